Background: an optimization exercise with open tools, aiming at small area. Do not read the settings as production practice.
At most, simulation tests tie the RTL to the original design; equivalence was not proved.
Runs are listed by start time; runs that overlapped did not see each other's results, and the first one shown may already differ from the original design.
The series may have gaps, and a smaller design here may also do less where the tests do not look.
The RTL of runs 1 to 9 was laid out without a check of its function.
Power and IR drop assume default switching activity.

**constraint.sdc**
```tcl
create_clock -name core_clock -period 10.0 [get_ports {clk_i}]
set_input_delay 2.0000 -clock core_clock [delete_from_list [all_inputs] [get_ports {clk_i}]]
set_output_delay 2.0000 -clock core_clock [all_outputs]
set_load 0.01 [all_outputs]
```
**config.mk**
```make
export PLATFORM = sky130hd
export DESIGN_NAME = usb_uvc_top
export DESIGN_NICKNAME = usb_uvc_top
export VERILOG_FILES = /design/flow/design.v
export SDC_FILE = /design/flow/constraint.sdc
export NUM_CORES = 4
export LEC_CHECK = 0
export CAP_MARGIN = 20
export CORE_MARGIN = 2
export CORE_UTILIZATION = 40
export SLEW_MARGIN = 20
```
**design.v**
```verilog
module usbf_crc16
(
     input  [ 15:0]  crc_in_i
    ,input  [  7:0]  din_i
    ,output [ 15:0]  crc_out_o
);
assign crc_out_o[15] =    din_i[0] ^ din_i[1] ^ din_i[2] ^ din_i[3] ^ din_i[4] ^ din_i[5] ^ din_i[6] ^ din_i[7] ^ 
                        crc_in_i[7] ^ crc_in_i[6] ^ crc_in_i[5] ^ crc_in_i[4] ^ crc_in_i[3] ^ crc_in_i[2] ^ crc_in_i[1] ^ crc_in_i[0];
assign crc_out_o[14] =    din_i[0] ^ din_i[1] ^ din_i[2] ^ din_i[3] ^ din_i[4] ^ din_i[5] ^ din_i[6] ^
                        crc_in_i[6] ^ crc_in_i[5] ^ crc_in_i[4] ^ crc_in_i[3] ^ crc_in_i[2] ^ crc_in_i[1] ^ crc_in_i[0];
assign crc_out_o[13] =    din_i[6] ^ din_i[7] ^ 
                        crc_in_i[7] ^ crc_in_i[6];
assign crc_out_o[12] =    din_i[5] ^ din_i[6] ^ 
                        crc_in_i[6] ^ crc_in_i[5];
assign crc_out_o[11] =    din_i[4] ^ din_i[5] ^ 
                        crc_in_i[5] ^ crc_in_i[4];
assign crc_out_o[10] =    din_i[3] ^ din_i[4] ^ 
                        crc_in_i[4] ^ crc_in_i[3];
assign crc_out_o[9] =     din_i[2] ^ din_i[3] ^ 
                        crc_in_i[3] ^ crc_in_i[2];
assign crc_out_o[8] =     din_i[1] ^ din_i[2] ^ 
                        crc_in_i[2] ^ crc_in_i[1];
assign crc_out_o[7] =     din_i[0] ^ din_i[1] ^ 
                        crc_in_i[15] ^ crc_in_i[1] ^ crc_in_i[0];
assign crc_out_o[6] =     din_i[0] ^ 
                        crc_in_i[14] ^ crc_in_i[0];
assign crc_out_o[5] =     crc_in_i[13];
assign crc_out_o[4] =     crc_in_i[12];
assign crc_out_o[3] =     crc_in_i[11];
assign crc_out_o[2] =     crc_in_i[10];
assign crc_out_o[1] =     crc_in_i[9];
assign crc_out_o[0] =     din_i[0] ^ din_i[1] ^ din_i[2] ^ din_i[3] ^ din_i[4] ^ din_i[5] ^ din_i[6] ^ din_i[7] ^
                        crc_in_i[8] ^ crc_in_i[7] ^ crc_in_i[6] ^ crc_in_i[5] ^ crc_in_i[4] ^ crc_in_i[3] ^ crc_in_i[2] ^ crc_in_i[1] ^ crc_in_i[0];
endmodule
module usbf_sie_rx
(
     input           clk_i
    ,input           rst_i
    ,input           enable_i
    ,input  [  7:0]  utmi_data_i
    ,input           utmi_rxvalid_i
    ,input           utmi_rxactive_i
    ,input  [  6:0]  current_addr_i
    ,output [  7:0]  pid_o
    ,output          frame_valid_o
    ,output [ 10:0]  frame_number_o
    ,output          token_valid_o
    ,output [  6:0]  token_addr_o
    ,output [  3:0]  token_ep_o
    ,output          token_crc_err_o
    ,output          handshake_valid_o
    ,output          data_valid_o
    ,output          data_strb_o
    ,output [  7:0]  data_o
    ,output          data_last_o
    ,output          data_crc_err_o
    ,output          data_complete_o
);
localparam STATE_W                       = 4;
localparam STATE_RX_IDLE                 = 4'd0;
localparam STATE_RX_TOKEN2               = 4'd1;
localparam STATE_RX_TOKEN3               = 4'd2;
localparam STATE_RX_TOKEN_COMPLETE       = 4'd3;
localparam STATE_RX_SOF2                 = 4'd4;
localparam STATE_RX_SOF3                 = 4'd5;
localparam STATE_RX_DATA                 = 4'd6;
localparam STATE_RX_DATA_COMPLETE        = 4'd7;
localparam STATE_RX_IGNORED              = 4'd8;
reg [STATE_W-1:0] state_q;
reg [11-1:0]      frame_num_q;
reg [7-1:0]        token_dev_q;
reg [4-1:0]         token_ep_q;
reg [8-1:0]        token_pid_q;
reg [31:0] data_buffer_q;
reg [3:0]  data_valid_q;
reg [3:0]  rx_active_q;
wire shift_en_w = (utmi_rxvalid_i & utmi_rxactive_i) || !utmi_rxactive_i;
always @ (posedge clk_i or posedge rst_i)
if (rst_i)
    data_buffer_q <= 32'b0;
else if (shift_en_w)
    data_buffer_q <= {utmi_data_i, data_buffer_q[31:8]};
always @ (posedge clk_i or posedge rst_i)
if (rst_i)
    data_valid_q <= 4'b0;
else if (shift_en_w)
    data_valid_q <= {(utmi_rxvalid_i & utmi_rxactive_i), data_valid_q[3:1]};
else
    data_valid_q <= {data_valid_q[3:1], 1'b0};
reg [1:0] data_crc_q;
always @ (posedge clk_i or posedge rst_i)
if (rst_i)
    data_crc_q <= 2'b0;
else if (shift_en_w)
    data_crc_q <= {!utmi_rxactive_i, data_crc_q[1]};
always @ (posedge clk_i or posedge rst_i)
if (rst_i)
    rx_active_q <= 4'b0;
else
    rx_active_q <= {utmi_rxactive_i, rx_active_q[3:1]};
wire [7:0] data_w       = data_buffer_q[7:0];
wire       data_ready_w = data_valid_q[0];
wire       crc_byte_w   = data_crc_q[0];
wire       rx_active_w  = rx_active_q[0];
wire       address_match_w = (token_dev_q == current_addr_i);
reg [STATE_W-1:0] next_state_r;
always @ *
begin
    next_state_r = state_q;
    case (state_q)
    STATE_RX_IDLE :
    begin
       if (data_ready_w)
       begin
           case (data_w)
              8'hE1, 8'h69, 8'h2D, 8'hB4:
                    next_state_r  = STATE_RX_TOKEN2;
              8'hA5:
                    next_state_r  = STATE_RX_SOF2;
              8'hC3, 8'h4B, 8'h87, 8'h0F:
              begin
                    next_state_r  = STATE_RX_DATA;
              end
              8'hD2, 8'h5A, 8'h1E, 8'h96:
                    next_state_r  = STATE_RX_IDLE;
              default :  
                    next_state_r  = STATE_RX_IGNORED;
           endcase
       end
    end
    STATE_RX_IGNORED :
    begin
        if (!rx_active_w)
           next_state_r = STATE_RX_IDLE;
    end
    STATE_RX_SOF2 :
    begin
       if (data_ready_w)
           next_state_r = STATE_RX_SOF3;
       else if (!rx_active_w)
           next_state_r = STATE_RX_IDLE;
    end
    STATE_RX_SOF3 :
    begin
       if (data_ready_w || !rx_active_w)
           next_state_r = STATE_RX_IDLE;
    end
    STATE_RX_TOKEN2 :
    begin
       if (data_ready_w)
           next_state_r = STATE_RX_TOKEN3;
       else if (!rx_active_w)
           next_state_r = STATE_RX_IDLE;
    end
    STATE_RX_TOKEN3 :
    begin
       if (data_ready_w)
           next_state_r = STATE_RX_TOKEN_COMPLETE;
       else if (!rx_active_w)
           next_state_r = STATE_RX_IDLE;
    end
    STATE_RX_TOKEN_COMPLETE :
    begin
        next_state_r  = STATE_RX_IDLE;
    end
    STATE_RX_DATA :
    begin
       if (crc_byte_w)
            next_state_r = STATE_RX_DATA_COMPLETE;
    end
    STATE_RX_DATA_COMPLETE :
    begin
        if (!rx_active_w)
            next_state_r = STATE_RX_IDLE;
    end
    default :
       ;
    endcase
end
always @ (posedge clk_i or posedge rst_i)
if (rst_i)
    state_q   <= STATE_RX_IDLE;
else if (!enable_i)
    state_q   <= STATE_RX_IDLE;
else
    state_q   <= next_state_r;
reg handshake_valid_q;
always @ (posedge clk_i or posedge rst_i)
if (rst_i)
    handshake_valid_q <= 1'b0;
else if (state_q == STATE_RX_IDLE && data_ready_w)
begin
    case (data_w)
    8'hD2, 8'h5A, 8'h1E, 8'h96:
        handshake_valid_q <= address_match_w;
    default :
        handshake_valid_q <= 1'b0;
    endcase
end
else
    handshake_valid_q <= 1'b0;
assign handshake_valid_o = handshake_valid_q;
always @ (posedge clk_i or posedge rst_i)
if (rst_i)
    frame_num_q         <= 11'b0;
else if (state_q == STATE_RX_SOF2 && data_ready_w)
    frame_num_q         <= {3'b0, data_w};
else if (state_q == STATE_RX_SOF3 && data_ready_w)
    frame_num_q         <= {data_w[2:0], frame_num_q[7:0]};
else if (!enable_i)
    frame_num_q         <= 11'b0;
assign frame_number_o = frame_num_q;
reg frame_valid_q;
always @ (posedge clk_i or posedge rst_i)
if (rst_i)
    frame_valid_q <= 1'b0;
else
    frame_valid_q <= (state_q == STATE_RX_SOF3 && data_ready_w);
assign frame_valid_o = frame_valid_q;
always @ (posedge clk_i or posedge rst_i)
if (rst_i)
    token_pid_q <= 8'b0;
else if (state_q == STATE_RX_IDLE && data_ready_w)
    token_pid_q <= data_w;
else if (!enable_i)
    token_pid_q <= 8'b0;
assign pid_o = token_pid_q;
reg token_valid_q;
always @ (posedge clk_i or posedge rst_i)
if (rst_i)
    token_valid_q <= 1'b0;
else
    token_valid_q <= (state_q == STATE_RX_TOKEN_COMPLETE) && address_match_w;
assign token_valid_o = token_valid_q;
always @ (posedge clk_i or posedge rst_i)
if (rst_i)
    token_dev_q <= 7'b0;
else if (state_q == STATE_RX_TOKEN2 && data_ready_w)
    token_dev_q <= data_w[6:0];
else if (!enable_i)
    token_dev_q <= 7'b0;
assign token_addr_o = token_dev_q;
always @ (posedge clk_i or posedge rst_i)
if (rst_i)
    token_ep_q      <= 4'b0;
else if (state_q == STATE_RX_TOKEN2 && data_ready_w)
    token_ep_q[0]   <= data_w[7];
else if (state_q == STATE_RX_TOKEN3 && data_ready_w)
    token_ep_q[3:1] <= data_w[2:0];
else if (!enable_i)
    token_ep_q      <= 4'b0;
assign token_ep_o = token_ep_q;
assign token_crc_err_o = 1'b0;
wire [7:0] input_data_w  = data_w;
wire       input_ready_w = state_q == STATE_RX_DATA && data_ready_w && !crc_byte_w;
reg [15:0]  crc_sum_q;
wire [15:0] crc_out_w;
reg         crc_err_q;
usbf_crc16
u_crc16
(
    .crc_in_i(crc_sum_q),
    .din_i(data_w),
    .crc_out_o(crc_out_w)
);
always @ (posedge clk_i or posedge rst_i)
if (rst_i)
    crc_sum_q   <= 16'hFFFF;
else if (state_q == STATE_RX_IDLE)
    crc_sum_q   <= 16'hFFFF;
else if (data_ready_w)
    crc_sum_q   <= crc_out_w;
always @ (posedge clk_i or posedge rst_i)
if (rst_i)
    crc_err_q   <= 1'b0;
else if (state_q == STATE_RX_IDLE)
    crc_err_q   <= 1'b0;
else if (state_q == STATE_RX_DATA_COMPLETE && next_state_r == STATE_RX_IDLE)
    crc_err_q   <= (crc_sum_q != 16'hB001);
assign data_crc_err_o = crc_err_q;
reg data_complete_q;
always @ (posedge clk_i or posedge rst_i)
if (rst_i)
    data_complete_q   <= 1'b0;
else if (state_q == STATE_RX_DATA_COMPLETE && next_state_r == STATE_RX_IDLE)
    data_complete_q   <= 1'b1;
else
    data_complete_q   <= 1'b0;
assign data_complete_o = data_complete_q;
reg data_zlp_q;
always @ (posedge clk_i or posedge rst_i)
if (rst_i)
    data_zlp_q   <= 1'b0;
else if (state_q == STATE_RX_IDLE && next_state_r == STATE_RX_DATA)
    data_zlp_q   <= 1'b1;
else if (input_ready_w)
    data_zlp_q   <= 1'b0;
reg        valid_q;
reg        last_q;
reg [7:0]  data_q;
reg        mask_q;
always @ (posedge clk_i or posedge rst_i)
if (rst_i)
begin
    valid_q  <= 1'b0;
    data_q   <= 8'b0;
    mask_q   <= 1'b0;
    last_q   <= 1'b0;
end
else
begin
    valid_q  <= input_ready_w || ((state_q == STATE_RX_DATA) && crc_byte_w && data_zlp_q);
    data_q   <= input_data_w;
    mask_q   <= input_ready_w;
    last_q   <= (state_q == STATE_RX_DATA) && crc_byte_w;
end
assign data_valid_o = valid_q;
assign data_strb_o  = mask_q;
assign data_o       = data_q;
assign data_last_o  = last_q | crc_byte_w;
endmodule
module usbf_sie_tx
(
     input           clk_i
    ,input           rst_i
    ,input           enable_i
    ,input           chirp_i
    ,input           utmi_txready_i
    ,input           tx_valid_i
    ,input  [  7:0]  tx_pid_i
    ,input           data_valid_i
    ,input           data_strb_i
    ,input  [  7:0]  data_i
    ,input           data_last_i
    ,output [  7:0]  utmi_data_o
    ,output          utmi_txvalid_o
    ,output          tx_accept_o
    ,output          data_accept_o
);
localparam STATE_W                       = 3;
localparam STATE_TX_IDLE                 = 3'd0;
localparam STATE_TX_PID                  = 3'd1;
localparam STATE_TX_DATA                 = 3'd2;
localparam STATE_TX_CRC1                 = 3'd3;
localparam STATE_TX_CRC2                 = 3'd4;
localparam STATE_TX_DONE                 = 3'd5;
localparam STATE_TX_CHIRP                = 3'd6;
reg [STATE_W-1:0] state_q;
reg [STATE_W-1:0] next_state_r;
reg data_pid_q;
reg data_zlp_q;
always @ (posedge clk_i or posedge rst_i)
if (rst_i)
begin
    data_pid_q <= 1'b0;
    data_zlp_q <= 1'b0;
end
else if (!enable_i)
begin
    data_pid_q <= 1'b0;
    data_zlp_q <= 1'b0;
end
else if (tx_valid_i && tx_accept_o)
begin
    case (tx_pid_i)
    8'h0F, 8'h87, 8'hC3, 8'h4B:
    begin
        data_pid_q <= 1'b1;
        data_zlp_q <= data_valid_i && (data_strb_i == 1'b0) && data_last_i;
    end
    default :
    begin
        data_pid_q <= 1'b0;
        data_zlp_q <= 1'b0;
    end
    endcase
end
else if (next_state_r == STATE_TX_CRC1)
begin
    data_pid_q <= 1'b0;
    data_zlp_q <= 1'b0;
end
assign tx_accept_o = (state_q == STATE_TX_IDLE);
always @ *
begin
    next_state_r = state_q;
    case (state_q)
    STATE_TX_IDLE :
    begin
        if (chirp_i)
            next_state_r  = STATE_TX_CHIRP;
        else if (tx_valid_i)
            next_state_r  = STATE_TX_PID;
    end
    STATE_TX_PID :
    begin
        if (utmi_txready_i)
        begin
            if (data_zlp_q)
                next_state_r = STATE_TX_CRC1;
            else if (data_pid_q)
                next_state_r = STATE_TX_DATA;
            else
                next_state_r = STATE_TX_DONE;
        end
    end
    STATE_TX_DATA :
    begin
        if (utmi_txready_i)
        begin
            if (data_last_i)
                next_state_r  = STATE_TX_CRC1;
        end
    end
    STATE_TX_CRC1 :
    begin
        if (utmi_txready_i)
            next_state_r  = STATE_TX_CRC2;
    end
    STATE_TX_CRC2 :
    begin
        if (utmi_txready_i)
            next_state_r  = STATE_TX_DONE;
    end
    STATE_TX_DONE :
    begin
        if (!utmi_txvalid_o || utmi_txready_i)
            next_state_r  = STATE_TX_IDLE;
    end
    STATE_TX_CHIRP :
    begin
        if (!chirp_i)
            next_state_r  = STATE_TX_IDLE;
    end
    default :
       ;
    endcase
    if (!enable_i && !chirp_i)
        next_state_r  = STATE_TX_IDLE;
end
always @ (posedge clk_i or posedge rst_i)
if (rst_i)
    state_q   <= STATE_TX_IDLE;
else
    state_q   <= next_state_r;
reg       input_valid_r;
reg [7:0] input_byte_r;
reg       input_last_r;
always @ *
begin
    input_valid_r = data_strb_i & data_pid_q;
    input_byte_r  = data_i;
    input_last_r  = data_last_i;
end
reg data_accept_r;
always @ *
begin
    if (state_q == STATE_TX_DATA)
        data_accept_r = utmi_txready_i;
    else if (state_q == STATE_TX_PID && data_zlp_q)
        data_accept_r = utmi_txready_i;
    else
        data_accept_r = 1'b0;
end
assign data_accept_o = data_accept_r;
reg [15:0]  crc_sum_q;
wire [15:0] crc_out_w;
reg         crc_err_q;
usbf_crc16
u_crc16
(
    .crc_in_i(crc_sum_q),
    .din_i(utmi_data_o),
    .crc_out_o(crc_out_w)
);
always @ (posedge clk_i or posedge rst_i)
if (rst_i)
    crc_sum_q   <= 16'hFFFF;
else if (state_q == STATE_TX_IDLE)
    crc_sum_q   <= 16'hFFFF;
else if (state_q == STATE_TX_DATA && utmi_txvalid_o && utmi_txready_i)
    crc_sum_q   <= crc_out_w;
reg       valid_q;
reg [7:0] data_q;
always @ (posedge clk_i or posedge rst_i)
if (rst_i)
begin
    valid_q <= 1'b0;
    data_q  <= 8'b0;
end
else if (!enable_i)
begin
    valid_q <= 1'b0;
    data_q  <= 8'b0;
end
else if (tx_valid_i && tx_accept_o)
begin
    valid_q <= 1'b1;
    data_q  <= tx_pid_i;
end
else if (utmi_txready_i)
begin
    valid_q <= 1'b0;
    data_q  <= 8'b0;
end
reg       utmi_txvalid_r;
reg [7:0] utmi_data_r;
always @ *
begin
    if (state_q == STATE_TX_CHIRP)
    begin
        utmi_txvalid_r = 1'b1;
        utmi_data_r    = 8'b0;
    end
    else if (state_q == STATE_TX_CRC1)
    begin
        utmi_txvalid_r = 1'b1;
        utmi_data_r    = crc_sum_q[7:0] ^ 8'hFF;
    end
    else if (state_q == STATE_TX_CRC2)
    begin
        utmi_txvalid_r = 1'b1;
        utmi_data_r    = crc_sum_q[15:8] ^ 8'hFF;
    end
    else if (state_q == STATE_TX_DATA)
    begin
        utmi_txvalid_r = data_valid_i;
        utmi_data_r    = data_i;
    end
    else
    begin
        utmi_txvalid_r = valid_q;
        utmi_data_r    = data_q;
    end
end
assign utmi_txvalid_o = utmi_txvalid_r;
assign utmi_data_o    = utmi_data_r;
endmodule
module usbf_device_core
(
     input           clk_i
    ,input           rst_i
    ,input  [  7:0]  utmi_data_i
    ,input           utmi_txready_i
    ,input           utmi_rxvalid_i
    ,input           utmi_rxactive_i
    ,input           utmi_rxerror_i
    ,input  [  1:0]  utmi_linestate_i
    ,input           ep0_stall_i
    ,input           ep0_iso_i
    ,input           ep0_cfg_int_rx_i
    ,input           ep0_cfg_int_tx_i
    ,input           ep0_rx_space_i
    ,input           ep0_tx_ready_i
    ,input           ep0_tx_data_valid_i
    ,input           ep0_tx_data_strb_i
    ,input  [  7:0]  ep0_tx_data_i
    ,input           ep0_tx_data_last_i
    ,input           ep1_stall_i
    ,input           ep1_iso_i
    ,input           ep1_cfg_int_rx_i
    ,input           ep1_cfg_int_tx_i
    ,input           ep1_rx_space_i
    ,input           ep1_tx_ready_i
    ,input           ep1_tx_data_valid_i
    ,input           ep1_tx_data_strb_i
    ,input  [  7:0]  ep1_tx_data_i
    ,input           ep1_tx_data_last_i
    ,input           ep2_stall_i
    ,input           ep2_iso_i
    ,input           ep2_cfg_int_rx_i
    ,input           ep2_cfg_int_tx_i
    ,input           ep2_rx_space_i
    ,input           ep2_tx_ready_i
    ,input           ep2_tx_data_valid_i
    ,input           ep2_tx_data_strb_i
    ,input  [  7:0]  ep2_tx_data_i
    ,input           ep2_tx_data_last_i
    ,input           ep3_stall_i
    ,input           ep3_iso_i
    ,input           ep3_cfg_int_rx_i
    ,input           ep3_cfg_int_tx_i
    ,input           ep3_rx_space_i
    ,input           ep3_tx_ready_i
    ,input           ep3_tx_data_valid_i
    ,input           ep3_tx_data_strb_i
    ,input  [  7:0]  ep3_tx_data_i
    ,input           ep3_tx_data_last_i
    ,input           reg_chirp_en_i
    ,input           reg_int_en_sof_i
    ,input           reg_sts_rst_clr_i
    ,input  [  6:0]  reg_dev_addr_i
    ,input  [  1:0]  iso_pid_init_i
    ,output          intr_o
    ,output          txact_o
    ,output [  7:0]  utmi_data_o
    ,output          utmi_txvalid_o
    ,output          rx_strb_o
    ,output [  7:0]  rx_data_o
    ,output          rx_last_o
    ,output          rx_crc_err_o
    ,output          ep0_rx_setup_o
    ,output          ep0_rx_valid_o
    ,output          ep0_tx_data_accept_o
    ,output          ep1_rx_setup_o
    ,output          ep1_rx_valid_o
    ,output          ep1_tx_data_accept_o
    ,output          ep2_rx_setup_o
    ,output          ep2_rx_valid_o
    ,output          ep2_tx_data_accept_o
    ,output          ep3_rx_setup_o
    ,output          ep3_rx_valid_o
    ,output          ep3_tx_data_accept_o
    ,output          reg_sts_rst_o
    ,output [ 10:0]  reg_sts_frame_num_o
);
localparam STATE_W                       = 3;
localparam STATE_RX_IDLE                 = 3'd0;
localparam STATE_RX_DATA                 = 3'd1;
localparam STATE_RX_DATA_READY           = 3'd2;
localparam STATE_RX_DATA_IGNORE          = 3'd3;
localparam STATE_TX_DATA                 = 3'd4;
localparam STATE_TX_DATA_COMPLETE        = 3'd5;
localparam STATE_TX_HANDSHAKE            = 3'd6;
localparam STATE_TX_CHIRP                = 3'd7;
reg [STATE_W-1:0] state_q;
reg [15-1:0] se0_cnt_q;
always @ (posedge clk_i or posedge rst_i)
if (rst_i)
    se0_cnt_q <= 15'b0;
else if (utmi_linestate_i == 2'b0)
begin
    if (!se0_cnt_q[15-1])
        se0_cnt_q <= se0_cnt_q + 15'd1;
end    
else
    se0_cnt_q <= 15'b0;
wire usb_rst_w = se0_cnt_q[15-1];
wire [11-1:0] frame_num_w;
wire                    frame_valid_w;
wire [7-1:0]   token_dev_w;
wire [4-1:0]    token_ep_w;
wire [8-1:0]   token_pid_w;
wire                    token_valid_w;
wire                    rx_data_valid_w;
wire                    rx_data_complete_w;
wire                    rx_handshake_w;
reg                     tx_data_valid_r;
reg                     tx_data_strb_r;
reg  [7:0]              tx_data_r;
reg                     tx_data_last_r;
wire                    tx_data_accept_w;
reg                     tx_valid_q;
reg [7:0]               tx_pid_q;
reg [1:0]               tx_iso_pid_sel;
wire                    tx_accept_w;
reg                     rx_space_q;
reg                     rx_space_r;
reg                     tx_ready_r;
reg                     out_data_bit_r;
reg                     in_data_bit_r;
reg                     ep_stall_r;
reg                     ep_iso_r;
reg                     rx_enable_q;
reg                     rx_setup_q;
reg                     ep0_out_data_bit_q;
reg                     ep0_in_data_bit_q;
reg                     ep1_out_data_bit_q;
reg                     ep1_in_data_bit_q;
reg                     ep2_out_data_bit_q;
reg                     ep2_in_data_bit_q;
reg                     ep3_out_data_bit_q;
reg                     ep3_in_data_bit_q;
reg [7-1:0]    current_addr_q;
usbf_sie_tx
u_sie_tx
(
    .clk_i(clk_i),
    .rst_i(rst_i),
    .enable_i(~usb_rst_w),
    .chirp_i(reg_chirp_en_i),
    .utmi_data_o(utmi_data_o),
    .utmi_txvalid_o(utmi_txvalid_o),
    .utmi_txready_i(utmi_txready_i),
    .tx_valid_i(tx_valid_q),
    .tx_pid_i(tx_pid_q),
    .tx_accept_o(tx_accept_w),
    .data_valid_i(tx_data_valid_r),
    .data_strb_i(tx_data_strb_r),
    .data_i(tx_data_r),
    .data_last_i(tx_data_last_r),
    .data_accept_o(tx_data_accept_w)
);
always @ *
begin
    tx_data_valid_r = 1'b0;
    tx_data_strb_r  = 1'b0;
    tx_data_r       = 8'b0;
    tx_data_last_r  = 1'b0;
    case (token_ep_w)
    4'd0:
    begin
        tx_data_valid_r = ep0_tx_data_valid_i;
        tx_data_strb_r  = ep0_tx_data_strb_i;
        tx_data_r       = ep0_tx_data_i;
        tx_data_last_r  = ep0_tx_data_last_i;
    end
    4'd1:
    begin
        tx_data_valid_r = ep1_tx_data_valid_i;
        tx_data_strb_r  = ep1_tx_data_strb_i;
        tx_data_r       = ep1_tx_data_i;
        tx_data_last_r  = ep1_tx_data_last_i;
    end
    4'd2:
    begin
        tx_data_valid_r = ep2_tx_data_valid_i;
        tx_data_strb_r  = ep2_tx_data_strb_i;
        tx_data_r       = ep2_tx_data_i;
        tx_data_last_r  = ep2_tx_data_last_i;
    end
    4'd3:
    begin
        tx_data_valid_r = ep3_tx_data_valid_i;
        tx_data_strb_r  = ep3_tx_data_strb_i;
        tx_data_r       = ep3_tx_data_i;
        tx_data_last_r  = ep3_tx_data_last_i;
    end
    default:
        ;
    endcase    
end
assign ep0_tx_data_accept_o = tx_data_accept_w & (token_ep_w == 4'd0);
assign ep1_tx_data_accept_o = tx_data_accept_w & (token_ep_w == 4'd1);
assign ep2_tx_data_accept_o = tx_data_accept_w & (token_ep_w == 4'd2);
assign ep3_tx_data_accept_o = tx_data_accept_w & (token_ep_w == 4'd3);
always @ *
begin
    rx_space_r     = 1'b0;
    tx_ready_r     = 1'b0;
    out_data_bit_r = 1'b0;
    in_data_bit_r  = 1'b0;
    ep_stall_r = 1'b0;
    ep_iso_r   = 1'b0;
    case (token_ep_w)
    4'd0:
    begin
        rx_space_r    = ep0_rx_space_i;
        tx_ready_r    = ep0_tx_ready_i;
        out_data_bit_r= ep0_out_data_bit_q;
        in_data_bit_r = ep0_in_data_bit_q;
        ep_stall_r    = ep0_stall_i;
        ep_iso_r      = ep0_iso_i;
    end
    4'd1:
    begin
        rx_space_r    = ep1_rx_space_i;
        tx_ready_r    = ep1_tx_ready_i;
        out_data_bit_r= ep1_out_data_bit_q;
        in_data_bit_r = ep1_in_data_bit_q;
        ep_stall_r    = ep1_stall_i;
        ep_iso_r      = ep1_iso_i;
    end
    4'd2:
    begin
        rx_space_r    = ep2_rx_space_i;
        tx_ready_r    = ep2_tx_ready_i;
        out_data_bit_r= ep2_out_data_bit_q;
        in_data_bit_r = ep2_in_data_bit_q;
        ep_stall_r    = ep2_stall_i;
        ep_iso_r      = ep2_iso_i;
    end
    4'd3:
    begin
        rx_space_r    = ep3_rx_space_i;
        tx_ready_r    = ep3_tx_ready_i;
        out_data_bit_r= ep3_out_data_bit_q;
        in_data_bit_r = ep3_in_data_bit_q;
        ep_stall_r    = ep3_stall_i;
        ep_iso_r      = ep3_iso_i;
    end
    default:
        ;
    endcase
end
always @ (posedge clk_i or posedge rst_i)
if (rst_i)
    rx_space_q <= 1'b0;
else if (state_q == STATE_RX_IDLE)
    rx_space_q <= rx_space_r;
usbf_sie_rx
u_sie_rx
(
    .clk_i(clk_i),
    .rst_i(rst_i),
    .enable_i(~usb_rst_w && ~reg_chirp_en_i),
    .utmi_data_i(utmi_data_i),
    .utmi_rxvalid_i(utmi_rxvalid_i),
    .utmi_rxactive_i(utmi_rxactive_i),
    .current_addr_i(current_addr_q),
    .pid_o(token_pid_w),
    .frame_valid_o(frame_valid_w),
    .frame_number_o(reg_sts_frame_num_o),
    .token_valid_o(token_valid_w),
    .token_addr_o(token_dev_w),
    .token_ep_o(token_ep_w),
    .token_crc_err_o(),
    .handshake_valid_o(rx_handshake_w),
    .data_valid_o(rx_data_valid_w),
    .data_strb_o(rx_strb_o),
    .data_o(rx_data_o),
    .data_last_o(rx_last_o),
    .data_complete_o(rx_data_complete_w),
    .data_crc_err_o(rx_crc_err_o)
);
assign ep0_rx_valid_o = rx_enable_q & rx_data_valid_w & (token_ep_w == 4'd0);
assign ep0_rx_setup_o = rx_setup_q & (token_ep_w == 4'd0);
assign ep1_rx_valid_o = rx_enable_q & rx_data_valid_w & (token_ep_w == 4'd1);
assign ep1_rx_setup_o = rx_setup_q & (token_ep_w == 4'd0);
assign ep2_rx_valid_o = rx_enable_q & rx_data_valid_w & (token_ep_w == 4'd2);
assign ep2_rx_setup_o = rx_setup_q & (token_ep_w == 4'd0);
assign ep3_rx_valid_o = rx_enable_q & rx_data_valid_w & (token_ep_w == 4'd3);
assign ep3_rx_setup_o = rx_setup_q & (token_ep_w == 4'd0);
reg [STATE_W-1:0] next_state_r;
assign txact_o = state_q == STATE_TX_DATA;
always @ *
begin
    next_state_r = state_q;
    case (state_q)
    STATE_RX_IDLE :
    begin
        if (token_valid_w)
        begin
            if (token_pid_w == 8'h69)
            begin
                if (ep_stall_r)
                    next_state_r  = STATE_TX_HANDSHAKE;
                else if (tx_ready_r)
                    next_state_r  = STATE_TX_DATA;
                else
                    next_state_r  = STATE_TX_HANDSHAKE;
            end
            else if (token_pid_w == 8'hB4)
            begin
                next_state_r  = STATE_TX_HANDSHAKE;
            end
            else if (token_pid_w == 8'hE1)
            begin
                if (ep_stall_r)
                    next_state_r  = STATE_RX_DATA_IGNORE;
                else if (rx_space_r)
                    next_state_r  = STATE_RX_DATA;
                else
                    next_state_r  = STATE_RX_DATA_IGNORE;
            end
            else if (token_pid_w == 8'h2D)
            begin
                if (rx_space_r)
                    next_state_r  = STATE_RX_DATA;
                else
                    next_state_r  = STATE_RX_DATA_IGNORE;
            end
        end
        else if (reg_chirp_en_i)
            next_state_r  = STATE_TX_CHIRP;
    end
    STATE_RX_DATA :
    begin
        if ((token_pid_w == 8'hC3 &&  out_data_bit_r && !ep_iso_r) ||
            (token_pid_w == 8'h4B && !out_data_bit_r && !ep_iso_r))
            next_state_r  = STATE_RX_DATA_IGNORE;
        else if (rx_data_valid_w && rx_last_o)
            next_state_r  = STATE_RX_DATA_READY;
    end
    STATE_RX_DATA_IGNORE :
    begin
        if (rx_data_valid_w && rx_last_o)
            next_state_r  = STATE_RX_DATA_READY;
    end
    STATE_RX_DATA_READY :
    begin
        if (rx_data_complete_w)
        begin
            if (rx_crc_err_o)
                next_state_r  = STATE_RX_IDLE;
            else if (ep_iso_r)
                next_state_r  = STATE_RX_IDLE;
            else
                next_state_r  = STATE_TX_HANDSHAKE;
        end
    end
    STATE_TX_DATA :
    begin
        if (!tx_valid_q || tx_accept_w)
            if (tx_data_valid_r && tx_data_last_r && tx_data_accept_w)
                next_state_r  = STATE_TX_DATA_COMPLETE;
    end
    STATE_TX_DATA_COMPLETE :
    begin
        next_state_r  = STATE_RX_IDLE;
    end
    STATE_TX_HANDSHAKE :
    begin
        if (tx_accept_w)
            next_state_r  = STATE_RX_IDLE;
    end
    STATE_TX_CHIRP :
    begin
        if (!reg_chirp_en_i)
            next_state_r  = STATE_RX_IDLE;
    end
    default :
       ;
    endcase
    if (usb_rst_w && !reg_chirp_en_i)
        next_state_r  = STATE_RX_IDLE;
end
always @ (posedge clk_i or posedge rst_i)
if (rst_i)
    state_q   <= STATE_RX_IDLE;
else
    state_q   <= next_state_r;
reg         tx_valid_r;
reg [7:0]   tx_pid_r;
always @ *
begin
    tx_valid_r = 1'b0;
    tx_pid_r   = 8'b0;
    case (state_q)
    STATE_RX_IDLE :
    begin
        if (token_valid_w)
        begin
            if (token_pid_w == 8'h69)
            begin
                if (ep_stall_r)
                begin
                    tx_valid_r = 1'b1;
                    tx_pid_r   = 8'h1E;
                end
                else if (tx_ready_r)
                begin
                    tx_valid_r = 1'b1;
                    if(ep_iso_r)
                        case(tx_iso_pid_sel)
                            2'd0: tx_pid_r   = 8'hC3;
                            2'd1: tx_pid_r   = 8'h4B;
                            2'd2: tx_pid_r   = 8'h87;
                            default: tx_pid_r   = 8'hC3;
                        endcase
                    else
                        tx_pid_r   = in_data_bit_r ? 8'h4B : 8'hC3;
                end
                else
                begin
                    tx_valid_r = 1'b1;
                    tx_pid_r   = 8'h5A;
                end
            end
            else if (token_pid_w == 8'hB4)
            begin
                if (ep_stall_r)
                begin
                    tx_valid_r = 1'b1;
                    tx_pid_r   = 8'h1E;
                end
                else if (rx_space_r)
                begin
                    tx_valid_r = 1'b1;
                    tx_pid_r   = 8'hD2;
                end
                else
                begin
                    tx_valid_r = 1'b1;
                    tx_pid_r   = 8'h5A;
                end
            end
        end
    end
    STATE_RX_DATA_READY :
    begin
       if (rx_data_complete_w)
       begin
            if (rx_crc_err_o)
                ;
            else if (ep_iso_r)
                ;
            else if (ep_stall_r)
            begin
                tx_valid_r = 1'b1;
                tx_pid_r   = 8'h1E;
            end
            else if ( (token_pid_w == 8'hC3 && out_data_bit_r) ||
                      (token_pid_w == 8'h4B && !out_data_bit_r) )
            begin
                tx_valid_r = 1'b1;
                tx_pid_r   = 8'hD2;
            end
            else if (!rx_space_q)
            begin
                tx_valid_r = 1'b1;
                tx_pid_r   = 8'h5A;
            end
            else
            begin
                tx_valid_r = 1'b1;
                tx_pid_r   = 8'hD2;
            end
       end
    end
    STATE_TX_CHIRP :
    begin
        tx_valid_r = 1'b1;
        tx_pid_r   = 8'b0;
    end
    default :
       ;
    endcase
end
always @ (posedge clk_i or posedge rst_i)
if (rst_i)
    tx_valid_q <= 1'b0;
else if (!tx_valid_q || tx_accept_w)
    tx_valid_q <= tx_valid_r;
always @ (posedge clk_i or posedge rst_i)
if (rst_i)
    tx_pid_q <= 8'b0;
else if (!tx_valid_q || tx_accept_w)
    tx_pid_q <= tx_pid_r;
always @ (posedge clk_i or posedge rst_i)
if (rst_i)
    rx_enable_q <= 1'b0;
else if (usb_rst_w ||reg_chirp_en_i)
    rx_enable_q <= 1'b0;
else
    rx_enable_q <= (state_q == STATE_RX_DATA);
always @ (posedge clk_i or posedge rst_i)
if (rst_i)
    rx_setup_q <= 1'b0;
else if (usb_rst_w ||reg_chirp_en_i)
    rx_setup_q <= 1'b0;
else if ((state_q == STATE_RX_IDLE) && token_valid_w && (token_pid_w == 8'h2D) && (token_ep_w == 4'd0))
    rx_setup_q <= 1'b1;
else
    rx_setup_q <= 1'b0;
reg addr_update_pending_q;
wire ep0_tx_zlp_w = ep0_tx_data_valid_i && (ep0_tx_data_strb_i == 1'b0) && 
                    ep0_tx_data_last_i && ep0_tx_data_accept_o;
reg sent_status_zlp_q;
always @ (posedge clk_i or posedge rst_i)
if (rst_i)
    sent_status_zlp_q   <= 1'b0;
else if (usb_rst_w)
    sent_status_zlp_q   <= 1'b0;
else if (ep0_tx_zlp_w)
    sent_status_zlp_q   <= 1'b1;
else if (rx_handshake_w)
    sent_status_zlp_q   <= 1'b0;
always @ (posedge clk_i or posedge rst_i)
if (rst_i)
    addr_update_pending_q   <= 1'b0;
else if ((sent_status_zlp_q && addr_update_pending_q && rx_handshake_w && token_pid_w == 8'hD2) || usb_rst_w)
    addr_update_pending_q   <= 1'b0;
else if (reg_dev_addr_i != current_addr_q)
    addr_update_pending_q   <= 1'b1;
always @ (posedge clk_i or posedge rst_i)
if (rst_i)
    current_addr_q  <= 7'b0;
else if (sent_status_zlp_q && addr_update_pending_q && rx_handshake_w && token_pid_w == 8'hD2)
    current_addr_q  <= reg_dev_addr_i;
reg new_out_bit_r;
reg new_in_bit_r;
always @ *
begin
    new_out_bit_r = out_data_bit_r;
    new_in_bit_r  = in_data_bit_r;
    case (state_q)
    STATE_RX_DATA_READY :
    begin
       if (rx_data_complete_w)
       begin
            if (rx_crc_err_o)
                ;
            else if (ep_iso_r)
                ;  
            else if (ep_stall_r)
                ;
            else if ( (token_pid_w == 8'hC3 && out_data_bit_r) ||
                      (token_pid_w == 8'h4B && !out_data_bit_r) )
                ;
            else if (!rx_space_q)
                ;
            else
                new_out_bit_r = !out_data_bit_r;
       end
    end
    STATE_RX_IDLE :
    begin
        if (token_valid_w)
        begin
            if (token_pid_w == 8'h2D)
            begin
                new_out_bit_r = 1'b0;
                new_in_bit_r  = 1'b1;
            end
        end
        else if (rx_handshake_w && token_pid_w == 8'hD2)
        begin
            new_in_bit_r = !in_data_bit_r;
        end
    end
    default:
        ;
    endcase
end
always @ (posedge clk_i or posedge rst_i)
if (rst_i)
begin
    ep0_out_data_bit_q <= 1'b0;
    ep0_in_data_bit_q  <= 1'b0;
end
else if (usb_rst_w)
begin
    ep0_out_data_bit_q <= 1'b0;
    ep0_in_data_bit_q  <= 1'b0;
end
else if (token_ep_w == 4'd0)
begin
    ep0_out_data_bit_q <= new_out_bit_r;
    ep0_in_data_bit_q  <= new_in_bit_r;
end
always @ (posedge clk_i or posedge rst_i)
if (rst_i)
begin
    ep1_out_data_bit_q <= 1'b0;
    ep1_in_data_bit_q  <= 1'b0;
end
else if (usb_rst_w)
begin
    ep1_out_data_bit_q <= 1'b0;
    ep1_in_data_bit_q  <= 1'b0;
end
else if (token_ep_w == 4'd1)
begin
    ep1_out_data_bit_q <= new_out_bit_r;
    ep1_in_data_bit_q  <= new_in_bit_r;
end
always @ (posedge clk_i or posedge rst_i)
if (rst_i)
begin
    ep2_out_data_bit_q <= 1'b0;
    ep2_in_data_bit_q  <= 1'b0;
end
else if (usb_rst_w)
begin
    ep2_out_data_bit_q <= 1'b0;
    ep2_in_data_bit_q  <= 1'b0;
end
else if (token_ep_w == 4'd2)
begin
    ep2_out_data_bit_q <= new_out_bit_r;
    ep2_in_data_bit_q  <= new_in_bit_r;
end
always @ (posedge clk_i or posedge rst_i)
if (rst_i)
begin
    ep3_out_data_bit_q <= 1'b0;
    ep3_in_data_bit_q  <= 1'b0;
end
else if (usb_rst_w)
begin
    ep3_out_data_bit_q <= 1'b0;
    ep3_in_data_bit_q  <= 1'b0;
end
else if (token_ep_w == 4'd3)
begin
    ep3_out_data_bit_q <= new_out_bit_r;
    ep3_in_data_bit_q  <= new_in_bit_r;
end
reg sof_r1;
reg sof_r2;
always @ (posedge clk_i)begin
    sof_r1 <= frame_valid_w;
    sof_r2 <= sof_r1;
end
always @ (posedge clk_i or posedge rst_i)
if (rst_i)
    tx_iso_pid_sel <= 2'b0;
else if (sof_r2)
    tx_iso_pid_sel <= iso_pid_init_i;
else if (ep_iso_r & tx_data_valid_r & tx_data_last_r & tx_data_accept_w)
    case(tx_iso_pid_sel)
        2'd2: tx_iso_pid_sel <= 2'b1;
        2'd1: tx_iso_pid_sel <= 2'b0;
        default: tx_iso_pid_sel <= 2'b0;
    endcase
reg rst_event_q;
always @ (posedge clk_i or posedge rst_i)
if (rst_i)
    rst_event_q <= 1'b0;
else if (usb_rst_w)
    rst_event_q <= 1'b1;
else if (reg_sts_rst_clr_i)
    rst_event_q <= 1'b0;
assign reg_sts_rst_o = rst_event_q;
reg intr_q;
reg cfg_int_rx_r;
reg cfg_int_tx_r;
always @ *
begin
    cfg_int_rx_r = 1'b0;
    cfg_int_tx_r = 1'b0;
    case (token_ep_w)
    4'd0:
    begin
        cfg_int_rx_r = ep0_cfg_int_rx_i;
        cfg_int_tx_r = ep0_cfg_int_tx_i;
    end
    4'd1:
    begin
        cfg_int_rx_r = ep1_cfg_int_rx_i;
        cfg_int_tx_r = ep1_cfg_int_tx_i;
    end
    4'd2:
    begin
        cfg_int_rx_r = ep2_cfg_int_rx_i;
        cfg_int_tx_r = ep2_cfg_int_tx_i;
    end
    4'd3:
    begin
        cfg_int_rx_r = ep3_cfg_int_rx_i;
        cfg_int_tx_r = ep3_cfg_int_tx_i;
    end
    default:
        ;
    endcase
end
always @ (posedge clk_i or posedge rst_i)
if (rst_i)
    intr_q <= 1'b0;
else if (frame_valid_w && reg_int_en_sof_i)
    intr_q <= 1'b1;
else if (!rst_event_q && usb_rst_w)
    intr_q <= 1'b1;
else if (state_q == STATE_RX_DATA_READY && rx_space_q && cfg_int_rx_r)
    intr_q <= 1'b1;
else if (state_q == STATE_TX_DATA_COMPLETE && cfg_int_tx_r)
    intr_q <= 1'b1;    
else
    intr_q <= 1'b0;
assign intr_o = intr_q;
/*verilator lint_off WIDTH*/
reg [79:0] dbg_state;
always @ *
begin
    dbg_state = "-";
    case (state_q)
    STATE_RX_IDLE: dbg_state = "IDLE";
    STATE_RX_DATA: dbg_state = "RX_DATA";
    STATE_RX_DATA_READY: dbg_state = "RX_DATA_READY";
    STATE_RX_DATA_IGNORE: dbg_state = "RX_IGNORE";
    STATE_TX_DATA: dbg_state = "TX_DATA";
    STATE_TX_DATA_COMPLETE: dbg_state = "TX_DATA_COMPLETE";
    STATE_TX_HANDSHAKE: dbg_state = "TX_HANDSHAKE";
    STATE_TX_CHIRP: dbg_state = "CHIRP";
    endcase
end
reg [79:0] dbg_pid;
reg [7:0]  dbg_pid_r;
always @ *
begin
    dbg_pid = "-";
    if (tx_valid_q && tx_accept_w)
        dbg_pid_r = tx_pid_q;
    else if (token_valid_w || rx_handshake_w || rx_data_valid_w)
        dbg_pid_r = token_pid_w;
    else
        dbg_pid_r = 8'b0;
    case (dbg_pid_r)
    8'hE1:
        dbg_pid = "OUT";
    8'h69:
        dbg_pid = "IN";
    8'hA5:
        dbg_pid = "SOF";
    8'h2D:
        dbg_pid = "SETUP";
    8'hB4:
        dbg_pid = "PING";
    8'hC3:
        dbg_pid = "DATA0";
    8'h4B:
        dbg_pid = "DATA1";
    8'h87:
        dbg_pid = "DATA2";
    8'h0F:
        dbg_pid = "MDATA";
    8'hD2:
        dbg_pid = "ACK";
    8'h5A:
        dbg_pid = "NAK";
    8'h1E:
        dbg_pid = "STALL";
    8'h96:
        dbg_pid = "NYET";
    8'h3C:
        dbg_pid = "PRE/ERR";
    8'h78:
        dbg_pid = "SPLIT";
    default:
        ;
    endcase
end
/*verilator lint_on WIDTH*/
endmodule
module usb_desc #(
        parameter VENDORID = 16'h0403, 
        parameter PRODUCTID = 16'h6010, 
        parameter VERSIONBCD = 16'h0100, 
        parameter VENDORSTR = "Gowinsemi",
        parameter VENDORSTR_LEN = 9, 
        parameter PRODUCTSTR = "Gowin USB Video",
        parameter PRODUCTSTR_LEN = 15, 
        parameter SERIALSTR = "Blank string",
        parameter SERIALSTR_LEN = 0,
        parameter HSSUPPORT = 0,
        parameter SELFPOWERED = 0
)
(
        input        CLK                  ,
        input        RESET                ,
        input  [9:0] i_descrom_raddr        ,
        output [7:0] o_descrom_rdat         ,
        output [9:0] o_desc_dev_addr        ,
        output [7:0] o_desc_dev_len         ,
        output [9:0] o_desc_qual_addr       ,
        output [7:0] o_desc_qual_len        ,
        output [9:0] o_desc_fscfg_addr      ,
        output [7:0] o_desc_fscfg_len       ,
        output [9:0] o_desc_hscfg_addr      ,
        output [7:0] o_desc_hscfg_len       ,
        output [9:0] o_desc_oscfg_addr      ,
        output [9:0] o_desc_strlang_addr    ,
        output [9:0] o_desc_strvendor_addr  ,
        output [7:0] o_desc_strvendor_len   ,
        output [9:0] o_desc_strproduct_addr ,
        output [7:0] o_desc_strproduct_len  ,
        output [9:0] o_desc_strserial_addr  ,
        output [7:0] o_desc_strserial_len   ,
        output       o_descrom_have_strings
);
    localparam  DESC_DEV_ADDR         = 0;
    localparam  DESC_DEV_LEN          = 18;
    localparam  DESC_QUAL_ADDR        = 20;
    localparam  DESC_QUAL_LEN         = 10;
    localparam  DESC_FSCFG_ADDR       = 32;
    localparam  DESC_FSCFG_LEN        = 174;
    localparam  DESC_HSCFG_ADDR       = DESC_FSCFG_ADDR;
    localparam  DESC_HSCFG_LEN        = DESC_FSCFG_LEN;
    localparam  DESC_OSCFG_ADDR       = DESC_HSCFG_ADDR + DESC_HSCFG_LEN;
    localparam  DESC_OSCFG_LEN        = 13;
    localparam  DESC_STRLANG_ADDR     = DESC_OSCFG_ADDR + DESC_OSCFG_LEN;
    localparam  DESC_STRVENDOR_ADDR   = DESC_STRLANG_ADDR + 4;
    localparam  DESC_STRVENDOR_LEN    = 2 + 2*VENDORSTR_LEN;
    localparam  DESC_STRPRODUCT_ADDR  = DESC_STRVENDOR_ADDR + DESC_STRVENDOR_LEN;
    localparam  DESC_STRPRODUCT_LEN   = 2 + 2*PRODUCTSTR_LEN;
    localparam  DESC_STRSERIAL_ADDR   = DESC_STRPRODUCT_ADDR + DESC_STRPRODUCT_LEN;
    localparam  DESC_STRSERIAL_LEN    = 2 + 2*SERIALSTR_LEN;
    localparam  DESC_END_ADDR         = DESC_STRSERIAL_ADDR + DESC_STRSERIAL_LEN;
    assign  o_desc_dev_addr        = DESC_DEV_ADDR        ;
    assign  o_desc_dev_len         = DESC_DEV_LEN         ;
    assign  o_desc_qual_addr       = DESC_QUAL_ADDR       ;
    assign  o_desc_qual_len        = DESC_QUAL_LEN        ;
    assign  o_desc_fscfg_addr      = DESC_FSCFG_ADDR      ;
    assign  o_desc_fscfg_len       = DESC_FSCFG_LEN       ;
    assign  o_desc_hscfg_addr      = DESC_HSCFG_ADDR      ;
    assign  o_desc_hscfg_len       = DESC_HSCFG_LEN       ;
    assign  o_desc_oscfg_addr      = DESC_OSCFG_ADDR      ;
    assign  o_desc_strlang_addr    = DESC_STRLANG_ADDR    ;
    assign  o_desc_strvendor_addr  = DESC_STRVENDOR_ADDR  ;
    assign  o_desc_strvendor_len   = DESC_STRVENDOR_LEN   ;
    assign  o_desc_strproduct_addr = DESC_STRPRODUCT_ADDR ;
    assign  o_desc_strproduct_len  = DESC_STRPRODUCT_LEN  ;
    assign  o_desc_strserial_addr  = DESC_STRSERIAL_ADDR  ;
    assign  o_desc_strserial_len   = DESC_STRSERIAL_LEN   ;
    localparam descrom_have_strings = (VENDORSTR_LEN > 0 || PRODUCTSTR_LEN > 0 || SERIALSTR_LEN > 0);
    localparam descrom_len = (HSSUPPORT || descrom_have_strings)?((descrom_have_strings)? DESC_END_ADDR : DESC_OSCFG_ADDR + DESC_OSCFG_LEN) : DESC_FSCFG_ADDR + DESC_FSCFG_LEN;
    assign o_descrom_have_strings = descrom_have_strings;
    localparam [31:0] C_WIDTH = 480;
    localparam [31:0] C_HEIGHT = 361;
    localparam [31:0] C_MIN_BIT_RATE = ((480 * 361 * 16 / 8) * 1 * 8);
    localparam [31:0] C_MAX_BIT_RATE = ((480 * 361 * 16 / 8) * 60 * 8);
    localparam [31:0] C_MAX_FRAME_SIZE = (480 * 361 * 16 / 8);
    localparam [31:0] C_FRAME_INTERVAL = (10000000/30);
    localparam [31:0] C_PACKET_SIZE = (1024);
    localparam [31:0] C_ADDITIONAL_PACKET = (2);
    reg [7:0] descrom [0 : descrom_len-1];
    integer i;
    integer z;
    always @(posedge CLK or posedge RESET)
      if(RESET) begin
        descrom[0]  <= 8'h12; 
        descrom[1]  <= 8'h01  ; 
        descrom[2]  <= (HSSUPPORT)? 8'h00 :8'h10; 
        descrom[3]  <= (HSSUPPORT)? 8'h02 :8'h01;
        descrom[4]  <= 8'hEF; 
        descrom[5]  <= 8'h02; 
        descrom[6]  <= 8'h01; 
        descrom[7]  <= 8'h40; 
        descrom[8]  <= VENDORID[7 : 0]; 
        descrom[9]  <= VENDORID[15 :8];
        descrom[10] <= PRODUCTID[7 :0]; 
        descrom[11] <= PRODUCTID[15 :8];
        descrom[12] <= VERSIONBCD[7 : 0]; 
        descrom[13] <= VERSIONBCD[15 : 8];
        descrom[14] <= (VENDORSTR_LEN > 0)?  8'h01: 8'h00; 
        descrom[15] <= (PRODUCTSTR_LEN > 0)? 8'h02: 8'h00; 
        descrom[16] <= (SERIALSTR_LEN > 0)?  8'h03: 8'h00; 
        descrom[17] <= 8'h01;                   
        descrom[18] <= 8'h00;
        descrom[19] <= 8'h00;
        descrom[DESC_QUAL_ADDR + 0] <= 8'h0a; 
        descrom[DESC_QUAL_ADDR + 1] <= 8'h06; 
        descrom[DESC_QUAL_ADDR + 2] <= 8'h00;
        descrom[DESC_QUAL_ADDR + 3] <= 8'h02; 
        descrom[DESC_QUAL_ADDR + 4] <= 8'h01; 
        descrom[DESC_QUAL_ADDR + 5] <= 8'h00; 
        descrom[DESC_QUAL_ADDR + 6] <= 8'h00; 
        descrom[DESC_QUAL_ADDR + 7] <= 8'h40; 
        descrom[DESC_QUAL_ADDR + 8] <= 8'h00; 
        descrom[DESC_QUAL_ADDR + 9] <= 8'h00; 
        descrom[DESC_QUAL_ADDR + 10] <= 8'h00;
        descrom[DESC_QUAL_ADDR + 11] <= 8'h00;
        descrom[DESC_FSCFG_ADDR + 0] <= 8'h09; 
        descrom[DESC_FSCFG_ADDR + 1] <= 8'h02  ; 
        descrom[DESC_FSCFG_ADDR + 2] <= DESC_FSCFG_LEN[7:0]; 
        descrom[DESC_FSCFG_ADDR + 3] <= DESC_FSCFG_LEN[15:8]; 
        descrom[DESC_FSCFG_ADDR + 4] <= 8'h02; 
        descrom[DESC_FSCFG_ADDR + 5] <= 8'h01; 
        descrom[DESC_FSCFG_ADDR + 6] <= 8'h00; 
        descrom[DESC_FSCFG_ADDR + 7] <= (SELFPOWERED)? 8'hc0 : 8'h80;  
        descrom[DESC_FSCFG_ADDR + 8] <= 8'hFA; 
        descrom[DESC_FSCFG_ADDR + 9 + 0]  <= 8'h08; 
        descrom[DESC_FSCFG_ADDR + 9 + 1] <= 8'h0B  ; 
        descrom[DESC_FSCFG_ADDR + 9 + 2] <= 8'h00; 
        descrom[DESC_FSCFG_ADDR + 9 + 3] <= 8'h02; 
        descrom[DESC_FSCFG_ADDR + 9 + 4] <= 8'h0E; 
        descrom[DESC_FSCFG_ADDR + 9 + 5] <= 8'h03; 
        descrom[DESC_FSCFG_ADDR + 9 + 6] <= 8'h00; 
        descrom[DESC_FSCFG_ADDR + 9 + 7] <= 8'h02; 
        descrom[DESC_FSCFG_ADDR + 17 + 0] <= 8'h09; 
        descrom[DESC_FSCFG_ADDR + 17 + 1] <= 8'h04  ; 
        descrom[DESC_FSCFG_ADDR + 17 + 2] <= 8'h00; 
        descrom[DESC_FSCFG_ADDR + 17 + 3] <= 8'h00; 
        descrom[DESC_FSCFG_ADDR + 17 + 4] <= 8'h01; 
        descrom[DESC_FSCFG_ADDR + 17 + 5] <= 8'h0E; 
        descrom[DESC_FSCFG_ADDR + 17 + 6] <= 8'h01; 
        descrom[DESC_FSCFG_ADDR + 17 + 7] <= 8'h00; 
        descrom[DESC_FSCFG_ADDR + 17 + 8] <= 8'h02; 
        descrom[DESC_FSCFG_ADDR + 26 + 0] <= 8'h0D; 
        descrom[DESC_FSCFG_ADDR + 26 + 1] <= 8'h24; 
        descrom[DESC_FSCFG_ADDR + 26 + 2] <= 8'h01; 
        descrom[DESC_FSCFG_ADDR + 26 + 3] <= 8'h10; 
        descrom[DESC_FSCFG_ADDR + 26 + 4] <= 8'h01; 
        descrom[DESC_FSCFG_ADDR + 26 + 5] <= 8'h28; 
        descrom[DESC_FSCFG_ADDR + 26 + 6] <= 8'h00; 
        descrom[DESC_FSCFG_ADDR + 26 + 7] <=  8'h00; 
        descrom[DESC_FSCFG_ADDR + 26 + 8] <=  8'h87; 
        descrom[DESC_FSCFG_ADDR + 26 + 9] <=  8'h93; 
        descrom[DESC_FSCFG_ADDR + 26 + 10] <= 8'h03; 
        descrom[DESC_FSCFG_ADDR + 26 + 11] <= 8'h01; 
        descrom[DESC_FSCFG_ADDR + 26 + 12] <= 8'h01; 
        descrom[DESC_FSCFG_ADDR + 39 + 0] <= 8'h12; 
        descrom[DESC_FSCFG_ADDR + 39 + 1] <= 8'h24; 
        descrom[DESC_FSCFG_ADDR + 39 + 2] <= 8'h02; 
        descrom[DESC_FSCFG_ADDR + 39 + 3] <= 8'h01; 
        descrom[DESC_FSCFG_ADDR + 39 + 4] <= 8'h01; 
        descrom[DESC_FSCFG_ADDR + 39 + 5] <= 8'h02; 
        descrom[DESC_FSCFG_ADDR + 39 + 6] <= 8'h00; 
        descrom[DESC_FSCFG_ADDR + 39 + 7] <= 8'h00; 
        descrom[DESC_FSCFG_ADDR + 39 + 8] <= 8'h00; 
        descrom[DESC_FSCFG_ADDR + 39 + 9] <= 8'h00; 
        descrom[DESC_FSCFG_ADDR + 39 + 10] <= 8'h00; 
        descrom[DESC_FSCFG_ADDR + 39 + 11] <= 8'h00; 
        descrom[DESC_FSCFG_ADDR + 39 + 12] <= 8'h00; 
        descrom[DESC_FSCFG_ADDR + 39 + 13] <= 8'h00; 
        descrom[DESC_FSCFG_ADDR + 39 + 14] <= 8'h03; 
        descrom[DESC_FSCFG_ADDR + 39 + 15] <= 8'h00; 
        descrom[DESC_FSCFG_ADDR + 39 + 16] <= 8'h00; 
        descrom[DESC_FSCFG_ADDR + 39 + 17] <= 8'h00; 
        descrom[DESC_FSCFG_ADDR + 57 + 0] <= 8'h09; 
        descrom[DESC_FSCFG_ADDR + 57 + 1] <= 8'h24; 
        descrom[DESC_FSCFG_ADDR + 57 + 2] <= 8'h03; 
        descrom[DESC_FSCFG_ADDR + 57 + 3] <= 8'h02; 
        descrom[DESC_FSCFG_ADDR + 57 + 4] <= 8'h01; 
        descrom[DESC_FSCFG_ADDR + 57 + 5] <= 8'h01; 
        descrom[DESC_FSCFG_ADDR + 57 + 6] <= 8'h00; 
        descrom[DESC_FSCFG_ADDR + 57 + 7] <= 8'h01; 
        descrom[DESC_FSCFG_ADDR + 57 + 8] <= 8'h00; 
        descrom[DESC_FSCFG_ADDR + 66 + 0] <= 8'h07; 
        descrom[DESC_FSCFG_ADDR + 66 + 1] <= 8'h05  ; 
        descrom[DESC_FSCFG_ADDR + 66 + 2] <= (8'h01   | 8'h80); 
        descrom[DESC_FSCFG_ADDR + 66 + 3] <= 8'h03; 
        descrom[DESC_FSCFG_ADDR + 66 + 4] <= 8'h40; 
        descrom[DESC_FSCFG_ADDR + 66 + 5] <= 8'h00; 
        descrom[DESC_FSCFG_ADDR + 66 + 6] <= 8'h09; 
        descrom[DESC_FSCFG_ADDR + 73 + 0] <= 8'h05; 
        descrom[DESC_FSCFG_ADDR + 73 + 1] <= 8'h25; 
        descrom[DESC_FSCFG_ADDR + 73 + 2] <= 8'h03; 
        descrom[DESC_FSCFG_ADDR + 73 + 3] <= 8'h40; 
        descrom[DESC_FSCFG_ADDR + 73 + 4] <= 8'h00; 
        descrom[DESC_FSCFG_ADDR + 78 + 0] <= 8'h09; 
        descrom[DESC_FSCFG_ADDR + 78 + 1] <= 8'h04  ; 
        descrom[DESC_FSCFG_ADDR + 78 + 2] <= 8'h01; 
        descrom[DESC_FSCFG_ADDR + 78 + 3] <= 8'h00; 
        descrom[DESC_FSCFG_ADDR + 78 + 4] <= 8'h00; 
        descrom[DESC_FSCFG_ADDR + 78 + 5] <= 8'h0E; 
        descrom[DESC_FSCFG_ADDR + 78 + 6] <= 8'h02; 
        descrom[DESC_FSCFG_ADDR + 78 + 7] <= 8'h00; 
        descrom[DESC_FSCFG_ADDR + 78 + 8] <= 8'h00; 
        descrom[DESC_FSCFG_ADDR + 87 + 0] <= 8'h0E; 
        descrom[DESC_FSCFG_ADDR + 87 + 1] <= 8'h24; 
        descrom[DESC_FSCFG_ADDR + 87 + 2] <= 8'h01; 
        descrom[DESC_FSCFG_ADDR + 87 + 3] <= 8'h01; 
        descrom[DESC_FSCFG_ADDR + 87 + 4] <= 8'h47; 
        descrom[DESC_FSCFG_ADDR + 87 + 5] <= 8'h00; 
        descrom[DESC_FSCFG_ADDR + 87 + 6] <= (8'h02   | 8'h80); 
        descrom[DESC_FSCFG_ADDR + 87 + 7] <= 8'h00; 
        descrom[DESC_FSCFG_ADDR + 87 + 8] <= 8'h02; 
        descrom[DESC_FSCFG_ADDR + 87 + 9] <= 8'h01; 
        descrom[DESC_FSCFG_ADDR + 87 + 10] <= 8'h00; 
        descrom[DESC_FSCFG_ADDR + 87 + 11] <= 8'h00; 
        descrom[DESC_FSCFG_ADDR + 87 + 12] <= 8'h01; 
        descrom[DESC_FSCFG_ADDR + 87 + 13] <= 8'h00; 
        descrom[DESC_FSCFG_ADDR + 101 + 0] <= 8'h1B; 
        descrom[DESC_FSCFG_ADDR + 101 + 1] <= 8'h24; 
        descrom[DESC_FSCFG_ADDR + 101 + 2] <= 8'h04; 
        descrom[DESC_FSCFG_ADDR + 101 + 3] <= 8'h01; 
        descrom[DESC_FSCFG_ADDR + 101 + 4] <= 8'h01; 
        descrom[DESC_FSCFG_ADDR + 101 + 5 ] <= 8'h59; 
        descrom[DESC_FSCFG_ADDR + 101 + 6 ] <= 8'h55; 
        descrom[DESC_FSCFG_ADDR + 101 + 7 ] <= 8'h59; 
        descrom[DESC_FSCFG_ADDR + 101 + 8 ] <= 8'h32; 
        descrom[DESC_FSCFG_ADDR + 101 + 9 ] <= 8'h00; 
        descrom[DESC_FSCFG_ADDR + 101 + 10] <= 8'h00; 
        descrom[DESC_FSCFG_ADDR + 101 + 11] <= 8'h10; 
        descrom[DESC_FSCFG_ADDR + 101 + 12] <= 8'h00; 
        descrom[DESC_FSCFG_ADDR + 101 + 13] <= 8'h80; 
        descrom[DESC_FSCFG_ADDR + 101 + 14] <= 8'h00; 
        descrom[DESC_FSCFG_ADDR + 101 + 15] <= 8'h00; 
        descrom[DESC_FSCFG_ADDR + 101 + 16] <= 8'hAA; 
        descrom[DESC_FSCFG_ADDR + 101 + 17] <= 8'h00; 
        descrom[DESC_FSCFG_ADDR + 101 + 18] <= 8'h38; 
        descrom[DESC_FSCFG_ADDR + 101 + 19] <= 8'h9B; 
        descrom[DESC_FSCFG_ADDR + 101 + 20] <= 8'h71; 
        descrom[DESC_FSCFG_ADDR + 101 + 21] <= 16; 
        descrom[DESC_FSCFG_ADDR + 101 + 22] <= 8'h01; 
        descrom[DESC_FSCFG_ADDR + 101 + 23] <= 8'h00; 
        descrom[DESC_FSCFG_ADDR + 101 + 24] <= 8'h00; 
        descrom[DESC_FSCFG_ADDR + 101 + 25] <= 8'h00; 
        descrom[DESC_FSCFG_ADDR + 101 + 26] <= 8'h00; 
        descrom[DESC_FSCFG_ADDR + 128 + 0 ] <= 8'h1E; 
        descrom[DESC_FSCFG_ADDR + 128 + 1 ] <= 8'h24; 
        descrom[DESC_FSCFG_ADDR + 128 + 2 ] <= 8'h05; 
        descrom[DESC_FSCFG_ADDR + 128 + 3 ] <= 8'h01; 
        descrom[DESC_FSCFG_ADDR + 128 + 4 ] <= 8'h01; 
        descrom[DESC_FSCFG_ADDR + 128 + 5 ] <= C_WIDTH[7:0]; 
        descrom[DESC_FSCFG_ADDR + 128 + 6 ] <= C_WIDTH[15:8]; 
        descrom[DESC_FSCFG_ADDR + 128 + 7 ] <= C_HEIGHT[7:0]; 
        descrom[DESC_FSCFG_ADDR + 128 + 8 ] <= C_HEIGHT[15:8]; 
        descrom[DESC_FSCFG_ADDR + 128 + 9 ] <= C_MIN_BIT_RATE[7:0]; 
        descrom[DESC_FSCFG_ADDR + 128 + 10] <= C_MIN_BIT_RATE[15:8]; 
        descrom[DESC_FSCFG_ADDR + 128 + 11] <= C_MIN_BIT_RATE[23:16]; 
        descrom[DESC_FSCFG_ADDR + 128 + 12] <= C_MIN_BIT_RATE[31:24]; 
        descrom[DESC_FSCFG_ADDR + 128 + 13] <= C_MAX_BIT_RATE[7:0]; 
        descrom[DESC_FSCFG_ADDR + 128 + 14] <= C_MAX_BIT_RATE[15:8]; 
        descrom[DESC_FSCFG_ADDR + 128 + 15] <= C_MAX_BIT_RATE[23:16]; 
        descrom[DESC_FSCFG_ADDR + 128 + 16] <= C_MAX_BIT_RATE[31:24]; 
        descrom[DESC_FSCFG_ADDR + 128 + 17] <= C_MAX_FRAME_SIZE[7:0]; 
        descrom[DESC_FSCFG_ADDR + 128 + 18] <= C_MAX_FRAME_SIZE[15:8]; 
        descrom[DESC_FSCFG_ADDR + 128 + 19] <= C_MAX_FRAME_SIZE[23:16]; 
        descrom[DESC_FSCFG_ADDR + 128 + 20] <= C_MAX_FRAME_SIZE[31:24]; 
        descrom[DESC_FSCFG_ADDR + 128 + 21] <= C_FRAME_INTERVAL[7:0]; 
        descrom[DESC_FSCFG_ADDR + 128 + 22] <= C_FRAME_INTERVAL[15:8]; 
        descrom[DESC_FSCFG_ADDR + 128 + 23] <= C_FRAME_INTERVAL[23:16]; 
        descrom[DESC_FSCFG_ADDR + 128 + 24] <= C_FRAME_INTERVAL[31:24]; 
        descrom[DESC_FSCFG_ADDR + 128 + 25] <= 8'h01; 
        descrom[DESC_FSCFG_ADDR + 128 + 26] <= C_FRAME_INTERVAL[7:0]; 
        descrom[DESC_FSCFG_ADDR + 128 + 27] <= C_FRAME_INTERVAL[15:8]; 
        descrom[DESC_FSCFG_ADDR + 128 + 28] <= C_FRAME_INTERVAL[23:16]; 
        descrom[DESC_FSCFG_ADDR + 128 + 29] <= C_FRAME_INTERVAL[31:24]; 
        descrom[DESC_FSCFG_ADDR + 158 + 0] <= 8'h09; 
        descrom[DESC_FSCFG_ADDR + 158 + 1] <= 8'h04  ; 
        descrom[DESC_FSCFG_ADDR + 158 + 2] <= 8'h01; 
        descrom[DESC_FSCFG_ADDR + 158 + 3] <= 8'h01; 
        descrom[DESC_FSCFG_ADDR + 158 + 4] <= 8'h01; 
        descrom[DESC_FSCFG_ADDR + 158 + 5] <= 8'h0E; 
        descrom[DESC_FSCFG_ADDR + 158 + 6] <= 8'h02; 
        descrom[DESC_FSCFG_ADDR + 158 + 7] <= 8'h00; 
        descrom[DESC_FSCFG_ADDR + 158 + 8] <= 8'h00; 
        descrom[DESC_FSCFG_ADDR + 167 + 0] <= 8'h07; 
        descrom[DESC_FSCFG_ADDR + 167 + 1] <= 8'h05  ; 
        descrom[DESC_FSCFG_ADDR + 167 + 2] <= (8'h02   | 8'h80); 
        descrom[DESC_FSCFG_ADDR + 167 + 3] <= 8'h05; 
        descrom[DESC_FSCFG_ADDR + 167 + 4] <= C_PACKET_SIZE[7:0]; 
        descrom[DESC_FSCFG_ADDR + 167 + 5] <= {3'd0,C_ADDITIONAL_PACKET[1:0],C_PACKET_SIZE[10:8]}; 
        descrom[DESC_FSCFG_ADDR + 167 + 6] <= 8'h01; 
        descrom[DESC_OSCFG_ADDR + 0]  <= 8'h07;
        descrom[DESC_OSCFG_ADDR + 1]  <= 8'h00; 
        descrom[DESC_OSCFG_ADDR + 2]  <= 8'h00;
        descrom[DESC_OSCFG_ADDR + 3]  <= 8'h00; 
        descrom[DESC_OSCFG_ADDR + 4]  <= 8'h00; 
        descrom[DESC_OSCFG_ADDR + 5]  <= 8'h00; 
        descrom[DESC_OSCFG_ADDR + 6]  <= 8'h00; 
        descrom[DESC_OSCFG_ADDR + 7]  <= 8'h00; 
        descrom[DESC_OSCFG_ADDR + 8]  <= 8'h00; 
        descrom[DESC_OSCFG_ADDR + 9]  <= 8'h00; 
        descrom[DESC_OSCFG_ADDR + 10] <= 8'h00;
        descrom[DESC_OSCFG_ADDR + 11] <= 8'h00; 
        descrom[DESC_OSCFG_ADDR + 12] <= 8'h00; 
        if(descrom_len > DESC_STRLANG_ADDR)begin
            descrom[DESC_STRLANG_ADDR + 0] <= 8'h04;                 
            descrom[DESC_STRLANG_ADDR + 1] <= 8'h03;                 
            descrom[DESC_STRLANG_ADDR + 2] <= 8'h09;
            descrom[DESC_STRLANG_ADDR + 3] <= 8'h04;          
            descrom[DESC_STRVENDOR_ADDR + 0] <= 2 + 2*VENDORSTR_LEN;
            descrom[DESC_STRVENDOR_ADDR + 1] <= 8'h03;
            for(i = 0; i < VENDORSTR_LEN; i = i + 1) begin
                for(z = 0; z < 8; z = z + 1) begin
                    descrom[DESC_STRVENDOR_ADDR+ 2*i + 2][z] <= VENDORSTR[(VENDORSTR_LEN - 1 -i)*8+z];
                end
                descrom[DESC_STRVENDOR_ADDR+ 2*i + 3] <= 8'h00;
            end
            descrom[DESC_STRPRODUCT_ADDR + 0] <= 2 + 2*PRODUCTSTR_LEN;
            descrom[DESC_STRPRODUCT_ADDR + 1] <= 8'h03;
            for(i = 0; i < PRODUCTSTR_LEN; i = i + 1) begin
                for(z = 0; z < 8; z = z + 1) begin
                    descrom[DESC_STRPRODUCT_ADDR + 2*i + 2][z] <= PRODUCTSTR[(PRODUCTSTR_LEN - 1 - i)*8+z];
                end
                descrom[DESC_STRPRODUCT_ADDR + 2*i + 3] <= 8'h00;
            end
            descrom[DESC_STRSERIAL_ADDR + 0] <= 2 + 2*SERIALSTR_LEN;
            descrom[DESC_STRSERIAL_ADDR + 1] <= 8'h03;
            for(i = 0; i < SERIALSTR_LEN; i = i + 1) begin
                for(z = 0; z < 8; z = z + 1) begin
                    descrom[DESC_STRSERIAL_ADDR + 2*i + 2][z] <= SERIALSTR[(SERIALSTR_LEN - 1 - i)*8+z];
                end
                descrom[DESC_STRSERIAL_ADDR + 2*i + 3] <= 8'h00;
            end
        end
      end
    assign o_descrom_rdat = descrom[i_descrom_raddr];
endmodule
module usb_uvc_core
(
     input           clk_i
    ,input           rst_i
    ,input           enable_i
    ,input  [  7:0]  utmi_data_in_i
    ,input           utmi_txready_i
    ,input           utmi_rxvalid_i
    ,input           utmi_rxactive_i
    ,input           utmi_rxerror_i
    ,input  [  1:0]  utmi_linestate_i
    ,input           inport_valid_i
    ,input  [  7:0]  inport_data_i
    ,input  [  9:0]  inport_len_i
    ,input  [  1:0]  iso_pid_sel_i
    ,input  [  7:0]  frame_i
    ,input  [ 31:0]  pts_i
    ,output [  7:0]  utmi_data_out_o
    ,output          utmi_txvalid_o
    ,output [  1:0]  utmi_op_mode_o
    ,output [  1:0]  utmi_xcvrselect_o
    ,output          utmi_termselect_o
    ,output          utmi_dppulldown_o
    ,output          utmi_dmpulldown_o
    ,output          sof_o
    ,output          inport_accept_o
    ,output          txact_o
);
parameter USB_SPEED_HS = "True";  
function  [31:0] toLittleEndian_4byte;
    input [31:0] value;
begin
    toLittleEndian_4byte = {value[7:0], value[15:8], value[23:16], value[31:24]};
end
endfunction
wire [7:0]          DESC_DEVICE_ADDR    ;        
wire [15:0]         DESC_DEVICE_SIZE    ;        
wire [7:0]          DESC_CONF_ADDR      ;        
wire [15:0]         DESC_CONF_SIZE      ;        
wire [7:0]          DESC_STR_LANG_ADDR  ;        
wire [15:0]         DESC_STR_LANG_SIZE  ;        
wire [7:0]          DESC_STR_MAN_ADDR   ;        
wire [15:0]         DESC_STR_MAN_SIZE   ;        
wire [7:0]          DESC_STR_PROD_ADDR  ;        
wire [15:0]         DESC_STR_PROD_SIZE  ;        
wire [7:0]          DESC_STR_SERIAL_ADDR;        
wire [15:0]         DESC_STR_SERIAL_SIZE;        
wire [7:0]          CDC_LINE_CODING_ADDR;        
wire [15:0]         CDC_LINE_CODING_SIZE;        
assign DESC_STR_LANG_SIZE = 16'd4;
wire         usb_reset_w;
reg  [6:0]   device_addr_q;
wire         usb_ep0_tx_rd_w;
wire [7:0]   usb_ep0_tx_data_w;
wire         usb_ep0_tx_empty_w;
wire         usb_ep0_rx_wr_w;
wire [7:0]   usb_ep0_rx_data_w;
wire         usb_ep0_rx_full_w;
wire         usb_ep1_tx_rd_w;
wire [7:0]   usb_ep1_tx_data_w;
wire         usb_ep1_tx_empty_w;
wire         usb_ep1_rx_wr_w;
wire [7:0]   usb_ep1_rx_data_w;
wire         usb_ep1_rx_full_w;
wire         usb_ep2_tx_rd_w;
wire [7:0]   usb_ep2_tx_data_w;
wire         usb_ep2_tx_empty_w;
wire         usb_ep2_rx_wr_w;
wire [7:0]   usb_ep2_rx_data_w;
wire         usb_ep2_rx_full_w;
wire         usb_ep3_tx_rd_w;
wire [7:0]   usb_ep3_tx_data_w;
wire         usb_ep3_tx_empty_w;
wire         usb_ep3_rx_wr_w;
wire [7:0]   usb_ep3_rx_data_w;
wire         usb_ep3_rx_full_w;
wire        rx_strb_w;
wire [7:0]  rx_data_w;
wire        rx_last_w;
wire        rx_crc_err_w;
wire        ep0_rx_space_w;
wire        ep0_rx_valid_w;
wire        ep0_rx_setup_w;
wire        ep0_tx_ready_w;
wire        ep0_tx_data_valid_w;
wire        ep0_tx_data_strb_w;
wire [7:0]  ep0_tx_data_w;
wire        ep0_tx_data_last_w;
wire        ep0_tx_data_accept_w;
wire        ep0_tx_stall_w;
wire        ep1_rx_space_w;
wire        ep1_rx_valid_w;
wire        ep1_rx_setup_w;
wire        ep1_tx_ready_w;
wire        ep1_tx_data_valid_w;
wire        ep1_tx_data_strb_w;
wire [7:0]  ep1_tx_data_w;
wire        ep1_tx_data_last_w;
wire        ep1_tx_data_accept_w;
wire        ep1_tx_stall_w;
wire        ep2_rx_space_w;
wire        ep2_rx_valid_w;
wire        ep2_rx_setup_w;
wire        ep2_tx_ready_w;
wire        ep2_tx_data_valid_w;
wire        ep2_tx_data_strb_w;
wire [7:0]  ep2_tx_data_w;
wire        ep2_tx_data_last_w;
wire        ep2_tx_data_accept_w;
wire        ep2_tx_stall_w;
wire        ep3_rx_space_w;
wire        ep3_rx_valid_w;
wire        ep3_rx_setup_w;
wire        ep3_tx_ready_w;
wire        ep3_tx_data_valid_w;
wire        ep3_tx_data_strb_w;
wire [7:0]  ep3_tx_data_w;
wire        ep3_tx_data_last_w;
wire        ep3_tx_data_accept_w;
wire        ep3_tx_stall_w;
wire utmi_chirp_en_w;
wire usb_hs_w;
generate 
if (USB_SPEED_HS == "True")
begin
localparam STATE_W                       = 3;
localparam STATE_IDLE                    = 3'd0;
localparam STATE_WAIT_RST                = 3'd1;
localparam STATE_SEND_CHIRP_K            = 3'd2;
localparam STATE_WAIT_CHIRP_JK           = 3'd3;
localparam STATE_FULLSPEED               = 3'd4;
localparam STATE_HIGHSPEED               = 3'd5;
reg [STATE_W-1:0] state_q;
reg [STATE_W-1:0] next_state_r;
reg [20-1:0] usb_rst_time_q;
reg [7:0]            chirp_count_q;
reg [1:0]            last_linestate_q;
reg [21-1:0] usb_resume_time_q;
reg [20-1:0] usb_suspend_time_q;
localparam DETACH_TIME    = 20'd60000;   
localparam ATTACH_FS_TIME = 20'd180000;  
localparam CHIRPK_TIME    = 20'd246000;  
localparam HS_RESET_TIME  = 20'd600000;  
localparam HS_CHIRP_COUNT = 8'd5;
localparam SUSPEND_TIME   = 20'd180000;  
reg [  1:0]  utmi_op_mode_r;
reg [  1:0]  utmi_xcvrselect_r;
reg          utmi_termselect_r;
reg          utmi_dppulldown_r;
reg          utmi_dmpulldown_r;
always @ *
begin
    next_state_r = state_q;
    utmi_op_mode_r    = 2'd1;
    utmi_xcvrselect_r = 2'd0;
    utmi_termselect_r = 1'b0;
    utmi_dppulldown_r = 1'b0;
    utmi_dmpulldown_r = 1'b0;
    case (state_q)
    STATE_IDLE:
    begin
        if (enable_i && usb_rst_time_q >= DETACH_TIME)
            next_state_r = STATE_WAIT_RST;
    end
    STATE_WAIT_RST:
    begin
        utmi_op_mode_r    = 2'd0;
        utmi_xcvrselect_r = 2'd1;
        utmi_termselect_r = 1'b1;
        utmi_dppulldown_r = 1'b0;
        utmi_dmpulldown_r = 1'b0;
        if (usb_rst_time_q >= ATTACH_FS_TIME)
            next_state_r = STATE_SEND_CHIRP_K;
    end
    STATE_SEND_CHIRP_K:
    begin
        utmi_op_mode_r    = 2'd2;
        utmi_xcvrselect_r = 2'd0;
        utmi_termselect_r = 1'b1;
        utmi_dppulldown_r = 1'b0;
        utmi_dmpulldown_r = 1'b0;
        if (usb_rst_time_q >= CHIRPK_TIME)
            next_state_r = STATE_WAIT_CHIRP_JK;
    end
    STATE_WAIT_CHIRP_JK:
    begin
        utmi_op_mode_r    = 2'd2;
        utmi_xcvrselect_r = 2'd0;
        utmi_termselect_r = 1'b1;
        utmi_dppulldown_r = 1'b0;
        utmi_dmpulldown_r = 1'b0;
        if (chirp_count_q >= HS_CHIRP_COUNT)
            next_state_r = STATE_HIGHSPEED;
        else if (usb_rst_time_q >= HS_RESET_TIME)
            next_state_r = STATE_FULLSPEED;
    end
    STATE_FULLSPEED:
    begin
        utmi_op_mode_r    = 2'd0;
        utmi_xcvrselect_r = 2'd1;
        utmi_termselect_r = 1'b1;
        utmi_dppulldown_r = 1'b0;
        utmi_dmpulldown_r = 1'b0;
        if (usb_resume_time_q[21-1])
            next_state_r = STATE_HIGHSPEED;
        else if (usb_suspend_time_q >= HS_RESET_TIME)
            next_state_r = STATE_WAIT_RST;
    end
    STATE_HIGHSPEED:
    begin
        utmi_op_mode_r    = 2'd0;
        utmi_xcvrselect_r = 2'd0;
        utmi_termselect_r = 1'b0;
        utmi_dppulldown_r = 1'b0;
        utmi_dmpulldown_r = 1'b0;
        if (usb_suspend_time_q >= SUSPEND_TIME)
            next_state_r = STATE_FULLSPEED;
    end
    default:
        ;
    endcase
end
always @ (posedge clk_i or posedge rst_i)
if (rst_i)
    state_q   <= STATE_IDLE;
else
    state_q   <= next_state_r;
always @ (posedge clk_i or posedge rst_i)
if (rst_i)
    usb_rst_time_q <= 20'b0;
else if (next_state_r == STATE_WAIT_RST && state_q != STATE_WAIT_RST)
    usb_rst_time_q <=  20'b0;
else if (state_q == STATE_WAIT_RST && (utmi_linestate_i != 2'b00))
    usb_rst_time_q <=  20'b0;
else if (usb_rst_time_q != {(20){1'b1}})
    usb_rst_time_q <= usb_rst_time_q + 20'd1;
always @(posedge clk_i or posedge rst_i) begin
if(rst_i)
    usb_resume_time_q <= 0;
else if(state_q == STATE_FULLSPEED && utmi_linestate_i == 2'b10)
    usb_resume_time_q <= usb_resume_time_q + 21'd1;
else
    usb_resume_time_q <= 0;
end
always @(posedge clk_i or posedge rst_i) begin
if(rst_i)
    usb_suspend_time_q <= 0;
else if(utmi_linestate_i == 2'b00)
    usb_suspend_time_q <= usb_suspend_time_q + 20'd1;
else
    usb_suspend_time_q <= 0;
end
always @ (posedge clk_i or posedge rst_i)
if (rst_i)
    last_linestate_q   <= 2'b0;
else
    last_linestate_q   <= utmi_linestate_i;
always @ (posedge clk_i or posedge rst_i)
if (rst_i)
    chirp_count_q   <= 8'b0;
else if (state_q == STATE_SEND_CHIRP_K)
    chirp_count_q   <= 8'b0;
else if (state_q == STATE_WAIT_CHIRP_JK && (last_linestate_q != utmi_linestate_i) && chirp_count_q != 8'hFF)
    chirp_count_q   <= chirp_count_q + 8'd1;
assign utmi_op_mode_o    = utmi_op_mode_r;
assign utmi_xcvrselect_o = utmi_xcvrselect_r;
assign utmi_termselect_o = utmi_termselect_r;
assign utmi_dppulldown_o = utmi_dppulldown_r;
assign utmi_dmpulldown_o = utmi_dmpulldown_r;
assign utmi_chirp_en_w   = (state_q == STATE_SEND_CHIRP_K);
assign usb_hs_w          = (state_q == STATE_HIGHSPEED);
end
else
begin
reg [  1:0]  utmi_op_mode_r;
reg [  1:0]  utmi_xcvrselect_r;
reg          utmi_termselect_r;
reg          utmi_dppulldown_r;
reg          utmi_dmpulldown_r;
always @ *
begin
    if (enable_i)
    begin
        utmi_op_mode_r    = 2'd0;
        utmi_xcvrselect_r = 2'd1;
        utmi_termselect_r = 1'b1;
        utmi_dppulldown_r = 1'b0;
        utmi_dmpulldown_r = 1'b0;
    end
    else
    begin
        utmi_op_mode_r    = 2'd1;
        utmi_xcvrselect_r = 2'd0;
        utmi_termselect_r = 1'b0;
        utmi_dppulldown_r = 1'b0;
        utmi_dmpulldown_r = 1'b0;
    end
end
assign utmi_op_mode_o    = utmi_op_mode_r;
assign utmi_xcvrselect_o = utmi_xcvrselect_r;
assign utmi_termselect_o = utmi_termselect_r;
assign utmi_dppulldown_o = utmi_dppulldown_r;
assign utmi_dmpulldown_o = utmi_dmpulldown_r;
assign utmi_chirp_en_w   = 1'b0;
assign usb_hs_w          = 1'b0;
end
endgenerate
usbf_device_core
u_core
(
    .clk_i(clk_i),
    .rst_i(rst_i),
    .intr_o(sof_o),
    .utmi_data_o(utmi_data_out_o),
    .utmi_data_i(utmi_data_in_i),
    .utmi_txvalid_o(utmi_txvalid_o),
    .utmi_txready_i(utmi_txready_i),
    .utmi_rxvalid_i(utmi_rxvalid_i),
    .utmi_rxactive_i(utmi_rxactive_i),
    .utmi_rxerror_i(utmi_rxerror_i),
    .utmi_linestate_i(utmi_linestate_i),
    .reg_chirp_en_i(utmi_chirp_en_w),
    .reg_int_en_sof_i(1'b1),
    .reg_dev_addr_i(device_addr_q),
    .rx_strb_o(rx_strb_w),
    .rx_data_o(rx_data_w),
    .rx_last_o(rx_last_w),
    .rx_crc_err_o(rx_crc_err_w),
    .ep0_iso_i(1'b0),
    .ep0_stall_i(ep0_tx_stall_w),
    .ep0_cfg_int_rx_i(1'b0),
    .ep0_cfg_int_tx_i(1'b0),
    .ep0_rx_setup_o(ep0_rx_setup_w),
    .ep0_rx_valid_o(ep0_rx_valid_w),
    .ep0_rx_space_i(ep0_rx_space_w),
    .ep0_tx_ready_i(ep0_tx_ready_w),
    .ep0_tx_data_valid_i(ep0_tx_data_valid_w),
    .ep0_tx_data_strb_i(ep0_tx_data_strb_w),
    .ep0_tx_data_i(ep0_tx_data_w),
    .ep0_tx_data_last_i(ep0_tx_data_last_w),
    .ep0_tx_data_accept_o(ep0_tx_data_accept_w),
    .ep1_iso_i(1'b0),
    .ep1_stall_i(ep1_tx_stall_w),
    .ep1_cfg_int_rx_i(1'b0),
    .ep1_cfg_int_tx_i(1'b0),
    .ep1_rx_setup_o(ep1_rx_setup_w),
    .ep1_rx_valid_o(ep1_rx_valid_w),
    .ep1_rx_space_i(ep1_rx_space_w),
    .ep1_tx_ready_i(ep1_tx_ready_w),
    .ep1_tx_data_valid_i(ep1_tx_data_valid_w),
    .ep1_tx_data_strb_i(ep1_tx_data_strb_w),
    .ep1_tx_data_i(ep1_tx_data_w),
    .ep1_tx_data_last_i(ep1_tx_data_last_w),
    .ep1_tx_data_accept_o(ep1_tx_data_accept_w),
    .ep2_iso_i(1'b1),
    .ep2_stall_i(ep2_tx_stall_w),
    .ep2_cfg_int_rx_i(1'b0),
    .ep2_cfg_int_tx_i(1'b0),
    .ep2_rx_setup_o(ep2_rx_setup_w),
    .ep2_rx_valid_o(ep2_rx_valid_w),
    .ep2_rx_space_i(ep2_rx_space_w),
    .ep2_tx_ready_i(ep2_tx_ready_w),
    .ep2_tx_data_valid_i(ep2_tx_data_valid_w),
    .ep2_tx_data_strb_i(ep2_tx_data_strb_w),
    .ep2_tx_data_i(ep2_tx_data_w),
    .ep2_tx_data_last_i(ep2_tx_data_last_w),
    .ep2_tx_data_accept_o(ep2_tx_data_accept_w),
    .ep3_iso_i(1'b0),
    .ep3_stall_i(ep3_tx_stall_w),
    .ep3_cfg_int_rx_i(1'b0),
    .ep3_cfg_int_tx_i(1'b0),
    .ep3_rx_setup_o(ep3_rx_setup_w),
    .ep3_rx_valid_o(ep3_rx_valid_w),
    .ep3_rx_space_i(ep3_rx_space_w),
    .ep3_tx_ready_i(ep3_tx_ready_w),
    .ep3_tx_data_valid_i(ep3_tx_data_valid_w),
    .ep3_tx_data_strb_i(ep3_tx_data_strb_w),
    .ep3_tx_data_i(ep3_tx_data_w),
    .ep3_tx_data_last_i(ep3_tx_data_last_w),
    .ep3_tx_data_accept_o(ep3_tx_data_accept_w),
    .reg_sts_rst_clr_i(1'b1),
    .reg_sts_rst_o(usb_reset_w),
    .reg_sts_frame_num_o(),
    .txact_o(txact_o),
    .iso_pid_init_i(iso_pid_sel_i)
);
assign ep0_rx_space_w = 1'b1;
reg [7:0] setup_packet_q[0:7];
reg [2:0] setup_wr_idx_q;
reg       setup_frame_q;
reg       setup_valid_q;
reg       setup_data_q;
reg       status_ready_q;  
always @ (posedge clk_i or posedge rst_i)
if (rst_i)
begin
    setup_packet_q[0]  <= 8'b0;
    setup_packet_q[1]  <= 8'b0;
    setup_packet_q[2]  <= 8'b0;
    setup_packet_q[3]  <= 8'b0;
    setup_packet_q[4]  <= 8'b0;
    setup_packet_q[5]  <= 8'b0;
    setup_packet_q[6]  <= 8'b0;
    setup_packet_q[7]  <= 8'b0;
    setup_wr_idx_q     <= 3'b0;
    setup_valid_q      <= 1'b0;
    setup_frame_q      <= 1'b0;
    setup_data_q       <= 1'b0;
    status_ready_q     <= 1'b0;
end
else if (ep0_rx_setup_w)
begin
    setup_packet_q[0]  <= 8'b0;
    setup_packet_q[1]  <= 8'b0;
    setup_packet_q[2]  <= 8'b0;
    setup_packet_q[3]  <= 8'b0;
    setup_packet_q[4]  <= 8'b0;
    setup_packet_q[5]  <= 8'b0;
    setup_packet_q[6]  <= 8'b0;
    setup_packet_q[7]  <= 8'b0;
    setup_wr_idx_q     <= 3'b0;
    setup_valid_q      <= 1'b0;
    setup_frame_q      <= 1'b1;
    setup_data_q       <= 1'b0;
    status_ready_q     <= 1'b0;
end
else if (ep0_rx_valid_w && rx_strb_w)
begin
    setup_packet_q[setup_wr_idx_q] <= rx_data_w;
    setup_wr_idx_q      <= setup_wr_idx_q + 3'd1;
    setup_valid_q       <= setup_frame_q && rx_last_w;
    setup_data_q        <= !setup_frame_q && rx_last_w;
    if (rx_last_w)
        setup_frame_q   <= 1'b0;
end
else if (ep0_rx_valid_w && !rx_strb_w && rx_last_w)
begin
    setup_valid_q       <= 1'b0;
    status_ready_q      <= 1'b1;
end
else
    setup_valid_q       <= 1'b0;
wire [7:0]  bmRequestType_w = setup_packet_q[0];
wire [7:0]  bRequest_w      = setup_packet_q[1];
wire [15:0] wValue_w        = {setup_packet_q[3], setup_packet_q[2]};
wire [15:0] wIndex_w        = {setup_packet_q[5], setup_packet_q[4]};
wire [15:0] wLength         = {setup_packet_q[7], setup_packet_q[6]};
wire setup_get_w            = setup_valid_q && (bmRequestType_w[7] == 1'b1);
wire setup_set_w            = setup_valid_q && (bmRequestType_w[7] == 1'b0);
wire setup_no_data_w        = setup_set_w && (wLength == 16'b0);
wire [7:0]  bDescriptorType_w  = setup_packet_q[3];
wire [7:0]  bDescriptorIndex_w = setup_packet_q[2];
reg        ctrl_stall_r;  
reg        ctrl_ack_r;    
reg [15:0] ctrl_get_len_r;
reg        ctrl_resp_r;
reg        ctrl_resp_q;
reg [7:0]  desc_addr_r;
reg        addressed_q;
reg        addressed_r;
reg [6:0]  device_addr_r;
reg        configured_q;
reg        configured_r;
reg        set_with_data_q;
reg        set_with_data_r;
wire       data_status_zlp_w;
reg        endpt0_send_r;
reg        endpt0_send_q;
always @ *
begin
    ctrl_stall_r    = 1'b0;
    ctrl_get_len_r  = 16'b0;
    ctrl_ack_r      = 1'b0;
    desc_addr_r     = 8'b0;
    device_addr_r   = device_addr_q;
    addressed_r     = addressed_q;
    configured_r    = configured_q;
    set_with_data_r = set_with_data_q;
    ctrl_resp_r     = ctrl_resp_q;
    if (setup_valid_q)
    begin
        set_with_data_r = 1'b0;
        case (bmRequestType_w & 8'h60)
        8'h00:
        begin
            case (bRequest_w)
            8'h00:
            begin
                $display("GET_STATUS");
            end
            8'h01:
            begin
                $display("CLEAR_FEATURE");
                ctrl_ack_r = setup_set_w && setup_no_data_w;
            end
            8'h03:
            begin
                $display("SET_FEATURE");
                ctrl_ack_r = setup_set_w && setup_no_data_w;
            end
            8'h05:
            begin
                $display("SET_ADDRESS: Set device address %d", wValue_w[6:0]);
                ctrl_ack_r    = setup_set_w && setup_no_data_w;
                device_addr_r = wValue_w[6:0];
                addressed_r   = 1'b1;
            end
            8'h06:
            begin
                $display("GET_DESCRIPTOR: Type %d", bDescriptorType_w);
                case (bDescriptorType_w)
                8'h01:
                begin
                    desc_addr_r    = DESC_DEVICE_ADDR;
                    ctrl_get_len_r = DESC_DEVICE_SIZE;
                end
                8'h02:
                begin
                    desc_addr_r    = DESC_CONF_ADDR;
                    ctrl_get_len_r = DESC_CONF_SIZE;
                end
                8'h03:
                begin
                    case (bDescriptorIndex_w)
                    8'd0:
                    begin
                        desc_addr_r    = DESC_STR_LANG_ADDR;
                        ctrl_get_len_r = DESC_STR_LANG_SIZE;
                    end
                    8'd1:
                    begin
                        desc_addr_r    = DESC_STR_MAN_ADDR;
                        ctrl_get_len_r = DESC_STR_MAN_SIZE;
                    end
                    8'd2:
                    begin
                        desc_addr_r    = DESC_STR_PROD_ADDR;
                        ctrl_get_len_r = DESC_STR_PROD_SIZE;
                    end
                    8'd3:
                    begin
                        desc_addr_r    = DESC_STR_SERIAL_ADDR;
                        ctrl_get_len_r = DESC_STR_SERIAL_SIZE;
                    end
                    default:
                        ;
                    endcase
                end
                default:
                    ;
                endcase
            end
            8'h08:
            begin
                $display("GET_CONF");
            end
            8'h09:
            begin
                $display("SET_CONF: Configuration %x", wValue_w);
                if (wValue_w[7:0] == 8'd0)
                begin
                    configured_r = 1'b0;
                    ctrl_ack_r   = setup_set_w && setup_no_data_w;
                end
                else if (wValue_w[7:0] == 8'd1)
                begin
                    configured_r = 1'b1;
                    ctrl_ack_r   = setup_set_w && setup_no_data_w;
                end
                else
                    ctrl_stall_r = 1'b1;
            end
            8'h0A:
            begin
                $display("GET_INTERFACE");
                ctrl_stall_r = 1'b1;
            end
            8'h0B:
            begin
                $display("SET_INTERFACE: %x %x", wValue_w, wIndex_w);
                if ((wValue_w[7:0] == 8'd0 || wValue_w[7:0] == 8'd1) && wIndex_w[7:0] == 8'd1)
                    ctrl_ack_r   = setup_set_w && setup_no_data_w;
                else
                    ctrl_stall_r = 1'b1;
            end
            default:
            begin
                ctrl_stall_r = 1'b1;
            end
            endcase
        end
        8'h40:
        begin
            ctrl_stall_r = 1'b1;
        end
        8'h20:
        begin
            if (bRequest_w == 8'h81 && wIndex_w[7:0] == 8'd1 && wValue_w[15:8] == 8'd1)begin
                $display("UVC_GET_CONFIGURATION");
                ctrl_resp_r    = 1'b1;
                ctrl_get_len_r = 'd34;
            end
            else begin
                ctrl_ack_r      = 1'b1;
                set_with_data_r = setup_set_w && !setup_no_data_w;
            end
        end
        default:
        begin
            ctrl_stall_r = 1'b1;
        end
        endcase
    end
    else if (data_status_zlp_w)
        set_with_data_r = 1'b0;
end
always @ (posedge clk_i or posedge rst_i)
if (rst_i)
begin
    device_addr_q   <= 7'b0;
    addressed_q     <= 1'b0;
    configured_q    <= 1'b0;
    set_with_data_q <= 1'b0;
end
else if (usb_reset_w)
begin
    addressed_q     <= 1'b0;
    configured_q    <= 1'b0;
    set_with_data_q <= 1'b0;
end
else
begin
    device_addr_q   <= device_addr_r;
    addressed_q     <= addressed_r;
    configured_q    <= configured_r;
    set_with_data_q <= set_with_data_r;
end
reg        ctrl_sending_q;
reg [15:0] ctrl_send_idx_q;
reg [15:0] ctrl_send_len_q;
wire       ctrl_send_zlp_w = ctrl_sending_q && (ctrl_send_len_q != wLength);
reg        ctrl_sending_r;
reg [15:0] ctrl_send_idx_r;
reg [15:0] ctrl_send_len_r;
reg        ctrl_txvalid_q;
reg [7:0]  ctrl_txdata_q;
reg        ctrl_txstrb_q;
reg        ctrl_txlast_q;
reg        ctrl_txstall_q;
reg        ctrl_txvalid_r;
reg [7:0]  ctrl_txdata_r;
reg        ctrl_txstrb_r;
reg        ctrl_txlast_r;
reg        ctrl_txstall_r;
wire       ctrl_send_accept_w = ep0_tx_data_accept_w || !ep0_tx_data_valid_w;
reg [7:0]  desc_addr_q;
wire[7:0]  desc_data_w;
always @ *
begin
    ctrl_sending_r  = ctrl_sending_q;
    ctrl_send_idx_r = ctrl_send_idx_q;
    ctrl_send_len_r = ctrl_send_len_q;
    ctrl_txvalid_r  = ctrl_txvalid_q;
    ctrl_txdata_r   = ctrl_txdata_q;
    ctrl_txstrb_r   = ctrl_txstrb_q;
    ctrl_txlast_r   = ctrl_txlast_q;
    ctrl_txstall_r  = ctrl_txstall_q;
    if (setup_valid_q)
    begin
        if (ctrl_stall_r)
        begin
            ctrl_txvalid_r  = 1'b1;
            ctrl_txstrb_r   = 1'b0;
            ctrl_txlast_r   = 1'b1;
            ctrl_txstall_r  = 1'b1;
        end
        else if (ctrl_ack_r)
        begin
            ctrl_txvalid_r  = 1'b1;
            ctrl_txstrb_r   = 1'b0;
            ctrl_txlast_r   = 1'b1;
            ctrl_txstall_r  = 1'b0;
        end
        else
        begin
            ctrl_sending_r  = setup_get_w && !ctrl_stall_r;
            ctrl_send_idx_r = 16'b0;
            ctrl_send_len_r = ctrl_get_len_r;
            ctrl_txstall_r  = 1'b0;
        end
    end
    else if (status_ready_q)
    begin
        ctrl_sending_r  = 1'b0;
        ctrl_send_idx_r = 16'b0;
        ctrl_send_len_r = 16'b0;
        ctrl_txvalid_r  = 1'b0;
    end
    else if (set_with_data_q && setup_data_q)
    begin
        ctrl_txvalid_r  = 1'b1;
        ctrl_txstrb_r   = 1'b0;
        ctrl_txlast_r   = 1'b1;
        ctrl_txstall_r  = 1'b0;
    end
    else if (ctrl_sending_r && ctrl_send_accept_w)
    begin
        ctrl_txvalid_r  = 1'b1;
        ctrl_txdata_r   = ctrl_resp_q ? ep00_resp : desc_data_w;
        ctrl_txstrb_r   = 1'b1;
        ctrl_txlast_r   = usb_hs_w ? (ctrl_send_idx_r[5:0] == 6'b111111) : (ctrl_send_idx_r[2:0] == 3'b111);
        ctrl_send_idx_r = ctrl_send_idx_r + 16'd1;
        if (ctrl_send_idx_r == wLength)
        begin
            ctrl_sending_r = 1'b0;
            ctrl_txlast_r  = 1'b1;
        end
    end
    else if (ctrl_send_accept_w)
        ctrl_txvalid_r  = 1'b0;
end
assign data_status_zlp_w = set_with_data_q && setup_data_q && ctrl_send_accept_w;
always @ (posedge clk_i or posedge rst_i)
if (rst_i)
begin
    ctrl_sending_q  <= 1'b0;
    ctrl_send_idx_q <= 16'b0;
    ctrl_send_len_q <= 16'b0;
    ctrl_txvalid_q  <= 1'b0;
    ctrl_txdata_q   <= 8'b0;
    ctrl_txstrb_q   <= 1'b0;
    ctrl_txlast_q   <= 1'b0;
    ctrl_txstall_q  <= 1'b0;
    desc_addr_q     <= 8'b0;
    ctrl_resp_q     <= 1'b0;
end
else if (usb_reset_w)
begin
    ctrl_sending_q  <= 1'b0;
    ctrl_send_idx_q <= 16'b0;
    ctrl_send_len_q <= 16'b0;
    ctrl_txvalid_q  <= 1'b0;
    ctrl_txdata_q   <= 8'b0;
    ctrl_txstrb_q   <= 1'b0;
    ctrl_txlast_q   <= 1'b0;
    ctrl_txstall_q  <= 1'b0;
    desc_addr_q     <= 8'b0;
    ctrl_resp_q     <= 1'b0;
end
else
begin
    ctrl_sending_q  <= ctrl_sending_r;
    ctrl_send_idx_q <= ctrl_send_idx_r;
    ctrl_send_len_q <= ctrl_send_len_r;
    ctrl_txvalid_q  <= ctrl_txvalid_r;
    ctrl_txdata_q   <= ctrl_txdata_r;
    ctrl_txstrb_q   <= ctrl_txstrb_r;
    ctrl_txlast_q   <= ctrl_txlast_r;
    ctrl_txstall_q  <= ctrl_txstall_r;
    if (setup_valid_q)
        desc_addr_q     <= desc_addr_r;
    else if (ctrl_sending_r && ctrl_send_accept_w)
        desc_addr_q     <= desc_addr_q + 8'd1;
    if(ctrl_resp_q && ~ctrl_sending_r)
        ctrl_resp_q     <= 1'b0;
    else
        ctrl_resp_q     <= ctrl_resp_r;
end
assign ep0_tx_ready_w      = ctrl_txvalid_q;
assign ep0_tx_data_valid_w = ctrl_txvalid_q;
assign ep0_tx_data_strb_w  = ctrl_txstrb_q;
assign ep0_tx_data_w       = ctrl_txdata_q;
assign ep0_tx_data_last_w  = ctrl_txlast_q;
assign ep0_tx_stall_w      = ctrl_txstall_q;
wire [34*8-1:0] UVC_PROBE_COMMIT = {
    16'h00_00,                                                      
     8'h01,                                                         
     8'h01,                                                         
    toLittleEndian_4byte((10000000/30)),                          
    16'h00_00,                                                      
    16'h00_00,                                                      
    16'h00_00,                                                      
    16'h00_00,                                                      
    16'h00_00,                                                      
    toLittleEndian_4byte((480 * 361 * 16 / 8)),                          
    toLittleEndian_4byte({32'd1024}),                               
    toLittleEndian_4byte({32'd60000000}),                           
     8'h00,                                                         
     8'h00,                                                         
     8'h00,                                                         
     8'h00                                                          
};
reg  [ 7:0] ep00_resp;
always @ (posedge clk_i)
    if ((bmRequestType_w[7:0] == 8'hA1) && wIndex_w[7:0] == 8'd1 && wValue_w[15:8] == 8'd1)
        ep00_resp <= (ctrl_send_idx_r < 16'd34) ? UVC_PROBE_COMMIT[ (34 - 1 - ctrl_send_idx_r) * 8 +: 8 ] : 8'h00;
    else
        ep00_resp <= 8'h0;
usb_desc
#(
         .VENDORID    (16'h33AA) 
        ,.PRODUCTID   (16'h0200) 
        ,.VERSIONBCD  (16'h0200)
        ,.HSSUPPORT   (1)
        ,.SELFPOWERED (0)
)
u_usb_desc (
         .CLK                    (clk_i               )
        ,.RESET                  (rst_i               )
        ,.i_descrom_raddr        (desc_addr_q         )
        ,.o_descrom_rdat         (desc_data_w         )
        ,.o_desc_dev_addr        (DESC_DEVICE_ADDR    )
        ,.o_desc_dev_len         (DESC_DEVICE_SIZE    )
        ,.o_desc_qual_addr       (DESC_QUAL_ADDR      )
        ,.o_desc_qual_len        (DESC_QUAL_LEN       )
        ,.o_desc_fscfg_addr      (DESC_CONF_ADDR      )
        ,.o_desc_fscfg_len       (DESC_CONF_SIZE      )
        ,.o_desc_hscfg_addr      (                    )
        ,.o_desc_hscfg_len       (                    )
        ,.o_desc_oscfg_addr      (                    )
        ,.o_desc_strlang_addr    (DESC_STR_LANG_ADDR  )
        ,.o_desc_strvendor_addr  (DESC_STR_MAN_ADDR   )
        ,.o_desc_strvendor_len   (DESC_STR_MAN_SIZE   )
        ,.o_desc_strproduct_addr (DESC_STR_PROD_ADDR  )
        ,.o_desc_strproduct_len  (DESC_STR_PROD_SIZE  )
        ,.o_desc_strserial_addr  (DESC_STR_SERIAL_ADDR)
        ,.o_desc_strserial_len   (DESC_STR_SERIAL_SIZE)
        ,.o_descrom_have_strings (DESCROM_HAVE_STRINGS)
);
assign ep1_tx_ready_w      = 1'b0;
assign ep1_tx_data_valid_w = 1'b0;
assign ep1_tx_data_strb_w  = 1'b0;
assign ep1_tx_data_w       = 8'b0;
assign ep1_tx_data_last_w  = 1'b0;
assign ep1_tx_stall_w      = 1'b0;
assign ep3_tx_ready_w      = 1'b0;
assign ep3_tx_data_valid_w = 1'b0;
assign ep3_tx_data_strb_w  = 1'b0;
assign ep3_tx_data_w       = 8'b0;
assign ep3_tx_data_last_w  = 1'b0;
assign ep3_tx_stall_w      = 1'b0;
assign ep1_rx_space_w      = 1'b0;
assign ep2_rx_space_w      = 1'b0;
assign ep3_rx_space_w      = 1'b0;
localparam HERADER_LEN = 12;
reg sof_d0;
reg sof_d1;
wire sof_rise;
always @(posedge clk_i or posedge rst_i) begin
    if (rst_i) begin
        sof_d0 <= 1'b0;
        sof_d1 <= 1'b0;
    end
    else begin
        sof_d0 <= sof_o;
        sof_d1 <= sof_d0;
    end
end
assign sof_rise = (sof_d0)&(~sof_d1);
reg [10:0] sofCounts;
reg [10:0] sofCounts_reg;
reg [3:0] sof_1ms;
always @(posedge clk_i or posedge rst_i) begin
    if (rst_i) begin
        sofCounts <= 11'd0;
        sof_1ms <= 4'd0;
    end
    else begin
        if (sof_rise) begin
            if (sof_1ms >= 4'd7) begin
                sof_1ms <= 4'd0;
            end
            else begin
                sof_1ms <= sof_1ms + 4'd1;
            end
        end
        if ((sof_rise)&&(sof_1ms == 3'd7)) begin
            sofCounts <= sofCounts + 'd1;
        end
    end
end
reg        inport_valid_q;
reg [9:0]  inport_cnt_q;
reg [7:0]  ep2_tx_data_r;
reg        pkt_head;
always @ (posedge clk_i or posedge rst_i)
if (rst_i)
    inport_valid_q <= 1'b0;
else if (inport_accept_o)
    inport_valid_q <= inport_valid_i;
wire [9:0]  max_packet_w   = inport_len_i;
wire        inport_last_w  = !inport_valid_i || (inport_cnt_q == max_packet_w);
always @ (posedge clk_i or posedge rst_i)
if (rst_i)
    inport_cnt_q  <= 10'd0;
else if (inport_last_w && ep2_tx_data_accept_w)
    inport_cnt_q  <= 10'd0;
else if (ep2_tx_data_valid_w && ep2_tx_data_accept_w)
    inport_cnt_q  <= inport_cnt_q + 10'd1;
assign ep2_tx_data_valid_w = inport_valid_q | pkt_head;
assign ep2_tx_data_w       = ep2_tx_data_r;
assign ep2_tx_ready_w      = ep2_tx_data_valid_w;
assign ep2_tx_data_strb_w  = ep2_tx_data_valid_w & ~(inport_len_i == 0);
assign ep2_tx_data_last_w  = inport_last_w;
assign ep2_tx_stall_w      = inport_len_i == 0;
assign inport_accept_o     = !inport_valid_q | (ep2_tx_data_accept_w & ~pkt_head);
always @ (*)
if(pkt_head)
    case (inport_cnt_q)
        10'd0 : ep2_tx_data_r = HERADER_LEN;
        10'd1 : ep2_tx_data_r = frame_i;
        10'd2 : ep2_tx_data_r = pts_i[7:0];      
        10'd3 : ep2_tx_data_r = pts_i[15:8];     
        10'd4 : ep2_tx_data_r = pts_i[23:16];    
        10'd5 : ep2_tx_data_r = pts_i[31:24];    
        10'd6 : ep2_tx_data_r = pts_i[7:0];      
        10'd7 : ep2_tx_data_r = pts_i[15:8];     
        10'd8 : ep2_tx_data_r = pts_i[23:16];    
        10'd9 : ep2_tx_data_r = pts_i[31:24];    
        10'd10 : ep2_tx_data_r = sofCounts[7:0];             
        10'd11 : ep2_tx_data_r = {5'd0,sofCounts[10:8]};     
        default: ep2_tx_data_r = inport_data_i;
    endcase
else
    ep2_tx_data_r = inport_data_i;
always @(posedge clk_i or posedge rst_i) begin
    if(rst_i)
        pkt_head <= 0;
    else if(sof_o)
        pkt_head <= 1;
    else if(inport_cnt_q == HERADER_LEN-1)
        pkt_head <= 0;
end
endmodule
module ulpi_wrapper
(
     input           ulpi_clk60_i
    ,input           ulpi_rst_i
    ,input  [  7:0]  ulpi_data_out_i
    ,input           ulpi_dir_i
    ,input           ulpi_nxt_i
    ,input  [  7:0]  utmi_data_out_i
    ,input           utmi_txvalid_i
    ,input  [  1:0]  utmi_op_mode_i
    ,input  [  1:0]  utmi_xcvrselect_i
    ,input           utmi_termselect_i
    ,input           utmi_dppulldown_i
    ,input           utmi_dmpulldown_i
    ,output [  7:0]  ulpi_data_in_o
    ,output          ulpi_stp_o
    ,output [  7:0]  utmi_data_in_o
    ,output          utmi_txready_o
    ,output          utmi_rxvalid_o
    ,output          utmi_rxactive_o
    ,output          utmi_rxerror_o
    ,output [  1:0]  utmi_linestate_o
);
localparam STATE_W          = 2;
localparam STATE_IDLE       = 2'd0;
localparam STATE_CMD        = 2'd1;
localparam STATE_DATA       = 2'd2;
localparam STATE_REG        = 2'd3;
reg [STATE_W-1:0]   state_q;
localparam REG_FUNC_CTRL = 8'h84;
localparam REG_OTG_CTRL  = 8'h8a;
localparam REG_TRANSMIT  = 8'h40;
localparam REG_WRITE     = 8'h80;
localparam REG_READ      = 8'hC0;
reg         mode_update_q;
reg [1:0]   xcvrselect_q;
reg         termselect_q;
reg [1:0]   opmode_q;
reg         phy_reset_q;
reg         mode_write_q;
wire mode_complete_w = (state_q == STATE_REG &&
                        mode_write_q         && 
                        ulpi_nxt_i           && 
                        !ulpi_dir_i);            
always @ (posedge ulpi_clk60_i or posedge ulpi_rst_i)
if (ulpi_rst_i)
begin
    mode_update_q   <= 1'b0;
    xcvrselect_q    <= 2'b0;
    termselect_q    <= 1'b0;
    opmode_q        <= 2'b11;
    phy_reset_q     <= 1'b1;
end
else
begin
    xcvrselect_q    <= utmi_xcvrselect_i;
    termselect_q    <= utmi_termselect_i;
    opmode_q        <= utmi_op_mode_i;
    if (mode_update_q && mode_complete_w)
    begin
        mode_update_q <= 1'b0;
        phy_reset_q   <= 1'b0;
    end
    else if (opmode_q     != utmi_op_mode_i     ||
             termselect_q != utmi_termselect_i ||
             xcvrselect_q != utmi_xcvrselect_i)
        mode_update_q <= 1'b1;
end
reg otg_update_q;
reg dppulldown_q;
reg dmpulldown_q;
reg otg_write_q;
wire otg_complete_w  = (state_q == STATE_REG &&
                        otg_write_q         && 
                        ulpi_nxt_i           && 
                        !ulpi_dir_i);            
always @ (posedge ulpi_clk60_i or posedge ulpi_rst_i)
if (ulpi_rst_i)
begin
    otg_update_q    <= 1'b0;
    dppulldown_q    <= 1'b1;
    dmpulldown_q    <= 1'b1;
end
else
begin
    dppulldown_q    <= utmi_dppulldown_i;
    dmpulldown_q    <= utmi_dmpulldown_i;
    if (otg_update_q && otg_complete_w)
        otg_update_q <= 1'b0;
    else if (dppulldown_q != utmi_dppulldown_i ||
             dmpulldown_q != utmi_dmpulldown_i)
        otg_update_q <= 1'b1;
end
reg ulpi_dir_q;
always @ (posedge ulpi_clk60_i or posedge ulpi_rst_i)
if (ulpi_rst_i)
    ulpi_dir_q <= 1'b0;
else
    ulpi_dir_q <= ulpi_dir_i;
wire turnaround_w = ulpi_dir_q ^ ulpi_dir_i;
localparam TX_DELAY_W       = 3;
localparam TX_START_DELAY   = 3'd7;
reg [TX_DELAY_W-1:0] tx_delay_q;
always @ (posedge ulpi_clk60_i or posedge ulpi_rst_i)
if (ulpi_rst_i)
    tx_delay_q <= {TX_DELAY_W{1'b0}};
else if (utmi_rxactive_o)
    tx_delay_q <= TX_START_DELAY;
else if (tx_delay_q != {TX_DELAY_W{1'b0}})
    tx_delay_q <= tx_delay_q - 1;
wire tx_delay_complete_w = (tx_delay_q == {TX_DELAY_W{1'b0}});
reg [7:0] tx_buffer_q[0:1];
reg       tx_valid_q[0:1];
reg       tx_wr_idx_q;
reg       tx_rd_idx_q;
wire      utmi_tx_ready_w;
wire      utmi_tx_accept_w;
always @ (posedge ulpi_clk60_i or posedge ulpi_rst_i)
if (ulpi_rst_i)
begin
    tx_buffer_q[0] <= 8'b0;
    tx_buffer_q[1] <= 8'b0;
    tx_valid_q[0]  <= 1'b0;
    tx_valid_q[1]  <= 1'b0;
    tx_wr_idx_q    <= 1'b0;
    tx_rd_idx_q    <= 1'b0;
end    
else
begin
    if (utmi_txvalid_i && utmi_txready_o)
    begin
        tx_buffer_q[tx_wr_idx_q] <= utmi_data_out_i;
        tx_valid_q[tx_wr_idx_q]  <= 1'b1;
        tx_wr_idx_q <= tx_wr_idx_q + 1'b1;
    end
    if (utmi_tx_ready_w && utmi_tx_accept_w)
    begin
        tx_valid_q[tx_rd_idx_q]  <= 1'b0;
        tx_rd_idx_q <= tx_rd_idx_q + 1'b1;
    end
end
assign utmi_txready_o  = ~tx_valid_q[tx_wr_idx_q] & tx_delay_complete_w;
assign utmi_tx_ready_w = tx_valid_q[tx_rd_idx_q];
wire [7:0] utmi_tx_data_w = tx_buffer_q[tx_rd_idx_q];
reg [7:0]           ulpi_data_q;
reg                 ulpi_stp_q;
reg [7:0]           data_q;
reg                 utmi_rxvalid_q;
reg                 utmi_rxerror_q;
reg                 utmi_rxactive_q;
reg [1:0]           utmi_linestate_q;
reg [7:0]           utmi_data_q;
always @ (posedge ulpi_clk60_i or posedge ulpi_rst_i)
if (ulpi_rst_i)
begin
    state_q             <= STATE_IDLE;
    ulpi_data_q         <= 8'b0;
    data_q              <= 8'b0;
    ulpi_stp_q          <= 1'b1;
    utmi_rxvalid_q      <= 1'b0;
    utmi_rxerror_q      <= 1'b0;
    utmi_rxactive_q     <= 1'b0;
    utmi_linestate_q    <= 2'b0;
    utmi_data_q         <= 8'b0;
    mode_write_q        <= 1'b0;
    otg_write_q         <= 1'b0;
end
else
begin
    ulpi_stp_q          <= 1'b0;
    utmi_rxvalid_q      <= 1'b0;
    if (turnaround_w && ulpi_dir_i && ulpi_nxt_i)
    begin
        utmi_rxactive_q <= 1'b1;
        if (state_q == STATE_REG)
        begin
            state_q       <= STATE_IDLE;
            ulpi_data_q   <= 8'b0;   
        end
    end
    else if (turnaround_w && !ulpi_dir_i)
    begin
        utmi_rxactive_q <= 1'b0;
        if (state_q == STATE_REG)
        begin
            state_q       <= STATE_IDLE;
            ulpi_data_q   <= 8'b0;   
        end
    end
    else if (!turnaround_w)
    begin
        if (ulpi_dir_i && !ulpi_nxt_i)
        begin
            utmi_linestate_q <= ulpi_data_out_i[1:0];
            case (ulpi_data_out_i[5:4])
            2'b00:
            begin
                utmi_rxactive_q <= 1'b0;
                utmi_rxerror_q  <= 1'b0;
            end
            2'b01: 
            begin
                utmi_rxactive_q <= 1'b1;
                utmi_rxerror_q  <= 1'b0;
            end
            2'b11:
            begin
                utmi_rxactive_q <= 1'b1;
                utmi_rxerror_q  <= 1'b1;
            end
            default:
                ;  
            endcase
        end
        else if (ulpi_dir_i && ulpi_nxt_i)
        begin
            utmi_rxvalid_q  <= 1'b1;
            utmi_data_q     <= ulpi_data_out_i;
        end
        else if (!ulpi_dir_i)
        begin        
            if ((state_q == STATE_IDLE) && mode_update_q)
            begin
                data_q        <= {1'b0, 1'b1, phy_reset_q, opmode_q, termselect_q, xcvrselect_q};
                ulpi_data_q   <= REG_FUNC_CTRL;
                otg_write_q   <= 1'b0;
                mode_write_q  <= 1'b1;
                state_q       <= STATE_CMD;
            end
            else if ((state_q == STATE_IDLE) && otg_update_q)
            begin
                data_q        <= {5'b0, dmpulldown_q, dppulldown_q, 1'b0};
                ulpi_data_q   <= REG_OTG_CTRL;
                otg_write_q   <= 1'b1;
                mode_write_q  <= 1'b0;
                state_q       <= STATE_CMD;
            end
            else if ((state_q == STATE_IDLE) && utmi_tx_ready_w)
            begin
                ulpi_data_q <= REG_TRANSMIT | {4'b0, utmi_tx_data_w[3:0]};
                state_q     <= STATE_DATA;
            end
            else if ((state_q == STATE_CMD) && ulpi_nxt_i)
            begin
                state_q     <= STATE_REG;
                ulpi_data_q <= data_q;
            end
            else if (state_q == STATE_REG && ulpi_nxt_i)
            begin
                state_q       <= STATE_IDLE;
                ulpi_data_q   <= 8'b0;   
                ulpi_stp_q    <= 1'b1;
                otg_write_q   <= 1'b0;
                mode_write_q  <= 1'b0;
            end
            else if (state_q == STATE_DATA && ulpi_nxt_i)
            begin
                if (!utmi_tx_ready_w)
                begin
                    state_q       <= STATE_IDLE;
                    ulpi_data_q   <= 8'b0;   
                    ulpi_stp_q    <= 1'b1;
                end
                else
                begin
                    state_q        <= STATE_DATA;
                    ulpi_data_q    <= utmi_tx_data_w;
                end
            end
        end
    end
end
assign utmi_tx_accept_w = ((state_q == STATE_IDLE) && !(mode_update_q || otg_update_q || turnaround_w) && !ulpi_dir_i) ||
                          (state_q == STATE_DATA && ulpi_nxt_i && !ulpi_dir_i);
assign ulpi_data_in_o       = ulpi_data_q;
assign ulpi_stp_o           = ulpi_stp_q;
assign utmi_linestate_o     = utmi_linestate_q;
assign utmi_data_in_o       = utmi_data_q;
assign utmi_rxerror_o       = utmi_rxerror_q;
assign utmi_rxactive_o      = utmi_rxactive_q;
assign utmi_rxvalid_o       = utmi_rxvalid_q;
endmodule
module frame
(
    input              CLK_I     ,        
    input              RST_I     ,        
    input              FIFO_AFULL_I,     
    input              FIFO_EMPTY_I,     
    input              SOF_I     ,       
    output [7:0]       DATA_O    ,       
    output             DVAL_O    ,       
    output [7:0]       FRAME_O   ,
    output [31:0]      PTS_O
);
localparam HERADER_LEN = 12;
localparam WIDTH  = 480 ; 
localparam HEIGHT = 361; 
localparam PAYLOAD_SIZE = ((3) * (1024));
localparam FRAME_SIZE = WIDTH * HEIGHT * 2;
reg sof_d0;
reg sof_d1;
wire sof_rise;
always @(posedge CLK_I or posedge RST_I) begin
    if (RST_I) begin
        sof_d0 <= 1'b0;
        sof_d1 <= 1'b0;
    end
    else begin
        sof_d0 <= SOF_I;
        sof_d1 <= sof_d0;
    end
end
assign sof_rise = (sof_d0)&(~sof_d1);
reg [10:0] sofCounts;
reg [10:0] sofCounts_reg;
reg [3:0] sof_1ms;
always @(posedge CLK_I or posedge RST_I) begin
    if (RST_I) begin
        sofCounts <= 11'd0;
        sof_1ms <= 4'd0;
    end
    else begin
        if (sof_rise) begin
            if (sof_1ms >= 4'd7) begin
                sof_1ms <= 4'd0;
            end
            else begin
                sof_1ms <= sof_1ms + 4'd1;
            end
        end
        if ((sof_rise)&&(sof_1ms == 3'd7)) begin
            sofCounts <= sofCounts + 'd1;
        end
    end
end
reg [31:0] pts;
reg [31:0] pts_reg;
always @(posedge CLK_I or posedge RST_I) begin
    if (RST_I) begin
        pts <= 32'd0;
    end
    else begin
        pts <= pts + 32'd1;
    end
end
reg [7:0] frame_r;
reg [15:0] byte_cnt;
reg [11:0] color_cnt;
reg [31:0] expectPixels;
reg frame_valid;
assign DATA_O = dout;
assign DVAL_O = dval;
reg [7:0] moving_pixel;
reg [7:0] dout;
reg       dval;
reg pkt_end;
assign FRAME_O = pkt_end ? frame_r | 8'h02 : frame_r;
assign PTS_O   = pts_reg;
always @(posedge CLK_I or posedge RST_I) begin
    if(RST_I)
        pkt_end <= 0;
    else if(expectPixels > FRAME_SIZE - PAYLOAD_SIZE - HERADER_LEN)
        pkt_end <= 1;
    else if(~frame_valid)
        pkt_end <= 0;
end
always @(posedge CLK_I or posedge RST_I) begin
    if (RST_I) begin
        frame_valid <= 1'b0;
        dout <= 8'd0;
        dval <= 1'd0;
        byte_cnt <= 16'd0;
        color_cnt <= 12'd0;
        expectPixels <= 32'd0;
        frame_r <= 8'h0C;
        pts_reg <= 32'd0;
        sofCounts_reg <= 11'd0;
        moving_pixel <= 8'd0;
    end
    else
        if (frame_valid) begin
            if(FIFO_AFULL_I == 1'b0) begin
                dval <= 1'b1;
                byte_cnt <= byte_cnt + 16'd1;
                if (color_cnt >= 12'd480 - 1) begin
                    color_cnt <= 12'd0;
                end
                else begin
                    color_cnt <= color_cnt + 4'd1;
                end
                if (expectPixels >= FRAME_SIZE - 1'b1) begin
                    frame_valid <= 1'b0;
                    expectPixels <= 32'd0;
                    frame_r <= {frame_r[7:1],frame_r[0]^1'b1};
                end
                else begin
                    expectPixels <= expectPixels + 1'b1;
                end
                if (color_cnt < 12'd80 - moving_pixel) begin  
                    case (byte_cnt[1:0])
                        2'd0 : dout <= 8'h20;
                        2'd1 : dout <= 8'h60;
                        2'd2 : dout <= 8'h20;
                        2'd3 : dout <= 8'hDC;
                    endcase
                end
                else if (color_cnt < 12'd160 - moving_pixel) begin  
                    case (byte_cnt[1:0])
                        2'd0 : dout <= 8'h00; 
                        2'd1 : dout <= 8'h00; 
                        2'd2 : dout <= 8'h00; 
                        2'd3 : dout <= 8'h00; 
                    endcase
                end
                else if (color_cnt < 12'd240 - moving_pixel) begin  
                    case (byte_cnt[1:0])
                        2'd0 : dout <= 8'h10; 
                        2'd1 : dout <= 8'hD0; 
                        2'd2 : dout <= 8'h10; 
                        2'd3 : dout <= 8'h70; 
                    endcase
                end
                else if (color_cnt < 12'd320 - moving_pixel) begin  
                    case (byte_cnt[1:0])
                        2'd0 : dout <= 8'h20; 
                        2'd1 : dout <= 8'h60; 
                        2'd2 : dout <= 8'h20; 
                        2'd3 : dout <= 8'hDC; 
                    endcase
                end
                else if (color_cnt < 12'd400 - moving_pixel) begin  
                    case (byte_cnt[1:0])
                        2'd0 : dout <= 8'h00; 
                        2'd1 : dout <= 8'h00; 
                        2'd2 : dout <= 8'h00; 
                        2'd3 : dout <= 8'h00; 
                    endcase
                end
                else if (color_cnt < 12'd480 - moving_pixel) begin  
                    case (byte_cnt[1:0])
                        2'd0 : dout <= 8'h10; 
                        2'd1 : dout <= 8'hD0; 
                        2'd2 : dout <= 8'h10; 
                        2'd3 : dout <= 8'h70; 
                    endcase
                end
                else begin
                    case (byte_cnt[1:0])
                        2'd0 : dout <= 8'h20;
                        2'd1 : dout <= 8'h60;
                        2'd2 : dout <= 8'h20;
                        2'd3 : dout <= 8'hDC;
                    endcase
                end
            end
            else begin
                dval <= 1'b0;
            end
        end
        else if ((sof_cnt == 16'd0)&&(sof_rise)) begin
            if (FIFO_EMPTY_I) begin
                if (color_cnt >= 480) begin
                    color_cnt <= 12'd4;
                end
                else if (color_cnt >= 476) begin
                    color_cnt <= 12'd0;
                end
                else begin
                    color_cnt <= color_cnt + 12'd4;
                end
                frame_valid <= 1'b1;
                pts_reg <= pts;
                sofCounts_reg <= sofCounts;
            end
            byte_cnt <= 16'd0;
            expectPixels <= 32'd0;
            dout <= 8'd0;
            dval <= 1'd0;
        end
        else begin
            byte_cnt <= 16'd0;
            expectPixels <= 32'd0;
            dout <= 8'd0;
            dval <= 1'd0;
        end
end
reg [15:0] sof_cnt;
always @(posedge CLK_I or posedge RST_I) begin
    if (RST_I) begin
        sof_cnt <= 16'd0;
    end
    else begin
        if (sof_rise) begin
            if (sof_cnt >= 103) begin
                sof_cnt <= 16'd0;
            end
            else begin
                sof_cnt <= sof_cnt + 16'd1;
            end
        end
    end
end
endmodule
module usb_uvc_top
(
     input           clk_i
    ,input           rst_i
    ,input  [  7:0]  ulpi_data_out_i
    ,input           ulpi_dir_i
    ,input           ulpi_nxt_i
    ,output [  7:0]  ulpi_data_in_o
    ,output          ulpi_stp_o
    ,output          fifo_wr_en_o
    ,output [  7:0]  fifo_wr_data_o
    ,output          fifo_rd_en_o
    ,input  [  7:0]  fifo_rd_data_i
    ,input  [ 11:0]  fifo_wnum_i
    ,input           fifo_aempty_i
    ,input           fifo_afull_i
    ,input           fifo_empty_i
);
wire  [  7:0]  utmi_data_out_w;
wire  [  7:0]  usb_rx_data_w;
wire           usb_tx_accept_w;
wire           enable_w = 1'h1;
wire           sof;
wire  [  1:0]  utmi_xcvrselect_w;
wire           utmi_termselect_w;
wire           utmi_rxvalid_w;
wire  [  1:0]  utmi_op_mode_w;
wire  [  7:0]  utmi_data_in_w;
wire           utmi_rxerror_w;
wire           utmi_rxactive_w;
wire  [  1:0]  utmi_linestate_w;
wire           usb_tx_valid_w;
wire           usb_rx_accept_w;
wire           utmi_dppulldown_w;
wire  [  7:0]  usb_tx_data_w;
wire           usb_rx_valid_w;
wire           utmi_txready_w;
wire           utmi_txvalid_w;
wire           utmi_dmpulldown_w;
wire [7:0]     usb_txdat;
reg  [9:0]     txdat_len;
reg            usb_txval;
wire           usb_txact;
reg  [1:0]     iso_pid_sel;
wire [7:0]     frame_idx;
wire [31:0]    frame_pts;
wire fifo_afull;
wire fifo_aempty;
wire fifo_empty;
wire [7:0]  fifo_rdat;
wire        fifo_rden;
wire [11:0] fifo_wnum;
usb_uvc_core
u_usb_uvc_core
(
     .clk_i(clk_i)
    ,.rst_i(rst_i)
    ,.enable_i(enable_w)
    ,.utmi_data_in_i(utmi_data_in_w)
    ,.utmi_txready_i(utmi_txready_w)
    ,.utmi_rxvalid_i(utmi_rxvalid_w)
    ,.utmi_rxactive_i(utmi_rxactive_w)
    ,.utmi_rxerror_i(utmi_rxerror_w)
    ,.utmi_linestate_i(utmi_linestate_w)
    ,.inport_valid_i(usb_tx_valid_w)
    ,.inport_data_i(usb_tx_data_w)
    ,.inport_len_i(txdat_len)
    ,.iso_pid_sel_i(iso_pid_sel)
    ,.frame_i(frame_idx)
    ,.pts_i(frame_pts)
    ,.utmi_data_out_o(utmi_data_out_w)
    ,.utmi_txvalid_o(utmi_txvalid_w)
    ,.utmi_op_mode_o(utmi_op_mode_w)
    ,.utmi_xcvrselect_o(utmi_xcvrselect_w)
    ,.utmi_termselect_o(utmi_termselect_w)
    ,.utmi_dppulldown_o(utmi_dppulldown_w)
    ,.utmi_dmpulldown_o(utmi_dmpulldown_w)
    ,.inport_accept_o(usb_tx_accept_w)
    ,.txact_o(usb_txact)
    ,.sof_o(sof)
);
ulpi_wrapper
u_usb_phy
(
     .ulpi_clk60_i(clk_i)
    ,.ulpi_rst_i(rst_i)
    ,.ulpi_data_out_i(ulpi_data_out_i)
    ,.ulpi_dir_i(ulpi_dir_i)
    ,.ulpi_nxt_i(ulpi_nxt_i)
    ,.utmi_data_out_i(utmi_data_out_w)
    ,.utmi_txvalid_i(utmi_txvalid_w)
    ,.utmi_op_mode_i(utmi_op_mode_w)
    ,.utmi_xcvrselect_i(utmi_xcvrselect_w)
    ,.utmi_termselect_i(utmi_termselect_w)
    ,.utmi_dppulldown_i(utmi_dppulldown_w)
    ,.utmi_dmpulldown_i(utmi_dmpulldown_w)
    ,.ulpi_data_in_o(ulpi_data_in_o)
    ,.ulpi_stp_o(ulpi_stp_o)
    ,.utmi_data_in_o(utmi_data_in_w)
    ,.utmi_txready_o(utmi_txready_w)
    ,.utmi_rxvalid_o(utmi_rxvalid_w)
    ,.utmi_rxactive_o(utmi_rxactive_w)
    ,.utmi_rxerror_o(utmi_rxerror_w)
    ,.utmi_linestate_o(utmi_linestate_w)
);
always @(posedge clk_i or posedge rst_i) begin
    if(rst_i) begin
                iso_pid_sel <= 2'd2; 
    end
    else begin
                if (sof) begin
                    if (fifo_afull) begin
                        iso_pid_sel <= 2'd2; 
                    end
                    else if (fifo_aempty) begin
                        iso_pid_sel <= 2'd0; 
                    end
                    else begin
                        iso_pid_sel <= 2'd1; 
                    end
                end
    end
end
wire [7:0] frame_data;
wire frame_dval;
assign usb_tx_data_w = fifo_rdat[7:0];
assign fifo_rden = usb_txact & usb_tx_accept_w;
frame u_frame
(
     .CLK_I       (clk_i     )       
    ,.RST_I       (rst_i     )       
    ,.FIFO_AFULL_I(fifo_afull)      
    ,.FIFO_EMPTY_I(fifo_empty)      
    ,.SOF_I       (sof       )      
    ,.DATA_O      (frame_data)      
    ,.DVAL_O      (frame_dval)      
    ,.FRAME_O     (frame_idx )
    ,.PTS_O       (frame_pts )
);
assign fifo_wr_en_o   = frame_dval;
assign fifo_wr_data_o = frame_data;
assign fifo_rd_en_o   = fifo_rden;
assign fifo_rdat      = fifo_rd_data_i;
assign fifo_wnum      = fifo_wnum_i;
assign fifo_aempty    = fifo_aempty_i;
assign fifo_afull     = fifo_afull_i;
assign fifo_empty     = fifo_empty_i;
assign usb_tx_valid_w = ~fifo_empty;
always@(posedge clk_i or posedge rst_i) begin
    if (rst_i) 
        txdat_len <= 10'd0;
    else if(usb_txact)
        txdat_len <= txdat_len;
    else begin
        if (fifo_afull)
            txdat_len <= 10'd1023;
        else begin
            if (frame_dval)
                txdat_len <= 10'd0;
            else if (fifo_empty)
                txdat_len <= 10'd0;
            else if (fifo_aempty)
                txdat_len <= fifo_wnum + 10'd11;
            else
                txdat_len <= 10'd1023;
        end
    end
end
endmodule
```
**run.sh**
```bash
#!/bin/bash
# synth_recipe.tcl (not shown) runs the flow's synth.tcl, then flattens the netlist and writes it again
# the make line also repeats each setting of config.mk as NAME=value (left out here)
make -C /OpenROAD-flow-scripts/flow DESIGN_CONFIG=/design/flow/config.mk WORK_HOME=/design/flow/orfs CLKGATE_MAP_FILE= SYNTH_SCRIPT=/design/flow/synth_recipe.tcl finish
```
==> run_results.csv, run 1 <==
group,metric,value,unit
timing,grt_setup_unrepaired,"false",
power_and_ir_drop,p_per_area,180.3,nW/µm²
cts,cts_setup_buffers,0,
detailed_routing,wl,84340,µm
layout,layout-drive-gt1-share,0.09369,
job,maxCapViolCount,0,
detailed_routing,drt-wirelength-per-cell,18.20,µm
yosys,yosys_most_used_dff,"dfrtp_1",
timing,slew_viol_final,0,
yosys,synth_seq_area_share,0.4618,
power_and_ir_drop,peakVddDrop,0.1452,mV
layout,fillers,7877,
critical_path,end_kind,"primary output",
cts,cts_tree,"done",
yosys,ys_seq_elements,609,
layout,fin_cells,4635,
critical_path,critPathMaxFanout,9,
timing,finalSetupViolCount,0,
yosys,synth_edf_count,0,
yosys,yosys.area.top_type_share,0.4261,
timing,slew-limit-headroom,0.2977,
timing,hold_viol,0,
layout,layout_common_cells,"dfrtp_1, nand2_1, nor2_1, o21ai_0, a21oi_1",
cts,clock_path_buffers,3,
timing,whs,0.3255,ns
placement,hpwlAfterDp,58070,µm
detailed_routing,first_iter_violations,2137,
layout,nNetsFinal,3611,
floorplanning,start_util,0.4033,
cts,cts_max_level,3,
placement,placed_cell_area,34440,µm²
floorplanning,die_height,291.3,µm
critical_path,r2r_setup_slack,4.85,ns
layout,largest_register_ffs,64,
critical_path,slowest_stage,"clkdlybuf4s50_1",
floorplanning,die-width,291.3,µm
global_routing,grt_pass1_wl,138900,µm
layout,multiInputGateArea,16730,µm²
placement,place.gp.congestion,0.9494,
floorplanning,core,81850,µm²
cts,clk_latency,0.61,ns
global_routing,grt_util_all_layers,0.1977,
cts,clkSinkCount,609,
min_path,hold_path.class,"reg2reg",
yosys,async_reset_ff_frac,0.9852,
floorplanning,rows,105,
global_routing,grt_pass1_vias,25320,
global_routing,grt_start_max_net_pins,166,
yosys,yosysTopAreaCell,"dfrtp_1",
power_and_ir_drop,power.total,0.006604,W
layout,diodes,0,
floorplanning,die_area,84830,µm²
yosys,synth_area,33010,µm²
yosys,yosysWarnings,29,
detailed_routing,vias_per_cell,5.663,
critical_path,crit_arrival,3.46,ns
timing,clock_skew,0.02408,ns
layout,register_area,15240,µm²
timing,fmax,183.1,MHz
yosys,synth_cells,3547,
yosys,synth.area.top_cells,"dfrtp_1, nand2_1, nor2_1, mux2_2, o21ai_0",
cts,clk_pin_slew_worst_paths,0.06,ns
cts,cts_inserted_buffers,67,
cts,cts_root_buf,"clkbuf_16",
global_routing,antenna_found_initial,0,
power_and_ir_drop,leakage,15.66,nW
critical_path,cpPeakStageDelay,0.59,ns
critical_path,crit_type,"reg2out",
timing,finalCriticalPeriod,5.462,ns
layout,utilization,0.4475,
timing,fin_crit_sh,0.5462,
detailed_routing,dr.pass1.iters,5,
detailed_routing,vias,26248,
critical_path,path_cells,"inv_1 -> ha_1 -> nor2b_1 -> nand2_1 -> nor3_1 -> buf_4 -> nand2_1 -> o21ai_0 -> nor2b_1 -> clkdlybuf4s50_1",
yosys,yosysUniqueCellTypes,96,
detailed_routing,final_antenna_net_count,0,
global_routing,grt.overflow.total,0,
yosys,syn_avg_cell_area,9.306,µm²
placement,portBuffers,49,
floorplanning,ios,54,
layout,layout_commonest_cell,"dfrtp_1",
detailed_routing,drc,0,
placement,place_inst,4516,
layout,fin_area,36630,µm²
critical_path,cp.required,8.00,ns
cts,cts_hold_buffers,0,
timing,worst_slew_pin_slew,1.045,ns
status,status,"no timing/DRC/antenna violations",
cts,cts_resized,0,
critical_path,cp-start-kind,"register",
layout,syn_to_final_growth,10.97,%
==> area by class of cell <==
cell class	count	area share
multi-input cells	2661	0.4568
flip-flops and latches	609	0.4161
clock buffers	100	0.05383
well taps	1070	0.03655
repair buffers	83	0.02114
inverters	93	0.009633
clock inverters	19	0.005909
==> power by group <==
group | internal [W] | switching (W)
sequential | 0.00268 | 0.000274
combinational | 0.000530 | 0.000663
clock | 0.00145 | 0.00101
==> worst max-delay path, delay by kind of cell, from the launching register on <==
| kind | cells | cell delay, ns |
|---|---|---|
| adders and majority gates | 1 | 0.17 |
| buffers and inverters | 3 | 0.88 |
| DFF | 1 | 0.36 |
| AOI/OAI and AO/OA | 1 | 0.22 |
| and+or+nand+nor | 5 | 1.23 |
==> path summary, 6_finish.rpt <==
path                                                                    end                                       startpoint  cells past startpoint
min in group asynchronous                 u_frame.color_cnt[10]$_DFFE_PP0P_                                            rst_i                      3
max in group asynchronous       u_usb_uvc_core.device_addr_q[0]$_DFFE_PP0P_                                            rst_i                      4
worst min-delay path                   u_usb_uvc_core.u_core.sof_r2$_DFF_P_             u_usb_uvc_core.u_core.sof_r1$_DFF_P_                      0
worst max-delay path                                           fifo_rd_en_o              u_usb_phy.tx_delay_q[0]$_DFFE_PP0P_                     10
worst max register to register       u_usb_uvc_core.ep00_resp[6]$_SDFF_PN0_  u_usb_uvc_core.setup_packet_q[2][5]$_DFFE_PP0P_                     14
worst min register to register         u_usb_uvc_core.u_core.sof_r2$_DFF_P_             u_usb_uvc_core.u_core.sof_r1$_DFF_P_                      0
==> routing by layer <==
metal / GRT usage / part of all wire / vias to the layer above
li1: - / - / 12673
met3: 0.02871 / 0.048 / 143
met2: 0.3068 / 0.45 / 668
met1: 0.2842 / 0.47 / 12764
met4: 0.06281 / 0.026 / 0
met5: 0 / 0 / -
==> metrics by stage <==
stage	setup TNS, ns	setup WS (ns)
finish	0	4.538
detailed placement	0	4.771
floorplan	-85.54	-0.1522
global placement	0	4.799
global route	0	4.213
CTS	0	4.442
==> Yosys cell counts (17+ instances only) <==
| master | number |
|---|---|
| dfrtp_1 | 562 |
| o31ai_1 | 18 |
| and3_1 | 55 |
| mux2i_1 | 50 |
| clkbuf_1 | 159 |
| nor3_1 | 88 |
| nand4_1 | 56 |
| ha_1 | 61 |
| mux2_2 | 107 |
| nor3b_1 | 17 |
| nor2b_1 | 52 |
| a211oi_1 | 21 |
| inv_1 | 93 |
| o21ai_0 | 220 |
| a22oi_1 | 27 |
| a21oi_1 | 217 |
| nand3_1 | 160 |
| o22ai_1 | 38 |
| nor4_1 | 50 |
| or2_2 | 21 |
| a31oi_1 | 43 |
| dfstp_2 | 38 |
| nor2_1 | 324 |
| or3_1 | 34 |
| and2_1 | 30 |
| a22o_1 | 39 |
| nand2b_1 | 39 |
| xor2_1 | 109 |
| buf_1 | 19 |
| xnor2_1 | 120 |
| nand2_1 | 369 |
| a21o_1 | 26 |
==> cells by family after synthesis <==
logic type,share of synthesized area
mux,0.05167
fa+ha+maj,0.02312
xor+xnor,0.06543
buf+inv,0.03252
simple gates,0.2090
other cells,0.0001136
compound gates,0.1564
flops,0.4618
==> run 2, diff against run 1 <==
--- a/config.mk
+++ b/config.mk
@@ -8,4 +8,5 @@
 export CAP_MARGIN = 20
 export CORE_MARGIN = 2
 export CORE_UTILIZATION = 40
+export CTS_BUF_LIST = sky130_fd_sc_hd__clkbuf_4
 export SLEW_MARGIN = 20
==> run 2 against run 1 <==
Effect of this change: still clean on timing, DRC and antenna; clock power decreased by 8.9%; global-route usage is 0.41 points higher; wire length rose by 1.3%; setup slack got worse by 0.41 ns; synthesized cell count unchanged; clock skew grew 0.038 ns; register-to-register slack got worse by 0.02 ns; clock-buffer cell count increased by 135; combinational power hardly changed; largest power group unchanged.
==> run_results.csv, run 2 <==
group,metric,value,unit
status,status,"no timing/DRC/antenna violations",
timing,finalSetupViolCount,0,
cts,cts_hold_buffers,0,
layout,layout_commonest_cell,"dfrtp_1",
global_routing,grt.overflow.total,0,
detailed_routing,first_iter_violations,2038,
critical_path,cp.required,8.00,ns
critical_path,end_kind,"primary output",
layout,multiInputGateArea,16730,µm²
placement,hpwlAfterDp,58070,µm
power_and_ir_drop,p_per_area,174.6,nW/µm²
detailed_routing,final_antenna_net_count,0,
global_routing,gr-max-usage-layer,"met2",
critical_path,crit_cells,10,
global_routing,grt_pass1_wl,140800,µm
critical_path,critPathMaxFanout,9,
critical_path,slowest_stage,"clkdlybuf4s50_1",
global_routing,use_met3,0.03825,
layout,nNetsFinal,3705,
critical_path,cpPeakStageDelay,0.59,ns
yosys,synth_seq_area_share,0.4618,
power_and_ir_drop,p_sw,0.002011,W
yosys,yosys_most_used_dff,"dfrtp_1",
detailed_routing,dr.pass1.iters,6,
global_routing,grt_start_max_net_pins,166,
power_and_ir_drop,power_frac_comb,0.187,
timing,fmax,170.4,MHz
cts,cts_setup_buffers,0,
critical_path,cp_num_buf_inv,3,
timing,fin_crit_sh,0.5868,
timing,slew-limit-headroom,0.3041,
layout,syn_to_final_growth,10.80,%
global_routing,met1_usage,0.2830,
floorplanning,die_area,84830,µm²
job,maxCapViolCount,0,
yosys,synth_cells,3547,
timing,slew_viol_final,0,
detailed_routing,drc,0,
floorplanning,die_height,291.3,µm
cts,clkSinkCount,609,
yosys,synth.area.top_cells,"dfrtp_1, nand2_1, nor2_1, mux2_2, o21ai_0",
timing,clock_skew,0.06238,ns
critical_path,critical-path-top-delay-family,"simple AND/OR/NAND/NOR gates",
layout,register_area,15240,µm²
floorplanning,rows,105,
power_and_ir_drop,peakVddDrop,0.1173,mV
critical_path,crit_arrival,3.87,ns
layout,layout_common_cells,"dfrtp_1, nand2_1, nor2_1, clkbuf_4, o21ai_0",
critical_path,r2r_setup_slack,4.83,ns
detailed_routing,wl,85400,µm
yosys,ys_seq_elements,609,
cts,cts_resized,0,
cts,clk_pin_slew_worst_paths,0.06,ns
yosys,synth_most_common_cell,"dfrtp_1",
global_routing,grt_use_met2,0.3044,
placement,portBuffers,49,
yosys,yosysWarnings,29,
detailed_routing,drt-wirelength-per-cell,17.76,µm
layout,layout-drive-gt1-share,0.1309,
power_and_ir_drop,internal-power,0.004376,W
layout,fillers,7983,
floorplanning,core,81850,µm²
yosys,yosys-top-cells-count,"dfrtp_1, nand2_1, nor2_1",
global_routing,antenna_found_initial,2,
critical_path,path_cells,"inv_1 -> ha_1 -> nor2b_1 -> nand2_1 -> nor3_1 -> buf_4 -> nand2_1 -> o21ai_0 -> nor2b_1 -> clkdlybuf4s50_1",
timing,setup_tns,0,ns
detailed_routing,vias_per_cell,5.595,
global_routing,grt_pass1_vias,26097,
timing,finalCriticalPeriod,5.868,ns
critical_path,ff2ff_path_depth,14,
cts,cts_inserted_buffers,160,
cts,clock_path_buffers,3,
cts,clk_latency,0.99,ns
detailed_routing,vias,26906,
yosys,yosys.area.top_type_share,0.4261,
yosys,yosysUniqueCellTypes,96,
min_path,holdPathStages,0,
power_and_ir_drop,switching_share,0.3149,
yosys,syn_avg_cell_area,9.306,µm²
cts,cts_tree,"done",
power_and_ir_drop,leakage,15.84,nW
yosys,async_reset_ff_frac,0.9852,
critical_path,cp-start-kind,"register",
critical_path,crit_type,"reg2out",
min_path,hold_path.class,"reg2reg",
layout,largest_register_ffs,64,
global_routing,grt_util_all_layers,0.2018,
power_and_ir_drop,power.total,0.006387,W
cts,cts_root_buf,"clkbuf_4",
timing,hold_viol,0,
yosys,yosysTopAreaCell,"dfrtp_1",
floorplanning,ios,54,
cts,cts_max_level,4,
timing,worst_slew_pin_slew,1.036,ns
yosys,synth_edf_count,0,
power_and_ir_drop,p_seq_frac,0.462,
floorplanning,die-width,291.3,µm
yosys,synth_area,33010,µm²
placement,place.gp.congestion,0.9494,
timing,grt_setup_unrepaired,"false",
floorplanning,start_util,0.4033,
power_and_ir_drop,p_clk_frac,0.350,
[run 2: cell count changes in the layout (fill, tap and decap cells not counted), sizes merged]
cell and change:
diode +3, clkbuf +135, inv +1, buf +1, clkinv +34
[run 2: worst paths after layout]
kind	start	endpoint
max	u_usb_phy.tx_delay_q[0]$_DFFE_PP0P_	fifo_rd_en_o
min	u_usb_uvc_core.u_core.sof_r1$_DFF_P_	u_usb_uvc_core.u_core.sof_r2$_DFF_P_
max reg2reg	u_usb_uvc_core.setup_packet_q[2][5]$_DFFE_PP0P_	u_usb_uvc_core.ep00_resp[6]$_SDFF_PN0_
min reg2reg	u_usb_uvc_core.u_core.sof_r1$_DFF_P_	u_usb_uvc_core.u_core.sof_r2$_DFF_P_
max in group asynchronous	rst_i	u_usb_uvc_core.u_core.sent_status_zlp_q$_DFFE_PP0P_
min in group asynchronous	rst_i	u_frame.color_cnt[9]$_DFFE_PP0P_
[run 2: power groups by stage]
stage	clock, W	combinational (W)	sequential [W]
global placement	0	0.00119	0.00299
detailed placement	0	0.00120	0.00300
finish	0.00224	0.00120	0.00295
floorplan	0	0.000954	0.00287
global route	0.00246	0.00133	0.00299
CTS	0.00233	0.00121	0.00295
[run 2: cells by family after synthesis]
kind of cell	after synthesis	share of synthesized area
compound gates	814	0.1564
xor+xnor	236	0.06543
fa+ha+maj	61	0.02312
buf+inv	279	0.03252
flops	609	0.4618
mux	157	0.05167
other cells	1	0.0001136
simple gates	1390	0.2090
[run 2: routing by layer]
layer | wire length [µm] | vias up | share of wire
li1 | - | 12999 | -
met1 | 39730 | 12891 | 0.47
met2 | 38030 | 806 | 0.45
met3 | 4645 | 210 | 0.054
met4 | 2999 | 0 | 0.035
met5 | 0 | - | 0
[run 2: layout make-up]
type,instances,area share
multi-input combinational,2661,0.4575
sequential,609,0.4168
clock buffer,235,0.04824
tap,1070,0.03661
timing repair buffer,84,0.02162
inverter,93,0.009648
clock inverter,54,0.009340
antenna,3,0.0002053
[run 2: through the flow]
step                setup WS [ns]  utilization  hold WS [ns]  cells  cell area [µm²]
finish                      4.132       0.4468        0.3267   4809            36570
global route                3.802       0.4468        0.3349   4808            36570
CTS                         4.007       0.4465        0.3299   4805            36540
detailed placement          4.771       0.4207        0.3138   4516            34440
global placement            4.799       0.4207        0.3101   4516            34430
floorplan                 -0.1522            -        0.3096   3549            33020
==> run 3, diff against run 2 <==
--- a/config.mk
+++ b/config.mk
@@ -8,5 +8,5 @@
 export CAP_MARGIN = 20
 export CORE_MARGIN = 2
 export CORE_UTILIZATION = 40
-export CTS_BUF_LIST = sky130_fd_sc_hd__clkbuf_4
+export CTS_BUF_LIST = sky130_fd_sc_hd__clkbuf_8
 export SLEW_MARGIN = 20
==> run 3 against run 2 <==
Effect of this change: still clean on timing, DRC and antenna; utilization hardly changed; synthesized cell count unchanged; clock-buffer cell count is 110 lower; clock skew fell by 0.0068 ns; first-iteration DRC count up 6.7%; register-to-register slack barely moved; final cell count shrank 2.1%; wire length shrank 0.65%; global-route usage shrank 0.28 points; largest power group unchanged.
==> run_results.csv, run 3 <==
group,metric,value,unit
critical_path,crit_type,"reg2out",
timing,clock_skew,0.05558,ns
layout,layout_common_cells,"dfrtp_1, nand2_1, nor2_1, o21ai_0, a21oi_1",
floorplanning,die_height,291.3,µm
critical_path,cp_num_buf_inv,3,
timing,finalSetupViolCount,0,
cts,cts_hold_buffers,0,
detailed_routing,wl,84840,µm
critical_path,slowest_stage,"clkdlybuf4s50_1",
layout,utilization,0.4472,
cts,cts_resized,0,
yosys,yosysWarnings,29,
power_and_ir_drop,p_seq_frac,0.458,
yosys,yosys_most_used_dff,"dfrtp_1",
min_path,holdPathStages,0,
yosys,synth_area,33010,µm²
placement,hpwlAfterDp,58070,µm
critical_path,cp-start-kind,"register",
critical_path,critPathMaxFanout,9,
power_and_ir_drop,switching_share,0.3116,
layout,layout_commonest_cell,"dfrtp_1",
timing,worst_slew_pin_slew,1.077,ns
layout,syn_to_final_growth,10.89,%
global_routing,grt_pass1_wl,139600,µm
cts,cts_root_buf,"clkbuf_8",
timing,fmax,179.9,MHz
layout,nNetsFinal,3646,
job,maxCapViolCount,0,
power_and_ir_drop,leakage,15.84,nW
yosys,synth_edf_count,0,
yosys,synth_seq_area_share,0.4618,
cts,clk_pin_slew_worst_paths,0.06,ns
global_routing,grt_pass1_vias,25593,
critical_path,crit_cells,10,
global_routing,grt_start_max_net_pins,166,
cts,cts_tree,"done",
cts,cts_setup_buffers,0,
critical_path,crit_arrival,3.56,ns
floorplanning,die_area,84830,µm²
power_and_ir_drop,p_sw,0.002009,W
detailed_routing,first_iter_violations,2175,
timing,whs,0.3248,ns
yosys,yosys.area.top_type_share,0.4261,
detailed_routing,final_antenna_net_count,0,
yosys,synth_most_common_cell,"dfrtp_1",
detailed_routing,drc,0,
floorplanning,rows,105,
cts,clkSinkCount,609,
floorplanning,ios,54,
placement,place.gp.congestion,0.9494,
floorplanning,die-width,291.3,µm
detailed_routing,vias_per_cell,5.610,
critical_path,cpPeakStageDelay,0.60,ns
timing,fin_crit_sh,0.5558,
timing,hold_viol,0,
yosys,yosysTopAreaCell,"dfrtp_1",
cts,clk_latency,0.73,ns
timing,slew_viol_final,0,
power_and_ir_drop,peakVddDrop,0.1095,mV
yosys,synth_cells,3547,
critical_path,ff2ff_path_depth,14,
yosys,ys_seq_elements,609,
yosys,yosys-top-cells-count,"dfrtp_1, nand2_1, nor2_1",
status,status,"no timing/DRC/antenna violations",
timing,grt_setup_unrepaired,"false",
detailed_routing,vias,26418,
placement,portBuffers,49,
yosys,synth.area.top_cells,"dfrtp_1, nand2_1, nor2_1, mux2_2, o21ai_0",
critical_path,critical-path-top-delay-family,"simple AND/OR/NAND/NOR gates",
layout,fin_area,36600,µm²
floorplanning,core,81850,µm²
layout,largest_register_ffs,64,
power_and_ir_drop,p_per_area,176.2,nW/µm²
power_and_ir_drop,power_frac_comb,0.185,
cts,cts_max_level,3,
critical_path,cp.required,8.00,ns
timing,slew-limit-headroom,0.2763,
detailed_routing,drt-wirelength-per-cell,18.02,µm
detailed_routing,dr.pass1.iters,6,
timing,finalCriticalPeriod,5.558,ns
power_and_ir_drop,internal-power,0.004439,W
cts,clock_path_buffers,3,
global_routing,grt.overflow.total,0,
floorplanning,start_util,0.4033,
yosys,async_reset_ff_frac,0.9852,
yosys,yosysUniqueCellTypes,96,
yosys,syn_avg_cell_area,9.306,µm²
critical_path,end_kind,"primary output",
power_and_ir_drop,p_clk_frac,0.357,
layout,layout-drive-gt1-share,0.1078,
min_path,hold_path.class,"reg2reg",
critical_path,path_cells,"inv_1 -> ha_1 -> nor2b_1 -> nand2_1 -> nor3_1 -> buf_4 -> nand2_1 -> o21ai_0 -> nor2b_1 -> clkdlybuf4s50_1",
global_routing,grt_util_all_layers,0.1990,
global_routing,antenna_found_initial,1,
cts,cts_inserted_buffers,102,
placement,placed_cell_area,34440,µm²
[run 3: kinds of logic (layout without fill, tap and decap cells)]
logic type / count (synthesis) / after routing / share of synthesized area
DFF: 609 / 609 / 0.4618
other: 1 / 4 / 0.0001136
and+or+nand+nor: 1390 / 1390 / 0.2090
buffers and inverters: 279 / 368 / 0.03252
AOI/OAI and AO/OA: 814 / 814 / 0.1564
adders and majority gates: 61 / 61 / 0.02312
muxes: 157 / 157 / 0.05167
xor gates and xnor gates: 236 / 236 / 0.06543
[run 3: final cells by class]
| type | count | area, µm² |
|---|---|---|
| fill | 7879 | 45240 |
| clock buffer | 125 | 1720 |
| tap | 1070 | 1339 |
| inverter | 93 | 352.8 |
| sequential | 609 | 15240 |
| antenna | 1 | 2.502 |
| timing repair buffer | 83 | 774.5 |
| multi-input combinational | 2661 | 16730 |
| clock inverter | 67 | 439.2 |
[run 3: power groups by stage]
stage          combinational [W]  clock, W  sequential [W]
4_1_cts                  0.00121   0.00238         0.00295
6_report                 0.00119   0.00230         0.00296
3_5_place_dp             0.00120         0         0.00300
3_3_place_gp             0.00119         0         0.00299
2_1_floorplan           0.000954         0         0.00287
5_1_grt                  0.00133   0.00250         0.00299
[run 3: routing by layer]
layer | part of all wire | GRT usage | vias up | routed length (µm)
li1 | - | - | 12755 | -
met1 | 0.47 | 0.2840 | 12791 | 39860
met2 | 0.45 | 0.3049 | 692 | 38140
met3 | 0.048 | 0.02817 | 180 | 4051
met4 | 0.033 | 0.07835 | 0 | 2784
met5 | 0 | 0 | - | 0
[run 3: through the flow]
step / instances / worst slack (ns) / TNS, ns / total power [W]
4_1_cts: 4708 / 4.311 / 0 / 0.006542
3_3_place_gp: 4516 / 4.799 / 0 / 0.004178
6_report: 4709 / 4.442 / 0 / 0.006448
5_1_grt: 4709 / 4.100 / 0 / 0.006819
2_1_floorplan: 3549 / -0.1522 / -85.54 / 0.003821
3_5_place_dp: 4516 / 4.771 / 0 / 0.004198
[run 3: worst paths after layout]
| path | to | slack [ns] | startpoint |
|---|---|---|---|
| setup / recovery | fifo_rd_en_o | 4.44 | u_usb_phy.tx_delay_q[0]$_DFFE_PP0P_ |
| hold / removal | u_usb_uvc_core.u_core.sof_r2$_DFF_P_ | 0.32 | u_usb_uvc_core.u_core.sof_r1$_DFF_P_ |
| setup reg to reg | u_usb_uvc_core.ep00_resp[6]$_SDFF_PN0_ | 4.84 | u_usb_uvc_core.setup_packet_q[2][5]$_DFFE_PP0P_ |
| hold reg to reg | u_usb_uvc_core.u_core.sof_r2$_DFF_P_ | 0.32 | u_usb_uvc_core.u_core.sof_r1$_DFF_P_ |
| max in group asynchronous | u_usb_uvc_core.u_core.u_sie_rx.token_ep_q[2]$_DFFE_PP0P_ | 6.58 | rst_i |
| min in group asynchronous | u_frame.color_cnt[10]$_DFFE_PP0P_ | 1.85 | rst_i |
==> run 4, diff against run 3 <==
==> design.v (replaced) <==
module usbf_crc16
(
     input  [ 15:0]  crc_in_i
    ,input  [  7:0]  din_i
    ,output [ 15:0]  crc_out_o
);
assign crc_out_o[15] =    din_i[0] ^ din_i[1] ^ din_i[2] ^ din_i[3] ^ din_i[4] ^ din_i[5] ^ din_i[6] ^ din_i[7] ^ 
                        crc_in_i[7] ^ crc_in_i[6] ^ crc_in_i[5] ^ crc_in_i[4] ^ crc_in_i[3] ^ crc_in_i[2] ^ crc_in_i[1] ^ crc_in_i[0];
assign crc_out_o[14] =    din_i[0] ^ din_i[1] ^ din_i[2] ^ din_i[3] ^ din_i[4] ^ din_i[5] ^ din_i[6] ^
                        crc_in_i[6] ^ crc_in_i[5] ^ crc_in_i[4] ^ crc_in_i[3] ^ crc_in_i[2] ^ crc_in_i[1] ^ crc_in_i[0];
assign crc_out_o[13] =    din_i[6] ^ din_i[7] ^ 
                        crc_in_i[7] ^ crc_in_i[6];
assign crc_out_o[12] =    din_i[5] ^ din_i[6] ^ 
                        crc_in_i[6] ^ crc_in_i[5];
assign crc_out_o[11] =    din_i[4] ^ din_i[5] ^ 
                        crc_in_i[5] ^ crc_in_i[4];
assign crc_out_o[10] =    din_i[3] ^ din_i[4] ^ 
                        crc_in_i[4] ^ crc_in_i[3];
assign crc_out_o[9] =     din_i[2] ^ din_i[3] ^ 
                        crc_in_i[3] ^ crc_in_i[2];
assign crc_out_o[8] =     din_i[1] ^ din_i[2] ^ 
                        crc_in_i[2] ^ crc_in_i[1];
assign crc_out_o[7] =     din_i[0] ^ din_i[1] ^ 
                        crc_in_i[15] ^ crc_in_i[1] ^ crc_in_i[0];
assign crc_out_o[6] =     din_i[0] ^ 
                        crc_in_i[14] ^ crc_in_i[0];
assign crc_out_o[5] =     crc_in_i[13];
assign crc_out_o[4] =     crc_in_i[12];
assign crc_out_o[3] =     crc_in_i[11];
assign crc_out_o[2] =     crc_in_i[10];
assign crc_out_o[1] =     crc_in_i[9];
assign crc_out_o[0] =     din_i[0] ^ din_i[1] ^ din_i[2] ^ din_i[3] ^ din_i[4] ^ din_i[5] ^ din_i[6] ^ din_i[7] ^
                        crc_in_i[8] ^ crc_in_i[7] ^ crc_in_i[6] ^ crc_in_i[5] ^ crc_in_i[4] ^ crc_in_i[3] ^ crc_in_i[2] ^ crc_in_i[1] ^ crc_in_i[0];
endmodule
module usbf_sie_rx
(
     input           clk_i
    ,input           rst_i
    ,input           enable_i
    ,input  [  7:0]  utmi_data_i
    ,input           utmi_rxvalid_i
    ,input           utmi_rxactive_i
    ,input  [  6:0]  current_addr_i
    ,output [  2:0]  pid_o
    ,output          frame_valid_o
    ,output          token_valid_o
    ,output [  3:0]  token_ep_o
    ,output          handshake_valid_o
    ,output          data_valid_o
    ,output          data_strb_o
    ,output [  7:0]  data_o
    ,output          data_last_o
    ,output          data_crc_err_o
    ,output          data_complete_o
);
localparam STATE_W                       = 4;
localparam STATE_RX_IDLE                 = 4'd0;
localparam STATE_RX_TOKEN2               = 4'd1;
localparam STATE_RX_TOKEN3               = 4'd2;
localparam STATE_RX_TOKEN_COMPLETE       = 4'd3;
localparam STATE_RX_SOF2                 = 4'd4;
localparam STATE_RX_SOF3                 = 4'd5;
localparam STATE_RX_DATA                 = 4'd6;
localparam STATE_RX_DATA_COMPLETE        = 4'd7;
localparam STATE_RX_IGNORED              = 4'd8;
reg [STATE_W-1:0] state_q;
reg [7-1:0]        token_dev_q;
reg [4-1:0]         token_ep_q;
reg [2:0]                   token_pid_q;
function [2:0] rp_code;
    input [7:0] pid;
begin
    case (pid)
    8'h69:    rp_code = 3'd1;
    8'hE1:   rp_code = 3'd2;
    8'h2D: rp_code = 3'd3;
    8'hB4:  rp_code = 3'd4;
    8'hC3: rp_code = 3'd5;
    8'h4B: rp_code = 3'd6;
    8'hD2:   rp_code = 3'd7;
    default:    rp_code = 3'd0;
    endcase
end
endfunction
reg [31:0] data_buffer_q;
reg [3:0]  data_valid_q;
reg [3:0]  rx_active_q;
wire shift_en_w = (utmi_rxvalid_i & utmi_rxactive_i) || !utmi_rxactive_i;
always @ (posedge clk_i)
    data_buffer_q[31:24] <= utmi_data_i;
always @ (posedge clk_i)
if (shift_en_w)
    data_buffer_q[23:0] <= data_buffer_q[31:8];
always @ (posedge clk_i or posedge rst_i)
if (rst_i)
    data_valid_q <= 4'b0;
else if (shift_en_w)
    data_valid_q <= {(utmi_rxvalid_i & utmi_rxactive_i), data_valid_q[3:1]};
else
    data_valid_q <= {data_valid_q[3:1], 1'b0};
reg [1:0] data_crc_q;
always @ (posedge clk_i or posedge rst_i)
if (rst_i)
    data_crc_q <= 2'b0;
else if (shift_en_w)
    data_crc_q <= {!utmi_rxactive_i, data_crc_q[1]};
always @ (posedge clk_i or posedge rst_i)
if (rst_i)
    rx_active_q <= 4'b0;
else
    rx_active_q <= {utmi_rxactive_i, rx_active_q[3:1]};
wire [7:0] data_w       = data_buffer_q[7:0];
wire       data_ready_w = data_valid_q[0];
wire       crc_byte_w   = data_crc_q[0];
wire       rx_active_w  = rx_active_q[0];
wire       address_match_w = (token_dev_q == current_addr_i);
reg [STATE_W-1:0] next_state_r;
always @ *
begin
    next_state_r = state_q;
    case (state_q)
    STATE_RX_IDLE :
    begin
       if (data_ready_w)
       begin
           case (data_w)
              8'hE1, 8'h69, 8'h2D, 8'hB4:
                    next_state_r  = STATE_RX_TOKEN2;
              8'hA5:
                    next_state_r  = STATE_RX_SOF2;
              8'hC3, 8'h4B, 8'h87, 8'h0F:
              begin
                    next_state_r  = STATE_RX_DATA;
              end
              8'hD2, 8'h5A, 8'h1E, 8'h96:
                    next_state_r  = STATE_RX_IDLE;
              default :  
                    next_state_r  = STATE_RX_IGNORED;
           endcase
       end
    end
    STATE_RX_IGNORED :
    begin
        if (!rx_active_w)
           next_state_r = STATE_RX_IDLE;
    end
    STATE_RX_SOF2 :
    begin
       if (data_ready_w)
           next_state_r = STATE_RX_SOF3;
       else if (!rx_active_w)
           next_state_r = STATE_RX_IDLE;
    end
    STATE_RX_SOF3 :
    begin
       if (data_ready_w || !rx_active_w)
           next_state_r = STATE_RX_IDLE;
    end
    STATE_RX_TOKEN2 :
    begin
       if (data_ready_w)
           next_state_r = STATE_RX_TOKEN3;
       else if (!rx_active_w)
           next_state_r = STATE_RX_IDLE;
    end
    STATE_RX_TOKEN3 :
    begin
       if (data_ready_w)
           next_state_r = STATE_RX_TOKEN_COMPLETE;
       else if (!rx_active_w)
           next_state_r = STATE_RX_IDLE;
    end
    STATE_RX_TOKEN_COMPLETE :
    begin
        next_state_r  = STATE_RX_IDLE;
    end
    STATE_RX_DATA :
    begin
       if (crc_byte_w)
            next_state_r = STATE_RX_DATA_COMPLETE;
    end
    STATE_RX_DATA_COMPLETE :
    begin
        if (!rx_active_w)
            next_state_r = STATE_RX_IDLE;
    end
    default :
       ;
    endcase
end
always @ (posedge clk_i or posedge rst_i)
if (rst_i)
    state_q   <= STATE_RX_IDLE;
else if (!enable_i)
    state_q   <= STATE_RX_IDLE;
else
    state_q   <= next_state_r;
reg handshake_valid_q;
always @ (posedge clk_i or posedge rst_i)
if (rst_i)
    handshake_valid_q <= 1'b0;
else if (state_q == STATE_RX_IDLE && data_ready_w)
begin
    case (data_w)
    8'hD2, 8'h5A, 8'h1E, 8'h96:
        handshake_valid_q <= address_match_w;
    default :
        handshake_valid_q <= 1'b0;
    endcase
end
else
    handshake_valid_q <= 1'b0;
assign handshake_valid_o = handshake_valid_q;
reg frame_valid_q;
always @ (posedge clk_i or posedge rst_i)
if (rst_i)
    frame_valid_q <= 1'b0;
else
    frame_valid_q <= (state_q == STATE_RX_SOF3 && data_ready_w);
assign frame_valid_o = frame_valid_q;
always @ (posedge clk_i or posedge rst_i)
if (rst_i)
    token_pid_q <= 3'd0;
else if (state_q == STATE_RX_IDLE && data_ready_w)
    token_pid_q <= rp_code(data_w);
else if (!enable_i)
    token_pid_q <= 3'd0;
assign pid_o = token_pid_q;
reg token_valid_q;
always @ (posedge clk_i or posedge rst_i)
if (rst_i)
    token_valid_q <= 1'b0;
else
    token_valid_q <= (state_q == STATE_RX_TOKEN_COMPLETE) && address_match_w;
assign token_valid_o = token_valid_q;
always @ (posedge clk_i or posedge rst_i)
if (rst_i)
    token_dev_q <= 7'b0;
else if (state_q == STATE_RX_TOKEN2 && data_ready_w)
    token_dev_q <= data_w[6:0];
else if (!enable_i)
    token_dev_q <= 7'b0;
always @ (posedge clk_i or posedge rst_i)
if (rst_i)
    token_ep_q      <= 4'b0;
else if (state_q == STATE_RX_TOKEN2 && data_ready_w)
    token_ep_q[0]   <= data_w[7];
else if (state_q == STATE_RX_TOKEN3 && data_ready_w)
    token_ep_q[3:1] <= data_w[2:0];
else if (!enable_i)
    token_ep_q      <= 4'b0;
assign token_ep_o = token_ep_q;
wire [7:0] input_data_w  = data_w;
wire       input_ready_w = state_q == STATE_RX_DATA && data_ready_w && !crc_byte_w;
reg [15:0]  crc_sum_q;
wire [15:0] crc_out_w;
reg         crc_err_q;
usbf_crc16
u_crc16
(
    .crc_in_i(crc_sum_q),
    .din_i(data_w),
    .crc_out_o(crc_out_w)
);
always @ (posedge clk_i or posedge rst_i)
if (rst_i)
    crc_sum_q   <= 16'hFFFF;
else if (state_q == STATE_RX_IDLE)
    crc_sum_q   <= 16'hFFFF;
else if (data_ready_w)
    crc_sum_q   <= crc_out_w;
always @ (posedge clk_i or posedge rst_i)
if (rst_i)
    crc_err_q   <= 1'b0;
else if (state_q == STATE_RX_IDLE)
    crc_err_q   <= 1'b0;
else if (state_q == STATE_RX_DATA_COMPLETE && next_state_r == STATE_RX_IDLE)
    crc_err_q   <= (crc_sum_q != 16'hB001);
assign data_crc_err_o = crc_err_q;
reg data_complete_q;
always @ (posedge clk_i or posedge rst_i)
if (rst_i)
    data_complete_q   <= 1'b0;
else if (state_q == STATE_RX_DATA_COMPLETE && next_state_r == STATE_RX_IDLE)
    data_complete_q   <= 1'b1;
else
    data_complete_q   <= 1'b0;
assign data_complete_o = data_complete_q;
reg data_zlp_q;
always @ (posedge clk_i or posedge rst_i)
if (rst_i)
    data_zlp_q   <= 1'b0;
else if (state_q == STATE_RX_IDLE && next_state_r == STATE_RX_DATA)
    data_zlp_q   <= 1'b1;
else if (input_ready_w)
    data_zlp_q   <= 1'b0;
reg        valid_q;
reg        last_q;
reg [7:0]  data_q;
reg        mask_q;
always @ (posedge clk_i or posedge rst_i)
if (rst_i)
begin
    valid_q  <= 1'b0;
    mask_q   <= 1'b0;
    last_q   <= 1'b0;
end
else
begin
    valid_q  <= input_ready_w || ((state_q == STATE_RX_DATA) && crc_byte_w && data_zlp_q);
    mask_q   <= input_ready_w;
    last_q   <= (state_q == STATE_RX_DATA) && crc_byte_w;
end
always @ (posedge clk_i)
    data_q   <= input_data_w;
assign data_valid_o = valid_q;
assign data_strb_o  = mask_q;
assign data_o       = data_q;
assign data_last_o  = last_q | crc_byte_w;
endmodule
module usbf_sie_tx
(
     input           clk_i
    ,input           rst_i
    ,input           enable_i
    ,input           chirp_i
    ,input           utmi_txready_i
    ,input           tx_valid_i
    ,input  [  2:0]  tx_pid_i
    ,input           data_valid_i
    ,input           data_strb_i
    ,input  [  7:0]  data_i
    ,input           data_last_i
    ,output [  7:0]  utmi_data_o
    ,output          utmi_txvalid_o
    ,output          tx_accept_o
    ,output          data_accept_o
);
localparam STATE_W                       = 3;
localparam STATE_TX_IDLE                 = 3'd0;
localparam STATE_TX_PID                  = 3'd1;
localparam STATE_TX_DATA                 = 3'd2;
localparam STATE_TX_CRC1                 = 3'd3;
localparam STATE_TX_CRC2                 = 3'd4;
localparam STATE_TX_DONE                 = 3'd5;
localparam STATE_TX_CHIRP                = 3'd6;
reg [STATE_W-1:0] state_q;
reg [STATE_W-1:0] next_state_r;
reg data_pid_q;
reg data_zlp_q;
always @ (posedge clk_i or posedge rst_i)
if (rst_i)
begin
    data_pid_q <= 1'b0;
    data_zlp_q <= 1'b0;
end
else if (!enable_i)
begin
    data_pid_q <= 1'b0;
    data_zlp_q <= 1'b0;
end
else if (tx_valid_i && tx_accept_o)
begin
    data_pid_q <= tx_pid_i[2];
    data_zlp_q <= tx_pid_i[2] && data_valid_i && (data_strb_i == 1'b0) && data_last_i;
end
else if (next_state_r == STATE_TX_CRC1)
begin
    data_pid_q <= 1'b0;
    data_zlp_q <= 1'b0;
end
assign tx_accept_o = (state_q == STATE_TX_IDLE);
always @ *
begin
    next_state_r = state_q;
    case (state_q)
    STATE_TX_IDLE :
    begin
        if (chirp_i)
            next_state_r  = STATE_TX_CHIRP;
        else if (tx_valid_i)
            next_state_r  = STATE_TX_PID;
    end
    STATE_TX_PID :
    begin
        if (utmi_txready_i)
        begin
            if (data_zlp_q)
                next_state_r = STATE_TX_CRC1;
            else if (data_pid_q)
                next_state_r = STATE_TX_DATA;
            else
                next_state_r = STATE_TX_DONE;
        end
    end
    STATE_TX_DATA :
    begin
        if (utmi_txready_i)
        begin
            if (data_last_i)
                next_state_r  = STATE_TX_CRC1;
        end
    end
    STATE_TX_CRC1 :
    begin
        if (utmi_txready_i)
            next_state_r  = STATE_TX_CRC2;
    end
    STATE_TX_CRC2 :
    begin
        if (utmi_txready_i)
            next_state_r  = STATE_TX_DONE;
    end
    STATE_TX_DONE :
    begin
        if (!utmi_txvalid_o || utmi_txready_i)
            next_state_r  = STATE_TX_IDLE;
    end
    STATE_TX_CHIRP :
    begin
        if (!chirp_i)
            next_state_r  = STATE_TX_IDLE;
    end
    default :
       ;
    endcase
    if (!enable_i && !chirp_i)
        next_state_r  = STATE_TX_IDLE;
end
always @ (posedge clk_i or posedge rst_i)
if (rst_i)
    state_q   <= STATE_TX_IDLE;
else
    state_q   <= next_state_r;
reg       input_valid_r;
reg [7:0] input_byte_r;
reg       input_last_r;
always @ *
begin
    input_valid_r = data_strb_i & data_pid_q;
    input_byte_r  = data_i;
    input_last_r  = data_last_i;
end
reg data_accept_r;
always @ *
begin
    if (state_q == STATE_TX_DATA)
        data_accept_r = utmi_txready_i;
    else if (state_q == STATE_TX_PID && data_zlp_q)
        data_accept_r = utmi_txready_i;
    else
        data_accept_r = 1'b0;
end
assign data_accept_o = data_accept_r;
reg [15:0]  crc_sum_q;
wire [15:0] crc_out_w;
reg         crc_err_q;
usbf_crc16
u_crc16
(
    .crc_in_i(crc_sum_q),
    .din_i(utmi_data_o),
    .crc_out_o(crc_out_w)
);
always @ (posedge clk_i or posedge rst_i)
if (rst_i)
    crc_sum_q   <= 16'hFFFF;
else if (state_q == STATE_TX_IDLE)
    crc_sum_q   <= 16'hFFFF;
else if (state_q == STATE_TX_DATA && utmi_txvalid_o && utmi_txready_i)
    crc_sum_q   <= crc_out_w;
reg       valid_q;
reg [2:0] data_q;      
reg [7:0] pid_byte_w;
always @ *
    case (data_q)
    3'd1: pid_byte_w = 8'h1E;
    3'd2:   pid_byte_w = 8'h5A;
    3'd3:   pid_byte_w = 8'hD2;
    3'd4: pid_byte_w = 8'hC3;
    3'd5: pid_byte_w = 8'h4B;
    3'd6: pid_byte_w = 8'h87;
    default:   pid_byte_w = 8'h00;
    endcase
always @ (posedge clk_i or posedge rst_i)
if (rst_i)
begin
    valid_q <= 1'b0;
    data_q  <= 3'd0;
end
else if (!enable_i)
begin
    valid_q <= 1'b0;
    data_q  <= 3'd0;
end
else if (tx_valid_i && tx_accept_o)
begin
    valid_q <= 1'b1;
    data_q  <= tx_pid_i;
end
else if (utmi_txready_i)
begin
    valid_q <= 1'b0;
    data_q  <= 3'd0;
end
reg       utmi_txvalid_r;
reg [7:0] utmi_data_r;
always @ *
begin
    if (state_q == STATE_TX_CHIRP)
    begin
        utmi_txvalid_r = 1'b1;
        utmi_data_r    = 8'b0;
    end
    else if (state_q == STATE_TX_CRC1)
    begin
        utmi_txvalid_r = 1'b1;
        utmi_data_r    = crc_sum_q[7:0] ^ 8'hFF;
    end
    else if (state_q == STATE_TX_CRC2)
    begin
        utmi_txvalid_r = 1'b1;
        utmi_data_r    = crc_sum_q[15:8] ^ 8'hFF;
    end
    else if (state_q == STATE_TX_DATA)
    begin
        utmi_txvalid_r = data_valid_i;
        utmi_data_r    = data_i;
    end
    else
    begin
        utmi_txvalid_r = valid_q;
        utmi_data_r    = pid_byte_w;
    end
end
assign utmi_txvalid_o = utmi_txvalid_r;
assign utmi_data_o    = utmi_data_r;
endmodule
module usbf_device_core
(
     input           clk_i
    ,input           rst_i
    ,input           usb_rst_i
    ,input  [  7:0]  utmi_data_i
    ,input           utmi_txready_i
    ,input           utmi_rxvalid_i
    ,input           utmi_rxactive_i
    ,input           reg_chirp_en_i
    ,input  [  6:0]  reg_dev_addr_i
    ,input           ep0_stall_i
    ,input           ep0_tx_data_valid_i
    ,input           ep0_tx_data_strb_i
    ,input  [  7:0]  ep0_tx_data_i
    ,input           ep0_tx_data_last_i
    ,input           ep2_stall_i
    ,input           ep2_tx_data_valid_i
    ,input           ep2_tx_data_strb_i
    ,input  [  7:0]  ep2_tx_data_i
    ,input           ep2_tx_data_last_i
    ,input  [  1:0]  iso_pid_init_i
    ,output          intr_o
    ,output [  7:0]  utmi_data_o
    ,output          utmi_txvalid_o
    ,output          rx_strb_o
    ,output [  7:0]  rx_data_o
    ,output          rx_last_o
    ,output          ep0_rx_setup_o
    ,output          ep0_rx_valid_o
    ,output          ep0_tx_data_accept_o
    ,output          ep2_tx_data_accept_o
    ,output          reg_sts_rst_o
    ,output          txact_o
);
localparam STATE_RX_IDLE                 = 3'd0;
localparam STATE_RX_DATA                 = 3'd1;
localparam STATE_RX_DATA_READY           = 3'd2;
localparam STATE_RX_DATA_IGNORE          = 3'd3;
localparam STATE_TX_DATA                 = 3'd4;
localparam STATE_TX_DATA_COMPLETE        = 3'd5;
localparam STATE_TX_HANDSHAKE            = 3'd6;
localparam STATE_TX_CHIRP                = 3'd7;
reg [2:0] state_q;
wire usb_rst_w = usb_rst_i;
wire                    frame_valid_w;
wire [3:0]              token_ep_w;
wire [2:0]              token_pid_w;
wire                    token_valid_w;
wire                    rx_data_valid_w;
wire                    rx_data_complete_w;
wire                    rx_crc_err_w;
wire                    rx_handshake_w;
reg                     tx_data_valid_r;
reg                     tx_data_strb_r;
reg  [7:0]              tx_data_r;
reg                     tx_data_last_r;
wire                    tx_data_accept_w;
reg                     tx_valid_q;
reg [2:0]               tx_pid_q;
reg [1:0]               tx_iso_pid_sel;
wire                    tx_accept_w;
reg                     rx_space_q;
reg                     rx_enable_q;
reg                     rx_setup_q;
reg                     ep0_out_data_bit_q;
reg                     ep0_in_data_bit_q;
reg                     ep1_out_data_bit_q;
reg                     ep3_out_data_bit_q;
reg [6:0]               current_addr_q;
wire ep0_w = (token_ep_w == 4'd0);
wire ep1_w = (token_ep_w == 4'd1);
wire ep2_w = (token_ep_w == 4'd2);
wire ep3_w = (token_ep_w == 4'd3);
usbf_sie_tx
u_sie_tx
(
    .clk_i(clk_i),
    .rst_i(rst_i),
    .enable_i(~usb_rst_w),
    .chirp_i(reg_chirp_en_i),
    .utmi_data_o(utmi_data_o),
    .utmi_txvalid_o(utmi_txvalid_o),
    .utmi_txready_i(utmi_txready_i),
    .tx_valid_i(tx_valid_q),
    .tx_pid_i(tx_pid_q),
    .tx_accept_o(tx_accept_w),
    .data_valid_i(tx_data_valid_r),
    .data_strb_i(tx_data_strb_r),
    .data_i(tx_data_r),
    .data_last_i(tx_data_last_r),
    .data_accept_o(tx_data_accept_w)
);
always @ *
begin
    tx_data_valid_r = 1'b0;
    tx_data_strb_r  = 1'b0;
    tx_data_r       = 8'b0;
    tx_data_last_r  = 1'b0;
    if (ep0_w)
    begin
        tx_data_valid_r = ep0_tx_data_valid_i;
        tx_data_strb_r  = ep0_tx_data_strb_i;
        tx_data_r       = ep0_tx_data_i;
        tx_data_last_r  = ep0_tx_data_last_i;
    end
    else if (ep2_w)
    begin
        tx_data_valid_r = ep2_tx_data_valid_i;
        tx_data_strb_r  = ep2_tx_data_strb_i;
        tx_data_r       = ep2_tx_data_i;
        tx_data_last_r  = ep2_tx_data_last_i;
    end
end
assign ep0_tx_data_accept_o = tx_data_accept_w & ep0_w;
assign ep2_tx_data_accept_o = tx_data_accept_w & ep2_w;
wire rx_space_r     = ep0_w;
wire tx_ready_r     = (ep0_w & ep0_tx_data_valid_i) | (ep2_w & ep2_tx_data_valid_i);
wire out_data_bit_r = (ep0_w & ep0_out_data_bit_q) | (ep1_w & ep1_out_data_bit_q) |
                      (ep3_w & ep3_out_data_bit_q);
wire in_data_bit_r  = ep0_in_data_bit_q;    
wire ep_stall_r     = (ep0_w & ep0_stall_i) | (ep2_w & ep2_stall_i);
wire ep_iso_r       = ep2_w;
always @ (posedge clk_i or posedge rst_i)
if (rst_i)
    rx_space_q <= 1'b0;
else if (state_q == STATE_RX_IDLE)
    rx_space_q <= rx_space_r;
usbf_sie_rx
u_sie_rx
(
    .clk_i(clk_i),
    .rst_i(rst_i),
    .enable_i(~usb_rst_w && ~reg_chirp_en_i),
    .utmi_data_i(utmi_data_i),
    .utmi_rxvalid_i(utmi_rxvalid_i),
    .utmi_rxactive_i(utmi_rxactive_i),
    .current_addr_i(current_addr_q),
    .pid_o(token_pid_w),
    .frame_valid_o(frame_valid_w),
    .token_valid_o(token_valid_w),
    .token_ep_o(token_ep_w),
    .handshake_valid_o(rx_handshake_w),
    .data_valid_o(rx_data_valid_w),
    .data_strb_o(rx_strb_o),
    .data_o(rx_data_o),
    .data_last_o(rx_last_o),
    .data_complete_o(rx_data_complete_w),
    .data_crc_err_o(rx_crc_err_w)
);
assign ep0_rx_valid_o = rx_enable_q & rx_data_valid_w & ep0_w;
assign ep0_rx_setup_o = rx_setup_q & ep0_w;
reg [2:0] next_state_r;
assign txact_o = state_q == STATE_TX_DATA;
wire pid_mismatch_w = (token_pid_w == 3'd5 &&  out_data_bit_r) ||
                      (token_pid_w == 3'd6 && !out_data_bit_r);
always @ *
begin
    next_state_r = state_q;
    case (state_q)
    STATE_RX_IDLE :
    begin
        if (token_valid_w)
        begin
            if (token_pid_w == 3'd1)
            begin
                if (ep_stall_r)
                    next_state_r  = STATE_TX_HANDSHAKE;
                else if (tx_ready_r)
                    next_state_r  = STATE_TX_DATA;
                else
                    next_state_r  = STATE_TX_HANDSHAKE;
            end
            else if (token_pid_w == 3'd4)
                next_state_r  = STATE_TX_HANDSHAKE;
            else if (token_pid_w == 3'd2)
            begin
                if (ep_stall_r)
                    next_state_r  = STATE_RX_DATA_IGNORE;
                else if (rx_space_r)
                    next_state_r  = STATE_RX_DATA;
                else
                    next_state_r  = STATE_RX_DATA_IGNORE;
            end
            else if (token_pid_w == 3'd3)
            begin
                if (rx_space_r)
                    next_state_r  = STATE_RX_DATA;
                else
                    next_state_r  = STATE_RX_DATA_IGNORE;
            end
        end
        else if (reg_chirp_en_i)
            next_state_r  = STATE_TX_CHIRP;
    end
    STATE_RX_DATA :
    begin
        if (pid_mismatch_w && !ep_iso_r)
            next_state_r  = STATE_RX_DATA_IGNORE;
        else if (rx_data_valid_w && rx_last_o)
            next_state_r  = STATE_RX_DATA_READY;
    end
    STATE_RX_DATA_IGNORE :
    begin
        if (rx_data_valid_w && rx_last_o)
            next_state_r  = STATE_RX_DATA_READY;
    end
    STATE_RX_DATA_READY :
    begin
        if (rx_data_complete_w)
        begin
            if (rx_crc_err_w)
                next_state_r  = STATE_RX_IDLE;
            else if (ep_iso_r)
                next_state_r  = STATE_RX_IDLE;
            else
                next_state_r  = STATE_TX_HANDSHAKE;
        end
    end
    STATE_TX_DATA :
    begin
        if (!tx_valid_q || tx_accept_w)
            if (tx_data_valid_r && tx_data_last_r && tx_data_accept_w)
                next_state_r  = STATE_TX_DATA_COMPLETE;
    end
    STATE_TX_DATA_COMPLETE :
        next_state_r  = STATE_RX_IDLE;
    STATE_TX_HANDSHAKE :
    begin
        if (tx_accept_w)
            next_state_r  = STATE_RX_IDLE;
    end
    default :  
    begin
        if (!reg_chirp_en_i)
            next_state_r  = STATE_RX_IDLE;
    end
    endcase
    if (usb_rst_w && !reg_chirp_en_i)
        next_state_r  = STATE_RX_IDLE;
end
always @ (posedge clk_i or posedge rst_i)
if (rst_i)
    state_q   <= STATE_RX_IDLE;
else
    state_q   <= next_state_r;
reg         tx_valid_r;
reg [2:0]   tx_pid_r;
always @ *
begin
    tx_valid_r = 1'b0;
    tx_pid_r   = 3'd0;
    case (state_q)
    STATE_RX_IDLE :
    begin
        if (token_valid_w)
        begin
            if (token_pid_w == 3'd1)
            begin
                tx_valid_r = 1'b1;
                if (ep_stall_r)
                    tx_pid_r   = 3'd1;
                else if (tx_ready_r)
                begin
                    if (ep_iso_r)
                        case (tx_iso_pid_sel)
                        2'd1:    tx_pid_r = 3'd5;
                        2'd2:    tx_pid_r = 3'd6;
                        default: tx_pid_r = 3'd4;
                        endcase
                    else
                        tx_pid_r   = in_data_bit_r ? 3'd5 : 3'd4;
                end
                else
                    tx_pid_r   = 3'd2;
            end
            else if (token_pid_w == 3'd4)
            begin
                tx_valid_r = 1'b1;
                if (ep_stall_r)
                    tx_pid_r   = 3'd1;
                else if (rx_space_r)
                    tx_pid_r   = 3'd3;
                else
                    tx_pid_r   = 3'd2;
            end
        end
    end
    STATE_RX_DATA_READY :
    begin
       if (rx_data_complete_w && !rx_crc_err_w && !ep_iso_r)
       begin
            tx_valid_r = 1'b1;
            if (ep_stall_r)
                tx_pid_r   = 3'd1;
            else if (pid_mismatch_w)
                tx_pid_r   = 3'd3;
            else if (!rx_space_q)
                tx_pid_r   = 3'd2;
            else
                tx_pid_r   = 3'd3;
       end
    end
    STATE_TX_CHIRP :
        tx_valid_r = 1'b1;
    default :
       ;
    endcase
end
always @ (posedge clk_i or posedge rst_i)
if (rst_i)
begin
    tx_valid_q <= 1'b0;
    tx_pid_q   <= 3'd0;
end
else if (!tx_valid_q || tx_accept_w)
begin
    tx_valid_q <= tx_valid_r;
    tx_pid_q   <= tx_pid_r;
end
always @ (posedge clk_i or posedge rst_i)
if (rst_i)
    rx_enable_q <= 1'b0;
else if (usb_rst_w || reg_chirp_en_i)
    rx_enable_q <= 1'b0;
else
    rx_enable_q <= (state_q == STATE_RX_DATA);
always @ (posedge clk_i or posedge rst_i)
if (rst_i)
    rx_setup_q <= 1'b0;
else if (usb_rst_w || reg_chirp_en_i)
    rx_setup_q <= 1'b0;
else
    rx_setup_q <= (state_q == STATE_RX_IDLE) && token_valid_w && (token_pid_w == 3'd3) && ep0_w;
reg addr_update_pending_q;
reg sent_status_zlp_q;
wire ep0_tx_zlp_w = ep0_tx_data_valid_i && !ep0_tx_data_strb_i &&
                    ep0_tx_data_last_i && ep0_tx_data_accept_o;
wire addr_ack_w = sent_status_zlp_q && addr_update_pending_q && rx_handshake_w &&
                  token_pid_w == 3'd7;
always @ (posedge clk_i or posedge rst_i)
if (rst_i)
    sent_status_zlp_q   <= 1'b0;
else if (usb_rst_w)
    sent_status_zlp_q   <= 1'b0;
else if (ep0_tx_zlp_w)
    sent_status_zlp_q   <= 1'b1;
else if (rx_handshake_w)
    sent_status_zlp_q   <= 1'b0;
always @ (posedge clk_i or posedge rst_i)
if (rst_i)
    addr_update_pending_q   <= 1'b0;
else if (addr_ack_w || usb_rst_w)
    addr_update_pending_q   <= 1'b0;
else if (reg_dev_addr_i != current_addr_q)
    addr_update_pending_q   <= 1'b1;
always @ (posedge clk_i or posedge rst_i)
if (rst_i)
    current_addr_q  <= 7'b0;
else if (addr_ack_w)
    current_addr_q  <= reg_dev_addr_i;
reg new_out_bit_r;
reg new_in_bit_r;
always @ *
begin
    new_out_bit_r = out_data_bit_r;
    new_in_bit_r  = in_data_bit_r;
    case (state_q)
    STATE_RX_DATA_READY :
    begin
       if (rx_data_complete_w && !rx_crc_err_w && !ep_iso_r && !ep_stall_r &&
           !pid_mismatch_w && rx_space_q)
            new_out_bit_r = !out_data_bit_r;
    end
    STATE_RX_IDLE :
    begin
        if (token_valid_w)
        begin
            if (token_pid_w == 3'd3)
            begin
                new_out_bit_r = 1'b0;
                new_in_bit_r  = 1'b1;
            end
        end
        else if (rx_handshake_w && token_pid_w == 3'd7)
            new_in_bit_r = !in_data_bit_r;
    end
    default:
        ;
    endcase
end
always @ (posedge clk_i or posedge rst_i)
if (rst_i)
begin
    ep0_out_data_bit_q <= 1'b0;
    ep0_in_data_bit_q  <= 1'b0;
end
else if (usb_rst_w)
begin
    ep0_out_data_bit_q <= 1'b0;
    ep0_in_data_bit_q  <= 1'b0;
end
else if (ep0_w)
begin
    ep0_out_data_bit_q <= new_out_bit_r;
    ep0_in_data_bit_q  <= new_in_bit_r;
end
always @ (posedge clk_i or posedge rst_i)
if (rst_i)
    ep1_out_data_bit_q <= 1'b0;
else if (usb_rst_w)
    ep1_out_data_bit_q <= 1'b0;
else if (ep1_w)
    ep1_out_data_bit_q <= new_out_bit_r;
always @ (posedge clk_i or posedge rst_i)
if (rst_i)
    ep3_out_data_bit_q <= 1'b0;
else if (usb_rst_w)
    ep3_out_data_bit_q <= 1'b0;
else if (ep3_w)
    ep3_out_data_bit_q <= new_out_bit_r;
reg sof_r1;
reg sof_r2;
always @ (posedge clk_i) begin
    sof_r1 <= frame_valid_w;
    sof_r2 <= sof_r1;
end
always @ (posedge clk_i or posedge rst_i)
if (rst_i)
    tx_iso_pid_sel <= 2'b0;
else if (sof_r2)
    tx_iso_pid_sel <= iso_pid_init_i;
else if (ep_iso_r & tx_data_valid_r & tx_data_last_r & tx_data_accept_w)
    tx_iso_pid_sel <= (tx_iso_pid_sel == 2'd2) ? 2'd1 : 2'd0;
reg rst_event_q;
always @ (posedge clk_i or posedge rst_i)
if (rst_i)
    rst_event_q <= 1'b0;
else
    rst_event_q <= usb_rst_w;
assign reg_sts_rst_o = rst_event_q;
reg intr_q;
always @ (posedge clk_i or posedge rst_i)
if (rst_i)
    intr_q <= 1'b0;
else
    intr_q <= frame_valid_w | (!rst_event_q && usb_rst_w);
assign intr_o = intr_q;
endmodule
module usb_desc
(
     input  [7:0] i_descrom_raddr
    ,output [7:0] o_descrom_rdat
);
reg [7:0] rom_r;
always @(*)
    case (i_descrom_raddr)
    8'd0: rom_r = 8'h12;
    8'd1: rom_r = 8'h01;
    8'd3: rom_r = 8'h02;
    8'd4: rom_r = 8'hEF;
    8'd5: rom_r = 8'h02;
    8'd6: rom_r = 8'h01;
    8'd7: rom_r = 8'h40;
    8'd8: rom_r = 8'hAA;
    8'd9: rom_r = 8'h33;
    8'd11: rom_r = 8'h02;
    8'd13: rom_r = 8'h02;
    8'd14: rom_r = 8'h01;
    8'd15: rom_r = 8'h02;
    8'd17: rom_r = 8'h01;
    8'd20: rom_r = 8'h0A;
    8'd21: rom_r = 8'h06;
    8'd23: rom_r = 8'h02;
    8'd24: rom_r = 8'h01;
    8'd27: rom_r = 8'h40;
    8'd32: rom_r = 8'h09;
    8'd33: rom_r = 8'h02;
    8'd34: rom_r = 8'hAE;
    8'd36: rom_r = 8'h02;
    8'd37: rom_r = 8'h01;
    8'd39: rom_r = 8'h80;
    8'd40: rom_r = 8'hFA;
    8'd41: rom_r = 8'h08;
    8'd42: rom_r = 8'h0B;
    8'd44: rom_r = 8'h02;
    8'd45: rom_r = 8'h0E;
    8'd46: rom_r = 8'h03;
    8'd48: rom_r = 8'h02;
    8'd49: rom_r = 8'h09;
    8'd50: rom_r = 8'h04;
    8'd53: rom_r = 8'h01;
    8'd54: rom_r = 8'h0E;
    8'd55: rom_r = 8'h01;
    8'd57: rom_r = 8'h02;
    8'd58: rom_r = 8'h0D;
    8'd59: rom_r = 8'h24;
    8'd60: rom_r = 8'h01;
    8'd61: rom_r = 8'h10;
    8'd62: rom_r = 8'h01;
    8'd63: rom_r = 8'h28;
    8'd66: rom_r = 8'h87;
    8'd67: rom_r = 8'h93;
    8'd68: rom_r = 8'h03;
    8'd69: rom_r = 8'h01;
    8'd70: rom_r = 8'h01;
    8'd71: rom_r = 8'h12;
    8'd72: rom_r = 8'h24;
    8'd73: rom_r = 8'h02;
    8'd74: rom_r = 8'h01;
    8'd75: rom_r = 8'h01;
    8'd76: rom_r = 8'h02;
    8'd85: rom_r = 8'h03;
    8'd89: rom_r = 8'h09;
    8'd90: rom_r = 8'h24;
    8'd91: rom_r = 8'h03;
    8'd92: rom_r = 8'h02;
    8'd93: rom_r = 8'h01;
    8'd94: rom_r = 8'h01;
    8'd96: rom_r = 8'h01;
    8'd98: rom_r = 8'h07;
    8'd99: rom_r = 8'h05;
    8'd100: rom_r = 8'h81;
    8'd101: rom_r = 8'h03;
    8'd102: rom_r = 8'h40;
    8'd104: rom_r = 8'h09;
    8'd105: rom_r = 8'h05;
    8'd106: rom_r = 8'h25;
    8'd107: rom_r = 8'h03;
    8'd108: rom_r = 8'h40;
    8'd110: rom_r = 8'h09;
    8'd111: rom_r = 8'h04;
    8'd112: rom_r = 8'h01;
    8'd115: rom_r = 8'h0E;
    8'd116: rom_r = 8'h02;
    8'd119: rom_r = 8'h0E;
    8'd120: rom_r = 8'h24;
    8'd121: rom_r = 8'h01;
    8'd122: rom_r = 8'h01;
    8'd123: rom_r = 8'h47;
    8'd125: rom_r = 8'h82;
    8'd127: rom_r = 8'h02;
    8'd128: rom_r = 8'h01;
    8'd131: rom_r = 8'h01;
    8'd133: rom_r = 8'h1B;
    8'd134: rom_r = 8'h24;
    8'd135: rom_r = 8'h04;
    8'd136: rom_r = 8'h01;
    8'd137: rom_r = 8'h01;
    8'd138: rom_r = 8'h59;
    8'd139: rom_r = 8'h55;
    8'd140: rom_r = 8'h59;
    8'd141: rom_r = 8'h32;
    8'd144: rom_r = 8'h10;
    8'd146: rom_r = 8'h80;
    8'd149: rom_r = 8'hAA;
    8'd151: rom_r = 8'h38;
    8'd152: rom_r = 8'h9B;
    8'd153: rom_r = 8'h71;
    8'd154: rom_r = 8'h10;
    8'd155: rom_r = 8'h01;
    8'd160: rom_r = 8'h1E;
    8'd161: rom_r = 8'h24;
    8'd162: rom_r = 8'h05;
    8'd163: rom_r = 8'h01;
    8'd164: rom_r = 8'h01;
    8'd165: rom_r = 8'hE0;
    8'd166: rom_r = 8'h01;
    8'd167: rom_r = 8'h69;
    8'd168: rom_r = 8'h01;
    8'd170: rom_r = 8'h4E;
    8'd171: rom_r = 8'h2A;
    8'd174: rom_r = 8'h48;
    8'd175: rom_r = 8'hEA;
    8'd176: rom_r = 8'h09;
    8'd177: rom_r = 8'hC0;
    8'd178: rom_r = 8'h49;
    8'd179: rom_r = 8'h05;
    8'd181: rom_r = 8'h15;
    8'd182: rom_r = 8'h16;
    8'd183: rom_r = 8'h05;
    8'd185: rom_r = 8'h01;
    8'd186: rom_r = 8'h15;
    8'd187: rom_r = 8'h16;
    8'd188: rom_r = 8'h05;
    8'd190: rom_r = 8'h09;
    8'd191: rom_r = 8'h04;
    8'd192: rom_r = 8'h01;
    8'd193: rom_r = 8'h01;
    8'd194: rom_r = 8'h01;
    8'd195: rom_r = 8'h0E;
    8'd196: rom_r = 8'h02;
    8'd199: rom_r = 8'h07;
    8'd200: rom_r = 8'h05;
    8'd201: rom_r = 8'h82;
    8'd202: rom_r = 8'h05;
    8'd204: rom_r = 8'h14;
    8'd205: rom_r = 8'h01;
    8'd206: rom_r = 8'h07;
    8'd219: rom_r = 8'h04;
    8'd220: rom_r = 8'h03;
    8'd221: rom_r = 8'h09;
    8'd222: rom_r = 8'h04;
    8'd223: rom_r = 8'h14;
    8'd224: rom_r = 8'h03;
    8'd225: rom_r = 8'h47;
    8'd227: rom_r = 8'h6F;
    8'd229: rom_r = 8'h77;
    8'd231: rom_r = 8'h69;
    8'd233: rom_r = 8'h6E;
    8'd235: rom_r = 8'h73;
    8'd237: rom_r = 8'h65;
    8'd239: rom_r = 8'h6D;
    8'd241: rom_r = 8'h69;
    8'd243: rom_r = 8'h20;
    8'd244: rom_r = 8'h03;
    8'd245: rom_r = 8'h47;
    8'd247: rom_r = 8'h6F;
    8'd249: rom_r = 8'h77;
    8'd251: rom_r = 8'h69;
    8'd253: rom_r = 8'h6E;
    8'd255: rom_r = 8'h20;
    default: rom_r = 8'h00;
    endcase
assign o_descrom_rdat = rom_r;
endmodule
module usb_uvc_core
(
     input           clk_i
    ,input           rst_i
    ,input           enable_i
    ,input  [  7:0]  utmi_data_in_i
    ,input           utmi_txready_i
    ,input           utmi_rxvalid_i
    ,input           utmi_rxactive_i
    ,input           utmi_rxerror_i
    ,input  [  1:0]  utmi_linestate_i
    ,input           inport_valid_i
    ,input  [  7:0]  inport_data_i
    ,input  [  9:0]  inport_len_i
    ,input  [  1:0]  iso_pid_sel_i
    ,input  [  7:0]  frame_i
    ,input  [ 31:0]  pts_i
    ,output [  7:0]  utmi_data_out_o
    ,output          utmi_txvalid_o
    ,output [  1:0]  utmi_op_mode_o
    ,output [  1:0]  utmi_xcvrselect_o
    ,output          utmi_termselect_o
    ,output          utmi_dppulldown_o
    ,output          utmi_dmpulldown_o
    ,output          sof_o
    ,output          inport_accept_o
    ,output          txact_o
);
localparam STATE_IDLE                    = 3'd0;
localparam STATE_WAIT_RST                = 3'd1;
localparam STATE_SEND_CHIRP_K            = 3'd2;
localparam STATE_WAIT_CHIRP_JK           = 3'd3;
localparam STATE_FULLSPEED               = 3'd4;
localparam STATE_HIGHSPEED               = 3'd5;
localparam DETACH_TIME    = 20'd60000;
localparam ATTACH_FS_TIME = 20'd180000;
localparam CHIRPK_TIME    = 20'd246000;
localparam HS_RESET_TIME  = 20'd600000;
localparam SUSPEND_TIME   = 20'd180000;
reg [2:0]  state_q;
reg [2:0]  next_state_r;
reg [20:0] tmr_q;
reg [19:0] susp_q;        
reg        susp_wrap_q;   
reg [2:0]  chirp_count_q;
reg [1:0]  last_linestate_q;
reg [1:0]  utmi_op_mode_r;
reg [1:0]  utmi_xcvrselect_r;
reg        utmi_termselect_r;
wire ls_se0_w = (utmi_linestate_i == 2'b00);
always @ *
begin
    next_state_r      = state_q;
    utmi_op_mode_r    = 2'd1;
    utmi_xcvrselect_r = 2'd0;
    utmi_termselect_r = 1'b0;
    case (state_q)
    STATE_IDLE:
    begin
        if (enable_i && tmr_q[19:0] >= DETACH_TIME)
            next_state_r = STATE_WAIT_RST;
    end
    STATE_WAIT_RST:
    begin
        utmi_op_mode_r    = 2'd0;
        utmi_xcvrselect_r = 2'd1;
        utmi_termselect_r = 1'b1;
        if (tmr_q[19:0] >= ATTACH_FS_TIME)
            next_state_r = STATE_SEND_CHIRP_K;
    end
    STATE_SEND_CHIRP_K:
    begin
        utmi_op_mode_r    = 2'd2;
        utmi_termselect_r = 1'b1;
        if (tmr_q[19:0] >= CHIRPK_TIME)
            next_state_r = STATE_WAIT_CHIRP_JK;
    end
    STATE_WAIT_CHIRP_JK:
    begin
        utmi_op_mode_r    = 2'd2;
        utmi_termselect_r = 1'b1;
        if (chirp_count_q >= 3'd5)
            next_state_r = STATE_HIGHSPEED;
        else if (tmr_q[19:0] >= HS_RESET_TIME)
            next_state_r = STATE_FULLSPEED;
    end
    STATE_FULLSPEED:
    begin
        utmi_op_mode_r    = 2'd0;
        utmi_xcvrselect_r = 2'd1;
        utmi_termselect_r = 1'b1;
        if (tmr_q[20])
            next_state_r = STATE_HIGHSPEED;
        else if (susp_q >= HS_RESET_TIME)
            next_state_r = STATE_WAIT_RST;
    end
    STATE_HIGHSPEED:
    begin
        utmi_op_mode_r    = 2'd0;
        if (susp_q >= SUSPEND_TIME)
            next_state_r = STATE_FULLSPEED;
    end
    default:
        ;
    endcase
end
always @ (posedge clk_i or posedge rst_i)
if (rst_i)
    state_q   <= STATE_IDLE;
else
    state_q   <= next_state_r;
wire tmr_clr_w = (next_state_r == STATE_WAIT_RST  && state_q != STATE_WAIT_RST) ||
                 (state_q == STATE_WAIT_RST && !ls_se0_w) ||
                 (next_state_r == STATE_FULLSPEED && state_q != STATE_FULLSPEED) ||
                 (state_q == STATE_FULLSPEED && utmi_linestate_i != 2'b10);
always @ (posedge clk_i or posedge rst_i)
if (rst_i)
    tmr_q <= 21'd0;
else if (tmr_clr_w)
    tmr_q <= 21'd0;
else
    tmr_q <= tmr_q + 21'd1;
always @(posedge clk_i or posedge rst_i)
if (rst_i)
begin
    susp_q      <= 20'd0;
    susp_wrap_q <= 1'b0;
end
else if (ls_se0_w)
begin
    susp_q      <= susp_q + 20'd1;
    if (&susp_q)
        susp_wrap_q <= 1'b1;
end
else
begin
    susp_q      <= 20'd0;
    susp_wrap_q <= 1'b0;
end
wire usb_rst_w = susp_wrap_q | (|susp_q[19:14]);
always @ (posedge clk_i or posedge rst_i)
if (rst_i)
    last_linestate_q   <= 2'b0;
else
    last_linestate_q   <= utmi_linestate_i;
always @ (posedge clk_i or posedge rst_i)
if (rst_i)
    chirp_count_q   <= 3'b0;
else if (state_q == STATE_SEND_CHIRP_K)
    chirp_count_q   <= 3'b0;
else if (state_q == STATE_WAIT_CHIRP_JK && (last_linestate_q != utmi_linestate_i))
    chirp_count_q   <= chirp_count_q + 3'd1;
assign utmi_op_mode_o    = utmi_op_mode_r;
assign utmi_xcvrselect_o = utmi_xcvrselect_r;
assign utmi_termselect_o = utmi_termselect_r;
assign utmi_dppulldown_o = 1'b0;
assign utmi_dmpulldown_o = 1'b0;
wire utmi_chirp_en_w = (state_q == STATE_SEND_CHIRP_K);
wire usb_hs_w        = (state_q == STATE_HIGHSPEED);
wire        usb_reset_w;
reg  [6:0]  device_addr_q;
wire        rx_strb_w;
wire [7:0]  rx_data_w;
wire        rx_last_w;
wire        ep0_rx_valid_w;
wire        ep0_rx_setup_w;
wire        ep0_tx_data_accept_w;
wire        ep2_tx_data_accept_w;
wire        ep0_tx_data_valid_w;
wire        ep0_tx_data_strb_w;
wire [7:0]  ep0_tx_data_w;
wire        ep0_tx_data_last_w;
wire        ep0_tx_stall_w;
wire        ep2_tx_data_valid_w;
wire        ep2_tx_data_strb_w;
wire [7:0]  ep2_tx_data_w;
wire        ep2_tx_data_last_w;
wire        ep2_tx_stall_w;
usbf_device_core
u_core
(
    .clk_i(clk_i),
    .rst_i(rst_i),
    .usb_rst_i(usb_rst_w),
    .intr_o(sof_o),
    .utmi_data_o(utmi_data_out_o),
    .utmi_data_i(utmi_data_in_i),
    .utmi_txvalid_o(utmi_txvalid_o),
    .utmi_txready_i(utmi_txready_i),
    .utmi_rxvalid_i(utmi_rxvalid_i),
    .utmi_rxactive_i(utmi_rxactive_i),
    .reg_chirp_en_i(utmi_chirp_en_w),
    .reg_dev_addr_i(device_addr_q),
    .rx_strb_o(rx_strb_w),
    .rx_data_o(rx_data_w),
    .rx_last_o(rx_last_w),
    .ep0_stall_i(ep0_tx_stall_w),
    .ep0_rx_setup_o(ep0_rx_setup_w),
    .ep0_rx_valid_o(ep0_rx_valid_w),
    .ep0_tx_data_valid_i(ep0_tx_data_valid_w),
    .ep0_tx_data_strb_i(ep0_tx_data_strb_w),
    .ep0_tx_data_i(ep0_tx_data_w),
    .ep0_tx_data_last_i(ep0_tx_data_last_w),
    .ep0_tx_data_accept_o(ep0_tx_data_accept_w),
    .ep2_stall_i(ep2_tx_stall_w),
    .ep2_tx_data_valid_i(ep2_tx_data_valid_w),
    .ep2_tx_data_strb_i(ep2_tx_data_strb_w),
    .ep2_tx_data_i(ep2_tx_data_w),
    .ep2_tx_data_last_i(ep2_tx_data_last_w),
    .ep2_tx_data_accept_o(ep2_tx_data_accept_w),
    .reg_sts_rst_o(usb_reset_w),
    .txact_o(txact_o),
    .iso_pid_init_i(iso_pid_sel_i)
);
localparam RQ_NOP   = 3'd0;  
localparam RQ_ACK   = 3'd1;  
localparam RQ_ADDR  = 3'd2;  
localparam RQ_DESC  = 3'd3;  
localparam RQ_CONF  = 3'd4;  
localparam RQ_SETIF = 3'd5;  
localparam RQ_UVC   = 3'd6;  
localparam RQ_STALL = 3'd7;  
function [2:0] rq_class;
    input [7:0] b;
begin
    case (b)
    8'h00, 8'h08: rq_class = RQ_NOP;
    8'h01, 8'h03: rq_class = RQ_ACK;
    8'h05:        rq_class = RQ_ADDR;
    8'h06:        rq_class = RQ_DESC;
    8'h09:        rq_class = RQ_CONF;
    8'h0B:        rq_class = RQ_SETIF;
    8'h81:        rq_class = RQ_UVC;
    default:      rq_class = RQ_STALL;
    endcase
end
endfunction
reg        rt_dir_q;      
reg [1:0]  rt_type_q;     
reg        rt_rcp1_q;     
reg [2:0]  rq_q;          
reg [7:0]  wvl_q;         
reg [1:0]  wvh_q;         
reg        wil1_q;        
reg [15:0] wLength;
reg [2:0] setup_wr_idx_q;
reg       setup_frame_q;
reg       setup_valid_q;
reg       setup_data_q;
reg       status_ready_q;
wire      setup_wr_w = ep0_rx_valid_w && rx_strb_w;
always @ (posedge clk_i or posedge rst_i)
if (rst_i)
begin
    rt_dir_q  <= 1'b0;
    rt_type_q <= 2'b0;
    rt_rcp1_q <= 1'b0;
    rq_q      <= RQ_NOP;
    wvl_q     <= 8'b0;
    wvh_q     <= 2'b0;
    wil1_q    <= 1'b0;
    wLength   <= 16'b0;
end
else if (ep0_rx_setup_w)
begin
    rt_dir_q  <= 1'b0;
    rt_type_q <= 2'b0;
    rt_rcp1_q <= 1'b0;
    rq_q      <= RQ_NOP;
    wvl_q     <= 8'b0;
    wvh_q     <= 2'b0;
    wil1_q    <= 1'b0;
    wLength   <= 16'b0;
end
else if (setup_wr_w)
begin
    case (setup_wr_idx_q)
    3'd0:
    begin
        rt_dir_q  <= rx_data_w[7];
        rt_type_q <= rx_data_w[6:5];
        rt_rcp1_q <= (rx_data_w[4:0] == 5'd1);
    end
    3'd1: rq_q  <= rq_class(rx_data_w);
    3'd2: wvl_q <= rx_data_w;
    3'd3: wvh_q <= (rx_data_w[7:2] == 6'd0) ? rx_data_w[1:0] : 2'd0;
    3'd4: wil1_q <= (rx_data_w == 8'd1);
    3'd5: ;
    3'd6: wLength[7:0]  <= rx_data_w;
    default: wLength[15:8] <= rx_data_w;
    endcase
end
always @ (posedge clk_i or posedge rst_i)
if (rst_i)
begin
    setup_wr_idx_q     <= 3'b0;
    setup_valid_q      <= 1'b0;
    setup_frame_q      <= 1'b0;
    setup_data_q       <= 1'b0;
    status_ready_q     <= 1'b0;
end
else if (ep0_rx_setup_w)
begin
    setup_wr_idx_q     <= 3'b0;
    setup_valid_q      <= 1'b0;
    setup_frame_q      <= 1'b1;
    setup_data_q       <= 1'b0;
    status_ready_q     <= 1'b0;
end
else if (setup_wr_w)
begin
    setup_wr_idx_q      <= setup_wr_idx_q + 3'd1;
    setup_valid_q       <= setup_frame_q && rx_last_w;
    setup_data_q        <= !setup_frame_q && rx_last_w;
    if (rx_last_w)
        setup_frame_q   <= 1'b0;
end
else if (ep0_rx_valid_w && !rx_strb_w && rx_last_w)
begin
    setup_valid_q       <= 1'b0;
    status_ready_q      <= 1'b1;
end
else
    setup_valid_q       <= 1'b0;
wire setup_get_w     = setup_valid_q &&  rt_dir_q;
wire setup_set_w     = setup_valid_q && !rt_dir_q;
wire setup_no_data_w = setup_set_w && (wLength == 16'b0);
wire set_ack_w       = setup_set_w && setup_no_data_w;
reg        ctrl_stall_r;
reg        ctrl_ack_r;
reg        ctrl_resp_r;
reg        ctrl_resp_q;
reg [7:0]  desc_addr_r;
reg [6:0]  device_addr_r;
reg        set_with_data_q;
reg        set_with_data_r;
wire       data_status_zlp_w;
always @ *
begin
    ctrl_stall_r    = 1'b0;
    ctrl_ack_r      = 1'b0;
    desc_addr_r     = 8'b0;
    device_addr_r   = device_addr_q;
    set_with_data_r = set_with_data_q;
    ctrl_resp_r     = ctrl_resp_q;
    if (setup_valid_q)
    begin
        set_with_data_r = 1'b0;
        case (rt_type_q)
        2'b00:
        begin
            case (rq_q)
            RQ_NOP:
                ;
            RQ_ACK:
                ctrl_ack_r = set_ack_w;
            RQ_ADDR:
            begin
                ctrl_ack_r    = set_ack_w;
                device_addr_r = wvl_q[6:0];
            end
            RQ_DESC:
            begin
                case (wvh_q)
                2'd1: desc_addr_r = 8'd0;
                2'd2: desc_addr_r = 8'd32;
                2'd3:
                    case (wvl_q)
                    8'd0: desc_addr_r = 8'd219;
                    8'd1: desc_addr_r = 8'd223;
                    8'd2: desc_addr_r = 8'd243;
                    8'd3: desc_addr_r = 8'd19;
                    default: ;
                    endcase
                default: ;
                endcase
            end
            RQ_CONF:
            begin
                if (wvl_q == 8'd0 || wvl_q == 8'd1)
                    ctrl_ack_r   = set_ack_w;
                else
                    ctrl_stall_r = 1'b1;
            end
            RQ_SETIF:
            begin
                if ((wvl_q == 8'd0 || wvl_q == 8'd1) && wil1_q)
                    ctrl_ack_r   = set_ack_w;
                else
                    ctrl_stall_r = 1'b1;
            end
            default:
                ctrl_stall_r = 1'b1;
            endcase
        end
        2'b01:
        begin
            if (rq_q == RQ_UVC && wil1_q && wvh_q == 2'd1)
                ctrl_resp_r    = 1'b1;
            else
            begin
                ctrl_ack_r      = 1'b1;
                set_with_data_r = setup_set_w && !setup_no_data_w;
            end
        end
        default:
            ctrl_stall_r = 1'b1;
        endcase
    end
    else if (data_status_zlp_w)
        set_with_data_r = 1'b0;
end
always @ (posedge clk_i or posedge rst_i)
if (rst_i)
begin
    device_addr_q   <= 7'b0;
    set_with_data_q <= 1'b0;
end
else if (usb_reset_w)
    set_with_data_q <= 1'b0;
else
begin
    device_addr_q   <= device_addr_r;
    set_with_data_q <= set_with_data_r;
end
reg        ctrl_sending_q;
reg [15:0] ctrl_send_idx_q;
reg        ctrl_sending_r;
reg [15:0] ctrl_send_idx_r;
reg        ctrl_txvalid_q;
reg [7:0]  ctrl_txdata_q;
reg        ctrl_txstrb_q;
reg        ctrl_txlast_q;
reg        ctrl_txstall_q;
reg        ctrl_txvalid_r;
reg [7:0]  ctrl_txdata_r;
reg        ctrl_txstrb_r;
reg        ctrl_txlast_r;
reg        ctrl_txstall_r;
wire       ctrl_send_accept_w = ep0_tx_data_accept_w || !ep0_tx_data_valid_w;
reg  [7:0] desc_addr_q;
wire [7:0] desc_data_w;
wire [7:0] ep00_resp;
always @ *
begin
    ctrl_sending_r  = ctrl_sending_q;
    ctrl_send_idx_r = ctrl_send_idx_q;
    ctrl_txvalid_r  = ctrl_txvalid_q;
    ctrl_txdata_r   = ctrl_txdata_q;
    ctrl_txstrb_r   = ctrl_txstrb_q;
    ctrl_txlast_r   = ctrl_txlast_q;
    ctrl_txstall_r  = ctrl_txstall_q;
    if (setup_valid_q)
    begin
        if (ctrl_stall_r)
        begin
            ctrl_txvalid_r  = 1'b1;
            ctrl_txstrb_r   = 1'b0;
            ctrl_txlast_r   = 1'b1;
            ctrl_txstall_r  = 1'b1;
        end
        else if (ctrl_ack_r)
        begin
            ctrl_txvalid_r  = 1'b1;
            ctrl_txstrb_r   = 1'b0;
            ctrl_txlast_r   = 1'b1;
            ctrl_txstall_r  = 1'b0;
        end
        else
        begin
            ctrl_sending_r  = setup_get_w;
            ctrl_send_idx_r = 16'b0;
            ctrl_txstall_r  = 1'b0;
        end
    end
    else if (status_ready_q)
    begin
        ctrl_sending_r  = 1'b0;
        ctrl_send_idx_r = 16'b0;
        ctrl_txvalid_r  = 1'b0;
    end
    else if (set_with_data_q && setup_data_q)
    begin
        ctrl_txvalid_r  = 1'b1;
        ctrl_txstrb_r   = 1'b0;
        ctrl_txlast_r   = 1'b1;
        ctrl_txstall_r  = 1'b0;
    end
    else if (ctrl_sending_r && ctrl_send_accept_w)
    begin
        ctrl_txvalid_r  = 1'b1;
        ctrl_txdata_r   = ctrl_resp_q ? ep00_resp : desc_data_w;
        ctrl_txstrb_r   = 1'b1;
        ctrl_txlast_r   = usb_hs_w ? (ctrl_send_idx_q[5:0] == 6'b111111) : (ctrl_send_idx_q[2:0] == 3'b111);
        ctrl_send_idx_r = ctrl_send_idx_q + 16'd1;
        if (ctrl_send_idx_r == wLength)
        begin
            ctrl_sending_r = 1'b0;
            ctrl_txlast_r  = 1'b1;
        end
    end
    else if (ctrl_send_accept_w)
        ctrl_txvalid_r  = 1'b0;
end
assign data_status_zlp_w = set_with_data_q && setup_data_q && ctrl_send_accept_w;
always @ (posedge clk_i or posedge rst_i)
if (rst_i)
begin
    ctrl_sending_q  <= 1'b0;
    ctrl_send_idx_q <= 16'b0;
    ctrl_txvalid_q  <= 1'b0;
    ctrl_txdata_q   <= 8'b0;
    ctrl_txstrb_q   <= 1'b0;
    ctrl_txlast_q   <= 1'b0;
    ctrl_txstall_q  <= 1'b0;
    desc_addr_q     <= 8'b0;
    ctrl_resp_q     <= 1'b0;
end
else if (usb_reset_w)
begin
    ctrl_sending_q  <= 1'b0;
    ctrl_send_idx_q <= 16'b0;
    ctrl_txvalid_q  <= 1'b0;
    ctrl_txdata_q   <= 8'b0;
    ctrl_txstrb_q   <= 1'b0;
    ctrl_txlast_q   <= 1'b0;
    ctrl_txstall_q  <= 1'b0;
    desc_addr_q     <= 8'b0;
    ctrl_resp_q     <= 1'b0;
end
else
begin
    ctrl_sending_q  <= ctrl_sending_r;
    ctrl_send_idx_q <= ctrl_send_idx_r;
    ctrl_txvalid_q  <= ctrl_txvalid_r;
    ctrl_txdata_q   <= ctrl_txdata_r;
    ctrl_txstrb_q   <= ctrl_txstrb_r;
    ctrl_txlast_q   <= ctrl_txlast_r;
    ctrl_txstall_q  <= ctrl_txstall_r;
    if (setup_valid_q)
        desc_addr_q     <= desc_addr_r;
    else if (ctrl_sending_r && ctrl_send_accept_w)
        desc_addr_q     <= desc_addr_q + 8'd1;
    if (ctrl_resp_q && ~ctrl_sending_r)
        ctrl_resp_q     <= 1'b0;
    else
        ctrl_resp_q     <= ctrl_resp_r;
end
assign ep0_tx_data_valid_w = ctrl_txvalid_q;
assign ep0_tx_data_strb_w  = ctrl_txstrb_q;
assign ep0_tx_data_w       = ctrl_txdata_q;
assign ep0_tx_data_last_w  = ctrl_txlast_q;
assign ep0_tx_stall_w      = ctrl_txstall_q;
reg probe_sel_q;
always @ (posedge clk_i)
    probe_sel_q <= rt_dir_q && (rt_type_q == 2'b01) && rt_rcp1_q && wil1_q && (wvh_q == 2'd1);
reg [7:0] probe_r;
always @ *
begin
    probe_r = 8'h00;
    if (ctrl_send_idx_q[15:6] == 10'd0)
        case (ctrl_send_idx_q[5:0])
        6'd2:  probe_r = 8'h01;
        6'd3:  probe_r = 8'h01;
        6'd4:  probe_r = 8'h15;
        6'd5:  probe_r = 8'h16;
        6'd6:  probe_r = 8'h05;
        6'd18: probe_r = 8'hC0;
        6'd19: probe_r = 8'h49;
        6'd20: probe_r = 8'h05;
        6'd23: probe_r = 8'h04;
        6'd27: probe_r = 8'h87;
        6'd28: probe_r = 8'h93;
        6'd29: probe_r = 8'h03;
        default: ;
        endcase
end
assign ep00_resp = probe_sel_q ? probe_r : 8'h00;
usb_desc
u_usb_desc
(
     .i_descrom_raddr (desc_addr_q)
    ,.o_descrom_rdat  (desc_data_w)
);
localparam HERADER_LEN = 12;
reg sof_d0;
reg sof_d1;
always @(posedge clk_i or posedge rst_i)
    if (rst_i) begin
        sof_d0 <= 1'b0;
        sof_d1 <= 1'b0;
    end else begin
        sof_d0 <= sof_o;
        sof_d1 <= sof_d0;
    end
wire sof_rise = sof_d0 & ~sof_d1;
reg [13:0] sof_cnt_q;
always @(posedge clk_i or posedge rst_i)
    if (rst_i)
        sof_cnt_q <= 14'd0;
    else if (sof_rise)
        sof_cnt_q <= sof_cnt_q + 14'd1;
wire [10:0] sofCounts = sof_cnt_q[13:3];
reg        inport_valid_q;
reg [9:0]  inport_cnt_q;
reg [7:0]  ep2_tx_data_r;
reg        pkt_head;
always @ (posedge clk_i or posedge rst_i)
if (rst_i)
    inport_valid_q <= 1'b0;
else if (inport_accept_o)
    inport_valid_q <= inport_valid_i;
wire        inport_last_w  = !inport_valid_i || (inport_cnt_q == inport_len_i);
always @ (posedge clk_i or posedge rst_i)
if (rst_i)
    inport_cnt_q  <= 10'd0;
else if (inport_last_w && ep2_tx_data_accept_w)
    inport_cnt_q  <= 10'd0;
else if (ep2_tx_data_valid_w && ep2_tx_data_accept_w)
    inport_cnt_q  <= inport_cnt_q + 10'd1;
assign ep2_tx_data_valid_w = inport_valid_q | pkt_head;
assign ep2_tx_data_w       = ep2_tx_data_r;
assign ep2_tx_data_strb_w  = ep2_tx_data_valid_w & ~(inport_len_i == 0);
assign ep2_tx_data_last_w  = inport_last_w;
assign ep2_tx_stall_w      = inport_len_i == 0;
assign inport_accept_o     = !inport_valid_q | (ep2_tx_data_accept_w & ~pkt_head);
always @ (*)
if (pkt_head && inport_cnt_q[9:4] == 6'd0)
    case (inport_cnt_q[3:0])
        4'd0 : ep2_tx_data_r = HERADER_LEN;
        4'd1 : ep2_tx_data_r = frame_i;
        4'd2 : ep2_tx_data_r = pts_i[7:0];
        4'd3 : ep2_tx_data_r = pts_i[15:8];
        4'd4 : ep2_tx_data_r = pts_i[23:16];
        4'd5 : ep2_tx_data_r = pts_i[31:24];
        4'd6 : ep2_tx_data_r = pts_i[7:0];
        4'd7 : ep2_tx_data_r = pts_i[15:8];
        4'd8 : ep2_tx_data_r = pts_i[23:16];
        4'd9 : ep2_tx_data_r = pts_i[31:24];
        4'd10: ep2_tx_data_r = sofCounts[7:0];
        4'd11: ep2_tx_data_r = {5'd0,sofCounts[10:8]};
        default: ep2_tx_data_r = inport_data_i;
    endcase
else
    ep2_tx_data_r = inport_data_i;
always @(posedge clk_i or posedge rst_i) begin
    if(rst_i)
        pkt_head <= 0;
    else if(sof_o)
        pkt_head <= 1;
    else if(inport_cnt_q == HERADER_LEN-1)
        pkt_head <= 0;
end
endmodule
module ulpi_wrapper
(
     input           ulpi_clk60_i
    ,input           ulpi_rst_i
    ,input  [  7:0]  ulpi_data_out_i
    ,input           ulpi_dir_i
    ,input           ulpi_nxt_i
    ,input  [  7:0]  utmi_data_out_i
    ,input           utmi_txvalid_i
    ,input  [  1:0]  utmi_op_mode_i
    ,input  [  1:0]  utmi_xcvrselect_i
    ,input           utmi_termselect_i
    ,input           utmi_dppulldown_i
    ,input           utmi_dmpulldown_i
    ,output [  7:0]  ulpi_data_in_o
    ,output          ulpi_stp_o
    ,output [  7:0]  utmi_data_in_o
    ,output          utmi_txready_o
    ,output          utmi_rxvalid_o
    ,output          utmi_rxactive_o
    ,output          utmi_rxerror_o
    ,output [  1:0]  utmi_linestate_o
);
localparam STATE_W          = 2;
localparam STATE_IDLE       = 2'd0;
localparam STATE_CMD        = 2'd1;
localparam STATE_DATA       = 2'd2;
localparam STATE_REG        = 2'd3;
reg [STATE_W-1:0]   state_q;
localparam REG_FUNC_CTRL = 8'h84;
localparam REG_OTG_CTRL  = 8'h8a;
localparam REG_TRANSMIT  = 8'h40;
localparam REG_WRITE     = 8'h80;
localparam REG_READ      = 8'hC0;
reg         mode_update_q;
reg [1:0]   xcvrselect_q;
reg         termselect_q;
reg [1:0]   opmode_q;
reg         phy_reset_q;
reg         mode_write_q;
wire mode_complete_w = (state_q == STATE_REG &&
                        mode_write_q         && 
                        ulpi_nxt_i           && 
                        !ulpi_dir_i);            
always @ (posedge ulpi_clk60_i or posedge ulpi_rst_i)
if (ulpi_rst_i)
begin
    mode_update_q   <= 1'b0;
    xcvrselect_q    <= 2'b0;
    termselect_q    <= 1'b0;
    opmode_q        <= 2'b11;
    phy_reset_q     <= 1'b1;
end
else
begin
    xcvrselect_q    <= utmi_xcvrselect_i;
    termselect_q    <= utmi_termselect_i;
    opmode_q        <= utmi_op_mode_i;
    if (mode_update_q && mode_complete_w)
    begin
        mode_update_q <= 1'b0;
        phy_reset_q   <= 1'b0;
    end
    else if (opmode_q     != utmi_op_mode_i     ||
             termselect_q != utmi_termselect_i ||
             xcvrselect_q != utmi_xcvrselect_i)
        mode_update_q <= 1'b1;
end
reg otg_update_q;
reg dppulldown_q;
reg dmpulldown_q;
reg otg_write_q;
wire otg_complete_w  = (state_q == STATE_REG &&
                        otg_write_q         && 
                        ulpi_nxt_i           && 
                        !ulpi_dir_i);            
always @ (posedge ulpi_clk60_i or posedge ulpi_rst_i)
if (ulpi_rst_i)
begin
    otg_update_q    <= 1'b0;
    dppulldown_q    <= 1'b1;
    dmpulldown_q    <= 1'b1;
end
else
begin
    dppulldown_q    <= utmi_dppulldown_i;
    dmpulldown_q    <= utmi_dmpulldown_i;
    if (otg_update_q && otg_complete_w)
        otg_update_q <= 1'b0;
    else if (dppulldown_q != utmi_dppulldown_i ||
             dmpulldown_q != utmi_dmpulldown_i)
        otg_update_q <= 1'b1;
end
reg ulpi_dir_q;
always @ (posedge ulpi_clk60_i or posedge ulpi_rst_i)
if (ulpi_rst_i)
    ulpi_dir_q <= 1'b0;
else
    ulpi_dir_q <= ulpi_dir_i;
wire turnaround_w = ulpi_dir_q ^ ulpi_dir_i;
localparam TX_DELAY_W       = 3;
localparam TX_START_DELAY   = 3'd7;
reg [TX_DELAY_W-1:0] tx_delay_q;
always @ (posedge ulpi_clk60_i or posedge ulpi_rst_i)
if (ulpi_rst_i)
    tx_delay_q <= {TX_DELAY_W{1'b0}};
else if (utmi_rxactive_o)
    tx_delay_q <= TX_START_DELAY;
else if (tx_delay_q != {TX_DELAY_W{1'b0}})
    tx_delay_q <= tx_delay_q - 1;
wire tx_delay_complete_w = (tx_delay_q == {TX_DELAY_W{1'b0}});
reg [7:0] tx_buffer_q[0:1];
reg       tx_valid_q[0:1];
reg       tx_wr_idx_q;
reg       tx_rd_idx_q;
wire      utmi_tx_ready_w;
wire      utmi_tx_accept_w;
always @ (posedge ulpi_clk60_i or posedge ulpi_rst_i)
if (ulpi_rst_i)
begin
    tx_valid_q[0]  <= 1'b0;
    tx_valid_q[1]  <= 1'b0;
    tx_wr_idx_q    <= 1'b0;
    tx_rd_idx_q    <= 1'b0;
end    
else
begin
    if (utmi_txvalid_i && utmi_txready_o)
    begin
        tx_valid_q[tx_wr_idx_q]  <= 1'b1;
        tx_wr_idx_q <= tx_wr_idx_q + 1'b1;
    end
    if (utmi_tx_ready_w && utmi_tx_accept_w)
    begin
        tx_valid_q[tx_rd_idx_q]  <= 1'b0;
        tx_rd_idx_q <= tx_rd_idx_q + 1'b1;
    end
end
always @ (posedge ulpi_clk60_i)
    if (utmi_txvalid_i && utmi_txready_o)
        tx_buffer_q[tx_wr_idx_q] <= utmi_data_out_i;
assign utmi_txready_o  = ~tx_valid_q[tx_wr_idx_q] & tx_delay_complete_w;
assign utmi_tx_ready_w = tx_valid_q[tx_rd_idx_q];
wire [7:0] utmi_tx_data_w = tx_buffer_q[tx_rd_idx_q];
reg [7:0]           ulpi_data_q;
reg                 ulpi_stp_q;
reg [7:0]           data_q;
reg                 utmi_rxvalid_q;
reg                 utmi_rxerror_q;
reg                 utmi_rxactive_q;
reg [1:0]           utmi_linestate_q;
reg [7:0]           utmi_data_q;
always @ (posedge ulpi_clk60_i or posedge ulpi_rst_i)
if (ulpi_rst_i)
begin
    state_q             <= STATE_IDLE;
    ulpi_data_q         <= 8'b0;
    ulpi_stp_q          <= 1'b1;
    utmi_rxvalid_q      <= 1'b0;
    utmi_rxerror_q      <= 1'b0;
    utmi_rxactive_q     <= 1'b0;
    utmi_linestate_q    <= 2'b0;
    mode_write_q        <= 1'b0;
    otg_write_q         <= 1'b0;
end
else
begin
    ulpi_stp_q          <= 1'b0;
    utmi_rxvalid_q      <= 1'b0;
    if (turnaround_w && ulpi_dir_i && ulpi_nxt_i)
    begin
        utmi_rxactive_q <= 1'b1;
        if (state_q == STATE_REG)
        begin
            state_q       <= STATE_IDLE;
            ulpi_data_q   <= 8'b0;   
        end
    end
    else if (turnaround_w && !ulpi_dir_i)
    begin
        utmi_rxactive_q <= 1'b0;
        if (state_q == STATE_REG)
        begin
            state_q       <= STATE_IDLE;
            ulpi_data_q   <= 8'b0;   
        end
    end
    else if (!turnaround_w)
    begin
        if (ulpi_dir_i && !ulpi_nxt_i)
        begin
            utmi_linestate_q <= ulpi_data_out_i[1:0];
            case (ulpi_data_out_i[5:4])
            2'b00:
            begin
                utmi_rxactive_q <= 1'b0;
                utmi_rxerror_q  <= 1'b0;
            end
            2'b01: 
            begin
                utmi_rxactive_q <= 1'b1;
                utmi_rxerror_q  <= 1'b0;
            end
            2'b11:
            begin
                utmi_rxactive_q <= 1'b1;
                utmi_rxerror_q  <= 1'b1;
            end
            default:
                ;  
            endcase
        end
        else if (ulpi_dir_i && ulpi_nxt_i)
        begin
            utmi_rxvalid_q  <= 1'b1;
        end
        else if (!ulpi_dir_i)
        begin        
            if ((state_q == STATE_IDLE) && mode_update_q)
            begin
                ulpi_data_q   <= REG_FUNC_CTRL;
                otg_write_q   <= 1'b0;
                mode_write_q  <= 1'b1;
                state_q       <= STATE_CMD;
            end
            else if ((state_q == STATE_IDLE) && otg_update_q)
            begin
                ulpi_data_q   <= REG_OTG_CTRL;
                otg_write_q   <= 1'b1;
                mode_write_q  <= 1'b0;
                state_q       <= STATE_CMD;
            end
            else if ((state_q == STATE_IDLE) && utmi_tx_ready_w)
            begin
                ulpi_data_q <= REG_TRANSMIT | {4'b0, utmi_tx_data_w[3:0]};
                state_q     <= STATE_DATA;
            end
            else if ((state_q == STATE_CMD) && ulpi_nxt_i)
            begin
                state_q     <= STATE_REG;
                ulpi_data_q <= data_q;
            end
            else if (state_q == STATE_REG && ulpi_nxt_i)
            begin
                state_q       <= STATE_IDLE;
                ulpi_data_q   <= 8'b0;   
                ulpi_stp_q    <= 1'b1;
                otg_write_q   <= 1'b0;
                mode_write_q  <= 1'b0;
            end
            else if (state_q == STATE_DATA && ulpi_nxt_i)
            begin
                if (!utmi_tx_ready_w)
                begin
                    state_q       <= STATE_IDLE;
                    ulpi_data_q   <= 8'b0;   
                    ulpi_stp_q    <= 1'b1;
                end
                else
                begin
                    state_q        <= STATE_DATA;
                    ulpi_data_q    <= utmi_tx_data_w;
                end
            end
        end
    end
end
always @ (posedge ulpi_clk60_i)
    if (!turnaround_w && ulpi_dir_i && ulpi_nxt_i)
        utmi_data_q <= ulpi_data_out_i;
always @ (posedge ulpi_clk60_i)
    if (!turnaround_w && !ulpi_dir_i && state_q == STATE_IDLE)
    begin
        if (mode_update_q)
            data_q <= {1'b0, 1'b1, phy_reset_q, opmode_q, termselect_q, xcvrselect_q};
        else if (otg_update_q)
            data_q <= {5'b0, dmpulldown_q, dppulldown_q, 1'b0};
    end
assign utmi_tx_accept_w = ((state_q == STATE_IDLE) && !(mode_update_q || otg_update_q || turnaround_w) && !ulpi_dir_i) ||
                          (state_q == STATE_DATA && ulpi_nxt_i && !ulpi_dir_i);
assign ulpi_data_in_o       = ulpi_data_q;
assign ulpi_stp_o           = ulpi_stp_q;
assign utmi_linestate_o     = utmi_linestate_q;
assign utmi_data_in_o       = utmi_data_q;
assign utmi_rxerror_o       = utmi_rxerror_q;
assign utmi_rxactive_o      = utmi_rxactive_q;
assign utmi_rxvalid_o       = utmi_rxvalid_q;
endmodule
module frame
(
    input              CLK_I     ,
    input              RST_I     ,
    input              FIFO_AFULL_I,
    input              FIFO_EMPTY_I,
    input              SOF_I     ,
    output [7:0]       DATA_O    ,
    output             DVAL_O    ,
    output [7:0]       FRAME_O   ,
    output [31:0]      PTS_O
);
localparam FRAME_SIZE = 480 * 361 * 2;           
localparam PKT_END_TH = FRAME_SIZE - 3072 - 12;  
reg sof_d0;
reg sof_d1;
always @(posedge CLK_I or posedge RST_I)
    if (RST_I) begin
        sof_d0 <= 1'b0;
        sof_d1 <= 1'b0;
    end else begin
        sof_d0 <= SOF_I;
        sof_d1 <= sof_d0;
    end
wire sof_rise = sof_d0 & ~sof_d1;
reg [31:0] pts;
always @(posedge CLK_I or posedge RST_I)
    if (RST_I) pts <= 32'd0;
    else       pts <= pts + 32'd1;
reg [31:0] pts_reg;
reg [18:0] cnt_q;        
reg [4:0]  bar_q;        
reg [1:0]  col_q;        
reg        frame_valid;
reg        fr0;
reg        pkt_end;
reg        dval;
reg [7:0]  dout;
reg [6:0]  sof_cnt;
assign DATA_O  = dout;
assign DVAL_O  = dval;
assign FRAME_O = {6'b000011, pkt_end, fr0};
assign PTS_O   = pts_reg;
always @(posedge CLK_I or posedge RST_I)
    if (RST_I)
        pkt_end <= 1'b0;
    else if (cnt_q > PKT_END_TH)
        pkt_end <= 1'b1;
    else if (~frame_valid)
        pkt_end <= 1'b0;
wire       last_w   = (cnt_q == FRAME_SIZE - 1);
wire       bar_end  = (bar_q == 5'd19);
wire [1:0] col_inc  = (col_q == 2'd2) ? 2'd0 : col_q + 2'd1;
reg [7:0] pix_r;
always @(*)
    case (col_q)
    2'd0:    case (cnt_q[1:0])
             2'd0: pix_r = 8'h20; 2'd1: pix_r = 8'h60;
             2'd2: pix_r = 8'h20; default: pix_r = 8'hDC;
             endcase
    2'd2:    case (cnt_q[1:0])
             2'd0: pix_r = 8'h10; 2'd1: pix_r = 8'hD0;
             2'd2: pix_r = 8'h10; default: pix_r = 8'h70;
             endcase
    default: pix_r = 8'h00;
    endcase
always @(posedge CLK_I or posedge RST_I)
    if (RST_I) begin
        frame_valid <= 1'b0;
        dval        <= 1'b0;
        cnt_q       <= 19'd0;
        bar_q       <= 5'd0;
        col_q       <= 2'd0;
        fr0         <= 1'b0;
        pts_reg     <= 32'd0;
    end else if (frame_valid) begin
        if (!FIFO_AFULL_I) begin
            dval <= 1'b1;
            if (cnt_q[1:0] == 2'd3) begin
                if (bar_end) begin
                    bar_q <= 5'd0;
                    col_q <= col_inc;
                end else
                    bar_q <= bar_q + 5'd1;
            end
            if (last_w) begin
                frame_valid <= 1'b0;
                cnt_q       <= 19'd0;
                fr0         <= ~fr0;
            end else
                cnt_q <= cnt_q + 19'd1;
        end else
            dval <= 1'b0;
    end else begin
        if ((sof_cnt == 7'd0) && sof_rise && FIFO_EMPTY_I) begin
            if (bar_end) begin
                bar_q <= 5'd0;
                col_q <= col_inc;
            end else
                bar_q <= bar_q + 5'd1;
            frame_valid <= 1'b1;
            pts_reg     <= pts;
        end
        dval <= 1'b0;
    end
always @(posedge CLK_I)
    dout <= pix_r;
always @(posedge CLK_I or posedge RST_I)
    if (RST_I)
        sof_cnt <= 7'd0;
    else if (sof_rise)
        sof_cnt <= (sof_cnt >= 7'd103) ? 7'd0 : sof_cnt + 7'd1;
endmodule
module usb_uvc_top
(
     input           clk_i
    ,input           rst_i
    ,input  [  7:0]  ulpi_data_out_i
    ,input           ulpi_dir_i
    ,input           ulpi_nxt_i
    ,output [  7:0]  ulpi_data_in_o
    ,output          ulpi_stp_o
    ,output          fifo_wr_en_o
    ,output [  7:0]  fifo_wr_data_o
    ,output          fifo_rd_en_o
    ,input  [  7:0]  fifo_rd_data_i
    ,input  [ 11:0]  fifo_wnum_i
    ,input           fifo_aempty_i
    ,input           fifo_afull_i
    ,input           fifo_empty_i
);
wire  [  7:0]  utmi_data_out_w;
wire  [  7:0]  usb_rx_data_w;
wire           usb_tx_accept_w;
wire           enable_w = 1'h1;
wire           sof;
wire  [  1:0]  utmi_xcvrselect_w;
wire           utmi_termselect_w;
wire           utmi_rxvalid_w;
wire  [  1:0]  utmi_op_mode_w;
wire  [  7:0]  utmi_data_in_w;
wire           utmi_rxerror_w;
wire           utmi_rxactive_w;
wire  [  1:0]  utmi_linestate_w;
wire           usb_tx_valid_w;
wire           usb_rx_accept_w;
wire           utmi_dppulldown_w;
wire  [  7:0]  usb_tx_data_w;
wire           usb_rx_valid_w;
wire           utmi_txready_w;
wire           utmi_txvalid_w;
wire           utmi_dmpulldown_w;
wire [7:0]     usb_txdat;
reg  [9:0]     txdat_len;
reg            usb_txval;
wire           usb_txact;
reg  [1:0]     iso_pid_sel;
wire [7:0]     frame_idx;
wire [31:0]    frame_pts;
wire fifo_afull;
wire fifo_aempty;
wire fifo_empty;
wire [7:0]  fifo_rdat;
wire        fifo_rden;
wire [11:0] fifo_wnum;
usb_uvc_core
u_usb_uvc_core
(
     .clk_i(clk_i)
    ,.rst_i(rst_i)
    ,.enable_i(enable_w)
    ,.utmi_data_in_i(utmi_data_in_w)
    ,.utmi_txready_i(utmi_txready_w)
    ,.utmi_rxvalid_i(utmi_rxvalid_w)
    ,.utmi_rxactive_i(utmi_rxactive_w)
    ,.utmi_rxerror_i(utmi_rxerror_w)
    ,.utmi_linestate_i(utmi_linestate_w)
    ,.inport_valid_i(usb_tx_valid_w)
    ,.inport_data_i(usb_tx_data_w)
    ,.inport_len_i(txdat_len)
    ,.iso_pid_sel_i(iso_pid_sel)
    ,.frame_i(frame_idx)
    ,.pts_i(frame_pts)
    ,.utmi_data_out_o(utmi_data_out_w)
    ,.utmi_txvalid_o(utmi_txvalid_w)
    ,.utmi_op_mode_o(utmi_op_mode_w)
    ,.utmi_xcvrselect_o(utmi_xcvrselect_w)
    ,.utmi_termselect_o(utmi_termselect_w)
    ,.utmi_dppulldown_o(utmi_dppulldown_w)
    ,.utmi_dmpulldown_o(utmi_dmpulldown_w)
    ,.inport_accept_o(usb_tx_accept_w)
    ,.txact_o(usb_txact)
    ,.sof_o(sof)
);
ulpi_wrapper
u_usb_phy
(
     .ulpi_clk60_i(clk_i)
    ,.ulpi_rst_i(rst_i)
    ,.ulpi_data_out_i(ulpi_data_out_i)
    ,.ulpi_dir_i(ulpi_dir_i)
    ,.ulpi_nxt_i(ulpi_nxt_i)
    ,.utmi_data_out_i(utmi_data_out_w)
    ,.utmi_txvalid_i(utmi_txvalid_w)
    ,.utmi_op_mode_i(utmi_op_mode_w)
    ,.utmi_xcvrselect_i(utmi_xcvrselect_w)
    ,.utmi_termselect_i(utmi_termselect_w)
    ,.utmi_dppulldown_i(utmi_dppulldown_w)
    ,.utmi_dmpulldown_i(utmi_dmpulldown_w)
    ,.ulpi_data_in_o(ulpi_data_in_o)
    ,.ulpi_stp_o(ulpi_stp_o)
    ,.utmi_data_in_o(utmi_data_in_w)
    ,.utmi_txready_o(utmi_txready_w)
    ,.utmi_rxvalid_o(utmi_rxvalid_w)
    ,.utmi_rxactive_o(utmi_rxactive_w)
    ,.utmi_rxerror_o(utmi_rxerror_w)
    ,.utmi_linestate_o(utmi_linestate_w)
);
always @(posedge clk_i or posedge rst_i) begin
    if(rst_i) begin
                iso_pid_sel <= 2'd2; 
    end
    else begin
                if (sof) begin
                    if (fifo_afull) begin
                        iso_pid_sel <= 2'd2; 
                    end
                    else if (fifo_aempty) begin
                        iso_pid_sel <= 2'd0; 
                    end
                    else begin
                        iso_pid_sel <= 2'd1; 
                    end
                end
    end
end
wire [7:0] frame_data;
wire frame_dval;
assign usb_tx_data_w = fifo_rdat[7:0];
assign fifo_rden = usb_txact & usb_tx_accept_w;
frame u_frame
(
     .CLK_I       (clk_i     )       
    ,.RST_I       (rst_i     )       
    ,.FIFO_AFULL_I(fifo_afull)      
    ,.FIFO_EMPTY_I(fifo_empty)      
    ,.SOF_I       (sof       )      
    ,.DATA_O      (frame_data)      
    ,.DVAL_O      (frame_dval)      
    ,.FRAME_O     (frame_idx )
    ,.PTS_O       (frame_pts )
);
assign fifo_wr_en_o   = frame_dval;
assign fifo_wr_data_o = frame_data;
assign fifo_rd_en_o   = fifo_rden;
assign fifo_rdat      = fifo_rd_data_i;
assign fifo_wnum      = fifo_wnum_i;
assign fifo_aempty    = fifo_aempty_i;
assign fifo_afull     = fifo_afull_i;
assign fifo_empty     = fifo_empty_i;
assign usb_tx_valid_w = ~fifo_empty;
always@(posedge clk_i or posedge rst_i) begin
    if (rst_i) 
        txdat_len <= 10'd0;
    else if(usb_txact)
        txdat_len <= txdat_len;
    else begin
        if (fifo_afull)
            txdat_len <= 10'd1023;
        else begin
            if (frame_dval)
                txdat_len <= 10'd0;
            else if (fifo_empty)
                txdat_len <= 10'd0;
            else if (fifo_aempty)
                txdat_len <= fifo_wnum + 10'd11;
            else
                txdat_len <= 10'd1023;
        end
    end
end
endmodule
--- a/config.mk
+++ b/config.mk
@@ -8,5 +8,7 @@
 export CAP_MARGIN = 20
 export CORE_MARGIN = 2
 export CORE_UTILIZATION = 40
-export CTS_BUF_LIST = sky130_fd_sc_hd__clkbuf_8
+export CTS_BUF_LIST = sky130_fd_sc_hd__clkbuf_16
+export CTS_CLUSTER_DIAMETER = 60
+export CTS_CLUSTER_SIZE = 22
 export SLEW_MARGIN = 20
==> run 4 against run 3 <==
Effect of this change: fmax shrank 2.4%; clock skew shrank 0.029 ns; final cell count down 20%; final area fell by 18%; clock-buffer cell count fell by 82; synthesized cell count decreased by 18%; still clean; setup slack worse by 0.14 ns; total power is 31% lower.
==> run_results.csv, run 4 <==
group,metric,value,unit
floorplanning,die-width,265.4,µm
yosys,ys_seq_elements,495,
yosys,yosys-top-cells-count,"dfrtp_1, nand2_1, nor2_1",
yosys,synth_edf_count,55,
cts,cts_max_level,2,
placement,place_inst,3685,
yosys,syn_avg_cell_area,9.419,µm²
layout,nNetsFinal,2958,
floorplanning,die_area,70420,µm²
cts,cts_tree,"done",
critical_path,end_kind,"primary output",
cts,clk_pin_slew_worst_paths,0.09,ns
layout,syn_to_final_growth,9.186,%
detailed_routing,drc,0,
global_routing,antenna_found_initial,1,
layout,utilization,0.4427,
global_routing,grt.overflow.total,0,
cts,cts_setup_buffers,0,
cts,clkSinkCount,495,
placement,portBuffers,49,
timing,finalSetupViolCount,0,
yosys,synth_cells,2901,
critical_path,r2r-end,"u_usb_uvc_core.u_core.u_sie_tx.crc_sum_q[0]$_DFFE_PP1P_",
floorplanning,ios,54,
global_routing,use_met3,0.02500,
timing,slew-limit-headroom,0.2478,
timing,fmax,175.5,MHz
status,status,"no timing/DRC/antenna violations",
min_path,min_from,"u_usb_uvc_core.u_core.sof_r1$_DFF_P_",
yosys,synth_seq_area_share,0.4607,
floorplanning,die_height,265.4,µm
yosys,yosysUniqueCellTypes,108,
timing,hold_viol,0,
floorplanning,rows,95,
layout,fillers,6347,
layout,largest_register_ffs,64,
global_routing,met1_usage,0.2717,
detailed_routing,dr.pass1.iters,6,
placement,hpwlAfterDp,47870,µm
critical_path,critPathMaxFanout,34,
layout,layout_common_cells,"dfrtp_1, nand2_1, nor2_1, o21ai_0, a21oi_1",
layout,fin_cells,3760,
min_path,holdPathStages,0,
power_and_ir_drop,p_per_area,150.2,nW/µm²
placement,placed_cell_area,28400,µm²
timing,grt_setup_unrepaired,"false",
global_routing,gr-max-usage-layer,"met2",
global_routing,grt_start_max_net_pins,170,
detailed_routing,first_iter_violations,2108,
cts,clk_latency,0.59,ns
timing,fin_crit_sh,0.5697,
min_path,min_to,"u_usb_uvc_core.u_core.sof_r2$_DFF_P_",
timing,clock_skew,0.02638,ns
yosys,yosysWarnings,9,
timing,slew_viol_final,0,
cts,cts_root_buf,"clkbuf_16",
power_and_ir_drop,leakage,12.35,nW
power_and_ir_drop,peakVddDrop,0.1436,mV
cts,cts_hold_buffers,0,
floorplanning,start_util,0.4054,
detailed_routing,vias,21678,
critical_path,r2r_setup_slack,6.07,ns
layout,fin_area,29830,µm²
detailed_routing,vias_per_cell,5.765,
critical_path,cp.required,8.00,ns
global_routing,grt_pass1_wl,113500,µm
global_routing,grt_util_all_layers,0.1936,
detailed_routing,wl,68340,µm
yosys,synth.area.top_cells,"dfrtp_1, edfxtp_1, nand2_1, xnor2_1, dfstp_2",
critical_path,ff2ff_path_depth,10,
placement,place.gp.congestion,0.8861,
yosys,synth_area,27320,µm²
critical_path,crit_start,"u_usb_uvc_core.u_core.u_sie_tx.state_q[1]$_DFF_PP0_",
yosys,yosysTopAreaCell,"dfrtp_1",
yosys,yosys_most_used_dff,"dfrtp_1",
yosys,synth_most_common_cell,"dfrtp_1",
detailed_routing,final_antenna_net_count,0,
critical_path,cp-start-kind,"register",
job,maxCapViolCount,0,
cts,clock_path_buffers,3,
global_routing,grt_pass1_vias,21059,
global_routing,grt_use_met2,0.3181,
min_path,hold_path.class,"reg2reg",
critical_path,r2r-start,"u_usb_uvc_core.u_core.u_sie_tx.state_q[1]$_DFF_PP0_",
layout,layout-drive-gt1-share,0.08071,
timing,finalCriticalPeriod,5.697,ns
floorplanning,core,67400,µm²
yosys,async_reset_ff_frac,0.8404,
yosys,yosys.area.top_type_share,0.3462,
timing,worst_slew_pin_slew,1.128,ns
critical_path,crit_type,"reg2out",
critical_path,crit_arrival,3.70,ns
timing,setup_tns,0,ns
cts,cts_inserted_buffers,41,
layout,diodes,0,
cts,cts_resized,0,
detailed_routing,drt-wirelength-per-cell,18.18,µm
layout,layout_commonest_cell,"dfrtp_1",
run 4: cell count changes in the layout (fill, tap and decap cells not counted), sizes merged, moves of 24 or more:
cell and delta:
mux2 -45, nand2 -34, a22o -24, nor3 -26, nor2 -73, dfrtp -184, inv -24, edfxtp +55
clkbuf -82, a21oi -45, nand3 -54, o21ai -37
run 4: cell type report:
class                           instances  area, µm²  share of cell area
Sequential cell                       495      12590              0.4221
Inverter                               87      330.3             0.01107
Clock buffer                           43       1076             0.03607
Tap cell                              873       1092             0.03661
Clock inverter                         32      346.6             0.01162
Multi-Input combinational cell       2162      13740              0.4605
Timing Repair Buffer                   68      658.1             0.02206
run 4: power by group:
part / internal [W] / leakage (nW) / switching, W
logic: 0.000208 / 5.43 / 0.000291
registers: 0.00213 / 6.21 / 0.000135
clock network: 0.000864 / 0.705 / 0.000851
run 4: critical path: stages (launching register included):
cell and delay, ns:
dfrtp_1 0.95, nor2b_1 0.31, nor2_1 0.08, or3_1 0.42, nand2b_1 0.28, o21ai_0 0.34
nor2b_1 0.18, clkdlybuf4s50_1 0.55
run 4: kinds of logic (layout without fill, tap and decap cells):
family,after synthesis,after routing,share of synthesized area
xor+xnor,219,219,0.07326
flops,495,495,0.4607
compound gates,691,691,0.1631
simple gates,1073,1073,0.1916
fa+ha+maj,69,69,0.03150
buf+inv,246,230,0.03709
other cells,1,3,0.0001372
mux,107,107,0.04263
run 4: worst max-delay path by stage:
stage                                            end  slack (ns)  cells past startpoint
after floorplan           iso_pid_sel[0]$_DFFE_PP0P_        2.42                      1
after global placement                  fifo_rd_en_o        4.97                      9
after detailed placement                fifo_rd_en_o        4.93                      7
after CTS                               fifo_rd_en_o        4.27                      9
after global routing                    fifo_rd_en_o        4.04                      7
final                                   fifo_rd_en_o        4.30                      7
run 4: metal layers:
layer  wire [µm]  vias up
li1            -    10334
met1       31380    10702
met2       32210      531
met3        3291      109
met4        1449        2
met5          15        -
run 4: stage by stage:
stage	setup slack [ns]	hold slack (ns)	power, W
finish	4.303	0.3385	0.004480
global placement	4.967	0.3142	0.002791
global route	4.042	0.3502	0.004695
CTS	4.267	0.3407	0.004539
detailed placement	4.926	0.3200	0.002803
floorplan	2.421	0.3096	0.002634
==> run 5, diff against run 4 <==
--- a/config.mk
+++ b/config.mk
@@ -7,8 +7,8 @@
 export LEC_CHECK = 0
 export CAP_MARGIN = 20
 export CORE_MARGIN = 2
-export CORE_UTILIZATION = 40
+export CORE_UTILIZATION = 55
 export CTS_BUF_LIST = sky130_fd_sc_hd__clkbuf_16
-export CTS_CLUSTER_DIAMETER = 60
-export CTS_CLUSTER_SIZE = 22
+export CTS_CLUSTER_DIAMETER = 80
+export CTS_CLUSTER_SIZE = 18
 export SLEW_MARGIN = 20
==> run 5 against run 4 <==
Effect of this change: still clean; utilization increased by 15 points; synthesized cell count did not move; clock-buffer cell count decreased by 6; sequential power is essentially flat; setup slack worse by 0.0022 ns.
==> run_results.csv, run 5 <==
group,metric,value,unit
yosys,synth_cells,2901,
yosys,synthMuxAreaShare,0.04263,
placement,place.gp.congestion,0.9354,
yosys,yosys_most_used_dff,"dfrtp_1",
timing,hold_viol,0,
global_routing,grt_pass1_vias,20460,
status,status,"no timing/DRC/antenna violations",
cts,cts_resized,0,
critical_path,crit_type,"reg2out",
yosys,async_reset_ff_frac,0.8404,
layout,layout_commonest_cell,"dfrtp_1",
placement,hpwlAfterDp,47220,µm
floorplanning,die_height,226.9,µm
cts,clk_latency,0.57,ns
yosys,synth_most_common_cell,"dfrtp_1",
timing,whs,0.3206,ns
min_path,min_to,"u_usb_uvc_core.u_core.sof_r2$_DFF_P_",
detailed_routing,vias_per_cell,6.135,
critical_path,cp.required,8.00,ns
yosys,synth_xor_xnor_area_share,0.07326,
layout,layout_common_cells,"dfrtp_1, nand2_1, nor2_1, o21ai_0, a21oi_1",
cts,clk_pin_slew_worst_paths,0.08,ns
layout,nNetsFinal,2951,
yosys,ys_seq_elements,495,
cts,cts_hold_buffers,0,
detailed_routing,first_iter_violations,2095,
yosys,synth_area,27320,µm²
critical_path,crit_start,"u_usb_uvc_core.u_core.u_sie_tx.state_q[1]$_DFF_PP0_",
timing,slew_viol_final,0,
yosys,synthSimpleGateAreaFrac,0.1916,
global_routing,grt_pass1_wl,110900,µm
timing,finalWorstSetupSlack,4.301,ns
layout,diodes,0,
cts,cts_setup_buffers,0,
min_path,hold_path.class,"reg2reg",
floorplanning,die_area,51480,µm²
timing,finalCriticalPeriod,5.699,ns
min_path,min_from,"u_usb_uvc_core.u_core.sof_r1$_DFF_P_",
global_routing,grt_start_max_net_pins,171,
cts,cts_inserted_buffers,35,
yosys,syn_avg_cell_area,9.419,µm²
layout,layout-drive-gt1-share,0.07130,
floorplanning,start_util,0.5582,
cts,cts_root_buf,"clkbuf_16",
detailed_routing,drt-wirelength-per-cell,19.12,µm
global_routing,grt_util_all_layers,0.2678,
timing,setup_tns,0,ns
yosys,synth_edf_count,55,
floorplanning,die-width,226.9,µm
power_and_ir_drop,peakVddDrop,0.1190,mV
critical_path,crit_arrival,3.70,ns
yosys,synthAdderAreaFrac,0.03150,
timing,fin_crit_sh,0.5699,
layout,register_area,12590,µm²
detailed_routing,dr.pass1.iters,6,
cts,cts_tree,"done",
critical_path,end_kind,"primary output",
power_and_ir_drop,p_per_area,142.8,nW/µm²
yosys,yosysWarnings,9,
yosys,synth.area.top_cells,"dfrtp_1, edfxtp_1, nand2_1, xnor2_1, dfstp_2",
layout,utilization,0.5967,
timing,fmax,175.5,MHz
power_and_ir_drop,power.total,0.004172,W
cts,clkSinkCount,495,
floorplanning,ios,54,
layout,largest_register_ffs,64,
timing,slew-limit-headroom,0.3158,
critical_path,critPathMaxFanout,34,
floorplanning,rows,81,
power_and_ir_drop,leakage,12.23,nW
cts,clock_path_buffers,3,
yosys,yosysTopAreaCell,"dfrtp_1",
timing,worst_slew_pin_slew,1.021,ns
detailed_routing,final_antenna_net_count,0,
detailed_routing,drc,0,
yosys,synth_seq_area_share,0.4607,
global_routing,antenna_found_initial,0,
timing,clock_skew,0.02763,ns
layout,fillers,4206,
placement,portBuffers,49,
floorplanning,core,48950,µm²
critical_path,r2r-start,"u_usb_uvc_core.u_core.u_sie_tx.state_q[1]$_DFF_PP0_",
timing,finalSetupViolCount,0,
layout,multiInputGateArea,13740,µm²
yosys,synth_top_family_by_area,"simple AND/OR/NAND/NOR gates",
detailed_routing,wl,67680,µm
cts,cts_max_level,2,
job,maxCapViolCount,0,
placement,pre_cts_slack,4.841,ns
critical_path,r2r_setup_slack,5.92,ns
yosys,yosys.area.top_type_share,0.3462,
global_routing,grt.overflow.total,0,
critical_path,cp-start-kind,"register",
critical_path,r2r-end,"u_usb_uvc_core.u_core.u_sie_tx.crc_sum_q[0]$_DFFE_PP1P_",
layout,syn_to_final_growth,6.900,%
timing,grt_setup_unrepaired,"false",
min_path,holdPathStages,0,
critical_path,ff2ff_path_depth,10,
yosys,synth_compound_area_frac,0.1631,
yosys,yosys-top-cells-count,"dfrtp_1, nand2_1, nor2_1",
detailed_routing,vias,21713,
yosys,yosysUniqueCellTypes,108,
run 5: cell counts after synthesis:
No cell type changed its count.
run 5: where the power goes:
part / internal, W / switching (W) / leakage [nW] / total, W
registers: 0.00213 / 0.000135 / 6.21 / 0.00227
logic: 0.000206 / 0.000291 / 5.42 / 0.000497
clock network: 0.000684 / 0.000725 / 0.588 / 0.00141
run 5: how the worst max path moves through the flow:
stage	to	slack [ns]	cells past startpoint
after floorplan	iso_pid_sel[0]$_DFFE_PP0P_	2.42	1
after global placement	fifo_rd_en_o	4.86	7
after detailed placement	fifo_rd_en_o	4.84	7
after CTS	fifo_rd_en_o	4.22	7
after global routing	fifo_rd_en_o	4.01	7
final	fifo_rd_en_o	4.30	7
run 5: cell families (layout without fill, tap and decap cells):
kind of cell             Yosys count  count (layout)
adder cells (fa/ha/maj)           69              69
other                              1               3
AND/OR/NAND/NOR                 1073            1073
flip-flops                       495             495
XOR/XNOR                         219             219
multiplexers                     107             107
buffers and inverters            246             218
AO/OA/AOI/OAI                    691             691
run 5: per-stage QoR:
step                cell area [µm²]  std cells
finish                        29210       3539
global route                  29210       3539
CTS                           29200       3539
detailed placement            28130       3475
global placement              28130       3475
floorplan                     27340       2903
run 5: metal layers:
| metal | wire [µm] | GRT usage |
|---|---|---|
| met1 | 31340 | 0.3859 |
| met2 | 31470 | 0.4229 |
| met3 | 3333 | 0.03706 |
| met4 | 1539 | 0.07619 |
| met5 | 0 | 0 |
run 5: layout make-up:
cell class | count | share of cell area
well taps | 664 | 0.02844
repair buffers | 67 | 0.02197
flip-flops and latches | 495 | 0.4311
clock inverters | 27 | 0.005097
inverters | 87 | 0.01131
clock buffers | 37 | 0.03170
multi-input cells | 2162 | 0.4704
run 5: worst max-delay path: stages (launching register included):
cell             delay, ns
dfrtp_1               1.01
nor2b_1               0.31
nor2_1                0.07
or3_1                 0.44
nand2b_1              0.22
o21ai_0               0.21
nor2b_1               0.27
clkdlybuf4s50_1       0.59
==> run 6, diff against run 5 <==
==> flow/run.sh (new file) <==
#!/bin/bash
# Layout flow: the standard flow (standard.sh) with two changes.
#  1. Synthesis is the standard flow's own script (synth_recipe.tcl, ORFS synth.tcl) except
#     that the ABC call maps the logic with an area-oriented script
#     (flow/abc.script) in place of ORFS's speed script. The registers are
#     mapped before ABC runs, so they are the standard synthesis's.
#  2. The port buffers are buf_1 cells.
# Each tool's output is in orfs/logs/ (per step) and standard.log (make).
set -euo pipefail
W=$(pwd)
F=$W/flow
sed "s#^source \$::env(SCRIPTS_DIR)/synth_preamble.tcl\$#&\nset abc_args [lreplace \$abc_args 1 1 $F/abc.script]#" \
    "$FLOW_HOME/scripts/synth.tcl" > "$W/synth_area.tcl"
grep -q "$F/abc.script" "$W/synth_area.tcl"
sed "s#source \$::env(SCRIPTS_DIR)/synth.tcl#source $W/synth_area.tcl#" synth_recipe.tcl > "$W/synth_recipe_area.tcl"
grep -q "synth_area.tcl" "$W/synth_recipe_area.tcl"
export BUFFER_PORTS_ARGS="-buffer_cell sky130_fd_sc_hd__buf_1"
bash standard.sh SYNTH_SCRIPT="$W/synth_recipe_area.tcl" finish > "$W/standard.log" 2>&1
==> flow/abc.script (new file) <==
strash
&get -n
&deepsyn -T 60
&put
dch -f
amap
&get -n
&st
&dch
&nf -R 1000
&put
topo
==> standard.sh (new file) <==
#!/bin/bash
# synth_recipe.tcl (not shown) runs the flow's synth.tcl, then flattens the netlist and writes it again
# the make line also repeats each setting of config.mk as NAME=value (left out here)
make -C /OpenROAD-flow-scripts/flow DESIGN_CONFIG=/design/flow/config.mk WORK_HOME=/design/flow/orfs CLKGATE_MAP_FILE= SYNTH_SCRIPT=/design/flow/synth_recipe.tcl "${@:-finish}"
removed: run.sh
==> run 6 against run 5 <==
Effect of this change: setup slack better by 0.65 ns; area after synthesis is 12% lower; critical path type unchanged; sequential cell count unchanged; clock skew fell by 0.0083 ns; largest cell class is now registers; global-route usage shrank 0.30 points; die area is 12% lower; wire length decreased by 13%.
==> run_results.csv, run 6 <==
group,metric,value,unit
detailed_routing,drc,0,
min_path,min_from,"u_usb_uvc_core.u_core.sof_r1$_DFF_P_",
cts,cts_inserted_buffers,34,
power_and_ir_drop,p_seq_frac,0.545,
critical_path,critPathMaxFanout,8,
timing,fin_crit_sh,0.5049,
global_routing,grt_start_max_net_pins,158,
layout,layout_commonest_cell,"dfrtp_1",
critical_path,cp_num_buf_inv,2,
layout,largest_register_ffs,64,
timing,fmax,198.1,MHz
critical_path,cp-start-kind,"register",
power_and_ir_drop,leakage,11.43,nW
cts,cts_tree,"done",
min_path,min_to,"u_usb_uvc_core.u_core.sof_r2$_DFF_P_",
critical_path,path_cells,"clkinv_1 -> ha_1 -> nor2b_1 -> nand2_1 -> o21bai_1 -> o31ai_1 -> and2_0 -> buf_1",
yosys,synth.area.top_cells,"dfrtp_1, edfxtp_1, nand2_1, dfstp_2, a21oi_1",
critical_path,ff2ff_path_depth,11,
yosys,syn_avg_cell_area,10.04,µm²
critical_path,cp.required,8.00,ns
layout,syn_to_final_growth,8.722,%
layout,fin_area,26140,µm²
yosys,synth_cells,2394,
global_routing,grt_util_all_layers,0.2649,
timing,finalSetupViolCount,0,
power_and_ir_drop,internal-power,0.003081,W
power_and_ir_drop,switching_share,0.2849,
detailed_routing,final_antenna_net_count,0,
yosys,synth_seq_area_share,0.5236,
cts,cts_max_level,2,
min_path,hold_path.class,"reg2reg",
layout,layout-drive-gt1-share,0.03970,
cts,cts_resized,0,
critical_path,crit_arrival,3.05,ns
status,status,"no timing/DRC/antenna violations",
power_and_ir_drop,p_sw,0.001227,W
timing,worst_slew_pin_slew,1.033,ns
detailed_routing,drt-met1-wl,27080,µm
power_and_ir_drop,power_frac_comb,0.137,
detailed_routing,vias,19036,
detailed_routing,wl,58850,µm
yosys,synth_most_common_cell,"dfrtp_1",
timing,slew-limit-headroom,0.3063,
layout,nNetsFinal,2596,
critical_path,critical-path-top-delay-family,"simple AND/OR/NAND/NOR gates",
yosys,synth_edf_count,55,
timing,clock_skew,0.01929,ns
critical_path,end_kind,"primary output",
timing,setup_tns,0,ns
floorplanning,ios,54,
timing,finalCriticalPeriod,5.049,ns
yosys,synth_area,24040,µm²
floorplanning,die_height,213.1,µm
cts,clkSinkCount,495,
power_and_ir_drop,peakVddDrop,0.2096,mV
yosys,yosysUniqueCellTypes,65,
floorplanning,die-width,213.1,µm
placement,place.gp.congestion,0.9920,
floorplanning,die_area,45400,µm²
layout,layout_common_cells,"dfrtp_1, nand2_1, nor2_1, a21oi_1, o21ai_0",
power_and_ir_drop,p_per_area,164.8,nW/µm²
floorplanning,core,43080,µm²
critical_path,r2r-start,"u_usb_phy.tx_delay_q[0]$_DFFE_PP0P_",
critical_path,slowest_stage,"o21bai_1",
min_path,holdPathStages,0,
floorplanning,rows,76,
placement,hpwlAfterDp,41910,µm
yosys,async_reset_ff_frac,0.8404,
yosys,yosys-top-cells-count,"dfrtp_1, nand2_1, nor2_1",
detailed_routing,wl_met2,27210,µm
detailed_routing,dr.pass1.iters,6,
timing,hold_viol,0,
timing,grt_setup_unrepaired,"false",
yosys,yosysWarnings,9,
detailed_routing,wl_met3,3224,µm
layout,diodes,0,
yosys,yosys.area.top_type_share,0.3934,
cts,clk_latency,0.57,ns
detailed_routing,drt-wirelength-per-cell,18.96,µm
critical_path,r2r-end,"u_usb_uvc_core.ctrl_send_idx_q[3]$_DFFE_PP0P_",
critical_path,crit_type,"reg2out",
yosys,yosysTopAreaCell,"dfrtp_1",
detailed_routing,top_layer_used,"met4",
layout,fillers,3710,
global_routing,grt_pass1_vias,18186,
yosys,ys_seq_elements,495,
yosys,yosys_most_used_dff,"dfrtp_1",
cts,cts_hold_buffers,0,
detailed_routing,first_iter_violations,1697,
job,maxCapViolCount,0,
global_routing,grt_pass1_wl,96080,µm
cts,clock_path_buffers,3,
placement,placed_cell_area,25090,µm²
floorplanning,start_util,0.5582,
cts,clk_pin_slew_worst_paths,0.08,ns
critical_path,cpPeakStageDelay,0.41,ns
timing,slew_viol_final,0,
critical_path,crit_cells,8,
critical_path,r2r_setup_slack,5.30,ns
global_routing,antenna_found_initial,0,
placement,portBuffers,49,
cts,cts_root_buf,"clkbuf_16",
global_routing,grt.overflow.total,0,
power_and_ir_drop,p_clk_frac,0.318,
cts,cts_setup_buffers,0,
detailed_routing,vias_per_cell,6.133,
-- run 6: changes by cell type in the layout (fill, tap and decap cells not counted), sizes merged, moves of 46 or more --
cell           delta
o21ai            -70
nand3            -47
xnor2            -63
inv              -81
clkinv           +79
buf              +46
and3             +47
nand2            -64
clkdlybuf4s50    -49
-- run 6: worst max-delay path by stage --
stage | endpoint | slack, ns | startpoint
2_1_floorplan | iso_pid_sel[0]$_DFFE_PP0P_ | 0.28 | rst_i
6_report | fifo_rd_en_o | 4.95 | u_usb_phy.tx_delay_q[0]$_DFFE_PP0P_
4_1_cts | fifo_rd_en_o | 4.92 | u_usb_phy.tx_delay_q[0]$_DFFE_PP0P_
3_3_place_gp | u_usb_phy.ulpi_data_q[0]$_DFFE_PP0P_ | 4.82 | ulpi_dir_i
5_1_grt | fifo_rd_en_o | 4.77 | u_usb_phy.tx_delay_q[0]$_DFFE_PP0P_
3_5_place_dp | u_usb_phy.ulpi_data_q[3]$_DFFE_PP0P_ | 4.58 | ulpi_dir_i
-- run 6: cell families (layout without fill, tap and decap cells) --
kind of cell             Yosys count  count (layout)  synth area share
flip-flops                       495             495            0.5236
adder cells (fa/ha/maj)           68              68           0.03539
AND/OR/NAND/NOR                  942             942            0.1876
AO/OA/AOI/OAI                    622             622            0.1690
multiplexers                      56              56           0.02581
XOR/XNOR                         121             121           0.04408
buffers and inverters             89             212           0.01436
other                              1               3         0.0001560
-- run 6: area by class of cell --
cell class | count | area, µm² | area share
Inverter | 86 | 330.3 | 0.01264
Sequential cell | 495 | 12590 | 0.4816
Clock inverter | 27 | 163.9 | 0.006270
Multi-Input combinational cell | 1812 | 11140 | 0.4261
Timing Repair Buffer | 64 | 309.0 | 0.01182
Clock buffer | 35 | 875.8 | 0.03351
Tap cell | 585 | 732.0 | 0.02800
-- run 6: power groups by stage --
stage,Combinational [W],Clock [W],Sequential [W]
after global routing,0.000666,0.00149,0.00237
after floorplan,0.000426,0,0.00234
after CTS,0.000595,0.00141,0.00235
after detailed placement,0.000590,0,0.00238
final,0.000589,0.00137,0.00235
after global placement,0.000573,0,0.00238
-- run 6: through the flow --
step | hold slack (ns) | setup slack (ns) | util | power (W) | instances
3_5_place_dp | 0.3161 | 4.576 | 0.5824 | 0.002975 | 3042
5_1_grt | 0.3368 | 4.771 | 0.6068 | 0.004525 | 3104
6_report | 0.3338 | 4.951 | 0.6068 | 0.004308 | 3104
4_1_cts | 0.3303 | 4.919 | 0.6066 | 0.004353 | 3104
3_3_place_gp | 0.3135 | 4.824 | 0.5824 | 0.002952 | 3042
2_1_floorplan | 0.3096 | 0.2753 | - | 0.002771 | 2396
-- run 6: per-layer routing --
metal | vias to the layer above | GRT usage
li1 | 8994 | -
met1 | 9405 | 0.3830
met2 | 545 | 0.4222
met3 | 92 | 0.03339
met4 | 0 | 0.07331
met5 | - | 0
==> run 7, diff against run 6 <==
==> run.sh (new file) <==
#!/bin/bash
# synth_recipe.tcl (not shown) runs the flow's synth.tcl, then flattens the netlist and writes it again
# the make line also repeats each setting of config.mk as NAME=value (left out here)
make -C /OpenROAD-flow-scripts/flow DESIGN_CONFIG=/design/flow/config.mk WORK_HOME=/design/flow/orfs CLKGATE_MAP_FILE= SYNTH_SCRIPT=/design/flow/synth_recipe.tcl finish
--- a/config.mk
+++ b/config.mk
@@ -7,8 +7,8 @@
 export LEC_CHECK = 0
 export CAP_MARGIN = 20
 export CORE_MARGIN = 2
-export CORE_UTILIZATION = 55
+export CORE_UTILIZATION = 60
 export CTS_BUF_LIST = sky130_fd_sc_hd__clkbuf_16
-export CTS_CLUSTER_DIAMETER = 80
-export CTS_CLUSTER_SIZE = 18
+export CTS_CLUSTER_DIAMETER = 90
+export CTS_CLUSTER_SIZE = 26
 export SLEW_MARGIN = 20
removed: flow/run.sh
removed: flow/abc.script
removed: standard.sh
==> run 7 against run 6 <==
Effect of this change: synthesized cell count increased by 21%; clock skew rose by 0.0098 ns; still clean on timing, DRC and antenna; non-clock buffer count rose by 8; largest cell class is now multi-input gates; sequential share of layout area is 4.6 points lower; sequential power fell by 4%; register-to-register slack better by 0.67 ns.
==> run_results.csv, run 7 <==
group,metric,value,unit
floorplanning,die_height,217.4,µm
floorplanning,die_area,47260,µm²
critical_path,ff2ff_path_depth,12,
layout,diodes,0,
timing,whs,0.3378,ns
cts,clk_pin_slew_worst_paths,0.10,ns
status,status,"no timing/DRC/antenna violations",
yosys,yosys-top-cells-count,"dfrtp_1, nand2_1, nor2_1",
power_and_ir_drop,peakVddDrop,0.1413,mV
cts,clk_latency,0.60,ns
cts,clkSinkCount,495,
power_and_ir_drop,power.total,0.003937,W
min_path,min_to,"u_usb_uvc_core.u_core.sof_r2$_DFF_P_",
yosys,synth_top_family_by_area,"simple AND/OR/NAND/NOR gates",
yosys,synth.area.top_cells,"dfrtp_1, edfxtp_1, nand2_1, xnor2_1, dfstp_2",
yosys,synthSimpleGateAreaFrac,0.1916,
layout,layout_common_cells,"dfrtp_1, nand2_1, nor2_1, o21ai_0, a21oi_1",
layout,largest_register_ffs,64,
yosys,yosysUniqueCellTypes,108,
critical_path,crit_start,"u_usb_phy.tx_delay_q[0]$_DFFE_PP0P_",
yosys,synth_most_common_cell,"dfrtp_1",
global_routing,grt.overflow.total,0,
critical_path,slowest_stage,"clkdlybuf4s50_1",
min_path,min_from,"u_usb_uvc_core.u_core.sof_r1$_DFF_P_",
timing,slew-limit-headroom,0.2056,
layout,layout_commonest_cell,"dfrtp_1",
timing,fin_crit_sh,0.5799,
cts,cts_root_buf,"clkbuf_16",
timing,worst_slew_pin_slew,1.182,ns
yosys,synth_edf_count,55,
critical_path,cp-start-kind,"register",
yosys,synth_cells,2901,
job,maxCapViolCount,0,
yosys,syn_avg_cell_area,9.419,µm²
critical_path,cp.required,8.00,ns
critical_path,cpPeakStageDelay,0.60,ns
critical_path,crit_cells,9,
critical_path,critical-path-top-delay-family,"simple AND/OR/NAND/NOR gates",
cts,cts_tree,"done",
placement,place_inst,3416,
timing,fmax,172.5,MHz
floorplanning,core,45190,µm²
yosys,yosysWarnings,9,
critical_path,r2r-start,"u_usb_uvc_core.inport_cnt_q[0]$_DFFE_PP0P_",
layout,layout-drive-gt1-share,0.06918,
placement,hpwlAfterDp,47680,µm
critical_path,crit_type,"reg2out",
global_routing,antenna_found_initial,1,
detailed_routing,vias,21723,
yosys,synth_seq_area_share,0.4607,
yosys,async_reset_ff_frac,0.8404,
placement,portBuffers,49,
cts,cts_setup_buffers,0,
detailed_routing,drt-wirelength-per-cell,19.34,µm
detailed_routing,wl,66950,µm
layout,nNetsFinal,2946,
detailed_routing,vias_per_cell,6.275,
cts,cts_resized,0,
global_routing,grt_start_max_net_pins,138,
floorplanning,die-width,217.4,µm
timing,finalCriticalPeriod,5.799,ns
yosys,yosys.area.top_type_share,0.3462,
floorplanning,rows,78,
timing,setup_tns,0,ns
yosys,synthAdderAreaFrac,0.03150,
global_routing,grt_pass1_wl,109800,µm
layout,syn_to_final_growth,5.683,%
timing,clock_skew,0.02910,ns
yosys,synth_xor_xnor_area_share,0.07326,
floorplanning,start_util,0.6047,
min_path,hold_path.class,"reg2reg",
critical_path,crit_arrival,3.80,ns
cts,cts_inserted_buffers,25,
yosys,yosysTopAreaCell,"dfrtp_1",
detailed_routing,final_antenna_net_count,0,
critical_path,r2r-end,"u_usb_uvc_core.u_core.u_sie_tx.crc_sum_q[15]$_DFFE_PP1P_",
global_routing,grt_util_all_layers,0.2850,
detailed_routing,first_iter_violations,2114,
timing,grt_setup_unrepaired,"false",
power_and_ir_drop,leakage,12.09,nW
yosys,synthMuxAreaShare,0.04263,
timing,slew_viol_final,0,
detailed_routing,drc,0,
critical_path,end_kind,"primary output",
cts,cts_max_level,1,
placement,place.gp.congestion,0.9469,
min_path,holdPathStages,0,
timing,finalSetupViolCount,0,
yosys,synth_area,27320,µm²
detailed_routing,dr.pass1.iters,6,
yosys,synth_compound_area_frac,0.1631,
critical_path,cp_num_buf_inv,2,
floorplanning,ios,54,
critical_path,critPathMostFrequentCell,"nand2b_1",
cts,clock_path_buffers,3,
cts,cts_hold_buffers,0,
yosys,ys_seq_elements,495,
power_and_ir_drop,p_per_area,136.3,nW/µm²
global_routing,grt_pass1_vias,20657,
timing,hold_viol,0,
critical_path,critPathMaxFanout,11,
yosys,yosys_most_used_dff,"dfrtp_1",
layout,fin_cells,3462,
critical_path,r2r_setup_slack,5.97,ns
critical_path,path_cells,"inv_1 -> ha_1 -> nand2b_1 -> a211o_1 -> or3_1 -> nand2b_1 -> o21ai_0 -> nor2b_1 -> clkdlybuf4s50_1",
## run 7: cell count changes after synthesis, sizes merged, moves of 35 or more
cell,previous run,this run
nand3,59,106
and3,82,35
clkinv,86,1
xnor2,61,124
o21ai,117,187
nand2,272,336
inv,0,86
buf,3,38
a22o,50,15
clkbuf,0,121
mux2i,8,44
## run 7: area by class of cell
type,instances,area [µm²]
fillers,3750,16310
multi-input cells,2162,13740
flip-flops and latches,495,12590
well taps,600,750.7
repair buffers,72,675.6
clock buffers,25,625.6
inverters,87,330.3
clock inverters,21,163.9
## run 7: worst max-delay path by stage
stage	to	slack (ns)
2_1_floorplan	iso_pid_sel[0]$_DFFE_PP0P_	2.42
3_3_place_gp	fifo_rd_en_o	4.85
3_5_place_dp	fifo_rd_en_o	4.82
4_1_cts	fifo_rd_en_o	4.17
5_1_grt	fifo_rd_en_o	4.05
6_report	fifo_rd_en_o	4.20
## run 7: per-layer routing
| layer | routed length (µm) | global-route usage | up-vias | part of all wire |
|---|---|---|---|---|
| met3 | 3727 | 0.03047 | 108 | 0.056 |
| li1 | - | - | 10291 | - |
| met5 | 13 | 0 | - | 0.00019 |
| met4 | 1832 | 0.08402 | 2 | 0.027 |
| met2 | 31730 | 0.4659 | 690 | 0.47 |
| met1 | 29640 | 0.4036 | 10632 | 0.44 |
## run 7: worst register-to-register path, delay by kind of cell, from the launching register on
family / cells / cell delay (ns)
compound gates: 3 / 1.34
xor+xnor: 4 / 1.15
fa+ha+maj: 1 / 0.29
buf+inv: 1 / 0.13
flops: 1 / 0.48
mux: 1 / 0.32
simple gates: 2 / 0.25
## run 7: report_power, final
part	switching (W)	internal [W]	total, W	leakage [nW]
combinational	0.000310	0.000209	0.000519	5.45
sequential	0.000120	0.00213	0.00225	6.21
clock	0.000684	0.000482	0.00117	0.432
## run 7: kinds of logic (layout without fill, tap and decap cells)
family,after synthesis,in the layout
and+or+nand+nor,1073,1073
AOI/OAI and AO/OA,691,691
DFF,495,495
buffers and inverters,246,205
xor gates and xnor gates,219,219
muxes,107,107
adders and majority gates,69,69
other,1,3
## run 7: through the flow
stage	area (µm²)	util	worst slack [ns]
final	28880	0.6391	4.201
after CTS	28870	0.6390	4.165
after global routing	28880	0.6391	4.054
after detailed placement	28080	0.6215	4.820
after global placement	28080	0.6215	4.854
after floorplan	27340	-	2.421
==> run 8, diff against run 7 <==
==> flow/run.sh (new file) <==
#!/bin/bash
# Layout flow: the standard flow (standard.sh) with two changes.
#  1. Synthesis is the standard flow's own script (synth_recipe.tcl, ORFS synth.tcl) except
#     that the ABC call maps the logic with an area-oriented script
#     (flow/abc.script) in place of ORFS's speed script. The registers are
#     mapped before ABC runs, so they are the standard synthesis's.
#  2. The port buffers are buf_1 cells.
# Each tool's output is in orfs/logs/ (per step) and standard.log (make).
set -euo pipefail
W=$(pwd)
F=$W/flow
sed "s#^source \$::env(SCRIPTS_DIR)/synth_preamble.tcl\$#&\nset abc_args [lreplace \$abc_args 1 1 $F/abc.script]#" \
    "$FLOW_HOME/scripts/synth.tcl" > "$W/synth_area.tcl"
grep -q "$F/abc.script" "$W/synth_area.tcl"
sed "s#source \$::env(SCRIPTS_DIR)/synth.tcl#source $W/synth_area.tcl#" synth_recipe.tcl > "$W/synth_recipe_area.tcl"
grep -q "synth_area.tcl" "$W/synth_recipe_area.tcl"
export BUFFER_PORTS_ARGS="-buffer_cell sky130_fd_sc_hd__buf_1"
bash standard.sh SYNTH_SCRIPT="$W/synth_recipe_area.tcl" finish > "$W/standard.log" 2>&1
==> flow/abc.script (new file) <==
strash
&get -n
&deepsyn -T 60
&put
dch -f
amap
&get -n
&st
&dch
&nf -R 1000
&put
topo
==> standard.sh (new file) <==
#!/bin/bash
# synth_recipe.tcl (not shown) runs the flow's synth.tcl, then flattens the netlist and writes it again
# the make line also repeats each setting of config.mk as NAME=value (left out here)
make -C /OpenROAD-flow-scripts/flow DESIGN_CONFIG=/design/flow/config.mk WORK_HOME=/design/flow/orfs CLKGATE_MAP_FILE= SYNTH_SCRIPT=/design/flow/synth_recipe.tcl "${@:-finish}"
removed: run.sh
==> run 8 against run 7 <==
Effect of this change: final cell count fell by 11%; sequential share of layout area rose by 5.1 points; critical path depth fell by 1; total power fell by 2.6%; fmax rose by 10%; wire length fell by 11%; combinational power fell by 12%; die area fell by 11%; global-route usage rose by 0.31 points; area after synthesis fell by 11%.
==> run_results.csv, run 8 <==
group,metric,value,unit
yosys,synth_most_common_cell,"dfrtp_1",
cts,cts_max_level,1,
placement,hpwlAfterDp,42670,µm
timing,grt_setup_unrepaired,"false",
layout,layout_common_cells,"dfrtp_1, nand2_1, nor2_1, a21oi_1, o21ai_0",
timing,slew_viol_final,0,
yosys,ys_seq_elements,495,
detailed_routing,vias_per_cell,6.325,
timing,finalCriticalPeriod,5.256,ns
floorplanning,rows,73,
critical_path,end_kind,"primary output",
timing,setup_tns,0,ns
global_routing,grt_util_all_layers,0.2881,
job,maxCapViolCount,0,
cts,cts_tree,"done",
floorplanning,die-width,204.8,µm
yosys,synth_seq_area_share,0.5202,
detailed_routing,drt-wirelength-per-cell,19.37,µm
timing,hold_viol,0,
global_routing,grt_pass1_wl,98220,µm
timing,fin_crit_sh,0.5256,
yosys,synth.area.top_cells,"dfrtp_1, edfxtp_1, a21oi_1, dfstp_2, nand2_1",
yosys,yosys_most_used_dff,"dfrtp_1",
yosys,yosys.area.top_type_share,0.3909,
timing,finalSetupViolCount,0,
cts,clk_pin_slew_worst_paths,0.10,ns
floorplanning,ios,54,
yosys,yosysUniqueCellTypes,65,
detailed_routing,vias,19404,
placement,portBuffers,49,
global_routing,grt_pass1_vias,18899,
critical_path,cp.required,8.00,ns
min_path,hold_path.class,"reg2reg",
global_routing,grt_start_max_net_pins,158,
yosys,syn_avg_cell_area,9.943,µm²
cts,clock_path_buffers,3,
placement,place.gp.congestion,0.9376,
floorplanning,die_area,41960,µm²
cts,cts_inserted_buffers,23,
detailed_routing,wl,59440,µm
detailed_routing,dr.pass1.iters,6,
status,status,"no timing/DRC/antenna violations",
cts,clk_latency,0.59,ns
cts,cts_resized,0,
yosys,synth_area,24200,µm²
cts,clkSinkCount,495,
power_and_ir_drop,power.total,0.003832,W
cts,cts_root_buf,"clkbuf_16",
cts,cts_setup_buffers,0,
timing,slew-limit-headroom,0.2426,
power_and_ir_drop,peakVddDrop,0.1795,mV
power_and_ir_drop,p_per_area,148.1,nW/µm²
yosys,synth_cells,2434,
critical_path,cp-start-kind,"register",
detailed_routing,first_iter_violations,1547,
layout,layout-drive-gt1-share,0.03344,
power_and_ir_drop,leakage,11.13,nW
yosys,yosysWarnings,9,
timing,worst_slew_pin_slew,1.127,ns
critical_path,critPathMaxFanout,7,
yosys,async_reset_ff_frac,0.8404,
cts,cts_hold_buffers,0,
global_routing,grt.overflow.total,0,
layout,syn_to_final_growth,6.897,%
floorplanning,core,39730,µm²
critical_path,crit_type,"reg2out",
floorplanning,start_util,0.6091,
layout,largest_register_ffs,64,
layout,layout_commonest_cell,"dfrtp_1",
global_routing,antenna_found_initial,1,
yosys,yosysTopAreaCell,"dfrtp_1",
timing,clock_skew,0.02589,ns
timing,finalWorstSetupSlack,4.744,ns
layout,nNetsFinal,2628,
yosys,yosys-top-cells-count,"dfrtp_1, nand2_1, nor2_1",
timing,fmax,190.3,MHz
placement,pre_cts_slack,5.128,ns
critical_path,crit_arrival,3.26,ns
yosys,synth_edf_count,55,
detailed_routing,drc,0,
floorplanning,die_height,204.8,µm
detailed_routing,final_antenna_net_count,0,
-- run 8: final timing paths --
kind | from | endpoint | slack, ns | cells past startpoint
max | u_usb_phy.tx_delay_q[0]$_DFFE_PP0P_ | fifo_rd_en_o | 4.74 | 8
min reg2reg | u_usb_uvc_core.u_core.sof_r1$_DFF_P_ | u_usb_uvc_core.u_core.sof_r2$_DFF_P_ | 0.33 | 0
min in group asynchronous | rst_i | u_frame.sof_cnt[3]$_DFFE_PP0P_ | 1.59 | 2
max in group asynchronous | rst_i | u_usb_uvc_core.u_core.current_addr_q[3]$_DFFE_PP0P_ | 6.99 | 3
min | u_usb_uvc_core.u_core.sof_r1$_DFF_P_ | u_usb_uvc_core.u_core.sof_r2$_DFF_P_ | 0.33 | 0
max reg2reg | u_usb_uvc_core.ctrl_send_idx_q[0]$_DFFE_PP0P_ | u_usb_uvc_core.desc_addr_q[7]$_DFFE_PP0P_ | 5.60 | 17
-- run 8: layout make-up --
class | count | area, µm²
Timing Repair Buffer | 67 | 331.6
Multi-Input combinational cell | 1840 | 11230
Fill cell | 3230 | 13860
Sequential cell | 495 | 12590
Inverter | 98 | 375.4
Clock inverter | 19 | 103.9
Antenna cell | 1 | 2.502
Tap cell | 525 | 656.9
Clock buffer | 23 | 575.6
-- run 8: routing by layer --
| layer | global-route usage | wire length (µm) |
|---|---|---|
| met4 | 0.07635 | 1581 |
| met3 | 0.02609 | 3134 |
| met2 | 0.4697 | 27920 |
| met1 | 0.4165 | 26810 |
| met5 | 0 | 0 |
-- run 8: metrics by stage --
| stage | area [µm²] | utilization | instances | hold slack, ns |
|---|---|---|---|---|
| finish | 25870 | 0.6511 | 3068 | 0.3347 |
| CTS | 25870 | 0.6510 | 3067 | 0.3340 |
| detailed placement | 25190 | 0.6339 | 3025 | 0.3121 |
| global route | 25870 | 0.6510 | 3067 | 0.3520 |
| floorplan | 24210 | - | 2436 | 0.3096 |
| global placement | 25190 | 0.6339 | 3025 | 0.3119 |
-- run 8: power by group --
| part | switching, W | internal (W) |
|---|---|---|
| Combinational | 0.000286 | 0.000173 |
| Clock | 0.000642 | 0.000433 |
| Sequential | 0.000144 | 0.00216 |
| Total | 0.00107 | 0.00276 |
-- run 8: logic make-up after synthesis --
kind of cell	count (synthesis)	synth area share
buffers and inverters	101	0.01613
flip-flops	495	0.5202
adder cells (fa/ha/maj)	68	0.03516
other	1	0.0001550
AND/OR/NAND/NOR	931	0.1852
multiplexers	50	0.02290
AO/OA/AOI/OAI	659	0.1735
XOR/XNOR	129	0.04669
-- run 8: worst max-delay path: stages, from the launching register on --
cell and delay (ns):
dfrtp_1 0.40, clkinv_1 0.07, ha_1 0.16, nor2b_1 0.37, nand2_1 0.27, a21o_1 0.31
or4_1 0.52, a21oi_1 0.37, buf_1 0.20
==> run 9, diff against run 8 <==
--- a/config.mk
+++ b/config.mk
@@ -7,8 +7,8 @@
 export LEC_CHECK = 0
 export CAP_MARGIN = 20
 export CORE_MARGIN = 2
-export CORE_UTILIZATION = 60
+export CORE_UTILIZATION = 65
 export CTS_BUF_LIST = sky130_fd_sc_hd__clkbuf_16
-export CTS_CLUSTER_DIAMETER = 90
-export CTS_CLUSTER_SIZE = 26
+export CTS_CLUSTER_DIAMETER = 80
+export CTS_CLUSTER_SIZE = 32
 export SLEW_MARGIN = 20
==> run 9 against run 8 <==
Effect of this change: hold slack improved by 0.0077 ns; setup slack gained 0.062 ns; wire length is 1.3% lower; sequential cell count is the same; clock power up 7%; critical path type unchanged; critical endpoint unchanged; largest cell class unchanged.
==> run_results.csv, run 9 <==
group,metric,value,unit
global_routing,grt_pass1_vias,18933,
global_routing,grt_use_met2,0.4885,
detailed_routing,vias,19559,
timing,fmax,192.5,MHz
critical_path,critical-path-top-delay-family,"simple AND/OR/NAND/NOR gates",
power_and_ir_drop,power.total,0.003909,W
yosys,yosys-top-cells-count,"dfrtp_1, nand2_1, nor2_1",
layout,multiInputGateArea,11240,µm²
layout,syn_to_final_growth,7.166,%
power_and_ir_drop,peakVddDrop,0.2028,mV
global_routing,grt_pass1_wl,96740,µm
timing,worst_slew_pin_slew,0.9665,ns
yosys,yosys.area.top_type_share,0.3909,
floorplanning,die_height,197.0,µm
layout,register_area,12590,µm²
cts,clock_path_buffers,3,
yosys,synth_seq_area_share,0.5202,
global_routing,grt_start_max_net_pins,195,
yosys,async_reset_ff_frac,0.8404,
floorplanning,die_area,38790,µm²
timing,fin_crit_sh,0.5194,
yosys,synth.area.top_cells,"dfrtp_1, edfxtp_1, a21oi_1, dfstp_2, nand2_1",
timing,slew-limit-headroom,0.3557,
cts,clkSinkCount,495,
min_path,hold_path.class,"reg2reg",
detailed_routing,final_antenna_net_count,0,
critical_path,r2r-start,"u_usb_uvc_core.ctrl_send_idx_q[0]$_DFFE_PP0P_",
floorplanning,die-width,197.0,µm
job,maxCapViolCount,0,
critical_path,end_kind,"primary output",
floorplanning,rows,70,
timing,slew_viol_final,0,
yosys,yosysTopAreaCell,"dfrtp_1",
cts,cts_tree,"done",
timing,setup_tns,0,ns
layout,layout_commonest_cell,"dfrtp_1",
placement,placed_cell_area,25120,µm²
cts,cts_hold_buffers,0,
global_routing,gr-max-usage-layer,"met2",
critical_path,critPathMaxFanout,7,
yosys,yosysUniqueCellTypes,65,
yosys,synth_area,24200,µm²
timing,clock_skew,0.03239,ns
critical_path,slowest_stage,"or4_1",
placement,hpwlAfterDp,41960,µm
placement,place_inst,2968,
yosys,syn_avg_cell_area,9.943,µm²
yosys,yosysWarnings,9,
critical_path,path_cells,"clkinv_1 -> ha_1 -> nor2b_1 -> nand2_1 -> a21o_1 -> or4_1 -> a21oi_1 -> buf_1",
layout,nNetsFinal,2629,
cts,cts_inserted_buffers,23,
placement,portBuffers,49,
floorplanning,ios,54,
detailed_routing,drc,0,
cts,cts_setup_buffers,0,
critical_path,cp_num_buf_inv,2,
global_routing,grt_util_all_layers,0.3063,
timing,finalSetupViolCount,0,
yosys,synth_most_common_cell,"dfrtp_1",
power_and_ir_drop,p_per_area,150.7,nW/µm²
detailed_routing,dr.pass1.iters,6,
status,status,"no timing/DRC/antenna violations",
yosys,synth_edf_count,55,
critical_path,cpPeakStageDelay,0.53,ns
detailed_routing,vias_per_cell,6.496,
global_routing,grt.overflow.total,0,
timing,grt_setup_unrepaired,"false",
layout,layout_common_cells,"dfrtp_1, nand2_1, nor2_1, a21oi_1, o21ai_0",
critical_path,crit_type,"reg2out",
layout,fillers,2691,
layout,layout-drive-gt1-share,0.03814,
detailed_routing,drt-wirelength-per-cell,19.48,µm
floorplanning,core,36610,µm²
cts,clk_pin_slew_worst_paths,0.11,ns
critical_path,cp.required,8.00,ns
detailed_routing,first_iter_violations,1704,
layout,largest_register_ffs,64,
detailed_routing,wl,58640,µm
cts,cts_resized,0,
yosys,yosys_most_used_dff,"dfrtp_1",
global_routing,use_met3,0.03628,
critical_path,crit_arrival,3.19,ns
layout,fin_area,25930,µm²
timing,finalCriticalPeriod,5.194,ns
cts,clk_latency,0.59,ns
min_path,min_from,"u_usb_uvc_core.u_core.sof_r1$_DFF_P_",
timing,whs,0.3424,ns
layout,fin_cells,3011,
layout,diodes,0,
floorplanning,start_util,0.6610,
placement,place.gp.congestion,0.9580,
global_routing,antenna_found_initial,0,
yosys,ys_seq_elements,495,
timing,hold_viol,0,
cts,cts_root_buf,"clkbuf_16",
critical_path,crit_start,"u_usb_phy.tx_delay_q[0]$_DFFE_PP0P_",
yosys,synth_cells,2434,
power_and_ir_drop,leakage,11.15,nW
critical_path,cp-start-kind,"register",
global_routing,met1_usage,0.4389,
cts,cts_max_level,1,
[run 9: cell type report]
cell class,count,share of cell area
repair buffers,68,0.01399
clock inverters,19,0.007960
inverters,98,0.01447
well taps,468,0.02258
flip-flops and latches,495,0.4854
multi-input cells,1840,0.4334
clock buffers,23,0.02219
[run 9: worst paths after layout]
check,slack (ns),cells past startpoint,endpoint
min in group asynchronous,1.65,2,u_usb_phy.ulpi_data_q[3]$_DFFE_PP0P_
min reg2reg,0.34,0,u_usb_uvc_core.u_core.sof_r2$_DFF_P_
max reg2reg,5.61,20,u_usb_uvc_core.desc_addr_q[7]$_DFFE_PP0P_
min,0.34,0,u_usb_uvc_core.u_core.sof_r2$_DFF_P_
max,4.81,8,fifo_rd_en_o
max in group asynchronous,6.81,4,u_usb_uvc_core.u_core.u_sie_rx.token_ep_q[2]$_DFFE_PP0P_
[run 9: cells by family after synthesis]
logic type               after synthesis  share of synthesized area
AO/OA/AOI/OAI                        659                     0.1735
XOR/XNOR                             129                    0.04669
other                                  1                  0.0001550
AND/OR/NAND/NOR                      931                     0.1852
buffers and inverters                101                    0.01613
flip-flops                           495                     0.5202
multiplexers                          50                    0.02290
adder cells (fa/ha/maj)               68                    0.03516
[run 9: per-stage QoR]
stage / util / setup slack, ns
floorplan: - / 0.2753
detailed placement: 0.6861 / 5.143
global route: 0.7084 / 4.599
global placement: 0.6861 / 5.271
finish: 0.7084 / 4.807
CTS: 0.7074 / 4.765
[run 9: metal layers]
layer | vias to the layer above | share of wire
li1 | 9104 | -
met1 | 9635 | 0.44
met2 | 697 | 0.47
met3 | 123 | 0.056
met4 | 0 | 0.034
met5 | - | 0
[run 9: power breakdown]
part           internal (W)  total (W)  switching [W]  leakage [nW]
Sequential          0.00216    0.00230       0.000141          6.21
Clock              0.000462    0.00115       0.000690         0.388
Combinational      0.000174   0.000461       0.000286          4.55
==> run 10, diff against run 9 <==
--- a/design.v
+++ b/design.v
@@ -262,10 +262,8 @@
     .din_i(data_w),
     .crc_out_o(crc_out_w)
 );
-always @ (posedge clk_i or posedge rst_i)
-if (rst_i)
-    crc_sum_q   <= 16'hFFFF;
-else if (state_q == STATE_RX_IDLE)
+always @ (posedge clk_i)
+if (state_q == STATE_RX_IDLE)
     crc_sum_q   <= 16'hFFFF;
 else if (data_ready_w)
     crc_sum_q   <= crc_out_w;
@@ -462,10 +460,8 @@
     .din_i(utmi_data_o),
     .crc_out_o(crc_out_w)
 );
-always @ (posedge clk_i or posedge rst_i)
-if (rst_i)
-    crc_sum_q   <= 16'hFFFF;
-else if (state_q == STATE_TX_IDLE)
+always @ (posedge clk_i)
+if (state_q == STATE_TX_IDLE)
     crc_sum_q   <= 16'hFFFF;
 else if (state_q == STATE_TX_DATA && utmi_txvalid_o && utmi_txready_i)
     crc_sum_q   <= crc_out_w;
@@ -1196,11 +1192,13 @@
 localparam STATE_WAIT_CHIRP_JK           = 3'd3;
 localparam STATE_FULLSPEED               = 3'd4;
 localparam STATE_HIGHSPEED               = 3'd5;
-localparam DETACH_TIME    = 20'd60000;
-localparam ATTACH_FS_TIME = 20'd180000;
-localparam CHIRPK_TIME    = 20'd246000;
 localparam HS_RESET_TIME  = 20'd600000;
 localparam SUSPEND_TIME   = 20'd180000;
+localparam L_DETACH_TIME    = 21'h1CD0C2;
+localparam L_ATTACH_FS_TIME = 21'h1134A1;
+localparam L_CHIRPK_TIME    = 21'h09CCC6;
+localparam L_HS_RESET_TIME  = 21'h076E15;
+localparam L_RESUME_TIME    = 21'h1557FF;
 reg [2:0]  state_q;
 reg [2:0]  next_state_r;
 reg [20:0] tmr_q;
@@ -1221,7 +1219,7 @@
     case (state_q)
     STATE_IDLE:
     begin
-        if (enable_i && tmr_q[19:0] >= DETACH_TIME)
+        if (enable_i && tmr_q == L_DETACH_TIME)
             next_state_r = STATE_WAIT_RST;
     end
     STATE_WAIT_RST:
@@ -1229,14 +1227,14 @@
         utmi_op_mode_r    = 2'd0;
         utmi_xcvrselect_r = 2'd1;
         utmi_termselect_r = 1'b1;
-        if (tmr_q[19:0] >= ATTACH_FS_TIME)
+        if (tmr_q == L_ATTACH_FS_TIME)
             next_state_r = STATE_SEND_CHIRP_K;
     end
     STATE_SEND_CHIRP_K:
     begin
         utmi_op_mode_r    = 2'd2;
         utmi_termselect_r = 1'b1;
-        if (tmr_q[19:0] >= CHIRPK_TIME)
+        if (tmr_q == L_CHIRPK_TIME)
             next_state_r = STATE_WAIT_CHIRP_JK;
     end
     STATE_WAIT_CHIRP_JK:
@@ -1245,7 +1243,7 @@
         utmi_termselect_r = 1'b1;
         if (chirp_count_q >= 3'd5)
             next_state_r = STATE_HIGHSPEED;
-        else if (tmr_q[19:0] >= HS_RESET_TIME)
+        else if (tmr_q == L_HS_RESET_TIME)
             next_state_r = STATE_FULLSPEED;
     end
     STATE_FULLSPEED:
@@ -1253,7 +1251,7 @@
         utmi_op_mode_r    = 2'd0;
         utmi_xcvrselect_r = 2'd1;
         utmi_termselect_r = 1'b1;
-        if (tmr_q[20])
+        if (tmr_q == L_RESUME_TIME)
             next_state_r = STATE_HIGHSPEED;
         else if (susp_q >= HS_RESET_TIME)
             next_state_r = STATE_WAIT_RST;
@@ -1283,7 +1281,7 @@
 else if (tmr_clr_w)
     tmr_q <= 21'd0;
 else
-    tmr_q <= tmr_q + 21'd1;
+    tmr_q <= {tmr_q[19:0], ~(tmr_q[20] ^ tmr_q[18])};
 always @(posedge clk_i or posedge rst_i)
 if (rst_i)
 begin
@@ -2116,8 +2114,8 @@
     output [7:0]       FRAME_O   ,
     output [31:0]      PTS_O
 );
-localparam FRAME_SIZE = 480 * 361 * 2;           
-localparam PKT_END_TH = FRAME_SIZE - 3072 - 12;  
+localparam L_PKT_END = 17'h06A37;    
+localparam L_LAST    = 17'h152C7;    
 reg sof_d0;
 reg sof_d1;
 always @(posedge CLK_I or posedge RST_I)
@@ -2134,7 +2132,8 @@
     if (RST_I) pts <= 32'd0;
     else       pts <= pts + 32'd1;
 reg [31:0] pts_reg;
-reg [18:0] cnt_q;        
+reg [1:0]  cnt_lo;       
+reg [16:0] cnt_hi;
 reg [4:0]  bar_q;        
 reg [1:0]  col_q;        
 reg        frame_valid;
@@ -2150,21 +2149,21 @@
 always @(posedge CLK_I or posedge RST_I)
     if (RST_I)
         pkt_end <= 1'b0;
-    else if (cnt_q > PKT_END_TH)
+    else if (cnt_lo == 2'd1 && cnt_hi == L_PKT_END)
         pkt_end <= 1'b1;
     else if (~frame_valid)
         pkt_end <= 1'b0;
-wire       last_w   = (cnt_q == FRAME_SIZE - 1);
+wire       last_w   = (cnt_lo == 2'd3 && cnt_hi == L_LAST);
 wire       bar_end  = (bar_q == 5'd19);
 wire [1:0] col_inc  = (col_q == 2'd2) ? 2'd0 : col_q + 2'd1;
 reg [7:0] pix_r;
 always @(*)
     case (col_q)
-    2'd0:    case (cnt_q[1:0])
+    2'd0:    case (cnt_lo)
              2'd0: pix_r = 8'h20; 2'd1: pix_r = 8'h60;
              2'd2: pix_r = 8'h20; default: pix_r = 8'hDC;
              endcase
-    2'd2:    case (cnt_q[1:0])
+    2'd2:    case (cnt_lo)
              2'd0: pix_r = 8'h10; 2'd1: pix_r = 8'hD0;
              2'd2: pix_r = 8'h10; default: pix_r = 8'h70;
              endcase
@@ -2174,7 +2173,8 @@
     if (RST_I) begin
         frame_valid <= 1'b0;
         dval        <= 1'b0;
-        cnt_q       <= 19'd0;
+        cnt_lo      <= 2'd0;
+        cnt_hi      <= 17'd0;
         bar_q       <= 5'd0;
         col_q       <= 2'd0;
         fr0         <= 1'b0;
@@ -2182,7 +2182,7 @@
     end else if (frame_valid) begin
         if (!FIFO_AFULL_I) begin
             dval <= 1'b1;
-            if (cnt_q[1:0] == 2'd3) begin
+            if (cnt_lo == 2'd3) begin
                 if (bar_end) begin
                     bar_q <= 5'd0;
                     col_q <= col_inc;
@@ -2191,10 +2191,14 @@
             end
             if (last_w) begin
                 frame_valid <= 1'b0;
-                cnt_q       <= 19'd0;
+                cnt_lo      <= 2'd0;
+                cnt_hi      <= 17'd0;
                 fr0         <= ~fr0;
-            end else
-                cnt_q <= cnt_q + 19'd1;
+            end else begin
+                cnt_lo <= cnt_lo + 2'd1;
+                if (cnt_lo == 2'd3)
+                    cnt_hi <= {cnt_hi[15:0], ~(cnt_hi[16] ^ cnt_hi[13])};
+            end
         end else
             dval <= 1'b0;
     end else begin
--- a/config.mk
+++ b/config.mk
@@ -7,8 +7,8 @@
 export LEC_CHECK = 0
 export CAP_MARGIN = 20
 export CORE_MARGIN = 2
-export CORE_UTILIZATION = 65
+export CORE_UTILIZATION = 60
 export CTS_BUF_LIST = sky130_fd_sc_hd__clkbuf_16
-export CTS_CLUSTER_DIAMETER = 80
-export CTS_CLUSTER_SIZE = 32
+export CTS_CLUSTER_DIAMETER = 90
+export CTS_CLUSTER_SIZE = 26
 export SLEW_MARGIN = 20
==> run 10 against run 9 <==
Effect of this change: sequential cell count unchanged; via count down 3.4%; combinational power increased by 39%; wire length grew 0.31%; clock skew down 0.013 ns; hold slack worse by 0.0049 ns; non-clock buffer count is 5 lower; final cell count shrank 0.96%; sequential share of layout area grew 0.35 points; largest cell class unchanged.
==> run_results.csv, run 10 <==
group,metric,value,unit
status,status,"no timing/DRC/antenna violations",
detailed_routing,first_iter_violations,1708,
cts,clkSinkCount,495,
detailed_routing,dr.pass1.iters,6,
detailed_routing,drt-wirelength-per-cell,19.73,µm
yosys,yosys_most_used_dff,"dfrtp_1",
critical_path,cp-endpoint,"fifo_rd_en_o",
critical_path,cpPeakStageDelay,0.41,ns
detailed_routing,drc,0,
layout,layout_commonest_cell,"dfrtp_1",
critical_path,crit_type,"reg2out",
cts,cts_setup_buffers,0,
cts,cts_max_level,1,
critical_path,r2r-end,"u_usb_uvc_core.desc_addr_q[7]$_DFFE_PP0P_",
global_routing,grt_pass1_wl,95830,µm
timing,fmax,190.6,MHz
power_and_ir_drop,p_per_area,159.2,nW/µm²
critical_path,path_cells,"clkinv_1 -> ha_1 -> nor2b_1 -> nand2_1 -> nor2_1 -> nor2_1 -> nand2b_1 -> o21ai_0 -> nor2b_1 -> buf_1",
yosys,yosysWarnings,9,
power_and_ir_drop,peakVddDrop,0.1734,mV
layout,diodes,0,
timing,slew-limit-headroom,0.3461,
yosys,synth_most_common_cell,"dfrtp_1",
floorplanning,die_area,41100,µm²
timing,setup_tns,0,ns
layout,layout_common_cells,"dfrtp_1, nand2_1, nor2_1, a21oi_1, o21ai_0",
timing,clock_skew,0.01985,ns
yosys,yosysUniqueCellTypes,68,
yosys,yosys-top-cells-count,"dfrtp_1, nand2_1, nor2_1",
cts,cts_root_buf,"clkbuf_16",
floorplanning,ios,54,
cts,clk_pin_slew_worst_paths,0.10,ns
detailed_routing,final_antenna_net_count,0,
critical_path,cp_num_buf_inv,2,
layout,nNetsFinal,2550,
placement,place_inst,2940,
cts,cts_tree,"done",
cts,cts_inserted_buffers,23,
yosys,ys_seq_elements,495,
layout,fin_cells,2982,
timing,finalSetupViolCount,0,
floorplanning,core,38830,µm²
power_and_ir_drop,leakage,10.79,nW
layout,layout-drive-gt1-share,0.02029,
critical_path,ff2ff_path_depth,22,
yosys,yosys.area.top_type_share,0.3992,
cts,cts_resized,0,
yosys,synth_area,23700,µm²
critical_path,slowest_stage,"dfrtp_1",
detailed_routing,wl,58820,µm
layout,largest_register_ffs,64,
detailed_routing,vias,18885,
layout,syn_to_final_growth,6.933,%
floorplanning,rows,72,
global_routing,grt_start_max_net_pins,107,
timing,finalCriticalPeriod,5.246,ns
job,maxCapViolCount,0,
yosys,async_reset_ff_frac,0.7758,
critical_path,critical-path-top-delay-family,"simple AND/OR/NAND/NOR gates",
global_routing,grt_pass1_vias,18275,
critical_path,critPathMaxFanout,11,
placement,portBuffers,49,
timing,fin_crit_sh,0.5246,
global_routing,antenna_found_initial,1,
critical_path,r2r-start,"u_usb_uvc_core.ctrl_send_idx_q[0]$_DFFE_PP0P_",
global_routing,grt_util_all_layers,0.2872,
critical_path,crit_arrival,3.25,ns
yosys,syn_avg_cell_area,10.04,µm²
critical_path,cp-start-kind,"register",
cts,cts_hold_buffers,0,
placement,place.gp.congestion,0.9221,
detailed_routing,vias_per_cell,6.333,
critical_path,crit_start,"u_usb_phy.tx_delay_q[0]$_DFFE_PP0P_",
yosys,synth_seq_area_share,0.5229,
yosys,synth.area.top_cells,"dfrtp_1, edfxtp_1, dfxtp_1, a21oi_1, nand2_1",
critical_path,r2r_setup_slack,5.09,ns
floorplanning,die_height,202.7,µm
timing,worst_slew_pin_slew,0.9733,ns
timing,hold_viol,0,
critical_path,cp.required,8.00,ns
placement,hpwlAfterDp,42310,µm
floorplanning,start_util,0.6103,
yosys,synth_edf_count,55,
timing,slew_viol_final,0,
yosys,yosysTopAreaCell,"dfrtp_1",
cts,clock_path_buffers,3,
floorplanning,die-width,202.7,µm
critical_path,end_kind,"primary output",
global_routing,grt.overflow.total,0,
timing,grt_setup_unrepaired,"false",
critical_path,crit_cells,10,
min_path,hold_path.class,"reg2reg",
yosys,synth_cells,2361,
cts,clk_latency,0.57,ns
-- run 10: worst min-delay path by stage --
stage / startpoint / endpoint / slack [ns] / depth (start not counted)
final: u_usb_uvc_core.u_core.sof_r1$_DFF_P_ / u_usb_uvc_core.u_core.sof_r2$_DFF_P_ / 0.34 / 0
after global routing: u_usb_uvc_core.u_core.sof_r1$_DFF_P_ / u_usb_uvc_core.u_core.sof_r2$_DFF_P_ / 0.35 / 0
after CTS: u_usb_uvc_core.u_core.sof_r1$_DFF_P_ / u_usb_uvc_core.u_core.sof_r2$_DFF_P_ / 0.34 / 0
after global placement: u_usb_uvc_core.u_core.sof_r1$_DFF_P_ / u_usb_uvc_core.u_core.sof_r2$_DFF_P_ / 0.31 / 0
after floorplan: u_usb_uvc_core.u_core.sof_r1$_DFF_P_ / u_usb_uvc_core.u_core.sof_r2$_DFF_P_ / 0.31 / 0
after detailed placement: u_usb_uvc_core.u_core.sof_r1$_DFF_P_ / u_usb_uvc_core.u_core.sof_r2$_DFF_P_ / 0.31 / 0
-- run 10: cell families after synthesis --
kind of cell / share of synthesized area
and+or+nand+nor: 0.1877
buffers and inverters: 0.01346
DFF: 0.5229
other: 0.0001583
AOI/OAI and AO/OA: 0.1653
muxes: 0.02968
xor gates and xnor gates: 0.04546
adders and majority gates: 0.03538
-- run 10: per-layer routing --
| metal | wire [µm] | up-vias | GRT usage |
|---|---|---|---|
| met5 | 0 | - | 0 |
| met4 | 2191 | 0 | 0.1053 |
| met3 | 3358 | 142 | 0.02857 |
| met2 | 27050 | 669 | 0.4596 |
| met1 | 26230 | 9274 | 0.4105 |
| li1 | - | 8800 | - |
-- run 10: worst register-to-register path, delay by kind of cell, from the launching register on --
kind / cells / cell delay, ns
AOI/OAI and AO/OA: 10 / 1.85
and+or+nand+nor: 8 / 1.72
DFF: 1 / 0.52
xor gates and xnor gates: 2 / 0.33
adders and majority gates: 1 / 0.29
buffers and inverters: 1 / 0.11
-- run 10: power by group --
part           switching (W)  internal, W
clock               0.000623     0.000444
combinational       0.000399     0.000240
sequential          0.000159      0.00217
-- run 10: layout make-up --
type | instances | area, µm²
Fill cell | 3169 | 13490
Clock inverter | 17 | 81.33
Multi-Input combinational cell | 1786 | 11010
Clock buffer | 24 | 600.6
Inverter | 79 | 304.0
Sequential cell | 495 | 12390
Timing Repair Buffer | 63 | 305.3
Tap cell | 518 | 648.1
-- run 10: metrics by stage --
stage                     hold slack (ns)  worst slack [ns]  utilization  total power (W)  cell area [µm²]
final                              0.3376             4.754       0.6526         0.004034            25340
after global routing               0.3485             4.413       0.6526         0.004227            25340
after CTS                          0.3397             4.782       0.6520         0.004049            25310
after detailed placement           0.3146             5.196       0.6344         0.002994            24630
after global placement             0.3108             5.180       0.6342         0.002973            24620
after floorplan                    0.3096            0.8540            -         0.002789            23700
==> run 11, diff against run 10 <==
--- a/design.v
+++ b/design.v
@@ -267,12 +267,8 @@
     crc_sum_q   <= 16'hFFFF;
 else if (data_ready_w)
     crc_sum_q   <= crc_out_w;
-always @ (posedge clk_i or posedge rst_i)
-if (rst_i)
-    crc_err_q   <= 1'b0;
-else if (state_q == STATE_RX_IDLE)
-    crc_err_q   <= 1'b0;
-else if (state_q == STATE_RX_DATA_COMPLETE && next_state_r == STATE_RX_IDLE)
+always @ (posedge clk_i)
+if (state_q == STATE_RX_DATA_COMPLETE && next_state_r == STATE_RX_IDLE)
     crc_err_q   <= (crc_sum_q != 16'hB001);
 assign data_crc_err_o = crc_err_q;
 reg data_complete_q;
@@ -285,10 +281,8 @@
     data_complete_q   <= 1'b0;
 assign data_complete_o = data_complete_q;
 reg data_zlp_q;
-always @ (posedge clk_i or posedge rst_i)
-if (rst_i)
-    data_zlp_q   <= 1'b0;
-else if (state_q == STATE_RX_IDLE && next_state_r == STATE_RX_DATA)
+always @ (posedge clk_i)
+if (state_q == STATE_RX_IDLE && next_state_r == STATE_RX_DATA)
     data_zlp_q   <= 1'b1;
 else if (input_ready_w)
     data_zlp_q   <= 1'b0;
@@ -482,23 +476,22 @@
 if (rst_i)
 begin
     valid_q <= 1'b0;
-    data_q  <= 3'd0;
 end
 else if (!enable_i)
 begin
     valid_q <= 1'b0;
-    data_q  <= 3'd0;
 end
 else if (tx_valid_i && tx_accept_o)
 begin
     valid_q <= 1'b1;
-    data_q  <= tx_pid_i;
 end
 else if (utmi_txready_i)
 begin
     valid_q <= 1'b0;
-    data_q  <= 3'd0;
 end
+always @ (posedge clk_i)
+if (tx_valid_i && tx_accept_o)
+    data_q  <= tx_pid_i;
 reg       utmi_txvalid_r;
 reg [7:0] utmi_data_r;
 always @ *
@@ -843,15 +836,12 @@
 end
 always @ (posedge clk_i or posedge rst_i)
 if (rst_i)
-begin
     tx_valid_q <= 1'b0;
-    tx_pid_q   <= 3'd0;
-end
 else if (!tx_valid_q || tx_accept_w)
-begin
     tx_valid_q <= tx_valid_r;
+always @ (posedge clk_i)
+if (!tx_valid_q || tx_accept_w)
     tx_pid_q   <= tx_pid_r;
-end
 always @ (posedge clk_i or posedge rst_i)
 if (rst_i)
     rx_enable_q <= 1'b0;
@@ -1411,19 +1401,8 @@
 reg       setup_data_q;
 reg       status_ready_q;
 wire      setup_wr_w = ep0_rx_valid_w && rx_strb_w;
-always @ (posedge clk_i or posedge rst_i)
-if (rst_i)
-begin
-    rt_dir_q  <= 1'b0;
-    rt_type_q <= 2'b0;
-    rt_rcp1_q <= 1'b0;
-    rq_q      <= RQ_NOP;
-    wvl_q     <= 8'b0;
-    wvh_q     <= 2'b0;
-    wil1_q    <= 1'b0;
-    wLength   <= 16'b0;
-end
-else if (ep0_rx_setup_w)
+always @ (posedge clk_i)
+if (ep0_rx_setup_w)
 begin
     rt_dir_q  <= 1'b0;
     rt_type_q <= 2'b0;
@@ -1669,45 +1648,50 @@
 if (rst_i)
 begin
     ctrl_sending_q  <= 1'b0;
-    ctrl_send_idx_q <= 16'b0;
     ctrl_txvalid_q  <= 1'b0;
     ctrl_txdata_q   <= 8'b0;
     ctrl_txstrb_q   <= 1'b0;
     ctrl_txlast_q   <= 1'b0;
     ctrl_txstall_q  <= 1'b0;
-    desc_addr_q     <= 8'b0;
     ctrl_resp_q     <= 1'b0;
 end
 else if (usb_reset_w)
 begin
     ctrl_sending_q  <= 1'b0;
-    ctrl_send_idx_q <= 16'b0;
     ctrl_txvalid_q  <= 1'b0;
     ctrl_txdata_q   <= 8'b0;
     ctrl_txstrb_q   <= 1'b0;
     ctrl_txlast_q   <= 1'b0;
     ctrl_txstall_q  <= 1'b0;
-    desc_addr_q     <= 8'b0;
     ctrl_resp_q     <= 1'b0;
 end
 else
 begin
     ctrl_sending_q  <= ctrl_sending_r;
-    ctrl_send_idx_q <= ctrl_send_idx_r;
     ctrl_txvalid_q  <= ctrl_txvalid_r;
     ctrl_txdata_q   <= ctrl_txdata_r;
     ctrl_txstrb_q   <= ctrl_txstrb_r;
     ctrl_txlast_q   <= ctrl_txlast_r;
     ctrl_txstall_q  <= ctrl_txstall_r;
-    if (setup_valid_q)
-        desc_addr_q     <= desc_addr_r;
-    else if (ctrl_sending_r && ctrl_send_accept_w)
-        desc_addr_q     <= desc_addr_q + 8'd1;
     if (ctrl_resp_q && ~ctrl_sending_r)
         ctrl_resp_q     <= 1'b0;
     else
         ctrl_resp_q     <= ctrl_resp_r;
 end
+always @ (posedge clk_i or posedge rst_i)
+if (rst_i)
+begin
+    ctrl_send_idx_q <= 16'b0;
+    desc_addr_q     <= 8'b0;
+end
+else
+begin
+    ctrl_send_idx_q <= ctrl_send_idx_r;
+    if (setup_valid_q)
+        desc_addr_q     <= desc_addr_r;
+    else if (ctrl_sending_r && ctrl_send_accept_w)
+        desc_addr_q     <= desc_addr_q + 8'd1;
+end
 assign ep0_tx_data_valid_w = ctrl_txvalid_q;
 assign ep0_tx_data_strb_w  = ctrl_txstrb_q;
 assign ep0_tx_data_w       = ctrl_txdata_q;
@@ -2370,7 +2354,7 @@
 assign fifo_empty     = fifo_empty_i;
 assign usb_tx_valid_w = ~fifo_empty;
 always@(posedge clk_i or posedge rst_i) begin
-    if (rst_i) 
+    if (rst_i)
         txdat_len <= 10'd0;
     else if(usb_txact)
         txdat_len <= txdat_len;
==> run 11 against run 10 <==
Effect of this change: utilization fell by 0.17 points; register-to-register slack better by 0.42 ns; clock skew is 0.0026 ns higher; critical path depth shrank 1; hold slack gained 0.0029 ns; clock-buffer cell count shrank 1; combinational power is 7.2% lower; largest power group unchanged; highest routed layer unchanged.
==> run_results.csv, run 11 <==
group,metric,value,unit
status,status,"no timing/DRC/antenna violations",
yosys,synth_most_common_cell,"dfrtp_1",
timing,fin_crit_sh,0.5196,
critical_path,cp.required,8.00,ns
yosys,syn_avg_cell_area,9.974,µm²
layout,layout_commonest_cell,"dfrtp_1",
critical_path,crit_arrival,3.20,ns
detailed_routing,drt-wirelength-per-cell,18.99,µm
global_routing,grt_pass1_vias,17889,
cts,cts_resized,0,
cts,clk_latency,0.56,ns
yosys,async_reset_ff_frac,0.6909,
yosys,yosysUniqueCellTypes,69,
floorplanning,rows,72,
min_path,min_to,"u_usb_uvc_core.u_core.sof_r2$_DFF_P_",
global_routing,grt_util_all_layers,0.2764,
detailed_routing,drc,0,
critical_path,r2r-start,"u_usb_uvc_core.inport_cnt_q[0]$_DFFE_PP0P_",
yosys,yosysTopAreaCell,"dfrtp_1",
timing,finalCriticalPeriod,5.196,ns
yosys,synth_area,23490,µm²
timing,worst_slew_pin_slew,0.8959,ns
layout,fillers,3069,
layout,syn_to_final_growth,7.090,%
job,maxCapViolCount,0,
global_routing,antenna_found_initial,0,
placement,hpwlAfterDp,40480,µm
yosys,yosysWarnings,9,
critical_path,end_kind,"primary output",
yosys,synth.area.top_cells,"dfrtp_1, edfxtp_1, dfxtp_1, a21oi_1, nand2_1",
timing,clock_skew,0.02243,ns
yosys,synth_cells,2355,
critical_path,ff2ff_path_depth,18,
placement,placed_cell_area,24430,µm²
power_and_ir_drop,p_per_area,159.7,nW/µm²
yosys,synth_edf_count,62,
timing,fmax,192.5,MHz
timing,slew_viol_final,0,
placement,pre_cts_slack,5.356,ns
floorplanning,start_util,0.6078,
critical_path,critPathMaxFanout,9,
min_path,hold_path.class,"reg2reg",
cts,clkSinkCount,495,
layout,layout-drive-gt1-share,0.02076,
yosys,yosys_most_used_dff,"dfrtp_1",
detailed_routing,first_iter_violations,1790,
power_and_ir_drop,leakage,10.51,nW
min_path,min_from,"u_usb_uvc_core.u_core.sof_r1$_DFF_P_",
cts,clock_path_buffers,3,
floorplanning,die-width,201.9,µm
detailed_routing,vias,18697,
floorplanning,ios,54,
cts,cts_max_level,1,
yosys,yosys.area.top_type_share,0.3580,
cts,cts_tree,"done",
detailed_routing,wl,56510,µm
yosys,synth_seq_area_share,0.5215,
layout,fin_area,25150,µm²
detailed_routing,dr.pass1.iters,9,
cts,clk_pin_slew_worst_paths,0.09,ns
floorplanning,core,38650,µm²
placement,place.gp.congestion,0.9382,
timing,hold_viol,0,
timing,setup_tns,0,ns
critical_path,cp-start-kind,"register",
detailed_routing,vias_per_cell,6.285,
timing,slew-limit-headroom,0.4027,
critical_path,r2r-end,"u_usb_uvc_core.u_core.u_sie_tx.crc_sum_q[0]$_SDFFE_PP1P_",
detailed_routing,final_antenna_net_count,0,
layout,diodes,0,
layout,utilization,0.6509,
layout,largest_register_ffs,64,
critical_path,r2r_setup_slack,5.51,ns
floorplanning,die_height,201.9,µm
timing,finalWorstSetupSlack,4.804,ns
layout,nNetsFinal,2544,
timing,grt_setup_unrepaired,"false",
yosys,yosys-top-cells-count,"dfrtp_1, nand2_1, nor2_1",
yosys,ys_seq_elements,495,
global_routing,grt.overflow.total,0,
global_routing,grt_pass1_wl,92600,µm
placement,portBuffers,49,
power_and_ir_drop,power.total,0.004016,W
cts,cts_root_buf,"clkbuf_16",
layout,layout_common_cells,"dfrtp_1, nand2_1, nor2_1, a21oi_1, o21ai_0",
power_and_ir_drop,peakVddDrop,0.1623,mV
cts,cts_setup_buffers,0,
floorplanning,die_area,40750,µm²
cts,cts_hold_buffers,0,
global_routing,grt_start_max_net_pins,189,
critical_path,crit_type,"reg2out",
timing,finalSetupViolCount,0,
min_path,holdPathStages,0,
cts,cts_inserted_buffers,23,
run 11: changes by cell type after synthesis, sizes merged, moves of 10 or more:
| cell | change |
|---|---|
| dfrtp | -42 |
| clkinv | +11 |
| o21ai | -10 |
| dfxtp | +35 |
| xnor2 | -12 |
| o22ai | +15 |
| nand2 | -16 |
run 11: cell families after synthesis:
logic type,synth area share
xor+xnor,0.04139
buf+inv,0.01534
other cells,0.0001597
flops,0.5215
simple gates,0.1877
compound gates,0.1688
fa+ha+maj,0.03569
mux,0.02951
run 11: worst max-delay path, stage by stage, from the launching register on:
cell and delay [ns]:
dfrtp_1 0.40, clkinv_1 0.07, ha_1 0.15, nor2b_1 0.30
nand2_1 0.28, nor2_1 0.21, nand2_1 0.26, or3_1 0.41
a21boi_0 0.35, buf_1 0.20
run 11: worst max path at each step:
stage                                                    from  cells after the start  slack, ns                          to
after floorplan                                         rst_i                      1       1.66  iso_pid_sel[0]$_DFFE_PP0P_
after global placement    u_usb_phy.tx_delay_q[0]$_DFFE_PP0P_                      9       5.40                fifo_rd_en_o
after detailed placement  u_usb_phy.tx_delay_q[0]$_DFFE_PP0P_                      9       5.36                fifo_rd_en_o
after CTS                 u_usb_phy.tx_delay_q[0]$_DFFE_PP0P_                      9       4.74                fifo_rd_en_o
after global routing      u_usb_phy.tx_delay_q[0]$_DFFE_PP0P_                      9       4.55                fifo_rd_en_o
final                     u_usb_phy.tx_delay_q[0]$_DFFE_PP0P_                      9       4.80                fifo_rd_en_o
run 11: layer usage:
| layer | up-vias | GRT usage | routed length [µm] |
|---|---|---|---|
| met2 | 639 | 0.4289 | 25570 |
| li1 | 8821 | - | - |
| met4 | 0 | 0.07983 | 1533 |
| met3 | 116 | 0.03757 | 3668 |
| met5 | - | 0 | 0 |
| met1 | 9121 | 0.4088 | 25730 |
run 11: stage by stage:
| stage | instances | hold slack [ns] |
|---|---|---|
| 5_1_grt | 2975 | 0.3534 |
| 6_report | 2975 | 0.3404 |
| 3_3_place_gp | 2933 | 0.3119 |
| 4_1_cts | 2973 | 0.3420 |
| 2_1_floorplan | 2357 | 0.3096 |
| 3_5_place_dp | 2933 | 0.3193 |
run 11: report_power, final:
part,switching [W],internal (W)
Sequential,0.000161,0.00219
Clock,0.000622,0.000454
Combinational,0.000361,0.000232
run 11: cell type report:
| type | count | area, µm² | share of cell area |
|---|---|---|---|
| inverter | 90 | 350.3 | 0.01393 |
| multi-input combinational | 1769 | 10900 | 0.4335 |
| clock inverter | 17 | 105.1 | 0.004178 |
| sequential | 495 | 12250 | 0.4870 |
| clock buffer | 23 | 575.6 | 0.02288 |
| tap | 518 | 648.1 | 0.02577 |
| timing repair buffer | 63 | 321.6 | 0.01278 |
==> run 12, diff against run 11 <==
--- a/design.v
+++ b/design.v
@@ -1165,6 +1165,7 @@
     ,input  [  1:0]  iso_pid_sel_i
     ,input  [  7:0]  frame_i
     ,input  [ 31:0]  pts_i
+    ,input           pts_vld_i
     ,output [  7:0]  utmi_data_out_o
     ,output          utmi_txvalid_o
     ,output [  1:0]  utmi_op_mode_o
@@ -1290,10 +1291,7 @@
     susp_wrap_q <= 1'b0;
 end
 wire usb_rst_w = susp_wrap_q | (|susp_q[19:14]);
-always @ (posedge clk_i or posedge rst_i)
-if (rst_i)
-    last_linestate_q   <= 2'b0;
-else
+always @ (posedge clk_i)
     last_linestate_q   <= utmi_linestate_i;
 always @ (posedge clk_i or posedge rst_i)
 if (rst_i)
@@ -1770,19 +1768,30 @@
 assign ep2_tx_data_last_w  = inport_last_w;
 assign ep2_tx_stall_w      = inport_len_i == 0;
 assign inport_accept_o     = !inport_valid_q | (ep2_tx_data_accept_w & ~pkt_head);
+reg [7:0] pts_b;
+always @ (*)
+begin
+    case ({~inport_cnt_q[1], inport_cnt_q[0]})
+    2'd0:    pts_b = pts_i[7:0];
+    2'd1:    pts_b = pts_i[15:8];
+    2'd2:    pts_b = pts_i[23:16];
+    default: pts_b = pts_i[31:24];
+    endcase
+    pts_b = pts_b & {8{pts_vld_i}};
+end
 always @ (*)
 if (pkt_head && inport_cnt_q[9:4] == 6'd0)
     case (inport_cnt_q[3:0])
         4'd0 : ep2_tx_data_r = HERADER_LEN;
         4'd1 : ep2_tx_data_r = frame_i;
-        4'd2 : ep2_tx_data_r = pts_i[7:0];
-        4'd3 : ep2_tx_data_r = pts_i[15:8];
-        4'd4 : ep2_tx_data_r = pts_i[23:16];
-        4'd5 : ep2_tx_data_r = pts_i[31:24];
-        4'd6 : ep2_tx_data_r = pts_i[7:0];
-        4'd7 : ep2_tx_data_r = pts_i[15:8];
-        4'd8 : ep2_tx_data_r = pts_i[23:16];
-        4'd9 : ep2_tx_data_r = pts_i[31:24];
+        4'd2 : ep2_tx_data_r = pts_b;
+        4'd3 : ep2_tx_data_r = pts_b;
+        4'd4 : ep2_tx_data_r = pts_b;
+        4'd5 : ep2_tx_data_r = pts_b;
+        4'd6 : ep2_tx_data_r = pts_b;
+        4'd7 : ep2_tx_data_r = pts_b;
+        4'd8 : ep2_tx_data_r = pts_b;
+        4'd9 : ep2_tx_data_r = pts_b;
         4'd10: ep2_tx_data_r = sofCounts[7:0];
         4'd11: ep2_tx_data_r = {5'd0,sofCounts[10:8]};
         default: ep2_tx_data_r = inport_data_i;
@@ -2096,7 +2105,8 @@
     output [7:0]       DATA_O    ,
     output             DVAL_O    ,
     output [7:0]       FRAME_O   ,
-    output [31:0]      PTS_O
+    output [31:0]      PTS_O     ,
+    output             PTS_VLD_O
 );
 localparam L_PKT_END = 17'h06A37;    
 localparam L_LAST    = 17'h152C7;    
@@ -2116,6 +2126,7 @@
     if (RST_I) pts <= 32'd0;
     else       pts <= pts + 32'd1;
 reg [31:0] pts_reg;
+reg        pts_vld;      
 reg [1:0]  cnt_lo;       
 reg [16:0] cnt_hi;
 reg [4:0]  bar_q;        
@@ -2130,6 +2141,7 @@
 assign DVAL_O  = dval;
 assign FRAME_O = {6'b000011, pkt_end, fr0};
 assign PTS_O   = pts_reg;
+assign PTS_VLD_O = pts_vld;
 always @(posedge CLK_I or posedge RST_I)
     if (RST_I)
         pkt_end <= 1'b0;
@@ -2162,7 +2174,7 @@
         bar_q       <= 5'd0;
         col_q       <= 2'd0;
         fr0         <= 1'b0;
-        pts_reg     <= 32'd0;
+        pts_vld     <= 1'b0;
     end else if (frame_valid) begin
         if (!FIFO_AFULL_I) begin
             dval <= 1'b1;
@@ -2193,7 +2205,7 @@
             end else
                 bar_q <= bar_q + 5'd1;
             frame_valid <= 1'b1;
-            pts_reg     <= pts;
+            pts_vld     <= 1'b1;
         end
         dval <= 1'b0;
     end
@@ -2204,6 +2216,9 @@
         sof_cnt <= 7'd0;
     else if (sof_rise)
         sof_cnt <= (sof_cnt >= 7'd103) ? 7'd0 : sof_cnt + 7'd1;
+always @(posedge CLK_I)
+    if (!frame_valid && (sof_cnt == 7'd0) && sof_rise && FIFO_EMPTY_I)
+        pts_reg <= pts;
 endmodule
 module usb_uvc_top
 (
@@ -2251,6 +2266,7 @@
 reg  [1:0]     iso_pid_sel;
 wire [7:0]     frame_idx;
 wire [31:0]    frame_pts;
+wire           frame_pts_vld;
 wire fifo_afull;
 wire fifo_aempty;
 wire fifo_empty;
@@ -2275,6 +2291,7 @@
     ,.iso_pid_sel_i(iso_pid_sel)
     ,.frame_i(frame_idx)
     ,.pts_i(frame_pts)
+    ,.pts_vld_i(frame_pts_vld)
     ,.utmi_data_out_o(utmi_data_out_w)
     ,.utmi_txvalid_o(utmi_txvalid_w)
     ,.utmi_op_mode_o(utmi_op_mode_w)
@@ -2343,6 +2360,7 @@
     ,.DVAL_O      (frame_dval)      
     ,.FRAME_O     (frame_idx )
     ,.PTS_O       (frame_pts )
+    ,.PTS_VLD_O   (frame_pts_vld)
 );
 assign fifo_wr_en_o   = frame_dval;
 assign fifo_wr_data_o = frame_data;
==> flow/abc.script (replaced) <==
strash
&get -n
&deepsyn -T 60
&put
dch -f
amap
&get -n
&st
&dch
&nf -R 1000
&put
&get -n
&st
&dch -f
&nf -R 1000 -p
&put
topo
==> run 12 against run 11 <==
Effect of this change: fmax increased by 2.6%; sequential power increased by 3%; total power increased by 7.5%; wire length increased by 3.1%; hold slack got worse by 0.00091 ns; setup slack improved by 0.13 ns; critical path type unchanged.
==> run_results.csv, run 12 <==
group,metric,value,unit
detailed_routing,drc,0,
yosys,yosysUniqueCellTypes,63,
yosys,synth.area.top_cells,"dfrtp_1, edfxtp_1, dfxtp_1, a21oi_1, nor2_1",
cts,cts_root_buf,"clkbuf_16",
yosys,syn_avg_cell_area,10.16,µm²
layout,fillers,3178,
yosys,yosys-top-cells-count,"dfrtp_1, nor2_1, nand2_1",
placement,hpwlAfterDp,41760,µm
yosys,ys_seq_elements,496,
global_routing,grt_pass1_vias,17679,
detailed_routing,vias,18455,
floorplanning,ios,54,
timing,slew-limit-headroom,0.2684,
timing,worst_slew_pin_slew,1.089,ns
cts,cts_setup_buffers,0,
floorplanning,core,38560,µm²
yosys,synth_seq_area_share,0.5326,
critical_path,cp-start-kind,"register",
yosys,yosys.area.top_type_share,0.3250,
status,status,"no timing/DRC/antenna violations",
layout,layout-drive-gt1-share,0.02246,
yosys,async_reset_ff_frac,0.6230,
cts,cts_inserted_buffers,24,
power_and_ir_drop,leakage,10.12,nW
detailed_routing,vias_per_cell,6.316,
layout,diodes,0,
layout,layout_commonest_cell,"dfrtp_1",
cts,clkSinkCount,496,
power_and_ir_drop,power.total,0.004315,W
floorplanning,die_height,201.2,µm
critical_path,end_kind,"primary output",
global_routing,grt_pass1_wl,94330,µm
power_and_ir_drop,peakVddDrop,0.2022,mV
floorplanning,rows,72,
cts,cts_tree,"done",
timing,finalWorstSetupSlack,4.935,ns
detailed_routing,final_antenna_net_count,0,
yosys,yosys_most_used_dff,"dfrtp_1",
timing,clock_skew,0.02792,ns
yosys,synth_area,23330,µm²
yosys,yosysTopAreaCell,"dfrtp_1",
detailed_routing,dr.pass1.iters,6,
min_path,hold_path.class,"reg2reg",
floorplanning,die_area,40470,µm²
layout,utilization,0.6498,
cts,clock_path_buffers,3,
detailed_routing,wl,58260,µm
detailed_routing,first_iter_violations,1713,
critical_path,crit_arrival,3.06,ns
critical_path,crit_type,"reg2out",
layout,largest_register_ffs,64,
global_routing,grt.overflow.total,0,
cts,cts_hold_buffers,0,
cts,clk_pin_slew_worst_paths,0.11,ns
floorplanning,die-width,201.2,µm
timing,grt_setup_unrepaired,"false",
global_routing,grt_util_all_layers,0.2875,
detailed_routing,drt-wirelength-per-cell,19.94,µm
layout,nNetsFinal,2485,
yosys,synth_edf_count,94,
timing,hold_viol,0,
timing,slew_viol_final,0,
job,maxCapViolCount,0,
placement,place.gp.congestion,0.9745,
global_routing,antenna_found_initial,0,
timing,fmax,197.4,MHz
power_and_ir_drop,p_per_area,172.2,nW/µm²
layout,syn_to_final_growth,7.391,%
layout,layout_common_cells,"dfrtp_1, nor2_1, nand2_1, a21oi_1, o21ai_0",
yosys,synth_most_common_cell,"dfrtp_1",
floorplanning,start_util,0.6050,
timing,finalSetupViolCount,0,
critical_path,critPathMaxFanout,8,
timing,setup_tns,0,ns
timing,finalCriticalPeriod,5.065,ns
cts,cts_resized,0,
yosys,yosysWarnings,9,
global_routing,grt_start_max_net_pins,179,
critical_path,cp.required,8.00,ns
yosys,synth_cells,2297,
placement,portBuffers,49,
timing,whs,0.3395,ns
cts,cts_max_level,1,
placement,pre_cts_slack,5.528,ns
cts,clk_latency,0.58,ns
timing,fin_crit_sh,0.5065,
## run 12: cell count changes after synthesis, moves of 13 or more
cell      delta
dfrtp_1     -33
mux2_1      -33
edfxtp_1    +32
nand2_1     -30
a21oi_1     -18
clkinv_1    -18
nand3_1     +17
nor2b_1     +17
xor2_1      +13
## run 12: path summary, 6_finish.rpt
| check | cells past startpoint | to | slack (ns) | start |
|---|---|---|---|---|
| min reg2reg | 0 | u_usb_uvc_core.u_core.sof_r2$_DFF_P_ | 0.34 | u_usb_uvc_core.u_core.sof_r1$_DFF_P_ |
| min in group asynchronous | 2 | u_usb_uvc_core.ctrl_txdata_q[1]$_DFFE_PP0P_ | 1.65 | rst_i |
| min | 0 | u_usb_uvc_core.u_core.sof_r2$_DFF_P_ | 0.34 | u_usb_uvc_core.u_core.sof_r1$_DFF_P_ |
| max | 8 | fifo_rd_en_o | 4.94 | u_usb_phy.tx_delay_q[1]$_DFFE_PP0P_ |
| max in group asynchronous | 3 | u_usb_uvc_core.ctrl_txstall_q$_DFFE_PP0P_ | 6.75 | rst_i |
| max reg2reg | 16 | u_usb_uvc_core.u_core.u_sie_tx.crc_sum_q[0]$_SDFFE_PP1P_ | 5.79 | u_usb_uvc_core.inport_cnt_q[0]$_DFFE_PP0P_ |
## run 12: cell families after synthesis
family | count (synthesis) | share of synthesized area
AND/OR/NAND/NOR | 893 | 0.1883
AO/OA/AOI/OAI | 611 | 0.1700
flip-flops | 496 | 0.5326
XOR/XNOR | 124 | 0.04655
buffers and inverters | 75 | 0.01255
adder cells (fa/ha/maj) | 64 | 0.03433
multiplexers | 33 | 0.01550
other | 1 | 0.0001607
## run 12: power breakdown
part | switching [W] | leakage, nW | internal, W
combinational | 0.000464 | 4.12 | 0.000305
sequential | 0.000187 | 5.58 | 0.00224
clock | 0.000650 | 0.417 | 0.000470
total | 0.00130 | 10.1 | 0.00301
## run 12: final cells by class
cell class	count	area, µm²	share of cell area
well taps	518	648.1	0.02587
clock buffers	25	625.6	0.02497
multi-input cells	1728	10640	0.4246
repair buffers	64	316.6	0.01264
clock inverters	19	123.9	0.004944
inverters	72	277.8	0.01109
flip-flops and latches	496	12420	0.4959
## run 12: metrics by stage
stage	instances	instance area, µm²
6_report	2922	25050
5_1_grt	2922	25050
4_1_cts	2922	25050
3_5_place_dp	2878	24300
3_3_place_gp	2877	24290
2_1_floorplan	2299	23340
## run 12: worst max-delay path, cell delays in order, from the launching register on
cell and delay (ns):
dfrtp_1 0.40, clkinv_1 0.07, ha_1 0.15, nor2b_1 0.27
nand2_1 0.28, or3_1 0.55, o31ai_1 0.42, and2_0 0.19
buf_1 0.15
## run 12: per-layer routing
metal  share of wire  vias up  track usage
li1                -     8680            -
met1            0.45     9046       0.4105
met2            0.46      614       0.4548
met3           0.057      115      0.03580
met4           0.038        0       0.1069
met5               0        -            0
==> run 13, diff against run 12 <==
--- a/config.mk
+++ b/config.mk
@@ -8,7 +8,7 @@
 export CAP_MARGIN = 20
 export CORE_MARGIN = 2
 export CORE_UTILIZATION = 60
-export CTS_BUF_LIST = sky130_fd_sc_hd__clkbuf_16
-export CTS_CLUSTER_DIAMETER = 90
-export CTS_CLUSTER_SIZE = 26
+export CTS_BUF_LIST = sky130_fd_sc_hd__clkbuf_8
+export CTS_CLUSTER_DIAMETER = 60
+export CTS_CLUSTER_SIZE = 14
 export SLEW_MARGIN = 20
==> run 13 against run 12 <==
Effect of this change: critical endpoint unchanged; global-route usage rose by 0.48 points; wire length rose by 0.57%; die area did not move; utilization rose by 0.21 points; still clean.
==> run_results.csv, run 13 <==
group,metric,value,unit
power_and_ir_drop,leakage,10.21,nW
timing,finalCriticalPeriod,5.135,ns
critical_path,r2r-end,"u_usb_uvc_core.u_core.u_sie_tx.crc_sum_q[0]$_SDFFE_PP1P_",
power_and_ir_drop,p_per_area,172.8,nW/µm²
floorplanning,ios,54,
global_routing,grt_pass1_wl,95270,µm
cts,cts_max_level,2,
critical_path,critPathMaxFanout,8,
layout,nNetsFinal,2504,
floorplanning,core,38560,µm²
yosys,yosysTopAreaCell,"dfrtp_1",
yosys,synth_edf_count,94,
global_routing,grt_pass1_vias,17885,
detailed_routing,drt-wirelength-per-cell,19.80,µm
critical_path,end_kind,"primary output",
cts,cts_inserted_buffers,43,
placement,portBuffers,49,
critical_path,cpPeakStageDelay,0.55,ns
critical_path,slowest_stage,"or3_1",
cts,cts_hold_buffers,0,
cts,clkSinkCount,496,
timing,worst_slew_pin_slew,1.081,ns
yosys,yosysWarnings,9,
power_and_ir_drop,p_sw,0.001325,W
critical_path,r2r-start,"u_usb_uvc_core.inport_cnt_q[0]$_DFFE_PP0P_",
layout,layout_commonest_cell,"dfrtp_1",
yosys,yosys-top-cells-count,"dfrtp_1, nor2_1, nand2_1",
min_path,hold_path.class,"reg2reg",
yosys,synth.area.top_cells,"dfrtp_1, edfxtp_1, dfxtp_1, a21oi_1, nor2_1",
detailed_routing,vias_per_cell,6.287,
cts,cts_tree,"done",
timing,fin_crit_sh,0.5135,
status,status,"no timing/DRC/antenna violations",
detailed_routing,vias,18602,
global_routing,antenna_found_initial,0,
timing,clock_skew,0.03564,ns
yosys,yosys.area.top_type_share,0.3250,
min_path,holdPathStages,0,
floorplanning,die_height,201.2,µm
floorplanning,die-width,201.2,µm
cts,clk_latency,0.66,ns
timing,slew-limit-headroom,0.2736,
critical_path,crit_arrival,3.14,ns
critical_path,path_cells,"clkinv_1 -> ha_1 -> nor2b_1 -> nand2_1 -> or3_1 -> o31ai_1 -> and2_0 -> buf_1",
critical_path,cp-start-kind,"register",
global_routing,grt_start_max_net_pins,179,
cts,cts_setup_buffers,0,
yosys,yosysUniqueCellTypes,63,
power_and_ir_drop,peakVddDrop,0.1596,mV
yosys,syn_avg_cell_area,10.16,µm²
detailed_routing,dr.pass1.iters,6,
cts,clk_pin_slew_worst_paths,0.09,ns
global_routing,grt_util_all_layers,0.2924,
timing,setup_tns,0,ns
yosys,synth_area,23330,µm²
floorplanning,die_area,40470,µm²
layout,syn_to_final_growth,7.734,%
floorplanning,rows,72,
power_and_ir_drop,p_clk_frac,0.266,
placement,hpwlAfterDp,41760,µm
power_and_ir_drop,switching_share,0.3051,
critical_path,r2r_setup_slack,5.76,ns
timing,finalSetupViolCount,0,
cts,clock_path_buffers,3,
job,maxCapViolCount,0,
min_path,min_to,"u_usb_uvc_core.u_core.sof_r2$_DFF_P_",
cts,cts_resized,0,
timing,grt_setup_unrepaired,"false",
critical_path,crit_type,"reg2out",
min_path,min_from,"u_usb_uvc_core.u_core.sof_r1$_DFF_P_",
yosys,synth_most_common_cell,"dfrtp_1",
critical_path,crit_start,"u_usb_phy.tx_delay_q[0]$_DFFE_PP0P_",
detailed_routing,wl,58590,µm
critical_path,cp_num_buf_inv,2,
layout,largest_register_ffs,64,
power_and_ir_drop,power_frac_comb,0.176,
global_routing,grt.overflow.total,0,
critical_path,ff2ff_path_depth,16,
power_and_ir_drop,p_seq_frac,0.559,
detailed_routing,first_iter_violations,1743,
yosys,yosys_most_used_dff,"dfrtp_1",
yosys,synth_seq_area_share,0.5326,
detailed_routing,drc,0,
layout,fin_area,25130,µm²
layout,layout_common_cells,"dfrtp_1, nor2_1, nand2_1, a21oi_1, o21ai_0",
placement,placed_cell_area,24300,µm²
timing,hold_viol,0,
critical_path,critical-path-top-delay-family,"simple AND/OR/NAND/NOR gates",
power_and_ir_drop,internal-power,0.003018,W
layout,layout-drive-gt1-share,0.03361,
layout,fillers,3191,
floorplanning,start_util,0.6050,
detailed_routing,final_antenna_net_count,0,
yosys,ys_seq_elements,496,
placement,place.gp.congestion,0.9745,
yosys,async_reset_ff_frac,0.6230,
critical_path,cp.required,8.00,ns
timing,fmax,194.7,MHz
cts,cts_root_buf,"clkbuf_8",
timing,slew_viol_final,0,
yosys,synth_cells,2297,
-- run 13: cell counts after synthesis --
Identical to the previous run, type by type.
-- run 13: logic make-up (layout without fill, tap and decap cells) --
| family | Yosys count | count (layout) | share of synthesized area |
|---|---|---|---|
| AND/OR/NAND/NOR | 893 | 893 | 0.1883 |
| other | 1 | 4 | 0.0001607 |
| buffers and inverters | 75 | 216 | 0.01255 |
| multiplexers | 33 | 33 | 0.01550 |
| adder cells (fa/ha/maj) | 64 | 64 | 0.03433 |
| XOR/XNOR | 124 | 124 | 0.04655 |
| AO/OA/AOI/OAI | 611 | 611 | 0.1700 |
| flip-flops | 496 | 496 | 0.5326 |
-- run 13: how the worst max path moves through the flow --
stage | end | cells after the start | slack [ns]
floorplan | iso_pid_sel[0]$_DFFE_PP0P_ | 1 | 2.29
global placement | u_frame.col_q[0]$_DFFE_PP0P_ | 9 | 5.12
detailed placement | fifo_rd_en_o | 8 | 5.53
CTS | fifo_rd_en_o | 8 | 4.83
global route | fifo_rd_en_o | 8 | 4.71
finish | fifo_rd_en_o | 8 | 4.86
-- run 13: worst reg2reg max path, cell delays in order (launching register included) --
cell	delay, ns
dfrtp_1	0.48
clkinv_1	0.14
ha_1	0.38
nor4_1	0.43
nor2_1	0.11
nor2_1	0.62
a221oi_1	0.20
o21ai_0	0.13
a31oi_1	0.06
a21oi_1	0.27
xnor2_1	0.21
xor2_1	0.29
xor2_1	0.20
xnor2_1	0.12
xnor2_1	0.27
xnor2_1	0.15
a21oi_1	0.08
-- run 13: metal layers --
| layer | GRT usage | part of all wire |
|---|---|---|
| met1 | 0.4133 | 0.44 |
| met2 | 0.4574 | 0.45 |
| met3 | 0.04341 | 0.065 |
| met4 | 0.1182 | 0.037 |
| met5 | 0 | 0 |
-- run 13: power groups by stage --
stage                     Clock [W]  Sequential, W  Combinational [W]
after floorplan                   0        0.00241           0.000572
after global placement            0        0.00246           0.000741
after detailed placement          0        0.00246           0.000761
after CTS                   0.00119        0.00242           0.000764
after global routing        0.00127        0.00245           0.000853
final                       0.00115        0.00243           0.000764
-- run 13: final cells by class --
class	count	area, µm²	share of cell area
Tap cell	518	648.1	0.02579
Inverter	72	277.8	0.01105
Timing Repair Buffer	64	316.6	0.01260
Antenna cell	1	2.502	0.00009957
Multi-Input combinational cell	1728	10640	0.4232
Clock inverter	32	166.4	0.006621
Clock buffer	48	660.6	0.02629
Sequential cell	496	12420	0.4943
-- run 13: per-stage QoR --
step | total power [W] | std cells | hold WS, ns | utilization | worst slack, ns
2_1_floorplan | 0.002986 | 2299 | 0.3096 | - | 2.294
3_3_place_gp | 0.003196 | 2877 | 0.3163 | 0.6299 | 5.121
3_5_place_dp | 0.003226 | 2878 | 0.3175 | 0.6303 | 5.528
4_1_cts | 0.004379 | 2958 | 0.3389 | 0.6518 | 4.830
5_1_grt | 0.004571 | 2958 | 0.3402 | 0.6518 | 4.713
6_report | 0.004343 | 2959 | 0.3381 | 0.6518 | 4.865
==> run 14, diff against run 13 <==
==> config.mk (replaced) <==
export PLATFORM = sky130hd
export DESIGN_NAME = usb_uvc_top
export DESIGN_NICKNAME = usb_uvc_top
export VERILOG_FILES = /design/flow/design.v
export SDC_FILE = /design/flow/constraint.sdc
export NUM_CORES = 4
export LEC_CHECK = 0
export CAP_MARGIN = 5
export CORE_MARGIN = 2
export CORE_UTILIZATION = 60
export CTS_BUF_LIST = sky130_fd_sc_hd__clkbuf_16
export CTS_CLUSTER_DIAMETER = 90
export CTS_CLUSTER_SIZE = 26
export SLEW_MARGIN = 5
==> run 14 against run 13 <==
Effect of this change: sequential cell count unchanged; sequential share of layout area increased by 0.20 points; critical path depth unchanged; via count decreased by 0.78%; wire length decreased by 0.20%; utilization decreased by 0.26 points; clock power about the same; fmax increased by 0.51%; setup slack improved by 0.026 ns; die area unchanged; synthesized cell count unchanged; largest cell class unchanged.
==> run_results.csv, run 14 <==
group,metric,value,unit
placement,portBuffers,49,
power_and_ir_drop,power_frac_comb,0.178,
timing,setup_tns,0,ns
detailed_routing,vias,18457,
critical_path,slowest_stage,"or3_1",
yosys,synth.area.top_cells,"dfrtp_1, edfxtp_1, dfxtp_1, a21oi_1, nor2_1",
power_and_ir_drop,peakVddDrop,0.1896,mV
timing,hold_viol,0,
yosys,yosys_most_used_dff,"dfrtp_1",
cts,cts_setup_buffers,0,
timing,whs,0.3362,ns
power_and_ir_drop,leakage,10.11,nW
power_and_ir_drop,switching_share,0.3015,
critical_path,critPathMaxFanout,8,
cts,cts_max_level,1,
critical_path,crit_type,"reg2out",
cts,cts_tree,"done",
yosys,yosysTopAreaCell,"dfrtp_1",
cts,cts_root_buf,"clkbuf_16",
timing,clock_skew,0.02499,ns
timing,slew_viol_final,0,
yosys,yosys-top-cells-count,"dfrtp_1, nor2_1, nand2_1",
layout,syn_to_final_growth,7.310,%
timing,finalSetupViolCount,0,
yosys,yosys.area.top_type_share,0.3250,
yosys,synthAdderAreaFrac,0.03433,
timing,grt_setup_unrepaired,"false",
yosys,synthMuxAreaShare,0.01550,
layout,nNetsFinal,2484,
yosys,ys_seq_elements,496,
yosys,yosysUniqueCellTypes,63,
global_routing,antenna_found_initial,1,
detailed_routing,vias_per_cell,6.317,
placement,hpwlAfterDp,41740,µm
critical_path,cp-start-kind,"register",
power_and_ir_drop,p_sw,0.001301,W
cts,cts_resized,0,
critical_path,cp_num_buf_inv,2,
detailed_routing,wl,58470,µm
cts,clk_pin_slew_worst_paths,0.11,ns
job,maxCapViolCount,0,
global_routing,met1_usage,0.4112,
layout,layout-drive-gt1-share,0.02206,
yosys,synth_cells,2297,
timing,fmax,195.7,MHz
yosys,synth_area,23330,µm²
yosys,syn_avg_cell_area,10.16,µm²
timing,slew-limit-headroom,0.2487,
power_and_ir_drop,p_per_area,172.3,nW/µm²
timing,finalCriticalPeriod,5.110,ns
global_routing,use_met3,0.03984,
cts,clkSinkCount,496,
critical_path,crit_arrival,3.11,ns
timing,finalWorstSetupSlack,4.890,ns
min_path,hold_path.class,"reg2reg",
critical_path,cp.required,8.00,ns
layout,layout_commonest_cell,"dfrtp_1",
detailed_routing,first_iter_violations,1716,
critical_path,cpPeakStageDelay,0.56,ns
power_and_ir_drop,p_seq_frac,0.563,
power_and_ir_drop,p_clk_frac,0.259,
layout,layout_common_cells,"dfrtp_1, nor2_1, nand2_1, a21oi_1, o21ai_0",
power_and_ir_drop,internal-power,0.003013,W
floorplanning,die_height,201.2,µm
layout,fillers,3249,
global_routing,gr-max-usage-layer,"met2",
timing,fin_crit_sh,0.5110,
yosys,yosysWarnings,9,
yosys,synth_most_common_cell,"dfrtp_1",
cts,clk_latency,0.59,ns
layout,largest_register_ffs,64,
global_routing,grt_pass1_wl,94550,µm
yosys,async_reset_ff_frac,0.6230,
placement,place.gp.congestion,0.9745,
detailed_routing,drc,0,
critical_path,path_cells,"clkinv_1 -> ha_1 -> nor2b_1 -> nand2_1 -> or3_1 -> o31ai_1 -> and2_0 -> buf_1",
yosys,synth_xor_xnor_area_share,0.04655,
floorplanning,core,38560,µm²
status,status,"no timing/DRC/antenna violations",
cts,cts_inserted_buffers,24,
cts,cts_hold_buffers,0,
yosys,synth_compound_area_frac,0.1700,
critical_path,end_kind,"primary output",
placement,pre_cts_slack,5.058,ns
yosys,synth_edf_count,94,
cts,clock_path_buffers,3,
detailed_routing,drt-wirelength-per-cell,20.01,µm
critical_path,critical-path-top-delay-family,"simple AND/OR/NAND/NOR gates",
detailed_routing,dr.pass1.iters,6,
floorplanning,die-width,201.2,µm
global_routing,grt_pass1_vias,17710,
global_routing,grt_util_all_layers,0.2887,
floorplanning,ios,54,
global_routing,grt_start_max_net_pins,179,
global_routing,grt.overflow.total,0,
global_routing,grt_use_met2,0.4496,
floorplanning,rows,72,
timing,worst_slew_pin_slew,1.118,ns
yosys,synth_seq_area_share,0.5326,
yosys,synthSimpleGateAreaFrac,0.1883,
yosys,synth_top_family_by_area,"simple AND/OR/NAND/NOR gates",
detailed_routing,final_antenna_net_count,0,
floorplanning,die_area,40470,µm²
floorplanning,start_util,0.6050,
run 14: cell counts after synthesis:
No cell type changed its count.
run 14: layer usage:
layer / part of all wire / vias to the layer above / wire, µm
li1: - / 8664 / -
met3: 0.061 / 127 / 3591
met5: 0 / - / 0
met2: 0.45 / 611 / 26200
met4: 0.044 / 0 / 2571
met1: 0.45 / 9055 / 26100
run 14: metrics by stage:
stage / utilization / std cells / cell area [µm²] / power [W]
after floorplan: - / 2299 / 23340 / 0.002986
after global placement: 0.6299 / 2877 / 24290 / 0.003196
after detailed placement: 0.6299 / 2877 / 24290 / 0.003224
after CTS: 0.6492 / 2921 / 25030 / 0.004335
after global routing: 0.6492 / 2921 / 25030 / 0.004522
final: 0.6493 / 2922 / 25030 / 0.004314
run 14: kinds of logic (layout without fill, tap and decap cells):
family,count (synthesis),in the layout
AO/OA/AOI/OAI,611,611
other,1,4
flip-flops,496,496
buffers and inverters,75,179
AND/OR/NAND/NOR,893,893
adder cells (fa/ha/maj),64,64
multiplexers,33,33
XOR/XNOR,124,124
run 14: area by class of cell:
cell class	count	area, µm²	area share
clock buffer	25	625.6	0.02499
clock inverter	19	117.6	0.004698
timing repair buffer	63	301.5	0.01205
inverter	72	277.8	0.01110
antenna	1	2.502	0.00009996
tap	518	648.1	0.02589
multi-input combinational	1728	10640	0.4249
sequential	496	12420	0.4963
run 14: path summary, 6_finish.rpt:
check / to / from / slack, ns / cells past startpoint
worst min-delay path: u_usb_uvc_core.u_core.sof_r2$_DFF_P_ / u_usb_uvc_core.u_core.sof_r1$_DFF_P_ / 0.34 / 0
min in group asynchronous: u_frame.pts[23]$_DFF_PP0_ / rst_i / 1.62 / 2
max in group asynchronous: u_usb_uvc_core.tmr_q[6]$_DFF_PP0_ / rst_i / 6.76 / 3
worst min register to register: u_usb_uvc_core.u_core.sof_r2$_DFF_P_ / u_usb_uvc_core.u_core.sof_r1$_DFF_P_ / 0.34 / 0
worst max-delay path: fifo_rd_en_o / u_usb_phy.tx_delay_q[1]$_DFFE_PP0P_ / 4.89 / 8
worst max register to register: u_usb_uvc_core.u_core.u_sie_tx.crc_sum_q[0]$_SDFFE_PP1P_ / u_usb_uvc_core.inport_cnt_q[0]$_DFFE_PP0P_ / 5.81 / 16
run 14: worst reg2reg max path, stage by stage, from the launching register on:
cell and delay, ns:
dfrtp_1 0.47, clkinv_1 0.13, ha_1 0.38, nor4_1 0.44, nor2_1 0.11, nor2_1 0.60
a221oi_1 0.21, o21ai_0 0.13, a31oi_1 0.06, a21oi_1 0.27, xnor2_1 0.20, xor2_1 0.28
xor2_1 0.20, xnor2_1 0.19, xnor2_1 0.20, xnor2_1 0.15, a21oi_1 0.08
run 14: power groups by stage:
stage,combinational (W),sequential (W),clock [W]
floorplan,0.000572,0.00241,0
global placement,0.000741,0.00246,0
detailed placement,0.000761,0.00246,0
CTS,0.000766,0.00242,0.00115
global route,0.000858,0.00245,0.00121
finish,0.000769,0.00243,0.00112
==> run 15, diff against run 14 <==
--- a/config.mk
+++ b/config.mk
@@ -5,10 +5,11 @@
 export SDC_FILE = /design/flow/constraint.sdc
 export NUM_CORES = 4
 export LEC_CHECK = 0
-export CAP_MARGIN = 5
+export CAP_MARGIN = 20
 export CORE_MARGIN = 2
-export CORE_UTILIZATION = 60
+export CORE_UTILIZATION = 70
 export CTS_BUF_LIST = sky130_fd_sc_hd__clkbuf_16
 export CTS_CLUSTER_DIAMETER = 90
 export CTS_CLUSTER_SIZE = 26
-export SLEW_MARGIN = 5
+export PLACE_DENSITY = 0.8
+export SLEW_MARGIN = 20
==> run 15 against run 14 <==
Effect of this change: area after synthesis decreased by 0.35%; die area decreased by 14%; highest routed layer is now met5; still clean on timing, DRC and antenna; final cell count decreased by 2.4%; fmax increased by 1.1%; largest power group unchanged; combinational power decreased by 9.9%.
==> run_results.csv, run 15 <==
group,metric,value,unit
status,status,"no timing/DRC/antenna violations",
global_routing,use_met3,0.05315,
placement,place.gp.congestion,0.9614,
yosys,async_reset_ff_frac,0.6230,
cts,clock_path_buffers,3,
floorplanning,die-width,186.2,µm
critical_path,cp_num_buf_inv,0,
detailed_routing,wl,59980,µm
layout,fillers,2179,
yosys,synth_cells,2305,
power_and_ir_drop,peakVddDrop,0.1998,mV
critical_path,crit_arrival,5.50,ns
floorplanning,core,32620,µm²
yosys,yosys-top-cells-count,"dfrtp_1, nor2_1, nand2_1",
critical_path,ff2ff_path_depth,16,
yosys,yosys_most_used_dff,"dfrtp_1",
yosys,syn_avg_cell_area,10.09,µm²
layout,nNetsFinal,2490,
floorplanning,start_util,0.7127,
global_routing,grt_pass1_wl,94790,µm
detailed_routing,vias_per_cell,6.760,
detailed_routing,first_iter_violations,2350,
critical_path,r2r-start,"u_usb_uvc_core.inport_cnt_q[6]$_DFFE_PP0P_",
timing,slew_viol_final,0,
layout,largest_register_ffs,64,
critical_path,end_kind,"register",
layout,layout_commonest_cell,"dfrtp_1",
floorplanning,ios,54,
yosys,ys_seq_elements,496,
critical_path,r2r-end,"u_usb_uvc_core.u_core.u_sie_tx.crc_sum_q[0]$_SDFFE_PP1P_",
power_and_ir_drop,p_per_area,168.2,nW/µm²
cts,clk_pin_slew_worst_paths,0.10,ns
layout,layout-drive-gt1-share,0.02076,
detailed_routing,final_antenna_net_count,0,
cts,clk_latency,0.58,ns
yosys,synth.area.top_cells,"dfrtp_1, edfxtp_1, dfxtp_1, nor2_1, a21oi_1",
cts,cts_hold_buffers,0,
timing,grt_setup_unrepaired,"false",
cts,cts_max_level,1,
detailed_routing,dr.pass1.iters,7,
cts,clkSinkCount,496,
cts,cts_setup_buffers,0,
placement,place_inst,2807,
yosys,synth_edf_count,94,
critical_path,slowest_stage,"a2111oi_0",
placement,pre_cts_slack,5.018,ns
critical_path,cpPeakStageDelay,0.67,ns
timing,finalWorstSetupSlack,4.948,ns
layout,syn_to_final_growth,6.674,%
yosys,yosys.area.top_type_share,0.3262,
yosys,yosysTopAreaCell,"dfrtp_1",
global_routing,antenna_found_initial,3,
min_path,holdPathStages,0,
layout,fin_cells,2851,
critical_path,path_cells,"or4_1 -> a2111oi_0 -> nand2_1 -> a21oi_1 -> nor2_1 -> a221oi_1 -> o21ai_0 -> a221oi_1 -> a21oi_1 -> xnor2_1 -> xor2_1 -> xor2_1 -> xnor2_1 -> xor2_1 -> xor2_1 -> a21oi_1",
timing,worst_slew_pin_slew,0.9521,ns
min_path,min_to,"u_usb_uvc_core.u_core.sof_r2$_DFF_P_",
timing,hold_viol,0,
cts,cts_tree,"done",
critical_path,critPathMostFrequentCell,"xor2_1",
timing,setup_tns,0,ns
timing,slew-limit-headroom,0.3640,
timing,finalCriticalPeriod,5.052,ns
yosys,synth_most_common_cell,"dfrtp_1",
critical_path,cp-start-kind,"register",
detailed_routing,drc,0,
layout,utilization,0.7602,
floorplanning,rows,66,
cts,cts_resized,0,
yosys,yosysUniqueCellTypes,65,
timing,fmax,198.0,MHz
global_routing,grt_start_max_net_pins,154,
yosys,synth_seq_area_share,0.5345,
detailed_routing,vias,19274,
layout,layout_common_cells,"dfrtp_1, nor2_1, nand2_1, a21oi_1, o21ai_0",
floorplanning,die_height,186.2,µm
timing,whs,0.3426,ns
global_routing,grt.overflow.total,0,
critical_path,cp.required,10.45,ns
yosys,yosysWarnings,9,
cts,cts_inserted_buffers,23,
floorplanning,die_area,34680,µm²
cts,cts_root_buf,"clkbuf_16",
critical_path,crit_type,"reg2reg",
placement,portBuffers,49,
global_routing,grt_pass1_vias,18317,
placement,hpwlAfterDp,42190,µm
yosys,synth_area,23250,µm²
global_routing,grt_use_met2,0.5597,
power_and_ir_drop,leakage,10.20,nW
global_routing,gr-max-usage-layer,"met2",
job,maxCapViolCount,0,
timing,clock_skew,0.02894,ns
critical_path,critical-path-top-delay-family,"compound AO/OA/AOI/OAI gates",
min_path,hold_path.class,"reg2reg",
timing,finalSetupViolCount,0,
global_routing,met1_usage,0.4662,
critical_path,critPathMaxFanout,8,
min_path,min_from,"u_usb_uvc_core.u_core.sof_r1$_DFF_P_",
detailed_routing,drt-wirelength-per-cell,21.04,µm
critical_path,r2r_setup_slack,4.95,ns
timing,fin_crit_sh,0.5052,
global_routing,grt_util_all_layers,0.3451,
-- run 15: changes by cell type after synthesis, moves of 9 or more --
| cell | delta |
|---|---|
| a31oi_1 | -13 |
| nor3_1 | +12 |
| and2_0 | -22 |
| a21oi_1 | -9 |
| nand2_1 | +14 |
| nand3_1 | -10 |
| xnor2_1 | -15 |
| o21ai_0 | +17 |
| and3_1 | +13 |
| nor2b_1 | +20 |
-- run 15: stage by stage --
stage	cell area [µm²]	power [W]
final	24800	0.004171
after global routing	24800	0.004336
after CTS	24750	0.004165
after detailed placement	24080	0.003119
after global placement	24080	0.003077
after floorplan	23250	0.002907
-- run 15: power breakdown --
group          switching, W  internal, W
registers          0.000186      0.00223
logic              0.000421     0.000272
clock network      0.000635     0.000430
total               0.00124      0.00293
-- run 15: how the worst max path moves through the flow --
stage | start | to | cells after the start
2_1_floorplan | rst_i | iso_pid_sel[0]$_DFFE_PP0P_ | 1
3_3_place_gp | u_usb_uvc_core.inport_cnt_q[6]$_DFFE_PP0P_ | u_usb_uvc_core.u_core.u_sie_tx.crc_sum_q[0]$_SDFFE_PP1P_ | 16
3_5_place_dp | u_usb_uvc_core.inport_cnt_q[6]$_DFFE_PP0P_ | u_usb_uvc_core.u_core.u_sie_tx.crc_sum_q[0]$_SDFFE_PP1P_ | 16
4_1_cts | u_usb_uvc_core.inport_cnt_q[6]$_DFFE_PP0P_ | u_usb_uvc_core.u_core.u_sie_tx.crc_sum_q[0]$_SDFFE_PP1P_ | 16
5_1_grt | u_usb_uvc_core.inport_cnt_q[6]$_DFFE_PP0P_ | u_usb_uvc_core.u_core.u_sie_tx.crc_sum_q[0]$_SDFFE_PP1P_ | 16
6_report | u_usb_uvc_core.inport_cnt_q[6]$_DFFE_PP0P_ | u_usb_uvc_core.u_core.u_sie_tx.crc_sum_q[0]$_SDFFE_PP1P_ | 16
-- run 15: cells by family (layout without fill, tap and decap cells) --
| logic type | after synthesis | in the layout | synth area share |
|---|---|---|---|
| buffers and inverters | 72 | 173 | 0.01211 |
| other | 1 | 4 | 0.0001613 |
| and+or+nand+nor | 926 | 926 | 0.1946 |
| DFF | 496 | 496 | 0.5345 |
| muxes | 31 | 31 | 0.01475 |
| adders and majority gates | 64 | 64 | 0.03445 |
| AOI/OAI and AO/OA | 603 | 603 | 0.1672 |
| xor gates and xnor gates | 112 | 112 | 0.04220 |
-- run 15: routing by layer --
metal | wire (µm) | up-vias
met2 | 27930 | 1032
met5 | 13 | -
met1 | 23970 | 9355
li1 | - | 8660
met3 | 5211 | 225
met4 | 2849 | 2
-- run 15: area by class of cell --
cell class | instances | area, µm² | share of cell area
flip-flops and latches | 496 | 12420 | 0.5010
multi-input cells | 1739 | 10570 | 0.4262
clock buffers | 23 | 575.6 | 0.02321
well taps | 442 | 553.0 | 0.02230
repair buffers | 62 | 305.3 | 0.01231
inverters | 69 | 271.5 | 0.01095
clock inverters | 19 | 96.34 | 0.003885
diodes | 1 | 2.502 | 0.0001009
==> run 16, diff against run 15 <==
==> config.mk (replaced) <==
export PLATFORM = sky130hd
export DESIGN_NAME = usb_uvc_top
export DESIGN_NICKNAME = usb_uvc_top
export VERILOG_FILES = /design/flow/design.v
export SDC_FILE = /design/flow/constraint.sdc
export NUM_CORES = 4
export LEC_CHECK = 0
export CAP_MARGIN = 5
export CORE_MARGIN = 2
export CORE_UTILIZATION = 78
export CTS_BUF_LIST = sky130_fd_sc_hd__clkbuf_16
export CTS_CLUSTER_DIAMETER = 90
export CTS_CLUSTER_SIZE = 26
export PLACE_DENSITY = 0.9
export SLEW_MARGIN = 5
==> run 16 against run 15 <==
Effect of this change: total power increased by 0.85%; utilization increased by 7.8 points; global-route usage increased by 6.5 points; clock power about the same; non-clock buffer count decreased by 2; sequential power about the same; sequential cell count unchanged; critical endpoint is now fifo_rd_en_o; largest power group unchanged.
==> run_results.csv, run 16 <==
group,metric,value,unit
timing,worst_slew_pin_slew,1.068,ns
timing,finalWorstSetupSlack,4.849,ns
yosys,ys_seq_elements,496,
layout,layout_commonest_cell,"dfrtp_1",
detailed_routing,wl,63640,µm
critical_path,r2r-start,"u_usb_uvc_core.inport_cnt_q[6]$_DFFE_PP0P_",
floorplanning,core,29480,µm²
critical_path,slowest_stage,"and2_0",
floorplanning,rows,63,
yosys,yosysWarnings,9,
global_routing,grt_pass1_vias,19497,
cts,cts_hold_buffers,0,
cts,cts_setup_buffers,0,
detailed_routing,drc,0,
yosys,synth_most_common_cell,"dfrtp_1",
placement,hpwlAfterDp,43170,µm
global_routing,antenna_found_initial,0,
cts,cts_resized,0,
detailed_routing,drt-wirelength-per-cell,22.77,µm
cts,cts_root_buf,"clkbuf_16",
cts,clock_path_buffers,3,
placement,pre_cts_slack,5.397,ns
yosys,yosysUniqueCellTypes,65,
power_and_ir_drop,peakVddDrop,0.2037,mV
timing,slew-limit-headroom,0.2834,
layout,layout_common_cells,"dfrtp_1, nor2_1, nand2_1, a21oi_1, o21ai_0",
yosys,async_reset_ff_frac,0.6230,
timing,finalSetupViolCount,0,
critical_path,cp.required,8.00,ns
min_path,min_from,"u_usb_uvc_core.u_core.u_sie_rx.rx_active_q[3]$_DFF_PP0_",
yosys,yosys.area.top_type_share,0.3262,
min_path,hold_path.class,"reg2reg",
critical_path,r2r_setup_slack,5.15,ns
yosys,synth_area,23250,µm²
placement,place.gp.congestion,1.053,
cts,clk_latency,0.58,ns
critical_path,r2r-end,"u_usb_uvc_core.u_core.u_sie_tx.crc_sum_q[0]$_SDFFE_PP1P_",
yosys,synth_edf_count,94,
detailed_routing,dr.pass1.iters,12,
cts,cts_inserted_buffers,23,
yosys,syn_avg_cell_area,10.09,µm²
yosys,yosys_most_used_dff,"dfrtp_1",
timing,finalCriticalPeriod,5.151,ns
yosys,synth_cells,2305,
floorplanning,start_util,0.7885,
floorplanning,die_height,176.6,µm
timing,fmax,194.1,MHz
layout,syn_to_final_growth,6.243,%
floorplanning,ios,54,
yosys,synth_seq_area_share,0.5345,
critical_path,path_cells,"clkinv_1 -> ha_1 -> nor2b_1 -> and2_0 -> o21ai_0 -> buf_4 -> o31ai_1 -> and2_0 -> buf_1",
critical_path,crit_type,"reg2out",
yosys,yosys-top-cells-count,"dfrtp_1, nor2_1, nand2_1",
timing,setup_tns,0,ns
global_routing,grt_util_all_layers,0.4098,
min_path,holdPathStages,0,
job,maxCapViolCount,0,
critical_path,cp-start-kind,"register",
timing,fin_crit_sh,0.5151,
critical_path,cpPeakStageDelay,0.45,ns
cts,clkSinkCount,496,
timing,slew_viol_final,0,
cts,cts_tree,"done",
layout,largest_register_ffs,64,
critical_path,end_kind,"primary output",
yosys,yosysTopAreaCell,"dfrtp_1",
floorplanning,die_area,31200,µm²
global_routing,grt_pass1_wl,101800,µm
power_and_ir_drop,p_per_area,170.3,nW/µm²
cts,clk_pin_slew_worst_paths,0.10,ns
placement,portBuffers,49,
cts,cts_max_level,1,
critical_path,ff2ff_path_depth,16,
global_routing,grt_start_max_net_pins,159,
layout,nNetsFinal,2488,
power_and_ir_drop,leakage,10.19,nW
yosys,synth.area.top_cells,"dfrtp_1, edfxtp_1, dfxtp_1, nor2_1, a21oi_1",
status,status,"no timing/DRC/antenna violations",
layout,diodes,0,
timing,grt_setup_unrepaired,"false",
detailed_routing,vias_per_cell,7.186,
floorplanning,die-width,176.6,µm
detailed_routing,vias,20085,
detailed_routing,first_iter_violations,3161,
critical_path,critPathMaxFanout,8,
layout,layout-drive-gt1-share,0.01871,
min_path,min_to,"u_usb_uvc_core.u_core.u_sie_rx.rx_active_q[2]$_DFF_PP0_",
critical_path,crit_arrival,3.15,ns
timing,hold_viol,0,
global_routing,grt.overflow.total,0,
critical_path,critPathMostFrequentCell,"and2_0",
detailed_routing,final_antenna_net_count,0,
timing,clock_skew,0.03266,ns
==> run 16: how the worst max path moves through the flow <==
stage	start	to	slack, ns	depth (start not counted)
4_1_cts	u_usb_phy.tx_delay_q[0]$_DFFE_PP0P_	fifo_rd_en_o	4.95	9
5_1_grt	u_usb_phy.tx_delay_q[0]$_DFFE_PP0P_	fifo_rd_en_o	4.68	9
3_5_place_dp	ulpi_dir_i	u_usb_phy.ulpi_data_q[0]$_DFFE_PP0P_	5.40	10
6_report	u_usb_phy.tx_delay_q[0]$_DFFE_PP0P_	fifo_rd_en_o	4.85	9
3_3_place_gp	ulpi_dir_i	u_usb_phy.ulpi_data_q[0]$_DFFE_PP0P_	5.49	10
2_1_floorplan	rst_i	iso_pid_sel[0]$_DFFE_PP0P_	2.29	1
==> run 16: through the flow <==
step	util	hold WS (ns)	cell area, µm²	instances	total power, W
2_1_floorplan	-	0.3096	23250	2307	0.002907
3_3_place_gp	0.8145	0.3236	24010	2754	0.003065
3_5_place_dp	0.8145	0.3210	24010	2754	0.003130
4_1_cts	0.8377	0.3346	24700	2795	0.004173
5_1_grt	0.8377	0.3423	24700	2795	0.004354
6_report	0.8377	0.3352	24700	2795	0.004207
==> run 16: area by class of cell <==
cell class	count	area, µm²
Sequential cell	496	12420
Tap cell	390	488.0
Timing Repair Buffer	60	279.0
Clock buffer	24	600.6
Clock inverter	17	85.08
Inverter	69	266.5
Fill cell	1522	4783
Multi-Input combinational cell	1739	10550
==> run 16: layer usage <==
metal  wire length [µm]  track usage  vias up
li1                   -            -     8655
met1              23250       0.5441     9541
met2              30680       0.6733     1533
met3               6288      0.05863      356
met4               3416       0.1959        0
met5                  0            0        -
==> run 16: logic make-up after synthesis <==
kind of cell / count (synthesis) / synth area share
buf+inv: 72 / 0.01211
flops: 496 / 0.5345
other cells: 1 / 0.0001613
compound gates: 603 / 0.1672
simple gates: 926 / 0.1946
mux: 31 / 0.01475
xor+xnor: 112 / 0.04220
fa+ha+maj: 64 / 0.03445
==> run 16: power by group <==
group / internal [W] / switching (W)
logic: 0.000272 / 0.000444
clock network: 0.000445 / 0.000630
registers: 0.00223 / 0.000189
total: 0.00294 / 0.00126
==> run 16: critical path: cells and delay by family, from the launching register on <==
kind,cells,cell delay [ns]
AOI/OAI and AO/OA,2,0.61
adders and majority gates,1,0.17
buffers and inverters,3,0.43
DFF,1,0.41
and+or+nand+nor,3,0.96

==> port drivers added, routing unchanged <==
No port has a modelled driver above. Below, the same layouts with a new extraction and two added sets of constraints. Step 1 (the two cells are an assumption about what drives the block):
set clk [get_ports {clk_i}]
set_driving_cell -lib_cell sky130_fd_sc_hd__clkbuf_16 $clk
set_driving_cell -lib_cell sky130_fd_sc_hd__buf_2 [delete_from_list [all_inputs] $clk]
Step 2, shift: input delay + t, output delay - t, t = (earliest + latest rising clock arrival at the registers) / 2. This alone moves slack from input paths to output paths. Three values: no drivers, after step 1, after step 2; two values: the first two.
| run | t, ns | slack for setup (ns) | clock arrival spread, ns |
|---|---|---|---|
| run 1 | 0.663 | 4.538 / 4.471 / 4.745 | 0.026 / 0.025 |
| run 2 | 1.026 | 4.132 / 4.076 / 4.809 | 0.081 / 0.080 |
| run 3 | 0.763 | 4.442 / 4.388 / 4.735 | 0.068 / 0.068 |
| run 4 | 0.641 | 4.303 / 4.242 / 4.883 | 0.027 / 0.027 |
| run 5 | 0.618 | 4.301 / 4.243 / 4.861 | 0.029 / 0.030 |
| run 6 | 0.617 | 4.951 / 4.894 / 4.725 | 0.022 / 0.021 |
| run 7 | 0.645 | 4.201 / 4.145 / 4.789 | 0.039 / 0.039 |
| run 8 | 0.631 | 4.744 / 4.689 / 5.142 | 0.027 / 0.028 |
| run 9 | 0.632 | 4.806 / 4.747 / 5.093 | 0.035 / 0.034 |
| run 10 | 0.614 | 4.754 / 4.699 / 5.091 | 0.022 / 0.022 |
| run 11 | 0.612 | 4.804 / 4.747 / 5.359 | 0.028 / 0.028 |
| run 12 | 0.622 | 4.935 / 4.877 / 5.499 | 0.040 / 0.040 |
| run 13 | 0.694 | 4.865 / 4.812 / 5.506 | 0.036 / 0.036 |
| run 14 | 0.627 | 4.890 / 4.835 / 5.100 | 0.038 / 0.037 |
| run 15 | 0.618 | 4.948 / 4.948 / 4.948 | 0.033 / 0.034 |
| run 16 | 0.611 | 4.849 / 4.796 / 5.152 | 0.046 / 0.046 |
After both steps setup and hold are still met in every run listed. The setup slack of run 6, which loses most, moves by -0.057 ns with the drivers and by -0.226 ns with both steps.
